From an optimization exercise on the open Yosys and OpenROAD flow, aimed at small area; shortcuts taken in it are not production practice.
RTL that was checked went through simulation tests only; none was proved equivalent to the original.
Order is by start time. A run may have started before the one above it ended, and the first run may already hold edits.
The series may have gaps, and a smaller design here may also do less where the tests do not look.
The RTL of runs 2, 6 to 9 and 12 was laid out without a check of its function.
The flow treats the clock pin as an ideal source, which a real chip does not have.
No activity file was given, so power comes from the tool's default toggle rates.

--- flow/config.mk ---
export PLATFORM = sky130hd
export DESIGN_NAME = jt51
export DESIGN_NICKNAME = jt51
export VERILOG_FILES = /design/flow/design.v
export SDC_FILE = /design/flow/constraint.sdc
export NUM_CORES = 4
export LEC_CHECK = 0
export CAP_MARGIN = 20
export CORE_MARGIN = 2
export CORE_UTILIZATION = 40
export SLEW_MARGIN = 20
export SYNTH_MEMORY_MAX_BITS = 65536
--- flow/constraint.sdc ---
create_clock -name core_clock -period 12.0 [get_ports {clk}]
set_input_delay 2.4000 -clock core_clock [delete_from_list [all_inputs] [get_ports {clk}]]
set_output_delay 2.4000 -clock core_clock [all_outputs]
set_load 0.01 [all_outputs]
--- flow/design.v ---
`timescale 1ns / 1ps
module jt51_phinc_rom(
	input  		[9:0]	keycode,
	output reg	[11:0]	phinc
);
always @(*) begin : read_lut	
	case( keycode )   
        10'd0:   phinc = { 12'd1299 };  
        10'd1:   phinc = { 12'd1300 };  
        10'd2:   phinc = { 12'd1301 };  
        10'd3:   phinc = { 12'd1302 };  
        10'd4:   phinc = { 12'd1303 };  
        10'd5:   phinc = { 12'd1304 };  
        10'd6:   phinc = { 12'd1305 };  
        10'd7:   phinc = { 12'd1306 };  
        10'd8:   phinc = { 12'd1308 };  
        10'd9:   phinc = { 12'd1309 };  
        10'd10:  phinc = { 12'd1310 };  
        10'd11:  phinc = { 12'd1311 };  
        10'd12:  phinc = { 12'd1313 };  
        10'd13:  phinc = { 12'd1314 };  
        10'd14:  phinc = { 12'd1315 };  
        10'd15:  phinc = { 12'd1316 };  
        10'd16:  phinc = { 12'd1318 };  
        10'd17:  phinc = { 12'd1319 };  
        10'd18:  phinc = { 12'd1320 };  
        10'd19:  phinc = { 12'd1321 };  
        10'd20:  phinc = { 12'd1322 };  
        10'd21:  phinc = { 12'd1323 };  
        10'd22:  phinc = { 12'd1324 };  
        10'd23:  phinc = { 12'd1325 };  
        10'd24:  phinc = { 12'd1327 };  
        10'd25:  phinc = { 12'd1328 };  
        10'd26:  phinc = { 12'd1329 };  
        10'd27:  phinc = { 12'd1330 };  
        10'd28:  phinc = { 12'd1332 };  
        10'd29:  phinc = { 12'd1333 };  
        10'd30:  phinc = { 12'd1334 };  
        10'd31:  phinc = { 12'd1335 };  
        10'd32:  phinc = { 12'd1337 };  
        10'd33:  phinc = { 12'd1338 };  
        10'd34:  phinc = { 12'd1339 };  
        10'd35:  phinc = { 12'd1340 };  
        10'd36:  phinc = { 12'd1341 };  
        10'd37:  phinc = { 12'd1342 };  
        10'd38:  phinc = { 12'd1343 };  
        10'd39:  phinc = { 12'd1344 };  
        10'd40:  phinc = { 12'd1346 };  
        10'd41:  phinc = { 12'd1347 };  
        10'd42:  phinc = { 12'd1348 };  
        10'd43:  phinc = { 12'd1349 };  
        10'd44:  phinc = { 12'd1351 };  
        10'd45:  phinc = { 12'd1352 };  
        10'd46:  phinc = { 12'd1353 };  
        10'd47:  phinc = { 12'd1354 };  
        10'd48:  phinc = { 12'd1356 };  
        10'd49:  phinc = { 12'd1357 };  
        10'd50:  phinc = { 12'd1358 };  
        10'd51:  phinc = { 12'd1359 };  
        10'd52:  phinc = { 12'd1361 };  
        10'd53:  phinc = { 12'd1362 };  
        10'd54:  phinc = { 12'd1363 };  
        10'd55:  phinc = { 12'd1364 };  
        10'd56:  phinc = { 12'd1366 };  
        10'd57:  phinc = { 12'd1367 };  
        10'd58:  phinc = { 12'd1368 };  
        10'd59:  phinc = { 12'd1369 };  
        10'd60:  phinc = { 12'd1371 };  
        10'd61:  phinc = { 12'd1372 };  
        10'd62:  phinc = { 12'd1373 };  
        10'd63:  phinc = { 12'd1374 };  
        10'd64:  phinc = { 12'd1376 };  
        10'd65:  phinc = { 12'd1377 };  
        10'd66:  phinc = { 12'd1378 };  
        10'd67:  phinc = { 12'd1379 };  
        10'd68:  phinc = { 12'd1381 };  
        10'd69:  phinc = { 12'd1382 };  
        10'd70:  phinc = { 12'd1383 };  
        10'd71:  phinc = { 12'd1384 };  
        10'd72:  phinc = { 12'd1386 };  
        10'd73:  phinc = { 12'd1387 };  
        10'd74:  phinc = { 12'd1388 };  
        10'd75:  phinc = { 12'd1389 };  
        10'd76:  phinc = { 12'd1391 };  
        10'd77:  phinc = { 12'd1392 };  
        10'd78:  phinc = { 12'd1393 };  
        10'd79:  phinc = { 12'd1394 };  
        10'd80:  phinc = { 12'd1396 };  
        10'd81:  phinc = { 12'd1397 };  
        10'd82:  phinc = { 12'd1398 };  
        10'd83:  phinc = { 12'd1399 };  
        10'd84:  phinc = { 12'd1401 };  
        10'd85:  phinc = { 12'd1402 };  
        10'd86:  phinc = { 12'd1403 };  
        10'd87:  phinc = { 12'd1404 };  
        10'd88:  phinc = { 12'd1406 };  
        10'd89:  phinc = { 12'd1407 };  
        10'd90:  phinc = { 12'd1408 };  
        10'd91:  phinc = { 12'd1409 };  
        10'd92:  phinc = { 12'd1411 };  
        10'd93:  phinc = { 12'd1412 };  
        10'd94:  phinc = { 12'd1413 };  
        10'd95:  phinc = { 12'd1414 };  
        10'd96:  phinc = { 12'd1416 };  
        10'd97:  phinc = { 12'd1417 };  
        10'd98:  phinc = { 12'd1418 };  
        10'd99:  phinc = { 12'd1419 };  
        10'd100:     phinc = { 12'd1421 };  
        10'd101:     phinc = { 12'd1422 };  
        10'd102:     phinc = { 12'd1423 };  
        10'd103:     phinc = { 12'd1424 };  
        10'd104:     phinc = { 12'd1426 };  
        10'd105:     phinc = { 12'd1427 };  
        10'd106:     phinc = { 12'd1429 };  
        10'd107:     phinc = { 12'd1430 };  
        10'd108:     phinc = { 12'd1431 };  
        10'd109:     phinc = { 12'd1432 };  
        10'd110:     phinc = { 12'd1434 };  
        10'd111:     phinc = { 12'd1435 };  
        10'd112:     phinc = { 12'd1437 };  
        10'd113:     phinc = { 12'd1438 };  
        10'd114:     phinc = { 12'd1439 };  
        10'd115:     phinc = { 12'd1440 };  
        10'd116:     phinc = { 12'd1442 };  
        10'd117:     phinc = { 12'd1443 };  
        10'd118:     phinc = { 12'd1444 };  
        10'd119:     phinc = { 12'd1445 };  
        10'd120:     phinc = { 12'd1447 };  
        10'd121:     phinc = { 12'd1448 };  
        10'd122:     phinc = { 12'd1449 };  
        10'd123:     phinc = { 12'd1450 };  
        10'd124:     phinc = { 12'd1452 };  
        10'd125:     phinc = { 12'd1453 };  
        10'd126:     phinc = { 12'd1454 };  
        10'd127:     phinc = { 12'd1455 };  
        10'd128:     phinc = { 12'd1458 };  
        10'd129:     phinc = { 12'd1459 };  
        10'd130:     phinc = { 12'd1460 };  
        10'd131:     phinc = { 12'd1461 };  
        10'd132:     phinc = { 12'd1463 };  
        10'd133:     phinc = { 12'd1464 };  
        10'd134:     phinc = { 12'd1465 };  
        10'd135:     phinc = { 12'd1466 };  
        10'd136:     phinc = { 12'd1468 };  
        10'd137:     phinc = { 12'd1469 };  
        10'd138:     phinc = { 12'd1471 };  
        10'd139:     phinc = { 12'd1472 };  
        10'd140:     phinc = { 12'd1473 };  
        10'd141:     phinc = { 12'd1474 };  
        10'd142:     phinc = { 12'd1476 };  
        10'd143:     phinc = { 12'd1477 };  
        10'd144:     phinc = { 12'd1479 };  
        10'd145:     phinc = { 12'd1480 };  
        10'd146:     phinc = { 12'd1481 };  
        10'd147:     phinc = { 12'd1482 };  
        10'd148:     phinc = { 12'd1484 };  
        10'd149:     phinc = { 12'd1485 };  
        10'd150:     phinc = { 12'd1486 };  
        10'd151:     phinc = { 12'd1487 };  
        10'd152:     phinc = { 12'd1489 };  
        10'd153:     phinc = { 12'd1490 };  
        10'd154:     phinc = { 12'd1492 };  
        10'd155:     phinc = { 12'd1493 };  
        10'd156:     phinc = { 12'd1494 };  
        10'd157:     phinc = { 12'd1495 };  
        10'd158:     phinc = { 12'd1497 };  
        10'd159:     phinc = { 12'd1498 };  
        10'd160:     phinc = { 12'd1501 };  
        10'd161:     phinc = { 12'd1502 };  
        10'd162:     phinc = { 12'd1503 };  
        10'd163:     phinc = { 12'd1504 };  
        10'd164:     phinc = { 12'd1506 };  
        10'd165:     phinc = { 12'd1507 };  
        10'd166:     phinc = { 12'd1509 };  
        10'd167:     phinc = { 12'd1510 };  
        10'd168:     phinc = { 12'd1512 };  
        10'd169:     phinc = { 12'd1513 };  
        10'd170:     phinc = { 12'd1514 };  
        10'd171:     phinc = { 12'd1515 };  
        10'd172:     phinc = { 12'd1517 };  
        10'd173:     phinc = { 12'd1518 };  
        10'd174:     phinc = { 12'd1520 };  
        10'd175:     phinc = { 12'd1521 };  
        10'd176:     phinc = { 12'd1523 };  
        10'd177:     phinc = { 12'd1524 };  
        10'd178:     phinc = { 12'd1525 };  
        10'd179:     phinc = { 12'd1526 };  
        10'd180:     phinc = { 12'd1528 };  
        10'd181:     phinc = { 12'd1529 };  
        10'd182:     phinc = { 12'd1531 };  
        10'd183:     phinc = { 12'd1532 };  
        10'd184:     phinc = { 12'd1534 };  
        10'd185:     phinc = { 12'd1535 };  
        10'd186:     phinc = { 12'd1536 };  
        10'd187:     phinc = { 12'd1537 };  
        10'd188:     phinc = { 12'd1539 };  
        10'd189:     phinc = { 12'd1540 };  
        10'd190:     phinc = { 12'd1542 };  
        10'd191:     phinc = { 12'd1543 };  
        10'd192:     phinc = { 12'd1458 };  
        10'd193:     phinc = { 12'd1459 };  
        10'd194:     phinc = { 12'd1460 };  
        10'd195:     phinc = { 12'd1461 };  
        10'd196:     phinc = { 12'd1463 };  
        10'd197:     phinc = { 12'd1464 };  
        10'd198:     phinc = { 12'd1465 };  
        10'd199:     phinc = { 12'd1466 };  
        10'd200:     phinc = { 12'd1468 };  
        10'd201:     phinc = { 12'd1469 };  
        10'd202:     phinc = { 12'd1471 };  
        10'd203:     phinc = { 12'd1472 };  
        10'd204:     phinc = { 12'd1473 };  
        10'd205:     phinc = { 12'd1474 };  
        10'd206:     phinc = { 12'd1476 };  
        10'd207:     phinc = { 12'd1477 };  
        10'd208:     phinc = { 12'd1479 };  
        10'd209:     phinc = { 12'd1480 };  
        10'd210:     phinc = { 12'd1481 };  
        10'd211:     phinc = { 12'd1482 };  
        10'd212:     phinc = { 12'd1484 };  
        10'd213:     phinc = { 12'd1485 };  
        10'd214:     phinc = { 12'd1486 };  
        10'd215:     phinc = { 12'd1487 };  
        10'd216:     phinc = { 12'd1489 };  
        10'd217:     phinc = { 12'd1490 };  
        10'd218:     phinc = { 12'd1492 };  
        10'd219:     phinc = { 12'd1493 };  
        10'd220:     phinc = { 12'd1494 };  
        10'd221:     phinc = { 12'd1495 };  
        10'd222:     phinc = { 12'd1497 };  
        10'd223:     phinc = { 12'd1498 };  
        10'd224:     phinc = { 12'd1501 };  
        10'd225:     phinc = { 12'd1502 };  
        10'd226:     phinc = { 12'd1503 };  
        10'd227:     phinc = { 12'd1504 };  
        10'd228:     phinc = { 12'd1506 };  
        10'd229:     phinc = { 12'd1507 };  
        10'd230:     phinc = { 12'd1509 };  
        10'd231:     phinc = { 12'd1510 };  
        10'd232:     phinc = { 12'd1512 };  
        10'd233:     phinc = { 12'd1513 };  
        10'd234:     phinc = { 12'd1514 };  
        10'd235:     phinc = { 12'd1515 };  
        10'd236:     phinc = { 12'd1517 };  
        10'd237:     phinc = { 12'd1518 };  
        10'd238:     phinc = { 12'd1520 };  
        10'd239:     phinc = { 12'd1521 };  
        10'd240:     phinc = { 12'd1523 };  
        10'd241:     phinc = { 12'd1524 };  
        10'd242:     phinc = { 12'd1525 };  
        10'd243:     phinc = { 12'd1526 };  
        10'd244:     phinc = { 12'd1528 };  
        10'd245:     phinc = { 12'd1529 };  
        10'd246:     phinc = { 12'd1531 };  
        10'd247:     phinc = { 12'd1532 };  
        10'd248:     phinc = { 12'd1534 };  
        10'd249:     phinc = { 12'd1535 };  
        10'd250:     phinc = { 12'd1536 };  
        10'd251:     phinc = { 12'd1537 };  
        10'd252:     phinc = { 12'd1539 };  
        10'd253:     phinc = { 12'd1540 };  
        10'd254:     phinc = { 12'd1542 };  
        10'd255:     phinc = { 12'd1543 };  
        10'd256:     phinc = { 12'd1545 };  
        10'd257:     phinc = { 12'd1546 };  
        10'd258:     phinc = { 12'd1547 };  
        10'd259:     phinc = { 12'd1548 };  
        10'd260:     phinc = { 12'd1550 };  
        10'd261:     phinc = { 12'd1551 };  
        10'd262:     phinc = { 12'd1553 };  
        10'd263:     phinc = { 12'd1554 };  
        10'd264:     phinc = { 12'd1556 };  
        10'd265:     phinc = { 12'd1557 };  
        10'd266:     phinc = { 12'd1558 };  
        10'd267:     phinc = { 12'd1559 };  
        10'd268:     phinc = { 12'd1561 };  
        10'd269:     phinc = { 12'd1562 };  
        10'd270:     phinc = { 12'd1564 };  
        10'd271:     phinc = { 12'd1565 };  
        10'd272:     phinc = { 12'd1567 };  
        10'd273:     phinc = { 12'd1568 };  
        10'd274:     phinc = { 12'd1569 };  
        10'd275:     phinc = { 12'd1570 };  
        10'd276:     phinc = { 12'd1572 };  
        10'd277:     phinc = { 12'd1573 };  
        10'd278:     phinc = { 12'd1575 };  
        10'd279:     phinc = { 12'd1576 };  
        10'd280:     phinc = { 12'd1578 };  
        10'd281:     phinc = { 12'd1579 };  
        10'd282:     phinc = { 12'd1580 };  
        10'd283:     phinc = { 12'd1581 };  
        10'd284:     phinc = { 12'd1583 };  
        10'd285:     phinc = { 12'd1584 };  
        10'd286:     phinc = { 12'd1586 };  
        10'd287:     phinc = { 12'd1587 };  
        10'd288:     phinc = { 12'd1590 };  
        10'd289:     phinc = { 12'd1591 };  
        10'd290:     phinc = { 12'd1592 };  
        10'd291:     phinc = { 12'd1593 };  
        10'd292:     phinc = { 12'd1595 };  
        10'd293:     phinc = { 12'd1596 };  
        10'd294:     phinc = { 12'd1598 };  
        10'd295:     phinc = { 12'd1599 };  
        10'd296:     phinc = { 12'd1601 };  
        10'd297:     phinc = { 12'd1602 };  
        10'd298:     phinc = { 12'd1604 };  
        10'd299:     phinc = { 12'd1605 };  
        10'd300:     phinc = { 12'd1607 };  
        10'd301:     phinc = { 12'd1608 };  
        10'd302:     phinc = { 12'd1609 };  
        10'd303:     phinc = { 12'd1610 };  
        10'd304:     phinc = { 12'd1613 };  
        10'd305:     phinc = { 12'd1614 };  
        10'd306:     phinc = { 12'd1615 };  
        10'd307:     phinc = { 12'd1616 };  
        10'd308:     phinc = { 12'd1618 };  
        10'd309:     phinc = { 12'd1619 };  
        10'd310:     phinc = { 12'd1621 };  
        10'd311:     phinc = { 12'd1622 };  
        10'd312:     phinc = { 12'd1624 };  
        10'd313:     phinc = { 12'd1625 };  
        10'd314:     phinc = { 12'd1627 };  
        10'd315:     phinc = { 12'd1628 };  
        10'd316:     phinc = { 12'd1630 };  
        10'd317:     phinc = { 12'd1631 };  
        10'd318:     phinc = { 12'd1632 };  
        10'd319:     phinc = { 12'd1633 };  
        10'd320:     phinc = { 12'd1637 };  
        10'd321:     phinc = { 12'd1638 };  
        10'd322:     phinc = { 12'd1639 };  
        10'd323:     phinc = { 12'd1640 };  
        10'd324:     phinc = { 12'd1642 };  
        10'd325:     phinc = { 12'd1643 };  
        10'd326:     phinc = { 12'd1645 };  
        10'd327:     phinc = { 12'd1646 };  
        10'd328:     phinc = { 12'd1648 };  
        10'd329:     phinc = { 12'd1649 };  
        10'd330:     phinc = { 12'd1651 };  
        10'd331:     phinc = { 12'd1652 };  
        10'd332:     phinc = { 12'd1654 };  
        10'd333:     phinc = { 12'd1655 };  
        10'd334:     phinc = { 12'd1656 };  
        10'd335:     phinc = { 12'd1657 };  
        10'd336:     phinc = { 12'd1660 };  
        10'd337:     phinc = { 12'd1661 };  
        10'd338:     phinc = { 12'd1663 };  
        10'd339:     phinc = { 12'd1664 };  
        10'd340:     phinc = { 12'd1666 };  
        10'd341:     phinc = { 12'd1667 };  
        10'd342:     phinc = { 12'd1669 };  
        10'd343:     phinc = { 12'd1670 };  
        10'd344:     phinc = { 12'd1672 };  
        10'd345:     phinc = { 12'd1673 };  
        10'd346:     phinc = { 12'd1675 };  
        10'd347:     phinc = { 12'd1676 };  
        10'd348:     phinc = { 12'd1678 };  
        10'd349:     phinc = { 12'd1679 };  
        10'd350:     phinc = { 12'd1681 };  
        10'd351:     phinc = { 12'd1682 };  
        10'd352:     phinc = { 12'd1685 };  
        10'd353:     phinc = { 12'd1686 };  
        10'd354:     phinc = { 12'd1688 };  
        10'd355:     phinc = { 12'd1689 };  
        10'd356:     phinc = { 12'd1691 };  
        10'd357:     phinc = { 12'd1692 };  
        10'd358:     phinc = { 12'd1694 };  
        10'd359:     phinc = { 12'd1695 };  
        10'd360:     phinc = { 12'd1697 };  
        10'd361:     phinc = { 12'd1698 };  
        10'd362:     phinc = { 12'd1700 };  
        10'd363:     phinc = { 12'd1701 };  
        10'd364:     phinc = { 12'd1703 };  
        10'd365:     phinc = { 12'd1704 };  
        10'd366:     phinc = { 12'd1706 };  
        10'd367:     phinc = { 12'd1707 };  
        10'd368:     phinc = { 12'd1709 };  
        10'd369:     phinc = { 12'd1710 };  
        10'd370:     phinc = { 12'd1712 };  
        10'd371:     phinc = { 12'd1713 };  
        10'd372:     phinc = { 12'd1715 };  
        10'd373:     phinc = { 12'd1716 };  
        10'd374:     phinc = { 12'd1718 };  
        10'd375:     phinc = { 12'd1719 };  
        10'd376:     phinc = { 12'd1721 };  
        10'd377:     phinc = { 12'd1722 };  
        10'd378:     phinc = { 12'd1724 };  
        10'd379:     phinc = { 12'd1725 };  
        10'd380:     phinc = { 12'd1727 };  
        10'd381:     phinc = { 12'd1728 };  
        10'd382:     phinc = { 12'd1730 };  
        10'd383:     phinc = { 12'd1731 };  
        10'd384:     phinc = { 12'd1734 };  
        10'd385:     phinc = { 12'd1735 };  
        10'd386:     phinc = { 12'd1737 };  
        10'd387:     phinc = { 12'd1738 };  
        10'd388:     phinc = { 12'd1740 };  
        10'd389:     phinc = { 12'd1741 };  
        10'd390:     phinc = { 12'd1743 };  
        10'd391:     phinc = { 12'd1744 };  
        10'd392:     phinc = { 12'd1746 };  
        10'd393:     phinc = { 12'd1748 };  
        10'd394:     phinc = { 12'd1749 };  
        10'd395:     phinc = { 12'd1751 };  
        10'd396:     phinc = { 12'd1752 };  
        10'd397:     phinc = { 12'd1754 };  
        10'd398:     phinc = { 12'd1755 };  
        10'd399:     phinc = { 12'd1757 };  
        10'd400:     phinc = { 12'd1759 };  
        10'd401:     phinc = { 12'd1760 };  
        10'd402:     phinc = { 12'd1762 };  
        10'd403:     phinc = { 12'd1763 };  
        10'd404:     phinc = { 12'd1765 };  
        10'd405:     phinc = { 12'd1766 };  
        10'd406:     phinc = { 12'd1768 };  
        10'd407:     phinc = { 12'd1769 };  
        10'd408:     phinc = { 12'd1771 };  
        10'd409:     phinc = { 12'd1773 };  
        10'd410:     phinc = { 12'd1774 };  
        10'd411:     phinc = { 12'd1776 };  
        10'd412:     phinc = { 12'd1777 };  
        10'd413:     phinc = { 12'd1779 };  
        10'd414:     phinc = { 12'd1780 };  
        10'd415:     phinc = { 12'd1782 };  
        10'd416:     phinc = { 12'd1785 };  
        10'd417:     phinc = { 12'd1786 };  
        10'd418:     phinc = { 12'd1788 };  
        10'd419:     phinc = { 12'd1789 };  
        10'd420:     phinc = { 12'd1791 };  
        10'd421:     phinc = { 12'd1793 };  
        10'd422:     phinc = { 12'd1794 };  
        10'd423:     phinc = { 12'd1796 };  
        10'd424:     phinc = { 12'd1798 };  
        10'd425:     phinc = { 12'd1799 };  
        10'd426:     phinc = { 12'd1801 };  
        10'd427:     phinc = { 12'd1802 };  
        10'd428:     phinc = { 12'd1804 };  
        10'd429:     phinc = { 12'd1806 };  
        10'd430:     phinc = { 12'd1807 };  
        10'd431:     phinc = { 12'd1809 };  
        10'd432:     phinc = { 12'd1811 };  
        10'd433:     phinc = { 12'd1812 };  
        10'd434:     phinc = { 12'd1814 };  
        10'd435:     phinc = { 12'd1815 };  
        10'd436:     phinc = { 12'd1817 };  
        10'd437:     phinc = { 12'd1819 };  
        10'd438:     phinc = { 12'd1820 };  
        10'd439:     phinc = { 12'd1822 };  
        10'd440:     phinc = { 12'd1824 };  
        10'd441:     phinc = { 12'd1825 };  
        10'd442:     phinc = { 12'd1827 };  
        10'd443:     phinc = { 12'd1828 };  
        10'd444:     phinc = { 12'd1830 };  
        10'd445:     phinc = { 12'd1832 };  
        10'd446:     phinc = { 12'd1833 };  
        10'd447:     phinc = { 12'd1835 };  
        10'd448:     phinc = { 12'd1734 };  
        10'd449:     phinc = { 12'd1735 };  
        10'd450:     phinc = { 12'd1737 };  
        10'd451:     phinc = { 12'd1738 };  
        10'd452:     phinc = { 12'd1740 };  
        10'd453:     phinc = { 12'd1741 };  
        10'd454:     phinc = { 12'd1743 };  
        10'd455:     phinc = { 12'd1744 };  
        10'd456:     phinc = { 12'd1746 };  
        10'd457:     phinc = { 12'd1748 };  
        10'd458:     phinc = { 12'd1749 };  
        10'd459:     phinc = { 12'd1751 };  
        10'd460:     phinc = { 12'd1752 };  
        10'd461:     phinc = { 12'd1754 };  
        10'd462:     phinc = { 12'd1755 };  
        10'd463:     phinc = { 12'd1757 };  
        10'd464:     phinc = { 12'd1759 };  
        10'd465:     phinc = { 12'd1760 };  
        10'd466:     phinc = { 12'd1762 };  
        10'd467:     phinc = { 12'd1763 };  
        10'd468:     phinc = { 12'd1765 };  
        10'd469:     phinc = { 12'd1766 };  
        10'd470:     phinc = { 12'd1768 };  
        10'd471:     phinc = { 12'd1769 };  
        10'd472:     phinc = { 12'd1771 };  
        10'd473:     phinc = { 12'd1773 };  
        10'd474:     phinc = { 12'd1774 };  
        10'd475:     phinc = { 12'd1776 };  
        10'd476:     phinc = { 12'd1777 };  
        10'd477:     phinc = { 12'd1779 };  
        10'd478:     phinc = { 12'd1780 };  
        10'd479:     phinc = { 12'd1782 };  
        10'd480:     phinc = { 12'd1785 };  
        10'd481:     phinc = { 12'd1786 };  
        10'd482:     phinc = { 12'd1788 };  
        10'd483:     phinc = { 12'd1789 };  
        10'd484:     phinc = { 12'd1791 };  
        10'd485:     phinc = { 12'd1793 };  
        10'd486:     phinc = { 12'd1794 };  
        10'd487:     phinc = { 12'd1796 };  
        10'd488:     phinc = { 12'd1798 };  
        10'd489:     phinc = { 12'd1799 };  
        10'd490:     phinc = { 12'd1801 };  
        10'd491:     phinc = { 12'd1802 };  
        10'd492:     phinc = { 12'd1804 };  
        10'd493:     phinc = { 12'd1806 };  
        10'd494:     phinc = { 12'd1807 };  
        10'd495:     phinc = { 12'd1809 };  
        10'd496:     phinc = { 12'd1811 };  
        10'd497:     phinc = { 12'd1812 };  
        10'd498:     phinc = { 12'd1814 };  
        10'd499:     phinc = { 12'd1815 };  
        10'd500:     phinc = { 12'd1817 };  
        10'd501:     phinc = { 12'd1819 };  
        10'd502:     phinc = { 12'd1820 };  
        10'd503:     phinc = { 12'd1822 };  
        10'd504:     phinc = { 12'd1824 };  
        10'd505:     phinc = { 12'd1825 };  
        10'd506:     phinc = { 12'd1827 };  
        10'd507:     phinc = { 12'd1828 };  
        10'd508:     phinc = { 12'd1830 };  
        10'd509:     phinc = { 12'd1832 };  
        10'd510:     phinc = { 12'd1833 };  
        10'd511:     phinc = { 12'd1835 };  
        10'd512:     phinc = { 12'd1837 };  
        10'd513:     phinc = { 12'd1838 };  
        10'd514:     phinc = { 12'd1840 };  
        10'd515:     phinc = { 12'd1841 };  
        10'd516:     phinc = { 12'd1843 };  
        10'd517:     phinc = { 12'd1845 };  
        10'd518:     phinc = { 12'd1846 };  
        10'd519:     phinc = { 12'd1848 };  
        10'd520:     phinc = { 12'd1850 };  
        10'd521:     phinc = { 12'd1851 };  
        10'd522:     phinc = { 12'd1853 };  
        10'd523:     phinc = { 12'd1854 };  
        10'd524:     phinc = { 12'd1856 };  
        10'd525:     phinc = { 12'd1858 };  
        10'd526:     phinc = { 12'd1859 };  
        10'd527:     phinc = { 12'd1861 };  
        10'd528:     phinc = { 12'd1864 };  
        10'd529:     phinc = { 12'd1865 };  
        10'd530:     phinc = { 12'd1867 };  
        10'd531:     phinc = { 12'd1868 };  
        10'd532:     phinc = { 12'd1870 };  
        10'd533:     phinc = { 12'd1872 };  
        10'd534:     phinc = { 12'd1873 };  
        10'd535:     phinc = { 12'd1875 };  
        10'd536:     phinc = { 12'd1877 };  
        10'd537:     phinc = { 12'd1879 };  
        10'd538:     phinc = { 12'd1880 };  
        10'd539:     phinc = { 12'd1882 };  
        10'd540:     phinc = { 12'd1884 };  
        10'd541:     phinc = { 12'd1885 };  
        10'd542:     phinc = { 12'd1887 };  
        10'd543:     phinc = { 12'd1888 };  
        10'd544:     phinc = { 12'd1891 };  
        10'd545:     phinc = { 12'd1892 };  
        10'd546:     phinc = { 12'd1894 };  
        10'd547:     phinc = { 12'd1895 };  
        10'd548:     phinc = { 12'd1897 };  
        10'd549:     phinc = { 12'd1899 };  
        10'd550:     phinc = { 12'd1900 };  
        10'd551:     phinc = { 12'd1902 };  
        10'd552:     phinc = { 12'd1904 };  
        10'd553:     phinc = { 12'd1906 };  
        10'd554:     phinc = { 12'd1907 };  
        10'd555:     phinc = { 12'd1909 };  
        10'd556:     phinc = { 12'd1911 };  
        10'd557:     phinc = { 12'd1912 };  
        10'd558:     phinc = { 12'd1914 };  
        10'd559:     phinc = { 12'd1915 };  
        10'd560:     phinc = { 12'd1918 };  
        10'd561:     phinc = { 12'd1919 };  
        10'd562:     phinc = { 12'd1921 };  
        10'd563:     phinc = { 12'd1923 };  
        10'd564:     phinc = { 12'd1925 };  
        10'd565:     phinc = { 12'd1926 };  
        10'd566:     phinc = { 12'd1928 };  
        10'd567:     phinc = { 12'd1930 };  
        10'd568:     phinc = { 12'd1932 };  
        10'd569:     phinc = { 12'd1933 };  
        10'd570:     phinc = { 12'd1935 };  
        10'd571:     phinc = { 12'd1937 };  
        10'd572:     phinc = { 12'd1939 };  
        10'd573:     phinc = { 12'd1940 };  
        10'd574:     phinc = { 12'd1942 };  
        10'd575:     phinc = { 12'd1944 };  
        10'd576:     phinc = { 12'd1946 };  
        10'd577:     phinc = { 12'd1947 };  
        10'd578:     phinc = { 12'd1949 };  
        10'd579:     phinc = { 12'd1951 };  
        10'd580:     phinc = { 12'd1953 };  
        10'd581:     phinc = { 12'd1954 };  
        10'd582:     phinc = { 12'd1956 };  
        10'd583:     phinc = { 12'd1958 };  
        10'd584:     phinc = { 12'd1960 };  
        10'd585:     phinc = { 12'd1961 };  
        10'd586:     phinc = { 12'd1963 };  
        10'd587:     phinc = { 12'd1965 };  
        10'd588:     phinc = { 12'd1967 };  
        10'd589:     phinc = { 12'd1968 };  
        10'd590:     phinc = { 12'd1970 };  
        10'd591:     phinc = { 12'd1972 };  
        10'd592:     phinc = { 12'd1975 };  
        10'd593:     phinc = { 12'd1976 };  
        10'd594:     phinc = { 12'd1978 };  
        10'd595:     phinc = { 12'd1980 };  
        10'd596:     phinc = { 12'd1982 };  
        10'd597:     phinc = { 12'd1983 };  
        10'd598:     phinc = { 12'd1985 };  
        10'd599:     phinc = { 12'd1987 };  
        10'd600:     phinc = { 12'd1989 };  
        10'd601:     phinc = { 12'd1990 };  
        10'd602:     phinc = { 12'd1992 };  
        10'd603:     phinc = { 12'd1994 };  
        10'd604:     phinc = { 12'd1996 };  
        10'd605:     phinc = { 12'd1997 };  
        10'd606:     phinc = { 12'd1999 };  
        10'd607:     phinc = { 12'd2001 };  
        10'd608:     phinc = { 12'd2003 };  
        10'd609:     phinc = { 12'd2004 };  
        10'd610:     phinc = { 12'd2006 };  
        10'd611:     phinc = { 12'd2008 };  
        10'd612:     phinc = { 12'd2010 };  
        10'd613:     phinc = { 12'd2011 };  
        10'd614:     phinc = { 12'd2013 };  
        10'd615:     phinc = { 12'd2015 };  
        10'd616:     phinc = { 12'd2017 };  
        10'd617:     phinc = { 12'd2019 };  
        10'd618:     phinc = { 12'd2021 };  
        10'd619:     phinc = { 12'd2022 };  
        10'd620:     phinc = { 12'd2024 };  
        10'd621:     phinc = { 12'd2026 };  
        10'd622:     phinc = { 12'd2028 };  
        10'd623:     phinc = { 12'd2029 };  
        10'd624:     phinc = { 12'd2032 };  
        10'd625:     phinc = { 12'd2033 };  
        10'd626:     phinc = { 12'd2035 };  
        10'd627:     phinc = { 12'd2037 };  
        10'd628:     phinc = { 12'd2039 };  
        10'd629:     phinc = { 12'd2041 };  
        10'd630:     phinc = { 12'd2043 };  
        10'd631:     phinc = { 12'd2044 };  
        10'd632:     phinc = { 12'd2047 };  
        10'd633:     phinc = { 12'd2048 };  
        10'd634:     phinc = { 12'd2050 };  
        10'd635:     phinc = { 12'd2052 };  
        10'd636:     phinc = { 12'd2054 };  
        10'd637:     phinc = { 12'd2056 };  
        10'd638:     phinc = { 12'd2058 };  
        10'd639:     phinc = { 12'd2059 };  
        10'd640:     phinc = { 12'd2062 };  
        10'd641:     phinc = { 12'd2063 };  
        10'd642:     phinc = { 12'd2065 };  
        10'd643:     phinc = { 12'd2067 };  
        10'd644:     phinc = { 12'd2069 };  
        10'd645:     phinc = { 12'd2071 };  
        10'd646:     phinc = { 12'd2073 };  
        10'd647:     phinc = { 12'd2074 };  
        10'd648:     phinc = { 12'd2077 };  
        10'd649:     phinc = { 12'd2078 };  
        10'd650:     phinc = { 12'd2080 };  
        10'd651:     phinc = { 12'd2082 };  
        10'd652:     phinc = { 12'd2084 };  
        10'd653:     phinc = { 12'd2086 };  
        10'd654:     phinc = { 12'd2088 };  
        10'd655:     phinc = { 12'd2089 };  
        10'd656:     phinc = { 12'd2092 };  
        10'd657:     phinc = { 12'd2093 };  
        10'd658:     phinc = { 12'd2095 };  
        10'd659:     phinc = { 12'd2097 };  
        10'd660:     phinc = { 12'd2099 };  
        10'd661:     phinc = { 12'd2101 };  
        10'd662:     phinc = { 12'd2103 };  
        10'd663:     phinc = { 12'd2104 };  
        10'd664:     phinc = { 12'd2107 };  
        10'd665:     phinc = { 12'd2108 };  
        10'd666:     phinc = { 12'd2110 };  
        10'd667:     phinc = { 12'd2112 };  
        10'd668:     phinc = { 12'd2114 };  
        10'd669:     phinc = { 12'd2116 };  
        10'd670:     phinc = { 12'd2118 };  
        10'd671:     phinc = { 12'd2119 };  
        10'd672:     phinc = { 12'd2122 };  
        10'd673:     phinc = { 12'd2123 };  
        10'd674:     phinc = { 12'd2125 };  
        10'd675:     phinc = { 12'd2127 };  
        10'd676:     phinc = { 12'd2129 };  
        10'd677:     phinc = { 12'd2131 };  
        10'd678:     phinc = { 12'd2133 };  
        10'd679:     phinc = { 12'd2134 };  
        10'd680:     phinc = { 12'd2137 };  
        10'd681:     phinc = { 12'd2139 };  
        10'd682:     phinc = { 12'd2141 };  
        10'd683:     phinc = { 12'd2142 };  
        10'd684:     phinc = { 12'd2145 };  
        10'd685:     phinc = { 12'd2146 };  
        10'd686:     phinc = { 12'd2148 };  
        10'd687:     phinc = { 12'd2150 };  
        10'd688:     phinc = { 12'd2153 };  
        10'd689:     phinc = { 12'd2154 };  
        10'd690:     phinc = { 12'd2156 };  
        10'd691:     phinc = { 12'd2158 };  
        10'd692:     phinc = { 12'd2160 };  
        10'd693:     phinc = { 12'd2162 };  
        10'd694:     phinc = { 12'd2164 };  
        10'd695:     phinc = { 12'd2165 };  
        10'd696:     phinc = { 12'd2168 };  
        10'd697:     phinc = { 12'd2170 };  
        10'd698:     phinc = { 12'd2172 };  
        10'd699:     phinc = { 12'd2173 };  
        10'd700:     phinc = { 12'd2176 };  
        10'd701:     phinc = { 12'd2177 };  
        10'd702:     phinc = { 12'd2179 };  
        10'd703:     phinc = { 12'd2181 };  
        10'd704:     phinc = { 12'd2062 };  
        10'd705:     phinc = { 12'd2063 };  
        10'd706:     phinc = { 12'd2065 };  
        10'd707:     phinc = { 12'd2067 };  
        10'd708:     phinc = { 12'd2069 };  
        10'd709:     phinc = { 12'd2071 };  
        10'd710:     phinc = { 12'd2073 };  
        10'd711:     phinc = { 12'd2074 };  
        10'd712:     phinc = { 12'd2077 };  
        10'd713:     phinc = { 12'd2078 };  
        10'd714:     phinc = { 12'd2080 };  
        10'd715:     phinc = { 12'd2082 };  
        10'd716:     phinc = { 12'd2084 };  
        10'd717:     phinc = { 12'd2086 };  
        10'd718:     phinc = { 12'd2088 };  
        10'd719:     phinc = { 12'd2089 };  
        10'd720:     phinc = { 12'd2092 };  
        10'd721:     phinc = { 12'd2093 };  
        10'd722:     phinc = { 12'd2095 };  
        10'd723:     phinc = { 12'd2097 };  
        10'd724:     phinc = { 12'd2099 };  
        10'd725:     phinc = { 12'd2101 };  
        10'd726:     phinc = { 12'd2103 };  
        10'd727:     phinc = { 12'd2104 };  
        10'd728:     phinc = { 12'd2107 };  
        10'd729:     phinc = { 12'd2108 };  
        10'd730:     phinc = { 12'd2110 };  
        10'd731:     phinc = { 12'd2112 };  
        10'd732:     phinc = { 12'd2114 };  
        10'd733:     phinc = { 12'd2116 };  
        10'd734:     phinc = { 12'd2118 };  
        10'd735:     phinc = { 12'd2119 };  
        10'd736:     phinc = { 12'd2122 };  
        10'd737:     phinc = { 12'd2123 };  
        10'd738:     phinc = { 12'd2125 };  
        10'd739:     phinc = { 12'd2127 };  
        10'd740:     phinc = { 12'd2129 };  
        10'd741:     phinc = { 12'd2131 };  
        10'd742:     phinc = { 12'd2133 };  
        10'd743:     phinc = { 12'd2134 };  
        10'd744:     phinc = { 12'd2137 };  
        10'd745:     phinc = { 12'd2139 };  
        10'd746:     phinc = { 12'd2141 };  
        10'd747:     phinc = { 12'd2142 };  
        10'd748:     phinc = { 12'd2145 };  
        10'd749:     phinc = { 12'd2146 };  
        10'd750:     phinc = { 12'd2148 };  
        10'd751:     phinc = { 12'd2150 };  
        10'd752:     phinc = { 12'd2153 };  
        10'd753:     phinc = { 12'd2154 };  
        10'd754:     phinc = { 12'd2156 };  
        10'd755:     phinc = { 12'd2158 };  
        10'd756:     phinc = { 12'd2160 };  
        10'd757:     phinc = { 12'd2162 };  
        10'd758:     phinc = { 12'd2164 };  
        10'd759:     phinc = { 12'd2165 };  
        10'd760:     phinc = { 12'd2168 };  
        10'd761:     phinc = { 12'd2170 };  
        10'd762:     phinc = { 12'd2172 };  
        10'd763:     phinc = { 12'd2173 };  
        10'd764:     phinc = { 12'd2176 };  
        10'd765:     phinc = { 12'd2177 };  
        10'd766:     phinc = { 12'd2179 };  
        10'd767:     phinc = { 12'd2181 };  
        10'd768:     phinc = { 12'd2185 };  
        10'd769:     phinc = { 12'd2186 };  
        10'd770:     phinc = { 12'd2188 };  
        10'd771:     phinc = { 12'd2190 };  
        10'd772:     phinc = { 12'd2192 };  
        10'd773:     phinc = { 12'd2194 };  
        10'd774:     phinc = { 12'd2196 };  
        10'd775:     phinc = { 12'd2197 };  
        10'd776:     phinc = { 12'd2200 };  
        10'd777:     phinc = { 12'd2202 };  
        10'd778:     phinc = { 12'd2204 };  
        10'd779:     phinc = { 12'd2205 };  
        10'd780:     phinc = { 12'd2208 };  
        10'd781:     phinc = { 12'd2209 };  
        10'd782:     phinc = { 12'd2211 };  
        10'd783:     phinc = { 12'd2213 };  
        10'd784:     phinc = { 12'd2216 };  
        10'd785:     phinc = { 12'd2218 };  
        10'd786:     phinc = { 12'd2220 };  
        10'd787:     phinc = { 12'd2222 };  
        10'd788:     phinc = { 12'd2223 };  
        10'd789:     phinc = { 12'd2226 };  
        10'd790:     phinc = { 12'd2227 };  
        10'd791:     phinc = { 12'd2230 };  
        10'd792:     phinc = { 12'd2232 };  
        10'd793:     phinc = { 12'd2234 };  
        10'd794:     phinc = { 12'd2236 };  
        10'd795:     phinc = { 12'd2238 };  
        10'd796:     phinc = { 12'd2239 };  
        10'd797:     phinc = { 12'd2242 };  
        10'd798:     phinc = { 12'd2243 };  
        10'd799:     phinc = { 12'd2246 };  
        10'd800:     phinc = { 12'd2249 };  
        10'd801:     phinc = { 12'd2251 };  
        10'd802:     phinc = { 12'd2253 };  
        10'd803:     phinc = { 12'd2255 };  
        10'd804:     phinc = { 12'd2256 };  
        10'd805:     phinc = { 12'd2259 };  
        10'd806:     phinc = { 12'd2260 };  
        10'd807:     phinc = { 12'd2263 };  
        10'd808:     phinc = { 12'd2265 };  
        10'd809:     phinc = { 12'd2267 };  
        10'd810:     phinc = { 12'd2269 };  
        10'd811:     phinc = { 12'd2271 };  
        10'd812:     phinc = { 12'd2272 };  
        10'd813:     phinc = { 12'd2275 };  
        10'd814:     phinc = { 12'd2276 };  
        10'd815:     phinc = { 12'd2279 };  
        10'd816:     phinc = { 12'd2281 };  
        10'd817:     phinc = { 12'd2283 };  
        10'd818:     phinc = { 12'd2285 };  
        10'd819:     phinc = { 12'd2287 };  
        10'd820:     phinc = { 12'd2288 };  
        10'd821:     phinc = { 12'd2291 };  
        10'd822:     phinc = { 12'd2292 };  
        10'd823:     phinc = { 12'd2295 };  
        10'd824:     phinc = { 12'd2297 };  
        10'd825:     phinc = { 12'd2299 };  
        10'd826:     phinc = { 12'd2301 };  
        10'd827:     phinc = { 12'd2303 };  
        10'd828:     phinc = { 12'd2304 };  
        10'd829:     phinc = { 12'd2307 };  
        10'd830:     phinc = { 12'd2308 };  
        10'd831:     phinc = { 12'd2311 };  
        10'd832:     phinc = { 12'd2315 };  
        10'd833:     phinc = { 12'd2317 };  
        10'd834:     phinc = { 12'd2319 };  
        10'd835:     phinc = { 12'd2321 };  
        10'd836:     phinc = { 12'd2322 };  
        10'd837:     phinc = { 12'd2325 };  
        10'd838:     phinc = { 12'd2326 };  
        10'd839:     phinc = { 12'd2329 };  
        10'd840:     phinc = { 12'd2331 };  
        10'd841:     phinc = { 12'd2333 };  
        10'd842:     phinc = { 12'd2335 };  
        10'd843:     phinc = { 12'd2337 };  
        10'd844:     phinc = { 12'd2338 };  
        10'd845:     phinc = { 12'd2341 };  
        10'd846:     phinc = { 12'd2342 };  
        10'd847:     phinc = { 12'd2345 };  
        10'd848:     phinc = { 12'd2348 };  
        10'd849:     phinc = { 12'd2350 };  
        10'd850:     phinc = { 12'd2352 };  
        10'd851:     phinc = { 12'd2354 };  
        10'd852:     phinc = { 12'd2355 };  
        10'd853:     phinc = { 12'd2358 };  
        10'd854:     phinc = { 12'd2359 };  
        10'd855:     phinc = { 12'd2362 };  
        10'd856:     phinc = { 12'd2364 };  
        10'd857:     phinc = { 12'd2366 };  
        10'd858:     phinc = { 12'd2368 };  
        10'd859:     phinc = { 12'd2370 };  
        10'd860:     phinc = { 12'd2371 };  
        10'd861:     phinc = { 12'd2374 };  
        10'd862:     phinc = { 12'd2375 };  
        10'd863:     phinc = { 12'd2378 };  
        10'd864:     phinc = { 12'd2382 };  
        10'd865:     phinc = { 12'd2384 };  
        10'd866:     phinc = { 12'd2386 };  
        10'd867:     phinc = { 12'd2388 };  
        10'd868:     phinc = { 12'd2389 };  
        10'd869:     phinc = { 12'd2392 };  
        10'd870:     phinc = { 12'd2393 };  
        10'd871:     phinc = { 12'd2396 };  
        10'd872:     phinc = { 12'd2398 };  
        10'd873:     phinc = { 12'd2400 };  
        10'd874:     phinc = { 12'd2402 };  
        10'd875:     phinc = { 12'd2404 };  
        10'd876:     phinc = { 12'd2407 };  
        10'd877:     phinc = { 12'd2410 };  
        10'd878:     phinc = { 12'd2411 };  
        10'd879:     phinc = { 12'd2414 };  
        10'd880:     phinc = { 12'd2417 };  
        10'd881:     phinc = { 12'd2419 };  
        10'd882:     phinc = { 12'd2421 };  
        10'd883:     phinc = { 12'd2423 };  
        10'd884:     phinc = { 12'd2424 };  
        10'd885:     phinc = { 12'd2427 };  
        10'd886:     phinc = { 12'd2428 };  
        10'd887:     phinc = { 12'd2431 };  
        10'd888:     phinc = { 12'd2433 };  
        10'd889:     phinc = { 12'd2435 };  
        10'd890:     phinc = { 12'd2437 };  
        10'd891:     phinc = { 12'd2439 };  
        10'd892:     phinc = { 12'd2442 };  
        10'd893:     phinc = { 12'd2445 };  
        10'd894:     phinc = { 12'd2446 };  
        10'd895:     phinc = { 12'd2449 };  
        10'd896:     phinc = { 12'd2452 };  
        10'd897:     phinc = { 12'd2454 };  
        10'd898:     phinc = { 12'd2456 };  
        10'd899:     phinc = { 12'd2458 };  
        10'd900:     phinc = { 12'd2459 };  
        10'd901:     phinc = { 12'd2462 };  
        10'd902:     phinc = { 12'd2463 };  
        10'd903:     phinc = { 12'd2466 };  
        10'd904:     phinc = { 12'd2468 };  
        10'd905:     phinc = { 12'd2470 };  
        10'd906:     phinc = { 12'd2472 };  
        10'd907:     phinc = { 12'd2474 };  
        10'd908:     phinc = { 12'd2477 };  
        10'd909:     phinc = { 12'd2480 };  
        10'd910:     phinc = { 12'd2481 };  
        10'd911:     phinc = { 12'd2484 };  
        10'd912:     phinc = { 12'd2488 };  
        10'd913:     phinc = { 12'd2490 };  
        10'd914:     phinc = { 12'd2492 };  
        10'd915:     phinc = { 12'd2494 };  
        10'd916:     phinc = { 12'd2495 };  
        10'd917:     phinc = { 12'd2498 };  
        10'd918:     phinc = { 12'd2499 };  
        10'd919:     phinc = { 12'd2502 };  
        10'd920:     phinc = { 12'd2504 };  
        10'd921:     phinc = { 12'd2506 };  
        10'd922:     phinc = { 12'd2508 };  
        10'd923:     phinc = { 12'd2510 };  
        10'd924:     phinc = { 12'd2513 };  
        10'd925:     phinc = { 12'd2516 };  
        10'd926:     phinc = { 12'd2517 };  
        10'd927:     phinc = { 12'd2520 };  
        10'd928:     phinc = { 12'd2524 };  
        10'd929:     phinc = { 12'd2526 };  
        10'd930:     phinc = { 12'd2528 };  
        10'd931:     phinc = { 12'd2530 };  
        10'd932:     phinc = { 12'd2531 };  
        10'd933:     phinc = { 12'd2534 };  
        10'd934:     phinc = { 12'd2535 };  
        10'd935:     phinc = { 12'd2538 };  
        10'd936:     phinc = { 12'd2540 };  
        10'd937:     phinc = { 12'd2542 };  
        10'd938:     phinc = { 12'd2544 };  
        10'd939:     phinc = { 12'd2546 };  
        10'd940:     phinc = { 12'd2549 };  
        10'd941:     phinc = { 12'd2552 };  
        10'd942:     phinc = { 12'd2553 };  
        10'd943:     phinc = { 12'd2556 };  
        10'd944:     phinc = { 12'd2561 };  
        10'd945:     phinc = { 12'd2563 };  
        10'd946:     phinc = { 12'd2565 };  
        10'd947:     phinc = { 12'd2567 };  
        10'd948:     phinc = { 12'd2568 };  
        10'd949:     phinc = { 12'd2571 };  
        10'd950:     phinc = { 12'd2572 };  
        10'd951:     phinc = { 12'd2575 };  
        10'd952:     phinc = { 12'd2577 };  
        10'd953:     phinc = { 12'd2579 };  
        10'd954:     phinc = { 12'd2581 };  
        10'd955:     phinc = { 12'd2583 };  
        10'd956:     phinc = { 12'd2586 };  
        10'd957:     phinc = { 12'd2589 };  
        10'd958:     phinc = { 12'd2590 };  
        10'd959:     phinc = { 12'd2593 };  
        10'd960:     phinc = { 12'd2452 };  
        10'd961:     phinc = { 12'd2454 };  
        10'd962:     phinc = { 12'd2456 };  
        10'd963:     phinc = { 12'd2458 };  
        10'd964:     phinc = { 12'd2459 };  
        10'd965:     phinc = { 12'd2462 };  
        10'd966:     phinc = { 12'd2463 };  
        10'd967:     phinc = { 12'd2466 };  
        10'd968:     phinc = { 12'd2468 };  
        10'd969:     phinc = { 12'd2470 };  
        10'd970:     phinc = { 12'd2472 };  
        10'd971:     phinc = { 12'd2474 };  
        10'd972:     phinc = { 12'd2477 };  
        10'd973:     phinc = { 12'd2480 };  
        10'd974:     phinc = { 12'd2481 };  
        10'd975:     phinc = { 12'd2484 };  
        10'd976:     phinc = { 12'd2488 };  
        10'd977:     phinc = { 12'd2490 };  
        10'd978:     phinc = { 12'd2492 };  
        10'd979:     phinc = { 12'd2494 };  
        10'd980:     phinc = { 12'd2495 };  
        10'd981:     phinc = { 12'd2498 };  
        10'd982:     phinc = { 12'd2499 };  
        10'd983:     phinc = { 12'd2502 };  
        10'd984:     phinc = { 12'd2504 };  
        10'd985:     phinc = { 12'd2506 };  
        10'd986:     phinc = { 12'd2508 };  
        10'd987:     phinc = { 12'd2510 };  
        10'd988:     phinc = { 12'd2513 };  
        10'd989:     phinc = { 12'd2516 };  
        10'd990:     phinc = { 12'd2517 };  
        10'd991:     phinc = { 12'd2520 };  
        10'd992:     phinc = { 12'd2524 };  
        10'd993:     phinc = { 12'd2526 };  
        10'd994:     phinc = { 12'd2528 };  
        10'd995:     phinc = { 12'd2530 };  
        10'd996:     phinc = { 12'd2531 };  
        10'd997:     phinc = { 12'd2534 };  
        10'd998:     phinc = { 12'd2535 };  
        10'd999:     phinc = { 12'd2538 };  
        10'd1000:    phinc = { 12'd2540 };  
        10'd1001:    phinc = { 12'd2542 };  
        10'd1002:    phinc = { 12'd2544 };  
        10'd1003:    phinc = { 12'd2546 };  
        10'd1004:    phinc = { 12'd2549 };  
        10'd1005:    phinc = { 12'd2552 };  
        10'd1006:    phinc = { 12'd2553 };  
        10'd1007:    phinc = { 12'd2556 };  
        10'd1008:    phinc = { 12'd2561 };  
        10'd1009:    phinc = { 12'd2563 };  
        10'd1010:    phinc = { 12'd2565 };  
        10'd1011:    phinc = { 12'd2567 };  
        10'd1012:    phinc = { 12'd2568 };  
        10'd1013:    phinc = { 12'd2571 };  
        10'd1014:    phinc = { 12'd2572 };  
        10'd1015:    phinc = { 12'd2575 };  
        10'd1016:    phinc = { 12'd2577 };  
        10'd1017:    phinc = { 12'd2579 };  
        10'd1018:    phinc = { 12'd2581 };  
        10'd1019:    phinc = { 12'd2583 };  
        10'd1020:    phinc = { 12'd2586 };  
        10'd1021:    phinc = { 12'd2589 };  
        10'd1022:    phinc = { 12'd2590 };  
        10'd1023:    phinc = { 12'd2593 };  
    endcase
end
endmodule
`timescale 1ns / 1ps
module jt51_exprom
(
    input [4:0]         addr,
    input               rst,
    input               clk,
    input               cen,
    output reg [44:0]   exp
);
    reg [44:0] explut[31:0];
    initial
    begin
    explut[0] = 45'b111110101011010110001011010000010010111011011;
    explut[1] = 45'b111101010011010101000011001100101110110101011;
    explut[2] = 45'b111011111011010011110111001000110010101110011;
    explut[3] = 45'b111010100101010010101111000100110010101000011;
    explut[4] = 45'b111001001101010001100111000000110010100001011;
    explut[5] = 45'b110111111011010000011110111101010010011011011;
    explut[6] = 45'b110110100011001111010110111001010010010100100;
    explut[7] = 45'b110101001011001110001110110101110010001110011;
    explut[8] = 45'b110011111011001101000110110001110010001000011;
    explut[9] = 45'b110010100011001011111110101110010010000010011;
    explut[10] = 45'b110001010011001010111010101010010001111011011;
    explut[11] = 45'b101111111011001001110010100110110001110101011;
    explut[12] = 45'b101110101011001000101010100011001101101111011;
    explut[13] = 45'b101101010101000111100110011111010001101001011;
    explut[14] = 45'b101100000011000110100010011011110001100011011;
    explut[15] = 45'b101010110011000101011110011000010001011101011;
    explut[16] = 45'b101001100011000100011010010100101101010111011;
    explut[17] = 45'b101000010011000011010010010001001101010001011;
    explut[18] = 45'b100111000011000010010010001101101101001011011;
    explut[19] = 45'b100101110011000001001110001010001101000101011;
    explut[20] = 45'b100100100011000000001010000110010000111111011;
    explut[21] = 45'b100011010010111111001010000011001100111001011;
    explut[22] = 45'b100010000010111110000101111111101100110011011;
    explut[23] = 45'b100000110010111101000001111100001100101101011;
    explut[24] = 45'b011111101010111100000001111000101100101000010;
    explut[25] = 45'b011110011010111011000001110101001100100010011;
    explut[26] = 45'b011101001010111010000001110001110000011100011;
    explut[27] = 45'b011100000010111001000001101110010000010110011;
    explut[28] = 45'b011010110010111000000001101011001100010001011;
    explut[29] = 45'b011001101010110111000001100111101100001011011;
    explut[30] = 45'b011000100000110110000001100100010000000110010;
    explut[31] = 45'b010111010010110101000001100001001100000000011;
    end
    always @(posedge clk, posedge rst) if( rst ) begin exp <= 0; end else if(cen) begin
        exp <= explut[addr];
    end
endmodule
`timescale 1ns / 1ps
module jt51_phrom
(
	input [4:0] addr,
	input rst,
	input clk,
	input cen,
	output reg [45:0] ph
);
	reg [45:0] sinetable[31:0];
	initial
	begin
	sinetable[5'd0 ] = 46'b0001100000100100010001000010101010101001010010;
	sinetable[5'd1 ] = 46'b0001100000110100000100000010010001001101000001;
	sinetable[5'd2 ] = 46'b0001100000110100000100110010001011001101100000;
	sinetable[5'd3 ] = 46'b0001110000010000000000110010110001001101110010;
	sinetable[5'd4 ] = 46'b0001110000010000001100000010111010001101101001;
	sinetable[5'd5 ] = 46'b0001110000010100001001100010000000101101111010;
	sinetable[5'd6 ] = 46'b0001110000010100001101100010010011001101011010;
	sinetable[5'd7 ] = 46'b0001110000011100000101010010111000101111111100;
	sinetable[5'd8 ] = 46'b0001110000111000000001110010101110001101110111;
	sinetable[5'd9 ] = 46'b0001110000111000010100111000011101011010100110;
	sinetable[5'd10] = 46'b0001110000111100011000011000111100001001111010;
	sinetable[5'd11] = 46'b0001110000111100011100111001101011001001110111;
	sinetable[5'd12] = 46'b0100100001010000010001011001001000111010110111;
	sinetable[5'd13] = 46'b0100100001010100010001001001110001111100101010;
	sinetable[5'd14] = 46'b0100100001010100010101101101111110100101000110;
	sinetable[5'd15] = 46'b0100100011100000001000011001010110101101111001;
	sinetable[5'd16] = 46'b0100100011100100001000101011100101001011101111;
	sinetable[5'd17] = 46'b0100100011101100000111011010000001011010110001;
	sinetable[5'd18] = 46'b0100110011001000000111101010000010111010111111;
	sinetable[5'd19] = 46'b0100110011001100001011011110101110110110000001;
	sinetable[5'd20] = 46'b0100110011101000011010111011001010001101110001;
	sinetable[5'd21] = 46'b0100110011101101011010110101111001010100001111;
	sinetable[5'd22] = 46'b0111000010000001010111000101010101010110010111;
	sinetable[5'd23] = 46'b0111000010000101010111110111110101010010111011;
	sinetable[5'd24] = 46'b0111000010110101101000101100001000010000011001;
	sinetable[5'd25] = 46'b0111010010011001100100011110100100010010010010;
	sinetable[5'd26] = 46'b0111010010111010100101100101000000110100100011;
	sinetable[5'd27] = 46'b1010000010011010101101011101100001110010011010;
	sinetable[5'd28] = 46'b1010000010111111111100100111010100010000111001;
	sinetable[5'd29] = 46'b1010010111110100110010001100111001010110100000;
	sinetable[5'd30] = 46'b1011010111010011111011011110000100110010100001;
	sinetable[5'd31] = 46'b1110011011110001111011100111100001110110100111;
	end
	always @(posedge clk, posedge rst) if( rst ) begin ph <= 0; end else if(cen)
		ph <= sinetable[addr];
endmodule
`timescale 1ns / 1ps
module jt51_lin2exp(
  input      [15:0] lin,
  output reg [9:0] man,
  output reg [2:0] exp
);
always @(*) begin
  casez( lin[15:9] )
    7'b10?????: begin
        man = lin[15:6];
        exp = 3'd7;
      end
    7'b110????: begin
        man = lin[14:5];
        exp = 3'd6;
      end
    7'b1110???: begin
        man = lin[13:4];
        exp = 3'd5;
      end
    7'b11110??: begin
        man = lin[12:3];
        exp = 3'd4;
      end
    7'b111110?: begin
        man = lin[11:2];
        exp = 3'd3;
      end
    7'b1111110: begin
        man = lin[10:1];
        exp = 3'd2;
      end
    7'b1111111: begin
        man = lin[ 9:0];
        exp = 3'd1;
      end    
    7'b01?????: begin
        man = lin[15:6];
        exp = 3'd7;
      end
    7'b001????: begin
        man = lin[14:5];
        exp = 3'd6;
      end
    7'b0001???: begin
        man = lin[13:4];
        exp = 3'd5;
      end
    7'b00001??: begin
        man = lin[12:3];
        exp = 3'd4;
      end
    7'b000001?: begin
        man = lin[11:2];
        exp = 3'd3;
      end
    7'b0000001: begin
        man = lin[10:1];
        exp = 3'd2;
      end
    7'b0000000: begin
        man = lin[ 9:0];
        exp = 3'd1;
      end
    default: begin
        man = lin[9:0];
        exp = 3'd1;
      end
  endcase
end
endmodule
`timescale 1ns / 1ps
module jt51_exp2lin(
  output	reg signed 	[15:0] 	lin,
  input 		signed	[9:0] 	man,
  input			[2:0] 	exp
);
always @(*) begin
	case( exp )
		3'd7: lin = { man, 6'b0 };
		3'd6: lin = { {1{man[9]}}, man, 5'b0 };
		3'd5: lin = { {2{man[9]}}, man, 4'b0 };
		3'd4: lin = { {3{man[9]}}, man, 3'b0 };
		3'd3: lin = { {4{man[9]}}, man, 2'b0 };
		3'd2: lin = { {5{man[9]}}, man, 1'b0 };
		3'd1: lin = { {6{man[9]}}, man };
		3'd0: lin = 16'd0;		
	endcase	
end
endmodule
`timescale 1ns / 1ps
module jt51_mmr(
    input           rst,
    input           clk,
    input           cen,         
    input   [7:0]   din,
    input           write,
    input           a0,
    output  reg     busy,
    output  reg     ct1,
    output  reg     ct2,
    output  reg         ne,
    output  reg [4:0]   nfrq,
    output  reg [7:0]   lfo_freq,
    output  reg [1:0]   lfo_w,
    output  reg [6:0]   lfo_amd,
    output  reg [6:0]   lfo_pmd,
    output  reg         lfo_rst,
    output  reg [9:0]   value_A,
    output  reg [7:0]   value_B,
    output  reg         load_A,
    output  reg         load_B,
    output  reg         enable_irq_A,
    output  reg         enable_irq_B,
    output  reg         clr_flag_A,
    output  reg         clr_flag_B,
    input               overflow_A,
    output  [1:0]   rl_I,
    output  [2:0]   fb_II,
    output  [2:0]   con_I,
    output  [6:0]   kc_I,
    output  [5:0]   kf_I,
    output  [2:0]   pms_I,
    output  [1:0]   ams_VII,
    output  [2:0]   dt1_II,
    output  [3:0]   mul_VI,
    output  [6:0]   tl_VII,
    output  [1:0]   ks_III,
    output  [4:0]   arate_II,
    output          amsen_VII,
    output  [4:0]   rate1_II,
    output  [1:0]   dt2_I,
    output  [4:0]   rate2_II,
    output  [3:0]   d1l_I,
    output  [3:0]   rrate_II,
    output          keyon_II,
    output  [1:0]   cur_op,
    output          op31_no,
    output          op31_acc,
    output          zero,
    output          m1_enters,
    output          m2_enters,
    output          c1_enters,
    output          c2_enters,
    output          use_prevprev1,
    output          use_internal_x,
    output          use_internal_y,
    output          use_prev2,
    output          use_prev1
);
reg [7:0] selected_register, din_copy ;
reg       up_rl,  up_kc,  up_kf,  up_pms,
          up_dt1, up_tl,  up_ks,  up_dt2,
          up_d1l, up_keyon,   up_amsen;
reg [1:0] up_op;
reg [2:0] up_ch;
wire    busy_reg;
parameter   REG_TEST    =   8'h01,
            REG_TEST2   =   8'h02,
            REG_KON     =   8'h08,
            REG_NOISE   =   8'h0f,
            REG_CLKA1   =   8'h10,
            REG_CLKA2   =   8'h11,
            REG_CLKB    =   8'h12,
            REG_TIMER   =   8'h14,
            REG_LFRQ    =   8'h18,
            REG_PMDAMD  =   8'h19,
            REG_CTW     =   8'h1b,
            REG_DUMP    =   8'h1f;
reg csm;
always @(posedge clk, posedge rst) begin : memory_mapped_registers
    if( rst ) begin
        selected_register   <= 8'h0;
        { up_rl, up_kc, up_kf, up_pms, up_dt1, up_tl,
                up_ks, up_amsen, up_dt2, up_d1l, up_keyon } <= 11'd0;
        nfrq <= 5'b0;
        ne   <= 1'b0;
        { value_A, value_B } <= 18'd0;
        { clr_flag_B, clr_flag_A,
        enable_irq_B, enable_irq_A, load_B, load_A } <= 6'd0;
        { lfo_amd, lfo_pmd }    <= 14'h0;
        lfo_freq        <= 8'd0;
        lfo_w           <= 2'd0;
        lfo_rst         <= 1'b0;
        { ct2, ct1 }    <= 2'd0;
        csm             <= 1'b0;
        din_copy        <= 8'd0;
        up_op           <= 2'd0;
        up_ch           <= 3'd0;
    end else begin
        if( write ) begin
            if( !a0 )
                selected_register <= din;
            else begin
                din_copy <= din;
                up_op    <= selected_register[4:3];  
                up_ch    <= selected_register[2:0];  
                up_rl    <= 1'b0;
                up_kc    <= 1'b0;
                up_kf    <= 1'b0;
                up_pms   <= 1'b0;
                up_dt1   <= 1'b0;
                up_tl    <= 1'b0;
                up_ks    <= 1'b0;
                up_amsen <= 1'b0;
                up_dt2   <= 1'b0;
                up_d1l   <= 1'b0;
                up_keyon <= 1'b0;
                if( selected_register < 8'h20 ) begin
                    case( selected_register)
                    REG_TEST:   lfo_rst <= 1'b1;  
                    REG_KON:    up_keyon     <= 1'b1;
                    REG_NOISE:  { ne, nfrq } <= { din[7], din[4:0] };
                    REG_CLKA1:  value_A[9:2] <= din;
                    REG_CLKA2:  value_A[1:0] <= din[1:0];
                    REG_CLKB:   value_B      <= din;
                    REG_TIMER: begin
                        csm <= din[7];
                        { clr_flag_B, clr_flag_A,
                          enable_irq_B, enable_irq_A,
                          load_B, load_A } <= din[5:0];
                        end
                    REG_LFRQ:   lfo_freq <= din;
                    REG_PMDAMD: begin
                        if( !din[7] )
                            lfo_amd <= din[6:0];
                        else
                            lfo_pmd <= din[6:0];
                        end
                    REG_CTW: begin
                        { ct2, ct1 } <= din[7:6];
                        lfo_w        <= din[1:0];
                        end
                    default:;
                    endcase
                end else
                if( selected_register < 8'h40 ) begin
                    case( selected_register[4:3] )
                        2'h0: up_rl <= 1'b1;
                        2'h1: up_kc <= 1'b1;
                        2'h2: up_kf <= 1'b1;
                        2'h3: up_pms<= 1'b1;
                    endcase
                end
                else
                begin
                    case( selected_register[7:5] )
                        3'h2: up_dt1    <= 1'b1;
                        3'h3: up_tl     <= 1'b1;
                        3'h4: up_ks     <= 1'b1;
                        3'h5: up_amsen  <= 1'b1;
                        3'h6: up_dt2    <= 1'b1;
                        3'h7: up_d1l    <= 1'b1;
                        default:;
                    endcase
                end
            end
        end
        else begin  
            csm     <= 1'b0;
            lfo_rst <= 1'b0;
            { clr_flag_B, clr_flag_A } <= 2'd0;
        end
    end
end
reg [4:0] busy_cnt;  
reg       old_write;
always @(posedge clk, posedge rst) if( rst ) begin busy <= 0; busy_cnt <= 0; old_write <= 0; end else
    if( rst ) begin
        busy <= 1'b0;
        busy_cnt <= 5'd0;
    end
    else begin
        old_write <= write;
        if (!old_write && write && a0 ) begin  
            busy <= 1'b1;
            busy_cnt <= 5'd0;
        end
        else if(cen) begin
            if( busy_cnt == 5'd31 ) busy <= 1'b0;
            busy_cnt <= busy_cnt+5'd1;
        end
    end
jt51_reg u_reg(
    .rst        ( rst       ),
    .clk        ( clk       ),       
    .cen        ( cen       ),       
    .din        ( din_copy  ),
    .up_rl      ( up_rl     ),
    .up_kc      ( up_kc     ),
    .up_kf      ( up_kf     ),
    .up_pms     ( up_pms    ),
    .up_dt1     ( up_dt1    ),
    .up_tl      ( up_tl     ),
    .up_ks      ( up_ks     ),
    .up_amsen   ( up_amsen  ),
    .up_dt2     ( up_dt2    ),
    .up_d1l     ( up_d1l    ),
    .up_keyon   ( up_keyon  ),
    .op         ( up_op     ),       
    .ch         ( up_ch     ),       
    .csm        ( csm       ),
    .overflow_A ( overflow_A),
    .busy       ( busy_reg  ),
    .rl_I       ( rl_I      ),
    .fb_II      ( fb_II     ),
    .con_I      ( con_I     ),
    .kc_I       ( kc_I      ),
    .kf_I       ( kf_I      ),
    .pms_I      ( pms_I     ),
    .ams_VII    ( ams_VII   ),
    .dt1_II     ( dt1_II    ),
    .dt2_I      ( dt2_I     ),
    .mul_VI     ( mul_VI    ),
    .tl_VII     ( tl_VII    ),
    .ks_III     ( ks_III    ),
    .arate_II   ( arate_II  ),
    .amsen_VII  ( amsen_VII ),
    .rate1_II   ( rate1_II  ),
    .rate2_II   ( rate2_II  ),
    .rrate_II   ( rrate_II  ),
    .d1l_I      ( d1l_I     ),
    .keyon_II   ( keyon_II  ),
    .cur_op     ( cur_op    ),
    .op31_no    ( op31_no   ),
    .op31_acc   ( op31_acc  ),
    .zero       ( zero      ),
    .m1_enters  ( m1_enters ),
    .m2_enters  ( m2_enters ),
    .c1_enters  ( c1_enters ),
    .c2_enters  ( c2_enters ),
    .use_prevprev1  ( use_prevprev1     ),
    .use_internal_x ( use_internal_x    ),
    .use_internal_y ( use_internal_y    ),
    .use_prev2      ( use_prev2         ),
    .use_prev1      ( use_prev1         )
);
endmodule
`timescale 1ns / 1ps
module jt51_reg(
    input           rst,
    input           clk,
    input           cen,         
    input   [7:0]   din,
    input           up_rl,
    input           up_kc,
    input           up_kf,
    input           up_pms,
    input           up_dt1,
    input           up_tl,
    input           up_ks,
    input           up_amsen,
    input           up_dt2,
    input           up_d1l,
    input           up_keyon,
    input   [1:0]   op,      
    input   [2:0]   ch,      
    input           csm,
    input           overflow_A,
    output  reg     busy,
    output  [1:0]   rl_I,
    output  [2:0]   fb_II,
    output  [2:0]   con_I,
    output  [6:0]   kc_I,
    output  [5:0]   kf_I,
    output  [2:0]   pms_I,
    output  [1:0]   ams_VII,
    output  [2:0]   dt1_II,
    output  [3:0]   mul_VI,
    output  [6:0]   tl_VII,
    output  [1:0]   ks_III,
    output          amsen_VII,
    output  [4:0]   arate_II,
    output  [4:0]   rate1_II,
    output  [4:0]   rate2_II,
    output  [3:0]   rrate_II,
    output  [1:0]   dt2_I,
    output  [3:0]   d1l_I,
    output          keyon_II,
    output  reg     zero,
    output  reg     m1_enters,
    output  reg     m2_enters,
    output  reg     c1_enters,
    output  reg     c2_enters,
    output          use_prevprev1,
    output          use_internal_x,
    output          use_internal_y,
    output          use_prev2,
    output          use_prev1,
    output  [1:0]   cur_op,
    output  reg     op31_no,
    output  reg     op31_acc
);
reg     kon, koff;
reg [1:0] csm_state;
reg [4:0] csm_cnt;
wire csm_kon  = csm_state[0];
wire csm_koff = csm_state[1];
always @(*) begin
    m1_enters = cur_op == 2'b00;
    m2_enters = cur_op == 2'b01;
    c1_enters = cur_op == 2'b10;
    c2_enters = cur_op == 2'b11;
end
wire up =   up_rl | up_kc | up_kf | up_pms | up_dt1 | up_tl |
            up_ks | up_amsen | up_dt2 | up_d1l | up_keyon;
reg [4:0]   cur;
always @(posedge clk, posedge rst) if( rst ) begin op31_no <= 0; op31_acc <= 0; end else if(cen) begin
    op31_no  <= cur == 5'o10;
    op31_acc <= cur == 5'o16;
end
assign cur_op = cur[4:3];
wire [4:0] req_I   = { op, ch };
wire [4:0] req_II  = req_I   + 5'd1;
wire [4:0] req_III = req_II  + 5'd1;
wire [4:0] req_IV  = req_III + 5'd1;
wire [4:0] req_V   = req_IV  + 5'd1;
wire [4:0] req_VI  = req_V   + 5'd1;
wire [4:0] req_VII = req_VI  + 5'd1;
wire    update_op_I     = cur == req_I;
wire    update_op_II    = cur == req_II;
wire    update_op_III   = cur == req_III;
wire    update_op_IV    = cur == req_IV;
wire    update_op_V     = cur == req_V;
wire    update_op_VI    = cur == req_VI;
wire    update_op_VII   = cur == req_VII;
wire up_rl_ch   = up_rl     & update_op_I;
wire up_fb_ch   = up_rl     & update_op_II;
wire up_con_ch  = up_rl     & update_op_I;
wire up_kc_ch   = up_kc     & update_op_I;
wire up_kf_ch   = up_kf     & update_op_I;
wire up_pms_ch  = up_pms    & update_op_I;
wire up_ams_ch  = up_pms    & update_op_VII;
wire up_dt1_op  = up_dt1    & update_op_II;  
wire up_mul_op  = up_dt1    & update_op_VI;  
wire up_tl_op   = up_tl     & update_op_VII;
wire up_ks_op   = up_ks     & update_op_III;  
wire up_amsen_op= up_amsen  & update_op_VII;  
wire up_dt2_op  = up_dt2    & update_op_I;  
wire up_d1l_op  = up_d1l    & update_op_I;  
wire up_ar_op   = up_ks     & update_op_II;  
wire up_d1r_op  = up_amsen  & update_op_II;  
wire up_d2r_op  = up_dt2    & update_op_II;  
wire up_rr_op   = up_d1l    & update_op_II;  
wire [4:0] next = cur+5'd1;
always @(posedge clk, posedge rst) begin : up_counter
    if( rst ) begin
        cur     <= 5'h0;
        zero    <= 1'b0;
        busy    <= 1'b0;
    end
    else if(cen) begin
        cur     <= next;
        zero    <= next== 5'd0;
        if( &cur ) busy <= up && !busy;
    end
end
wire [2:0] cur_ch =  cur[2:0];
wire [3:0] keyon_op = din[6:3];
wire [2:0] keyon_ch = din[2:0];
jt51_kon u_kon (
    .rst       (rst       ),
    .clk       (clk       ),
    .cen       (cen       ),
    .keyon_op  (keyon_op  ),
    .keyon_ch  (keyon_ch  ),
    .cur_op    (cur_op    ),
    .cur_ch    (cur_ch    ),
    .up_keyon  (up_keyon && busy ),
    .csm       (csm       ),
    .overflow_A(overflow_A),
    .keyon_II  (keyon_II  )
);
jt51_mod u_mod(
    .alg_I      ( con_I ),
    .m1_enters  ( m1_enters ),
    .m2_enters  ( m2_enters ),
    .c1_enters  ( c1_enters ),
    .c2_enters  ( c2_enters ),
    .use_prevprev1 ( use_prevprev1  ),
    .use_internal_x( use_internal_x ),
    .use_internal_y( use_internal_y ),
    .use_prev2   ( use_prev2      ),
    .use_prev1   ( use_prev1      )
);
jt51_csr_op u_csr_op(
    .rst            (  rst          ),
    .clk            (  clk          ),
    .cen            (  cen          ),   
    .din            (  din          ),
    .up_dt1_op      (  up_dt1_op    ),
    .up_mul_op      (  up_mul_op    ),
    .up_tl_op       (  up_tl_op     ),
    .up_ks_op       (  up_ks_op     ),
    .up_amsen_op    (  up_amsen_op  ),
    .up_dt2_op      (  up_dt2_op    ),
    .up_d1l_op      (  up_d1l_op    ),
    .up_ar_op       (  up_ar_op     ),
    .up_d1r_op      (  up_d1r_op    ),
    .up_d2r_op      (  up_d2r_op    ),
    .up_rr_op       (  up_rr_op     ),
    .dt1            (  dt1_II       ),
    .mul            (  mul_VI       ),
    .tl             (  tl_VII       ),
    .ks             (  ks_III       ),
    .amsen          (  amsen_VII    ),
    .dt2            (  dt2_I        ),
    .d1l            (  d1l_I        ),
    .arate          (  arate_II     ),
    .rate1          (  rate1_II     ),
    .rate2          (  rate2_II     ),
    .rrate          (  rrate_II     )
);
jt51_csr_ch u_csr_ch(
    .rst        (  rst          ),
    .clk        (  clk          ),
    .cen        (  cen          ),
    .din        (  din          ),
    .up_rl_ch   (  up_rl_ch     ),
    .up_fb_ch   (  up_fb_ch     ),
    .up_con_ch  (  up_con_ch    ),
    .up_kc_ch   (  up_kc_ch     ),
    .up_kf_ch   (  up_kf_ch     ),
    .up_ams_ch  (  up_ams_ch    ),
    .up_pms_ch  (  up_pms_ch    ),
    .rl         (  rl_I         ),
    .fb         (  fb_II        ),
    .con        (  con_I        ),
    .kc         (  kc_I         ),
    .kf         (  kf_I         ),
    .ams        (  ams_VII      ),
    .pms        (  pms_I        )
);
endmodule
`timescale 1ns / 1ps
module jt51(
    input               rst,     
    input               clk,     
    input               cen,     
    input               cen_p1,  
    input               cs_n,    
    input               wr_n,    
    input               a0,
    input       [7:0]   din,  
    output      [7:0]   dout,  
    output              ct1,
    output              ct2,
    output              irq_n,   
    output              sample,  
    output  signed  [15:0] left,
    output  signed  [15:0] right,
    output  signed  [15:0] xleft,
    output  signed  [15:0] xright,
    output  [15:0] dacleft,
    output  [15:0] dacright
);
assign dacleft  = { ~xleft [15],  xleft[14:0] };
assign dacright = { ~xright[15], xright[14:0] };
wire [9:0]  value_A;
wire [7:0]  value_B;
wire        load_A, load_B;
wire        enable_irq_A, enable_irq_B;
wire        clr_flag_A, clr_flag_B;
wire        flag_A, flag_B, overflow_A;
wire        zero;
jt51_timers u_timers( 
    .clk        ( clk           ),
    .cen        ( cen_p1        ),
    .rst        ( rst           ),
    .zero       ( zero          ),
    .value_A    ( value_A       ),
    .value_B    ( value_B       ),
    .load_A     ( load_A        ),
    .load_B     ( load_B        ),
    .enable_irq_A( enable_irq_A ),
    .enable_irq_B( enable_irq_B ),
    .clr_flag_A ( clr_flag_A    ),
    .clr_flag_B ( clr_flag_B    ),
    .flag_A     ( flag_A        ),
    .flag_B     ( flag_B        ),
    .overflow_A ( overflow_A    ),
    .irq_n      ( irq_n         )
);
/*verilator tracing_off*/
wire    [1:0]   rl_I;
wire    [2:0]   fb_II;
wire    [2:0]   con_I;
wire    [6:0]   kc_I;
wire    [5:0]   kf_I;
wire    [2:0]   pms_I;
wire    [1:0]   ams_VII;
wire    [2:0]   dt1_II;
wire    [3:0]   mul_VI;
wire    [6:0]   tl_VII;
wire    [1:0]   ks_III;
wire    [4:0]   arate_II;
wire            amsen_VII;
wire    [4:0]   rate1_II;
wire    [1:0]   dt2_I;
wire    [4:0]   rate2_II;
wire    [3:0]   d1l_I;
wire    [3:0]   rrate_II;
wire    [1:0]   cur_op;
assign  sample =zero;
wire            keyon_II;
wire    [7:0]   lfo_freq;
wire    [1:0]   lfo_w;
wire            lfo_rst;
wire    [6:0]   am;
wire    [7:0]   pm;
wire    [6:0]   amd, pmd;
wire m1_enters, m2_enters, c1_enters, c2_enters;
wire use_prevprev1,use_internal_x,use_internal_y, use_prev2,use_prev1;
jt51_lfo u_lfo(
    .rst        ( rst       ),
    .clk        ( clk       ),
    .cen        ( cen       ),   
    .zero       ( zero      ),
    .lfo_rst    ( lfo_rst   ),
    .lfo_freq   ( lfo_freq  ),
    .lfo_w      ( lfo_w     ),
    .lfo_amd    ( amd       ),
    .lfo_pmd    ( pmd       ),
    .am         ( am        ),
    .pm_u       ( pm        )
);
wire    [ 4:0]  keycode_III;
wire    [ 9:0]  ph_X;
wire            pg_rst_III;
jt51_pg u_pg(
    .rst        ( rst       ),
    .clk        ( clk       ),               
    .cen        ( cen_p1    ),
    .zero       ( zero      ),
    .kc_I       ( kc_I      ),
    .kf_I       ( kf_I      ),
    .mul_VI     ( mul_VI    ),
    .dt1_II     ( dt1_II    ),
    .dt2_I      ( dt2_I     ),
    .pms_I      ( pms_I     ),
    .pm         ( pm        ),
    .pg_rst_III ( pg_rst_III    ),
    .keycode_III( keycode_III   ),
    .pg_phase_X ( ph_X          )
);
wire [9:0]  eg_XI;
jt51_eg u_eg(
    .rst        ( rst       ),
    .clk        ( clk       ),
    .cen        ( cen_p1    ),
    .zero       ( zero      ),
    .keycode_III(keycode_III),   
    .arate_II   ( arate_II  ),
    .rate1_II   ( rate1_II  ),
    .rate2_II   ( rate2_II  ),
    .rrate_II   ( rrate_II  ),
    .d1l_I      ( d1l_I     ),
    .ks_III     ( ks_III    ),
    .keyon_II   ( keyon_II  ),
    .pg_rst_III ( pg_rst_III),
    .tl_VII     ( tl_VII    ),
    .am         ( am        ),
    .ams_VII    ( ams_VII   ),
    .amsen_VII  ( amsen_VII ),
    .eg_XI      ( eg_XI )
);
wire signed [13:0] op_out;
jt51_op u_op(
    .rst            ( rst               ),
    .clk            ( clk               ),
    .cen            ( cen_p1            ),
    .pg_phase_X     ( ph_X              ),
    .con_I          ( con_I             ),
    .fb_II          ( fb_II             ),
    .eg_atten_XI    ( eg_XI             ),
    .m1_enters      ( m1_enters         ),
    .c1_enters      ( c1_enters         ),
    .use_prevprev1  ( use_prevprev1     ),
    .use_internal_x ( use_internal_x    ),
    .use_internal_y ( use_internal_y    ),
    .use_prev2      ( use_prev2         ),
    .use_prev1      ( use_prev1         ),  
    .test_214       ( 1'b0              ),
    .op_XVII        ( op_out            )
);
wire    [4:0] nfrq;
wire    [10:0] noise_out;
wire          ne, op31_acc, op31_no;
jt51_noise u_noise(
    .rst    ( rst       ),
    .clk    ( clk       ),
    .cen    ( cen_p1    ),
    .nfrq   ( nfrq      ),  
    .eg     ( eg_XI     ),
    .out    ( noise_out ),
    .op31_no( op31_no   )
);
jt51_acc u_acc(
    .rst        ( rst           ),
    .clk        ( clk           ),
    .cen        ( cen_p1        ),
    .m1_enters  ( m1_enters     ),
    .m2_enters  ( m2_enters     ),
    .c1_enters  ( c1_enters     ),
    .c2_enters  ( c2_enters     ),
    .op31_acc   ( op31_acc      ),
    .rl_I       ( rl_I          ),
    .con_I      ( con_I         ),
    .op_out     ( op_out        ),
    .ne         ( ne            ),
    .noise      ( noise_out     ),
    .left       ( left          ),
    .right      ( right         ),
    .xleft      ( xleft         ),
    .xright     ( xright        )
);
wire    busy;
wire    write = !cs_n && !wr_n;
assign  dout = { busy, 5'h0, flag_B, flag_A };
/*verilator tracing_on*/
jt51_mmr u_mmr(
    .rst        ( rst           ),
    .clk        ( clk           ),
    .cen        ( cen_p1        ),
    .a0         ( a0            ),
    .write      ( write         ),
    .din        ( din           ),
    .busy       ( busy          ),
    .ct1        ( ct1           ),
    .ct2        ( ct2           ),
    .lfo_freq   ( lfo_freq      ),
    .lfo_w      ( lfo_w         ),
    .lfo_amd    ( amd           ),
    .lfo_pmd    ( pmd           ),
    .lfo_rst    ( lfo_rst       ),
    .ne         ( ne            ),
    .nfrq       ( nfrq          ),
    .value_A    ( value_A       ),
    .value_B    ( value_B       ),
    .load_A     ( load_A        ),
    .load_B     ( load_B        ),
    .enable_irq_A( enable_irq_A ),
    .enable_irq_B( enable_irq_B ),
    .clr_flag_A ( clr_flag_A    ),
    .clr_flag_B ( clr_flag_B    ),  
    .overflow_A ( overflow_A    ),
    .rl_I       ( rl_I          ),
    .fb_II      ( fb_II         ),
    .con_I      ( con_I         ),
    .kc_I       ( kc_I          ),
    .kf_I       ( kf_I          ),
    .pms_I      ( pms_I         ),
    .ams_VII    ( ams_VII       ),
    .dt1_II     ( dt1_II        ),
    .mul_VI     ( mul_VI        ),
    .tl_VII     ( tl_VII        ),
    .ks_III     ( ks_III        ),
    .arate_II   ( arate_II      ),
    .amsen_VII  ( amsen_VII     ),
    .rate1_II   ( rate1_II      ),
    .dt2_I      ( dt2_I         ),
    .rate2_II   ( rate2_II      ),
    .d1l_I      ( d1l_I         ),
    .rrate_II   ( rrate_II      ),
    .keyon_II   ( keyon_II      ),
    .cur_op     ( cur_op        ),
    .op31_no    ( op31_no       ),
    .op31_acc   ( op31_acc      ),
    .zero       ( zero          ),
    .m1_enters  ( m1_enters     ),
    .m2_enters  ( m2_enters     ),
    .c1_enters  ( c1_enters     ),
    .c2_enters  ( c2_enters     ),
    .use_prevprev1  ( use_prevprev1     ),
    .use_internal_x ( use_internal_x    ),
    .use_internal_y ( use_internal_y    ),
    .use_prev2      ( use_prev2         ),
    .use_prev1      ( use_prev1         )
);
endmodule
`timescale 1ns / 1ps
module jt51_acc(
    input                   rst,
    input                   clk,
    input                   cen,
    input                   m1_enters,
    input                   m2_enters,
    input                   c1_enters,
    input                   c2_enters,
    input                   op31_acc,
    input           [1:0]   rl_I,
    input           [2:0]   con_I,
    input   signed  [13:0]  op_out,
    input                   ne,      
    input   signed  [10:0]  noise,
    output  signed  [15:0]  left,
    output  signed  [15:0]  right,
    output  reg signed  [15:0]  xleft,   
    output  reg signed  [15:0]  xright    
);
reg signed [13:0] op_val;
always @(*) begin
    if( ne && op31_acc )  
        op_val = { {2{noise[10]}}, noise, 1'd0 };
    else
        op_val = op_out;
end
reg sum_en;
always @(*) begin
    case ( con_I )
        3'd0,3'd1,3'd2,3'd3:    sum_en = m2_enters;
        3'd4:                   sum_en = m1_enters | m2_enters;
        3'd5,3'd6:              sum_en = ~c1_enters;        
        3'd7:                   sum_en = 1'b1;
        default:                sum_en = 1'bx;
    endcase
end
wire ren = rl_I[1];
wire len = rl_I[0];
reg signed [16:0] pre_left, pre_right;
wire signed [15:0] total;
wire signed [16:0] total_ex = {total[15],total};
reg sum_all;
wire rst_sum = c2_enters;
function signed [15:0] lim16;
    input signed [16:0] din;
    lim16 = !din[16] &&  din[15] ? 16'h7fff : 
           ( din[16] && !din[15] ? 16'h8000 : din[15:0] );
endfunction
always @(posedge clk, posedge rst) if( rst ) begin sum_all <= 0; pre_right <= 0; pre_left <= 0; xleft <= 0; xright <= 0; end else begin
    if( rst ) begin
        sum_all <= 1'b0;
    end
    else if(cen) begin
        if( rst_sum )  begin
            sum_all <= 1'b1;
            if( !sum_all ) begin
                pre_right <= ren ? total_ex : 17'd0;
                pre_left  <= len ? total_ex : 17'd0;
            end
            else begin
                pre_right <= pre_right + (ren ? total_ex : 17'd0);
                pre_left  <= pre_left  + (len ? total_ex : 17'd0);
            end
        end
        if( c1_enters ) begin
            sum_all <= 1'b0;
            xleft  <= lim16(pre_left);
            xright <= lim16(pre_right);
        end
    end
end
reg  signed [15:0] opsum;
wire signed [16:0] opsum10 = {{3{op_val[13]}},op_val}+{total[15],total};
always @(*) begin
    if( rst_sum )
        opsum = sum_en ? { {2{op_val[13]}}, op_val } : 16'd0;
    else begin
        if( sum_en )
            if( opsum10[16]==opsum10[15] )
                opsum = opsum10[15:0];
            else begin
                opsum = opsum10[16] ? 16'h8000 : 16'h7fff;
            end
        else
            opsum = total;
    end
end
jt51_sh #(.width(16),.stages(8)) u_acc(
    .rst    ( rst       ),
    .clk    ( clk       ),
    .cen    ( cen       ),
    .din    ( opsum     ),
    .drop   ( total     )
);
wire signed [9:0] left_man, right_man;
wire [2:0] left_exp, right_exp;
jt51_exp2lin left_reconstruct(
    .lin( left      ),
    .man( left_man  ),
    .exp( left_exp  )
);
jt51_exp2lin right_reconstruct(
    .lin( right     ),
    .man( right_man ),
    .exp( right_exp )
);
jt51_lin2exp left2exp(
  .lin( xleft    ),
  .man( left_man ),
  .exp( left_exp ) );
jt51_lin2exp right2exp(
  .lin( xright    ),
  .man( right_man ),
  .exp( right_exp ) );
endmodule
`timescale 1ns / 1ps
module jt51_timers(
    input         rst,
    input         clk,
    input         cen,
    input         zero,
    input [9:0]   value_A,
    input [7:0]   value_B,
    input         load_A,
    input         load_B,
    input         clr_flag_A,
    input         clr_flag_B,
    input         enable_irq_A,
    input         enable_irq_B,
    output        flag_A,
    output        flag_B,
    output        overflow_A,
    output        irq_n
);
assign irq_n = ~( (flag_A&enable_irq_A) | (flag_B&enable_irq_B) );
jt51_timer #(.counter_width(10)) timer_A(
    .rst        ( rst       ),
    .clk        ( clk       ), 
    .cen        ( cen       ), 
    .zero       ( zero      ),
    .start_value( value_A   ),  
    .load       ( load_A    ),
    .clr_flag   ( clr_flag_A),
    .flag       ( flag_A    ),
    .overflow   ( overflow_A)
);
jt51_timer #(.counter_width(12)) timer_B(
    .rst        ( rst           ),
    .clk        ( clk           ), 
    .cen        ( cen           ), 
    .zero       ( zero          ),
    .start_value( {value_B,4'b0}),  
    .load       ( load_B        ),
    .clr_flag   ( clr_flag_B    ),
    .flag       ( flag_B        ),
    .overflow   (               )
);
endmodule
module jt51_timer #(parameter counter_width = 10 )
(
    input   rst,
    input   clk, 
    input   cen, 
    input   zero, 
    input   [counter_width-1:0] start_value,
    input   load,
    input   clr_flag,
    output reg flag,
    output reg overflow
);
reg last_load;
reg [counter_width-1:0] cnt, next;
always@(posedge clk, posedge rst)
    if( rst )
        flag <= 1'b0;
    else   begin
        if( clr_flag )
            flag <= 1'b0;
        else if(overflow) flag<=1'b1;
    end
always @(*) begin
    {overflow, next } = { 1'b0, cnt } + 1'b1;
end
always @(posedge clk, posedge rst) if( rst ) begin
    last_load <= 1'b0;
    cnt       <= {counter_width{1'b0}};
end else if(cen && zero) begin : counter
    last_load <= load;
    if( (load && !last_load) || overflow ) begin
      cnt  <= start_value;
    end     
    else if( last_load ) cnt <= next;
end
endmodule
`timescale 1ns / 1ps
module jt51_eg(
    input               rst,
    input               clk,
    input               cen,
    input               zero,
    input       [4:0]   keycode_III,
    input       [4:0]   arate_II,
    input       [4:0]   rate1_II,
    input       [4:0]   rate2_II,
    input       [3:0]   rrate_II,
    input       [3:0]   d1l_I,
    input       [1:0]   ks_III,
    input               keyon_II,
    output  reg         pg_rst_III,
    input       [6:0]   tl_VII,
    input       [6:0]   am,
    input       [1:0]   ams_VII,
    input               amsen_VII,
    output      [9:0]   eg_XI
);
localparam ATTACK=2'd0,
           DECAY1=2'd1,
           DECAY2=2'd2,
           RELEASE=2'd3;
reg     [4:0]   d1level_II;
reg     [2:0]   cnt_V;
reg     [5:0]   rate_IV;
wire    [9:0]   eg_VI;
reg     [9:0]   eg_VII, eg_VIII;
wire    [9:0]   eg_II;
reg     [11:0]  sum_eg_tl_VII;
reg     step_V, step_VI;
reg     sum_up;
reg     [5:0]   rate_V;
reg     [5:1]   rate_VI;
reg     [1:0]   eg_cnt_base;
reg     [14:0]  eg_cnt;
reg     [8:0]   am_final_VII;
always @(posedge clk) begin : envelope_counter
    if( rst ) begin
        eg_cnt_base <= 2'd0;
        eg_cnt      <=15'd0;
    end
    else if(cen) begin
        if( zero ) begin
            if( eg_cnt_base == 2'd2 ) begin
                eg_cnt      <= eg_cnt + 1'b1;
                eg_cnt_base <= 2'd0;
            end
            else eg_cnt_base <= eg_cnt_base + 1'b1;
        end
    end
end
wire            cnt_out;  
reg     [6:0]   pre_rate_III;
reg     [4:0]   cfg_III;
always @(*) begin : pre_rate_calc
    if( cfg_III == 5'd0 )
        pre_rate_III = 7'd0;
    else
        case( ks_III )
            2'd3:   pre_rate_III = { 1'b0, cfg_III, 1'b0 } + { 2'b0, keycode_III      };
            2'd2:   pre_rate_III = { 1'b0, cfg_III, 1'b0 } + { 3'b0, keycode_III[4:1] };
            2'd1:   pre_rate_III = { 1'b0, cfg_III, 1'b0 } + { 4'b0, keycode_III[4:2] };
            2'd0:   pre_rate_III = { 1'b0, cfg_III, 1'b0 } + { 5'b0, keycode_III[4:3] };
        endcase
end
reg [7:0]   step_idx;
reg [1:0]   state_in_III, state_in_IV, state_in_V, state_in_VI;
always @(*) begin : rate_step
    if( rate_V[5:4]==2'b11 ) begin  
        if( rate_V[5:2]==4'hf && state_in_V == ATTACK)
            step_idx = 8'b11111111;  
        else
        case( rate_V[1:0] )
            2'd0: step_idx = 8'b00000000;
            2'd1: step_idx = 8'b10001000;  
            2'd2: step_idx = 8'b10101010;  
            2'd3: step_idx = 8'b11101110;  
        endcase
    end
    else begin
        if( rate_V[5:2]==4'd0 && state_in_V != ATTACK)
            step_idx = 8'b11111110;  
        else
        case( rate_V[1:0] )
            2'd0: step_idx = 8'b10101010;  
            2'd1: step_idx = 8'b11101010;  
            2'd2: step_idx = 8'b11101110;  
            2'd3: step_idx = 8'b11111110;  
        endcase
    end
    step_V = rate_V[5:1]==5'd0 ? 1'b0 : step_idx[ cnt_V ];
end
wire    ar_off_VI;
always @(posedge clk, posedge rst) if( rst ) begin d1level_II <= 0; end else if(cen) begin
    if( d1l_I == 4'd15 )
        d1level_II <= 5'h10;  
    else
        d1level_II <= {1'b0,d1l_I};
end
wire    keyon_last_II;
wire    keyon_now_II  = !keyon_last_II && keyon_II;
wire    keyoff_now_II = keyon_last_II && !keyon_II;
wire    ar_off_II = keyon_now_II && (arate_II == 5'h1f);
wire [1:0]  state_II;
always @(posedge clk, posedge rst) if( rst ) begin pg_rst_III <= 0; cfg_III <= 0; state_in_III <= 0; end else if(cen) begin
    pg_rst_III <= keyon_now_II;
    if( keyoff_now_II ) begin
        cfg_III <= { rrate_II, 1'b1 };
        state_in_III <= RELEASE;
    end
    else begin
        if( keyon_now_II ) begin
            cfg_III <= arate_II;
            state_in_III <= ATTACK;
        end
        else begin : sel_rate
            case ( state_II )
                ATTACK: begin
                    if( eg_II==10'd0 ) begin
                        state_in_III <= DECAY1;
                        cfg_III      <= rate1_II;
                    end
                    else begin
                        state_in_III <= state_II;  
                        cfg_III      <= arate_II;
                    end
                end
                DECAY1: begin
                    if( eg_II[9:5] >= d1level_II ) begin
                        cfg_III      <= rate2_II;
                        state_in_III <= DECAY2;
                    end
                    else begin
                        cfg_III      <= rate1_II;
                        state_in_III <= state_II;    
                    end
                end
                DECAY2: begin
                        cfg_III      <= rate2_II;
                        state_in_III <= state_II;    
                    end
                RELEASE: begin
                        cfg_III      <= { rrate_II, 1'b1 };
                        state_in_III <= state_II;    
                    end
            endcase
        end
    end
end
always @(posedge clk, posedge rst) if( rst ) begin state_in_IV <= 0; rate_IV <= 0; end else if(cen) begin
    state_in_IV <= state_in_III;
    rate_IV <= pre_rate_III[6] ? 6'd63 : pre_rate_III[5:0];
end
always @(posedge clk, posedge rst) if( rst ) begin state_in_V <= 0; rate_V <= 0; cnt_V <= 0; end else if(cen) begin
    state_in_V  <= state_in_IV;
    rate_V <= rate_IV;
    if( state_in_IV == ATTACK )
        case( rate_IV[5:2] )
            4'h0: cnt_V <= eg_cnt[13:11];
            4'h1: cnt_V <= eg_cnt[12:10];
            4'h2: cnt_V <= eg_cnt[11: 9];
            4'h3: cnt_V <= eg_cnt[10: 8];
            4'h4: cnt_V <= eg_cnt[ 9: 7];
            4'h5: cnt_V <= eg_cnt[ 8: 6];
            4'h6: cnt_V <= eg_cnt[ 7: 5];
            4'h7: cnt_V <= eg_cnt[ 6: 4];
            4'h8: cnt_V <= eg_cnt[ 5: 3];
            4'h9: cnt_V <= eg_cnt[ 4: 2];
            4'ha: cnt_V <= eg_cnt[ 3: 1];
            default: cnt_V <= eg_cnt[ 2: 0];
        endcase
    else
        case( rate_IV[5:2] )
            4'h0: cnt_V <= eg_cnt[14:12];
            4'h1: cnt_V <= eg_cnt[13:11];
            4'h2: cnt_V <= eg_cnt[12:10];
            4'h3: cnt_V <= eg_cnt[11: 9];
            4'h4: cnt_V <= eg_cnt[10: 8];
            4'h5: cnt_V <= eg_cnt[ 9: 7];
            4'h6: cnt_V <= eg_cnt[ 8: 6];
            4'h7: cnt_V <= eg_cnt[ 7: 5];
            4'h8: cnt_V <= eg_cnt[ 6: 4];
            4'h9: cnt_V <= eg_cnt[ 5: 3];
            4'ha: cnt_V <= eg_cnt[ 4: 2];
            4'hb: cnt_V <= eg_cnt[ 3: 1];
            default: cnt_V <= eg_cnt[ 2: 0];
        endcase
end
always @(posedge clk, posedge rst) if( rst ) begin state_in_VI <= 0; rate_VI <= 0; sum_up <= 0; step_VI <= 0; end else if(cen) begin
    state_in_VI <= state_in_V;
    rate_VI     <= rate_V[5:1];
    sum_up      <= cnt_V[0] != cnt_out;
    step_VI     <= step_V;
end
reg [8:0] ar_sum0_VI;
reg [9:0] ar_result_VI, ar_sum_VI;
always @(*) begin : ar_calculation
    casez( rate_VI[5:2] )
        default: ar_sum0_VI = { 3'd0, eg_VI[9:4] } + 9'd1;
        4'b1100: ar_sum0_VI = { 3'd0, eg_VI[9:4] } + 9'd1;
        4'b1101: ar_sum0_VI = { 2'd0, eg_VI[9:3] } + 9'd1;
        4'b111?: ar_sum0_VI = { 1'd0, eg_VI[9:2] } + 9'd1;
    endcase
    if( rate_VI[5:4] == 2'b11 )
        ar_sum_VI = step_VI ? { ar_sum0_VI, 1'b0 } : { 1'b0, ar_sum0_VI };
    else
        ar_sum_VI = step_VI ? { 1'b0, ar_sum0_VI } : 10'd0;
    ar_result_VI = ar_sum_VI<eg_VI ? eg_VI-ar_sum_VI : 10'd0;
end
always @(posedge clk, posedge rst) if( rst ) begin eg_VII <= 0; end else if(cen) begin
    if( ar_off_VI )
        eg_VII <= 10'd0;
    else
    if( state_in_VI == ATTACK ) begin
        if( sum_up && eg_VI != 10'd0 )
            if( rate_VI[5:1]==5'hf )
                eg_VII <= 10'd0;
            else
                eg_VII <= ar_result_VI;
        else
            eg_VII <= eg_VI;
    end
    else begin : DECAY_SUM
        if( sum_up ) begin
            if ( eg_VI<= (10'd1023-10'd8) )
                case( rate_VI[5:2] )
                    4'b1100: eg_VII <= eg_VI + { 8'd0, step_VI, ~step_VI };  
                    4'b1101: eg_VII <= eg_VI + { 7'd0, step_VI, ~step_VI, 1'b0 };  
                    4'b1110: eg_VII <= eg_VI + { 6'd0, step_VI, ~step_VI, 2'b0 };  
                    4'b1111: eg_VII <= eg_VI + 10'd8; 
                    default: eg_VII <= eg_VI + { 8'd0, step_VI, 1'b0 };
                endcase
            else eg_VII <= 10'h3FF;
        end
        else eg_VII <= eg_VI;
    end
end
always @(*) begin : sum_eg_and_tl
    casez( {amsen_VII, ams_VII } )
        3'b0??,3'b100: am_final_VII = 9'd0;
        3'b101: am_final_VII = { 2'b00, am };
        3'b110: am_final_VII = { 1'b0, am, 1'b0};
        3'b111: am_final_VII = { am, 2'b0      };
    endcase
    sum_eg_tl_VII = { 2'b0, tl_VII,   3'd0 }
               + {2'b0, eg_VII}
               + {2'b0, am_final_VII, 1'b0 };
end
always @(posedge clk, posedge rst) if( rst ) begin eg_VIII <= 0; end else if(cen) begin
    eg_VIII <= sum_eg_tl_VII[11:10] > 2'b0 ? {10{1'b1}} : sum_eg_tl_VII[9:0];
end
jt51_sh #( .width(10), .stages(3) ) u_egpadding (
    .rst    ( rst       ),
    .clk    ( clk       ),
    .cen    ( cen       ),
    .din    ( eg_VIII   ),
    .drop   ( eg_XI     )
);
jt51_sh #( .width(10), .stages(32-7+2), .rstval(1'b1) ) u_eg1sh(
    .rst    ( rst       ),
    .clk    ( clk       ),
    .cen    ( cen       ),
    .din    ( eg_VII    ),
    .drop   ( eg_II     )
);
jt51_sh #( .width(10), .stages(4), .rstval(1'b1) ) u_eg2sh(
    .rst    ( rst       ),
    .clk    ( clk       ),
    .cen    ( cen       ),
    .din    ( eg_II     ),
    .drop   ( eg_VI     )
);
jt51_sh #( .width(1), .stages(4) ) u_aroffsh(
    .rst    ( rst       ),
    .clk    ( clk       ),
    .cen    ( cen       ),
    .din    ( ar_off_II ),
    .drop   ( ar_off_VI )
);
jt51_sh #( .width(1), .stages(32) ) u_konsh(
    .rst    ( rst       ),
    .clk    ( clk       ),
    .din    ( keyon_II  ),
    .cen    ( cen       ),
    .drop   ( keyon_last_II )
);
jt51_sh #( .width(1), .stages(32) ) u_cntsh(
    .rst    ( rst       ),
    .clk    ( clk       ),
    .cen    ( cen       ),
    .din    ( cnt_V[0]  ),
    .drop   ( cnt_out   )
);
jt51_sh #( .width(2), .stages(32-3+2), .rstval(1'b1) ) u_statesh(
    .rst    ( rst       ),
    .clk    ( clk       ),
    .cen    ( cen       ),
    .din    ( state_in_III  ),
    .drop   ( state_II )
);
endmodule
`timescale 1ns / 1ps
module jt51_op(
    input               rst,
    input               clk,
    input               cen,             
    input       [9:0]   pg_phase_X,
    input       [2:0]   con_I,
    input       [2:0]   fb_II,
    input       [9:0]   eg_atten_XI,
    input               use_prevprev1,
    input               use_internal_x,
    input               use_internal_y,    
    input               use_prev2,
    input               use_prev1,
    input               test_214,
    input               m1_enters,
    input               c1_enters,
    output signed   [13:0]  op_XVII
);
wire signed [13:0] prev1, prevprev1, prev2;
jt51_sh #( .width(14), .stages(8)) prev1_buffer(
    .rst    ( rst   ),
    .clk    ( clk   ),
    .cen    ( cen   ),
    .din    ( c1_enters ? op_XVII : prev1 ),
    .drop   ( prev1 )
);
jt51_sh #( .width(14), .stages(8)) prevprev1_buffer(
    .rst    ( rst   ),
    .clk    ( clk   ),
    .cen    ( cen   ),
    .din    ( c1_enters ? prev1 : prevprev1 ),
    .drop   ( prevprev1 )
);
jt51_sh #( .width(14), .stages(8)) prev2_buffer(
    .rst    ( rst   ),
    .clk    ( clk   ),
    .cen    ( cen   ),
    .din    ( m1_enters ? op_XVII : prev2 ),
    .drop   ( prev2 )
);
reg [13:0]  x,  y;
reg [14:0]  xs, ys, pm_preshift_II;
reg         m1_II;
always @(*) begin
    x  = ( {14{use_prevprev1}}  & prevprev1 ) |
          ( {14{use_internal_x}} & op_XVII ) |
          ( {14{use_prev2}}      & prev2 );
    y  = ( {14{use_prev1}}      & prev1 ) |
          ( {14{use_internal_y}} & op_XVII );
    xs = { x[13], x };  
    ys = { y[13], y };  
end
always @(posedge clk, posedge rst) if( rst ) begin pm_preshift_II <= 0; m1_II <= 0; end else if(cen) begin
    pm_preshift_II <= xs + ys;  
    m1_II <= m1_enters;
end
reg  [9:0]  phasemod_II;
wire [9:0]  phasemod_X;
always @(*) begin
    if (!m1_II )  
        phasemod_II = pm_preshift_II[10:1];  
    else  
        case( fb_II )
            3'd0: phasemod_II = 10'd0;      
            3'd1: phasemod_II = { {4{pm_preshift_II[14]}}, pm_preshift_II[14:9] };
            3'd2: phasemod_II = { {3{pm_preshift_II[14]}}, pm_preshift_II[14:8] };
            3'd3: phasemod_II = { {2{pm_preshift_II[14]}}, pm_preshift_II[14:7] };
            3'd4: phasemod_II = {    pm_preshift_II[14],   pm_preshift_II[14:6] };
            3'd5: phasemod_II = pm_preshift_II[14:5];
            3'd6: phasemod_II = pm_preshift_II[13:4];
            3'd7: phasemod_II = pm_preshift_II[12:3];
            default: phasemod_II = 10'dx;
        endcase
end
jt51_sh #( .width(10), .stages(8)) phasemod_sh(
    .rst    ( rst           ),
    .clk    ( clk           ),
    .cen    ( cen           ),
    .din    ( phasemod_II   ),
    .drop   ( phasemod_X    )
);
reg [ 9:0]  phase;
reg [ 7:0]  phaselo_XI, aux_X;
reg signbit_X;
always @(*) begin
    phase   = phasemod_X + pg_phase_X;
    aux_X   = phase[7:0] ^ {8{~phase[8]}};
    signbit_X = phase[9];
end
always @(posedge clk, posedge rst) if( rst ) begin phaselo_XI <= 0; end else if(cen) begin    
    phaselo_XI <= aux_X;
end
wire [45:0] sta_XI;
jt51_phrom u_phrom(
    .rst    ( rst       ),
    .clk    ( clk       ),
    .cen    ( cen       ),
    .addr   ( aux_X[5:1]),
    .ph     ( sta_XI    )
);
reg [18:0]  stb;
reg [10:0]  stf, stg;
reg [11:0]  logsin;
reg [10:0]  subtresult;
reg [11:0]  atten_internal_XI;
always @(*) begin
    case( phaselo_XI[7:6] )
        2'b00: stb = { 10'b0, sta_XI[29], sta_XI[25], 2'b0, sta_XI[18], 
            sta_XI[14], 1'b0, sta_XI[7] , sta_XI[3] };
        2'b01: stb = { 6'b0 , sta_XI[37], sta_XI[34], 2'b0, sta_XI[28], 
            sta_XI[24], 2'b0, sta_XI[17], sta_XI[13], sta_XI[10], sta_XI[6], sta_XI[2] };
        2'b10: stb = { 2'b0, sta_XI[43], sta_XI[41], 2'b0, sta_XI[36],
            sta_XI[33], 2'b0, sta_XI[27], sta_XI[23], 1'b0, sta_XI[20],
            sta_XI[16], sta_XI[12], sta_XI[9], sta_XI[5], sta_XI[1] };
        2'b11: stb = {
              sta_XI[45], sta_XI[44], sta_XI[42], sta_XI[40]
            , sta_XI[39], sta_XI[38], sta_XI[35], sta_XI[32]
            , sta_XI[31], sta_XI[30], sta_XI[26], sta_XI[22]
            , sta_XI[21], sta_XI[19], sta_XI[15], sta_XI[11]
            , sta_XI[8], sta_XI[4], sta_XI[0] };
        default: stb = 19'dx;
    endcase
    stf = { stb[18:15], stb[12:11], stb[8:7], stb[4:3], stb[0] };
    if( phaselo_XI[0] )
        stg = { 2'b0, stb[14], stb[14:13], stb[10:9], stb[6:5], stb[2:1] };
    else
        stg = 11'd0;
    logsin = stf + stg;  
    subtresult = eg_atten_XI + logsin[11:2];
    atten_internal_XI = { subtresult[9:0], logsin[1:0] } | {12{subtresult[10]}};
end
wire [44:0] exp_XII;
reg  [11:0] totalatten_XII;
reg  [12:0] etb;
reg  [ 9:0] etf;
reg  [ 2:0] etg;
jt51_exprom u_exprom(
    .rst    ( rst           ),
    .clk    ( clk           ),
    .cen    ( cen           ),
    .addr   ( atten_internal_XI[5:1] ),
    .exp    ( exp_XII       )
);
always @(posedge clk, posedge rst) if( rst ) begin totalatten_XII <= 0; end else if(cen) begin
    totalatten_XII <= atten_internal_XI;
end
always @(*) begin    
    case( totalatten_XII[7:6] )
        2'b00: begin
                etf = { 1'b1, exp_XII[44:36]  };
                etg = { 1'b1, exp_XII[35:34] };             
            end
        2'b01: begin
                etf = exp_XII[33:24];
                etg = { 2'b10, exp_XII[23] };               
            end
        2'b10: begin
                etf = { 1'b0, exp_XII[22:14]  };
                etg = exp_XII[13:11];               
            end
        2'b11: begin
                etf = { 2'b00, exp_XII[10:3]  };
                etg = exp_XII[2:0];
            end
    endcase 
end
reg [9:0]   mantissa_XIII;
reg [3:0]   exponent_XIII;
always @(posedge clk, posedge rst) if( rst ) begin mantissa_XIII <= 0; exponent_XIII <= 0; end else if(cen) begin
    mantissa_XIII <= etf + { 7'd0, totalatten_XII[0] ? 3'd0 : etg };  
    exponent_XIII <= totalatten_XII[11:8];
end
reg [12:0]  shifter, shifter_2, shifter_3;
always @(*) begin    
    shifter = { 3'b001, mantissa_XIII };
    case( ~exponent_XIII[1:0] )
        2'b00: shifter_2 = { 1'b0, shifter[12:1] };  
        2'b01: shifter_2 = shifter;
        2'b10: shifter_2 = { shifter[11:0], 1'b0 };
        2'b11: shifter_2 = { shifter[10:0], 2'b0 };
    endcase
    case( ~exponent_XIII[3:2] )
        2'b00: shifter_3 = {12'b0, shifter_2[12]   };
        2'b01: shifter_3 = { 8'b0, shifter_2[12:8] };
        2'b10: shifter_3 = { 4'b0, shifter_2[12:4] };
        2'b11: shifter_3 = shifter_2;
    endcase
end
reg signed [13:0] op_XIII;
wire signbit_XIII;
always @(*) begin
    op_XIII = ({ test_214, shifter_3 } ^ {14{signbit_XIII}}) + {13'd0, signbit_XIII};               
end
jt51_sh #( .width(14), .stages(4)) out_padding(
    .rst    ( rst       ),
    .clk    ( clk       ),
    .cen    ( cen       ),
    .din    ( op_XIII   ),  
    .drop   ( op_XVII   )
);
jt51_sh #( .width(1), .stages(3)) shsignbit(
    .rst    ( rst       ),
    .clk    ( clk       ),
    .cen    ( cen       ),
    .din    ( signbit_X ),
    .drop   ( signbit_XIII  )
);
endmodule
`timescale 1ns / 1ps
module jt51_sh #(parameter width=5, stages=32, rstval=1'b0 ) (
    input                           rst,
    input                           clk,
    input                           cen,
    input       [width-1:0]         din,
    output      [width-1:0]         drop
);
reg [stages-1:0] bits[width-1:0];
genvar i;
generate
    for (i=0; i < width; i=i+1) begin: bit_shifter
        always @(posedge clk, posedge rst) begin
            if(rst)
                bits[i] <= {stages{rstval}};
            else if(cen)
                bits[i] <= {bits[i][stages-2:0], din[i]};
        end
        assign drop[i] = bits[i][stages-1];
    end
endgenerate
endmodule
`timescale 1ns / 1ps
module jt51_pg(
    input               rst,
    input               clk,
    input               cen  ,
    input               zero,
    input       [6:0]   kc_I,
    input       [5:0]   kf_I,
    input       [3:0]   mul_VI,
    input       [2:0]   dt1_II,
    input       [1:0]   dt2_I,
    input       [7:0]   pm,
    input       [2:0]   pms_I,
    input               pg_rst_III,
    output  reg [ 4:0]  keycode_III,
    output      [ 9:0]  pg_phase_X
);
wire [19:0] ph_VII;
reg [19:0]  phase_base_VI, phase_step_VII, ph_VIII;
reg [17:0]  phase_base_IV, phase_base_V;
wire pg_rst_VII;
wire        [11:0]  phinc_III;
reg [ 9:0]  phinc_addr_III;
reg [13:0]  keycode_II;
reg [5:0]   dt1_kf_III;
reg [ 2:0]  dt1_kf_IV;
reg [4:0]   pow2;
reg [4:0]   dt1_offset_V;
reg [2:0]   pow2ind_IV;
reg  [2:0]  dt1_III, dt1_IV, dt1_V;
jt51_phinc_rom u_phinctable(
    .keycode( phinc_addr_III[9:0]  ),
    .phinc  ( phinc_III    )
);
always @(*) begin : calcpow2
    case( pow2ind_IV )
        3'd0: pow2 = 5'd16;
        3'd1: pow2 = 5'd17;
        3'd2: pow2 = 5'd19;
        3'd3: pow2 = 5'd20;
        3'd4: pow2 = 5'd22;
        3'd5: pow2 = 5'd24;
        3'd6: pow2 = 5'd26;
        3'd7: pow2 = 5'd29;
    endcase
end
reg [5:0] dt1_limit, dt1_unlimited;
reg [4:0] dt1_limited_IV;
always @(*) begin : dt1_limit_mux
    case( dt1_IV[1:0] )
        default: dt1_limit = 6'd8;
        2'd1: dt1_limit    = 6'd8;
        2'd2: dt1_limit    = 6'd16;
        2'd3: dt1_limit    = 6'd22;
    endcase
    case( dt1_kf_IV )
        3'd0:   dt1_unlimited = { 5'd0, pow2[4]   };  
        3'd1:   dt1_unlimited = { 4'd0, pow2[4:3] };  
        3'd2:   dt1_unlimited = { 3'd0, pow2[4:2] };  
        3'd3:   dt1_unlimited = { 2'd0, pow2[4:1] };
        3'd4:   dt1_unlimited = { 1'd0, pow2[4:0] };
        3'd5:   dt1_unlimited = { pow2[4:0], 1'd0 };
        default:dt1_unlimited = 6'd0;
    endcase
    dt1_limited_IV = dt1_unlimited > dt1_limit ? 
                            dt1_limit[4:0] : dt1_unlimited[4:0]; 
end
reg signed [8:0] mod_I;
always @(*) begin
    case( pms_I )  
        3'd0: mod_I = 9'd0;
        3'd1: mod_I = { 7'd0, pm[6:5] };
        3'd2: mod_I = { 6'd0, pm[6:4] };
        3'd3: mod_I = { 5'd0, pm[6:3] };
        3'd4: mod_I = { 4'd0, pm[6:2] };
        3'd5: mod_I = { 3'd0, pm[6:1] };
        3'd6: mod_I = { 1'd0, pm[6:0], 1'b0 };
        3'd7: mod_I = {      pm[6:0], 2'b0 };
    endcase     
end
reg [3:0]   octave_III;
wire [12:0] keycode_I;
jt51_pm u_pm(
    .kc_I   ( kc_I      ),
    .kf_I   ( kf_I      ),
    .add    ( ~pm[7]    ),
    .mod_I  ( mod_I     ),
    .kcex   ( keycode_I )
);
parameter dt2_lim2 = 8'd11 + 8'd64;
parameter dt2_lim3 = 8'd31 + 8'd64;
always @(posedge clk, posedge rst) if( rst ) begin keycode_II <= 0; end else if(cen) begin : phase_calculation
    case ( dt2_I )
        2'd0: keycode_II <=  { 1'b0, keycode_I } +
            (keycode_I[7:6]==2'd3 ? 14'd64:14'd0);
        2'd1: keycode_II <= { 1'b0, keycode_I } + 14'd512 +
            (keycode_I[7:6]==2'd3 ? 14'd64:14'd0);
        2'd2: keycode_II <= { 1'b0, keycode_I } + 14'd628 +
            (keycode_I[7:0]>dt2_lim2 ? 14'd64:14'd0);
        2'd3: keycode_II <= { 1'b0, keycode_I } + 14'd800 + 
            (keycode_I[7:0]>dt2_lim3  ? 14'd64:14'd0);
    endcase
end
always @(posedge clk, posedge rst) if( rst ) begin phinc_addr_III <= 0; octave_III <= 0; keycode_III <= 0; dt1_kf_III <= 0; dt1_III <= 0; end else if(cen) begin 
    phinc_addr_III  <= keycode_II[9:0];
    octave_III  <= keycode_II[13:10];
    keycode_III <=  keycode_II[12:8];
    case( dt1_II[1:0] )
        2'd1:   dt1_kf_III  <=  keycode_II[13:8]    - (6'b1<<2);
        2'd2:   dt1_kf_III  <=  keycode_II[13:8]    + (6'b1<<2);
        2'd3:   dt1_kf_III  <=  keycode_II[13:8]    + (6'b1<<3);
        default:dt1_kf_III  <=  keycode_II[13:8];
    endcase
    dt1_III   <= dt1_II;
end
always @(posedge clk, posedge rst) if( rst ) begin phase_base_IV <= 0; pow2ind_IV <= 0; dt1_IV <= 0; dt1_kf_IV <= 0; end else if(cen) begin
    case( octave_III )
        4'd0:   phase_base_IV   <=  { 8'd0, phinc_III[11:2] };
        4'd1:   phase_base_IV   <=  { 7'd0, phinc_III[11:1] };
        4'd2:   phase_base_IV   <=  { 6'd0, phinc_III[11:0] };
        4'd3:   phase_base_IV   <=  { 5'd0, phinc_III[11:0], 1'b0 };
        4'd4:   phase_base_IV   <=  { 4'd0, phinc_III[11:0], 2'b0 };
        4'd5:   phase_base_IV   <=  { 3'd0, phinc_III[11:0], 3'b0 };
        4'd6:   phase_base_IV   <=  { 2'd0, phinc_III[11:0], 4'b0 };
        4'd7:   phase_base_IV   <=  { 1'd0, phinc_III[11:0], 5'b0 };
        4'd8:   phase_base_IV   <=  {       phinc_III[11:0], 6'b0 };
        default:phase_base_IV   <=  18'd0;
    endcase
    pow2ind_IV  <= dt1_kf_III[2:0];
    dt1_IV      <= dt1_III;
    dt1_kf_IV   <= dt1_kf_III[5:3];
end
always @(posedge clk, posedge rst) if( rst ) begin phase_base_V <= 0; dt1_offset_V <= 0; dt1_V <= 0; end else if(cen) begin
    if( phase_base_IV > 18'd82976 ) 
        phase_base_V <= 18'd82976;
    else
        phase_base_V <= phase_base_IV;
    dt1_offset_V <= dt1_limited_IV;
    dt1_V <= dt1_IV;
end
always @(posedge clk, posedge rst) if( rst ) begin phase_base_VI <= 0; end else if(cen) begin
    if( dt1_V[1:0]==2'd0 )
        phase_base_VI   <=  {2'b0, phase_base_V};
    else begin
        if( !dt1_V[2] )
            phase_base_VI   <= {2'b0, phase_base_V} + { 15'd0, dt1_offset_V };
        else
            phase_base_VI   <= {2'b0, phase_base_V} - { 15'd0, dt1_offset_V };
    end
end
always @(posedge clk, posedge rst) if( rst ) begin phase_step_VII <= 0; end else if(cen) begin
    if( mul_VI==4'd0 )
        phase_step_VII  <= { 1'b0, phase_base_VI[19:1] };
    else
        phase_step_VII  <= phase_base_VI * mul_VI;
end
always @(posedge clk, posedge rst) begin
    if( rst )
        ph_VIII <= 20'd0;
    else if(cen) begin 
        ph_VIII <= pg_rst_VII ? 20'd0 : ph_VII + phase_step_VII;
    end
end
reg [19:0] ph_IX;
always @(posedge clk, posedge rst) begin
    if( rst )
        ph_IX <= 20'd0;
    else if(cen) begin
        ph_IX <= ph_VIII[19:0];
    end
end
reg [19:0] ph_X;
assign pg_phase_X = ph_X[19:10];
always @(posedge clk, posedge rst) begin
    if( rst ) begin
        ph_X  <= 20'd0;
    end else if(cen) begin
        ph_X  <= ph_IX;
    end
end
jt51_sh #( .width(20), .stages(32-3) ) u_phsh(
    .rst    ( rst       ),    
    .clk    ( clk       ),
    .cen    ( cen       ),
    .din    ( ph_X      ),
    .drop   ( ph_VII    )
);
jt51_sh #( .width(1), .stages(4) ) u_pgrstsh(
    .rst    ( rst       ),
    .clk    ( clk       ),
    .cen    ( cen       ),
    .din    ( pg_rst_III),
    .drop   ( pg_rst_VII)
);
endmodule
`timescale 1ns / 1ps
module jt51_lfo(
    input               rst,
    input               clk,
    input               cen,
    input               zero,
    input               lfo_rst,
    input       [7:0]   lfo_freq,
    input       [6:0]   lfo_amd,
    input       [6:0]   lfo_pmd,    
    input       [1:0]   lfo_w,
    output  reg [6:0]   am,
    output  reg [7:0]   pm_u
);
reg signed [7:0] pm;
always @(*) begin: signed_to_unsigned
    if( pm[7] ) begin
        pm_u[7] = pm[7];
        pm_u[6:0] = ~pm[6:0];
    end
    else pm_u = pm;
end
wire [6:0] noise_am;
wire [7:0] noise_pm;
parameter b0=3;
reg [15+b0:0] base;
always @(posedge clk) begin : base_counter
    if( rst ) begin
        base    <= {b0+16{1'b0}};
    end
    else if(cen) begin
        if( zero ) base <= base + 1'b1;
    end
end
reg sel_base;
reg [4:0] freq_sel;
always @(*) begin : base_mux
    freq_sel = {1'b0,lfo_freq[7:4]} 
        + ( lfo_w==2'd2 ? 5'b1 : 5'b0 );
    case( freq_sel )
        5'h10: sel_base = base[b0-1]; 
        5'hf: sel_base = base[b0+0]; 
        5'he: sel_base = base[b0+1]; 
        5'hd: sel_base = base[b0+2]; 
        5'hc: sel_base = base[b0+3]; 
        5'hb: sel_base = base[b0+4]; 
        5'ha: sel_base = base[b0+5]; 
        5'h9: sel_base = base[b0+6]; 
        5'h8: sel_base = base[b0+7]; 
        5'h7: sel_base = base[b0+8]; 
        5'h6: sel_base = base[b0+9]; 
        5'h5: sel_base = base[b0+10]; 
        5'h4: sel_base = base[b0+11]; 
        5'h3: sel_base = base[b0+12]; 
        5'h2: sel_base = base[b0+13]; 
        5'h1: sel_base = base[b0+14]; 
        5'h0: sel_base = base[b0+15]; 
        default: sel_base = base[b0-1]; 
    endcase
end
reg [7:0] cnt, cnt_lim;
reg signed [10:0] am_bresenham;
reg signed [ 9:0] pm_bresenham;
always @(*) begin : counter_limit
    case( lfo_freq[3:0] )
        4'hf: cnt_lim = 8'd66;
        4'he: cnt_lim = 8'd68;
        4'hd: cnt_lim = 8'd70;
        4'hc: cnt_lim = 8'd73;
        4'hb: cnt_lim = 8'd76;
        4'ha: cnt_lim = 8'd79;
        4'h9: cnt_lim = 8'd82;
        4'h8: cnt_lim = 8'd85;
        4'h7: cnt_lim = 8'd89;
        4'h6: cnt_lim = 8'd93;
        4'h5: cnt_lim = 8'd98;
        4'h4: cnt_lim = 8'd102;
        4'h3: cnt_lim = 8'd108;
        4'h2: cnt_lim = 8'd114;
        4'h1: cnt_lim = 8'd120;
        4'h0: cnt_lim = 8'd128;
    endcase
end
wire signed [7:0] pmd_min = (~{1'b0, lfo_pmd[6:0]})+8'b1;
reg lfo_clk, last_base, am_up, pm_up;
always @(posedge clk, posedge rst) 
    if( rst ) begin
        last_base   <= 1'd0;
        lfo_clk     <= 1'b0;
        cnt         <= 8'd0;
        am          <= 7'd0;
        pm          <= 8'd0;
        am_up       <= 1'b1;
        pm_up       <= 1'b1;
        am_bresenham <= 11'd0;
        pm_bresenham <= 10'd0;
    end else begin
        if( lfo_rst ) begin  
            last_base   <= 1'd0;
            lfo_clk     <= 1'b0;
            cnt         <= 8'd0;
            am          <= 7'd0;
            pm          <= 8'd0;
            am_up       <= 1'b1;
            pm_up       <= 1'b1;
            am_bresenham <= 11'd0;
            pm_bresenham <= 10'd0;
        end else if ( cen ) begin
        last_base <= sel_base;
        if( last_base != sel_base ) begin
            case( lfo_w )
            2'd0: begin  
                if( am_bresenham > 0 ) begin
                    if( am == lfo_amd ) begin
                        am <= 7'd0;
                        am_bresenham <= 11'd0;
                    end
                    else begin
                        am <= am + 1'b1;
                        am_bresenham <= am_bresenham 
                        - { 2'd0, cnt_lim, 1'b0} + {4'd0,lfo_amd};               
                    end
                end
                else am_bresenham <= am_bresenham + {4'd0,lfo_amd};
                if( pm_bresenham > 0 ) begin
                    if( pm == { 1'b0, lfo_pmd } ) begin
                        pm <= pmd_min;
                        pm_bresenham <= 10'd0;
                    end
                    else begin
                        pm <= pm + 1'b1;
                        pm_bresenham <= pm_bresenham 
                        - {2'd0,cnt_lim} + {3'd0,lfo_pmd};
                    end
                end
                else pm_bresenham <= pm_bresenham + {3'b0,lfo_pmd};
                end
            2'd1:  
                if( cnt == cnt_lim ) begin
                    cnt <= 8'd0;
                    lfo_clk <= ~lfo_clk;
                    am <= lfo_clk ? lfo_amd : 7'd0;
                    pm <= lfo_clk ? {1'b0, lfo_pmd } : pmd_min;
                end
                else cnt <= cnt + 1'd1;         
            2'd2:  begin  
                if( am_bresenham > 0 ) begin
                    if( am == lfo_amd && am_up) begin
                        am_up <= 1'b0;
                        am_bresenham <= 11'd0;
                    end
                    else if( am == 7'd0 && !am_up) begin
                        am_up <= 1'b1;
                        am_bresenham <= 11'd0;
                    end
                    else begin
                        am <= am_up ? am+1'b1 : am-1'b1;
                        am_bresenham <= am_bresenham 
                        - { 2'b0, cnt_lim, 1'b0} + {4'd0,lfo_amd};               
                    end
                end
                else am_bresenham <= am_bresenham + {4'd0,lfo_amd};
                if( pm_bresenham > 0 ) begin
                    if( pm == {1'b0, lfo_pmd} && pm_up) begin
                        pm_up <= 1'b0;
                        pm_bresenham <= 10'd0;
                    end
                    else if( pm == pmd_min && !pm_up) begin
                        pm_up <= 1'b1;
                        pm_bresenham <= 10'd0;
                    end
                    else begin
                        pm <= pm_up ? pm+1'b1 : pm-1'b1;
                        pm_bresenham <= pm_bresenham 
                        - {2'd0,cnt_lim} + {3'd0,lfo_pmd};
                    end
                end
                else pm_bresenham <= pm_bresenham + {3'd0,lfo_pmd};
                end
            2'd3: begin 
                casez( lfo_amd )  
                    7'b1??????: am <= noise_am[6:0];
                    7'b01?????: am <= { 1'b0, noise_am[5:0] };
                    7'b001????: am <= { 2'b0, noise_am[4:0] };
                    7'b0001???: am <= { 3'b0, noise_am[3:0] };
                    7'b00001??: am <= { 4'b0, noise_am[2:0] };
                    7'b000001?: am <= { 5'b0, noise_am[1:0] };
                    7'b0000001: am <= { 6'b0, noise_am[0]   };
                    default:    am <= 7'd0;
                endcase
                casez( lfo_pmd ) 
                    7'b1??????: pm <= noise_pm;
                    7'b01?????: pm <= { {2{noise_pm[7]}}, noise_pm[5:0] };
                    7'b001????: pm <= { {3{noise_pm[7]}}, noise_pm[4:0] };
                    7'b0001???: pm <= { {4{noise_pm[7]}}, noise_pm[3:0] };
                    7'b00001??: pm <= { {5{noise_pm[7]}}, noise_pm[2:0] };
                    7'b000001?: pm <= { {6{noise_pm[7]}}, noise_pm[1:0] };
                    7'b0000001: pm <= { {7{noise_pm[7]}}, noise_pm[0]   };
                    default:    pm <= 8'd0;
                endcase 
                end         
            endcase
        end
    end
end
genvar aux;
generate
    for( aux=0; aux<7; aux=aux+1 ) begin : amnoise
        jt51_lfo_lfsr #(.init(aux*aux+aux) ) u_noise_am(
            .rst( rst ),
            .clk( clk ),
            .cen( cen ),
            .base(sel_base),
            .out( noise_am[aux] )
        );
    end
    for( aux=0; aux<8; aux=aux+1 ) begin : pmnoise
        jt51_lfo_lfsr #(.init(4*aux*aux-3*aux+40) ) u_noise_pm(
            .rst( rst ),
            .clk( clk ),
            .cen( cen ),
            .base(sel_base),
            .out( noise_pm[aux] )
        );
    end
endgenerate
endmodule
`timescale 1ns / 1ps
module jt51_lfo_lfsr #(parameter init=220 )(
    input   rst,
    input   clk,
    input   cen,
    input   base,
    output  out
);
reg [18:0] bb;
assign out = bb[18];
reg last_base;
always @(posedge clk, posedge rst) begin : base_counter
    if( rst ) begin
        bb          <= init[18:0];
        last_base   <= 1'b0;
    end
    else if(cen) begin
        last_base <= base;
        if( last_base != base ) begin   
            bb[18:1]    <= bb[17:0];
            bb[0]       <= ^{bb[0],bb[1],bb[14],bb[15],bb[17],bb[18]};
        end
    end
end
endmodule
`timescale 1ns / 1ps
module jt51_pm(
	input	[6:0]	kc_I,
    input	[5:0]	kf_I,
    input	[8:0]	mod_I,
    input			add,
    output	reg [12:0] kcex
);
reg [9:0] lim;
reg [13:0] kcex0, kcex1;
reg [1:0] extra;
reg [6:0] kcin;
reg carry;
always @(*) begin: kc_input_cleaner
	{ carry, kcin } = kc_I[1:0]==2'd3 ? { 1'b0, kc_I } + 8'd1 : {1'b0,kc_I};
end
always @(*) begin : addition
	lim = { 1'd0, mod_I } +  { 4'd0, kf_I };
    case( kcin[3:0] )
		default:
        	if( lim>=10'd448 ) extra = 2'd2;
            else if( lim>=10'd256 ) extra = 2'd1;
            else extra = 2'd0;
         4'd1,4'd5,4'd9,4'd13:
        	if( lim>=10'd384 ) extra = 2'd2;
            else if( lim>=10'd192 ) extra = 2'd1;
            else extra = 2'd0;
         4'd2,4'd6,4'd10,4'd14:
        	if( lim>=10'd512 ) extra = 2'd3;
        	else if( lim>=10'd320 ) extra = 2'd2;
            else if( lim>=10'd128 ) extra = 2'd1;
            else extra = 2'd0;            
    endcase
    kcex0 = {1'b0,kcin,kf_I} + { 6'd0, extra, 6'd0 } + { 5'd0, mod_I };
    kcex1 = kcex0[7:6]==2'd3 ? kcex0 + 14'd64 : kcex0;    
end
reg signed [9:0] slim;
reg [1:0] sextra;
reg [13:0] skcex0, skcex1;
always @(*) begin : subtraction
	slim = { 1'd0, mod_I } - { 4'd0, kf_I };
    case( kcin[3:0] )
		default:
        	if( slim>=10'sd449 ) sextra = 2'd3;
        	else if( slim>=10'sd257 ) sextra = 2'd2;
            else if( slim>=10'sd65 ) sextra = 2'd1;
            else sextra = 2'd0;
         4'd1,4'd5,4'd9,4'd13:
	        if( slim>=10'sd321 ) sextra = 2'd2;
            else if( slim>=10'sd129 ) sextra = 2'd1;
            else sextra = 2'd0;
         4'd2,4'd6,4'd10,4'd14:
        	if( slim>=10'sd385 ) sextra = 2'd2;
            else if( slim>=10'sd193 ) sextra = 2'd1;
            else sextra = 2'd0;            
    endcase
    skcex0 = {1'b0,kcin,kf_I} - { 6'd0, sextra, 6'd0 } - { 5'd0, mod_I };
    skcex1 = skcex0[7:6]==2'd3 ? skcex0 - 14'd64 : skcex0;
end
always @(*) begin : mux
	if ( add )
	    kcex = kcex1[13] | carry ? {3'd7, 4'd14, 6'd63} : kcex1[12:0];
    else
	    kcex = carry ? {3'd7, 4'd14, 6'd63} : (skcex1[13] ? 13'd0 : skcex1[12:0]);
end
endmodule
`timescale 1ns / 1ps
module jt51_noise(
    input           rst,
    input           clk,
    input           cen,
    input   [4:0]   nfrq,
    input   [9:0]   eg,
    input           op31_no,
    output  reg [10:0]  out
);
reg         base;
reg [3:0]   cnt;
always @(posedge clk, posedge rst)
    if( rst ) begin
        cnt  <= 4'b0;
        base <= 1'b0;
    end
    else if(cen) begin
        if( op31_no ) begin
            if ( &cnt ) begin               
                cnt  <= nfrq[4:1];  
            end
            else cnt <= cnt + 4'b1;
            base <= &cnt;
        end
        else base <= 1'b0;
    end
wire rnd_sign;
always @(posedge clk, posedge rst) if( rst ) begin out <= 0; end else if(cen) begin
    if( op31_no )
        out <= { rnd_sign, {10{~rnd_sign}}^eg };
end
jt51_noise_lfsr #(.init(90)) u_lfsr (
    .rst    ( rst      ),
    .clk    ( clk      ),
    .cen    ( cen      ),
    .base   ( base     ),
    .out    ( rnd_sign )
);
endmodule
`timescale 1ns / 1ps
module jt51_noise_lfsr #(parameter init=14220 )(
    input   rst,
    input   clk,
    input   cen,
    input   base,
    output  out
);
reg [16:0] bb;
assign out = bb[16];
always @(posedge clk, posedge rst) begin : base_counter
    if( rst ) begin
        bb          <= init[16:0];
    end
    else if(cen) begin
        if(  base ) begin   
            bb[16:1]    <= bb[15:0];
            bb[0]       <= ~(bb[16]^bb[13]);
        end
    end
end
endmodule
`timescale 1ns / 1ps
module jt51_kon(
    input           rst,
    input           clk,
    input           cen,
    input   [3:0]   keyon_op,
    input   [2:0]   keyon_ch,
    input   [1:0]   cur_op,
    input   [2:0]   cur_ch,
    input           up_keyon,
    input           csm,
    input           overflow_A,
    output  reg     keyon_II
);
reg din;
wire drop;
reg [3:0] cur_op_hot;
always @(posedge clk, posedge rst) if( rst ) begin keyon_II <= 0; end else if (cen)
    keyon_II <= (csm&&overflow_A) || drop;
always @(*) begin
    case( cur_op )
        2'd0: cur_op_hot = 4'b0001;  
        2'd1: cur_op_hot = 4'b0100;  
        2'd2: cur_op_hot = 4'b0010;  
        2'd3: cur_op_hot = 4'b1000;  
    endcase
    din = keyon_ch==cur_ch && up_keyon ? |(keyon_op&cur_op_hot) : drop;
end
jt51_sh #(.width(1),.stages(32)) u_konch(
    .rst    ( rst       ),
    .clk    ( clk       ),
    .cen    ( cen       ),
    .din    ( din       ),
    .drop   ( drop      )
);
endmodule
`timescale 1ns / 1ps
module jt51_mod(
    input       m1_enters,
    input       m2_enters,
    input       c1_enters,
    input       c2_enters,
    input [2:0] alg_I,
    output reg  use_prevprev1,
    output reg  use_internal_x,
    output reg  use_internal_y,    
    output reg  use_prev2,
    output reg  use_prev1       
);
reg [7:0] alg_hot;
always @(*) begin
    case( alg_I )
        3'd0: alg_hot = 8'h1;   
        3'd1: alg_hot = 8'h2;   
        3'd2: alg_hot = 8'h4;   
        3'd3: alg_hot = 8'h8;   
        3'd4: alg_hot = 8'h10;  
        3'd5: alg_hot = 8'h20;  
        3'd6: alg_hot = 8'h40;  
        3'd7: alg_hot = 8'h80;  
        default: alg_hot = 8'hx;
    endcase
end
always @(*) begin
    use_prevprev1   = m1_enters | (m2_enters&alg_hot[5]);
    use_prev2       = (m2_enters&(|alg_hot[2:0])) | (c2_enters&alg_hot[3]);
    use_internal_x  = c2_enters & alg_hot[2];
    use_internal_y  = c2_enters & (|{alg_hot[4:3],alg_hot[1:0]});
    use_prev1       = m1_enters | (m2_enters&alg_hot[1]) |
        (c1_enters&(|{alg_hot[6:3],alg_hot[0]}) )|
        (c2_enters&(|{alg_hot[5],alg_hot[2]}));
end
endmodule
module jt51_csr_op(
    input               rst,
    input               clk,
    input               cen,
    input        [ 7:0] din,
    input               up_dt1_op,  
    input               up_mul_op,  
    input               up_tl_op,   
    input               up_ks_op,   
    input               up_amsen_op,
    input               up_dt2_op,  
    input               up_d1l_op,  
    input               up_ar_op,   
    input               up_d1r_op,  
    input               up_d2r_op,  
    input               up_rr_op, 
    output        [2:0] dt1,
    output        [3:0] mul,
    output        [6:0] tl,
    output        [1:0] ks,
    output              amsen, 
    output        [1:0] dt2,
    output        [3:0] d1l,
    output        [4:0] arate,
    output        [4:0] rate1,
    output        [4:0] rate2,
    output        [3:0] rrate
);
wire    [2:0]   dt1_in  = din[6:4];
wire    [3:0]   mul_in  = din[3:0];
wire    [6:0]   tl_in   = din[6:0];
wire    [1:0]   ks_in   = din[7:6];
wire            amsen_in= din[7];
wire    [1:0]   dt2_in  = din[7:6];
wire    [3:0]   d1l_in  = din[7:4];
wire    [4:0]   ar_in   = din[4:0];
wire    [4:0]   d1r_in  = din[4:0];
wire    [4:0]   d2r_in  = din[4:0];
wire    [3:0]   rr_in   = din[3:0];
wire [30:0] reg0_in = {   
        up_dt1_op   ? dt1_in    : dt1,           
        up_mul_op   ? mul_in    : mul,           
        up_ks_op    ? ks_in     : ks,            
        up_amsen_op ? amsen_in  : amsen,         
        up_dt2_op   ? dt2_in    : dt2,           
        up_d1l_op   ? d1l_in    : d1l,           
        up_ar_op    ? ar_in     : arate,         
        up_d1r_op   ? d1r_in    : rate1,         
        up_d2r_op   ? d2r_in    : rate2    };    
wire [10:0] reg1_in = {
        up_tl_op    ? tl_in     : tl,            
        up_rr_op    ? rr_in     : rrate    };    
wire [30:0] reg0_out;
wire [10:0] reg1_out;
assign { dt1, mul, ks, amsen, dt2, d1l, arate, rate1, rate2, tl, rrate  } 
    = {reg0_out, reg1_out};
jt51_sh #( .width(31), .stages(32)) u_reg0op(
    .rst    ( rst      ),
    .clk    ( clk      ),
    .cen    ( cen      ),
    .din    ( reg0_in  ),
    .drop   ( reg0_out )
);
jt51_sh #( .width(11), .stages(32), .rstval(1'b1)) u_reg1op(
    .rst    ( rst      ),
    .clk    ( clk      ),
    .cen    ( cen      ),
    .din    ( reg1_in  ),
    .drop   ( reg1_out )
);
endmodule
module jt51_csr_ch(
    input         rst,
    input         clk,
    input         cen,
    input  [ 7:0] din,
    input         up_rl_ch,  
    input         up_fb_ch,  
    input         up_con_ch, 
    input         up_kc_ch,  
    input         up_kf_ch,  
    input         up_ams_ch, 
    input         up_pms_ch, 
    output  [1:0] rl,
    output  [2:0] fb,
    output  [2:0] con,
    output  [6:0] kc,
    output  [5:0] kf,
    output  [1:0] ams,
    output  [2:0] pms
);
wire    [1:0]   rl_in   = din[7:6];
wire    [2:0]   fb_in   = din[5:3];
wire    [2:0]   con_in  = din[2:0];
wire    [6:0]   kc_in   = din[6:0];
wire    [5:0]   kf_in   = din[7:2];
wire    [1:0]   ams_in  = din[1:0];
wire    [2:0]   pms_in  = din[6:4];
wire [25:0] reg_in = {   
        up_rl_ch    ? rl_in     : rl,
        up_fb_ch    ? fb_in     : fb,
        up_con_ch   ? con_in    : con,
        up_kc_ch    ? kc_in     : kc,
        up_kf_ch    ? kf_in     : kf,
        up_ams_ch   ? ams_in    : ams,
        up_pms_ch   ? pms_in    : pms   };
wire [25:0] reg_out;
assign { rl, fb, con, kc, kf, ams, pms  } = reg_out;
jt51_sh #( .width(26), .stages(8)) u_regop(
    .rst    ( rst     ),
    .clk    ( clk     ),
    .cen    ( cen     ),
    .din    ( reg_in  ),
    .drop   ( reg_out )
);
endmodule
--- flow/run.sh ---
#!/bin/bash
# synth_recipe.tcl (not shown) runs the flow's synth.tcl, then flattens the netlist and writes it again
# the make line also repeats each setting of config.mk as NAME=value (left out here)
make -C /OpenROAD-flow-scripts/flow DESIGN_CONFIG=/design/flow/config.mk WORK_HOME=/design/flow/orfs CLKGATE_MAP_FILE= SYNTH_SCRIPT=/design/flow/synth_recipe.tcl finish
==> results of run 1 <==
worst min path at each step:
| stage | startpoint | to | slack, ps | depth (start not counted) |
|---|---|---|---|---|
| 3_5_place_dp | u_mmr.clr_flag_A | u_timers.timer_A.flag | 410 | 1 |
| 6_report | u_mmr.clr_flag_A | u_timers.timer_A.flag | 420 | 1 |
| 3_3_place_gp | u_mmr.clr_flag_A | u_timers.timer_A.flag | 410 | 1 |
| 4_1_cts | u_mmr.clr_flag_A | u_timers.timer_A.flag | 430 | 1 |
| 2_1_floorplan | u_mmr.clr_flag_A | u_timers.timer_A.flag | 400 | 1 |
| 5_1_grt | u_mmr.clr_flag_A | u_timers.timer_A.flag | 430 | 1 |
logic make-up after synthesis:
kind of cell	Yosys count	share of synthesized area
other cells	1	0.0000195
xor+xnor	483	0.0222
compound gates	2413	0.0794
flops	4221	0.552
buf+inv	1359	0.0285
simple gates	2486	0.0594
fa+ha+maj	454	0.0325
mux	3848	0.226
cell type report:
type	count	share of cell area
repair buffers	302	0.0137
inverters	384	0.00675
flip-flops and latches	4221	0.495
diodes	2	0.0000233
multi-input cells	9689	0.377
clock buffers	664	0.0600
clock inverters	149	0.00999
well taps	6400	0.0373
power by group through the flow:
stage          Sequential [mW]  Combinational [mW]  Clock (mW)
6_report                  23.0                21.4        14.0
5_1_grt                   23.7                23.5        15.1
2_1_floorplan             22.4                16.8           0
3_3_place_gp              23.2                21.0           0
3_5_place_dp              23.3                21.2           0
4_1_cts                   23.1                21.3        14.4
layout by cell type (no fill, tap or decap), types with 177 or more instances in the layout:
master     count
clkbuf_16    443
xnor2_1      299
nand3_1      189
a21oi_1      722
nor2_1       777
o21ai_0      627
dfstp_2      775
nand2_1      791
inv_1        366
xor2_1       177
mux2_2      3573
ha_1         372
mux2i_1      230
dfrtp_1     3403
metrics by stage:
step / hold WS (ps) / power (mW) / std cells / worst slack (ps) / utilization
after global placement: 412 / 44.1 / 21000 / 1780 / 0.417
final: 423 / 58.3 / 21800 / 1880 / 0.448
after floorplan: 403 / 39.1 / 15300 / -60010 / -
after global routing: 433 / 62.3 / 21800 / 1030 / 0.448
after CTS: 426 / 58.8 / 21800 / 1820 / 0.448
after detailed placement: 414 / 44.4 / 21000 / 1880 / 0.417
metal layers:
| layer | part of all wire | vias up | track usage |
|---|---|---|---|
| met5 | 0.000070 | - | 0 |
| met4 | 0.031 | 4 | 0.0486 |
| met3 | 0.041 | 680 | 0.0195 |
| met2 | 0.45 | 2036 | 0.244 |
| met1 | 0.48 | 57900 | 0.225 |
| li1 | - | 53800 | - |
==> results.py, run 1 <==
metrics = {
    "global_route": {
        "grt_use_total": 0.156,
        "grt_antenna_before_repair": 10,
        "grt_pass1_vias": 114000,
        "grt-ovfl-total": 0,
        "grt_max_degree": 212,
        "grt_pass1_wl_um": 634000,
    },
    "clock_tree": {
        "hold_buffers": 0,
        "cts_buffer_depth": 4,
        "cts-resized-gates": 0,
        "post_cts_buffers": 0,
        "cts-htree-levels": 5,
        "cts-root-buf": "clkbuf_16",
        "cts_buffers": 438,
        "cts_tree": "done",
        "clkSinkCount": 4221,
        "clkTransAtPathRegs_ps": 60,
        "worstSkewPairLatency_ps": 1000,
    },
    "power": {
        "power_frac_comb": 0.366,
        "seqPwrFrac": 0.394,
        "internal-power_mw": 37.5,
        "switching_share": 0.357,
        "p_per_area_nw_per_um2": 271,
        "vdd_drop_max_mv": 0.693,
        "power_frac_clock": 0.239,
        "cellLeakagePower_nw": 95.0,
        "p_switching_mw": 20.8,
    },
    "place": {
        "placed_area_sq_um": 200000,
        "hpwlAfterDp_um": 246000,
        "portBuffers": 117,
        "place_congestion": 0.881,
    },
    "critical_path": {
        "ff2ff_path_depth": 41,
        "cp-startpoint": "u_mmr.u_reg.u_csr_ch.u_regop.bits[1][7]",
        "critPathSlowestCell": "dfrtp_1",
        "crit_end": "u_pg.keycode_II[12]",
        "cp_num_buf_inv": 3,
        "critPathKind": "flop to flop",
        "crit_path_max_incr_delay_ps": 800,
        "arrival_ps": 11010,
        "reg2reg_to": "u_pg.keycode_II[12]",
        "crit_family": "compound AO/OA/AOI/OAI gates",
        "required_ps": 12890,
        "path_depth": 41,
        "r2r-start": "u_mmr.u_reg.u_csr_ch.u_regop.bits[1][7]",
        "end_kind": "flop",
        "critPathLaunchType": "flop",
        "path_max_fanout": 21,
        "regToRegSetupSlack_ps": 1880,
    },
    "cells_and_area": {
        "syn2layout_area_growth_pct": 11.4,
        "top_regs": "u_mmr.u_reg.u_csr_op.u_reg0op.bits x992, u_pg.u_phsh.bits x580, u_mmr.u_reg.u_csr_op.u_reg1op.bits x352",
        "ff_latch_area_sq_um": 106000,
        "largest_register_ffs": 992,
        "multi_input_area_sq_um": 80900,
        "nFillCells": 44000,
        "drive_above_1_share": 0.350,
        "nets": 15500,
        "final_area_sq_um": 215000,
        "top_register": "u_mmr.u_reg.u_csr_op.u_reg0op.bits",
    },
    "synth": {
        "synth-edff-count": 0,
        "synth_top_area_share": 0.443,
        "synth_warnings": 64,
        "synth-async-reset-ratio": 0.991,
        "synth-seq-cells": 4221,
        "netlist_top_cells_area": "dfrtp_1, mux2_2, dfstp_2, ha_1, a21oi_1",
        "avgSynthCellArea_sq_um": 12.6,
        "synth_common_cells": "mux2_2, dfrtp_1, clkbuf_1, nand2_1, nor2_1",
        "synthMostInstantiatedCell": "mux2_2",
        "synthCells": 15300,
        "synth_ff_type": "dfrtp_1",
        "ys_types": 139,
        "syn_area_sq_um": 193000,
        "yosysTopAreaCell": "dfrtp_1",
        "yosysSeqAreaShare": 0.552,
    },
    "sta": {
        "setup_viol": 0,
        "worstMarginPinSlew_ps": 1230,
        "relSlewSlack": 0.175,
        "fin_skew_ps": 69.4,
        "min_period_ps": 10120,
        "finalHoldViolations": 0,
        "fmax_ghz": 0.0988,
        "rsz0062_at_grt": "false",
        "fin_setup_tns_ps": 0,
        "slew_violations": 0,
        "fin_crit_sh": 0.843,
    },
    "worst_hold_path": {
        "hold_path.class": "flop to flop",
    },
    "route": {
        "vias": 114000,
        "vias_per_cell": 5.25,
        "wl_um": 385000,
        "ant_nets": 0,
        "drc": 0,
        "wl_per_cell_um": 17.6,
        "drt_iter0_drc": 8030,
        "drt-pass1-iter-count": 8,
    },
    "die": {
        "die_w_um": 698,
        "rows": 254,
        "initial_utilization": 0.402,
        "num_io_pins": 123,
        "fp.dieH_um": 698,
        "core_region_area_sq_um": 479000,
        "dieArea_sq_um": 487000,
    },
    "job": {
        "max-cap-violations": 0,
    },
    "outcome": {
        "status": "timing/DRC/antenna clean",
    },
}
==> run 2, diff against run 1 <==
--- a/flow/design.v
+++ b/flow/design.v
@@ -1278,5 +1278,11 @@
     output          use_internal_y,
     output          use_prev2,
-    output          use_prev1
+    output          use_prev1,
+    output  [41:0]  csrop_din,
+    input   [41:0]  csrop_q,
+    output  [25:0]  csrch_din,
+    input   [25:0]  csrch_q,
+    output          kon_din,
+    input           kon_q
 );
 reg [7:0] selected_register, din_copy ;
@@ -1465,5 +1471,11 @@
     .use_internal_y ( use_internal_y    ),
     .use_prev2      ( use_prev2         ),
-    .use_prev1      ( use_prev1         )
+    .use_prev1      ( use_prev1         ),
+    .csrop_din      ( csrop_din         ),
+    .csrop_q        ( csrop_q           ),
+    .csrch_din      ( csrch_din         ),
+    .csrch_q        ( csrch_q           ),
+    .kon_din        ( kon_din           ),
+    .kon_q          ( kon_q             )
 );
 endmodule
@@ -1521,5 +1533,11 @@
     output  [1:0]   cur_op,
     output  reg     op31_no,
-    output  reg     op31_acc
+    output  reg     op31_acc,
+    output  [41:0]  csrop_din,
+    input   [41:0]  csrop_q,
+    output  [25:0]  csrch_din,
+    input   [25:0]  csrch_q,
+    output          kon_din,
+    input           kon_q
 );
 reg     kon, koff;
@@ -1601,4 +1619,6 @@
     .csm       (csm       ),
     .overflow_A(overflow_A),
+    .kon_din   (kon_din   ),
+    .kon_q     (kon_q     ),
     .keyon_II  (keyon_II  )
 );
@@ -1641,5 +1661,7 @@
     .rate1          (  rate1_II     ),
     .rate2          (  rate2_II     ),
-    .rrate          (  rrate_II     )
+    .rrate          (  rrate_II     ),
+    .ring_din       (  csrop_din    ),
+    .ring_q         (  csrop_q      )
 );
 jt51_csr_ch u_csr_ch(
@@ -1661,5 +1683,7 @@
     .kf         (  kf_I         ),
     .ams        (  ams_VII      ),
-    .pms        (  pms_I        )
+    .pms        (  pms_I        ),
+    .ring_din   (  csrch_din    ),
+    .ring_q     (  csrch_q      )
 );
 endmodule
@@ -1773,5 +1797,9 @@
     .pg_rst_III ( pg_rst_III    ),
     .keycode_III( keycode_III   ),
-    .pg_phase_X ( ph_X          )
+    .pg_phase_X ( ph_X          ),
+    .ph_din     ( ph_din        ),
+    .ph_VII     ( ph_VII        ),
+    .ph_X_q     ( ph_X_q        ),
+    .pg_rst_VII ( pg_rst_VII    )
 );
 wire [9:0]  eg_XI;
@@ -1794,5 +1822,16 @@
     .ams_VII    ( ams_VII   ),
     .amsen_VII  ( amsen_VII ),
-    .eg_XI      ( eg_XI )
+    .eg_XI      ( eg_XI ),
+    .eg_din     ( eg_din        ),
+    .eg_VII     ( eg_VII        ),
+    .eg_II      ( eg_II         ),
+    .eg_VI      ( eg_VI         ),
+    .ar_off_II  ( ar_off_II     ),
+    .ar_off_VI  ( ar_off_VI     ),
+    .keyon_last_II( keyon_last_II ),
+    .cnt_V0     ( cnt_V0        ),
+    .cnt_out    ( cnt_out       ),
+    .state_in_III( state_in_III ),
+    .state_II   ( state_II      )
 );
 wire signed [13:0] op_out;
@@ -1813,5 +1852,17 @@
     .use_prev1      ( use_prev1         ),  
     .test_214       ( 1'b0              ),
-    .op_XVII        ( op_out            )
+    .op_XVII        ( op_out            ),
+    .prev1_din      ( prev1_din         ),
+    .prevprev1_din  ( prevprev1_din     ),
+    .prev2_din      ( prev2_din         ),
+    .prev1          ( prev1             ),
+    .prevprev1      ( prevprev1         ),
+    .prev2          ( prev2             ),
+    .phasemod_din   ( phasemod_din      ),
+    .phasemod_X     ( phasemod_X        ),
+    .op_din         ( op_din            ),
+    .op_q           ( op_q              ),
+    .signbit_din    ( signbit_din       ),
+    .signbit_XIII   ( signbit_XIII      )
 );
 wire    [4:0] nfrq;
@@ -1844,5 +1895,7 @@
     .right      ( right         ),
     .xleft      ( xleft         ),
-    .xright     ( xright        )
+    .xright     ( xright        ),
+    .acc_din    ( acc_din       ),
+    .total      ( acc_total     )
 );
 wire    busy;
@@ -1907,6 +1960,76 @@
     .use_internal_y ( use_internal_y    ),
     .use_prev2      ( use_prev2         ),
-    .use_prev1      ( use_prev1         )
+    .use_prev1      ( use_prev1         ),
+    .csrop_din      ( csrop_din         ),
+    .csrop_q        ( csrop_q           ),
+    .csrch_din      ( csrch_din         ),
+    .csrch_q        ( csrch_q           ),
+    .kon_din        ( kon_din           ),
+    .kon_q          ( kon_q             )
 );
+reg [5:0] rcnt;
+always @(posedge clk, posedge rst)
+    if( rst )
+        rcnt <= 6'd0;
+    else if( cen_p1 && !rcnt[5] )
+        rcnt <= rcnt + 6'd1;
+wire v1  = rcnt != 6'd0;
+wire v3  = rcnt >= 6'd3;
+wire v4  = rcnt >= 6'd4;
+wire v8  = rcnt >= 6'd8;
+wire v28 = rcnt >= 6'd28;
+wire v31 = rcnt >= 6'd31;
+wire v32 = rcnt[5];
+wire r27 = rcnt == 6'd27;
+wire r31 = rcnt == 6'd31;
+wire [41:0] csrop_din, csrop_q;
+wire [19:0] ph_din, ph_VII;
+wire [ 9:0] ph_X_q;
+wire [ 9:0] eg_din, eg_VII, eg_II, eg_VI;
+wire [ 1:0] state_in_III, state_II;
+wire        kon_din, kon_q, keyon_last_II, cnt_V0, cnt_out;
+wire        ar_off_II, ar_off_VI, pg_rst_VII, signbit_din, signbit_XIII;
+wire [79:0] r32_din = { signbit_din, pg_rst_III, ar_off_II, cnt_V0, keyon_II,
+    kon_din, state_in_III, eg_din, ph_din, csrop_din };
+wire [16*32*5-1:0] r32;
+wire [79:0] r32_t1, r32_t3, r32_t4, r32_t28, r32_t31, r32_t32;
+jt51_ring #(.R(5),.S(32)) u_r32( .clk(clk), .ld(cen_p1), .din(r32_din), .q(r32) );
+jt51_rtap #(.R(5),.S(32),.M( 1)) u_r32t1 ( .q(r32), .w(r32_t1 ) );
+jt51_rtap #(.R(5),.S(32),.M( 3)) u_r32t3 ( .q(r32), .w(r32_t3 ) );
+jt51_rtap #(.R(5),.S(32),.M( 4)) u_r32t4 ( .q(r32), .w(r32_t4 ) );
+jt51_rtap #(.R(5),.S(32),.M(28)) u_r32t28( .q(r32), .w(r32_t28) );
+jt51_rtap #(.R(5),.S(32),.M(31)) u_r32t31( .q(r32), .w(r32_t31) );
+jt51_rtap #(.R(5),.S(32),.M(32)) u_r32t32( .q(r32), .w(r32_t32) );
+assign csrop_q      = v32 ? r32_t32[41:0] : { 31'd0, 11'h7ff };
+assign ph_VII       = v32 ? r32_t32[61:42] : 20'd0;
+assign ph_X_q       = v3  ? r32_t3[61:52]  : 10'd0;
+assign eg_VII       = v1  ? r32_t1[71:62]  : 10'd0;
+assign eg_II        = v28 ? r32_t28[71:62] : (r27 ? 10'd0 : 10'h3ff);
+assign eg_VI        = v32 ? r32_t32[71:62] : (r31 ? 10'd0 : 10'h3ff);
+assign state_II     = v31 ? r32_t31[73:72] : 2'd3;
+assign kon_q        = v32 & r32_t32[74];
+assign keyon_last_II= v32 & r32_t32[75];
+assign cnt_out      = v32 & r32_t32[76];
+assign ar_off_VI    = v4  & r32_t4[77];
+assign pg_rst_VII   = v4  & r32_t4[78];
+assign signbit_XIII = v3  & r32_t3[79];
+wire [25:0] csrch_din, csrch_q;
+wire [15:0] acc_din, acc_total;
+wire [13:0] prev1_din, prevprev1_din, prev2_din, prev1, prevprev1, prev2;
+wire [ 9:0] phasemod_din, phasemod_X;
+wire [95:0] r8_din = { 2'd0, phasemod_din, prev2_din, prevprev1_din, prev1_din,
+    acc_din, csrch_din };
+wire [16*8*6-1:0] r8;
+wire [95:0] r8_t8;
+jt51_ring #(.R(6),.S(8)) u_r8( .clk(clk), .ld(cen_p1), .din(r8_din), .q(r8) );
+jt51_rtap #(.R(6),.S(8),.M(8)) u_r8t8( .q(r8), .w(r8_t8) );
+assign { phasemod_X, prev2, prevprev1, prev1, acc_total, csrch_q } =
+    v8 ? r8_t8[93:0] : 94'd0;
+wire [13:0] op_din, op_q;
+wire [16*4-1:0] r4;
+wire [15:0] r4_t4;
+jt51_ring #(.R(1),.S(4)) u_r4( .clk(clk), .ld(cen_p1), .din({2'd0,op_din}), .q(r4) );
+jt51_rtap #(.R(1),.S(4),.M(4)) u_r4t4( .q(r4), .w(r4_t4) );
+assign op_q = v4 ? r4_t4[13:0] : 14'd0;
 endmodule
 `timescale 1ns / 1ps
@@ -1928,5 +2051,7 @@
     output  signed  [15:0]  right,
     output  reg signed  [15:0]  xleft,   
-    output  reg signed  [15:0]  xright    
+    output  reg signed  [15:0]  xright,
+    output  signed      [15:0]  acc_din,
+    input   signed      [15:0]  total
 );
 reg signed [13:0] op_val;
@@ -1950,5 +2075,4 @@
 wire len = rl_I[0];
 reg signed [16:0] pre_left, pre_right;
-wire signed [15:0] total;
 wire signed [16:0] total_ex = {total[15],total};
 reg sum_all;
@@ -1998,11 +2122,5 @@
     end
 end
-jt51_sh #(.width(16),.stages(8)) u_acc(
-    .rst    ( rst       ),
-    .clk    ( clk       ),
-    .cen    ( cen       ),
-    .din    ( opsum     ),
-    .drop   ( total     )
-);
+assign acc_din = opsum;
 wire signed [9:0] left_man, right_man;
 wire [2:0] left_exp, right_exp;
@@ -2124,5 +2242,16 @@
     input       [1:0]   ams_VII,
     input               amsen_VII,
-    output      [9:0]   eg_XI
+    output      [9:0]   eg_XI,
+    output reg  [9:0]   eg_din,      
+    input       [9:0]   eg_VII,
+    input       [9:0]   eg_II,
+    input       [9:0]   eg_VI,
+    output              ar_off_II,
+    input               ar_off_VI,
+    input               keyon_last_II,
+    output              cnt_V0,
+    input               cnt_out,
+    output reg  [1:0]   state_in_III,
+    input       [1:0]   state_II
 );
 localparam ATTACK=2'd0,
@@ -2133,7 +2262,5 @@
 reg     [2:0]   cnt_V;
 reg     [5:0]   rate_IV;
-wire    [9:0]   eg_VI;
-reg     [9:0]   eg_VII, eg_VIII;
-wire    [9:0]   eg_II;
+reg     [9:0]   eg_VIII;
 reg     [11:0]  sum_eg_tl_VII;
 reg     step_V, step_VI;
@@ -2159,5 +2286,4 @@
     end
 end
-wire            cnt_out;  
 reg     [6:0]   pre_rate_III;
 reg     [4:0]   cfg_III;
@@ -2174,5 +2300,6 @@
 end
 reg [7:0]   step_idx;
-reg [1:0]   state_in_III, state_in_IV, state_in_V, state_in_VI;
+reg [1:0]   state_in_IV, state_in_V, state_in_VI;
+assign cnt_V0 = cnt_V[0];
 always @(*) begin : rate_step
     if( rate_V[5:4]==2'b11 ) begin  
@@ -2200,5 +2327,4 @@
     step_V = rate_V[5:1]==5'd0 ? 1'b0 : step_idx[ cnt_V ];
 end
-wire    ar_off_VI;
 always @(posedge clk, posedge rst) if( rst ) begin d1level_II <= 0; end else if(cen) begin
     if( d1l_I == 4'd15 )
@@ -2207,9 +2333,7 @@
         d1level_II <= {1'b0,d1l_I};
 end
-wire    keyon_last_II;
 wire    keyon_now_II  = !keyon_last_II && keyon_II;
 wire    keyoff_now_II = keyon_last_II && !keyon_II;
-wire    ar_off_II = keyon_now_II && (arate_II == 5'h1f);
-wire [1:0]  state_II;
+assign  ar_off_II = keyon_now_II && (arate_II == 5'h1f);
 always @(posedge clk, posedge rst) if( rst ) begin pg_rst_III <= 0; cfg_III <= 0; state_in_III <= 0; end else if(cen) begin
     pg_rst_III <= keyon_now_II;
@@ -2317,16 +2441,16 @@
     ar_result_VI = ar_sum_VI<eg_VI ? eg_VI-ar_sum_VI : 10'd0;
 end
-always @(posedge clk, posedge rst) if( rst ) begin eg_VII <= 0; end else if(cen) begin
+always @(*) begin
     if( ar_off_VI )
-        eg_VII <= 10'd0;
+        eg_din = 10'd0;
     else
     if( state_in_VI == ATTACK ) begin
         if( sum_up && eg_VI != 10'd0 )
             if( rate_VI[5:1]==5'hf )
-                eg_VII <= 10'd0;
+                eg_din = 10'd0;
             else
-                eg_VII <= ar_result_VI;
+                eg_din = ar_result_VI;
         else
-            eg_VII <= eg_VI;
+            eg_din = eg_VI;
     end
     else begin : DECAY_SUM
@@ -2334,13 +2458,13 @@
             if ( eg_VI<= (10'd1023-10'd8) )
                 case( rate_VI[5:2] )
-                    4'b1100: eg_VII <= eg_VI + { 8'd0, step_VI, ~step_VI };  
-                    4'b1101: eg_VII <= eg_VI + { 7'd0, step_VI, ~step_VI, 1'b0 };  
-                    4'b1110: eg_VII <= eg_VI + { 6'd0, step_VI, ~step_VI, 2'b0 };  
-                    4'b1111: eg_VII <= eg_VI + 10'd8; 
-                    default: eg_VII <= eg_VI + { 8'd0, step_VI, 1'b0 };
+                    4'b1100: eg_din = eg_VI + { 8'd0, step_VI, ~step_VI };  
+                    4'b1101: eg_din = eg_VI + { 7'd0, step_VI, ~step_VI, 1'b0 };  
+                    4'b1110: eg_din = eg_VI + { 6'd0, step_VI, ~step_VI, 2'b0 };  
+                    4'b1111: eg_din = eg_VI + 10'd8; 
+                    default: eg_din = eg_VI + { 8'd0, step_VI, 1'b0 };
                 endcase
-            else eg_VII <= 10'h3FF;
+            else eg_din = 10'h3FF;
         end
-        else eg_VII <= eg_VI;
+        else eg_din = eg_VI;
     end
 end
@@ -2366,46 +2490,4 @@
     .drop   ( eg_XI     )
 );
-jt51_sh #( .width(10), .stages(32-7+2), .rstval(1'b1) ) u_eg1sh(
-    .rst    ( rst       ),
-    .clk    ( clk       ),
-    .cen    ( cen       ),
-    .din    ( eg_VII    ),
-    .drop   ( eg_II     )
-);
-jt51_sh #( .width(10), .stages(4), .rstval(1'b1) ) u_eg2sh(
-    .rst    ( rst       ),
-    .clk    ( clk       ),
-    .cen    ( cen       ),
-    .din    ( eg_II     ),
-    .drop   ( eg_VI     )
-);
-jt51_sh #( .width(1), .stages(4) ) u_aroffsh(
-    .rst    ( rst       ),
-    .clk    ( clk       ),
-    .cen    ( cen       ),
-    .din    ( ar_off_II ),
-    .drop   ( ar_off_VI )
-);
-jt51_sh #( .width(1), .stages(32) ) u_konsh(
-    .rst    ( rst       ),
-    .clk    ( clk       ),
-    .din    ( keyon_II  ),
-    .cen    ( cen       ),
-    .drop   ( keyon_last_II )
-);
-jt51_sh #( .width(1), .stages(32) ) u_cntsh(
-    .rst    ( rst       ),
-    .clk    ( clk       ),
-    .cen    ( cen       ),
-    .din    ( cnt_V[0]  ),
-    .drop   ( cnt_out   )
-);
-jt51_sh #( .width(2), .stages(32-3+2), .rstval(1'b1) ) u_statesh(
-    .rst    ( rst       ),
-    .clk    ( clk       ),
-    .cen    ( cen       ),
-    .din    ( state_in_III  ),
-    .drop   ( state_II )
-);
 endmodule
 `timescale 1ns / 1ps
@@ -2426,28 +2508,21 @@
     input               m1_enters,
     input               c1_enters,
-    output signed   [13:0]  op_XVII
-);
-wire signed [13:0] prev1, prevprev1, prev2;
-jt51_sh #( .width(14), .stages(8)) prev1_buffer(
-    .rst    ( rst   ),
-    .clk    ( clk   ),
-    .cen    ( cen   ),
-    .din    ( c1_enters ? op_XVII : prev1 ),
-    .drop   ( prev1 )
-);
-jt51_sh #( .width(14), .stages(8)) prevprev1_buffer(
-    .rst    ( rst   ),
-    .clk    ( clk   ),
-    .cen    ( cen   ),
-    .din    ( c1_enters ? prev1 : prevprev1 ),
-    .drop   ( prevprev1 )
-);
-jt51_sh #( .width(14), .stages(8)) prev2_buffer(
-    .rst    ( rst   ),
-    .clk    ( clk   ),
-    .cen    ( cen   ),
-    .din    ( m1_enters ? op_XVII : prev2 ),
-    .drop   ( prev2 )
-);
+    output signed   [13:0]  op_XVII,
+    output          [13:0]  prev1_din,
+    output          [13:0]  prevprev1_din,
+    output          [13:0]  prev2_din,
+    input   signed  [13:0]  prev1,
+    input   signed  [13:0]  prevprev1,
+    input   signed  [13:0]  prev2,
+    output          [ 9:0]  phasemod_din,
+    input           [ 9:0]  phasemod_X,
+    output          [13:0]  op_din,
+    input           [13:0]  op_q,
+    output                  signbit_din,
+    input                   signbit_XIII
+);
+assign prev1_din     = c1_enters ? op_XVII : prev1;
+assign prevprev1_din = c1_enters ? prev1   : prevprev1;
+assign prev2_din     = m1_enters ? op_XVII : prev2;
 reg [13:0]  x,  y;
 reg [14:0]  xs, ys, pm_preshift_II;
@@ -2467,5 +2542,5 @@
 end
 reg  [9:0]  phasemod_II;
-wire [9:0]  phasemod_X;
+assign phasemod_din = phasemod_II;
 always @(*) begin
     if (!m1_II )  
@@ -2484,11 +2559,4 @@
         endcase
 end
-jt51_sh #( .width(10), .stages(8)) phasemod_sh(
-    .rst    ( rst           ),
-    .clk    ( clk           ),
-    .cen    ( cen           ),
-    .din    ( phasemod_II   ),
-    .drop   ( phasemod_X    )
-);
 reg [ 9:0]  phase;
 reg [ 7:0]  phaselo_XI, aux_X;
@@ -2599,22 +2667,10 @@
 end
 reg signed [13:0] op_XIII;
-wire signbit_XIII;
 always @(*) begin
     op_XIII = ({ test_214, shifter_3 } ^ {14{signbit_XIII}}) + {13'd0, signbit_XIII};               
 end
-jt51_sh #( .width(14), .stages(4)) out_padding(
-    .rst    ( rst       ),
-    .clk    ( clk       ),
-    .cen    ( cen       ),
-    .din    ( op_XIII   ),  
-    .drop   ( op_XVII   )
-);
-jt51_sh #( .width(1), .stages(3)) shsignbit(
-    .rst    ( rst       ),
-    .clk    ( clk       ),
-    .cen    ( cen       ),
-    .din    ( signbit_X ),
-    .drop   ( signbit_XIII  )
-);
+assign op_din      = op_XIII;
+assign op_XVII     = op_q;
+assign signbit_din = signbit_X;
 endmodule
 `timescale 1ns / 1ps
@@ -2655,10 +2711,12 @@
     input               pg_rst_III,
     output  reg [ 4:0]  keycode_III,
-    output      [ 9:0]  pg_phase_X
+    output      [ 9:0]  pg_phase_X,
+    output      [19:0]  ph_din,
+    input       [19:0]  ph_VII,
+    input       [ 9:0]  ph_X_q,
+    input               pg_rst_VII
 );
-wire [19:0] ph_VII;
-reg [19:0]  phase_base_VI, phase_step_VII, ph_VIII;
+reg [19:0]  phase_base_VI, phase_step_VII;
 reg [17:0]  phase_base_IV, phase_base_V;
-wire pg_rst_VII;
 wire        [11:0]  phinc_III;
 reg [ 9:0]  phinc_addr_III;
@@ -2796,42 +2854,6 @@
         phase_step_VII  <= phase_base_VI * mul_VI;
 end
-always @(posedge clk, posedge rst) begin
-    if( rst )
-        ph_VIII <= 20'd0;
-    else if(cen) begin 
-        ph_VIII <= pg_rst_VII ? 20'd0 : ph_VII + phase_step_VII;
-    end
-end
-reg [19:0] ph_IX;
-always @(posedge clk, posedge rst) begin
-    if( rst )
-        ph_IX <= 20'd0;
-    else if(cen) begin
-        ph_IX <= ph_VIII[19:0];
-    end
-end
-reg [19:0] ph_X;
-assign pg_phase_X = ph_X[19:10];
-always @(posedge clk, posedge rst) begin
-    if( rst ) begin
-        ph_X  <= 20'd0;
-    end else if(cen) begin
-        ph_X  <= ph_IX;
-    end
-end
-jt51_sh #( .width(20), .stages(32-3) ) u_phsh(
-    .rst    ( rst       ),    
-    .clk    ( clk       ),
-    .cen    ( cen       ),
-    .din    ( ph_X      ),
-    .drop   ( ph_VII    )
-);
-jt51_sh #( .width(1), .stages(4) ) u_pgrstsh(
-    .rst    ( rst       ),
-    .clk    ( clk       ),
-    .cen    ( cen       ),
-    .din    ( pg_rst_III),
-    .drop   ( pg_rst_VII)
-);
+assign ph_din     = pg_rst_VII ? 20'd0 : ph_VII + phase_step_VII;
+assign pg_phase_X = ph_X_q;
 endmodule
 `timescale 1ns / 1ps
@@ -3227,4 +3249,6 @@
     input           csm,
     input           overflow_A,
+    output          kon_din,
+    input           kon_q,
     output  reg     keyon_II
 );
@@ -3243,11 +3267,6 @@
     din = keyon_ch==cur_ch && up_keyon ? |(keyon_op&cur_op_hot) : drop;
 end
-jt51_sh #(.width(1),.stages(32)) u_konch(
-    .rst    ( rst       ),
-    .clk    ( clk       ),
-    .cen    ( cen       ),
-    .din    ( din       ),
-    .drop   ( drop      )
-);
+assign kon_din = din;
+assign drop    = kon_q;
 endmodule
 `timescale 1ns / 1ps
@@ -3314,5 +3333,7 @@
     output        [4:0] rate1,
     output        [4:0] rate2,
-    output        [3:0] rrate
+    output        [3:0] rrate,
+    output       [41:0] ring_din,
+    input        [41:0] ring_q
 );
 wire    [2:0]   dt1_in  = din[6:4];
@@ -3344,18 +3365,6 @@
 assign { dt1, mul, ks, amsen, dt2, d1l, arate, rate1, rate2, tl, rrate  } 
     = {reg0_out, reg1_out};
-jt51_sh #( .width(31), .stages(32)) u_reg0op(
-    .rst    ( rst      ),
-    .clk    ( clk      ),
-    .cen    ( cen      ),
-    .din    ( reg0_in  ),
-    .drop   ( reg0_out )
-);
-jt51_sh #( .width(11), .stages(32), .rstval(1'b1)) u_reg1op(
-    .rst    ( rst      ),
-    .clk    ( clk      ),
-    .cen    ( cen      ),
-    .din    ( reg1_in  ),
-    .drop   ( reg1_out )
-);
+assign ring_din = { reg0_in, reg1_in };
+assign { reg0_out, reg1_out } = ring_q;
 endmodule
 module jt51_csr_ch(
@@ -3377,5 +3386,7 @@
     output  [5:0] kf,
     output  [1:0] ams,
-    output  [2:0] pms
+    output  [2:0] pms,
+    output [25:0] ring_din,
+    input  [25:0] ring_q
 );
 wire    [1:0]   rl_in   = din[7:6];
@@ -3396,10 +3407,34 @@
 wire [25:0] reg_out;
 assign { rl, fb, con, kc, kf, ams, pms  } = reg_out;
-jt51_sh #( .width(26), .stages(8)) u_regop(
-    .rst    ( rst     ),
-    .clk    ( clk     ),
-    .cen    ( cen     ),
-    .din    ( reg_in  ),
-    .drop   ( reg_out )
+assign ring_din = reg_in;
+assign reg_out  = ring_q;
+endmodule
+module jt51_ring #(parameter R=1, S=32) (
+    input                    clk,
+    input                    ld,
+    input      [16*R-1:0]    din,
+    output reg [16*S*R-1:0]  q
+);
+localparam D = 16*S;
+integer r;
+always @(posedge clk) begin
+    for( r=0; r<R; r=r+1 ) begin
+        q[r*D +: D] <= { q[r*D +: D-1], q[r*D+D-1] };
+        if( ld ) q[r*D +: 16] <= din[r*16 +: 16];
+    end
+end
+endmodule
+module jt51_rtap #(parameter R=1, S=32, M=1) (
+    input  [16*S*R-1:0] q,
+    output [16*R-1:0]   w
 );
+localparam D = 16*S;
+genvar r, i;
+generate
+    for( r=0; r<R; r=r+1 ) begin : g_r
+        for( i=0; i<16; i=i+1 ) begin : g_i
+            assign w[16*r+i] = q[r*D + (16*M-1+i)%D];
+        end
+    end
+endgenerate
 endmodule
==> run 2 against run 1 <==
Effect of this change:
- still clean on timing, DRC and antenna
- first-iteration DRC count is 13% lower
- global-route usage is 0.21 points higher
- combinational power is 35% lower
- clock power hardly changed
- sequential power is 28% lower
- via count is 26% lower
- critical path depth is 1 higher
- setup slack worse by 750 ps
- core utilization is 1.3 points higher
- clock skew is 5.3 ps higher
- critical path type unchanged
==> results.py, run 2 <==
metrics = {
    "critical_path": {
        "ff2ff_path_depth": 42,
        "required_ps": 12770,
        "cp-startpoint": "rcnt[3]",
        "crit_end": "u_pg.keycode_II[12]",
        "regToRegSetupSlack_ps": 1140,
        "crit_path_max_incr_delay_ps": 760,
        "path_max_fanout": 20,
        "critPathSlowestCell": "or3_2",
        "critPathKind": "flop to flop",
        "r2r-start": "rcnt[3]",
        "critPathLaunchType": "flop",
        "arrival_ps": 11640,
        "end_kind": "flop",
        "reg2reg_to": "u_pg.keycode_II[12]",
    },
    "sta": {
        "relSlewSlack": 0.228,
        "fin_skew_ps": 74.7,
        "fin_crit_sh": 0.905,
        "slew_violations": 0,
        "min_period_ps": 10860,
        "setup_viol": 0,
        "worstMarginPinSlew_ps": 1150,
        "holdWs_ps": 285,
        "finalHoldViolations": 0,
        "fmax_ghz": 0.0921,
        "rsz0062_at_grt": "false",
    },
    "cells_and_area": {
        "syn2layout_area_growth_pct": 14.7,
        "top_register": "u_r32.q",
        "nets": 12500,
        "top_regs": "u_r32.q x2560, u_r8.q x768, u_lfo.pmnoise.u_noise_pm.bb x152",
        "final_cell_mix": "dfxtp_1, nand2_1, dfrtp_1",
        "largest_register_ffs": 2560,
        "final_common_cell": "dfxtp_1",
        "ff_latch_area_sq_um": 91500,
        "multi_input_area_sq_um": 46200,
        "nFillCells": 32000,
        "final_area_sq_um": 162000,
        "drive_above_1_share": 0.123,
    },
    "die": {
        "rows": 218,
        "core_region_area_sq_um": 352000,
        "num_io_pins": 123,
        "fp.dieH_um": 599,
        "initial_utilization": 0.402,
        "die_w_um": 599,
        "dieArea_sq_um": 359000,
    },
    "clock_tree": {
        "cts-resized-gates": 0,
        "clkSinkCount": 4338,
        "clkTransAtPathRegs_ps": 60,
        "hold_buffers": 0,
        "cts_buffers": 423,
        "cts-root-buf": "clkbuf_16",
        "cts-htree-levels": 5,
        "cts_buffer_depth": 4,
        "post_cts_buffers": 0,
        "cts_tree": "done",
        "worstSkewPairLatency_ps": 980,
    },
    "synth": {
        "ys_types": 103,
        "synth_common_cells": "dfxtp_1, nand2_1, dfrtp_1, nor2_1, o21ai_0",
        "synth-seq-cells": 4338,
        "avgSynthCellArea_sq_um": 11.9,
        "syn_area_sq_um": 142000,
        "synth_top_area_share": 0.485,
        "netlist_top_cells_area": "dfxtp_1, dfrtp_1, mux2_2, ha_1, nand2_1",
        "yosysTopAreaCell": "dfxtp_1",
        "synth-async-reset-ratio": 0.210,
        "synthMostInstantiatedCell": "dfxtp_1",
        "synth-edff-count": 0,
        "synth_warnings": 40,
        "synth_ff_type": "dfxtp_1",
        "synthCells": 11900,
        "yosysSeqAreaShare": 0.646,
    },
    "job": {
        "max-cap-violations": 0,
    },
    "worst_hold_path": {
        "min-delay-start": "u_r32.q[690]",
        "hold_path.class": "flop to flop",
    },
    "global_route": {
        "grt_max_degree": 170,
        "grt-ovfl-total": 0,
        "grt_pass1_wl_um": 462000,
        "grt_use_total": 0.158,
        "grt_antenna_before_repair": 7,
        "grt_pass1_vias": 82000,
    },
    "place": {
        "place_congestion": 0.892,
        "portBuffers": 117,
        "placed_area_sq_um": 147000,
        "hpwlAfterDp_um": 180000,
    },
    "route": {
        "ant_nets": 0,
        "drt-pass1-iter-count": 6,
        "wl_um": 287000,
        "vias": 85000,
        "vias_per_cell": 4.97,
        "drc": 0,
        "wl_per_cell_um": 16.8,
        "drt_iter0_drc": 6966,
    },
    "power": {
        "vdd_drop_max_mv": 0.460,
        "report.power.total_mw": 44.6,
        "p_per_area_nw_per_um2": 274,
        "cellLeakagePower_nw": 67.9,
    },
    "outcome": {
        "status": "timing/DRC/antenna clean",
    },
}
-- run 2: cell count changes in the layout (fill, tap and decap cells not counted), sizes merged, moves of 100 or more --
cell   previous run  this run
mux2           3574       475
dfrtp          3410       859
dfxtp            36      3428
mux2i           231       117
a21oi           729       629
dfstp           775        51
-- run 2: logic make-up after synthesis --
| kind of cell | share of synthesized area |
|---|---|
| DFF | 0.646 |
| and+or+nand+nor | 0.0838 |
| AOI/OAI and AO/OA | 0.113 |
| buffers and inverters | 0.0282 |
| muxes | 0.0521 |
| xor gates and xnor gates | 0.0313 |
| adders and majority gates | 0.0448 |
| other | 0.0000265 |
-- run 2: critical path: cells and delay by family (launching register included) --
kind,cells,cell delay [ps]
fa+ha+maj,7,2480
xor+xnor,2,620
simple gates,13,2660
mux,1,70
buf+inv,4,530
flops,1,500
compound gates,15,3840
-- run 2: worst min path at each step --
stage | to | slack (ps) | depth (start not counted)
floorplan | u_r32.q[1000] | 310 | 0
global placement | u_r32.q[693] | 310 | 0
detailed placement | u_r32.q[1083] | 310 | 0
CTS | u_r32.q[360] | 280 | 0
global route | u_r32.q[360] | 290 | 0
finish | u_r32.q[691] | 280 | 0
-- run 2: cell type report --
cell class	instances	area share
Multi-Input combinational cell	6613	0.284
Timing Repair Buffer	240	0.0134
Tap cell	4730	0.0364
Clock inverter	206	0.0182
Clock buffer	588	0.0756
Sequential cell	4338	0.563
Antenna cell	5	0.0000770
Inverter	369	0.00857
-- run 2: through the flow --
step           cells  utilization  setup TNS [ps]  setup slack [ps]
6_report       17100        0.461               0              1140
5_1_grt        17100        0.461               0              58.3
4_1_cts        17100        0.461               0              1110
3_5_place_dp   16300        0.417               0              1150
3_3_place_gp   16300        0.417               0              1140
2_1_floorplan  11900            -        -2706620             -5960
-- run 2: routing by layer --
layer  up-vias  routed length (um)  GRT usage
met5         -                  21          0
met3       557               18400     0.0294
li1      41400                   -          -
met1     40700              140000      0.234
met4         4                8560     0.0514
met2      2347              120000      0.230
-- run 2: report_power, final --
part | switching [mW] | leakage, nW | internal, mW
Clock | 5.63 | 7.46 | 8.42
Sequential | 0.849 | 39.5 | 15.7
Combinational | 8.77 | 21.0 | 5.21
Total | 15.3 | 67.9 | 29.3
==> run 3, diff against run 2 <==
--- a/flow/design.v
+++ b/flow/design.v
@@ -1036,97 +1036,86 @@
 module jt51_exprom
 (
-    input [4:0]         addr,
-    input               rst,
-    input               clk,
-    input               cen,
+    input      [4:0]        addr,
     output reg [44:0]   exp
 );
-    reg [44:0] explut[31:0];
-    initial
-    begin
-    explut[0] = 45'b111110101011010110001011010000010010111011011;
-    explut[1] = 45'b111101010011010101000011001100101110110101011;
-    explut[2] = 45'b111011111011010011110111001000110010101110011;
-    explut[3] = 45'b111010100101010010101111000100110010101000011;
-    explut[4] = 45'b111001001101010001100111000000110010100001011;
-    explut[5] = 45'b110111111011010000011110111101010010011011011;
-    explut[6] = 45'b110110100011001111010110111001010010010100100;
-    explut[7] = 45'b110101001011001110001110110101110010001110011;
-    explut[8] = 45'b110011111011001101000110110001110010001000011;
-    explut[9] = 45'b110010100011001011111110101110010010000010011;
-    explut[10] = 45'b110001010011001010111010101010010001111011011;
-    explut[11] = 45'b101111111011001001110010100110110001110101011;
-    explut[12] = 45'b101110101011001000101010100011001101101111011;
-    explut[13] = 45'b101101010101000111100110011111010001101001011;
-    explut[14] = 45'b101100000011000110100010011011110001100011011;
-    explut[15] = 45'b101010110011000101011110011000010001011101011;
-    explut[16] = 45'b101001100011000100011010010100101101010111011;
-    explut[17] = 45'b101000010011000011010010010001001101010001011;
-    explut[18] = 45'b100111000011000010010010001101101101001011011;
-    explut[19] = 45'b100101110011000001001110001010001101000101011;
-    explut[20] = 45'b100100100011000000001010000110010000111111011;
-    explut[21] = 45'b100011010010111111001010000011001100111001011;
-    explut[22] = 45'b100010000010111110000101111111101100110011011;
-    explut[23] = 45'b100000110010111101000001111100001100101101011;
-    explut[24] = 45'b011111101010111100000001111000101100101000010;
-    explut[25] = 45'b011110011010111011000001110101001100100010011;
-    explut[26] = 45'b011101001010111010000001110001110000011100011;
-    explut[27] = 45'b011100000010111001000001101110010000010110011;
-    explut[28] = 45'b011010110010111000000001101011001100010001011;
-    explut[29] = 45'b011001101010110111000001100111101100001011011;
-    explut[30] = 45'b011000100000110110000001100100010000000110010;
-    explut[31] = 45'b010111010010110101000001100001001100000000011;
-    end
-    always @(posedge clk, posedge rst) if( rst ) begin exp <= 0; end else if(cen) begin
-        exp <= explut[addr];
-    end
+always @(*) begin
+    case( addr )
+        5'd0: exp = 45'b111110101011010110001011010000010010111011011;
+        5'd1: exp = 45'b111101010011010101000011001100101110110101011;
+        5'd2: exp = 45'b111011111011010011110111001000110010101110011;
+        5'd3: exp = 45'b111010100101010010101111000100110010101000011;
+        5'd4: exp = 45'b111001001101010001100111000000110010100001011;
+        5'd5: exp = 45'b110111111011010000011110111101010010011011011;
+        5'd6: exp = 45'b110110100011001111010110111001010010010100100;
+        5'd7: exp = 45'b110101001011001110001110110101110010001110011;
+        5'd8: exp = 45'b110011111011001101000110110001110010001000011;
+        5'd9: exp = 45'b110010100011001011111110101110010010000010011;
+        5'd10: exp = 45'b110001010011001010111010101010010001111011011;
+        5'd11: exp = 45'b101111111011001001110010100110110001110101011;
+        5'd12: exp = 45'b101110101011001000101010100011001101101111011;
+        5'd13: exp = 45'b101101010101000111100110011111010001101001011;
+        5'd14: exp = 45'b101100000011000110100010011011110001100011011;
+        5'd15: exp = 45'b101010110011000101011110011000010001011101011;
+        5'd16: exp = 45'b101001100011000100011010010100101101010111011;
+        5'd17: exp = 45'b101000010011000011010010010001001101010001011;
+        5'd18: exp = 45'b100111000011000010010010001101101101001011011;
+        5'd19: exp = 45'b100101110011000001001110001010001101000101011;
+        5'd20: exp = 45'b100100100011000000001010000110010000111111011;
+        5'd21: exp = 45'b100011010010111111001010000011001100111001011;
+        5'd22: exp = 45'b100010000010111110000101111111101100110011011;
+        5'd23: exp = 45'b100000110010111101000001111100001100101101011;
+        5'd24: exp = 45'b011111101010111100000001111000101100101000010;
+        5'd25: exp = 45'b011110011010111011000001110101001100100010011;
+        5'd26: exp = 45'b011101001010111010000001110001110000011100011;
+        5'd27: exp = 45'b011100000010111001000001101110010000010110011;
+        5'd28: exp = 45'b011010110010111000000001101011001100010001011;
+        5'd29: exp = 45'b011001101010110111000001100111101100001011011;
+        5'd30: exp = 45'b011000100000110110000001100100010000000110010;
+        5'd31: exp = 45'b010111010010110101000001100001001100000000011;
+    endcase
+end
 endmodule
 `timescale 1ns / 1ps
 module jt51_phrom
 (
-	input [4:0] addr,
-	input rst,
-	input clk,
-	input cen,
-	output reg [45:0] ph
-);
-	reg [45:0] sinetable[31:0];
-	initial
-	begin
-	sinetable[5'd0 ] = 46'b0001100000100100010001000010101010101001010010;
-	sinetable[5'd1 ] = 46'b0001100000110100000100000010010001001101000001;
-	sinetable[5'd2 ] = 46'b0001100000110100000100110010001011001101100000;
-	sinetable[5'd3 ] = 46'b0001110000010000000000110010110001001101110010;
-	sinetable[5'd4 ] = 46'b0001110000010000001100000010111010001101101001;
-	sinetable[5'd5 ] = 46'b0001110000010100001001100010000000101101111010;
-	sinetable[5'd6 ] = 46'b0001110000010100001101100010010011001101011010;
-	sinetable[5'd7 ] = 46'b0001110000011100000101010010111000101111111100;
-	sinetable[5'd8 ] = 46'b0001110000111000000001110010101110001101110111;
-	sinetable[5'd9 ] = 46'b0001110000111000010100111000011101011010100110;
-	sinetable[5'd10] = 46'b0001110000111100011000011000111100001001111010;
-	sinetable[5'd11] = 46'b0001110000111100011100111001101011001001110111;
-	sinetable[5'd12] = 46'b0100100001010000010001011001001000111010110111;
-	sinetable[5'd13] = 46'b0100100001010100010001001001110001111100101010;
-	sinetable[5'd14] = 46'b0100100001010100010101101101111110100101000110;
-	sinetable[5'd15] = 46'b0100100011100000001000011001010110101101111001;
-	sinetable[5'd16] = 46'b0100100011100100001000101011100101001011101111;
-	sinetable[5'd17] = 46'b0100100011101100000111011010000001011010110001;
-	sinetable[5'd18] = 46'b0100110011001000000111101010000010111010111111;
-	sinetable[5'd19] = 46'b0100110011001100001011011110101110110110000001;
-	sinetable[5'd20] = 46'b0100110011101000011010111011001010001101110001;
-	sinetable[5'd21] = 46'b0100110011101101011010110101111001010100001111;
-	sinetable[5'd22] = 46'b0111000010000001010111000101010101010110010111;
-	sinetable[5'd23] = 46'b0111000010000101010111110111110101010010111011;
-	sinetable[5'd24] = 46'b0111000010110101101000101100001000010000011001;
-	sinetable[5'd25] = 46'b0111010010011001100100011110100100010010010010;
-	sinetable[5'd26] = 46'b0111010010111010100101100101000000110100100011;
-	sinetable[5'd27] = 46'b1010000010011010101101011101100001110010011010;
-	sinetable[5'd28] = 46'b1010000010111111111100100111010100010000111001;
-	sinetable[5'd29] = 46'b1010010111110100110010001100111001010110100000;
-	sinetable[5'd30] = 46'b1011010111010011111011011110000100110010100001;
-	sinetable[5'd31] = 46'b1110011011110001111011100111100001110110100111;
-	end
-	always @(posedge clk, posedge rst) if( rst ) begin ph <= 0; end else if(cen)
-		ph <= sinetable[addr];
+    input      [4:0]        addr,
+    output reg [45:0]   ph
+);
+always @(*) begin
+    case( addr )
+        5'd0: ph = 46'b0001100000100100010001000010101010101001010010;
+        5'd1: ph = 46'b0001100000110100000100000010010001001101000001;
+        5'd2: ph = 46'b0001100000110100000100110010001011001101100000;
+        5'd3: ph = 46'b0001110000010000000000110010110001001101110010;
+        5'd4: ph = 46'b0001110000010000001100000010111010001101101001;
+        5'd5: ph = 46'b0001110000010100001001100010000000101101111010;
+        5'd6: ph = 46'b0001110000010100001101100010010011001101011010;
+        5'd7: ph = 46'b0001110000011100000101010010111000101111111100;
+        5'd8: ph = 46'b0001110000111000000001110010101110001101110111;
+        5'd9: ph = 46'b0001110000111000010100111000011101011010100110;
+        5'd10: ph = 46'b0001110000111100011000011000111100001001111010;
+        5'd11: ph = 46'b0001110000111100011100111001101011001001110111;
+        5'd12: ph = 46'b0100100001010000010001011001001000111010110111;
+        5'd13: ph = 46'b0100100001010100010001001001110001111100101010;
+        5'd14: ph = 46'b0100100001010100010101101101111110100101000110;
+        5'd15: ph = 46'b0100100011100000001000011001010110101101111001;
+        5'd16: ph = 46'b0100100011100100001000101011100101001011101111;
+        5'd17: ph = 46'b0100100011101100000111011010000001011010110001;
+        5'd18: ph = 46'b0100110011001000000111101010000010111010111111;
+        5'd19: ph = 46'b0100110011001100001011011110101110110110000001;
+        5'd20: ph = 46'b0100110011101000011010111011001010001101110001;
+        5'd21: ph = 46'b0100110011101101011010110101111001010100001111;
+        5'd22: ph = 46'b0111000010000001010111000101010101010110010111;
+        5'd23: ph = 46'b0111000010000101010111110111110101010010111011;
+        5'd24: ph = 46'b0111000010110101101000101100001000010000011001;
+        5'd25: ph = 46'b0111010010011001100100011110100100010010010010;
+        5'd26: ph = 46'b0111010010111010100101100101000000110100100011;
+        5'd27: ph = 46'b1010000010011010101101011101100001110010011010;
+        5'd28: ph = 46'b1010000010111111111100100111010100010000111001;
+        5'd29: ph = 46'b1010010111110100110010001100111001010110100000;
+        5'd30: ph = 46'b1011010111010011111011011110000100110010100001;
+        5'd31: ph = 46'b1110011011110001111011100111100001110110100111;
+    endcase
+end
 endmodule
 `timescale 1ns / 1ps
@@ -1712,4 +1701,70 @@
 assign dacleft  = { ~xleft [15],  xleft[14:0] };
 assign dacright = { ~xright[15], xright[14:0] };
+wire            keyon_II;
+wire            pg_rst_III;
+reg [5:0] rcnt;
+always @(posedge clk, posedge rst)
+    if( rst )
+        rcnt <= 6'd0;
+    else if( cen_p1 && !rcnt[5] )
+        rcnt <= rcnt + 6'd1;
+wire v1  = rcnt != 6'd0;
+wire v3  = rcnt >= 6'd3;
+wire v4  = rcnt >= 6'd4;
+wire v8  = rcnt >= 6'd8;
+wire v28 = rcnt >= 6'd28;
+wire v31 = rcnt >= 6'd31;
+wire v32 = rcnt[5];
+wire r27 = rcnt == 6'd27;
+wire r31 = rcnt == 6'd31;
+wire [41:0] csrop_din, csrop_q;
+wire [19:0] ph_din, ph_VII;
+wire [ 9:0] ph_X_q;
+wire [ 9:0] eg_din, eg_VII, eg_II, eg_VI;
+wire [ 1:0] state_in_III, state_II;
+wire        kon_din, kon_q, keyon_last_II, cnt_V0, cnt_out;
+wire        ar_off_II, ar_off_VI, pg_rst_VII, signbit_din, signbit_XIII;
+wire [79:0] r32_din = { signbit_din, pg_rst_III, ar_off_II, cnt_V0, keyon_II,
+    kon_din, state_in_III, eg_din, ph_din, csrop_din };
+wire [16*32*5-1:0] r32;
+wire [79:0] r32_t1, r32_t3, r32_t4, r32_t28, r32_t31, r32_t32;
+jt51_ring #(.R(5),.S(32)) u_r32( .clk(clk), .ld(cen_p1), .din(r32_din), .q(r32) );
+jt51_rtap #(.R(5),.S(32),.M( 1)) u_r32t1 ( .q(r32), .w(r32_t1 ) );
+jt51_rtap #(.R(5),.S(32),.M( 3)) u_r32t3 ( .q(r32), .w(r32_t3 ) );
+jt51_rtap #(.R(5),.S(32),.M( 4)) u_r32t4 ( .q(r32), .w(r32_t4 ) );
+jt51_rtap #(.R(5),.S(32),.M(28)) u_r32t28( .q(r32), .w(r32_t28) );
+jt51_rtap #(.R(5),.S(32),.M(31)) u_r32t31( .q(r32), .w(r32_t31) );
+jt51_rtap #(.R(5),.S(32),.M(32)) u_r32t32( .q(r32), .w(r32_t32) );
+assign csrop_q      = v32 ? r32_t32[41:0] : { 31'd0, 11'h7ff };
+assign ph_VII       = v32 ? r32_t32[61:42] : 20'd0;
+assign ph_X_q       = v3  ? r32_t3[61:52]  : 10'd0;
+assign eg_VII       = v1  ? r32_t1[71:62]  : 10'd0;
+assign eg_II        = v28 ? r32_t28[71:62] : (r27 ? 10'd0 : 10'h3ff);
+assign eg_VI        = v32 ? r32_t32[71:62] : (r31 ? 10'd0 : 10'h3ff);
+assign state_II     = v31 ? r32_t31[73:72] : 2'd3;
+assign kon_q        = v32 & r32_t32[74];
+assign keyon_last_II= v32 & r32_t32[75];
+assign cnt_out      = v32 & r32_t32[76];
+assign ar_off_VI    = v4  & r32_t4[77];
+assign pg_rst_VII   = v4  & r32_t4[78];
+assign signbit_XIII = v3  & r32_t3[79];
+wire [25:0] csrch_din, csrch_q;
+wire [15:0] acc_din, acc_total;
+wire [13:0] prev1_din, prevprev1_din, prev2_din, prev1, prevprev1, prev2;
+wire [ 9:0] phasemod_din, phasemod_X;
+wire [95:0] r8_din = { 2'd0, phasemod_din, prev2_din, prevprev1_din, prev1_din,
+    acc_din, csrch_din };
+wire [16*8*6-1:0] r8;
+wire [95:0] r8_t8;
+jt51_ring #(.R(6),.S(8)) u_r8( .clk(clk), .ld(cen_p1), .din(r8_din), .q(r8) );
+jt51_rtap #(.R(6),.S(8),.M(8)) u_r8t8( .q(r8), .w(r8_t8) );
+assign { phasemod_X, prev2, prevprev1, prev1, acc_total, csrch_q } =
+    v8 ? r8_t8[93:0] : 94'd0;
+wire [13:0] op_din, op_q;
+wire [16*4-1:0] r4;
+wire [15:0] r4_t4;
+jt51_ring #(.R(1),.S(4)) u_r4( .clk(clk), .ld(cen_p1), .din({2'd0,op_din}), .q(r4) );
+jt51_rtap #(.R(1),.S(4),.M(4)) u_r4t4( .q(r4), .w(r4_t4) );
+assign op_q = v4 ? r4_t4[13:0] : 14'd0;
 wire [9:0]  value_A;
 wire [7:0]  value_B;
@@ -1758,5 +1813,4 @@
 wire    [1:0]   cur_op;
 assign  sample =zero;
-wire            keyon_II;
 wire    [7:0]   lfo_freq;
 wire    [1:0]   lfo_w;
@@ -1782,5 +1836,4 @@
 wire    [ 4:0]  keycode_III;
 wire    [ 9:0]  ph_X;
-wire            pg_rst_III;
 jt51_pg u_pg(
     .rst        ( rst       ),
@@ -1864,5 +1917,6 @@
     .op_q           ( op_q              ),
     .signbit_din    ( signbit_din       ),
-    .signbit_XIII   ( signbit_XIII      )
+    .signbit_XIII   ( signbit_XIII      ),
+    .v1             ( v1                )
 );
 wire    [4:0] nfrq;
@@ -1968,68 +2022,4 @@
     .kon_q          ( kon_q             )
 );
-reg [5:0] rcnt;
-always @(posedge clk, posedge rst)
-    if( rst )
-        rcnt <= 6'd0;
-    else if( cen_p1 && !rcnt[5] )
-        rcnt <= rcnt + 6'd1;
-wire v1  = rcnt != 6'd0;
-wire v3  = rcnt >= 6'd3;
-wire v4  = rcnt >= 6'd4;
-wire v8  = rcnt >= 6'd8;
-wire v28 = rcnt >= 6'd28;
-wire v31 = rcnt >= 6'd31;
-wire v32 = rcnt[5];
-wire r27 = rcnt == 6'd27;
-wire r31 = rcnt == 6'd31;
-wire [41:0] csrop_din, csrop_q;
-wire [19:0] ph_din, ph_VII;
-wire [ 9:0] ph_X_q;
-wire [ 9:0] eg_din, eg_VII, eg_II, eg_VI;
-wire [ 1:0] state_in_III, state_II;
-wire        kon_din, kon_q, keyon_last_II, cnt_V0, cnt_out;
-wire        ar_off_II, ar_off_VI, pg_rst_VII, signbit_din, signbit_XIII;
-wire [79:0] r32_din = { signbit_din, pg_rst_III, ar_off_II, cnt_V0, keyon_II,
-    kon_din, state_in_III, eg_din, ph_din, csrop_din };
-wire [16*32*5-1:0] r32;
-wire [79:0] r32_t1, r32_t3, r32_t4, r32_t28, r32_t31, r32_t32;
-jt51_ring #(.R(5),.S(32)) u_r32( .clk(clk), .ld(cen_p1), .din(r32_din), .q(r32) );
-jt51_rtap #(.R(5),.S(32),.M( 1)) u_r32t1 ( .q(r32), .w(r32_t1 ) );
-jt51_rtap #(.R(5),.S(32),.M( 3)) u_r32t3 ( .q(r32), .w(r32_t3 ) );
-jt51_rtap #(.R(5),.S(32),.M( 4)) u_r32t4 ( .q(r32), .w(r32_t4 ) );
-jt51_rtap #(.R(5),.S(32),.M(28)) u_r32t28( .q(r32), .w(r32_t28) );
-jt51_rtap #(.R(5),.S(32),.M(31)) u_r32t31( .q(r32), .w(r32_t31) );
-jt51_rtap #(.R(5),.S(32),.M(32)) u_r32t32( .q(r32), .w(r32_t32) );
-assign csrop_q      = v32 ? r32_t32[41:0] : { 31'd0, 11'h7ff };
-assign ph_VII       = v32 ? r32_t32[61:42] : 20'd0;
-assign ph_X_q       = v3  ? r32_t3[61:52]  : 10'd0;
-assign eg_VII       = v1  ? r32_t1[71:62]  : 10'd0;
-assign eg_II        = v28 ? r32_t28[71:62] : (r27 ? 10'd0 : 10'h3ff);
-assign eg_VI        = v32 ? r32_t32[71:62] : (r31 ? 10'd0 : 10'h3ff);
-assign state_II     = v31 ? r32_t31[73:72] : 2'd3;
-assign kon_q        = v32 & r32_t32[74];
-assign keyon_last_II= v32 & r32_t32[75];
-assign cnt_out      = v32 & r32_t32[76];
-assign ar_off_VI    = v4  & r32_t4[77];
-assign pg_rst_VII   = v4  & r32_t4[78];
-assign signbit_XIII = v3  & r32_t3[79];
-wire [25:0] csrch_din, csrch_q;
-wire [15:0] acc_din, acc_total;
-wire [13:0] prev1_din, prevprev1_din, prev2_din, prev1, prevprev1, prev2;
-wire [ 9:0] phasemod_din, phasemod_X;
-wire [95:0] r8_din = { 2'd0, phasemod_din, prev2_din, prevprev1_din, prev1_din,
-    acc_din, csrch_din };
-wire [16*8*6-1:0] r8;
-wire [95:0] r8_t8;
-jt51_ring #(.R(6),.S(8)) u_r8( .clk(clk), .ld(cen_p1), .din(r8_din), .q(r8) );
-jt51_rtap #(.R(6),.S(8),.M(8)) u_r8t8( .q(r8), .w(r8_t8) );
-assign { phasemod_X, prev2, prevprev1, prev1, acc_total, csrch_q } =
-    v8 ? r8_t8[93:0] : 94'd0;
-wire [13:0] op_din, op_q;
-wire [16*4-1:0] r4;
-wire [15:0] r4_t4;
-jt51_ring #(.R(1),.S(4)) u_r4( .clk(clk), .ld(cen_p1), .din({2'd0,op_din}), .q(r4) );
-jt51_rtap #(.R(1),.S(4),.M(4)) u_r4t4( .q(r4), .w(r4_t4) );
-assign op_q = v4 ? r4_t4[13:0] : 14'd0;
 endmodule
 `timescale 1ns / 1ps
@@ -2520,5 +2510,6 @@
     input           [13:0]  op_q,
     output                  signbit_din,
-    input                   signbit_XIII
+    input                   signbit_XIII,
+    input                   v1           
 );
 assign prev1_din     = c1_enters ? op_XVII : prev1;
@@ -2572,8 +2563,5 @@
 wire [45:0] sta_XI;
 jt51_phrom u_phrom(
-    .rst    ( rst       ),
-    .clk    ( clk       ),
-    .cen    ( cen       ),
-    .addr   ( aux_X[5:1]),
+    .addr   ( phaselo_XI[5:1] ),
     .ph     ( sta_XI    )
 );
@@ -2606,4 +2594,5 @@
         stg = 11'd0;
     logsin = stf + stg;  
+    if( !v1 ) logsin = 12'd0;
     subtresult = eg_atten_XI + logsin[11:2];
     atten_internal_XI = { subtresult[9:0], logsin[1:0] } | {12{subtresult[10]}};
@@ -2615,8 +2604,5 @@
 reg  [ 2:0] etg;
 jt51_exprom u_exprom(
-    .rst    ( rst           ),
-    .clk    ( clk           ),
-    .cen    ( cen           ),
-    .addr   ( atten_internal_XI[5:1] ),
+    .addr   ( totalatten_XII[5:1] ),
     .exp    ( exp_XII       )
 );
@@ -2647,5 +2633,5 @@
 reg [3:0]   exponent_XIII;
 always @(posedge clk, posedge rst) if( rst ) begin mantissa_XIII <= 0; exponent_XIII <= 0; end else if(cen) begin
-    mantissa_XIII <= etf + { 7'd0, totalatten_XII[0] ? 3'd0 : etg };  
+    mantissa_XIII <= !v1 ? 10'h204 : etf + { 7'd0, totalatten_XII[0] ? 3'd0 : etg };  
     exponent_XIII <= totalatten_XII[11:8];
 end
@@ -3062,25 +3048,36 @@
     end
 end
-genvar aux;
-generate
-    for( aux=0; aux<7; aux=aux+1 ) begin : amnoise
-        jt51_lfo_lfsr #(.init(aux*aux+aux) ) u_noise_am(
-            .rst( rst ),
-            .clk( clk ),
-            .cen( cen ),
-            .base(sel_base),
-            .out( noise_am[aux] )
-        );
-    end
-    for( aux=0; aux<8; aux=aux+1 ) begin : pmnoise
-        jt51_lfo_lfsr #(.init(4*aux*aux-3*aux+40) ) u_noise_pm(
-            .rst( rst ),
-            .clk( clk ),
-            .cen( cen ),
-            .base(sel_base),
-            .out( noise_pm[aux] )
-        );
+reg [18:0] nbb;
+reg        nlast_base;
+always @(posedge clk, posedge rst) begin : noise_lfsr
+    if( rst ) begin
+        nbb        <= 19'd1;
+        nlast_base <= 1'b0;
     end
-endgenerate
+    else if(cen) begin
+        nlast_base <= sel_base;
+        if( nlast_base != sel_base ) begin
+            nbb[18:1] <= nbb[17:0];
+            nbb[0]    <= ^{nbb[0],nbb[1],nbb[14],nbb[15],nbb[17],nbb[18]};
+        end
+    end
+end
+assign noise_am = {
+    nbb[13]^nbb[14]^nbb[16]^nbb[18],             
+    nbb[14]^nbb[16]^nbb[17],                     
+    nbb[14]^nbb[15]^nbb[17]^nbb[18],             
+    nbb[15]^nbb[18],                             
+    nbb[16],                                     
+    nbb[17]^nbb[18],                             
+    1'b0 };                                      
+assign noise_pm = {
+    nbb[11]^nbb[15]^nbb[18],                     
+    nbb[11]^nbb[12]^nbb[14]^nbb[15]^nbb[16],     
+    nbb[12]^nbb[14]^nbb[15]^nbb[16],             
+    nbb[12]^nbb[13]^nbb[16]^nbb[18],             
+    nbb[12]^nbb[13]^nbb[14]^nbb[17],             
+    nbb[13]^nbb[16]^nbb[17]^nbb[18],             
+    nbb[13]^nbb[14]^nbb[16]^nbb[17]^nbb[18],     
+    nbb[13]^nbb[14]^nbb[16]^nbb[17] };           
 endmodule
 `timescale 1ns / 1ps
==> run 3 against run 2 <==
Effect of this change:
- still clean
- clock power fell by 13%
- non-clock buffer count down 26
- critical path depth shrank 4
- register-to-register slack gained 910 ps
- sequential share of layout area grew 0.29 points
- power is 16% lower
- die area shrank 9.6%
- via count is 6.0% lower
- hold slack got worse by 10 ps
==> results.py, run 3 <==
metrics = {
    "synth": {
        "synth-async-reset-ratio": 0.141,
        "syn_area_sq_um": 128000,
        "synthMostInstantiatedCell": "dfxtp_1",
        "synth-seq-cells": 3992,
        "synth-edff-count": 0,
        "synth_common_cells": "dfxtp_1, nand2_1, o21ai_0, nor2_1, a21oi_1",
        "yosysSeqAreaShare": 0.647,
        "netlist_top_cells_area": "dfxtp_1, dfrtp_1, ha_1, nand2_1, o21ai_0",
        "yosysTopAreaCell": "dfxtp_1",
        "synth_ff_type": "dfxtp_1",
        "synthCells": 11200,
        "ys_types": 97,
        "synth_warnings": 25,
        "synth_top_area_share": 0.537,
        "avgSynthCellArea_sq_um": 11.5,
    },
    "power": {
        "p_switching_mw": 12.0,
        "switching_share": 0.321,
        "report.power.total_mw": 37.5,
        "vdd_drop_max_mv": 0.146,
        "power_frac_comb": 0.257,
        "cellLeakagePower_nw": 60.1,
        "seqPwrFrac": 0.413,
        "internal-power_mw": 25.4,
        "p_per_area_nw_per_um2": 256,
        "power_frac_clock": 0.330,
    },
    "place": {
        "hpwlAfterDp_um": 180000,
        "portBuffers": 117,
        "place_ws_ps": 2080,
        "placed_area_sq_um": 133000,
        "place_congestion": 0.885,
        "dp_cells": 15000,
    },
    "critical_path": {
        "path_max_fanout": 18,
        "crit_path_max_incr_delay_ps": 690,
        "cpMostUsedCell": "ha_1",
        "arrival_ps": 10730,
        "critPathSlowestCell": "dfxtp_1",
        "critPathLaunchType": "flop",
        "critPathKind": "flop to flop",
        "required_ps": 12780,
        "end_kind": "flop",
    },
    "sta": {
        "rsz0062_at_grt": "false",
        "worstMarginPinSlew_ps": 1110,
        "slew_violations": 0,
        "finalHoldViolations": 0,
        "relSlewSlack": 0.260,
        "fin_skew_ps": 53.9,
        "fin_setup_tns_ps": 0,
        "fin_crit_sh": 0.829,
        "setup_viol": 0,
        "holdWs_ps": 275,
        "min_period_ps": 9950,
        "fmax_ghz": 0.100,
        "finalWorstSetupSlack_ps": 2050,
    },
    "cells_and_area": {
        "finalNonFillerCells": 15700,
        "final_cell_mix": "dfxtp_1, nand2_1, o21ai_0",
        "largest_register_ffs": 2560,
        "final_area_sq_um": 146000,
        "top_regs": "u_r32.q x2560, u_r8.q x768, u_r4.q x64",
        "top_register": "u_r32.q",
        "syn2layout_area_growth_pct": 14.3,
        "final_common_cell": "dfxtp_1",
        "nets": 11600,
        "drive_above_1_share": 0.0953,
        "fin_util": 0.460,
    },
    "global_route": {
        "grt_pass1_wl_um": 448000,
        "grt_pass1_vias": 79700,
        "grt-ovfl-total": 0,
        "grt_max_degree": 156,
        "grt_use_total": 0.169,
        "grt_antenna_before_repair": 9,
    },
    "clock_tree": {
        "worstSkewPairLatency_ps": 940,
        "cts_buffer_depth": 4,
        "cts_buffers": 385,
        "post_cts_buffers": 0,
        "cts-resized-gates": 0,
        "cts_tree": "done",
        "hold_buffers": 0,
        "cts-root-buf": "clkbuf_16",
        "cts-htree-levels": 5,
        "clkTransAtPathRegs_ps": 60,
        "clkSinkCount": 3992,
    },
    "route": {
        "wl_per_cell_um": 17.8,
        "vias": 79900,
        "ant_nets": 0,
        "drc": 0,
        "vias_per_cell": 5.09,
        "drt-pass1-iter-count": 8,
        "wl_um": 279000,
        "drt_iter0_drc": 5951,
    },
    "die": {
        "num_io_pins": 123,
        "fp.dieH_um": 569,
        "dieArea_sq_um": 324000,
        "die_w_um": 569,
        "initial_utilization": 0.402,
        "rows": 207,
        "core_region_area_sq_um": 318000,
    },
    "job": {
        "max-cap-violations": 0,
    },
    "worst_hold_path": {
        "hold_path.class": "flop to flop",
    },
    "outcome": {
        "status": "timing/DRC/antenna clean",
    },
}
run 3: changes by cell type after synthesis, sizes merged, moves of 24 or more:
cell    previous run  this run
o21ai            635       716
buf              184       130
nand2            880       947
dfrtp            859       557
dfstp             51         7
xnor2            318       267
nand2b            92       125
nor2             702       666
a221o             37         8
xor2             180       148
mux2             475       214
a31oi            107        73
a21oi            629       598
o221ai            53        29
run 3: final timing paths:
kind / from / endpoint / slack (ps) / depth (start not counted)
max: u_r8.q[127] / u_pg.keycode_II[11] / 2050 / 38
min in group asynchronous: rst / u_acc.pre_right[8] / 2160 / 3
max in group asynchronous: rst / u_eg.rate_V[2] / 7560 / 5
min: u_r8.q[308] / u_r8.q[309] / 270 / 0
max reg2reg: u_r8.q[127] / u_pg.keycode_II[11] / 2050 / 38
min reg2reg: u_r8.q[308] / u_r8.q[309] / 270 / 0
run 3: layout make-up:
| type | instances | area [sq um] |
|---|---|---|
| antenna | 6 | 15.0 |
| sequential | 3992 | 82800 |
| clock inverter | 173 | 2110 |
| multi-input combinational | 6200 | 41300 |
| inverter | 380 | 1430 |
| fill | 28700 | 172000 |
| clock buffer | 544 | 11400 |
| tap | 4180 | 5230 |
| timing repair buffer | 214 | 1940 |
run 3: layer usage:
metal,track usage,up-vias,part of all wire
met4,0.0572,2,0.030
met3,0.0273,537,0.056
li1,-,38400,-
met1,0.240,38600,0.47
met2,0.262,2312,0.44
met5,0,-,0.000025
run 3: kinds of logic (layout without fill, tap and decap cells):
kind of cell	after synthesis	count (layout)	share of synthesized area
fa+ha+maj	452	452	0.0490
xor+xnor	415	415	0.0284
buf+inv	967	1311	0.0299
mux	341	341	0.0313
other cells	1	11	0.0000293
simple gates	2602	2602	0.0943
compound gates	2385	2385	0.120
flops	3992	3992	0.647
run 3: critical path, delay by kind of cell (launching register included):
| family | cells | cell delay, ps |
|---|---|---|
| adder cells (fa/ha/maj) | 6 | 2190 |
| multiplexers | 1 | 90 |
| AND/OR/NAND/NOR | 8 | 1420 |
| flip-flops | 1 | 690 |
| XOR/XNOR | 2 | 390 |
| AO/OA/AOI/OAI | 17 | 4680 |
| buffers and inverters | 4 | 340 |
run 3: power groups by stage:
| stage | Clock, mW | Combinational, mW | Sequential, mW |
|---|---|---|---|
| after global placement | 0 | 9.44 | 15.7 |
| after global routing | 13.3 | 10.7 | 15.6 |
| after CTS | 12.8 | 9.57 | 15.5 |
| after detailed placement | 0 | 9.51 | 15.7 |
| final | 12.3 | 9.63 | 15.5 |
| after floorplan | 0 | 7.31 | 15.1 |
==> run 4, diff against run 3 <==
--- a/flow/config.mk
+++ b/flow/config.mk
@@ -9,4 +9,6 @@
 export CORE_MARGIN = 2
 export CORE_UTILIZATION = 40
+export CTS_BUF_LIST = sky130_fd_sc_hd__clkbuf_4 sky130_fd_sc_hd__clkbuf_8
+export CTS_CLUSTER_SIZE = 20
 export SLEW_MARGIN = 20
 export SYNTH_MEMORY_MAX_BITS = 65536
==> run 4 against run 3 <==
Effect of this change:
- final cell count rose by 2.4%
- critical path depth unchanged
- area after synthesis unchanged
- routed wire length grew 1.2%
- largest cell class unchanged
- sequential power barely moved
- still clean
- non-clock buffer count unchanged
- maximum frequency fell by 0.57%
- power shrank 0.35%
==> results.py, run 4 <==
metrics = {
    "global_route": {
        "grtUsageMet3": 0.0316,
        "grt_pass1_wl_um": 453000,
        "grt_pass1_vias": 81800,
        "grt_use_total": 0.171,
        "grt-ovfl-total": 0,
        "grt_max_degree": 156,
        "busiest_layer": "met2",
        "grt_antenna_before_repair": 8,
        "use_met2": 0.262,
        "met1_usage": 0.239,
    },
    "sta": {
        "rsz0062_at_grt": "false",
        "worstMarginPinSlew_ps": 1110,
        "finalHoldViolations": 0,
        "fin_skew_ps": 82.2,
        "finalWorstSetupSlack_ps": 1990,
        "fmax_ghz": 0.0999,
        "slew_violations": 0,
        "relSlewSlack": 0.252,
        "fin_crit_sh": 0.834,
        "min_period_ps": 10010,
        "setup_viol": 0,
        "fin_setup_tns_ps": 0,
        "holdWs_ps": 244,
    },
    "power": {
        "cellLeakagePower_nw": 60.8,
        "p_per_area_nw_per_um2": 255,
        "report.power.total_mw": 37.3,
        "vdd_drop_max_mv": 0.139,
    },
    "synth": {
        "synthCells": 11200,
        "avgSynthCellArea_sq_um": 11.5,
        "synth_common_cells": "dfxtp_1, nand2_1, o21ai_0, nor2_1, a21oi_1",
        "yosysTopAreaCell": "dfxtp_1",
        "syn_area_sq_um": 128000,
        "synth_warnings": 25,
        "synth_top_area_share": 0.537,
        "synth-seq-cells": 3992,
        "synth_ff_type": "dfxtp_1",
        "synth-edff-count": 0,
        "netlist_top_cells_area": "dfxtp_1, dfrtp_1, ha_1, nand2_1, o21ai_0",
        "synth-async-reset-ratio": 0.141,
        "ys_types": 97,
        "yosysSeqAreaShare": 0.647,
        "synthMostInstantiatedCell": "dfxtp_1",
    },
    "critical_path": {
        "critPathSlowestCell": "dfxtp_1",
        "path_max_fanout": 18,
        "crit_path_max_incr_delay_ps": 690,
        "required_ps": 12960,
        "critPathKind": "flop to flop",
        "critPathLaunchType": "flop",
        "cpMostUsedCell": "ha_1",
        "end_kind": "flop",
        "arrival_ps": 10970,
    },
    "die": {
        "die_w_um": 569,
        "initial_utilization": 0.402,
        "num_io_pins": 123,
        "rows": 207,
        "dieArea_sq_um": 324000,
        "core_region_area_sq_um": 318000,
        "fp.dieH_um": 569,
    },
    "place": {
        "portBuffers": 117,
        "place_congestion": 0.885,
        "dp_cells": 15000,
        "place_ws_ps": 2080,
        "hpwlAfterDp_um": 180000,
    },
    "clock_tree": {
        "worstSkewPairLatency_ps": 1190,
        "clkTransAtPathRegs_ps": 60,
        "cts_buffers": 615,
        "post_cts_buffers": 0,
        "cts-root-buf": "clkbuf_8",
        "cts-resized-gates": 0,
        "cts_tree": "done",
        "cts-htree-levels": 6,
        "clkSinkCount": 3992,
        "cts_buffer_depth": 4,
        "hold_buffers": 0,
    },
    "route": {
        "drc": 0,
        "wl_per_cell_um": 17.6,
        "vias": 81100,
        "ant_nets": 0,
        "vias_per_cell": 5.05,
        "drt_iter0_drc": 5879,
        "drt-pass1-iter-count": 10,
        "wl_um": 283000,
    },
    "cells_and_area": {
        "final_cell_mix": "dfxtp_1, nand2_1, clkbuf_8",
        "ff_latch_area_sq_um": 82800,
        "syn2layout_area_growth_pct": 14.6,
        "top_register": "u_r32.q",
        "top_regs": "u_r32.q x2560, u_r8.q x768, u_r4.q x64",
        "largest_register_ffs": 2560,
        "nFillCells": 28800,
        "final_common_cell": "dfxtp_1",
        "drive_above_1_share": 0.129,
        "multi_input_area_sq_um": 41300,
        "finalNonFillerCells": 16100,
        "nets": 11900,
    },
    "outcome": {
        "status": "timing/DRC/antenna clean",
    },
    "job": {
        "max-cap-violations": 0,
    },
    "worst_hold_path": {
        "hold_path.class": "flop to flop",
    },
}
[run 4: worst paths after layout]
check	slack (ps)	from	endpoint	cells after the start
max in group asynchronous	8120	rst	u_eg.rate_V[4]	5
min in group asynchronous	1870	rst	u_acc.pre_right[9]	3
hold reg to reg	240	u_r8.q[340]	u_r8.q[341]	0
setup reg to reg	1990	u_r8.q[127]	u_pg.keycode_II[11]	38
setup / recovery	1990	u_r8.q[127]	u_pg.keycode_II[11]	38
hold / removal	240	u_r8.q[340]	u_r8.q[341]	0
[run 4: where the power goes]
part           leakage, nW  internal [mW]  switching (mW)
clock                 7.30           6.90            5.30
sequential            35.0           14.4            1.07
combinational         18.5           3.80            5.84
total                 60.8           25.1            12.2
[run 4: cells by family (layout without fill, tap and decap cells)]
logic type | Yosys count | in the layout | synth area share
flip-flops | 3992 | 3992 | 0.647
AND/OR/NAND/NOR | 2602 | 2602 | 0.0943
AO/OA/AOI/OAI | 2385 | 2385 | 0.120
buffers and inverters | 967 | 1691 | 0.0299
adder cells (fa/ha/maj) | 452 | 452 | 0.0490
XOR/XNOR | 415 | 415 | 0.0284
multiplexers | 341 | 341 | 0.0313
other | 1 | 12 | 0.0000293
[run 4: final cells by class]
class / instances / area share
tap: 4180 / 0.0357
sequential: 3992 / 0.565
clock buffer: 944 / 0.0803
clock inverter: 153 / 0.0139
antenna: 7 / 0.000120
multi-input combinational: 6200 / 0.282
timing repair buffer: 214 / 0.0132
inverter: 380 / 0.00978
[run 4: metal layers]
layer	vias up	wire length, um
met3	640	15700
met1	39100	134000
met5	-	9
met4	2	9310
met2	2379	124000
li1	39000	-
[run 4: worst max-delay path, delay by kind of cell (launching register included)]
family | cells | cell delay, ps
adder cells (fa/ha/maj) | 6 | 2180
multiplexers | 1 | 90
flip-flops | 1 | 690
buffers and inverters | 4 | 340
XOR/XNOR | 2 | 390
AO/OA/AOI/OAI | 17 | 4680
AND/OR/NAND/NOR | 8 | 1410
[run 4: stage by stage]
stage,area [sq um],util
6_report,147000,0.461
5_1_grt,147000,0.461
4_1_cts,146000,0.461
3_5_place_dp,133000,0.417
3_3_place_gp,133000,0.417
2_1_floorplan,128000,-
==> run 5, diff against run 4 <==
--- a/flow/config.mk
+++ b/flow/config.mk
@@ -6,9 +6,8 @@
 export NUM_CORES = 4
 export LEC_CHECK = 0
+export ABC_AREA = 1
 export CAP_MARGIN = 20
 export CORE_MARGIN = 2
 export CORE_UTILIZATION = 40
-export CTS_BUF_LIST = sky130_fd_sc_hd__clkbuf_4 sky130_fd_sc_hd__clkbuf_8
-export CTS_CLUSTER_SIZE = 20
 export SLEW_MARGIN = 20
 export SYNTH_MEMORY_MAX_BITS = 65536
==> run 5 against run 4 <==
Effect of this change:
- core utilization decreased by 0.22 points
- clock skew decreased by 27 ps
- synthesized cell count increased by 13%
- non-clock buffer count decreased by 14
- first-iteration DRC count increased by 5.7%
- maximum frequency increased by 1.8%
- hold slack improved by 38 ps
- flip-flop and latch count unchanged
- final area decreased by 0.64%
- sequential power about the same
- critical path type unchanged
==> results.py, run 5 <==
metrics = {
    "global_route": {
        "grt_use_total": 0.167,
        "grt-ovfl-total": 0,
        "grt_max_degree": 158,
        "grt_antenna_before_repair": 9,
        "met1_usage": 0.242,
        "grtUsageMet3": 0.0265,
        "grt_pass1_wl_um": 441000,
        "grt_pass1_vias": 79400,
        "busiest_layer": "met2",
        "use_met2": 0.250,
    },
    "synth": {
        "avgSynthCellArea_sq_um": 10.1,
        "syn_area_sq_um": 127000,
        "synth_ff_type": "dfxtp_1",
        "synth-seq-cells": 3992,
        "synth-edff-count": 0,
        "synthCells": 12600,
        "synthMostInstantiatedCell": "dfxtp_1",
        "synth_warnings": 25,
        "synth-async-reset-ratio": 0.141,
        "yosysSeqAreaShare": 0.649,
        "synth_common_cells": "dfxtp_1, nand2_1, inv_1, o21ai_0, nor2_1",
        "synth_top_area_share": 0.538,
        "ys_types": 81,
        "netlist_top_cells_area": "dfxtp_1, dfrtp_1, nand2_1, o21ai_0, ha_1",
        "yosysTopAreaCell": "dfxtp_1",
    },
    "power": {
        "p_per_area_nw_per_um2": 246,
        "vdd_drop_max_mv": 0.164,
        "cellLeakagePower_nw": 63.2,
    },
    "cells_and_area": {
        "final_common_cell": "dfxtp_1",
        "largest_register_ffs": 2560,
        "nets": 13200,
        "syn2layout_area_growth_pct": 14.2,
        "drive_above_1_share": 0.0653,
        "top_register": "u_r32.q",
        "fin_util": 0.458,
        "top_regs": "u_r32.q x2560, u_r8.q x768, u_r4.q x64",
        "final_area_sq_um": 146000,
        "final_cell_mix": "dfxtp_1, nand2_1, inv_1",
    },
    "clock_tree": {
        "cts_tree": "done",
        "cts_buffer_depth": 4,
        "clkTransAtPathRegs_ps": 60,
        "cts_buffers": 372,
        "worstSkewPairLatency_ps": 870,
        "cts-htree-levels": 5,
        "hold_buffers": 0,
        "cts-resized-gates": 0,
        "post_cts_buffers": 0,
        "cts-root-buf": "clkbuf_16",
        "clkSinkCount": 3992,
    },
    "critical_path": {
        "cpMostUsedCell": "nand2_1",
        "crit_path_max_incr_delay_ps": 870,
        "path_max_fanout": 16,
        "path_depth": 55,
        "end_kind": "flop",
        "crit_end": "u_pg.keycode_II[12]",
        "reg2reg_to": "u_pg.keycode_II[12]",
        "regToRegSetupSlack_ps": 2170,
        "critPathKind": "flop to flop",
        "cp-startpoint": "u_lfo.pm[7]",
        "arrival_ps": 10550,
        "required_ps": 12710,
        "critPathSlowestCell": "xnor2_1",
        "crit_family": "simple AND/OR/NAND/NOR gates",
        "r2r-start": "u_lfo.pm[7]",
        "critPathLaunchType": "flop",
        "ff2ff_path_depth": 55,
        "cp_num_buf_inv": 9,
    },
    "route": {
        "drc": 0,
        "drt_iter0_drc": 6217,
        "wl_per_cell_um": 15.9,
        "vias": 82700,
        "ant_nets": 0,
        "vias_per_cell": 4.80,
        "wl_um": 274000,
        "drt-pass1-iter-count": 6,
    },
    "sta": {
        "rsz0062_at_grt": "false",
        "slew_violations": 0,
        "fmax_ghz": 0.102,
        "fin_setup_tns_ps": 0,
        "relSlewSlack": 0.240,
        "fin_crit_sh": 0.820,
        "worstMarginPinSlew_ps": 1130,
        "setup_viol": 0,
        "finalWorstSetupSlack_ps": 2170,
        "holdWs_ps": 282,
        "finalHoldViolations": 0,
        "fin_skew_ps": 55.0,
        "min_period_ps": 9830,
    },
    "place": {
        "portBuffers": 117,
        "hpwlAfterDp_um": 181000,
        "place_ws_ps": 2250,
        "placed_area_sq_um": 133000,
        "place_congestion": 0.918,
    },
    "die": {
        "num_io_pins": 123,
        "rows": 207,
        "dieArea_sq_um": 323000,
        "initial_utilization": 0.401,
        "die_w_um": 569,
        "core_region_area_sq_um": 318000,
        "fp.dieH_um": 569,
    },
    "worst_hold_path": {
        "hold_path.class": "flop to flop",
    },
    "outcome": {
        "status": "timing/DRC/antenna clean",
    },
    "job": {
        "max-cap-violations": 0,
    },
}
==> run 5: cell count changes in the layout (fill, tap and decap cells not counted), sizes merged, moves of 89 or more <==
cell	previous run	this run
nand2b	125	0
o22ai	44	133
nor2b	101	0
inv	413	1236
xnor2	267	97
mux2	214	4
nor2	666	956
nand3	163	444
and3	117	2
clkbuf	944	527
o21ai	716	1068
mux2i	101	0
nand2	947	2036
==> run 5: logic make-up (layout without fill, tap and decap cells) <==
group           Yosys count  count (layout)  synth area share
flops                  3992            3992             0.649
simple gates           3770            3770             0.122
compound gates         2422            2422             0.108
buf+inv                1648            2123            0.0504
fa+ha+maj               451             451            0.0491
xor+xnor                289             289            0.0202
mux                       4               4          0.000353
other cells               1               9         0.0000294
==> run 5: metal layers <==
layer  wire [um]  vias up
met5           0        -
met4        9850        0
met3       14900      623
met2      115000     2190
met1      134000    38500
li1            -    41400
==> run 5: stage by stage <==
step / power, mW / std cells
2_1_floorplan: 21.5 / 12600
3_3_place_gp: 24.1 / 16600
3_5_place_dp: 24.1 / 16600
4_1_cts: 36.1 / 17200
5_1_grt: 38.0 / 17200
6_report: 35.9 / 17200
==> run 5: where the power goes <==
group / leakage [nW] / switching [mW] / internal, mW
clock network: 6.22 / 4.96 / 6.94
logic: 22.0 / 5.58 / 2.92
registers: 34.9 / 0.838 / 14.6
total: 63.2 / 11.4 / 24.5
==> run 5: layout make-up <==
cell class | instances | area [sq um]
Timing Repair Buffer | 200 | 1820
Antenna cell | 4 | 10.0
Fill cell | 29700 | 172000
Clock inverter | 152 | 1950
Multi-Input combinational cell | 6941 | 38400
Tap cell | 4180 | 5230
Clock buffer | 527 | 10800
Sequential cell | 3992 | 82800
Inverter | 1244 | 4690
==> run 5: worst min path at each step <==
stage                        startpoint            end  cells past startpoint
after floorplan            u_r32.q[999]  u_r32.q[1000]                      0
after global placement    u_r32.q[2100]  u_r32.q[2101]                      0
after detailed placement  u_r32.q[1240]  u_r32.q[1241]                      0
after CTS                  u_r32.q[540]   u_r32.q[541]                      0
after global routing      u_r32.q[1131]  u_r32.q[1132]                      0
final                      u_r32.q[540]   u_r32.q[541]                      0
==> run 5: worst register-to-register path, delay by kind of cell, from the launching register on <==
family,cells,cell delay (ps)
AND/OR/NAND/NOR,26,3100
flip-flops,1,650
XOR/XNOR,2,1070
adder cells (fa/ha/maj),6,2130
buffers and inverters,9,870
AO/OA/AOI/OAI,12,1910
==> run 6, diff against run 5 <==
--- a/flow/design.v
+++ b/flow/design.v
@@ -1710,4 +1710,5 @@
         rcnt <= rcnt + 6'd1;
 wire v1  = rcnt != 6'd0;
+wire v2  = rcnt >= 6'd2;
 wire v3  = rcnt >= 6'd3;
 wire v4  = rcnt >= 6'd4;
@@ -1728,7 +1729,8 @@
     kon_din, state_in_III, eg_din, ph_din, csrop_din };
 wire [16*32*5-1:0] r32;
-wire [79:0] r32_t1, r32_t3, r32_t4, r32_t28, r32_t31, r32_t32;
+wire [79:0] r32_t1, r32_t2, r32_t3, r32_t4, r32_t28, r32_t31, r32_t32;
 jt51_ring #(.R(5),.S(32)) u_r32( .clk(clk), .ld(cen_p1), .din(r32_din), .q(r32) );
 jt51_rtap #(.R(5),.S(32),.M( 1)) u_r32t1 ( .q(r32), .w(r32_t1 ) );
+jt51_rtap #(.R(5),.S(32),.M( 2)) u_r32t2 ( .q(r32), .w(r32_t2 ) );
 jt51_rtap #(.R(5),.S(32),.M( 3)) u_r32t3 ( .q(r32), .w(r32_t3 ) );
 jt51_rtap #(.R(5),.S(32),.M( 4)) u_r32t4 ( .q(r32), .w(r32_t4 ) );
@@ -1743,4 +1745,7 @@
 assign eg_VI        = v32 ? r32_t32[71:62] : (r31 ? 10'd0 : 10'h3ff);
 assign state_II     = v31 ? r32_t31[73:72] : 2'd3;
+wire [1:0] state_in_IV = v1 ? r32_t1[73:72] : 2'd0;
+wire [1:0] state_in_V  = v2 ? r32_t2[73:72] : 2'd0;
+wire [1:0] state_in_VI = v3 ? r32_t3[73:72] : 2'd0;
 assign kon_q        = v32 & r32_t32[74];
 assign keyon_last_II= v32 & r32_t32[75];
@@ -1886,5 +1891,8 @@
     .cnt_out    ( cnt_out       ),
     .state_in_III( state_in_III ),
-    .state_II   ( state_II      )
+    .state_II   ( state_II      ),
+    .state_in_IV( state_in_IV   ),
+    .state_in_V ( state_in_V    ),
+    .state_in_VI( state_in_VI   )
 );
 wire signed [13:0] op_out;
@@ -2243,5 +2251,8 @@
     input               cnt_out,
     output reg  [1:0]   state_in_III,
-    input       [1:0]   state_II
+    input       [1:0]   state_II,
+    input       [1:0]   state_in_IV,
+    input       [1:0]   state_in_V,
+    input       [1:0]   state_in_VI
 );
 localparam ATTACK=2'd0,
@@ -2290,5 +2301,4 @@
 end
 reg [7:0]   step_idx;
-reg [1:0]   state_in_IV, state_in_V, state_in_VI;
 assign cnt_V0 = cnt_V[0];
 always @(*) begin : rate_step
@@ -2371,10 +2381,8 @@
     end
 end
-always @(posedge clk, posedge rst) if( rst ) begin state_in_IV <= 0; rate_IV <= 0; end else if(cen) begin
-    state_in_IV <= state_in_III;
+always @(posedge clk, posedge rst) if( rst ) begin rate_IV <= 0; end else if(cen) begin
     rate_IV <= pre_rate_III[6] ? 6'd63 : pre_rate_III[5:0];
 end
-always @(posedge clk, posedge rst) if( rst ) begin state_in_V <= 0; rate_V <= 0; cnt_V <= 0; end else if(cen) begin
-    state_in_V  <= state_in_IV;
+always @(posedge clk, posedge rst) if( rst ) begin rate_V <= 0; cnt_V <= 0; end else if(cen) begin
     rate_V <= rate_IV;
     if( state_in_IV == ATTACK )
@@ -2410,6 +2418,5 @@
         endcase
 end
-always @(posedge clk, posedge rst) if( rst ) begin state_in_VI <= 0; rate_VI <= 0; sum_up <= 0; step_VI <= 0; end else if(cen) begin
-    state_in_VI <= state_in_V;
+always @(posedge clk, posedge rst) if( rst ) begin rate_VI <= 0; sum_up <= 0; step_VI <= 0; end else if(cen) begin
     rate_VI     <= rate_V[5:1];
     sum_up      <= cnt_V[0] != cnt_out;
==> flow/flow/run.sh (new file) <==
#!/bin/bash
# The standard layout (standard.sh), with one change: the clock tree is
# built without dummy loads (clock_tree_synthesis -dont_use_dummy_load).
# The other clock_tree_synthesis arguments are the ones ORFS's cts.tcl uses
# by default. The make output goes to standard.log; ORFS writes each step's
# own log under orfs/logs/.
set -euo pipefail
export CTS_ARGS="-sink_clustering_enable -repair_clock_nets -dont_use_dummy_load"
bash standard.sh finish > standard.log 2>&1
==> flow/standard.sh (new file) <==
#!/bin/bash
# synth_recipe.tcl (not shown) runs the flow's synth.tcl, then flattens the netlist and writes it again
# the make line also repeats each setting of config.mk as NAME=value (left out here)
make -C /OpenROAD-flow-scripts/flow DESIGN_CONFIG=/design/flow/config.mk WORK_HOME=/design/flow/orfs CLKGATE_MAP_FILE= SYNTH_SCRIPT=/design/flow/synth_recipe.tcl "${@:-finish}"
--- a/flow/config.mk
+++ b/flow/config.mk
@@ -6,5 +6,4 @@
 export NUM_CORES = 4
 export LEC_CHECK = 0
-export ABC_AREA = 1
 export CAP_MARGIN = 20
 export CORE_MARGIN = 2
removed: flow/run.sh
==> run 6 against run 5 <==
Effect of this change:
- routed wire length grew 0.18%
- area after synthesis grew 0.21%
- final cell count down 11%
- combinational power is 14% lower
- clock power shrank 16%
- hold slack worse by 52 ps
- clock skew rose by 46 ps
- highest routed layer is now met5
==> results.py, run 6 <==
metrics = {
    "synth": {
        "synth_ff_type": "dfxtp_1",
        "synth_top_area_share": 0.537,
        "yosysSeqAreaShare": 0.647,
        "synth_warnings": 25,
        "synth-seq-cells": 3986,
        "synthCells": 11100,
        "ys_types": 111,
        "netlist_top_cells_area": "dfxtp_1, dfrtp_1, ha_1, o21ai_0, nand2_1",
        "avgSynthCellArea_sq_um": 11.5,
        "synth_common_cells": "dfxtp_1, nand2_1, o21ai_0, nor2_1, a21oi_1",
        "synth-edff-count": 0,
        "synthMostInstantiatedCell": "dfxtp_1",
        "synth-async-reset-ratio": 0.140,
        "yosysTopAreaCell": "dfxtp_1",
        "syn_area_sq_um": 128000,
    },
    "route": {
        "vias_per_cell": 5.14,
        "vias": 78500,
        "drt_iter0_drc": 5789,
        "wl_um": 275000,
        "drc": 0,
        "ant_nets": 0,
        "wl_per_cell_um": 18.0,
        "drt-pass1-iter-count": 6,
    },
    "sta": {
        "fmax_ghz": 0.0981,
        "relSlewSlack": 0.242,
        "finalWorstSetupSlack_ps": 1810,
        "rsz0062_at_grt": "false",
        "finalHoldViolations": 0,
        "holdWs_ps": 229,
        "fin_crit_sh": 0.849,
        "slew_violations": 0,
        "setup_viol": 0,
        "min_period_ps": 10190,
        "worstMarginPinSlew_ps": 1140,
        "fin_skew_ps": 101,
    },
    "cells_and_area": {
        "top_register": "u_r32.q",
        "nets": 11600,
        "drive_above_1_share": 0.0774,
        "final_cell_mix": "dfxtp_1, nand2_1, o21ai_0",
        "fin_util": 0.448,
        "final_common_cell": "dfxtp_1",
        "largest_register_ffs": 2560,
        "top_regs": "u_r32.q x2560, u_r8.q x768, u_r4.q x64",
        "syn2layout_area_growth_pct": 11.4,
    },
    "clock_tree": {
        "post_cts_buffers": 0,
        "cts_tree": "done",
        "clkTransAtPathRegs_ps": 60,
        "clkSinkCount": 3986,
        "cts_buffers": 386,
        "cts-resized-gates": 0,
        "worstSkewPairLatency_ps": 930,
        "hold_buffers": 0,
    },
    "power": {
        "p_per_area_nw_per_um2": 229,
        "power_frac_comb": 0.224,
        "vdd_drop_max_mv": 0.140,
        "internal-power_mw": 23.0,
        "p_switching_mw": 9.63,
        "cellLeakagePower_nw": 58.5,
        "power_frac_clock": 0.307,
        "switching_share": 0.295,
        "seqPwrFrac": 0.468,
    },
    "critical_path": {
        "critPathLaunchType": "flop",
        "end_kind": "flop",
        "required_ps": 12760,
        "arrival_ps": 10960,
        "cpMostUsedCell": "o21ai_0",
        "path_max_fanout": 10,
        "crit_path_max_incr_delay_ps": 620,
        "crit_family": "compound AO/OA/AOI/OAI gates",
        "critPathKind": "flop to flop",
        "critPathSlowestCell": "or3_2",
        "cp_num_buf_inv": 4,
    },
    "global_route": {
        "grt-ovfl-total": 0,
        "grt_max_degree": 139,
        "grt_use_total": 0.166,
        "grt_antenna_before_repair": 8,
        "grt_pass1_wl_um": 440000,
        "grt_pass1_vias": 77900,
    },
    "die": {
        "dieArea_sq_um": 324000,
        "rows": 207,
        "die_w_um": 569,
        "initial_utilization": 0.402,
        "fp.dieH_um": 569,
        "num_io_pins": 123,
        "core_region_area_sq_um": 318000,
    },
    "worst_hold_path": {
        "hold_path.class": "flop to flop",
    },
    "place": {
        "hpwlAfterDp_um": 178000,
        "place_ws_ps": 1830,
        "portBuffers": 117,
        "place_congestion": 0.873,
    },
    "outcome": {
        "status": "timing/DRC/antenna clean",
    },
    "job": {
        "max-cap-violations": 0,
    },
}
[run 6: cell count changes after synthesis, sizes merged, moves of 172 or more]
cell    before  now
clkbuf     274  446
inv       1216  356
nand2     2036  913
mux2         4  220
nand3      444  174
xnor2       97  277
o21ai     1068  708
nor2       956  635
[run 6: per-stage QoR]
step	instances	instance area, sq um	setup TNS [ps]	power, mW
after global routing	15300	142000	0	34.4
after global placement	14900	133000	0	22.7
final	15300	142000	0	32.6
after floorplan	11100	128000	-16490	20.6
after detailed placement	14900	133000	0	22.8
after CTS	15300	142000	0	33.0
[run 6: power groups by stage]
stage	Sequential [mW]	Combinational [mW]	Clock (mW)
CTS	15.3	7.28	10.4
global route	15.4	8.12	10.9
floorplan	15.1	5.57	0
finish	15.3	7.31	10.0
global placement	15.5	7.16	0
detailed placement	15.5	7.23	0
[run 6: kinds of logic after synthesis]
group	synth area share
flip-flops	0.647
adder cells (fa/ha/maj)	0.0495
multiplexers	0.0328
XOR/XNOR	0.0296
AO/OA/AOI/OAI	0.120
buffers and inverters	0.0292
other	0.0000294
AND/OR/NAND/NOR	0.0920
[run 6: path summary, 6_finish.rpt]
kind / startpoint / to / slack [ps] / depth (start not counted)
max: rcnt[3] / u_pg.keycode_II[12] / 1810 / 42
min reg2reg: u_r32.q[389] / u_r32.q[390] / 230 / 0
min in group asynchronous: rst / u_op.totalatten_XII[2] / 1670 / 2
min: u_r32.q[389] / u_r32.q[390] / 230 / 0
max reg2reg: rcnt[3] / u_pg.keycode_II[12] / 1810 / 42
max in group asynchronous: rst / u_mmr.lfo_pmd[4] / 7020 / 6
[run 6: worst register-to-register path, delay by kind of cell (launching register included)]
| kind | cells | cell delay (ps) |
|---|---|---|
| flip-flops | 1 | 440 |
| AO/OA/AOI/OAI | 19 | 4420 |
| multiplexers | 1 | 330 |
| buffers and inverters | 4 | 390 |
| XOR/XNOR | 1 | 370 |
| adder cells (fa/ha/maj) | 6 | 2160 |
| AND/OR/NAND/NOR | 11 | 1960 |
[run 6: final cells by class]
| cell class | count | area (sq um) |
|---|---|---|
| diodes | 4 | 10.0 |
| clock buffers | 386 | 9660 |
| fillers | 28800 | 175000 |
| inverters | 361 | 1360 |
| multi-input cells | 6152 | 41500 |
| flip-flops and latches | 3986 | 82600 |
| well taps | 4180 | 5230 |
| repair buffers | 220 | 1990 |
[run 6: per-layer routing]
layer	global-route usage	part of all wire	up-vias
met4	0.0570	0.030	2
met1	0.240	0.48	38000
met2	0.254	0.43	2211
li1	-	-	37800
met3	0.0246	0.056	540
met5	0	0.000073	-
==> run 7, diff against run 6 <==
--- a/flow/design.v
+++ b/flow/design.v
@@ -2703,5 +2703,5 @@
     input       [2:0]   pms_I,
     input               pg_rst_III,
-    output  reg [ 4:0]  keycode_III,
+    output      [ 4:0]  keycode_III,
     output      [ 9:0]  pg_phase_X,
     output      [19:0]  ph_din,
@@ -2713,7 +2713,8 @@
 reg [17:0]  phase_base_IV, phase_base_V;
 wire        [11:0]  phinc_III;
-reg [ 9:0]  phinc_addr_III;
+wire [ 9:0] phinc_addr_III;
 reg [13:0]  keycode_II;
 reg [5:0]   dt1_kf_III;
+reg [13:0]  keycode_II_III;  
 reg [ 2:0]  dt1_kf_IV;
 reg [4:0]   pow2;
@@ -2771,5 +2772,5 @@
     endcase     
 end
-reg [3:0]   octave_III;
+wire [3:0]  octave_III;
 wire [12:0] keycode_I;
 jt51_pm u_pm(
@@ -2794,16 +2795,19 @@
     endcase
 end
-always @(posedge clk, posedge rst) if( rst ) begin phinc_addr_III <= 0; octave_III <= 0; keycode_III <= 0; dt1_kf_III <= 0; dt1_III <= 0; end else if(cen) begin 
-    phinc_addr_III  <= keycode_II[9:0];
-    octave_III  <= keycode_II[13:10];
-    keycode_III <=  keycode_II[12:8];
-    case( dt1_II[1:0] )
-        2'd1:   dt1_kf_III  <=  keycode_II[13:8]    - (6'b1<<2);
-        2'd2:   dt1_kf_III  <=  keycode_II[13:8]    + (6'b1<<2);
-        2'd3:   dt1_kf_III  <=  keycode_II[13:8]    + (6'b1<<3);
-        default:dt1_kf_III  <=  keycode_II[13:8];
-    endcase
+always @(posedge clk, posedge rst) if( rst ) begin keycode_II_III <= 0; dt1_III <= 0; end else if(cen) begin
+    keycode_II_III <= keycode_II;
     dt1_III   <= dt1_II;
 end
+assign phinc_addr_III = keycode_II_III[9:0];
+assign octave_III     = keycode_II_III[13:10];
+assign keycode_III    = keycode_II_III[12:8];
+always @(*) begin
+    case( dt1_III[1:0] )
+        2'd1:   dt1_kf_III  =  keycode_II_III[13:8]    - (6'b1<<2);
+        2'd2:   dt1_kf_III  =  keycode_II_III[13:8]    + (6'b1<<2);
+        2'd3:   dt1_kf_III  =  keycode_II_III[13:8]    + (6'b1<<3);
+        default:dt1_kf_III  =  keycode_II_III[13:8];
+    endcase
+end
 always @(posedge clk, posedge rst) if( rst ) begin phase_base_IV <= 0; pow2ind_IV <= 0; dt1_IV <= 0; dt1_kf_IV <= 0; end else if(cen) begin
     case( octave_III )
==> flow/run.sh (new file) <==
#!/bin/bash
# synth_recipe.tcl (not shown) runs the flow's synth.tcl, then flattens the netlist and writes it again
# the make line also repeats each setting of config.mk as NAME=value (left out here)
make -C /OpenROAD-flow-scripts/flow DESIGN_CONFIG=/design/flow/config.mk WORK_HOME=/design/flow/orfs CLKGATE_MAP_FILE= SYNTH_SCRIPT=/design/flow/synth_recipe.tcl finish
--- a/flow/config.mk
+++ b/flow/config.mk
@@ -6,7 +6,10 @@
 export NUM_CORES = 4
 export LEC_CHECK = 0
+export ABC_AREA = 1
 export CAP_MARGIN = 20
 export CORE_MARGIN = 2
 export CORE_UTILIZATION = 40
+export CTS_CLUSTER_DIAMETER = 60
+export CTS_CLUSTER_SIZE = 30
 export SLEW_MARGIN = 20
 export SYNTH_MEMORY_MAX_BITS = 65536
removed: flow/flow/run.sh
removed: flow/standard.sh
==> run 7 against run 6 <==
Effect of this change:
- via count up 4.4%
- hold slack improved by 63 ps
- combinational power grew 8.3%
- critical path depth is 12 higher
- flip-flop and latch count shrank 4
- clock power about the same
- routed wire length fell by 3.5%
- first-iteration DRC count increased by 15%
- highest routed layer is now met4
==> results.py, run 7 <==
metrics = {
    "outcome": {
        "status": "timing/DRC/antenna clean",
    },
    "place": {
        "portBuffers": 117,
        "place_ws_ps": 2080,
        "placed_area_sq_um": 132000,
        "place_congestion": 0.915,
        "hpwlAfterDp_um": 174000,
    },
    "die": {
        "die_w_um": 568,
        "dieArea_sq_um": 322000,
        "num_io_pins": 123,
        "core_region_area_sq_um": 315000,
        "rows": 206,
        "initial_utilization": 0.403,
        "fp.dieH_um": 568,
    },
    "synth": {
        "netlist_top_cells_area": "dfxtp_1, dfrtp_1, nand2_1, o21ai_0, ha_1",
        "synth-seq-cells": 3982,
        "synthMostInstantiatedCell": "dfxtp_1",
        "syn_area_sq_um": 127000,
        "avgSynthCellArea_sq_um": 10.2,
        "yosysTopAreaCell": "dfxtp_1",
        "synth-async-reset-ratio": 0.139,
        "yosysSeqAreaShare": 0.649,
        "synth_top_area_share": 0.540,
        "ys_types": 87,
        "synth_ff_type": "dfxtp_1",
        "synthCells": 12500,
        "synth-edff-count": 0,
        "synth_warnings": 25,
        "synth_common_cells": "dfxtp_1, nand2_1, inv_1, o21ai_0, nor2_1",
    },
    "power": {
        "power_frac_clock": 0.299,
        "p_switching_mw": 11.1,
        "switching_share": 0.333,
        "vdd_drop_max_mv": 0.136,
        "internal-power_mw": 22.2,
        "power_frac_comb": 0.238,
        "p_per_area_nw_per_um2": 234,
        "cellLeakagePower_nw": 61.6,
        "seqPwrFrac": 0.463,
    },
    "worst_hold_path": {
        "hold_path.class": "flop to flop",
        "worstHoldEndpoint": "u_r8.q[146]",
        "min-delay-start": "u_r8.q[145]",
        "hold_depth": 0,
    },
    "critical_path": {
        "critPathLaunchType": "flop",
        "cpMostUsedCell": "inv_1",
        "ff2ff_path_depth": 54,
        "crit_path_max_incr_delay_ps": 620,
        "required_ps": 12740,
        "end_kind": "flop",
        "r2r-start": "rcnt[5]",
        "reg2reg_to": "u_pg.keycode_II[12]",
        "critPathSlowestCell": "nor4_1",
        "arrival_ps": 10790,
        "regToRegSetupSlack_ps": 1950,
        "cp-startpoint": "rcnt[5]",
        "path_max_fanout": 28,
        "critPathKind": "flop to flop",
    },
    "clock_tree": {
        "cts-resized-gates": 0,
        "cts_buffers": 268,
        "hold_buffers": 0,
        "worstSkewPairLatency_ps": 920,
        "clkSinkCount": 3982,
        "cts_tree": "done",
        "post_cts_buffers": 0,
        "cts-htree-levels": 5,
        "clkTransAtPathRegs_ps": 100,
        "cts_buffer_depth": 4,
        "cts-root-buf": "clkbuf_16",
    },
    "sta": {
        "holdWs_ps": 293,
        "relSlewSlack": 0.268,
        "fin_skew_ps": 101,
        "finalHoldViolations": 0,
        "finalWorstSetupSlack_ps": 1950,
        "min_period_ps": 10050,
        "fin_crit_sh": 0.837,
        "worstMarginPinSlew_ps": 1100,
        "fin_setup_tns_ps": 0,
        "rsz0062_at_grt": "false",
        "setup_viol": 0,
        "fmax_ghz": 0.0995,
        "slew_violations": 0,
    },
    "cells_and_area": {
        "syn2layout_area_growth_pct": 11.8,
        "fin_util": 0.450,
        "largest_register_ffs": 2560,
        "nets": 13000,
        "multi_input_area_sq_um": 38100,
        "top_regs": "u_r32.q x2560, u_r8.q x768, u_r4.q x64",
        "nFillCells": 29700,
        "final_area_sq_um": 142000,
        "top_register": "u_r32.q",
        "drive_above_1_share": 0.0541,
        "ff_latch_area_sq_um": 82500,
        "final_cell_mix": "dfxtp_1, nand2_1, inv_1",
        "final_common_cell": "dfxtp_1",
    },
    "global_route": {
        "grt_pass1_wl_um": 430000,
        "grt_use_total": 0.162,
        "grt_pass1_vias": 78200,
        "grt_antenna_before_repair": 3,
        "grt_max_degree": 190,
        "grt-ovfl-total": 0,
    },
    "route": {
        "vias": 82000,
        "drt-pass1-iter-count": 9,
        "wl_per_cell_um": 15.7,
        "vias_per_cell": 4.85,
        "drt_iter0_drc": 6677,
        "ant_nets": 0,
        "wl_um": 265000,
        "drc": 0,
    },
    "job": {
        "max-cap-violations": 0,
    },
}
==> run 7: changes by cell type after synthesis, moves of 110 or more <==
cell	previous run	this run
nand3_1	174	382
o21ai_0	690	999
clkbuf_1	446	299
nand2_1	912	2007
nor2b_1	110	0
xnor2_1	276	82
mux2_2	219	4
nand2b_1	127	0
nor2_1	635	904
inv_1	350	1207
==> run 7: metal layers <==
metal,part of all wire,wire (um),up-vias,GRT usage
met1,0.49,131000,38300,0.237
met2,0.42,110000,2192,0.241
li1,-,-,40900,-
met5,0,0,-,0
met4,0.034,8960,0,0.0578
met3,0.055,14600,592,0.0232
==> run 7: critical path: cells and delay by family (launching register included) <==
| family | cells | cell delay (ps) |
|---|---|---|
| buf+inv | 11 | 1640 |
| simple gates | 23 | 2840 |
| flops | 1 | 410 |
| xor+xnor | 1 | 310 |
| compound gates | 13 | 2410 |
| fa+ha+maj | 6 | 2190 |
==> run 7: layout make-up <==
| class | count | share of cell area |
|---|---|---|
| tap | 4160 | 0.0366 |
| sequential | 3982 | 0.581 |
| clock inverter | 180 | 0.0179 |
| clock buffer | 302 | 0.0501 |
| multi-input combinational | 6841 | 0.269 |
| inverter | 1248 | 0.0331 |
| timing repair buffer | 194 | 0.0128 |
| antenna | 1 | 0.0000176 |
==> run 7: logic make-up after synthesis <==
group           share of synthesized area
buf+inv                            0.0509
other cells                     0.0000295
mux                              0.000354
fa+ha+maj                          0.0494
simple gates                        0.118
compound gates                      0.111
flops                               0.649
xor+xnor                           0.0206
==> run 7: power by group through the flow <==
stage / combinational, mW / sequential [mW] / clock (mW)
3_5_place_dp: 7.78 / 15.7 / 0
3_3_place_gp: 7.77 / 15.7 / 0
6_report: 7.92 / 15.4 / 9.94
2_1_floorplan: 5.64 / 15.4 / 0
5_1_grt: 8.88 / 15.6 / 10.8
4_1_cts: 7.82 / 15.4 / 10.3
==> run 7: worst max-delay path by stage <==
stage	to	slack (ps)	cells after the start
3_3_place_gp	u_pg.keycode_II[12]	2040	53
3_5_place_dp	u_pg.keycode_II[12]	2080	54
4_1_cts	u_pg.keycode_II[12]	1970	54
6_report	u_pg.keycode_II[12]	1950	54
5_1_grt	u_pg.keycode_II[12]	920	54
2_1_floorplan	u_pg.keycode_II[12]	3920	60
==> run 7: per-stage QoR <==
stage,cells,power (mW)
finish,16900,33.2
global route,16900,35.2
CTS,16900,33.6
detailed placement,16400,23.5
global placement,16400,23.4
floorplan,12500,21.0
==> run 8, diff against run 7 <==
==> flow/flow/run.sh (new file) <==
#!/bin/bash
# The standard layout (standard.sh), with one change: the clock tree is
# built without dummy loads (clock_tree_synthesis -dont_use_dummy_load) and
# with larger sink clusters. The make output goes to standard.log; ORFS
# writes each step's own log under orfs/logs/.
set -euo pipefail
export CTS_ARGS="-sink_clustering_enable -repair_clock_nets -dont_use_dummy_load -sink_clustering_size 30 -sink_clustering_max_diameter 60"
bash standard.sh finish > standard.log 2>&1
==> flow/standard.sh (new file) <==
#!/bin/bash
# synth_recipe.tcl (not shown) runs the flow's synth.tcl, then flattens the netlist and writes it again
# the make line also repeats each setting of config.mk as NAME=value (left out here)
make -C /OpenROAD-flow-scripts/flow DESIGN_CONFIG=/design/flow/config.mk WORK_HOME=/design/flow/orfs CLKGATE_MAP_FILE= SYNTH_SCRIPT=/design/flow/synth_recipe.tcl "${@:-finish}"
--- a/flow/config.mk
+++ b/flow/config.mk
@@ -10,6 +10,4 @@
 export CORE_MARGIN = 2
 export CORE_UTILIZATION = 40
-export CTS_CLUSTER_DIAMETER = 60
-export CTS_CLUSTER_SIZE = 30
 export SLEW_MARGIN = 20
 export SYNTH_MEMORY_MAX_BITS = 65536
removed: flow/run.sh
==> run 8 against run 7 <==
Effect of this change:
- final cell count shrank 1.3%
- die area is the same
- global-route usage hardly changed
- final area fell by 2.1%
- non-clock buffer count stayed put
- still clean
- largest cell class unchanged
- sequential share of layout area is 1.2 points higher
- synthesized cell count did not move
==> results.py, run 8 <==
metrics = {
    "outcome": {
        "status": "timing/DRC/antenna clean",
    },
    "power": {
        "p_per_area_nw_per_um2": 225,
        "report.power.total_mw": 31.4,
        "seqPwrFrac": 0.491,
        "switching_share": 0.321,
        "vdd_drop_max_mv": 0.123,
        "internal-power_mw": 21.3,
        "cellLeakagePower_nw": 60.3,
        "power_frac_clock": 0.257,
        "p_switching_mw": 10.1,
        "power_frac_comb": 0.253,
    },
    "clock_tree": {
        "worstSkewPairLatency_ps": 900,
        "clkTransAtPathRegs_ps": 60,
        "cts_buffers": 268,
        "cts_tree": "done",
        "cts-resized-gates": 0,
        "clkSinkCount": 3982,
        "hold_buffers": 0,
        "post_cts_buffers": 0,
    },
    "sta": {
        "finalHoldViolations": 0,
        "setup_viol": 0,
        "fin_crit_sh": 0.836,
        "rsz0062_at_grt": "false",
        "min_period_ps": 10030,
        "fin_setup_tns_ps": 0,
        "finalWorstSetupSlack_ps": 1970,
        "fmax_ghz": 0.0997,
        "relSlewSlack": 0.256,
        "slew_violations": 0,
        "worstMarginPinSlew_ps": 1110,
        "fin_skew_ps": 128,
        "holdWs_ps": 258,
    },
    "critical_path": {
        "crit_path_max_incr_delay_ps": 620,
        "cp-startpoint": "rcnt[5]",
        "cpMostUsedCell": "inv_1",
        "end_kind": "flop",
        "arrival_ps": 10750,
        "critPathSlowestCell": "nor4_1",
        "required_ps": 12720,
        "path_max_fanout": 28,
        "r2r-start": "rcnt[5]",
        "critPathLaunchType": "flop",
        "critPathKind": "flop to flop",
    },
    "worst_hold_path": {
        "hold_path.class": "flop to flop",
        "min-delay-start": "u_r32.q[1247]",
    },
    "synth": {
        "synth-edff-count": 0,
        "synth_warnings": 25,
        "ys_types": 87,
        "synth_top_area_share": 0.540,
        "synthMostInstantiatedCell": "dfxtp_1",
        "synthCells": 12500,
        "synth_common_cells": "dfxtp_1, nand2_1, inv_1, o21ai_0, nor2_1",
        "syn_area_sq_um": 127000,
        "synth-async-reset-ratio": 0.139,
        "synth_ff_type": "dfxtp_1",
        "netlist_top_cells_area": "dfxtp_1, dfrtp_1, nand2_1, o21ai_0, ha_1",
        "yosysSeqAreaShare": 0.649,
        "avgSynthCellArea_sq_um": 10.2,
        "yosysTopAreaCell": "dfxtp_1",
        "synth-seq-cells": 3982,
    },
    "die": {
        "dieArea_sq_um": 322000,
        "fp.dieH_um": 568,
        "rows": 206,
        "core_region_area_sq_um": 315000,
        "num_io_pins": 123,
        "die_w_um": 568,
        "initial_utilization": 0.403,
    },
    "place": {
        "place_congestion": 0.915,
        "placed_area_sq_um": 132000,
        "place_ws_ps": 2080,
        "portBuffers": 117,
        "hpwlAfterDp_um": 174000,
        "dp_cells": 16400,
    },
    "cells_and_area": {
        "final_cell_mix": "dfxtp_1, nand2_1, inv_1",
        "nets": 13000,
        "drive_above_1_share": 0.0389,
        "syn2layout_area_growth_pct": 9.45,
        "top_register": "u_r32.q",
        "nFillCells": 29900,
        "finalNonFillerCells": 16700,
        "largest_register_ffs": 2560,
        "final_area_sq_um": 139000,
        "top_regs": "u_r32.q x2560, u_r8.q x768, u_r4.q x64",
        "final_common_cell": "dfxtp_1",
        "fin_util": 0.441,
    },
    "route": {
        "wl_per_cell_um": 15.8,
        "drt_iter0_drc": 6834,
        "vias_per_cell": 4.88,
        "wl_um": 264000,
        "vias": 81400,
        "drc": 0,
        "ant_nets": 0,
        "drt-pass1-iter-count": 6,
    },
    "global_route": {
        "grt_pass1_wl_um": 428000,
        "grt_antenna_before_repair": 3,
        "grt_max_degree": 190,
        "grt_use_total": 0.161,
        "grt-ovfl-total": 0,
        "grt_pass1_vias": 78000,
    },
    "job": {
        "max-cap-violations": 0,
    },
}
-- run 8: cell families after synthesis --
logic type / synth area share
flip-flops: 0.649
AND/OR/NAND/NOR: 0.118
AO/OA/AOI/OAI: 0.111
buffers and inverters: 0.0509
adder cells (fa/ha/maj): 0.0494
XOR/XNOR: 0.0206
multiplexers: 0.000354
other: 0.0000295
-- run 8: per-layer routing --
metal	vias to the layer above	routed length, um	GRT usage
met3	582	14600	0.0228
met5	-	0	0
met4	0	9220	0.0591
met1	38000	130000	0.236
li1	40600	-	-
met2	2141	110000	0.241
-- run 8: cell type report --
class,instances,area [sq um],area share
Antenna cell,1,2.50,0.0000180
Clock buffer,268,6710,0.0482
Timing Repair Buffer,194,1810,0.0130
Sequential cell,3982,82500,0.593
Tap cell,4160,5200,0.0374
Multi-Input combinational cell,6841,38100,0.274
Inverter,1248,4700,0.0338
-- run 8: worst paths after layout --
check | end | slack, ps | cells past startpoint
worst max-delay path | u_pg.keycode_II[12] | 1970 | 54
worst min-delay path | u_r32.q[1248] | 260 | 0
worst max register to register | u_pg.keycode_II[12] | 1970 | 54
worst min register to register | u_r32.q[1248] | 260 | 0
max in group asynchronous | u_lfo.am_bresenham[7] | 8190 | 4
min in group asynchronous | u_mmr.busy_cnt[4] | 2170 | 3
-- run 8: worst max-delay path: cells and delay by family, from the launching register on --
family	cells	cell delay (ps)
AOI/OAI and AO/OA	13	2440
xor gates and xnor gates	1	300
adders and majority gates	6	2200
buffers and inverters	11	1640
DFF	1	410
and+or+nand+nor	23	2840
-- run 8: power by group through the flow --
stage | combinational [mW] | clock [mW] | sequential (mW)
after global placement | 7.77 | 0 | 15.7
after detailed placement | 7.78 | 0 | 15.7
after CTS | 7.82 | 8.43 | 15.4
after floorplan | 5.64 | 0 | 15.4
final | 7.92 | 8.05 | 15.4
after global routing | 8.88 | 8.88 | 15.6
==> run 9, diff against run 8 <==
--- a/flow/config.mk
+++ b/flow/config.mk
@@ -9,5 +9,5 @@
 export CAP_MARGIN = 20
 export CORE_MARGIN = 2
-export CORE_UTILIZATION = 40
+export CORE_UTILIZATION = 60
 export SLEW_MARGIN = 20
 export SYNTH_MEMORY_MAX_BITS = 65536
==> run 9 against run 8 <==
Effect of this change:
- still clean
- routed wire length is 10% higher
- non-clock buffer count is 2 lower
- power is 3.2% lower
- maximum frequency is 1.0% higher
- flip-flop and latch count stayed put
- final area is 2.5% lower
- combinational power is 2% higher
- die area is 33% lower
- hold slack worse by 19 ps
- sequential power hardly changed
- area after synthesis stayed put
- core utilization is 20 points higher
- critical path type unchanged
==> results.py, run 9 <==
metrics = {
    "outcome": {
        "status": "timing/DRC/antenna clean",
    },
    "place": {
        "dp_cells": 15100,
        "portBuffers": 117,
        "hpwlAfterDp_um": 190000,
        "place_congestion": 0.943,
    },
    "synth": {
        "netlist_top_cells_area": "dfxtp_1, dfrtp_1, nand2_1, o21ai_0, ha_1",
        "synthCells": 12500,
        "synth_ff_type": "dfxtp_1",
        "syn_area_sq_um": 127000,
        "synth_common_cells": "dfxtp_1, nand2_1, inv_1, o21ai_0, nor2_1",
        "synthMostInstantiatedCell": "dfxtp_1",
        "synth_warnings": 25,
        "yosysTopAreaCell": "dfxtp_1",
        "avgSynthCellArea_sq_um": 10.2,
        "synth-seq-cells": 3982,
        "synth-async-reset-ratio": 0.139,
        "ys_types": 87,
        "synth-edff-count": 0,
        "synth_top_area_share": 0.540,
        "yosysSeqAreaShare": 0.649,
    },
    "clock_tree": {
        "cts_tree": "done",
        "worstSkewPairLatency_ps": 870,
        "clkTransAtPathRegs_ps": 90,
        "cts-resized-gates": 0,
        "cts_buffers": 197,
        "clkSinkCount": 3982,
        "post_cts_buffers": 0,
        "hold_buffers": 0,
    },
    "critical_path": {
        "required_ps": 12700,
        "arrival_ps": 10630,
        "crit_path_max_incr_delay_ps": 630,
        "critPathKind": "flop to flop",
        "path_max_fanout": 28,
        "critPathSlowestCell": "nor4_1",
        "cpMostUsedCell": "nand2_1",
        "end_kind": "flop",
        "critPathLaunchType": "flop",
    },
    "route": {
        "vias": 83600,
        "drt-pass1-iter-count": 8,
        "wl_per_cell_um": 19.1,
        "drt_iter0_drc": 7620,
        "drc": 0,
        "vias_per_cell": 5.47,
        "ant_nets": 0,
        "wl_um": 292000,
    },
    "sta": {
        "slew_violations": 0,
        "fin_setup_tns_ps": 0,
        "finalHoldViolations": 0,
        "fin_skew_ps": 94.0,
        "rsz0062_at_grt": "false",
        "setup_viol": 0,
        "relSlewSlack": 0.267,
        "worstMarginPinSlew_ps": 1100,
        "fin_crit_sh": 0.827,
        "min_period_ps": 9930,
        "fmax_ghz": 0.101,
    },
    "die": {
        "die_w_um": 464,
        "num_io_pins": 123,
        "dieArea_sq_um": 215000,
        "core_region_area_sq_um": 210000,
        "rows": 168,
        "fp.dieH_um": 464,
        "initial_utilization": 0.605,
    },
    "global_route": {
        "grt_antenna_before_repair": 14,
        "grt-ovfl-total": 0,
        "grt_pass1_vias": 83000,
        "grt_max_degree": 187,
        "grt_use_total": 0.268,
        "grt_pass1_wl_um": 465000,
    },
    "cells_and_area": {
        "final_common_cell": "dfxtp_1",
        "top_register": "u_r32.q",
        "top_regs": "u_r32.q x2560, u_r8.q x768, u_r4.q x64",
        "syn2layout_area_growth_pct": 6.69,
        "nets": 12900,
        "final_cell_mix": "dfxtp_1, nand2_1, inv_1",
        "finalNonFillerCells": 15300,
        "fin_util": 0.646,
        "drive_above_1_share": 0.0332,
        "largest_register_ffs": 2560,
    },
    "worst_hold_path": {
        "hold_path.class": "flop to flop",
    },
    "power": {
        "cellLeakagePower_nw": 59.4,
        "report.power.total_mw": 30.4,
        "p_per_area_nw_per_um2": 224,
        "vdd_drop_max_mv": 0.217,
    },
    "job": {
        "max-cap-violations": 0,
    },
}
==> run 9: path summary, 6_finish.rpt <==
path                               start             endpoint  slack (ps)  cells after the start
max                              rcnt[5]  u_pg.keycode_II[12]        2070                     56
min in group asynchronous            rst    u_mmr.busy_cnt[4]        2470                      2
min                        u_r32.q[1609]        u_r32.q[1610]         240                      0
min reg2reg                u_r32.q[1609]        u_r32.q[1610]         240                      0
max in group asynchronous            rst     u_acc.xright[14]        7170                      4
max reg2reg                      rcnt[5]  u_pg.keycode_II[12]        2070                     56
==> run 9: worst max-delay path, delay by kind of cell, from the launching register on <==
kind | cells | cell delay [ps]
DFF | 1 | 410
buffers and inverters | 11 | 1340
AOI/OAI and AO/OA | 10 | 2220
adders and majority gates | 6 | 2050
and+or+nand+nor | 28 | 3480
xor gates and xnor gates | 1 | 330
==> run 9: area by class of cell <==
cell class / instances / area, sq um
sequential: 3982 / 82500
fill: 16100 / 74400
multi-input combinational: 6841 / 38100
clock buffer: 197 / 4930
inverter: 1248 / 4700
tap: 2805 / 3510
timing repair buffer: 192 / 1760
antenna: 5 / 12.5
==> run 9: metrics by stage <==
stage	worst slack, ps	hold slack, ps	cell area [sq um]
after floorplan	3920	310	127000
after global placement	2080	310	131000
after detailed placement	2150	312	131000
after CTS	2140	233	136000
after global routing	1040	232	136000
final	2070	239	136000
==> run 9: kinds of logic after synthesis <==
group,Yosys count,synth area share
and+or+nand+nor,3655,0.118
adders and majority gates,452,0.0494
buffers and inverters,1663,0.0509
DFF,3982,0.649
other,1,0.0000295
muxes,4,0.000354
xor gates and xnor gates,296,0.0206
AOI/OAI and AO/OA,2429,0.111
==> run 9: routing by layer <==
metal  GRT usage  wire [um]  vias to the layer above  share of wire
met5           0         13                        -       0.000045
met4      0.0788       8750                        2          0.030
met3      0.0367      16700                      569          0.057
met2       0.433     134000                     2628           0.46
met1       0.376     132000                    39900           0.45
li1            -          -                    40500              -
==> run 9: power breakdown <==
| part | internal [mW] | switching (mW) |
|---|---|---|
| combinational | 2.76 | 5.34 |
| sequential | 14.6 | 0.867 |
| clock | 2.91 | 3.90 |
| total | 20.3 | 10.1 |
==> run 10, diff against run 9 <==
--- a/flow/design.v
+++ b/flow/design.v
@@ -1276,9 +1276,19 @@
 );
 reg [7:0] selected_register, din_copy ;
-reg       up_rl,  up_kc,  up_kf,  up_pms,
-          up_dt1, up_tl,  up_ks,  up_dt2,
-          up_d1l, up_keyon,   up_amsen;
+reg       up_keyon;
+reg [2:0] up_grp;
 reg [1:0] up_op;
 reg [2:0] up_ch;
+wire      up_chreg = up_grp == 3'd1;
+wire      up_rl    = up_chreg && up_op == 2'd0;
+wire      up_kc    = up_chreg && up_op == 2'd1;
+wire      up_kf    = up_chreg && up_op == 2'd2;
+wire      up_pms   = up_chreg && up_op == 2'd3;
+wire      up_dt1   = up_grp == 3'd2;
+wire      up_tl    = up_grp == 3'd3;
+wire      up_ks    = up_grp == 3'd4;
+wire      up_amsen = up_grp == 3'd5;
+wire      up_dt2   = up_grp == 3'd6;
+wire      up_d1l   = up_grp == 3'd7;
 wire    busy_reg;
 parameter   REG_TEST    =   8'h01,
@@ -1298,6 +1308,6 @@
     if( rst ) begin
         selected_register   <= 8'h0;
-        { up_rl, up_kc, up_kf, up_pms, up_dt1, up_tl,
-                up_ks, up_amsen, up_dt2, up_d1l, up_keyon } <= 11'd0;
+        up_grp   <= 3'd0;
+        up_keyon <= 1'b0;
         nfrq <= 5'b0;
         ne   <= 1'b0;
@@ -1322,14 +1332,5 @@
                 up_op    <= selected_register[4:3];  
                 up_ch    <= selected_register[2:0];  
-                up_rl    <= 1'b0;
-                up_kc    <= 1'b0;
-                up_kf    <= 1'b0;
-                up_pms   <= 1'b0;
-                up_dt1   <= 1'b0;
-                up_tl    <= 1'b0;
-                up_ks    <= 1'b0;
-                up_amsen <= 1'b0;
-                up_dt2   <= 1'b0;
-                up_d1l   <= 1'b0;
+                up_grp   <= selected_register[7:5];
                 up_keyon <= 1'b0;
                 if( selected_register < 8'h20 ) begin
@@ -1360,24 +1361,4 @@
                     default:;
                     endcase
-                end else
-                if( selected_register < 8'h40 ) begin
-                    case( selected_register[4:3] )
-                        2'h0: up_rl <= 1'b1;
-                        2'h1: up_kc <= 1'b1;
-                        2'h2: up_kf <= 1'b1;
-                        2'h3: up_pms<= 1'b1;
-                    endcase
-                end
-                else
-                begin
-                    case( selected_register[7:5] )
-                        3'h2: up_dt1    <= 1'b1;
-                        3'h3: up_tl     <= 1'b1;
-                        3'h4: up_ks     <= 1'b1;
-                        3'h5: up_amsen  <= 1'b1;
-                        3'h6: up_dt2    <= 1'b1;
-                        3'h7: up_d1l    <= 1'b1;
-                        default:;
-                    endcase
                 end
             end
--- a/flow/flow/run.sh
+++ b/flow/flow/run.sh
@@ -5,4 +5,4 @@
 # writes each step's own log under orfs/logs/.
 set -euo pipefail
-export CTS_ARGS="-sink_clustering_enable -repair_clock_nets -dont_use_dummy_load -sink_clustering_size 30 -sink_clustering_max_diameter 60"
+export CTS_ARGS="-sink_clustering_enable -repair_clock_nets -dont_use_dummy_load -sink_clustering_size 24 -sink_clustering_max_diameter 60"
 bash standard.sh finish > standard.log 2>&1
--- a/flow/config.mk
+++ b/flow/config.mk
@@ -7,7 +7,7 @@
 export LEC_CHECK = 0
 export ABC_AREA = 1
-export CAP_MARGIN = 20
+export CAP_MARGIN = 0
 export CORE_MARGIN = 2
 export CORE_UTILIZATION = 60
-export SLEW_MARGIN = 20
+export SLEW_MARGIN = 0
 export SYNTH_MEMORY_MAX_BITS = 65536
==> run 10 against run 9 <==
Effect of this change:
- still clean
- register-to-register slack worse by 510 ps
- power is 2.5% higher
- non-clock buffer count is 3 lower
- synthesized cell count is 0.33% higher
- clock skew is 27 ps higher
- die area hardly changed
- combinational power is 4.9% higher
- clock-buffer cell count is 23 higher
- final area is 0.34% higher
- clock power is 6.0% higher
- largest power group unchanged
- highest routed layer unchanged
==> results.py, run 10 <==
metrics = {
    "route": {
        "drt_iter0_drc": 7943,
        "wl_um": 312000,
        "drt-pass1-iter-count": 9,
        "ant_nets": 0,
        "wl_per_cell_um": 20.3,
        "vias_per_cell": 5.56,
        "vias": 85300,
        "drc": 0,
    },
    "power": {
        "cellLeakagePower_nw": 59.7,
        "p_per_area_nw_per_um2": 229,
        "vdd_drop_max_mv": 0.229,
        "report.power.total_mw": 31.1,
    },
    "place": {
        "portBuffers": 117,
        "hpwlAfterDp_um": 200000,
        "placed_area_sq_um": 131000,
        "place_ws_ps": 1810,
        "place_congestion": 0.960,
    },
    "global_route": {
        "grt_max_degree": 168,
        "grtUsageMet3": 0.0403,
        "grt_use_total": 0.286,
        "grt-ovfl-total": 0,
        "use_met2": 0.467,
        "met1_usage": 0.393,
        "grt_pass1_vias": 85200,
        "busiest_layer": "met2",
        "grt_pass1_wl_um": 490000,
        "grt_antenna_before_repair": 10,
    },
    "critical_path": {
        "arrival_ps": 11100,
        "cp-startpoint": "rcnt[4]",
        "critPathLaunchType": "flop",
        "crit_path_max_incr_delay_ps": 660,
        "required_ps": 12650,
        "critPathSlowestCell": "inv_1",
        "cpMostUsedCell": "nand2_1",
        "path_max_fanout": 15,
        "end_kind": "flop",
        "r2r-start": "rcnt[4]",
        "critPathKind": "flop to flop",
    },
    "synth": {
        "synth-edff-count": 0,
        "synth_top_area_share": 0.541,
        "synth-seq-cells": 3975,
        "synthMostInstantiatedCell": "dfxtp_1",
        "muxShareOfSynthArea": 0.000887,
        "synth_common_cells": "dfxtp_1, nand2_1, inv_1, o21ai_0, nor2_1",
        "syn_area_sq_um": 127000,
        "ys_types": 87,
        "avgSynthCellArea_sq_um": 10.1,
        "synth_warnings": 25,
        "synth_compound_area_frac": 0.109,
        "yosysSeqAreaShare": 0.649,
        "synthCells": 12500,
        "synth-async-reset-ratio": 0.138,
        "yosysTopAreaCell": "dfxtp_1",
        "yosys.area_share.adder": 0.0496,
        "synth_ff_type": "dfxtp_1",
        "yosys.area_share.simple": 0.119,
        "synth_xor_area_frac": 0.0210,
        "synth_top_family_by_area": "simple AND/OR/NAND/NOR gates",
        "netlist_top_cells_area": "dfxtp_1, dfrtp_1, nand2_1, o21ai_0, inv_1",
    },
    "worst_hold_path": {
        "min-delay-start": "u_r32.q[762]",
        "hold_path.class": "flop to flop",
    },
    "cells_and_area": {
        "drive_above_1_share": 0.0333,
        "final_cell_mix": "dfxtp_1, nand2_1, inv_1",
        "final_area_sq_um": 136000,
        "top_regs": "u_r32.q x2560, u_r8.q x768, u_r4.q x64",
        "final_common_cell": "dfxtp_1",
        "ff_latch_area_sq_um": 82300,
        "largest_register_ffs": 2560,
        "top_register": "u_r32.q",
        "multi_input_area_sq_um": 38100,
        "nets": 13000,
        "nFillCells": 15900,
        "syn2layout_area_growth_pct": 7.16,
    },
    "job": {
        "max-cap-violations": 0,
    },
    "die": {
        "initial_utilization": 0.604,
        "rows": 168,
        "fp.dieH_um": 464,
        "die_w_um": 464,
        "core_region_area_sq_um": 210000,
        "dieArea_sq_um": 215000,
        "num_io_pins": 123,
    },
    "sta": {
        "fin_setup_tns_ps": 0,
        "fmax_ghz": 0.0957,
        "rsz0062_at_grt": "false",
        "worstMarginPinSlew_ps": 1210,
        "slew_violations": 0,
        "fin_skew_ps": 121,
        "min_period_ps": 10440,
        "setup_viol": 0,
        "finalHoldViolations": 0,
        "fin_crit_sh": 0.870,
        "relSlewSlack": 0.193,
        "finalWorstSetupSlack_ps": 1560,
    },
    "clock_tree": {
        "clkSinkCount": 3975,
        "worstSkewPairLatency_ps": 870,
        "cts-resized-gates": 0,
        "clkTransAtPathRegs_ps": 90,
        "cts_buffers": 220,
        "hold_buffers": 0,
        "cts_tree": "done",
        "post_cts_buffers": 0,
    },
    "outcome": {
        "status": "timing/DRC/antenna clean",
    },
}
-- run 10: cell families (layout without fill, tap and decap cells) --
kind of cell    Yosys count  in the layout
fa+ha+maj               454            454
simple gates           3693           3693
mux                      11             11
buf+inv                1689           1691
xor+xnor                299            299
other cells               1             11
flops                  3975           3975
compound gates         2401           2401
-- run 10: power breakdown --
group | internal [mW] | switching (mW)
Sequential | 14.5 | 0.920
Combinational | 2.81 | 5.69
Clock | 3.23 | 3.98
-- run 10: worst paths after layout --
check	endpoint	slack, ps	depth (start not counted)
max	u_pg.keycode_II[11]	1560	59
min	u_r32.q[763]	250	0
max reg2reg	u_pg.keycode_II[11]	1560	59
min reg2reg	u_r32.q[763]	250	0
max in group asynchronous	u_pg.phase_base_V[17]	7570	4
min in group asynchronous	u_eg.state_in_III[0]	2160	2
-- run 10: metal layers --
| layer | share of wire | vias up |
|---|---|---|
| li1 | - | 40500 |
| met1 | 0.44 | 40700 |
| met2 | 0.46 | 3264 |
| met3 | 0.062 | 832 |
| met4 | 0.036 | 4 |
| met5 | 0.000083 | - |
-- run 10: metrics by stage --
step / util / cells / hold slack (ps)
5_1_grt: 0.648 / 15300 / 245
3_3_place_gp: 0.621 / 15100 / 309
4_1_cts: 0.648 / 15300 / 233
3_5_place_dp: 0.621 / 15100 / 312
2_1_floorplan: - / 12500 / 310
6_report: 0.648 / 15300 / 253
-- run 10: critical path, delay by kind of cell, from the launching register on --
kind	cells	cell delay (ps)
and+or+nand+nor	28	3320
adders and majority gates	6	2140
AOI/OAI and AO/OA	13	2250
DFF	1	440
xor gates and xnor gates	1	320
buffers and inverters	11	1740
-- run 10: layout make-up --
cell class,instances,area share
inverters,1282,0.0355
flip-flops and latches,3975,0.605
multi-input cells,6863,0.280
clock buffers,220,0.0405
well taps,2805,0.0258
diodes,6,0.000110
repair buffers,189,0.0128
==> run 11, diff against run 10 <==
--- a/flow/config.mk
+++ b/flow/config.mk
@@ -10,4 +10,5 @@
 export CORE_MARGIN = 2
 export CORE_UTILIZATION = 60
+export GPL_TIMING_DRIVEN = 0
 export SLEW_MARGIN = 0
 export SYNTH_MEMORY_MAX_BITS = 65536
==> run 11 against run 10 <==
Effect of this change:
- the layout now fails its checks (max-capacitance violations, max-slew violations)
- die area unchanged
- hold slack lost 1.4 ps
- non-clock buffer count increased by 335
- setup slack worse by 380 ps
- clock-buffer cell count is 3 lower
- critical endpoint unchanged
- clock power is 0.8% higher
- first-iteration DRC count is 43% higher
- flip-flop and latch count unchanged
==> results.py, run 11 <==
metrics = {
    "outcome": {
        "status": "finished with violations",
        "so.violations": "max-capacitance violations, max-slew violations",
    },
    "sta": {
        "slew_violations": 22,
        "fin_setup_tns_ps": 0,
        "fmax_ghz": 0.0924,
        "min_period_ps": 10830,
        "relSlewSlack": -0.0365,
        "finalHoldViolations": 0,
        "fin_crit_sh": 0.902,
        "finalWorstSetupSlack_ps": 1170,
        "setup_viol": 0,
        "rsz0062_at_grt": "false",
        "holdWs_ps": 252,
        "fin_skew_ps": 99.2,
        "worstMarginPinSlew_ps": 1550,
    },
    "critical_path": {
        "reg2reg_to": "u_pg.keycode_II[11]",
        "r2r-start": "u_lfo.pm[7]",
        "crit_path_max_incr_delay_ps": 1010,
        "crit_end": "u_pg.keycode_II[11]",
        "critPathSlowestCell": "nor4_1",
        "regToRegSetupSlack_ps": 1170,
        "cp-startpoint": "u_lfo.pm[7]",
        "end_kind": "flop",
        "required_ps": 12720,
        "critPathKind": "flop to flop",
        "ff2ff_path_depth": 54,
        "path_max_fanout": 10,
        "cpMostUsedCell": "nand2_1",
        "arrival_ps": 11550,
        "critPathLaunchType": "flop",
    },
    "synth": {
        "synth-async-reset-ratio": 0.138,
        "synth_ff_type": "dfxtp_1",
        "synthCells": 12500,
        "synth-seq-cells": 3975,
        "synth_common_cells": "dfxtp_1, nand2_1, inv_1, o21ai_0, nor2_1",
        "avgSynthCellArea_sq_um": 10.1,
        "synth_warnings": 25,
        "syn_area_sq_um": 127000,
        "synth_top_area_share": 0.541,
        "ys_types": 87,
        "yosysTopAreaCell": "dfxtp_1",
        "yosysSeqAreaShare": 0.649,
        "synth-edff-count": 0,
        "synthMostInstantiatedCell": "dfxtp_1",
        "netlist_top_cells_area": "dfxtp_1, dfrtp_1, nand2_1, o21ai_0, inv_1",
    },
    "place": {
        "placed_area_sq_um": 132000,
        "hpwlAfterDp_um": 248000,
        "place_ws_ps": 1010,
        "place_congestion": 0.985,
        "dp_cells": 15500,
        "portBuffers": 115,
    },
    "power": {
        "p_per_area_nw_per_um2": 232,
        "vdd_drop_max_mv": 0.210,
        "report.power.total_mw": 31.8,
        "cellLeakagePower_nw": 60.0,
    },
    "die": {
        "num_io_pins": 123,
        "die_w_um": 464,
        "dieArea_sq_um": 215000,
        "core_region_area_sq_um": 210000,
        "fp.dieH_um": 464,
        "initial_utilization": 0.604,
        "rows": 168,
    },
    "clock_tree": {
        "clkSinkCount": 3975,
        "worstSkewPairLatency_ps": 920,
        "hold_buffers": 0,
        "cts_buffers": 217,
        "cts_tree": "done",
        "post_cts_buffers": 0,
        "clkTransAtPathRegs_ps": 100,
    },
    "route": {
        "drc": 0,
        "vias_per_cell": 5.79,
        "wl_per_cell_um": 23.5,
        "wl_um": 369000,
        "drt_iter0_drc": 11400,
        "vias": 90700,
        "drt-pass1-iter-count": 12,
        "ant_nets": 0,
    },
    "cells_and_area": {
        "top_regs": "u_r32.q x2560, u_r8.q x768, u_r4.q x64",
        "final_area_sq_um": 137000,
        "nFillCells": 15600,
        "top_register": "u_r32.q",
        "final_cell_mix": "dfxtp_1, nand2_1, inv_1",
        "largest_register_ffs": 2560,
        "syn2layout_area_growth_pct": 8.06,
        "final_common_cell": "dfxtp_1",
        "finalNonFillerCells": 15700,
        "multi_input_area_sq_um": 38100,
        "fin_util": 0.653,
        "ff_latch_area_sq_um": 82300,
        "drive_above_1_share": 0.0314,
        "nets": 13300,
    },
    "global_route": {
        "grt-ovfl-total": 0,
        "grt_use_total": 0.336,
        "grt_max_degree": 166,
        "grt_pass1_wl_um": 557000,
        "grt_pass1_vias": 90400,
        "grt_antenna_before_repair": 25,
    },
    "worst_hold_path": {
        "hold_path.class": "flop to flop",
    },
    "job": {
        "max-cap-violations": 3,
    },
}
==> run 11: repair_timing <==
item	in CTS	in global routing
endpoints found under the setup margin	0	5
endpoints found under the hold margin	0	0
resized for setup	0	2
==> run 11: worst min path at each step <==
stage / from / depth (start not counted) / end / slack, ps
after floorplan: u_r32.q[999] / 0 / u_r32.q[1000] / 310
after global placement: u_r4.q[20] / 0 / u_r4.q[21] / 310
after detailed placement: u_r32.q[1196] / 0 / u_r32.q[1197] / 310
after CTS: u_r8.q[405] / 0 / u_r8.q[406] / 240
after global routing: u_r8.q[405] / 0 / u_r8.q[406] / 240
final: u_r8.q[405] / 0 / u_r8.q[406] / 250
==> run 11: routing by layer <==
| metal | share of wire | GRT usage |
|---|---|---|
| met1 | 0.40 | 0.437 |
| met2 | 0.46 | 0.540 |
| met3 | 0.086 | 0.0652 |
| met4 | 0.057 | 0.163 |
| met5 | 0.00033 | 0 |
==> run 11: cell type report <==
type	count	share of cell area
clock buffer	217	0.0396
tap	2805	0.0256
buffer	406	0.0129
timing repair buffer	118	0.00899
inverter	1282	0.0351
antenna	6	0.000109
multi-input combinational	6863	0.278
sequential	3975	0.600
==> run 11: worst max-delay path, delay by kind of cell, from the launching register on <==
kind | cells | cell delay [ps]
flip-flops | 1 | 330
adder cells (fa/ha/maj) | 7 | 2230
buffers and inverters | 11 | 2300
XOR/XNOR | 2 | 620
AND/OR/NAND/NOR | 24 | 3420
AO/OA/AOI/OAI | 10 | 1840
==> run 11: logic make-up after synthesis <==
logic type                 share of synthesized area
other                                      0.0000295
muxes                                       0.000887
AOI/OAI and AO/OA                              0.109
adders and majority gates                     0.0496
DFF                                            0.649
buffers and inverters                         0.0517
xor gates and xnor gates                      0.0210
and+or+nand+nor                                0.119
==> run 11: report_power, final <==
part | leakage (nW) | internal [mW] | switching (mW) | total (mW)
registers | 34.7 | 14.5 | 0.935 | 15.4
logic | 22.6 | 2.90 | 6.23 | 9.13
clock network | 2.67 | 3.19 | 4.09 | 7.28
==> run 12, diff against run 11 <==
--- a/flow/design.v
+++ b/flow/design.v
@@ -1748,9 +1748,18 @@
     v8 ? r8_t8[93:0] : 94'd0;
 wire [13:0] op_din, op_q;
-wire [16*4-1:0] r4;
-wire [15:0] r4_t4;
-jt51_ring #(.R(1),.S(4)) u_r4( .clk(clk), .ld(cen_p1), .din({2'd0,op_din}), .q(r4) );
-jt51_rtap #(.R(1),.S(4),.M(4)) u_r4t4( .q(r4), .w(r4_t4) );
-assign op_q = v4 ? r4_t4[13:0] : 14'd0;
+wire [ 9:0] eg_din_VIII, eg_XI;
+wire [ 5:0] rate_IV_q, rate_V;
+wire [ 5:1] rate_VI;
+wire [16*4*2-1:0] r4;
+wire [31:0] r4_t1, r4_t2, r4_t4;
+jt51_ring #(.R(2),.S(4)) u_r4( .clk(clk), .ld(cen_p1),
+    .din({2'd0, rate_IV_q, eg_din_VIII, op_din}), .q(r4) );
+jt51_rtap #(.R(2),.S(4),.M(1)) u_r4t1( .q(r4), .w(r4_t1) );
+jt51_rtap #(.R(2),.S(4),.M(2)) u_r4t2( .q(r4), .w(r4_t2) );
+jt51_rtap #(.R(2),.S(4),.M(4)) u_r4t4( .q(r4), .w(r4_t4) );
+assign op_q    = v4 ? r4_t4[13:0]  : 14'd0;
+assign eg_XI   = v4 ? r4_t4[23:14] : 10'd0;
+assign rate_V  = v1 ? r4_t1[29:24] : 6'd0;
+assign rate_VI = v2 ? r4_t2[29:25] : 5'd0;
 wire [9:0]  value_A;
 wire [7:0]  value_B;
@@ -1842,5 +1851,4 @@
     .pg_rst_VII ( pg_rst_VII    )
 );
-wire [9:0]  eg_XI;
 jt51_eg u_eg(
     .rst        ( rst       ),
@@ -1862,4 +1870,8 @@
     .amsen_VII  ( amsen_VII ),
     .eg_XI      ( eg_XI ),
+    .eg_din_VIII( eg_din_VIII   ),
+    .rate_IV_q  ( rate_IV_q     ),
+    .rate_V     ( rate_V        ),
+    .rate_VI    ( rate_VI       ),
     .eg_din     ( eg_din        ),
     .eg_VII     ( eg_VII        ),
@@ -2221,5 +2233,9 @@
     input       [1:0]   ams_VII,
     input               amsen_VII,
-    output      [9:0]   eg_XI,
+    input       [9:0]   eg_XI,
+    output      [9:0]   eg_din_VIII,
+    output      [5:0]   rate_IV_q,
+    input       [5:0]   rate_V,
+    input       [5:1]   rate_VI,
     output reg  [9:0]   eg_din,      
     input       [9:0]   eg_VII,
@@ -2244,10 +2260,8 @@
 reg     [2:0]   cnt_V;
 reg     [5:0]   rate_IV;
-reg     [9:0]   eg_VIII;
+assign rate_IV_q = rate_IV;
 reg     [11:0]  sum_eg_tl_VII;
 reg     step_V, step_VI;
 reg     sum_up;
-reg     [5:0]   rate_V;
-reg     [5:1]   rate_VI;
 reg     [1:0]   eg_cnt_base;
 reg     [14:0]  eg_cnt;
@@ -2365,6 +2379,5 @@
     rate_IV <= pre_rate_III[6] ? 6'd63 : pre_rate_III[5:0];
 end
-always @(posedge clk, posedge rst) if( rst ) begin rate_V <= 0; cnt_V <= 0; end else if(cen) begin
-    rate_V <= rate_IV;
+always @(posedge clk, posedge rst) if( rst ) begin cnt_V <= 0; end else if(cen) begin
     if( state_in_IV == ATTACK )
         case( rate_IV[5:2] )
@@ -2399,6 +2412,5 @@
         endcase
 end
-always @(posedge clk, posedge rst) if( rst ) begin rate_VI <= 0; sum_up <= 0; step_VI <= 0; end else if(cen) begin
-    rate_VI     <= rate_V[5:1];
+always @(posedge clk, posedge rst) if( rst ) begin sum_up <= 0; step_VI <= 0; end else if(cen) begin
     sum_up      <= cnt_V[0] != cnt_out;
     step_VI     <= step_V;
@@ -2458,14 +2470,5 @@
                + {2'b0, am_final_VII, 1'b0 };
 end
-always @(posedge clk, posedge rst) if( rst ) begin eg_VIII <= 0; end else if(cen) begin
-    eg_VIII <= sum_eg_tl_VII[11:10] > 2'b0 ? {10{1'b1}} : sum_eg_tl_VII[9:0];
-end
-jt51_sh #( .width(10), .stages(3) ) u_egpadding (
-    .rst    ( rst       ),
-    .clk    ( clk       ),
-    .cen    ( cen       ),
-    .din    ( eg_VIII   ),
-    .drop   ( eg_XI     )
-);
+assign eg_din_VIII = sum_eg_tl_VII[11:10] > 2'b0 ? {10{1'b1}} : sum_eg_tl_VII[9:0];
 endmodule
 `timescale 1ns / 1ps
--- a/flow/config.mk
+++ b/flow/config.mk
@@ -10,5 +10,4 @@
 export CORE_MARGIN = 2
 export CORE_UTILIZATION = 60
-export GPL_TIMING_DRIVEN = 0
 export SLEW_MARGIN = 0
 export SYNTH_MEMORY_MAX_BITS = 65536
==> run 12 against run 11 <==
Effect of this change:
- now clean on timing, DRC and antenna
- final area decreased by 0.97%
- die area down 0.15%
- power is 3.9% lower
- clock-buffer cell count rose by 4
==> results.py, run 12 <==
metrics = {
    "synth": {
        "synth-seq-cells": 3988,
        "synth_warnings": 23,
        "ys_types": 85,
        "synth_ff_type": "dfxtp_1",
        "avgSynthCellArea_sq_um": 10.2,
        "synthMostInstantiatedCell": "dfxtp_1",
        "synthCells": 12400,
        "synth_top_area_share": 0.552,
        "syn_area_sq_um": 127000,
        "yosysSeqAreaShare": 0.650,
        "netlist_top_cells_area": "dfxtp_1, dfrtp_1, nand2_1, o21ai_0, ha_1",
        "yosysTopAreaCell": "dfxtp_1",
        "synth_common_cells": "dfxtp_1, nand2_1, inv_1, o21ai_0, nor2_1",
        "synth-edff-count": 0,
        "synth-async-reset-ratio": 0.124,
    },
    "job": {
        "max-cap-violations": 0,
    },
    "place": {
        "place_congestion": 0.953,
        "dp_cells": 15000,
        "portBuffers": 117,
        "placed_area_sq_um": 130000,
        "place_ws_ps": 2340,
        "hpwlAfterDp_um": 194000,
    },
    "cells_and_area": {
        "drive_above_1_share": 0.0353,
        "final_cell_mix": "dfxtp_1, nand2_1, inv_1",
        "nets": 12900,
        "fin_util": 0.647,
        "syn2layout_area_growth_pct": 7.17,
        "final_common_cell": "dfxtp_1",
        "top_regs": "u_r32.q x2560, u_r8.q x768, u_r4.q x128",
        "top_register": "u_r32.q",
        "largest_register_ffs": 2560,
        "nFillCells": 16300,
        "finalNonFillerCells": 15300,
        "final_area_sq_um": 136000,
    },
    "outcome": {
        "status": "timing/DRC/antenna clean",
    },
    "clock_tree": {
        "cts_buffers": 221,
        "post_cts_buffers": 0,
        "cts_tree": "done",
        "worstSkewPairLatency_ps": 910,
        "clkSinkCount": 3988,
        "clkTransAtPathRegs_ps": 90,
        "hold_buffers": 0,
        "cts-resized-gates": 0,
    },
    "sta": {
        "relSlewSlack": 0.178,
        "finalHoldViolations": 0,
        "fin_skew_ps": 123,
        "worstMarginPinSlew_ps": 1230,
        "min_period_ps": 9760,
        "fin_setup_tns_ps": 0,
        "fin_crit_sh": 0.813,
        "setup_viol": 0,
        "slew_violations": 0,
        "finalWorstSetupSlack_ps": 2240,
        "fmax_ghz": 0.102,
        "rsz0062_at_grt": "false",
    },
    "worst_hold_path": {
        "hold_depth": 0,
        "hold_path.class": "flop to flop",
    },
    "global_route": {
        "grt_use_total": 0.272,
        "grt_antenna_before_repair": 12,
        "grt_max_degree": 172,
        "grt-ovfl-total": 0,
        "grt_pass1_vias": 83000,
        "grt_pass1_wl_um": 469000,
    },
    "critical_path": {
        "crit_path_max_incr_delay_ps": 830,
        "ff2ff_path_depth": 53,
        "required_ps": 12650,
        "critPathLaunchType": "flop",
        "path_max_fanout": 15,
        "arrival_ps": 10410,
        "critPathKind": "flop to flop",
        "end_kind": "flop",
        "critPathSlowestCell": "nor4_1",
    },
    "power": {
        "p_per_area_nw_per_um2": 225,
        "power_frac_clock": 0.237,
        "switching_share": 0.332,
        "internal-power_mw": 20.4,
        "cellLeakagePower_nw": 59.1,
        "vdd_drop_max_mv": 0.183,
        "p_switching_mw": 10.2,
        "seqPwrFrac": 0.503,
        "power_frac_comb": 0.260,
    },
    "route": {
        "ant_nets": 0,
        "wl_um": 296000,
        "vias_per_cell": 5.50,
        "wl_per_cell_um": 19.4,
        "vias": 83900,
        "drc": 0,
        "drt_iter0_drc": 7868,
        "drt-pass1-iter-count": 6,
    },
    "die": {
        "rows": 168,
        "dieArea_sq_um": 215000,
        "core_region_area_sq_um": 210000,
        "num_io_pins": 123,
        "initial_utilization": 0.604,
        "die_w_um": 464,
        "fp.dieH_um": 464,
    },
}
==> run 12: kinds of logic (layout without fill, tap and decap cells) <==
| family | Yosys count | count (layout) | synth area share |
|---|---|---|---|
| compound gates | 2408 | 2408 | 0.110 |
| xor+xnor | 270 | 270 | 0.0188 |
| fa+ha+maj | 457 | 457 | 0.0500 |
| buf+inv | 1690 | 1691 | 0.0519 |
| flops | 3988 | 3988 | 0.650 |
| mux | 11 | 11 | 0.000898 |
| other cells | 1 | 11 | 0.0000296 |
| simple gates | 3623 | 3623 | 0.118 |
==> run 12: area by class of cell <==
type | count | area [sq um] | share of cell area
clock buffers | 221 | 5530 | 0.0407
flip-flops and latches | 3988 | 82300 | 0.606
multi-input cells | 6774 | 37900 | 0.279
well taps | 2805 | 3510 | 0.0258
inverters | 1286 | 4840 | 0.0356
repair buffers | 184 | 1730 | 0.0127
diodes | 6 | 15.0 | 0.000111
==> run 12: worst paths after layout <==
| kind | slack [ps] | endpoint | startpoint |
|---|---|---|---|
| max | 2240 | u_pg.keycode_II[8] | u_lfo.pm[7] |
| min | 220 | u_r32.q[1656] | u_r32.q[1655] |
| max reg2reg | 2240 | u_pg.keycode_II[8] | u_lfo.pm[7] |
| min reg2reg | 220 | u_r32.q[1656] | u_r32.q[1655] |
| max in group asynchronous | 6900 | u_pg.keycode_II_III[4] | rst |
| min in group asynchronous | 2720 | u_mmr.value_B[1] | rst |
==> run 12: power groups by stage <==
stage	Combinational, mW	Clock [mW]	Sequential (mW)
2_1_floorplan	5.46	0	15.3
3_3_place_gp	7.67	0	15.6
3_5_place_dp	7.73	0	15.6
4_1_cts	7.81	7.39	15.4
5_1_grt	8.82	7.82	15.5
6_report	7.96	7.23	15.4
==> run 12: per-layer routing <==
metal,track usage,share of wire,vias to the layer above
li1,-,-,40400
met1,0.387,0.45,40000
met2,0.432,0.45,2942
met3,0.0400,0.064,579
met4,0.0806,0.029,4
met5,0,0.000098,-
==> run 12: critical path: cells and delay by family (launching register included) <==
kind	cells	cell delay (ps)
AOI/OAI and AO/OA	15	2080
DFF	1	670
adders and majority gates	7	2070
buffers and inverters	11	1110
xor gates and xnor gates	2	990
and+or+nand+nor	18	2690
==> run 12: through the flow <==
stage / total power [mW] / hold slack, ps
after floorplan: 20.8 / 310
after global placement: 23.3 / 309
after detailed placement: 23.4 / 312
after CTS: 30.6 / 205
after global routing: 32.2 / 205
final: 30.6 / 222
==> run 13, diff against run 12 <==
--- a/flow/design.v
+++ b/flow/design.v
@@ -1739,9 +1739,13 @@
 wire [13:0] prev1_din, prevprev1_din, prev2_din, prev1, prevprev1, prev2;
 wire [ 9:0] phasemod_din, phasemod_X;
-wire [95:0] r8_din = { 2'd0, phasemod_din, prev2_din, prevprev1_din, prev1_din,
+wire [ 2:0] dt1_II;
+wire [95:0] r8_din = { dt1_II[1:0], phasemod_din, prev2_din, prevprev1_din, prev1_din,
     acc_din, csrch_din };
 wire [16*8*6-1:0] r8;
-wire [95:0] r8_t8;
+wire [95:0] r8_t1, r8_t2, r8_t3, r8_t8;
 jt51_ring #(.R(6),.S(8)) u_r8( .clk(clk), .ld(cen_p1), .din(r8_din), .q(r8) );
+jt51_rtap #(.R(6),.S(8),.M(1)) u_r8t1( .q(r8), .w(r8_t1) );
+jt51_rtap #(.R(6),.S(8),.M(2)) u_r8t2( .q(r8), .w(r8_t2) );
+jt51_rtap #(.R(6),.S(8),.M(3)) u_r8t3( .q(r8), .w(r8_t3) );
 jt51_rtap #(.R(6),.S(8),.M(8)) u_r8t8( .q(r8), .w(r8_t8) );
 assign { phasemod_X, prev2, prevprev1, prev1, acc_total, csrch_q } =
@@ -1752,9 +1756,10 @@
 wire [ 5:1] rate_VI;
 wire [16*4*2-1:0] r4;
-wire [31:0] r4_t1, r4_t2, r4_t4;
+wire [31:0] r4_t1, r4_t2, r4_t3, r4_t4;
 jt51_ring #(.R(2),.S(4)) u_r4( .clk(clk), .ld(cen_p1),
-    .din({2'd0, rate_IV_q, eg_din_VIII, op_din}), .q(r4) );
+    .din({1'b0, dt1_II[2], rate_IV_q, eg_din_VIII, op_din}), .q(r4) );
 jt51_rtap #(.R(2),.S(4),.M(1)) u_r4t1( .q(r4), .w(r4_t1) );
 jt51_rtap #(.R(2),.S(4),.M(2)) u_r4t2( .q(r4), .w(r4_t2) );
+jt51_rtap #(.R(2),.S(4),.M(3)) u_r4t3( .q(r4), .w(r4_t3) );
 jt51_rtap #(.R(2),.S(4),.M(4)) u_r4t4( .q(r4), .w(r4_t4) );
 assign op_q    = v4 ? r4_t4[13:0]  : 14'd0;
@@ -1762,4 +1767,7 @@
 assign rate_V  = v1 ? r4_t1[29:24] : 6'd0;
 assign rate_VI = v2 ? r4_t2[29:25] : 5'd0;
+wire [2:0] dt1_III = v1 ? { r4_t1[30], r8_t1[95:94] } : 3'd0;
+wire [2:0] dt1_IV  = v2 ? { r4_t2[30], r8_t2[95:94] } : 3'd0;
+wire [2:0] dt1_V   = v3 ? { r4_t3[30], r8_t3[95:94] } : 3'd0;
 wire [9:0]  value_A;
 wire [7:0]  value_B;
@@ -1795,5 +1803,4 @@
 wire    [2:0]   pms_I;
 wire    [1:0]   ams_VII;
-wire    [2:0]   dt1_II;
 wire    [3:0]   mul_VI;
 wire    [6:0]   tl_VII;
@@ -1849,5 +1856,8 @@
     .ph_VII     ( ph_VII        ),
     .ph_X_q     ( ph_X_q        ),
-    .pg_rst_VII ( pg_rst_VII    )
+    .pg_rst_VII ( pg_rst_VII    ),
+    .dt1_III    ( dt1_III       ),
+    .dt1_IV     ( dt1_IV        ),
+    .dt1_V      ( dt1_V         )
 );
 jt51_eg u_eg(
@@ -2692,5 +2702,8 @@
     input       [19:0]  ph_VII,
     input       [ 9:0]  ph_X_q,
-    input               pg_rst_VII
+    input               pg_rst_VII,
+    input       [ 2:0]  dt1_III,
+    input       [ 2:0]  dt1_IV,
+    input       [ 2:0]  dt1_V
 );
 reg [19:0]  phase_base_VI, phase_step_VII;
@@ -2705,5 +2718,4 @@
 reg [4:0]   dt1_offset_V;
 reg [2:0]   pow2ind_IV;
-reg  [2:0]  dt1_III, dt1_IV, dt1_V;
 jt51_phinc_rom u_phinctable(
     .keycode( phinc_addr_III[9:0]  ),
@@ -2779,7 +2791,6 @@
     endcase
 end
-always @(posedge clk, posedge rst) if( rst ) begin keycode_II_III <= 0; dt1_III <= 0; end else if(cen) begin
+always @(posedge clk, posedge rst) if( rst ) begin keycode_II_III <= 0; end else if(cen) begin
     keycode_II_III <= keycode_II;
-    dt1_III   <= dt1_II;
 end
 assign phinc_addr_III = keycode_II_III[9:0];
@@ -2794,5 +2805,5 @@
     endcase
 end
-always @(posedge clk, posedge rst) if( rst ) begin phase_base_IV <= 0; pow2ind_IV <= 0; dt1_IV <= 0; dt1_kf_IV <= 0; end else if(cen) begin
+always @(posedge clk, posedge rst) if( rst ) begin phase_base_IV <= 0; pow2ind_IV <= 0; dt1_kf_IV <= 0; end else if(cen) begin
     case( octave_III )
         4'd0:   phase_base_IV   <=  { 8'd0, phinc_III[11:2] };
@@ -2808,8 +2819,7 @@
     endcase
     pow2ind_IV  <= dt1_kf_III[2:0];
-    dt1_IV      <= dt1_III;
     dt1_kf_IV   <= dt1_kf_III[5:3];
 end
-always @(posedge clk, posedge rst) if( rst ) begin phase_base_V <= 0; dt1_offset_V <= 0; dt1_V <= 0; end else if(cen) begin
+always @(posedge clk, posedge rst) if( rst ) begin phase_base_V <= 0; dt1_offset_V <= 0; end else if(cen) begin
     if( phase_base_IV > 18'd82976 ) 
         phase_base_V <= 18'd82976;
@@ -2817,5 +2827,4 @@
         phase_base_V <= phase_base_IV;
     dt1_offset_V <= dt1_limited_IV;
-    dt1_V <= dt1_IV;
 end
 always @(posedge clk, posedge rst) if( rst ) begin phase_base_VI <= 0; end else if(cen) begin
==> run 13 against run 12 <==
Effect of this change:
- highest routed layer is now met4
- clock power is 2% lower
- synthesized cell count is 0.26% lower
- maximum frequency is 1.5% lower
- global-route usage is 1.2 points lower
- clock-buffer cell count is 3 lower
- critical endpoint is now u_pg.keycode_II[10]
- still clean on timing, DRC and antenna
- combinational power is 43% higher
==> results.py, run 13 <==
metrics = {
    "place": {
        "dp_cells": 15000,
        "place_congestion": 0.966,
        "portBuffers": 117,
        "hpwlAfterDp_um": 187000,
    },
    "synth": {
        "synthMostInstantiatedCell": "dfxtp_1",
        "synth_top_area_share": 0.554,
        "synth_warnings": 23,
        "yosysTopAreaCell": "dfxtp_1",
        "synth-seq-cells": 3979,
        "avgSynthCellArea_sq_um": 10.2,
        "synth-edff-count": 0,
        "synth-async-reset-ratio": 0.122,
        "synth_common_cells": "dfxtp_1, nand2_1, inv_1, o21ai_0, nor2_1",
        "netlist_top_cells_area": "dfxtp_1, dfrtp_1, nand2_1, o21ai_0, inv_1",
        "ys_types": 83,
        "yosysSeqAreaShare": 0.651,
        "synth_ff_type": "dfxtp_1",
        "syn_area_sq_um": 126000,
        "synthCells": 12400,
    },
    "sta": {
        "relSlewSlack": 0.272,
        "fin_setup_tns_ps": 0,
        "worstMarginPinSlew_ps": 1090,
        "fmax_ghz": 0.101,
        "rsz0062_at_grt": "false",
        "holdWs_ps": 214,
        "min_period_ps": 9910,
        "fin_skew_ps": 143,
        "setup_viol": 0,
        "slew_violations": 0,
        "finalHoldViolations": 0,
        "fin_crit_sh": 0.826,
    },
    "power": {
        "report.power.total_mw": 34.0,
        "p_per_area_nw_per_um2": 252,
        "vdd_drop_max_mv": 0.201,
        "cellLeakagePower_nw": 59.2,
    },
    "route": {
        "wl_um": 282000,
        "drt-pass1-iter-count": 6,
        "drc": 0,
        "ant_nets": 0,
        "vias_per_cell": 5.45,
        "wl_per_cell_um": 18.5,
        "topRoutingLayerUsed": "met4",
        "wl_met2_um": 129000,
        "vias": 83100,
        "dr_wl_met3_um": 17400,
        "drt_iter0_drc": 7770,
        "wirelength_met1_um": 127000,
    },
    "job": {
        "max-cap-violations": 0,
    },
    "clock_tree": {
        "cts_buffers": 218,
        "cts-resized-gates": 0,
        "clkSinkCount": 3979,
        "post_cts_buffers": 0,
        "cts_tree": "done",
        "clkTransAtPathRegs_ps": 80,
        "worstSkewPairLatency_ps": 930,
        "hold_buffers": 0,
    },
    "critical_path": {
        "r2r-start": "u_lfo.pm[7]",
        "critPathSlowestCell": "nor4_1",
        "path_max_fanout": 12,
        "cp-startpoint": "u_lfo.pm[7]",
        "critPathLaunchType": "flop",
        "critPathKind": "flop to flop",
        "crit_path_max_incr_delay_ps": 840,
        "required_ps": 12680,
        "arrival_ps": 10590,
        "cpMostUsedCell": "nand2_1",
        "end_kind": "flop",
    },
    "global_route": {
        "grt_pass1_wl_um": 450000,
        "grt_antenna_before_repair": 4,
        "grt_use_total": 0.259,
        "grt-ovfl-total": 0,
        "grt_max_degree": 157,
        "grt_pass1_vias": 81800,
    },
    "die": {
        "die_w_um": 463,
        "initial_utilization": 0.602,
        "fp.dieH_um": 463,
        "num_io_pins": 123,
        "rows": 168,
        "core_region_area_sq_um": 209000,
        "dieArea_sq_um": 214000,
    },
    "cells_and_area": {
        "final_common_cell": "dfxtp_1",
        "drive_above_1_share": 0.0311,
        "nets": 12900,
        "top_register": "u_r32.q",
        "top_regs": "u_r32.q x2560, u_r8.q x768, u_r4.q x128",
        "ff_latch_area_sq_um": 82100,
        "nFillCells": 16400,
        "largest_register_ffs": 2560,
        "syn2layout_area_growth_pct": 7.21,
        "final_cell_mix": "dfxtp_1, nand2_1, inv_1",
        "multi_input_area_sq_um": 37600,
        "finalNonFillerCells": 15200,
    },
    "worst_hold_path": {
        "min-delay-start": "u_r4.q[39]",
        "hold_path.class": "flop to flop",
    },
    "outcome": {
        "status": "timing/DRC/antenna clean",
    },
}
-- run 13: changes by cell type in the layout (fill, tap and decap cells not counted), moves of 12 or more --
cell	change
nor2_2	-14
nand4_1	-12
o211ai_1	-12
a31oi_1	-24
a21oi_1	+62
o21ai_0	-58
xor2_1	+22
nor3_1	+14
nand3_1	+23
nand2_2	-13
-- run 13: path summary, 6_finish.rpt --
kind	cells past startpoint	to	slack (ps)
min in group asynchronous	3	u_mmr.busy_cnt[2]	2220
setup / recovery	59	u_pg.keycode_II[10]	2090
max in group asynchronous	5	u_acc.pre_right[4]	7570
hold / removal	0	u_r4.q[40]	210
hold reg to reg	0	u_r4.q[40]	210
setup reg to reg	59	u_pg.keycode_II[10]	2090
-- run 13: routing by layer --
metal	global-route usage	vias up
met3	0.0341	588
met5	0	-
li1	-	40300
met4	0.0878	0
met1	0.363	39400
met2	0.417	2891
-- run 13: critical path: cells and delay by family (launching register included) --
| family | cells | cell delay [ps] |
|---|---|---|
| flops | 1 | 620 |
| buf+inv | 11 | 1050 |
| fa+ha+maj | 7 | 2460 |
| simple gates | 28 | 3650 |
| xor+xnor | 1 | 490 |
| compound gates | 12 | 1460 |
-- run 13: cell families (layout without fill, tap and decap cells) --
| group | count (synthesis) | count (layout) | synth area share |
|---|---|---|---|
| AOI/OAI and AO/OA | 2374 | 2374 | 0.109 |
| xor gates and xnor gates | 290 | 290 | 0.0202 |
| adders and majority gates | 454 | 454 | 0.0499 |
| buffers and inverters | 1681 | 1694 | 0.0514 |
| DFF | 3979 | 3979 | 0.651 |
| muxes | 13 | 13 | 0.00106 |
| other | 1 | 10 | 0.0000297 |
| and+or+nand+nor | 3624 | 3624 | 0.118 |
-- run 13: power breakdown --
group	internal, mW	switching (mW)	leakage (nW)	total (mW)
logic	3.90	7.51	22.0	11.4
registers	14.6	0.951	34.5	15.5
clock network	3.20	3.89	2.69	7.10
total	21.7	12.4	59.2	34.0
-- run 13: layout make-up --
| class | count | area share |
|---|---|---|
| Inverter | 1290 | 0.0359 |
| Multi-Input combinational cell | 6760 | 0.278 |
| Antenna cell | 5 | 0.0000925 |
| Sequential cell | 3979 | 0.607 |
| Timing Repair Buffer | 186 | 0.0127 |
| Clock buffer | 218 | 0.0403 |
| Tap cell | 2805 | 0.0260 |
-- run 13: metrics by stage --
step | setup slack [ps] | utilization | instance area [sq um]
6_report | 2090 | 0.646 | 135000
3_3_place_gp | 2470 | 0.620 | 130000
3_5_place_dp | 2290 | 0.620 | 130000
5_1_grt | 1020 | 0.646 | 135000
2_1_floorplan | 654 | - | 126000
4_1_cts | 2150 | 0.646 | 135000
==> run 14, diff against run 13 <==
--- a/flow/flow/run.sh
+++ b/flow/flow/run.sh
@@ -5,4 +5,4 @@
 # writes each step's own log under orfs/logs/.
 set -euo pipefail
-export CTS_ARGS="-sink_clustering_enable -repair_clock_nets -dont_use_dummy_load -sink_clustering_size 24 -sink_clustering_max_diameter 60"
+export CTS_ARGS="-sink_clustering_enable -repair_clock_nets -dont_use_dummy_load -sink_clustering_size 28 -sink_clustering_max_diameter 60"
 bash standard.sh finish > standard.log 2>&1
==> run 14 against run 13 <==
Effect of this change:
- synthesized cell count unchanged
- critical path depth down 6
- sequential share of layout area increased by 0.20 points
- maximum frequency rose by 0.69%
- hold slack improved by 28 ps
- clock power decreased by 4.6%
- critical path type unchanged
- largest power group unchanged
==> results.py, run 14 <==
metrics = {
    "outcome": {
        "status": "timing/DRC/antenna clean",
    },
    "clock_tree": {
        "post_cts_buffers": 0,
        "hold_buffers": 0,
        "clkSinkCount": 3979,
        "clkTransAtPathRegs_ps": 90,
        "worstSkewPairLatency_ps": 910,
        "cts-resized-gates": 0,
        "cts_tree": "done",
        "cts_buffers": 200,
    },
    "die": {
        "die_w_um": 463,
        "core_region_area_sq_um": 209000,
        "dieArea_sq_um": 214000,
        "fp.dieH_um": 463,
        "rows": 168,
        "num_io_pins": 123,
        "initial_utilization": 0.602,
    },
    "sta": {
        "fin_skew_ps": 121,
        "setup_viol": 0,
        "relSlewSlack": 0.270,
        "min_period_ps": 9840,
        "slew_violations": 0,
        "fmax_ghz": 0.102,
        "fin_setup_tns_ps": 0,
        "rsz0062_at_grt": "false",
        "finalHoldViolations": 0,
        "fin_crit_sh": 0.820,
        "worstMarginPinSlew_ps": 1090,
    },
    "cells_and_area": {
        "final_common_cell": "dfxtp_1",
        "finalNonFillerCells": 15200,
        "nets": 12900,
        "syn2layout_area_growth_pct": 6.85,
        "top_regs": "u_r32.q x2560, u_r8.q x768, u_r4.q x128",
        "largest_register_ffs": 2560,
        "top_register": "u_r32.q",
        "final_cell_mix": "dfxtp_1, nand2_1, inv_1",
        "drive_above_1_share": 0.0297,
    },
    "synth": {
        "synth_ff_type": "dfxtp_1",
        "avgSynthCellArea_sq_um": 10.2,
        "synthCells": 12400,
        "synthMostInstantiatedCell": "dfxtp_1",
        "synth_top_area_share": 0.554,
        "synth-async-reset-ratio": 0.122,
        "synth-seq-cells": 3979,
        "netlist_top_cells_area": "dfxtp_1, dfrtp_1, nand2_1, o21ai_0, inv_1",
        "synth-edff-count": 0,
        "ys_types": 83,
        "yosysTopAreaCell": "dfxtp_1",
        "syn_area_sq_um": 126000,
        "synth_common_cells": "dfxtp_1, nand2_1, inv_1, o21ai_0, nor2_1",
        "yosysSeqAreaShare": 0.651,
        "synth_warnings": 23,
    },
    "power": {
        "p_per_area_nw_per_um2": 250,
        "power_frac_clock": 0.201,
        "switching_share": 0.364,
        "internal-power_mw": 21.4,
        "seqPwrFrac": 0.460,
        "p_switching_mw": 12.3,
        "power_frac_comb": 0.339,
        "vdd_drop_max_mv": 0.239,
        "cellLeakagePower_nw": 59.0,
        "report.power.total_mw": 33.7,
    },
    "critical_path": {
        "critPathSlowestCell": "nor4_1",
        "required_ps": 12690,
        "critPathLaunchType": "flop",
        "cpMostUsedCell": "nand2_1",
        "crit_path_max_incr_delay_ps": 810,
        "arrival_ps": 10540,
        "critPathKind": "flop to flop",
        "path_max_fanout": 12,
        "end_kind": "flop",
    },
    "global_route": {
        "grt_pass1_vias": 80800,
        "grt_pass1_wl_um": 444000,
        "grt_max_degree": 157,
        "grt_use_total": 0.256,
        "grt_antenna_before_repair": 3,
        "grt-ovfl-total": 0,
    },
    "job": {
        "max-cap-violations": 0,
    },
    "worst_hold_path": {
        "hold_path.class": "flop to flop",
    },
    "route": {
        "wl_per_cell_um": 18.3,
        "vias": 82800,
        "wl_um": 279000,
        "ant_nets": 0,
        "drt_iter0_drc": 7123,
        "drc": 0,
        "drt-pass1-iter-count": 8,
        "vias_per_cell": 5.44,
    },
    "place": {
        "dp_cells": 15000,
        "portBuffers": 117,
        "place_congestion": 0.966,
        "hpwlAfterDp_um": 187000,
    },
}
-- run 14: changes by cell type in the layout (fill, tap and decap cells not counted), sizes merged --
cell	before	now
clkbuf	218	200
diode	5	4
-- run 14: through the flow --
stage / setup slack, ps / utilization / area, sq um / hold slack, ps
after global placement: 2470 / 0.620 / 130000 / 310
final: 2160 / 0.644 / 135000 / 242
after CTS: 2150 / 0.644 / 135000 / 228
after floorplan: 654 / - / 126000 / 310
after detailed placement: 2290 / 0.620 / 130000 / 312
after global routing: 1020 / 0.644 / 135000 / 219
-- run 14: critical path: cells and delay by family, from the launching register on --
kind            cells  cell delay, ps
flops               1             620
simple gates       23            3380
compound gates     13            2140
xor+xnor            2             680
fa+ha+maj           6            2060
buf+inv             9             790
-- run 14: cell type report --
class                      instances  area [sq um]
sequential                      3979         82100
timing repair buffer             186          1720
tap                             2805          3510
clock buffer                     200          5000
fill                           16400         74600
antenna                            4          10.0
multi-input combinational       6760         37600
inverter                        1290          4860
-- run 14: kinds of logic (layout without fill, tap and decap cells) --
| logic type | Yosys count | in the layout | synth area share |
|---|---|---|---|
| flops | 3979 | 3979 | 0.651 |
| simple gates | 3624 | 3624 | 0.118 |
| compound gates | 2374 | 2374 | 0.109 |
| buf+inv | 1681 | 1676 | 0.0514 |
| fa+ha+maj | 454 | 454 | 0.0499 |
| xor+xnor | 290 | 290 | 0.0202 |
| mux | 13 | 13 | 0.00106 |
| other cells | 1 | 9 | 0.0000297 |
-- run 14: power groups by stage --
stage	combinational (mW)	clock, mW	sequential [mW]
after floorplan	8.20	0	15.4
after global placement	11.0	0	15.7
after detailed placement	11.1	0	15.8
after CTS	11.2	6.95	15.5
after global routing	12.7	7.39	15.7
final	11.4	6.77	15.5
-- run 14: layer usage --
metal	global-route usage	wire length, um
met5	0	0
met4	0.0815	8470
met3	0.0368	17700
met2	0.409	127000
met1	0.361	126000
-- run 14: final timing paths --
| check | start | endpoint | slack (ps) | cells after the start |
|---|---|---|---|---|
| min in group asynchronous | rst | u_lfo.nbb[5] | 2230 | 3 |
| max | u_lfo.pm[7] | u_pg.keycode_II[10] | 2160 | 53 |
| max in group asynchronous | rst | u_acc.pre_right[4] | 7570 | 5 |
| min | u_r4.q[39] | u_r4.q[40] | 240 | 0 |
| min reg2reg | u_r4.q[39] | u_r4.q[40] | 240 | 0 |
| max reg2reg | u_lfo.pm[7] | u_pg.keycode_II[10] | 2160 | 53 |
==> run 15, diff against run 14 <==
--- a/flow/flow/run.sh
+++ b/flow/flow/run.sh
@@ -5,4 +5,4 @@
 # writes each step's own log under orfs/logs/.
 set -euo pipefail
-export CTS_ARGS="-sink_clustering_enable -repair_clock_nets -dont_use_dummy_load -sink_clustering_size 28 -sink_clustering_max_diameter 60"
+export CTS_ARGS="-sink_clustering_enable -repair_clock_nets -dont_use_dummy_load -sink_clustering_size 24 -sink_clustering_max_diameter 60"
 bash standard.sh finish > standard.log 2>&1
--- a/flow/config.mk
+++ b/flow/config.mk
@@ -7,7 +7,7 @@
 export LEC_CHECK = 0
 export ABC_AREA = 1
-export CAP_MARGIN = 0
+export CAP_MARGIN = 20
 export CORE_MARGIN = 2
 export CORE_UTILIZATION = 60
-export SLEW_MARGIN = 0
+export SLEW_MARGIN = 20
 export SYNTH_MEMORY_MAX_BITS = 65536
==> run 15 against run 14 <==
Effect of this change:
- still clean on timing, DRC and antenna
- global-route usage rose by 0.34 points
- die area unchanged
- area after synthesis unchanged
- clock-buffer cell count up 18
- register-to-register slack got worse by 70 ps
- flip-flop and latch count stayed put
- maximum frequency is 0.69% lower
- combinational power hardly changed
- critical path type unchanged
- largest power group unchanged
==> results.py, run 15 <==
metrics = {
    "sta": {
        "slew_violations": 0,
        "relSlewSlack": 0.272,
        "worstMarginPinSlew_ps": 1090,
        "rsz0062_at_grt": "false",
        "fmax_ghz": 0.101,
        "fin_skew_ps": 143,
        "finalHoldViolations": 0,
        "min_period_ps": 9910,
        "setup_viol": 0,
        "fin_setup_tns_ps": 0,
        "fin_crit_sh": 0.826,
    },
    "power": {
        "seqPwrFrac": 0.456,
        "p_switching_mw": 12.4,
        "power_frac_clock": 0.209,
        "vdd_drop_max_mv": 0.201,
        "p_per_area_nw_per_um2": 252,
        "power_frac_comb": 0.335,
        "cellLeakagePower_nw": 59.2,
        "internal-power_mw": 21.7,
        "switching_share": 0.363,
    },
    "global_route": {
        "grt_max_degree": 157,
        "grt_pass1_vias": 81800,
        "grt_use_total": 0.259,
        "grt-ovfl-total": 0,
        "grt_antenna_before_repair": 4,
        "grt_pass1_wl_um": 450000,
    },
    "route": {
        "drt-pass1-iter-count": 6,
        "drt_iter0_drc": 7770,
        "drc": 0,
        "vias": 83100,
        "vias_per_cell": 5.45,
        "ant_nets": 0,
        "wl_um": 282000,
        "wl_per_cell_um": 18.5,
    },
    "clock_tree": {
        "cts_tree": "done",
        "clkSinkCount": 3979,
        "clkTransAtPathRegs_ps": 80,
        "cts_buffers": 218,
        "cts-resized-gates": 0,
        "post_cts_buffers": 0,
        "hold_buffers": 0,
        "worstSkewPairLatency_ps": 930,
    },
    "synth": {
        "synth_warnings": 23,
        "synthMostInstantiatedCell": "dfxtp_1",
        "yosysTopAreaCell": "dfxtp_1",
        "netlist_top_cells_area": "dfxtp_1, dfrtp_1, nand2_1, o21ai_0, inv_1",
        "synthCells": 12400,
        "synth_ff_type": "dfxtp_1",
        "avgSynthCellArea_sq_um": 10.2,
        "ys_types": 83,
        "synth_top_area_share": 0.554,
        "synth-seq-cells": 3979,
        "synth-edff-count": 0,
        "synth_common_cells": "dfxtp_1, nand2_1, inv_1, o21ai_0, nor2_1",
        "yosysSeqAreaShare": 0.651,
        "synth-async-reset-ratio": 0.122,
        "syn_area_sq_um": 126000,
    },
    "cells_and_area": {
        "ff_latch_area_sq_um": 82100,
        "nFillCells": 16400,
        "top_register": "u_r32.q",
        "top_regs": "u_r32.q x2560, u_r8.q x768, u_r4.q x128",
        "finalNonFillerCells": 15200,
        "nets": 12900,
        "final_cell_mix": "dfxtp_1, nand2_1, inv_1",
        "final_area_sq_um": 135000,
        "multi_input_area_sq_um": 37600,
        "syn2layout_area_growth_pct": 7.21,
        "drive_above_1_share": 0.0311,
        "final_common_cell": "dfxtp_1",
        "largest_register_ffs": 2560,
    },
    "critical_path": {
        "regToRegSetupSlack_ps": 2090,
        "critPathKind": "flop to flop",
        "crit_path_max_incr_delay_ps": 840,
        "end_kind": "flop",
        "cpMostUsedCell": "nand2_1",
        "reg2reg_to": "u_pg.keycode_II[10]",
        "critPathLaunchType": "flop",
        "arrival_ps": 10590,
        "path_max_fanout": 12,
        "ff2ff_path_depth": 59,
        "r2r-start": "u_lfo.pm[7]",
        "critPathSlowestCell": "nor4_1",
        "required_ps": 12680,
    },
    "worst_hold_path": {
        "hold_depth": 0,
        "worstHoldEndpoint": "u_r4.q[40]",
        "min-delay-start": "u_r4.q[39]",
        "hold_path.class": "flop to flop",
    },
    "die": {
        "num_io_pins": 123,
        "fp.dieH_um": 463,
        "initial_utilization": 0.602,
        "core_region_area_sq_um": 209000,
        "dieArea_sq_um": 214000,
        "die_w_um": 463,
        "rows": 168,
    },
    "place": {
        "hpwlAfterDp_um": 187000,
        "dp_cells": 15000,
        "portBuffers": 117,
        "placed_area_sq_um": 130000,
        "place_congestion": 0.966,
    },
    "outcome": {
        "status": "timing/DRC/antenna clean",
    },
    "job": {
        "max-cap-violations": 0,
    },
}
-- run 15: cell count changes in the layout (fill, tap and decap cells not counted) --
cell,change
clkbuf_16,+18
diode_2,+1
-- run 15: how the worst max path moves through the flow --
stage,cells past startpoint,slack (ps),startpoint,end
final,59,2090,u_lfo.pm[7],u_pg.keycode_II[10]
after CTS,59,2150,u_lfo.pm[7],u_pg.keycode_II[10]
after global placement,59,2470,u_lfo.pm[7],u_pg.keycode_II[10]
after global routing,59,1020,u_lfo.pm[7],u_pg.keycode_II[10]
after floorplan,2,650,rst,rcnt[0]
after detailed placement,59,2290,u_lfo.pm[7],u_pg.keycode_II[10]
-- run 15: cells by family after synthesis --
| family | after synthesis | synth area share |
|---|---|---|
| AOI/OAI and AO/OA | 2374 | 0.109 |
| buffers and inverters | 1681 | 0.0514 |
| adders and majority gates | 454 | 0.0499 |
| muxes | 13 | 0.00106 |
| xor gates and xnor gates | 290 | 0.0202 |
| other | 1 | 0.0000297 |
| DFF | 3979 | 0.651 |
| and+or+nand+nor | 3624 | 0.118 |
-- run 15: worst max-delay path, delay by kind of cell, from the launching register on --
family | cells | cell delay, ps
fa+ha+maj | 7 | 2460
simple gates | 28 | 3650
xor+xnor | 1 | 490
flops | 1 | 620
buf+inv | 11 | 1050
compound gates | 12 | 1460
-- run 15: power by group through the flow --
stage / registers (mW) / logic [mW] / clock network, mW
floorplan: 15.4 / 8.20 / 0
CTS: 15.5 / 11.2 / 7.28
finish: 15.5 / 11.4 / 7.10
global route: 15.7 / 12.7 / 7.72
detailed placement: 15.8 / 11.1 / 0
global placement: 15.7 / 11.0 / 0
-- run 15: final cells by class --
| type | count | share of cell area |
|---|---|---|
| well taps | 2805 | 0.0260 |
| clock buffers | 218 | 0.0403 |
| repair buffers | 186 | 0.0127 |
| inverters | 1290 | 0.0359 |
| flip-flops and latches | 3979 | 0.607 |
| diodes | 5 | 0.0000925 |
| multi-input cells | 6760 | 0.278 |
-- run 15: metal layers --
layer / up-vias / routed length (um) / part of all wire / global-route usage
met5: - / 0 / 0 / 0
li1: 40300 / - / - / -
met4: 0 / 9290 / 0.033 / 0.0878
met1: 39400 / 127000 / 0.45 / 0.363
met3: 588 / 17400 / 0.062 / 0.0341
met2: 2891 / 129000 / 0.46 / 0.417
-- run 15: metrics by stage --
step / util / setup WS [ps] / hold slack, ps / total power, mW
floorplan: - / 654 / 310 / 23.6
global placement: 0.620 / 2470 / 310 / 26.8
detailed placement: 0.620 / 2290 / 312 / 26.9
CTS: 0.646 / 2150 / 194 / 34.0
global route: 0.646 / 1020 / 191 / 36.1
finish: 0.646 / 2090 / 214 / 34.0
==> run 16, diff against run 15 <==
--- a/flow/flow/run.sh
+++ b/flow/flow/run.sh
@@ -5,4 +5,4 @@
 # writes each step's own log under orfs/logs/.
 set -euo pipefail
-export CTS_ARGS="-sink_clustering_enable -repair_clock_nets -dont_use_dummy_load -sink_clustering_size 24 -sink_clustering_max_diameter 60"
+export CTS_ARGS="-sink_clustering_enable -repair_clock_nets -dont_use_dummy_load -sink_clustering_size 30 -sink_clustering_max_diameter 60"
 bash standard.sh finish > standard.log 2>&1
--- a/flow/config.mk
+++ b/flow/config.mk
@@ -7,7 +7,7 @@
 export LEC_CHECK = 0
 export ABC_AREA = 1
-export CAP_MARGIN = 20
+export CAP_MARGIN = 0
 export CORE_MARGIN = 2
 export CORE_UTILIZATION = 60
-export SLEW_MARGIN = 20
+export SLEW_MARGIN = 0
 export SYNTH_MEMORY_MAX_BITS = 65536
==> run 16 against run 15 <==
Effect of this change:
- still clean
- register-to-register slack got worse by 98 ps
- combinational power barely moved
- maximum frequency down 0.98%
- critical path type unchanged
==> results.py, run 16 <==
metrics = {
    "sta": {
        "fin_skew_ps": 137,
        "rsz0062_at_grt": "false",
        "min_period_ps": 10010,
        "setup_viol": 0,
        "slew_violations": 0,
        "finalHoldViolations": 0,
        "fin_crit_sh": 0.834,
        "relSlewSlack": 0.250,
        "fin_setup_tns_ps": 0,
        "fmax_ghz": 0.0999,
        "worstMarginPinSlew_ps": 1110,
    },
    "die": {
        "initial_utilization": 0.602,
        "num_io_pins": 123,
        "core_region_area_sq_um": 209000,
        "rows": 168,
        "die_w_um": 463,
        "fp.dieH_um": 463,
        "dieArea_sq_um": 214000,
    },
    "place": {
        "hpwlAfterDp_um": 187000,
        "place_congestion": 0.966,
        "dp_cells": 15000,
        "portBuffers": 117,
    },
    "power": {
        "seqPwrFrac": 0.462,
        "internal-power_mw": 21.4,
        "power_frac_clock": 0.199,
        "switching_share": 0.364,
        "power_frac_comb": 0.339,
        "vdd_drop_max_mv": 0.201,
        "cellLeakagePower_nw": 58.9,
        "p_switching_mw": 12.2,
        "p_per_area_nw_per_um2": 249,
    },
    "critical_path": {
        "critPathKind": "flop to flop",
        "arrival_ps": 10690,
        "required_ps": 12680,
        "path_max_fanout": 12,
        "cp_num_buf_inv": 9,
        "crit_family": "simple AND/OR/NAND/NOR gates",
        "crit_path_max_incr_delay_ps": 870,
        "end_kind": "flop",
        "critPathLaunchType": "flop",
        "critPathSlowestCell": "nor4_1",
        "cpMostUsedCell": "nand2_1",
    },
    "clock_tree": {
        "hold_buffers": 0,
        "clkTransAtPathRegs_ps": 100,
        "clkSinkCount": 3979,
        "cts_tree": "done",
        "cts_buffers": 196,
        "worstSkewPairLatency_ps": 910,
        "cts-resized-gates": 0,
        "post_cts_buffers": 0,
    },
    "global_route": {
        "grt_max_degree": 157,
        "grt_use_total": 0.255,
        "grt-ovfl-total": 0,
        "grt_pass1_wl_um": 443000,
        "grt_pass1_vias": 80800,
        "grt_antenna_before_repair": 3,
    },
    "synth": {
        "netlist_top_cells_area": "dfxtp_1, dfrtp_1, nand2_1, o21ai_0, inv_1",
        "syn_area_sq_um": 126000,
        "synth_warnings": 23,
        "ys_types": 83,
        "synth_top_area_share": 0.554,
        "avgSynthCellArea_sq_um": 10.2,
        "yosysSeqAreaShare": 0.651,
        "synthMostInstantiatedCell": "dfxtp_1",
        "synth-seq-cells": 3979,
        "synth_ff_type": "dfxtp_1",
        "synthCells": 12400,
        "yosysTopAreaCell": "dfxtp_1",
        "synth-async-reset-ratio": 0.122,
        "synth-edff-count": 0,
        "synth_common_cells": "dfxtp_1, nand2_1, inv_1, o21ai_0, nor2_1",
    },
    "route": {
        "ant_nets": 0,
        "vias_per_cell": 5.44,
        "drt-pass1-iter-count": 6,
        "vias": 82800,
        "wl_per_cell_um": 18.2,
        "drt_iter0_drc": 7532,
        "drc": 0,
        "wl_um": 278000,
    },
    "cells_and_area": {
        "syn2layout_area_growth_pct": 6.78,
        "nets": 12900,
        "finalNonFillerCells": 15200,
        "drive_above_1_share": 0.0294,
        "top_regs": "u_r32.q x2560, u_r8.q x768, u_r4.q x128",
        "largest_register_ffs": 2560,
        "fin_util": 0.643,
        "top_register": "u_r32.q",
        "final_common_cell": "dfxtp_1",
        "final_cell_mix": "dfxtp_1, nand2_1, inv_1",
    },
    "worst_hold_path": {
        "hold_path.class": "flop to flop",
    },
    "outcome": {
        "status": "timing/DRC/antenna clean",
    },
    "job": {
        "max-cap-violations": 0,
    },
}
run 16: cell counts after synthesis:
No cell type changed its count.
run 16: final cells by class:
| type | count | area, sq um |
|---|---|---|
| multi-input combinational | 6760 | 37600 |
| timing repair buffer | 186 | 1720 |
| fill | 16500 | 74700 |
| antenna | 5 | 12.5 |
| tap | 2805 | 3510 |
| clock buffer | 196 | 4900 |
| inverter | 1290 | 4860 |
| sequential | 3979 | 82100 |
run 16: power groups by stage:
| stage | sequential [mW] | combinational, mW | clock [mW] |
|---|---|---|---|
| 2_1_floorplan | 15.4 | 8.20 | 0 |
| 3_3_place_gp | 15.7 | 11.0 | 0 |
| 3_5_place_dp | 15.8 | 11.1 | 0 |
| 4_1_cts | 15.5 | 11.2 | 6.86 |
| 5_1_grt | 15.7 | 12.7 | 7.30 |
| 6_report | 15.5 | 11.4 | 6.68 |
run 16: worst reg2reg max path: cells and delay by family (launching register included):
| family | cells | cell delay (ps) |
|---|---|---|
| fa+ha+maj | 6 | 2070 |
| simple gates | 23 | 3500 |
| compound gates | 13 | 2170 |
| xor+xnor | 2 | 640 |
| flops | 1 | 620 |
| buf+inv | 9 | 820 |
run 16: logic make-up (layout without fill, tap and decap cells):
| group | after synthesis | in the layout | synth area share |
|---|---|---|---|
| buffers and inverters | 1681 | 1672 | 0.0514 |
| other | 1 | 10 | 0.0000297 |
| muxes | 13 | 13 | 0.00106 |
| and+or+nand+nor | 3624 | 3624 | 0.118 |
| adders and majority gates | 454 | 454 | 0.0499 |
| xor gates and xnor gates | 290 | 290 | 0.0202 |
| DFF | 3979 | 3979 | 0.651 |
| AOI/OAI and AO/OA | 2374 | 2374 | 0.109 |
run 16: stage by stage:
step | hold WS, ps | area, sq um | worst slack, ps | total power [mW]
CTS | 199 | 135000 | 2140 | 33.6
global placement | 310 | 130000 | 2470 | 26.8
global route | 199 | 135000 | 992 | 35.7
floorplan | 310 | 126000 | 654 | 23.6
detailed placement | 312 | 130000 | 2290 | 26.9
finish | 211 | 135000 | 1990 | 33.6
run 16: per-layer routing:
layer	track usage	up-vias	part of all wire
met5	0	-	0
met4	0.0814	0	0.031
met3	0.0351	529	0.065
met2	0.407	2824	0.45
met1	0.360	39200	0.45
li1	-	40200	-
run 16: path summary, 6_finish.rpt:
path / end / depth (start not counted) / slack, ps / startpoint
max reg2reg: u_pg.keycode_II[10] / 53 / 1990 / u_lfo.pm[7]
min reg2reg: u_r32.q[2130] / 0 / 210 / u_r32.q[2129]
max in group asynchronous: u_acc.pre_right[4] / 5 / 7560 / rst
max: u_pg.keycode_II[10] / 53 / 1990 / u_lfo.pm[7]
min in group asynchronous: u_lfo.nbb[2] / 3 / 2170 / rst
min: u_r32.q[2130] / 0 / 210 / u_r32.q[2129]
==> run 17, diff against run 16 <==
--- a/flow/flow/run.sh
+++ b/flow/flow/run.sh
@@ -5,4 +5,4 @@
 # writes each step's own log under orfs/logs/.
 set -euo pipefail
-export CTS_ARGS="-sink_clustering_enable -repair_clock_nets -dont_use_dummy_load -sink_clustering_size 30 -sink_clustering_max_diameter 60"
+export CTS_ARGS="-sink_clustering_enable -repair_clock_nets -dont_use_dummy_load -sink_clustering_size 32 -sink_clustering_max_diameter 50"
 bash standard.sh finish > standard.log 2>&1
==> run 17 against run 16 <==
Effect of this change:
- critical endpoint is now u_pg.keycode_II[12]
- synthesized cell count unchanged
- critical path depth up 6
- largest cell class unchanged
- sequential share of layout area fell by 0.49 points
- routed wire length increased by 1.1%
- hold slack worse by 18 ps
- highest routed layer unchanged
- non-clock buffer count is the same
- final cell count grew 0.28%
- flip-flop and latch count unchanged
==> results.py, run 17 <==
metrics = {
    "critical_path": {
        "regToRegSetupSlack_ps": 2090,
        "required_ps": 12650,
        "r2r-start": "u_lfo.pm[7]",
        "crit_path_max_incr_delay_ps": 830,
        "critPathLaunchType": "flop",
        "arrival_ps": 10560,
        "cpMostUsedCell": "nand2_1",
        "path_max_fanout": 12,
        "reg2reg_to": "u_pg.keycode_II[12]",
        "end_kind": "flop",
        "ff2ff_path_depth": 59,
        "critPathSlowestCell": "nor4_1",
        "critPathKind": "flop to flop",
    },
    "clock_tree": {
        "cts-resized-gates": 0,
        "post_cts_buffers": 0,
        "hold_buffers": 0,
        "cts_buffers": 240,
        "clkSinkCount": 3979,
        "cts_tree": "done",
        "clkTransAtPathRegs_ps": 90,
        "worstSkewPairLatency_ps": 910,
    },
    "cells_and_area": {
        "top_regs": "u_r32.q x2560, u_r8.q x768, u_r4.q x128",
        "syn2layout_area_growth_pct": 7.65,
        "final_common_cell": "dfxtp_1",
        "largest_register_ffs": 2560,
        "top_register": "u_r32.q",
        "nFillCells": 16300,
        "final_cell_mix": "dfxtp_1, nand2_1, inv_1",
        "drive_above_1_share": 0.0328,
        "final_area_sq_um": 136000,
        "nets": 12900,
    },
    "synth": {
        "synth_common_cells": "dfxtp_1, nand2_1, inv_1, o21ai_0, nor2_1",
        "synth_top_area_share": 0.554,
        "synthMostInstantiatedCell": "dfxtp_1",
        "yosys.area_share.adder": 0.0499,
        "synth_top_family_by_area": "simple AND/OR/NAND/NOR gates",
        "synth_compound_area_frac": 0.109,
        "avgSynthCellArea_sq_um": 10.2,
        "synth_xor_area_frac": 0.0202,
        "netlist_top_cells_area": "dfxtp_1, dfrtp_1, nand2_1, o21ai_0, inv_1",
        "yosysSeqAreaShare": 0.651,
        "ys_types": 83,
        "syn_area_sq_um": 126000,
        "yosys.area_share.simple": 0.118,
        "synthCells": 12400,
        "synth-seq-cells": 3979,
        "synth-async-reset-ratio": 0.122,
        "synth_warnings": 23,
        "synth_ff_type": "dfxtp_1",
        "yosysTopAreaCell": "dfxtp_1",
        "synth-edff-count": 0,
        "muxShareOfSynthArea": 0.00106,
    },
    "worst_hold_path": {
        "min-delay-start": "u_r8.q[732]",
        "hold_depth": 0,
        "hold_path.class": "flop to flop",
        "worstHoldEndpoint": "u_r8.q[733]",
    },
    "place": {
        "place_congestion": 0.966,
        "hpwlAfterDp_um": 187000,
        "placed_area_sq_um": 130000,
        "portBuffers": 117,
        "place_ws_ps": 2290,
    },
    "global_route": {
        "use_met2": 0.413,
        "grt-ovfl-total": 0,
        "busiest_layer": "met2",
        "grtUsageMet3": 0.0361,
        "grt_antenna_before_repair": 6,
        "grt_pass1_wl_um": 448000,
        "met1_usage": 0.364,
        "grt_use_total": 0.258,
        "grt_max_degree": 157,
        "grt_pass1_vias": 81500,
    },
    "sta": {
        "relSlewSlack": 0.263,
        "worstMarginPinSlew_ps": 1100,
        "fmax_ghz": 0.101,
        "slew_violations": 0,
        "rsz0062_at_grt": "false",
        "setup_viol": 0,
        "finalWorstSetupSlack_ps": 2090,
        "finalHoldViolations": 0,
        "min_period_ps": 9910,
        "holdWs_ps": 193,
        "fin_crit_sh": 0.826,
        "fin_skew_ps": 134,
        "fin_setup_tns_ps": 0,
    },
    "outcome": {
        "status": "timing/DRC/antenna clean",
    },
    "route": {
        "ant_nets": 0,
        "vias_per_cell": 5.45,
        "vias": 83100,
        "drc": 0,
        "drt_iter0_drc": 7500,
        "wl_um": 281000,
        "wl_per_cell_um": 18.4,
        "drt-pass1-iter-count": 7,
    },
    "power": {
        "p_per_area_nw_per_um2": 253,
        "vdd_drop_max_mv": 0.201,
        "cellLeakagePower_nw": 59.4,
    },
    "die": {
        "initial_utilization": 0.602,
        "fp.dieH_um": 463,
        "core_region_area_sq_um": 209000,
        "dieArea_sq_um": 214000,
        "die_w_um": 463,
        "num_io_pins": 123,
        "rows": 168,
    },
    "job": {
        "max-cap-violations": 0,
    },
}
[run 17: layout make-up]
class | instances | area, sq um | share of cell area
sequential | 3979 | 82100 | 0.605
antenna | 3 | 7.51 | 0.0000553
timing repair buffer | 186 | 1720 | 0.0127
inverter | 1290 | 4860 | 0.0358
tap | 2805 | 3510 | 0.0258
clock buffer | 240 | 6010 | 0.0442
multi-input combinational | 6760 | 37600 | 0.277
[run 17: logic make-up (layout without fill, tap and decap cells)]
logic type | after synthesis | after routing
xor gates and xnor gates | 290 | 290
other | 1 | 8
buffers and inverters | 1681 | 1716
AOI/OAI and AO/OA | 2374 | 2374
DFF | 3979 | 3979
muxes | 13 | 13
adders and majority gates | 454 | 454
and+or+nand+nor | 3624 | 3624
[run 17: worst max-delay path, delay by kind of cell (launching register included)]
family | cells | cell delay (ps)
flip-flops | 1 | 610
AND/OR/NAND/NOR | 29 | 3740
AO/OA/AOI/OAI | 11 | 1330
adder cells (fa/ha/maj) | 7 | 2460
buffers and inverters | 11 | 1060
XOR/XNOR | 1 | 440
[run 17: worst max path at each step]
stage / startpoint / endpoint / slack (ps)
floorplan: rst / rcnt[0] / 650
global placement: u_lfo.pm[7] / u_pg.keycode_II[10] / 2470
detailed placement: u_lfo.pm[7] / u_pg.keycode_II[10] / 2290
CTS: u_lfo.pm[7] / u_pg.keycode_II[12] / 2130
global route: u_lfo.pm[7] / u_pg.keycode_II[12] / 1030
finish: u_lfo.pm[7] / u_pg.keycode_II[12] / 2090
[run 17: per-stage QoR]
step / total power [mW] / cells / utilization
2_1_floorplan: 23.6 / 12400 / -
3_3_place_gp: 26.8 / 15000 / 0.620
3_5_place_dp: 26.9 / 15000 / 0.620
4_1_cts: 34.4 / 15300 / 0.648
5_1_grt: 36.5 / 15300 / 0.649
6_report: 34.4 / 15300 / 0.649
[run 17: power by group]
group	switching [mW]	internal [mW]
registers	0.955	14.6
clock network	3.93	3.50
logic	7.50	3.90
total	12.4	22.0
[run 17: metal layers]
metal,share of wire,vias to the layer above
li1,-,40300
met5,0,-
met4,0.031,0
met1,0.45,39400
met3,0.062,587
met2,0.46,2808

[port drivers added, routing unchanged]
How much do the figures lean on ideal ports? The routed layouts below were timed once more, with nothing changed but the port constraints. Step 1, drivers: a clkbuf_16 drives clk and a buf_2 each remaining input, both assumed. Step 2 times the ports against the registers' clock, not the clock port: input delays grow and output delays shrink by t, the midpoint of the rising clock arrivals with the driver on. Three values: ideal ports, drivers, drivers and shift; two values: the first two.
| run | t, ns | setup slack, ns | hold WS [ns] | worst setup path after step 2 | worst data-port slew with drivers (ns) |
|---|---|---|---|---|---|
| run 1 | 1.095 | 1.883 / 1.883 / 1.883 | 0.423 / 0.423 / 0.423 | register to register | 0.08 |
| run 2 | 1.038 | 1.137 / 1.137 / 1.137 | 0.285 / 0.285 / 0.285 | register to register | 0.11 |
| run 3 | 1.022 | 2.049 / 2.049 / 2.049 | 0.275 / 0.275 / 0.275 | register to register | 0.06 |
| run 4 | 1.246 | 1.992 / 1.992 / 1.992 | 0.244 / 0.244 / 0.244 | register to register | 0.06 |
| run 5 | 0.960 | 2.166 / 2.166 / 2.166 | 0.282 / 0.282 / 0.282 | register to register | 0.13 |
| run 6 | 0.983 | 1.807 / 1.807 / 1.807 | 0.229 / 0.229 / 0.229 | register to register | 0.06 |
| run 7 | 0.975 | 1.951 / 1.951 / 1.951 | 0.293 / 0.293 / 0.293 | register to register | 0.12 |
| run 8 | 0.948 | 1.968 / 1.968 / 1.968 | 0.258 / 0.258 / 0.258 | register to register | 0.12 |
| run 9 | 0.942 | 2.070 / 2.070 / 2.070 | 0.239 / 0.239 / 0.239 | register to register | 0.07 |
| run 10 | 0.926 | 1.556 / 1.556 / 1.556 | 0.253 / 0.253 / 0.253 | register to register | 0.12 |
| run 11 | 0.956 | 1.174 / 1.174 / 1.174 | 0.252 / 0.252 / 0.252 | register to register | 0.24 |
| run 12 | 0.941 | 2.240 / 2.240 / 2.240 | 0.222 / 0.222 / 0.222 | register to register | 0.07 |
| run 13 | 0.938 | 2.088 / 2.088 / 2.088 | 0.214 / 0.214 / 0.214 | register to register | 0.12 |
| run 14 | 0.931 | 2.156 / 2.156 / 2.156 | 0.242 / 0.242 / 0.242 | register to register | 0.12 |
| run 15 | 0.938 | 2.088 / 2.088 / 2.088 | 0.214 / 0.214 / 0.214 | register to register | 0.12 |
| run 16 | 0.925 | 1.990 / 1.990 / 1.990 | 0.211 / 0.211 / 0.211 | register to register | 0.12 |
| run 17 | 0.925 | 2.094 / 2.094 / 2.094 | 0.193 / 0.193 / 0.193 | register to register | 0.12 |
